This is an optimization exercise on Yosys and OpenROAD, whose aim is small area and a short achievable clock period, not a production implementation.
RTL that was checked went through simulation tests only; none was proved equivalent to the original.
The runs stand in the order in which they began. Some may have run side by side, so a run need not build on the results above it, and the first need not be the original design.
Not every run is shown, and edits may drop behaviour that the tests do not exercise.
The RTL of runs 2 to 7, 11, 14 to 20, 22, 24 to 26, 29, 36, 37, 40, 49, 51, 55 to 59 and 61 was laid out without a check of its function.
In runs 19 and 21 to 61 the design's own scripts or RTL, not TritonCTS, make the clock network.
The flow treats the clock pin as an ideal source. Dropping or thinning the clock tree relies on that and would not hold on a real chip.
Power is estimated from default activity; no workload was simulated.

<file path="design.v">
module mult_unsigned #(
		parameter WIDTHA = 16,
		parameter WIDTHB = 24,
		parameter PIPELINE_DEPTH = 4
)
(
	input clk,rst,
	input [WIDTHA -1 :0] A,
	input [WIDTHB -1 :0] B,
	output [WIDTHA + WIDTHB - 1:0] result
);
reg [WIDTHA -1 :0] rA;
reg [WIDTHB -1 :0] rB;
reg [WIDTHA + WIDTHB - 1:0] M [PIPELINE_DEPTH-1:0];
integer i;
always @(posedge clk or posedge rst)
begin
	if (rst) begin
		rA <= 0;
		rB <= 0;
		for (i=0; i<PIPELINE_DEPTH; i=i+1)
		  M[i] <=0;
		end
	else
	begin
		rA <= A;
		rB <= B;
		M[0] <= rA * rB;
		for (i=0; i<PIPELINE_DEPTH-1; i=i+1)
			M[i+1] <= M[i];
	end
end
assign result = M[PIPELINE_DEPTH-1];
endmodule
</file>
<file path="run.sh">
#!/bin/bash
# synth_recipe.tcl (not shown) runs the flow's synth.tcl, then flattens the netlist and writes it again
# the make line also repeats each setting of config.mk as NAME=value (left out here)
make -C /OpenROAD-flow-scripts/flow DESIGN_CONFIG=/design/flow/config.mk WORK_HOME=/design/flow/orfs CLKGATE_MAP_FILE= SYNTH_SCRIPT=/design/flow/synth_recipe.tcl finish
</file>
<file path="config.mk">
export PLATFORM = sky130hd
export DESIGN_NAME = mult_unsigned
export DESIGN_NICKNAME = mult_unsigned
export VERILOG_FILES = /design/flow/design.v
export SDC_FILE = /design/flow/constraint.sdc
export NUM_CORES = 4
export LEC_CHECK = 0
export CAP_MARGIN = 20
export CORE_MARGIN = 2
export CORE_UTILIZATION = 40
export SLEW_MARGIN = 20
</file>
<file path="constraint.sdc">
create_clock -name core_clock -period 8.0 [get_ports {clk}]
set_input_delay 1.6000 -clock core_clock [delete_from_list [all_inputs] [get_ports {clk}]]
set_output_delay 1.6000 -clock core_clock [all_outputs]
set_load 0.01 [all_outputs]
</file>
==> impl_metrics.env, run 1 <==
export IMPL_num_nets_final=2152
export IMPL_rsz0062_at_grt="false"
export IMPL_netlist_instances=1655
export IMPL_crit_arrival_ns=6.86
export IMPL_setup_violations_final=0
export IMPL_max_slew_margin=0.390
export IMPL_cts_buffers=17
export IMPL_cts_clk_slew_worst_paths_ns=0.07
export IMPL_ioPinCount=82
export IMPL_cts_tree="yes"
export IMPL_fmax_ghz=0.153
export IMPL_worstHoldStart="M[2][24]"
export IMPL_syn_cell_area_mm2=0.0175
export IMPL_io_buffers=81
export IMPL_async_reset_ff_frac=1.00
export IMPL_placed_area_mm2=0.0189
export IMPL_utilization=0.451
export IMPL_cpMostUsedCell="fa_1"
export IMPL_final_cell_mix="inv_1 (352), fa_1 (306), nand2_1 (232)"
export IMPL_slew_viol_final=0
export IMPL_grt_max_degree=137
export IMPL_htree_num_levels=4
export IMPL_die_area_mm2=0.0456
export IMPL_r2r_start="rA[1]"
export IMPL_ctsResizeCount=0
export IMPL_hp_class="register to register"
export IMPL_grt_first_pass_wirelength_um=62200
export IMPL_fill_cells=4107
export IMPL_synth_edf_count=0
export IMPL_max_stage_delay_ns=0.93
export IMPL_crit_required_ns=8.34
export IMPL_n_antenna_cell=0
export IMPL_setup_tns_ns=0
export IMPL_cp_end_kind="register"
export IMPL_place_gp_congestion=0.862
export IMPL_detail_route_antenna_nets=0
export IMPL_insertion_delay_ns=0.46
export IMPL_path_cells="nand2_1 -> fa_1 -> fa_1 -> fa_1 -> inv_1 -> fa_1 -> fa_1 -> inv_1 -> fa_1 -> inv_1 -> ha_1 -> a21oi_2 -> nor2b_1 -> or4_4 -> o21ai_2 -> o211ai_4 -> o21a_1 -> o211a_1"
export IMPL_viasPerCell=4.84
export IMPL_die_y_um=213
export IMPL_ys_seq_elements=200
export IMPL_fin_crit_ns=6.52
export IMPL_cp_max_fo=24
export IMPL_remaining_drc_errors=0
export IMPL_status="no timing/DRC/antenna violations"
export IMPL_syn_to_final_growth_pct=11.0
export IMPL_coreArea_mm2=0.0432
export IMPL_final_hold_violation_count=0
export IMPL_drv_cap=0
export IMPL_ys_flop_type="dfrtp_1"
export IMPL_drtPass1Iterations=4
export IMPL_grt_ovfl_total=0
export IMPL_synth_seq_area_share=0.285
export IMPL_final_common_cell="inv_1"
export IMPL_postCtsHoldBufs=0
export IMPL_multiInputGateArea_mm2=0.0109
export IMPL_ys_warn_count=2
export IMPL_syn_area_per_cell_um2=10.6
export IMPL_crit_slowest_cell="dfrtp_1"
export IMPL_cts_setup_buffers=0
export IMPL_cts_sinks=200
export IMPL_regArea_mm2=0.00500
export IMPL_crit_type="register to register"
export IMPL_reg2reg_slack_ns=1.48
export IMPL_first_global_vias=12225
export IMPL_synthDistinctLibCells=55
export IMPL_cts_root_buf="clkbuf_16"
export IMPL_start_kind="register"
export IMPL_antenna_found_initial=0
export IMPL_routed_wl_um=37000
export IMPL_hpwl_um=29200
export IMPL_die_x_um=213
export IMPL_fin_crit_sh=0.815
export IMPL_grt_usage=0.178
export IMPL_rows=76
export IMPL_crit_start="rA[1]"
export IMPL_first_iter_violations=601
export IMPL_vias=11085
export IMPL_start_util=0.407
export IMPL_cts_buffer_depth=2
export IMPL_finClkSkew_ns=0.0154
export IMPL_drive_above_1_share=0.0299
export IMPL_wire_per_inst_um=16.2
export IMPL_stdcell_area_mm2=0.0195
export IMPL_worst_pin_slew_ns=0.914
worst max-delay path: cells and delay by family (launching register included):
kind / cells / cell delay (ns)
adder cells (fa/ha/maj): 7 / 3.51
flip-flops: 1 / 0.93
AO/OA/AOI/OAI: 5 / 1.12
buffers and inverters: 3 / 0.17
AND/OR/NAND/NOR: 3 / 0.67
synth_stat cells (2+ instances only):
| library cell | instances | area [um^2] |
|---|---|---|
| o21ai_1 | 2 | 10.0 |
| nor4_1 | 2 | 12.5 |
| clkbuf_1 | 59 | 221 |
| nand3_1 | 10 | 50.1 |
| nand4_1 | 5 | 31.3 |
| fa_1 | 306 | 6130 |
| and2_1 | 176 | 1100 |
| and4_1 | 2 | 17.5 |
| o211ai_1 | 3 | 22.5 |
| xor2_1 | 12 | 105 |
| o21ai_2 | 3 | 26.3 |
| a21oi_1 | 39 | 195 |
| nand2_1 | 232 | 871 |
| ha_1 | 112 | 1400 |
| nor2b_1 | 5 | 31.3 |
| inv_1 | 353 | 1330 |
| o21bai_1 | 4 | 30.0 |
| a21boi_0 | 2 | 15.0 |
| o21ai_0 | 12 | 60.1 |
| dfrtp_1 | 200 | 5000 |
| and3_1 | 3 | 18.8 |
| buf_2 | 4 | 20.0 |
| a21oi_2 | 2 | 17.5 |
| a211o_1 | 3 | 26.3 |
| a22oi_1 | 2 | 15.0 |
| a31oi_2 | 2 | 25.0 |
| nor3_1 | 3 | 15.0 |
| nand2b_1 | 2 | 12.5 |
| a21o_1 | 22 | 165 |
| nor2_1 | 20 | 75.1 |
| o21a_1 | 2 | 15.0 |
| a31oi_1 | 4 | 25.0 |
| xnor2_1 | 24 | 210 |
| nand4b_1 | 2 | 17.5 |
final cells by class:
class	instances	area share
multi-input cells	1036	0.562
flip-flops and latches	200	0.257
inverters	353	0.0684
repair buffers	84	0.0428
well taps	585	0.0376
clock buffers	19	0.0232
clock inverters	12	0.00925
cells by family (layout without fill, tap and decap cells):
| family | after synthesis | after routing | share of synthesized area |
|---|---|---|---|
| compound gates | 113 | 113 | 0.0443 |
| xor+xnor | 36 | 36 | 0.0180 |
| fa+ha+maj | 418 | 418 | 0.429 |
| buf+inv | 419 | 468 | 0.0910 |
| flops | 200 | 200 | 0.285 |
| simple gates | 469 | 469 | 0.133 |
final timing paths:
path / endpoint / depth (start not counted)
worst min-delay path: M[3][24] / 0
worst max register to register: M[0][39] / 18
min in group asynchronous: M[3][19] / 2
worst max-delay path: M[0][39] / 18
max in group asynchronous: rA[11] / 3
worst min register to register: M[3][24] / 0
registers in the layout, indices dropped and copies added (netlist names):
signal / count
M: 160
rB: 24
rA: 16
metal layers:
metal  vias to the layer above  part of all wire  global-route usage
met5                         -                 0                   0
met4                         0             0.027              0.0635
met3                        59             0.040              0.0261
met2                       244              0.54               0.323
met1                      5825              0.39               0.215
li1                       4957                 -                   -
through the flow:
step	instances	hold slack (ns)	setup slack, ns
finish	2289	0.343	1.48
global route	2289	0.349	1.17
CTS	2289	0.344	1.47
detailed placement	2258	0.335	1.48
global placement	2258	0.332	1.63
floorplan	1655	0.331	0.946
Power of run 1 is left out: the tool's default activity adds up to more than one toggle a clock period on the data nets, which glitch-free logic cannot reach.
## Run 2: large edit since run 1, in outline
design.v: 34 -> 1288 lines; modules unchanged: 0
  mult_unsigned: edited, 34 -> 1288 lines, not shown
==> run 2 against run 1 <==
Net effect: critical path depth is 4 higher; clock skew grew 0.021 ns; global-route usage increased by 5.3 points; fmax up 4.6%.
==> impl_metrics.env, run 2 <==
export IMPL_synth_top_family_by_area="adder cells"
export IMPL_slew_viol_final=0
export IMPL_final_cell_mix="a21oi_1 (220), dfxtp_1 (211), nand2_1 (185)"
export IMPL_drtPass1Iterations=6
export IMPL_die_y_um=225
export IMPL_fmax_ghz=0.161
export IMPL_crit_type="register to register"
export IMPL_regMostFlops="r2"
export IMPL_num_nets_final=2418
export IMPL_syn_area_per_cell_um2=8.62
export IMPL_fill_cells=4658
export IMPL_layout_setup_ws_ns=1.77
export IMPL_start_kind="register"
export IMPL_netlist_instances=2259
export IMPL_cts_root_buf="clkbuf_16"
export IMPL_synth_adder_area_share=0.236
export IMPL_setup_violations_final=0
export IMPL_insertion_delay_ns=0.60
export IMPL_crit_arrival_ns=6.69
export IMPL_cpMostUsedCell="fa_1"
export IMPL_synth_simple_area_share=0.132
export IMPL_hp_class="register to register"
export IMPL_antenna_found_initial=0
export IMPL_setup_tns_ns=0
export IMPL_status="no timing/DRC/antenna violations"
export IMPL_max_stage_delay_ns=0.69
export IMPL_wire_per_inst_um=20.9
export IMPL_fin_crit_ns=6.23
export IMPL_drive_above_1_share=0.0561
export IMPL_htree_num_levels=1
export IMPL_crit_required_ns=8.46
export IMPL_io_buffers=81
export IMPL_syn_to_final_growth_pct=10.7
export IMPL_ys_flop_type="dfxtp_1"
export IMPL_cts_buffers=29
export IMPL_ioPinCount=82
export IMPL_first_global_vias=15446
export IMPL_synth_edf_count=0
export IMPL_yosys_top_cells_area="dfxtp_1 (23%), fa_1 (19%), a21oi_1 (5.7%)"
export IMPL_hpwl_um=40800
export IMPL_remaining_drc_errors=0
export IMPL_rsz0062_at_grt="false"
export IMPL_cts_setup_buffers=0
export IMPL_post_place_ws_ns=1.79
export IMPL_worst_pin_slew_ns=1.15
export IMPL_grt_usage=0.231
export IMPL_synthMuxAreaShare=0
export IMPL_path_cells="fa_1 -> inv_1 -> fa_1 -> fa_1 -> fa_1 -> fa_1 -> fa_1 -> fa_1 -> fa_1 -> inv_1 -> fa_1 -> inv_1 -> fa_1 -> inv_1 -> fa_1 -> ha_1 -> and4b_1 -> nand2_1 -> nor4_1 -> nor4_2 -> o221ai_1 -> xor2_1"
export IMPL_die_x_um=225
export IMPL_detail_route_antenna_nets=0
export IMPL_postCtsHoldBufs=0
export IMPL_ys_seq_elements=264
export IMPL_synth_seq_area_share=0.283
export IMPL_max_slew_margin=0.235
export IMPL_grt_first_pass_wirelength_um=90500
export IMPL_fin_crit_sh=0.779
export IMPL_viasPerCell=5.91
export IMPL_cts_clk_slew_worst_paths_ns=0.07
export IMPL_first_iter_violations=1768
export IMPL_synth_top_cell_by_area="dfxtp_1"
export IMPL_ys_warn_count=1
export IMPL_die_area_mm2=0.0504
export IMPL_crit_slowest_cell="nor4_2"
export IMPL_async_reset_ff_frac=0.167
export IMPL_grt_max_degree=101
export IMPL_vias=16597
export IMPL_drv_cap=0
export IMPL_synth_compound_area_frac=0.229
export IMPL_regArea_mm2=0.00553
export IMPL_n_antenna_cell=0
export IMPL_place_gp_congestion=0.854
-- run 2: per-layer routing --
layer  part of all wire  vias to the layer above  global-route usage  routed length, um
met5                  0                        -                   0                  0
li1                   -                     7577                   -                  -
met2               0.45                      837               0.370              26500
met1               0.43                     8059               0.320              25300
met3              0.085                      124              0.0336               4990
met4              0.036                        0              0.0784               2110
-- run 2: cell type report --
type                            count  area share
Tap cell                          615      0.0357
Timing Repair Buffer              128      0.0544
Inverter                          191      0.0333
Clock inverter                     18      0.0108
Sequential cell                   264       0.257
Multi-Input combinational cell   1557       0.572
Clock buffer                       36      0.0372
-- run 2: metrics by stage --
step	std cells	cell area (um^2)	utilization	power, mW	hold WS (ns)
2_1_floorplan	2259	19500	-	5.41	0.310
3_3_place_gp	2754	20500	0.428	6.84	0.312
3_5_place_dp	2755	20500	0.429	6.94	0.312
4_1_cts	2809	21500	0.450	8.42	0.328
5_1_grt	2809	21500	0.450	9.04	0.330
6_report	2809	21500	0.450	8.38	0.326
-- run 2: critical path: cells and delay by family, from the launching register on --
kind / cells / cell delay (ns)
AOI/OAI and AO/OA: 1 / 0.27
adders and majority gates: 12 / 3.89
DFF: 1 / 0.35
xor gates and xnor gates: 1 / 0.19
buffers and inverters: 4 / 0.27
and+or+nand+nor: 4 / 1.14
-- run 2: kinds of logic (layout without fill, tap and decap cells) --
kind of cell | after synthesis | after routing
XOR/XNOR | 77 | 77
flip-flops | 264 | 264
other | 1 | 1
AO/OA/AOI/OAI | 674 | 674
adder cells (fa/ha/maj) | 273 | 273
buffers and inverters | 438 | 373
AND/OR/NAND/NOR | 532 | 532
-- run 2: worst paths after layout --
kind	from	to	slack, ns	cells past startpoint
min in group asynchronous	rst	r5[15]	1.52	2
worst max register to register	r2[6]	r3[31]	1.77	22
worst max-delay path	r2[6]	r3[31]	1.77	22
worst min register to register	r3[6]	r4[6]	0.33	0
worst min-delay path	r3[6]	r4[6]	0.33	0
max in group asynchronous	rst	r5[21]	5.93	2
==> run 3, diff against run 2 <==
--- a/config.mk
+++ b/config.mk
@@ -5,6 +5,7 @@
 export SDC_FILE = /design/flow/constraint.sdc
 export NUM_CORES = 4
 export LEC_CHECK = 0
+export ABC_CLOCK_PERIOD_IN_PS = 1500
 export CAP_MARGIN = 20
 export CORE_MARGIN = 2
 export CORE_UTILIZATION = 40
==> run 3 against run 2 <==
Net effect: wire length unchanged; global-route usage unchanged; register-to-register slack about the same; fmax unchanged; synthesized area did not move; clock skew unchanged; core utilization is the same; sequential share of layout area stayed put; first-iteration DRC count unchanged; non-clock buffer count did not move; sequential power barely moved; combinational power about the same; critical endpoint unchanged.
==> impl_metrics.env, run 3 <==
export IMPL_status="no timing/DRC/antenna violations"
export IMPL_setup_tns_ns=0
export IMPL_yosys_top_cells_area="dfxtp_1 (23%), fa_1 (19%), a21oi_1 (5.7%)"
export IMPL_drv_cap=0
export IMPL_n_antenna_cell=0
export IMPL_hp_class="register to register"
export IMPL_crit_type="register to register"
export IMPL_fin_crit_sh=0.779
export IMPL_final_cell_mix="a21oi_1 (220), dfxtp_1 (211), nand2_1 (185)"
export IMPL_remaining_drc_errors=0
export IMPL_start_kind="register"
export IMPL_htree_num_levels=1
export IMPL_wire_per_inst_um=20.9
export IMPL_first_iter_violations=1768
export IMPL_cts_sinks=264
export IMPL_post_place_ws_ns=1.79
export IMPL_hpwl_um=40800
export IMPL_crit_arrival_ns=6.69
export IMPL_viasPerCell=5.91
export IMPL_antenna_found_initial=0
export IMPL_utilization=0.450
export IMPL_crit_required_ns=8.46
export IMPL_drtPass1Iterations=6
export IMPL_worstHoldStart="r3[6]"
export IMPL_path_cells="fa_1 -> inv_1 -> fa_1 -> fa_1 -> fa_1 -> fa_1 -> fa_1 -> fa_1 -> fa_1 -> inv_1 -> fa_1 -> inv_1 -> fa_1 -> inv_1 -> fa_1 -> ha_1 -> and4b_1 -> nand2_1 -> nor4_1 -> nor4_2 -> o221ai_1 -> xor2_1"
export IMPL_cts_buffers=29
export IMPL_layout_setup_ws_ns=1.77
export IMPL_r2r_start="r2[6]"
export IMPL_syn_to_final_growth_pct=10.7
export IMPL_synth_seq_area_share=0.283
export IMPL_cts_clk_slew_worst_paths_ns=0.07
export IMPL_detail_route_antenna_nets=0
export IMPL_ioPinCount=82
export IMPL_grt_max_degree=101
export IMPL_cp_end_kind="register"
export IMPL_crit_slowest_cell="nor4_2"
export IMPL_reg2reg_slack_ns=1.77
export IMPL_ys_seq_elements=264
export IMPL_setup_violations_final=0
export IMPL_synth_edf_count=0
export IMPL_die_area_mm2=0.0504
export IMPL_max_stage_delay_ns=0.69
export IMPL_syn_area_per_cell_um2=8.62
export IMPL_postCtsHoldBufs=0
export IMPL_fmax_ghz=0.161
export IMPL_fin_crit_ns=6.23
export IMPL_grt_first_pass_wirelength_um=90500
export IMPL_grt_usage=0.231
export IMPL_rsz0062_at_grt="false"
export IMPL_slew_viol_final=0
export IMPL_crit_buf_inv=4
export IMPL_max_slew_margin=0.235
export IMPL_place_gp_congestion=0.854
export IMPL_io_buffers=81
export IMPL_ctsResizeCount=0
export IMPL_synth_top_cell_by_area="dfxtp_1"
export IMPL_r2r_cells=22
export IMPL_ys_warn_count=1
export IMPL_async_reset_ff_frac=0.167
export IMPL_vias=16597
export IMPL_cts_setup_buffers=0
export IMPL_die_y_um=225
export IMPL_die_x_um=225
export IMPL_holdPathStages=0
export IMPL_hold_slack_ns=0.326
export IMPL_first_global_vias=15446
export IMPL_worst_pin_slew_ns=1.15
export IMPL_drive_above_1_share=0.0561
export IMPL_insertion_delay_ns=0.60
export IMPL_r2r_end="r3[31]"
export IMPL_regMostFlops="r2"
run 3: cell counts after synthesis:
No cell type changed its count.
run 3: cell type report:
class,count,area [um^2]
Clock buffer,36,802
Clock inverter,18,233
Fill cell,4658,26300
Inverter,191,717
Multi-Input combinational cell,1557,12300
Sequential cell,264,5530
Tap cell,615,769
Timing Repair Buffer,128,1170
run 3: worst max-delay path by stage:
stage	startpoint	endpoint	slack [ns]	depth (start not counted)
2_1_floorplan	r2[6]	r3[31]	2.36	21
3_3_place_gp	r2[6]	r3[31]	1.89	22
3_5_place_dp	r2[6]	r3[31]	1.79	22
4_1_cts	r2[6]	r3[31]	1.77	22
5_1_grt	r2[6]	r3[31]	1.47	22
6_report	r2[6]	r3[31]	1.77	22
run 3: metal layers:
layer  part of all wire  global-route usage  wire length (um)
met5                  0                   0                 0
met4              0.036              0.0784              2110
met3              0.085              0.0336              4990
met2               0.45               0.370             26500
met1               0.43               0.320             25300
run 3: cell families after synthesis:
kind of cell | share of synthesized area
compound gates | 0.229
fa+ha+maj | 0.236
buf+inv | 0.0845
other cells | 0.000193
simple gates | 0.132
flops | 0.283
xor+xnor | 0.0346
run 3: power groups by stage:
| stage | Clock, mW | Combinational (mW) | Sequential, mW |
|---|---|---|---|
| 4_1_cts | 1.48 | 4.83 | 2.10 |
| 6_report | 1.44 | 4.85 | 2.09 |
| 2_1_floorplan | 0 | 3.34 | 2.07 |
| 3_3_place_gp | 0 | 4.73 | 2.11 |
| 5_1_grt | 1.53 | 5.36 | 2.15 |
| 3_5_place_dp | 0 | 4.81 | 2.13 |
run 3: through the flow:
stage	power [mW]	instances	cell area (um^2)
floorplan	5.41	2259	19500
global placement	6.84	2754	20500
detailed placement	6.94	2755	20500
CTS	8.42	2809	21500
global route	9.04	2809	21500
finish	8.38	2809	21500
==> run 4: too many edits to list; what changed since run 3 <==
design.v: 1288 -> 2552 lines; modules unchanged: 0
  mult_unsigned: edited, 1288 -> 2552 lines, not shown
--- a/config.mk
+++ b/config.mk
@@ -5,8 +5,8 @@
 export SDC_FILE = /design/flow/constraint.sdc
 export NUM_CORES = 4
 export LEC_CHECK = 0
-export ABC_CLOCK_PERIOD_IN_PS = 1500
 export CAP_MARGIN = 20
 export CORE_MARGIN = 2
 export CORE_UTILIZATION = 40
+export SETUP_SLACK_MARGIN = 5
 export SLEW_MARGIN = 20
==> run 4 against run 3 <==
Net effect: still clean on timing, DRC and antenna; register-to-register slack better by 2.9 ns; count of clock-buffer cells in the layout is 14 higher; sequential share of layout area is 1.2 points higher; global-route usage is 2.7 points lower; via count is 32% lower; final cell count is 15% lower; synthesized cell count is 28% lower; core utilization is 5.5 points higher; setup slack better by 2.9 ns; highest routed layer unchanged.
==> impl_metrics.env, run 4 <==
export IMPL_grt_util_met1=0.273
export IMPL_r2r_cells=11
export IMPL_rsz0062_at_grt="true"
export IMPL_fin_crit_sh=0.412
export IMPL_top_layer="met4"
export IMPL_crit_arrival_ns=3.72
export IMPL_setup_tns_ns=0
export IMPL_drtPass1Iterations=4
export IMPL_cp_end_kind="register"
export IMPL_wire_per_inst_um=18.5
export IMPL_cp_max_fo=2
export IMPL_r2r_end="r3[33]"
export IMPL_final_cell_mix="inv_1 (299), and2_1 (274), fa_1 (254)"
export IMPL_start_kind="register"
export IMPL_grt_max_degree=45
export IMPL_fin_crit_ns=3.30
export IMPL_p_total_mw=7.94
export IMPL_ys_seq_elements=276
export IMPL_hp_class="register to register"
export IMPL_drv_cap=0
export IMPL_remaining_drc_errors=0
export IMPL_setup_violations_final=0
export IMPL_crit_type="register to register"
export IMPL_synth_seq_area_share=0.328
export IMPL_cts_sinks=276
export IMPL_worstHoldStart="r3[38]"
export IMPL_pwr_group_sequential_mw=2.10
export IMPL_vias=11260
export IMPL_ys_warn_count=1
export IMPL_cellPowerDensity_mw_per_mm2=364
export IMPL_r2r_start="r2[26]"
export IMPL_max_slew_margin=0.389
export IMPL_syn_to_final_growth_pct=24.5
export IMPL_switchingPower_mw=3.16
export IMPL_stdcell_area_mm2=0.0218
export IMPL_die_x_um=213
export IMPL_ioPinCount=82
export IMPL_drive_above_1_share=0.199
export IMPL_async_reset_ff_frac=0.159
export IMPL_met2_usage=0.329
export IMPL_fmax_ghz=0.303
export IMPL_dr_wl_met2_um=20900
export IMPL_first_iter_violations=672
export IMPL_detail_route_antenna_nets=0
export IMPL_antenna_found_initial=0
export IMPL_place_gp_congestion=0.827
export IMPL_n_antenna_cell=0
export IMPL_synth_edf_count=0
export IMPL_wl_met1_um=19100
export IMPL_die_y_um=213
export IMPL_die_area_mm2=0.0455
export IMPL_crit_required_ns=8.42
export IMPL_io_buffers=81
export IMPL_cts_clk_slew_worst_paths_ns=0.06
export IMPL_worst_pin_slew_ns=0.916
export IMPL_syn_area_per_cell_um2=10.8
export IMPL_first_global_vias=12236
export IMPL_power_leader="combinational logic"
export IMPL_insertion_delay_ns=0.54
export IMPL_status="no timing/DRC/antenna violations"
export IMPL_slew_viol_final=0
export IMPL_viasPerCell=4.72
export IMPL_htree_num_levels=2
export IMPL_cts_buffers=34
export IMPL_postCtsHoldBufs=0
export IMPL_crit_start="r2[26]"
export IMPL_power_clock_mw=1.54
export IMPL_reg2reg_slack_ns=4.70
export IMPL_grt_usage=0.204
export IMPL_busiest_layer="met2"
export IMPL_hpwl_um=27800
## run 4: cell types whose count changed after synthesis, moves of 48 or more
cell | before | now
and2_1 | 71 | 298
a21oi_1 | 220 | 25
clkbuf_1 | 203 | 61
inv_1 | 184 | 323
fa_1 | 180 | 313
nor2_1 | 124 | 19
o22ai_1 | 86 | 1
a211oi_1 | 78 | 1
nor2b_1 | 72 | 1
maj3_1 | 68 | 0
o21ai_0 | 67 | 9
a22oi_1 | 51 | 0
o311a_1 | 50 | 2
## run 4: through the flow
step           hold slack, ns   util  std cells  worst slack [ns]
2_1_floorplan           0.310      -       1618              4.97
3_3_place_gp            0.313  0.441       2230              4.34
3_5_place_dp            0.312  0.441       2230              4.30
4_1_cts                 0.324  0.495       2374              4.66
5_1_grt                 0.329  0.505       2388              4.56
6_report                0.321  0.505       2388              4.70
## run 4: cells by family after synthesis
kind of cell,share of synthesized area
other,0.000214
AND/OR/NAND/NOR,0.154
XOR/XNOR,0.0105
adder cells (fa/ha/maj),0.395
flip-flops,0.328
buffers and inverters,0.0826
AO/OA/AOI/OAI,0.0301
## run 4: cell type report
cell class,instances,area [um^2]
Clock buffer,50,1010
Multi-Input combinational cell,957,10900
Timing Repair Buffer,186,1990
Sequential cell,276,5860
Tap cell,585,732
Fill cell,3947,21400
Clock inverter,11,118
Inverter,323,1210
## run 4: timing repair
item                                    4_1_cts  5_1_grt
cloned                                        3        1
setup buffers                                80       12
pin swaps                                    54       54
resized for setup                           182       94
endpoints found under the setup margin      116       54
## run 4: how the worst max path moves through the flow
stage                     slack [ns]      to
after floorplan                 4.97  r2[71]
after global placement          4.34  r2[77]
after detailed placement        4.30  r2[71]
after CTS                       4.66  r3[33]
after global routing            4.56  r3[17]
final                           4.70  r3[33]
## run 4: worst max-delay path, cell delays in order (launching register included)
cell and delay, ns:
dfxtp_2 0.32, fa_1 0.52, ha_1 0.32, nand4_1 0.21, a211oi_4 0.36, o2111ai_4 0.21
a211oi_4 0.32, o21ai_2 0.10, o21ai_2 0.16, a21oi_2 0.08, fa_2 0.55, inv_2 0.03
## Run 5: large edit since run 4, in outline
design.v: 2552 -> 1754 lines; modules unchanged: 0
  mult_unsigned: edited, 2552 -> 1754 lines, not shown
==> run 5 against run 4 <==
Net effect: synthesized cell count is 35% higher; final cell count is 21% higher; fmax rose by 5.4%; critical endpoint unchanged.
==> impl_metrics.env, run 5 <==
export IMPL_status="no timing/DRC/antenna violations"
export IMPL_drive_above_1_share=0.191
export IMPL_synth_top_family_by_area="adder cells"
export IMPL_max_stage_delay_ns=0.58
export IMPL_fmax_ghz=0.320
export IMPL_busiest_layer="met2"
export IMPL_dp_cells=2689
export IMPL_synth_edf_count=0
export IMPL_final_cell_mix="nand2_1 (245), dfxtp_1 (218), a21oi_1 (192)"
export IMPL_grt_max_degree=55
export IMPL_insertion_delay_ns=0.57
export IMPL_crit_slowest_cell="fa_1"
export IMPL_dr_wl_met2_um=27400
export IMPL_met2_usage=0.377
export IMPL_viasPerCell=5.95
export IMPL_fill_cells=4176
export IMPL_cp_endpoint="r3[33]"
export IMPL_hp_class="register to register"
export IMPL_top_layer="met4"
export IMPL_setup_violations_final=0
export IMPL_start_kind="register"
export IMPL_first_iter_violations=2447
export IMPL_syn_area_per_cell_um2=8.57
export IMPL_synth_xor_area_frac=0.0205
export IMPL_htree_num_levels=2
export IMPL_die_area_mm2=0.0487
export IMPL_grt_usage=0.261
export IMPL_io_buffers=81
export IMPL_critical_path_cell_count=9
export IMPL_synth_simple_area_share=0.138
export IMPL_worst_pin_slew_ns=0.812
export IMPL_instances_no_fill=2886
export IMPL_crit_start="r2[47]"
export IMPL_crit_arrival_ns=3.57
export IMPL_crit_type="register to register"
export IMPL_drv_cap=0
export IMPL_syn_to_final_growth_pct=27.5
export IMPL_wl_met1_um=25700
export IMPL_power_clock_mw=1.62
export IMPL_synth_compound_area_frac=0.199
export IMPL_die_x_um=221
export IMPL_crit_family="adder cells"
export IMPL_r2r_cells=9
export IMPL_drtPass1Iterations=8
export IMPL_cp_max_fo=4
export IMPL_rsz0062_at_grt="true"
export IMPL_fin_crit_sh=0.391
export IMPL_synthMuxAreaShare=0.00320
export IMPL_wire_per_inst_um=23.0
export IMPL_crit_required_ns=8.45
export IMPL_grt_util_met1=0.363
export IMPL_fin_crit_ns=3.13
export IMPL_die_y_um=221
export IMPL_n_antenna_cell=0
export IMPL_cts_sinks=280
export IMPL_cellPowerDensity_mw_per_mm2=355
export IMPL_reg2reg_slack_ns=4.87
export IMPL_vias=17178
export IMPL_p_total_mw=8.49
export IMPL_antenna_found_initial=0
export IMPL_remaining_drc_errors=0
export IMPL_r2r_start="r2[47]"
export IMPL_hpwl_um=36300
export IMPL_regArea_mm2=0.00588
export IMPL_power_leader="combinational logic"
export IMPL_cts_clk_slew_worst_paths_ns=0.07
export IMPL_r2r_end="r3[33]"
export IMPL_setup_tns_ns=0
export IMPL_ioPinCount=82
export IMPL_cts_buffers=34
export IMPL_postCtsHoldBufs=0
-- run 5: cell type report --
| type | count | share of cell area |
|---|---|---|
| repair buffers | 245 | 0.121 |
| flip-flops and latches | 280 | 0.246 |
| repair inverters | 3 | 0.000942 |
| clock inverters | 16 | 0.00821 |
| clock buffers | 46 | 0.0417 |
| well taps | 607 | 0.0318 |
| inverters | 171 | 0.0284 |
| multi-input cells | 1518 | 0.522 |
-- run 5: through the flow --
step / setup slack (ns) / util / hold WS, ns / cell area [um^2]
2_1_floorplan: 5.00 / - / 0.310 / 18800
4_1_cts: 4.84 / 0.490 / 0.326 / 22700
5_1_grt: 4.76 / 0.515 / 0.331 / 23900
6_report: 4.87 / 0.515 / 0.323 / 23900
3_3_place_gp: 3.95 / 0.427 / 0.310 / 19800
3_5_place_dp: 3.91 / 0.427 / 0.313 / 19800
-- run 5: how the worst min path moves through the flow --
stage           start     end  slack, ns  depth (start not counted)
2_1_floorplan   r3[0]   r4[0]       0.31                          0
3_3_place_gp   r3[38]  r4[38]       0.31                          0
3_5_place_dp   r3[18]  r4[18]       0.31                          0
4_1_cts        r3[24]  r4[24]       0.33                          0
5_1_grt        r3[29]  r4[29]       0.33                          0
6_report       r3[10]  r4[10]       0.32                          0
-- run 5: worst register-to-register path, stage by stage (launching register included) --
cell	delay, ns
dfxtp_2	0.36
fa_1	0.59
ha_4	0.23
a21o_1	0.18
a221o_1	0.36
a221oi_4	0.38
a2bb2oi_4	0.25
nand2_4	0.13
fa_2	0.38
xor2_1	0.15
-- run 5: what timing repair did --
action                     in CTS  in global routing
cloned                         25                 11
pin swaps                      28                 38
resized for setup             250                141
setup buffers                  51                 48
setup endpoints to repair     139                 59
-- run 5: kinds of logic (layout without fill, tap and decap cells) --
kind of cell / after synthesis / in the layout
AND/OR/NAND/NOR: 600 / 611
AO/OA/AOI/OAI: 576 / 576
buffers and inverters: 402 / 481
adder cells (fa/ha/maj): 280 / 280
flip-flops: 280 / 280
XOR/XNOR: 44 / 44
multiplexers: 6 / 6
other: 1 / 1
## Run 6: large edit since run 5, in outline
design.v: 1754 -> 1754 lines; modules unchanged: 0
  mult_unsigned: edited, 1754 -> 1754 lines, not shown
==> run 6 against run 5 <==
Net effect: die area is 1.9% higher; sequential share of layout area is 5.3 points lower; final cell count is 6.2% higher; core utilization is 5.1 points higher; largest cell class unchanged; synthesized area is 2.0% higher; highest routed layer unchanged; still clean on timing, DRC and antenna.
==> impl_metrics.env, run 6 <==
export IMPL_ys_flop_type="dfxtp_1"
export IMPL_grt_util_met1=0.355
export IMPL_met2_usage=0.422
export IMPL_clk_share=0.0354
export IMPL_yosys_area_top_type_share=0.208
export IMPL_grt_ovfl_total=0
export IMPL_nFlopsAndLatches=243
export IMPL_num_nonclk_inverters=214
export IMPL_setup_violations_final=0
export IMPL_crit_slowest_cell="fa_2"
export IMPL_syn_to_final_growth_pct=40.3
export IMPL_synth_edf_count=0
export IMPL_rows=80
export IMPL_clkbuf_count=34
export IMPL_insertion_delay_ns=0.58
export IMPL_start_kind="register"
export IMPL_grt_use_met3=0.0681
export IMPL_hpwl_um=37100
export IMPL_busiest_layer="met2"
export IMPL_r2r_cells=12
export IMPL_worst_pin_slew_ns=0.925
export IMPL_remaining_drc_errors=0
export IMPL_cts_clk_slew_worst_paths_ns=0.06
export IMPL_rsz0062_at_grt="true"
export IMPL_fin_crit_sh=0.436
export IMPL_final_cell_mix="a21oi_1 (229), nand2_1 (186), dfxtp_1 (170)"
export IMPL_fill_cells=3944
export IMPL_synth_compound_area_frac=0.243
export IMPL_top_layer="met4"
export IMPL_r2r_start="ra[6]"
export IMPL_max_stage_delay_ns=0.56
export IMPL_htree_num_levels=1
export IMPL_viasPerCell=6.15
export IMPL_die_x_um=223
export IMPL_die_y_um=223
export IMPL_layout_setup_ws_ns=4.52
export IMPL_cts_sinks=243
export IMPL_multiInputGateArea_mm2=0.0141
export IMPL_pwr_share_comb=0.518
export IMPL_synth_top_family_by_area="adder cells"
export IMPL_coreArea_mm2=0.0474
export IMPL_holdPathStages=0
export IMPL_first_global_vias=17954
export IMPL_synth_simple_area_share=0.114
export IMPL_cpMostUsedCell="fa_2"
export IMPL_antenna_found_initial=0
export IMPL_hp_class="register to register"
export IMPL_worstHoldStart="r3[21]"
export IMPL_regArea_mm2=0.00517
export IMPL_cellPowerDensity_mw_per_mm2=246
export IMPL_cts_root_buf="clkbuf_16"
export IMPL_post_place_ws_ns=3.03
export IMPL_fmax_ghz=0.287
export IMPL_cp_max_fo=6
export IMPL_synthMostInstantiatedCell="a21oi_1"
export IMPL_drive_above_1_share=0.323
export IMPL_cts_buffers=28
export IMPL_p_int_mw=4.03
export IMPL_dr_wl_met2_um=31400
export IMPL_crit_required_ns=8.48
export IMPL_wire_per_inst_um=23.7
export IMPL_io_buffers=81
export IMPL_nonClkBufAreaFrac=0.181
export IMPL_nWellTaps=615
export IMPL_slew_viol_final=0
export IMPL_crit_arrival_ns=3.97
export IMPL_wl_met1_um=27400
export IMPL_crit_type="register to register"
export IMPL_seq_share=0.193
export IMPL_grt_max_degree=56
export IMPL_ys_seq_elements=243
export IMPL_placed_area_mm2=0.0205
export IMPL_synth_xor_area_frac=0.0311
export IMPL_fin_crit_ns=3.48
export IMPL_synthDistinctLibCells=55
export IMPL_synthMuxAreaShare=0.000523
export IMPL_stdcell_area_mm2=0.0268
export IMPL_whs_endpoint="r4[21]"
export IMPL_drv_cap=0
export IMPL_max_slew_margin=0.383
export IMPL_crit_family="adder cells"
export IMPL_buffers=356
export IMPL_drtPass1Iterations=7
export IMPL_dominant_cells="multi-input gates"
export IMPL_die_area_mm2=0.0496
export IMPL_setup_tns_ns=0
export IMPL_multi_input_area_share=0.526
export IMPL_synth_seq_area_share=0.266
export IMPL_cts_tree="yes"
export IMPL_vias=18856
export IMPL_grt_usage=0.276
export IMPL_switching_share=0.390
export IMPL_reg2reg_slack_ns=4.52
export IMPL_ioPinCount=82
export IMPL_status="no timing/DRC/antenna violations"
export IMPL_first_iter_violations=2659
export IMPL_multi_input_comb_cells=1586
export IMPL_start_util=0.403
export IMPL_synth_adder_area_share=0.255
export IMPL_syn_area_per_cell_um2=8.39
export IMPL_r2r_end="r2[58]"
export IMPL_n_antenna_cell=0
==> run 6: cell types whose count changed after synthesis, moves of 33 or more <==
| cell | before | now |
|---|---|---|
| a211oi_1 | 8 | 59 |
| a21oi_1 | 204 | 281 |
| a221oi_1 | 90 | 26 |
| dfxtp_1 | 236 | 199 |
| inv_1 | 170 | 203 |
| nand2_1 | 252 | 193 |
| nor2_1 | 193 | 115 |
| nor2b_1 | 21 | 64 |
| o22ai_1 | 67 | 101 |
| o31ai_1 | 14 | 57 |
==> run 6: cells by family after synthesis <==
| family | after synthesis |
|---|---|
| AOI/OAI and AO/OA | 730 |
| and+or+nand+nor | 477 |
| buffers and inverters | 458 |
| adders and majority gates | 303 |
| DFF | 243 |
| xor gates and xnor gates | 68 |
| other | 1 |
| muxes | 1 |
==> run 6: worst max-delay path by stage <==
stage	cells after the start	end	startpoint	slack (ns)
after floorplan	14	r2[32]	ra[1]	4.80
after global placement	11	r2[46]	ra[4]	3.08
after detailed placement	11	r2[36]	ra[4]	3.03
after CTS	11	r2[44]	ra[7]	4.63
after global routing	12	r2[46]	ra[13]	4.46
final	12	r2[58]	ra[6]	4.52
==> run 6: power by group through the flow <==
stage                     Sequential, mW  Clock (mW)  Combinational [mW]
after floorplan                     1.87           0                2.07
after global placement              1.92           0                2.76
after detailed placement            1.92           0                2.87
after CTS                           1.88        1.35                3.20
after global routing                1.93        1.40                3.82
final                               1.89        1.30                3.42
==> run 6: repair_timing <==
action | CTS | global route
buffers inserted | 133 | 55
gates resized for setup | 445 | 215
hold buffers | 0 | 0
gates cloned | 48 | 6
pin swaps | 122 | 110
endpoints found under the setup margin | 103 | 57
==> run 6: through the flow <==
| stage | power (mW) | util | hold slack, ns | std cells |
|---|---|---|---|---|
| final | 6.61 | 0.566 | 0.305 | 3066 |
| after global routing | 7.15 | 0.566 | 0.320 | 3066 |
| after CTS | 6.42 | 0.536 | 0.316 | 3005 |
| after detailed placement | 4.79 | 0.431 | 0.312 | 2772 |
| after global placement | 4.67 | 0.431 | 0.310 | 2772 |
| after floorplan | 3.94 | - | 0.310 | 2281 |
## Run 7: large edit since run 6, in outline
design.v: 1754 -> 1560 lines; modules unchanged: 0
  mult_unsigned: edited, 1754 -> 1552 lines, not shown
  mult_fa: new, 4 lines
  mult_ha: new, 4 lines
==> module mult_fa as of run 7 <==
module mult_fa (input a, b, c, output s, co);
assign s = a ^ b ^ c;
assign co = (a & b) | (a & c) | (b & c);
endmodule
==> module mult_ha as of run 7 <==
module mult_ha (input a, b, output s, co);
assign s = a ^ b;
assign co = a & b;
endmodule
--- a/config.mk
+++ b/config.mk
@@ -10,3 +10,5 @@
 export CORE_UTILIZATION = 40
 export SETUP_SLACK_MARGIN = 5
 export SLEW_MARGIN = 20
+export SYNTH_HIERARCHICAL = 1
+export SYNTH_MINIMUM_KEEP_SIZE = 0
==> run 7 against run 6 <==
Net effect: hold slack gained 0.015 ns; largest power group unchanged; die area shrank 19%; sequential share of layout area grew 14 points; total power grew 21%; count of clock-buffer cells in the layout grew 11; non-clock buffer count shrank 252; final cell count shrank 39%; still clean; flip-flop and latch count grew 45; largest cell class unchanged.
==> impl_metrics.env, run 7 <==
export IMPL_insertion_delay_ns=0.58
export IMPL_vdd_drop_max_mv=0.191
export IMPL_die_area_mm2=0.0404
export IMPL_n_antenna_cell=0
export IMPL_final_hold_violation_count=0
export IMPL_first_iter_violations=778
export IMPL_cts_clk_slew_worst_paths_ns=0.06
export IMPL_seq_share=0.335
export IMPL_buffers=104
export IMPL_p_total_mw=8.02
export IMPL_max_stage_delay_ns=0.96
export IMPL_cp_end_kind="register"
export IMPL_final_cell_mix="dfxtp_1 (223), xnor2_1 (217), a22oi_1 (184)"
export IMPL_hp_class="register to register"
export IMPL_viasPerCell=5.25
export IMPL_fill_cells=3566
export IMPL_clk_share=0.0574
export IMPL_crit_slowest_cell="dfxtp_1"
export IMPL_cts_buffers=31
export IMPL_num_nets_final=1612
export IMPL_num_nonclk_inverters=40
export IMPL_critical_path_cell_count=5
export IMPL_layout_setup_ws_ns=5.00
export IMPL_crit_buf_inv=0
export IMPL_synthMostInstantiatedCell="dfxtp_1"
export IMPL_r2r_cells=5
export IMPL_crit_family="adder cells"
export IMPL_die_y_um=201
export IMPL_ys_warn_count=7
export IMPL_setup_violations_final=0
export IMPL_drive_above_1_share=0.0922
export IMPL_cts_sinks=288
export IMPL_crit_arrival_ns=3.41
export IMPL_holdPathStages=0
export IMPL_multi_input_area_share=0.510
export IMPL_p_leak_nw=7.07
export IMPL_routed_wl_um=37800
export IMPL_syn_cell_area_mm2=0.0155
export IMPL_grt_max_degree=52
export IMPL_fin_crit_ns=3.00
export IMPL_rows=72
export IMPL_io_buffers=81
export IMPL_fmax_ghz=0.334
export IMPL_place_gp_congestion=0.830
export IMPL_die_x_um=201
export IMPL_postCtsHoldBufs=0
export IMPL_ys_seq_elements=288
export IMPL_yosys_top_cells_area="dfxtp_1 (31%), fa_1 (22%), xnor2_1 (12%)"
export IMPL_multi_input_comb_cells=879
export IMPL_cellPowerDensity_mw_per_mm2=447
export IMPL_cts_tree="yes"
export IMPL_coreArea_mm2=0.0385
export IMPL_clkbuf_count=45
export IMPL_status="no timing/DRC/antenna violations"
export IMPL_largest_reg_flops=116
export IMPL_hpwl_um=24200
export IMPL_final_common_cell="dfxtp_1"
export IMPL_start_util=0.403
export IMPL_setup_tns_ns=0
export IMPL_ioPinCount=82
export IMPL_first_global_vias=10723
export IMPL_multiInputGateArea_mm2=0.00915
export IMPL_grt_usage=0.190
export IMPL_drtPass1Iterations=8
export IMPL_htree_num_levels=1
export IMPL_regMostFlops="r2"
export IMPL_cp_max_fo=17
export IMPL_antenna_found_initial=0
export IMPL_start_kind="register"
export IMPL_vias=9900
export IMPL_ys_flop_type="dfxtp_1"
export IMPL_cts_buffer_depth=3
export IMPL_slew_viol_final=0
export IMPL_synthDistinctLibCells=52
export IMPL_nonClkBufAreaFrac=0.0521
export IMPL_nFlopsAndLatches=288
export IMPL_crit_required_ns=8.41
export IMPL_drv_cap=0
export IMPL_regArea_mm2=0.00601
export IMPL_grt_first_pass_wirelength_um=60100
export IMPL_synth_edf_count=0
export IMPL_grt_ovfl_total=0
export IMPL_nWellTaps=518
export IMPL_async_reset_ff_frac=0.153
export IMPL_netlist_instances=1319
export IMPL_syn_to_final_growth_pct=15.6
export IMPL_cts_root_buf="clkbuf_16"
export IMPL_yosys_area_top_type_share=0.315
export IMPL_max_slew_margin=0.348
export IMPL_syn_area_per_cell_um2=11.8
export IMPL_synth_top_cell_by_area="dfxtp_1"
export IMPL_remaining_drc_errors=0
export IMPL_post_place_ws_ns=4.67
export IMPL_dominant_cells="multi-input gates"
export IMPL_rsz0062_at_grt="true"
export IMPL_worst_pin_slew_ns=0.977
export IMPL_cpMostUsedCell="fa_1"
export IMPL_wire_per_inst_um=20.1
export IMPL_detail_route_antenna_nets=0
export IMPL_crit_type="register to register"
export IMPL_fin_crit_sh=0.375
export IMPL_synth_seq_area_share=0.386
==> run 7: stage by stage <==
step	hold WS [ns]	utilization	std cells	area (um^2)
2_1_floorplan	0.310	-	1319	15500
3_3_place_gp	0.313	0.434	1824	16700
3_5_place_dp	0.312	0.434	1824	16700
4_1_cts	0.323	0.462	1883	17800
5_1_grt	0.331	0.466	1885	17900
6_report	0.320	0.466	1885	17900
==> run 7: logic make-up (layout without fill, tap and decap cells) <==
group | after synthesis | after routing | synth area share
flops | 288 | 288 | 0.386
compound gates | 254 | 254 | 0.122
xor+xnor | 232 | 232 | 0.131
fa+ha+maj | 226 | 226 | 0.266
simple gates | 165 | 165 | 0.0566
buf+inv | 152 | 200 | 0.0368
other cells | 1 | 1 | 0.000242
mux | 1 | 1 | 0.000726
==> run 7: final timing paths <==
check | endpoint | start | slack [ns]
worst max register to register | r2[53] | rb[7] | 5.00
min in group asynchronous | r5[19] | rst | 1.54
max in group asynchronous | r5[0] | rst | 6.01
worst min register to register | r4[34] | r3[34] | 0.32
worst max-delay path | r2[53] | rb[7] | 5.00
worst min-delay path | r4[34] | r3[34] | 0.32
==> run 7: Yosys stat by module (local to each module, per instance) <==
module	cell area [um^2]	cells inside
mult_ha	12.5	1
mult_fa	20.0	1
mult_unsigned	12000	1137
==> run 7: routing by layer <==
metal | share of wire | track usage | up-vias
met5 | 0 | 0 | -
met4 | 0.024 | 0.0646 | 0
met3 | 0.095 | 0.0537 | 73
met2 | 0.44 | 0.294 | 407
met1 | 0.44 | 0.256 | 4967
li1 | - | - | 4453
==> run 7: repair_timing <==
item                       in CTS  in global routing
setup buffers                   3                  2
setup endpoints to repair      78                 45
pin swaps                       2                 16
resized for setup              56                 33
==> run 7: power breakdown <==
part	internal, mW	total [mW]	switching, mW
logic	2.02	4.30	2.28
registers	2.04	2.31	0.265
clock network	0.837	1.42	0.579
total	4.89	8.02	3.12
## Run 8: large edit since run 7, in outline
design.v: 1560 -> 1560 lines; modules unchanged: 2
  mult_unsigned: edited, 1552 -> 1552 lines, not shown
==> run 8 against run 7 <==
Net effect: still clean on timing, DRC and antenna; total power down 22%; via count hardly changed; first-iteration DRC count rose by 22%; final area is 2.5% lower; synthesized cell count shrank 2.8%; count of clock-buffer cells in the layout down 4; fmax down 0.27%; non-clock buffer count up 22; critical path type unchanged; highest routed layer unchanged.
==> impl_metrics.env, run 8 <==
export IMPL_status="no timing/DRC/antenna violations"
export IMPL_post_place_ws_ns=4.50
export IMPL_first_iter_violations=947
export IMPL_ys_seq_elements=251
export IMPL_synth_seq_area_share=0.355
export IMPL_die_y_um=196
export IMPL_first_global_vias=10079
export IMPL_vias=9892
export IMPL_rsz0062_at_grt="true"
export IMPL_cts_buffer_depth=3
export IMPL_detail_route_antenna_nets=0
export IMPL_netlist_instances=1282
export IMPL_ctsResizeCount=94
export IMPL_synth_top_cell_by_area="dfxtp_1"
export IMPL_cp_end_kind="register"
export IMPL_synth_edf_count=0
export IMPL_coreArea_mm2=0.0365
export IMPL_cp_max_fo=24
export IMPL_remaining_drc_errors=0
export IMPL_dp_cells=1740
export IMPL_drv_cap=0
export IMPL_synth_commonest_cells="xnor2_1 (217), dfxtp_1 (207), a22oi_1 (184), fa_1 (173), clkbuf_1 (99)"
export IMPL_setup_violations_final=0
export IMPL_crit_type="register to register"
export IMPL_start_util=0.404
export IMPL_cts_root_buf="clkbuf_16"
export IMPL_worst_pin_slew_ns=0.664
export IMPL_grt_usage=0.192
export IMPL_viasPerCell=5.46
export IMPL_cts_tree="yes"
export IMPL_p_leak_nw=6.90
export IMPL_synthDistinctLibCells=52
export IMPL_hp_class="register to register"
export IMPL_fill_cells=3313
export IMPL_regMostFlops="r2"
export IMPL_antenna_found_initial=0
export IMPL_crit_arrival_ns=3.42
export IMPL_setup_tns_ns=0
export IMPL_fin_crit_ns=3.01
export IMPL_syn_to_final_growth_pct=18.3
export IMPL_rows=70
export IMPL_fmax_ghz=0.333
export IMPL_htree_num_levels=1
export IMPL_crit_required_ns=8.42
export IMPL_stdcell_area_mm2=0.0175
export IMPL_hpwl_um=23200
export IMPL_syn_area_per_cell_um2=11.5
export IMPL_drtPass1Iterations=6
export IMPL_vdd_drop_max_mv=0.183
export IMPL_cts_buffers=26
export IMPL_placed_area_mm2=0.0159
export IMPL_cts_setup_buffers=0
export IMPL_cts_sinks=251
export IMPL_drive_above_1_share=0.112
export IMPL_final_hold_violation_count=0
export IMPL_final_cell_mix="xnor2_1 (217), a22oi_1 (177), dfxtp_1 (172)"
export IMPL_insertion_delay_ns=0.55
export IMPL_path_cells="a22oi_1 -> xnor2_1 -> fa_1 -> fa_1 -> fa_1 -> fa_1"
export IMPL_synthMostInstantiatedCell="xnor2_1"
export IMPL_finClkSkew_ns=0.0185
export IMPL_max_stage_delay_ns=0.56
export IMPL_start_kind="register"
export IMPL_hold_slack_ns=0.323
export IMPL_place_gp_congestion=0.846
export IMPL_ys_flop_type="dfxtp_1"
export IMPL_grt_max_degree=52
export IMPL_die_area_mm2=0.0385
export IMPL_wire_per_inst_um=21.2
export IMPL_postCtsHoldBufs=0
export IMPL_yosys_area_top_type_share=0.281
export IMPL_utilization=0.478
export IMPL_p_total_mw=6.26
export IMPL_die_x_um=196
export IMPL_async_reset_ff_frac=0.175
export IMPL_yosys_top_cells_area="dfxtp_1 (28%), fa_1 (23%), xnor2_1 (13%)"
export IMPL_slew_viol_final=0
export IMPL_cts_clk_slew_worst_paths_ns=0.07
export IMPL_ioPinCount=82
export IMPL_grt_first_pass_wirelength_um=57200
export IMPL_routed_wl_um=38400
export IMPL_num_nets_final=1592
export IMPL_cellPowerDensity_mw_per_mm2=358
export IMPL_syn_cell_area_mm2=0.0148
export IMPL_layout_setup_ws_ns=4.99
export IMPL_max_slew_margin=0.557
export IMPL_ys_warn_count=7
export IMPL_io_buffers=81
export IMPL_largest_reg_flops=79
export IMPL_cpMostUsedCell="fa_1"
export IMPL_fin_crit_sh=0.376
export IMPL_instances_no_fill=1813
export IMPL_final_common_cell="xnor2_1"
export IMPL_crit_slowest_cell="dfxtp_4"
export IMPL_grt_ovfl_total=0
==> run 8: logic make-up (layout without fill, tap and decap cells) <==
logic type	count (synthesis)	count (layout)	synth area share
compound gates	254	254	0.129
flops	251	251	0.355
xor+xnor	232	232	0.138
fa+ha+maj	226	226	0.279
simple gates	165	165	0.0595
buf+inv	152	214	0.0386
other cells	1	2	0.000254
mux	1	1	0.000763
==> run 8: critical path, delay by kind of cell (launching register included) <==
| family | cells | cell delay (ns) |
|---|---|---|
| compound gates | 1 | 0.13 |
| xor+xnor | 1 | 0.25 |
| fa+ha+maj | 4 | 1.91 |
| flops | 1 | 0.56 |
==> run 8: report_power, final <==
group / internal (mW) / total, mW / leakage (nW) / switching [mW]
sequential: 1.79 / 1.97 / 2.32 / 0.177
clock: 0.741 / 1.23 / 0.421 / 0.491
combinational: 1.43 / 3.06 / 4.16 / 1.63
==> run 8: Yosys stat by module, one instance, submodules excluded <==
module,times used,flip-flops and latches
mult_fa,168,0
mult_ha,14,0
mult_unsigned,1,251
==> run 8: layout make-up <==
class / instances / area, um^2 / share of cell area
Antenna cell: 1 / 2.50 / 0.000143
Clock buffer: 41 / 790 / 0.0452
Clock inverter: 7 / 92.6 / 0.00530
Inverter: 40 / 150 / 0.00859
Multi-Input combinational cell: 879 / 9030 / 0.517
Sequential cell: 251 / 5360 / 0.307
Tap cell: 468 / 586 / 0.0335
Timing Repair Buffer: 126 / 1460 / 0.0836
==> run 8: routing by layer <==
metal,vias up,global-route usage,routed length (um)
li1,4376,-,-
met4,0,0.0746,1140
met5,-,0,0
met1,4906,0.268,16300
met2,522,0.296,17300
met3,88,0.0358,3560
==> run 8: final timing paths <==
kind	depth (start not counted)	end	from	slack, ns
worst max-delay path	6	r2[32]	r_two[1]	4.99
worst min-delay path	0	r4[17]	r3[17]	0.32
worst max register to register	6	r2[32]	r_two[1]	4.99
worst min register to register	0	r4[17]	r3[17]	0.32
max in group asynchronous	3	r5[34]	rst	5.98
min in group asynchronous	3	r5[13]	rst	1.58
==> run 9, diff against run 8 <==
==> flow/run.sh (new file) <==
#!/bin/bash
# Layout flow: the standard synthesis unchanged, then the standard ORFS
# steps with plain buffers on the ports and a tighter setup-repair target.
set -euo pipefail
bash standard.sh synth > synth.log 2>&1
sed -e 's/SETUP_SLACK_MARGIN=[-0-9.]*/SETUP_SLACK_MARGIN=5/' standard.sh > layout.sh
export BUFFER_PORTS_ARGS="-buffer_cell sky130_fd_sc_hd__buf_1"

bash layout.sh finish > layout.log 2>&1
==> standard.sh (new file) <==
#!/bin/bash
# synth_recipe.tcl (not shown) runs the flow's synth.tcl, then flattens the netlist and writes it again
# the make line also repeats each setting of config.mk as NAME=value (left out here)
make -C /OpenROAD-flow-scripts/flow DESIGN_CONFIG=/design/flow/config.mk WORK_HOME=/design/flow/orfs CLKGATE_MAP_FILE= SYNTH_SCRIPT=/design/flow/synth_recipe.tcl "${@:-finish}"
removed: run.sh
==> run 9 against run 8 <==
Net effect: non-clock buffer count did not move; count of clock-buffer cells in the layout fell by 5; hold slack got worse by 0.0071 ns; combinational power fell by 3%; die area did not move; global-route usage rose by 0.22 points; flip-flop and latch count did not move; total power rose by 0.95%; synthesized area did not move; critical path depth did not move; final area fell by 2.6%; first-iteration DRC count fell by 17%; critical path type unchanged; largest cell class unchanged; largest power group unchanged.
==> impl_metrics.env, run 9 <==
export IMPL_vias=9812
export IMPL_first_iter_violations=789
export IMPL_ys_flop_type="dfxtp_1"
export IMPL_max_slew_margin=0.562
export IMPL_rsz0062_at_grt="true"
export IMPL_cts_tree="yes"
export IMPL_setup_tns_ns=0
export IMPL_synth_seq_area_share=0.355
export IMPL_r2r_start="rb[12]"
export IMPL_ys_seq_elements=251
export IMPL_regMostFlops="r2"
export IMPL_utilization=0.466
export IMPL_crit_buf_inv=0
export IMPL_start_util=0.404
export IMPL_grt_ovfl_total=0
export IMPL_cellPowerDensity_mw_per_mm2=371
export IMPL_cts_root_buf="clkbuf_16"
export IMPL_drive_above_1_share=0.117
export IMPL_syn_area_per_cell_um2=11.5
export IMPL_max_stage_delay_ns=0.59
export IMPL_status="no timing/DRC/antenna violations"
export IMPL_grt_first_pass_wirelength_um=58000
export IMPL_drv_cap=0
export IMPL_die_x_um=196
export IMPL_crit_start="rb[12]"
export IMPL_finClkSkew_ns=0.0270
export IMPL_cts_buffers=28
export IMPL_crit_required_ns=8.42
export IMPL_place_gp_congestion=0.858
export IMPL_placed_area_mm2=0.0154
export IMPL_fin_crit_sh=0.377
export IMPL_grt_util_met1=0.262
export IMPL_fin_crit_ns=3.02
export IMPL_hpwl_um=23600
export IMPL_stdcell_area_mm2=0.0170
export IMPL_p_leak_nw=6.59
export IMPL_grt_use_met3=0.0409
export IMPL_grt_max_degree=52
export IMPL_cp_end_kind="register"
export IMPL_remaining_drc_errors=0
export IMPL_post_place_ws_ns=4.42
export IMPL_async_reset_ff_frac=0.175
export IMPL_synth_edf_count=0
export IMPL_setup_violations_final=0
export IMPL_detail_route_antenna_nets=0
export IMPL_hold_slack_ns=0.316
export IMPL_num_nets_final=1594
export IMPL_netlist_instances=1282
export IMPL_yosys_area_top_type_share=0.281
export IMPL_syn_cell_area_mm2=0.0148
export IMPL_p_total_mw=6.32
export IMPL_fmax_ghz=0.331
export IMPL_cts_buffer_depth=3
export IMPL_cts_sinks=251
export IMPL_start_kind="register"
export IMPL_crit_arrival_ns=3.44
export IMPL_insertion_delay_ns=0.57
export IMPL_instances_no_fill=1817
export IMPL_crit_family="adder cells"
export IMPL_io_buffers=81
export IMPL_cp_max_fo=17
export IMPL_vdd_drop_max_mv=0.192
export IMPL_cpMostUsedCell="fa_1"
export IMPL_synth_top_cell_by_area="dfxtp_1"
export IMPL_cts_clk_slew_worst_paths_ns=0.06
export IMPL_grt_usage=0.194
export IMPL_final_hold_violation_count=0
export IMPL_slew_viol_final=0
export IMPL_rows=70
export IMPL_wire_per_inst_um=20.4
export IMPL_synthDistinctLibCells=52
==> run 9: cell counts after synthesis <==
No cell type changed its count.
==> run 9: worst register-to-register path, cell delays in order (launching register included) <==
cell and delay, ns:
dfxtp_4 0.54, a22oi_1 0.19, xnor2_1 0.22, fa_1 0.49, fa_1 0.42, fa_1 0.59
fa_1 0.44
==> run 9: layer usage <==
metal	vias to the layer above	share of wire	wire length, um
li1	4385	-	-
met1	4853	0.43	15900
met2	494	0.46	16900
met3	80	0.089	3300
met4	0	0.028	1040
met5	-	0	0
==> run 9: Yosys stat by module, one instance, submodules excluded <==
module | cells | flip-flops and latches | times used | cell area [um^2]
mult_fa | 1 | 0 | 168 | 20.0
mult_ha | 1 | 0 | 14 | 12.5
mult_unsigned | 1100 | 251 | 1 | 11200
==> run 9: logic make-up (layout without fill, tap and decap cells) <==
family | Yosys count | in the layout | share of synthesized area
adder cells (fa/ha/maj) | 226 | 226 | 0.279
other | 1 | 2 | 0.000254
buffers and inverters | 152 | 218 | 0.0386
multiplexers | 1 | 1 | 0.000763
AO/OA/AOI/OAI | 254 | 254 | 0.129
XOR/XNOR | 232 | 232 | 0.138
flip-flops | 251 | 251 | 0.355
AND/OR/NAND/NOR | 165 | 165 | 0.0595
==> run 9: repair_timing <==
item / CTS / global route
setup endpoints to repair: 50 / 33
setup buffers: 0 / 25
resized for setup: 58 / 53
gates cloned: 0 / 1
pin swaps: 0 / 12
==> run 9: cell type report <==
type | instances | area (um^2)
multi-input cells | 879 | 9010
diodes | 1 | 2.50
flip-flops and latches | 251 | 5360
inverters | 40 | 150
repair buffers | 126 | 898
fillers | 3354 | 19500
clock inverters | 16 | 173
well taps | 468 | 586
clock buffers | 36 | 825
==> run 9: power by group <==
group          internal, mW  switching, mW
Combinational          1.37           1.61
Sequential             1.79          0.184
Clock                 0.828          0.531
==> run 9: path summary, 6_finish.rpt <==
kind | endpoint | depth (start not counted)
min in group asynchronous | r5[13] | 3
max in group asynchronous | r5[33] | 3
max | r2[26] | 6
min reg2reg | r4[19] | 0
max reg2reg | r2[26] | 6
min | r4[19] | 0
==> run 10, diff against run 9 <==
==> flow/run.sh (replaced) <==
#!/bin/bash
# Layout flow: the standard synthesis unchanged, then the standard ORFS
# steps with plain buffers on the ports and a tighter setup-repair target.
set -euo pipefail
bash standard.sh synth > synth.log 2>&1
sed -e 's/SETUP_SLACK_MARGIN=[-0-9.]*/SETUP_SLACK_MARGIN=5.5/' standard.sh > layout.sh
export BUFFER_PORTS_ARGS="-buffer_cell sky130_fd_sc_hd__buf_1"

bash layout.sh finish > layout.log 2>&1
==> run 10 against run 9 <==
Net effect: sequential share of layout area is 4.5 points lower; combinational power increased by 21%; global-route usage grew 2.1 points; wire length up 17%; register-to-register slack better by 0.04 ns; clock skew shrank 0.015 ns; critical path depth increased by 1; synthesized cell count unchanged; critical endpoint is now r2[40]; largest power group unchanged.
==> impl_metrics.env, run 10 <==
export IMPL_yosys_area_top_type_share=0.281
export IMPL_cts_root_buf="clkbuf_16"
export IMPL_first_iter_violations=979
export IMPL_p_leak_nw=7.81
export IMPL_fmax_ghz=0.336
export IMPL_io_buffers=81
export IMPL_synth_edf_count=0
export IMPL_crit_arrival_ns=3.39
export IMPL_start_util=0.404
export IMPL_vias=10414
export IMPL_cts_clk_slew_worst_paths_ns=0.06
export IMPL_place_gp_congestion=0.844
export IMPL_setup_tns_ns=0
export IMPL_cp_max_fo=12
export IMPL_regArea_mm2=0.00540
export IMPL_cts_setup_buffers=66
export IMPL_fin_crit_ns=2.98
export IMPL_cp_end_kind="register"
export IMPL_holdPathStages=0
export IMPL_slew_viol_final=0
export IMPL_fin_crit_sh=0.372
export IMPL_grt_max_degree=45
export IMPL_multiInputGateArea_mm2=0.0105
export IMPL_r2r_end="r2[40]"
export IMPL_ys_warn_count=7
export IMPL_crit_family="adder cells"
export IMPL_cts_buffers=27
export IMPL_num_nets_final=1694
export IMPL_cts_sinks=251
export IMPL_ys_flop_type="dfxtp_1"
export IMPL_rsz0062_at_grt="true"
export IMPL_crit_required_ns=8.41
export IMPL_status="no timing/DRC/antenna violations"
export IMPL_crit_start="r_one[3]"
export IMPL_drv_cap=0
export IMPL_start_kind="register"
export IMPL_syn_area_per_cell_um2=11.5
export IMPL_rows=70
export IMPL_detail_route_antenna_nets=0
export IMPL_setup_violations_final=0
export IMPL_insertion_delay_ns=0.55
export IMPL_utilization=0.547
export IMPL_wire_per_inst_um=22.7
export IMPL_cellPowerDensity_mw_per_mm2=346
export IMPL_n_antenna_cell=0
export IMPL_ys_seq_elements=251
export IMPL_async_reset_ff_frac=0.175
export IMPL_fill_cells=3001
export IMPL_cts_tree="yes"
export IMPL_whs_endpoint="r4[21]"
export IMPL_r2r_start="r_one[3]"
export IMPL_remaining_drc_errors=0
export IMPL_finClkSkew_ns=0.0115
export IMPL_ctsResizeCount=219
export IMPL_crit_buf_inv=1
export IMPL_grt_first_pass_wirelength_um=63400
export IMPL_hpwl_um=24400
export IMPL_grt_ovfl_total=0
export IMPL_hold_slack_ns=0.324
export IMPL_cts_buffer_depth=3
export IMPL_final_cell_mix="dfxtp_1 (165), xnor2_1 (150), a22oi_2 (113)"
export IMPL_synth_seq_area_share=0.355
export IMPL_netlist_instances=1282
export IMPL_synth_top_cell_by_area="dfxtp_1"
export IMPL_synthDistinctLibCells=52
export IMPL_instances_no_fill=1914
export IMPL_vdd_drop_max_mv=0.161
export IMPL_max_stage_delay_ns=0.54
export IMPL_post_place_ws_ns=4.47
export IMPL_final_hold_violation_count=0
export IMPL_drive_above_1_share=0.409
-- run 10: cell counts after synthesis --
No cell type changed its count.
-- run 10: worst max path at each step --
stage	to	slack (ns)	cells past startpoint
floorplan	r2[42]	5.20	8
global placement	r2[42]	4.46	6
detailed placement	r2[42]	4.47	6
CTS	r2[42]	5.08	6
global route	r2[48]	5.00	7
finish	r2[40]	5.02	7
-- run 10: report_power, final --
part / switching [mW] / internal (mW) / total, mW
sequential: 0.191 / 1.79 / 1.98
clock: 0.504 / 0.829 / 1.33
combinational: 1.87 / 1.73 / 3.60
-- run 10: routing by layer --
layer | routed length [um] | global-route usage | vias up
met5 | 0 | 0 | -
met4 | 1600 | 0.0853 | 0
met3 | 4080 | 0.0359 | 107
met2 | 19500 | 0.336 | 554
met1 | 18300 | 0.298 | 5161
li1 | - | - | 4592
-- run 10: cells by family (layout without fill, tap and decap cells) --
group | Yosys count | after routing | synth area share
AO/OA/AOI/OAI | 254 | 254 | 0.129
flip-flops | 251 | 251 | 0.355
adder cells (fa/ha/maj) | 226 | 226 | 0.279
other | 1 | 1 | 0.000254
XOR/XNOR | 232 | 232 | 0.138
AND/OR/NAND/NOR | 165 | 165 | 0.0595
buffers and inverters | 152 | 316 | 0.0386
multiplexers | 1 | 1 | 0.000763
-- run 10: Yosys stat by module (local to each module, per instance) --
module / flip-flops and latches / cells inside / copies in the design / area (um^2)
mult_fa: 0 / 1 / 168 / 20.0
mult_ha: 0 / 1 / 14 / 12.5
mult_unsigned: 251 / 1100 / 1 / 11200
-- run 10: final cells by class --
class,instances,share of cell area
well taps,468,0.0293
repair buffers,227,0.121
flip-flops and latches,251,0.270
clock inverters,12,0.0101
inverters,40,0.00771
clock buffers,37,0.0382
multi-input cells,879,0.524
-- run 10: stage by stage --
stage                     area (um^2)  power [mW]
final                           20000        6.91
after global routing            20000        7.46
after CTS                       18600        6.70
after detailed placement        15900        5.11
after global placement          15900        5.00
after floorplan                 16000        4.25
==> run 11, diff against run 10 <==
==> design.v: back to that of run 7 <==
==> flow/run.sh (replaced) <==
#!/bin/bash
# Layout flow: the standard synthesis unchanged, then the standard ORFS
# steps with plain buffers on the ports and the setup-repair target below.
set -euo pipefail
bash standard.sh synth > synth.log 2>&1
sed -e 's/SETUP_SLACK_MARGIN=[-0-9.]*/SETUP_SLACK_MARGIN=5/' standard.sh > layout.sh
export BUFFER_PORTS_ARGS="-buffer_cell sky130_fd_sc_hd__buf_1"

bash layout.sh finish > layout.log 2>&1
==> run 11 against run 10 <==
Net effect: still clean; core utilization down 9.3 points; clock skew grew 0.022 ns; hold slack gained 0.0016 ns; critical path depth rose by 3; synthesized area up 5.0%; final area is 13% lower; wire length down 11%; count of clock-buffer cells in the layout rose by 4; combinational power increased by 17%; total power up 15%; critical path type unchanged.
==> impl_metrics.env, run 11 <==
export IMPL_synth_seq_area_share=0.386
export IMPL_max_stage_delay_ns=0.59
export IMPL_utilization=0.453
export IMPL_fmax_ghz=0.335
export IMPL_synth_top_cell_by_area="dfxtp_1"
export IMPL_start_util=0.403
export IMPL_synth_edf_count=0
export IMPL_crit_buf_inv=1
export IMPL_crit_family="adder cells"
export IMPL_slew_viol_final=0
export IMPL_async_reset_ff_frac=0.153
export IMPL_cp_max_fo=3
export IMPL_syn_area_per_cell_um2=11.8
export IMPL_hpwl_um=24700
export IMPL_ys_warn_count=7
export IMPL_grt_ovfl_total=0
export IMPL_netlist_instances=1319
export IMPL_wire_per_inst_um=20.6
export IMPL_cts_buffer_depth=3
export IMPL_grt_max_degree=52
export IMPL_crit_required_ns=8.46
export IMPL_fin_crit_sh=0.373
export IMPL_detail_route_antenna_nets=0
export IMPL_place_gp_congestion=0.867
export IMPL_hold_slack_ns=0.325
export IMPL_cts_tree="yes"
export IMPL_vdd_drop_max_mv=0.213
export IMPL_grt_use_met3=0.0482
export IMPL_first_iter_violations=831
export IMPL_cts_buffers=31
export IMPL_top_layer="met4"
export IMPL_grt_util_met1=0.267
export IMPL_cts_root_buf="clkbuf_16"
export IMPL_met2_usage=0.301
export IMPL_synthDistinctLibCells=52
export IMPL_crit_arrival_ns=3.45
export IMPL_ys_flop_type="dfxtp_1"
export IMPL_wl_met3_um=3340
export IMPL_num_nets_final=1608
export IMPL_fill_cells=3547
export IMPL_vias=10044
export IMPL_rows=72
export IMPL_setup_violations_final=0
export IMPL_synth_commonest_cells="dfxtp_1 (244), xnor2_1 (217), a22oi_1 (184), fa_1 (173), clkbuf_1 (99)"
export IMPL_cellPowerDensity_mw_per_mm2=456
export IMPL_n_antenna_cell=0
export IMPL_yosys_area_top_type_share=0.315
export IMPL_final_hold_violation_count=0
export IMPL_io_buffers=81
export IMPL_cts_clk_slew_worst_paths_ns=0.06
export IMPL_placed_area_mm2=0.0161
export IMPL_drv_cap=0
export IMPL_post_place_ws_ns=4.63
export IMPL_ys_seq_elements=288
export IMPL_cp_end_kind="register"
export IMPL_die_y_um=201
export IMPL_fin_crit_ns=2.99
export IMPL_start_kind="register"
export IMPL_p_total_mw=7.96
export IMPL_insertion_delay_ns=0.58
export IMPL_busiest_layer="met2"
export IMPL_drive_above_1_share=0.0953
export IMPL_remaining_drc_errors=0
export IMPL_first_global_vias=10712
export IMPL_status="no timing/DRC/antenna violations"
export IMPL_stdcell_area_mm2=0.0174
export IMPL_instances_no_fill=1882
export IMPL_wl_met1_um=17200
export IMPL_setup_tns_ns=0
export IMPL_p_leak_nw=6.71
export IMPL_cts_sinks=288
## run 11: kinds of logic (layout without fill, tap and decap cells)
logic type,Yosys count,in the layout,share of synthesized area
xor+xnor,232,232,0.131
buf+inv,152,197,0.0368
mux,1,1,0.000726
simple gates,165,165,0.0566
flops,288,288,0.386
fa+ha+maj,226,226,0.266
compound gates,254,254,0.122
other cells,1,1,0.000242
## run 11: worst paths after layout
check / from / endpoint / slack, ns / cells after the start
setup / recovery: r2[13] / r3[33] / 5.01 / 10
hold / removal: r3[33] / r4[33] / 0.33 / 0
setup reg to reg: r2[13] / r3[33] / 5.01 / 10
hold reg to reg: r3[33] / r4[33] / 0.33 / 0
max in group asynchronous: rst / r5[2] / 6.33 / 3
min in group asynchronous: rst / r5[19] / 1.21 / 3
## run 11: worst reg2reg max path: stages, from the launching register on
cell and delay [ns]:
dfxtp_1 0.31, fa_1 0.59, ha_4 0.23, a21oi_1 0.28
o22ai_2 0.16, o21ai_4 0.24, a2111oi_4 0.11, buf_6 0.15
or2_4 0.27, fa_1 0.37, xor2_1 0.16
## run 11: repair_timing
item | in CTS | in global routing
pin swaps | 7 | 20
buffers inserted | 2 | 4
setup endpoints to repair | 43 | 44
gates resized for setup | 21 | 32
endpoints found under the hold margin | 0 | 0
## run 11: power breakdown
group / total [mW] / internal, mW / switching, mW
sequential: 2.33 / 2.04 / 0.287
combinational: 4.20 / 1.94 / 2.26
clock: 1.43 / 0.837 / 0.595
## run 11: cell type report
cell class | count | area, um^2 | share of cell area
Clock buffer | 41 | 876 | 0.0502
Clock inverter | 16 | 156 | 0.00897
Inverter | 40 | 150 | 0.00861
Sequential cell | 288 | 6020 | 0.345
Timing Repair Buffer | 100 | 450 | 0.0258
Tap cell | 518 | 648 | 0.0372
Multi-Input combinational cell | 879 | 9140 | 0.524
## run 11: Yosys stat by module, one instance, submodules excluded
module / cells / cell area, um^2 / copies in the design / flip-flops and latches
mult_unsigned: 1137 / 12000 / 1 / 288
mult_fa: 1 / 20.0 / 168 / 0
mult_ha: 1 / 12.5 / 14 / 0
==> run 12, diff against run 11 <==
==> design.v: back to that of run 8 <==
==> flow/run.sh (replaced) <==
#!/bin/bash
# Layout flow: the standard synthesis unchanged, then the standard ORFS
# steps with plain buffers on the ports and the setup-repair target below.
set -euo pipefail
bash standard.sh synth > synth.log 2>&1
sed -e 's/SETUP_SLACK_MARGIN=[-0-9.]*/SETUP_SLACK_MARGIN=4.8/' standard.sh > layout.sh
export BUFFER_PORTS_ARGS="-buffer_cell sky130_fd_sc_hd__buf_1"

bash layout.sh finish > layout.log 2>&1
==> run 12 against run 11 <==
Net effect: critical path depth is 4 lower; register-to-register slack lost 0.16 ns; die area fell by 4.7%; clock skew is 0.017 ns lower; first-iteration DRC count increased by 2.8%; combinational power is about 30% lower; synthesized area shrank 4.8%; setup slack got worse by 0.16 ns; synthesized cell count is 2.8% lower; still clean.
==> impl_metrics.env, run 12 <==
export IMPL_htree_num_levels=1
export IMPL_fill_cells=3375
export IMPL_fin_crit_ns=3.14
export IMPL_first_global_vias=10309
export IMPL_cts_tree="yes"
export IMPL_ys_flop_type="dfxtp_1"
export IMPL_syn_area_per_cell_um2=11.5
export IMPL_die_y_um=196
export IMPL_rows=70
export IMPL_wire_per_inst_um=20.2
export IMPL_fin_crit_sh=0.393
export IMPL_netlist_instances=1282
export IMPL_p_total_mw=6.10
export IMPL_io_buffers=81
export IMPL_final_hold_violation_count=0
export IMPL_drive_above_1_share=0.0801
export IMPL_instances_no_fill=1791
export IMPL_status="no timing/DRC/antenna violations"
export IMPL_r2r_cells=6
export IMPL_cellPowerDensity_mw_per_mm2=374
export IMPL_async_reset_ff_frac=0.175
export IMPL_fmax_ghz=0.318
export IMPL_crit_required_ns=8.41
export IMPL_yosys_area_top_type_share=0.281
export IMPL_placed_area_mm2=0.0154
export IMPL_hpwl_um=23400
export IMPL_slew_viol_final=0
export IMPL_r2r_end="r2[38]"
export IMPL_cts_clk_slew_worst_paths_ns=0.06
export IMPL_cts_buffers=27
export IMPL_synth_commonest_cells="xnor2_1 (217), dfxtp_1 (207), a22oi_1 (184), fa_1 (173), clkbuf_1 (99)"
export IMPL_crit_type="register to register"
export IMPL_first_iter_violations=854
export IMPL_num_nets_final=1570
export IMPL_n_antenna_cell=0
export IMPL_crit_buf_inv=0
export IMPL_drv_cap=0
export IMPL_cp_endpoint="r2[38]"
export IMPL_ctsResizeCount=24
export IMPL_grt_ovfl_total=0
export IMPL_place_gp_congestion=0.842
export IMPL_ys_warn_count=7
export IMPL_max_stage_delay_ns=0.65
export IMPL_setup_tns_ns=0
export IMPL_syn_cell_area_mm2=0.0148
export IMPL_critical_path_cell_count=6
export IMPL_synth_edf_count=0
export IMPL_synth_top_cell_by_area="dfxtp_1"
export IMPL_post_place_ws_ns=4.44
export IMPL_cts_buffer_depth=3
export IMPL_start_util=0.404
export IMPL_crit_start="rb[13]"
export IMPL_synth_seq_area_share=0.355
export IMPL_vdd_drop_max_mv=0.177
export IMPL_grt_max_degree=52
export IMPL_crit_arrival_ns=3.56
export IMPL_setup_violations_final=0
export IMPL_cts_setup_buffers=0
export IMPL_vias=9621
export IMPL_cp_max_fo=17
export IMPL_detail_route_antenna_nets=0
export IMPL_viasPerCell=5.37
export IMPL_r2r_start="rb[13]"
export IMPL_cts_root_buf="clkbuf_16"
export IMPL_start_kind="register"
export IMPL_remaining_drc_errors=0
export IMPL_crit_family="adder cells"
export IMPL_stdcell_area_mm2=0.0163
export IMPL_p_leak_nw=6.31
export IMPL_synthDistinctLibCells=52
export IMPL_insertion_delay_ns=0.55
-- run 12: cell type report --
type	count	area, um^2	share of cell area
Tap cell	468	586	0.0359
Clock buffer	39	761	0.0466
Multi-Input combinational cell	879	8960	0.549
Clock inverter	11	92.6	0.00567
Sequential cell	251	5300	0.324
Timing Repair Buffer	103	475	0.0291
Inverter	40	150	0.00920
-- run 12: stage by stage --
stage,hold slack (ns),utilization
global route,0.331,0.447
finish,0.323,0.447
detailed placement,0.313,0.422
floorplan,0.310,-
global placement,0.312,0.422
CTS,0.326,0.446
-- run 12: report_power, final --
group	switching [mW]	leakage [nW]	total [mW]	internal, mW
registers	0.183	2.31	1.98	1.79
clock network	0.502	0.417	1.19	0.693
logic	1.60	3.59	2.93	1.33
-- run 12: worst min-delay path by stage --
stage	cells after the start	to	slack [ns]	startpoint
6_report	0	r4[29]	0.32	r3[29]
5_1_grt	0	r4[5]	0.33	r3[5]
4_1_cts	0	r4[6]	0.33	r3[6]
3_5_place_dp	0	r4[5]	0.31	r3[5]
3_3_place_gp	0	r4[34]	0.31	r3[34]
2_1_floorplan	0	r4[0]	0.31	r3[0]
-- run 12: routing by layer --
| layer | wire length [um] | vias to the layer above | global-route usage |
|---|---|---|---|
| li1 | - | 4326 | - |
| met1 | 15600 | 4758 | 0.269 |
| met2 | 16200 | 451 | 0.299 |
| met3 | 3340 | 86 | 0.0442 |
| met4 | 962 | 0 | 0.0690 |
| met5 | 0 | - | 0 |
-- run 12: per-module statistics from Yosys (local to each module, per instance) --
| module | cells | times used | area (um^2) | flip-flops and latches |
|---|---|---|---|---|
| mult_fa | 1 | 168 | 20.0 | 0 |
| mult_ha | 1 | 14 | 12.5 | 0 |
| mult_unsigned | 1100 | 1 | 11200 | 251 |
-- run 12: cells by family after synthesis --
logic type / synth area share
AOI/OAI and AO/OA: 0.129
DFF: 0.355
xor gates and xnor gates: 0.138
adders and majority gates: 0.279
and+or+nand+nor: 0.0595
buffers and inverters: 0.0386
other: 0.000254
muxes: 0.000763
==> run 13, diff against run 12 <==
==> flow/run.sh (replaced) <==
#!/bin/bash
# Layout flow: the standard synthesis unchanged, then the standard ORFS
# steps with plain buffers on the ports and the setup-repair target below.
set -euo pipefail
bash standard.sh synth > synth.log 2>&1
sed -e 's/SETUP_SLACK_MARGIN=[-0-9.]*/SETUP_SLACK_MARGIN=5/' standard.sh > layout.sh
export BUFFER_PORTS_ARGS="-buffer_cell sky130_fd_sc_hd__buf_1"

bash layout.sh finish > layout.log 2>&1
--- a/config.mk
+++ b/config.mk
@@ -8,6 +8,8 @@
 export CAP_MARGIN = 20
 export CORE_MARGIN = 2
 export CORE_UTILIZATION = 40
+export CTS_CLUSTER_DIAMETER = 100
+export CTS_CLUSTER_SIZE = 30
 export SETUP_SLACK_MARGIN = 5
 export SLEW_MARGIN = 20
 export SYNTH_HIERARCHICAL = 1
==> run 13 against run 12 <==
Net effect: still clean on timing, DRC and antenna; die area is the same; via count grew 0.81%; global-route usage shrank 0.27 points; hold slack gained 0.014 ns; core utilization grew 0.83 points; critical path depth is the same; total power shrank 5.4%.
==> impl_metrics.env, run 13 <==
export IMPL_first_iter_violations=948
export IMPL_setup_tns_ns=0
export IMPL_grt_use_met3=0.0352
export IMPL_vias=9699
export IMPL_synthDistinctLibCells=52
export IMPL_rows=70
export IMPL_fin_crit_sh=0.380
export IMPL_remaining_drc_errors=0
export IMPL_cts_buffers=13
export IMPL_start_util=0.404
export IMPL_regArea_mm2=0.00537
export IMPL_synth_top_family_by_area="adder cells"
export IMPL_async_reset_ff_frac=0.175
export IMPL_synth_top_cell_by_area="dfxtp_1"
export IMPL_synthMostInstantiatedCell="xnor2_1"
export IMPL_cts_buffer_depth=3
export IMPL_drv_cap=0
export IMPL_io_buffers=81
export IMPL_cts_clk_slew_worst_paths_ns=0.11
export IMPL_yosys_area_top_type_share=0.281
export IMPL_num_nets_final=1582
export IMPL_hpwl_um=23600
export IMPL_crit_start="rb[16]"
export IMPL_r2r_start="rb[16]"
export IMPL_syn_cell_area_mm2=0.0148
export IMPL_utilization=0.455
export IMPL_p_leak_nw=6.37
export IMPL_final_hold_violation_count=0
export IMPL_met2_usage=0.306
export IMPL_fill_cells=3350
export IMPL_synth_commonest_cells="xnor2_1 (217), dfxtp_1 (207), a22oi_1 (184), fa_1 (173), clkbuf_1 (99)"
export IMPL_place_gp_congestion=0.858
export IMPL_status="no timing/DRC/antenna violations"
export IMPL_cellPowerDensity_mw_per_mm2=347
export IMPL_crit_arrival_ns=3.43
export IMPL_max_stage_delay_ns=0.55
export IMPL_start_kind="register"
export IMPL_grt_util_met1=0.266
export IMPL_synth_simple_area_share=0.0595
export IMPL_vdd_drop_max_mv=0.181
export IMPL_setup_violations_final=0
export IMPL_synth_adder_area_share=0.279
export IMPL_synth_compound_area_frac=0.129
export IMPL_grt_ovfl_total=0
export IMPL_syn_area_per_cell_um2=11.5
export IMPL_fin_crit_ns=3.04
export IMPL_synthMuxAreaShare=0.000763
export IMPL_die_y_um=196
export IMPL_crit_type="register to register"
export IMPL_netlist_instances=1282
export IMPL_slew_viol_final=0
export IMPL_synth_xor_area_frac=0.138
export IMPL_viasPerCell=5.42
export IMPL_worstHoldStart="r3[6]"
export IMPL_die_area_mm2=0.0385
export IMPL_max_slew_margin=0.562
export IMPL_insertion_delay_ns=0.52
export IMPL_busiest_layer="met2"
export IMPL_grt_max_degree=52
export IMPL_cts_root_buf="clkbuf_16"
export IMPL_htree_num_levels=1
export IMPL_cts_tree="yes"
export IMPL_crit_required_ns=8.39
export IMPL_ys_warn_count=7
export IMPL_drive_above_1_share=0.107
export IMPL_cp_max_fo=17
export IMPL_antenna_found_initial=1
export IMPL_synth_seq_area_share=0.355
export IMPL_crit_family="adder cells"
export IMPL_first_global_vias=10152
export IMPL_fmax_ghz=0.329
## run 13: cell counts after synthesis
No cell type changed its count.
## run 13: final cells by class
class	count	share of cell area
inverter	40	0.00903
antenna	1	0.000151
sequential	251	0.323
clock buffer	16	0.0221
tap	468	0.0352
clock inverter	6	0.00369
timing repair buffer	129	0.0614
multi-input combinational	879	0.545
## run 13: kinds of logic (layout without fill, tap and decap cells)
family / Yosys count / in the layout
buffers and inverters: 152 / 191
and+or+nand+nor: 165 / 165
adders and majority gates: 226 / 226
muxes: 1 / 1
AOI/OAI and AO/OA: 254 / 254
other: 1 / 2
xor gates and xnor gates: 232 / 232
DFF: 251 / 251
## run 13: stage by stage
step	total power [mW]	hold WS [ns]	cells	area (um^2)	setup WS [ns]
after detailed placement	4.93	0.312	1738	15400	4.42
after floorplan	4.14	0.310	1282	14800	5.00
after global routing	6.33	0.329	1789	16600	4.93
after CTS	5.74	0.331	1760	15900	4.94
after global placement	4.84	0.312	1738	15400	4.50
final	5.77	0.337	1790	16600	4.96
## run 13: power by group
group	internal [mW]	switching, mW
Sequential	1.79	0.181
Combinational	1.39	1.63
Clock	0.346	0.436
Total	3.52	2.25
## run 13: timing repair
item	in CTS	in global routing
setup buffers	0	25
resized for setup	61	69
setup endpoints to repair	49	35
pin swaps	0	16
cloned	0	4
hold buffers	0	0
## run 13: path summary, 6_finish.rpt
path | endpoint | slack (ns) | cells after the start
setup / recovery | r2[40] | 4.96 | 6
setup reg to reg | r2[40] | 4.96 | 6
min in group asynchronous | r5[13] | 1.22 | 3
max in group asynchronous | r5[31] | 6.32 | 3
hold reg to reg | r4[6] | 0.34 | 0
hold / removal | r4[6] | 0.34 | 0
## run 13: worst register-to-register path, cell delays in order (launching register included)
cell	delay [ns]
dfxtp_4	0.54
a22oi_1	0.15
xnor2_1	0.24
fa_1	0.55
fa_1	0.49
fa_1	0.53
fa_1	0.43
## run 13: routing by layer
layer,vias up,wire (um)
li1,4346,-
met1,4785,15900
met2,493,16900
met3,75,3570
met4,0,818
met5,-,0
--- run 14: outline of the changes from run 13 ---
design.v: 1560 -> 1524 lines; modules unchanged: 2
  mult_unsigned: edited, 1552 -> 1512 lines, not shown
  mult_pg: new, 4 lines
==> module mult_pg as of run 14 <==
module mult_pg (input a, b, output p, g);
assign p = a ^ b;
assign g = a & b;
endmodule
--- a/config.mk
+++ b/config.mk
@@ -8,8 +8,6 @@
 export CAP_MARGIN = 20
 export CORE_MARGIN = 2
 export CORE_UTILIZATION = 40
-export CTS_CLUSTER_DIAMETER = 100
-export CTS_CLUSTER_SIZE = 30
 export SETUP_SLACK_MARGIN = 5
 export SLEW_MARGIN = 20
 export SYNTH_HIERARCHICAL = 1
==> run 14 against run 13 <==
Net effect: final area rose by 5.0%; first-iteration DRC count is 22% lower; hold slack worse by 0.017 ns; register-to-register slack improved by 0.05 ns; critical endpoint is now r3[39].
==> impl_metrics.env, run 14 <==
export IMPL_cts_buffer_depth=3
export IMPL_synth_seq_area_share=0.388
export IMPL_grt_max_degree=52
export IMPL_fmax_ghz=0.335
export IMPL_buffers=105
export IMPL_insertion_delay_ns=0.54
export IMPL_hold_slack_ns=0.320
export IMPL_r2r_end="r3[39]"
export IMPL_die_area_mm2=0.0401
export IMPL_multi_input_area_share=0.520
export IMPL_p_leak_nw=6.77
export IMPL_ys_flop_type="dfxtp_1"
export IMPL_synthDistinctLibCells=49
export IMPL_hp_class="register to register"
export IMPL_num_nets_final=1590
export IMPL_placed_area_mm2=0.0161
export IMPL_final_hold_violation_count=0
export IMPL_antenna_found_initial=0
export IMPL_viasPerCell=5.31
export IMPL_drive_above_1_share=0.106
export IMPL_fin_crit_ns=2.99
export IMPL_stdcell_area_mm2=0.0175
export IMPL_postCtsHoldBufs=0
export IMPL_n_antenna_cell=0
export IMPL_fill_cells=3549
export IMPL_yosys_area_top_type_share=0.317
export IMPL_hpwl_um=22900
export IMPL_post_place_ws_ns=4.88
export IMPL_finClkSkew_ns=0.0165
export IMPL_cts_buffers=34
export IMPL_first_iter_violations=738
export IMPL_crit_arrival_ns=3.41
export IMPL_cpMostUsedCell="a21o_1"
export IMPL_worstHoldStart="r3[8]"
export IMPL_cts_sinks=288
export IMPL_rows=71
export IMPL_regArea_mm2=0.00601
export IMPL_nFlopsAndLatches=288
export IMPL_cp_endpoint="r3[39]"
export IMPL_synth_commonest_cells="dfxtp_1 (244), xnor2_1 (222), a22oi_1 (184), fa_1 (168), clkbuf_1 (97)"
export IMPL_start_kind="register"
export IMPL_synthMostInstantiatedCell="dfxtp_1"
export IMPL_r2r_cells=11
export IMPL_async_reset_ff_frac=0.153
export IMPL_largest_reg_flops=116
export IMPL_ys_seq_elements=288
export IMPL_dominant_cells="multi-input gates"
export IMPL_ioPinCount=82
export IMPL_cts_clk_slew_worst_paths_ns=0.06
export IMPL_layout_setup_ws_ns=5.01
export IMPL_yosys_top_cells_area="dfxtp_1 (32%), fa_1 (22%), xnor2_1 (13%)"
export IMPL_die_y_um=200
export IMPL_crit_start="r2[37]"
export IMPL_die_x_um=200
export IMPL_start_util=0.407
export IMPL_vdd_drop_max_mv=0.203
export IMPL_cp_max_fo=4
export IMPL_cellPowerDensity_mw_per_mm2=452
export IMPL_crit_required_ns=8.42
export IMPL_syn_cell_area_mm2=0.0154
export IMPL_fin_crit_sh=0.374
export IMPL_drv_cap=0
export IMPL_seq_share=0.344
export IMPL_cts_root_buf="clkbuf_16"
export IMPL_nonClkBufAreaFrac=0.0277
export IMPL_slew_viol_final=0
export IMPL_clk_share=0.0662
export IMPL_grt_usage=0.185
export IMPL_multi_input_comb_cells=869
export IMPL_rsz0062_at_grt="true"
export IMPL_holdPathStages=0
export IMPL_grt_ovfl_total=0
export IMPL_num_nonclk_inverters=22
export IMPL_routed_wl_um=36700
export IMPL_cts_tree="yes"
export IMPL_nWellTaps=511
export IMPL_syn_to_final_growth_pct=13.2
export IMPL_drtPass1Iterations=6
export IMPL_synth_top_cell_by_area="dfxtp_1"
export IMPL_netlist_instances=1290
export IMPL_io_buffers=81
export IMPL_crit_type="register to register"
export IMPL_place_gp_congestion=0.876
export IMPL_htree_num_levels=2
export IMPL_max_stage_delay_ns=0.59
export IMPL_first_global_vias=10321
export IMPL_setup_violations_final=0
export IMPL_syn_area_per_cell_um2=12.0
export IMPL_vias=9839
export IMPL_max_slew_margin=0.417
export IMPL_final_common_cell="dfxtp_1"
export IMPL_setup_tns_ns=0
export IMPL_reg2reg_slack_ns=5.01
export IMPL_synth_edf_count=0
export IMPL_r2r_start="r2[37]"
export IMPL_whs_endpoint="r4[8]"
export IMPL_path_cells="fa_1 -> ha_4 -> a21o_1 -> a21o_1 -> a21oi_2 -> o211ai_4 -> a31o_4 -> a21oi_4 -> o211ai_2 -> and3_1 -> a311o_1"
export IMPL_wire_per_inst_um=19.8
export IMPL_status="no timing/DRC/antenna violations"
export IMPL_clkbuf_count=49
export IMPL_ys_warn_count=7
export IMPL_remaining_drc_errors=0
## run 14: cell types whose count changed after synthesis, moves of 5 or more
cell,delta
xnor2_1,+5
nor2_1,-6
a31oi_1,+5
dfxtp_1,+37
nand2_1,-7
ha_1,+7
fa_1,-5
inv_1,-18
## run 14: repair_timing
item                       4_1_cts  5_1_grt
setup endpoints to repair       28       44
resized for setup               11       30
setup buffers                    4        2
pin swaps                        8        7
## run 14: where the power goes
part / switching [mW] / leakage, nW / internal (mW)
clock network: 0.599 / 0.572 / 0.960
logic: 2.08 / 3.57 / 1.94
registers: 0.266 / 2.62 / 2.05
## run 14: per-stage QoR
stage	instances	util	power, mW
floorplan	1290	-	5.08
global placement	1789	0.425	5.94
detailed placement	1789	0.425	6.01
CTS	1852	0.458	7.79
global route	1854	0.461	8.57
finish	1854	0.461	7.89
## run 14: worst max-delay path, delay by kind of cell, from the launching register on
kind            cells  cell delay [ns]
compound gates      8             1.58
fa+ha+maj           2             0.82
flops               1             0.31
simple gates        1             0.17
## run 14: logic make-up (layout without fill, tap and decap cells)
group | count (synthesis) | count (layout) | synth area share
flops | 288 | 288 | 0.388
xor+xnor | 235 | 235 | 0.133
compound gates | 249 | 249 | 0.123
simple gates | 155 | 155 | 0.0553
fa+ha+maj | 228 | 228 | 0.267
other cells | 2 | 2 | 0.000487
buf+inv | 133 | 186 | 0.0324
## run 14: layer usage
| layer | vias up | global-route usage | share of wire |
|---|---|---|---|
| met5 | - | 0 | 0 |
| met3 | 80 | 0.0566 | 0.094 |
| met4 | 0 | 0.0765 | 0.028 |
| li1 | 4381 | - | - |
| met1 | 4935 | 0.248 | 0.44 |
| met2 | 443 | 0.278 | 0.44 |
## run 14: modules after synthesis, one instance, submodules excluded
module / times used / flip-flops and latches / area [um^2]
mult_fa: 168 / 0 / 20.0
mult_pg: 40 / 0 / 12.5
mult_unsigned: 1 / 288 / 11400
mult_ha: 14 / 0 / 12.5
==> run 15, diff against run 14 <==
==> flow/run.sh (replaced) <==
#!/bin/bash
# Layout flow: the standard synthesis unchanged, then the standard ORFS
# steps with plain buffers on the ports and the setup-repair target below.
set -euo pipefail
bash standard.sh synth > synth.log 2>&1
sed -e 's/SETUP_SLACK_MARGIN=[-0-9.]*/SETUP_SLACK_MARGIN=5.3/' standard.sh > layout.sh
export BUFFER_PORTS_ARGS="-buffer_cell sky130_fd_sc_hd__buf_1"

bash layout.sh finish > layout.log 2>&1
--- a/config.mk
+++ b/config.mk
@@ -8,6 +8,8 @@
 export CAP_MARGIN = 20
 export CORE_MARGIN = 2
 export CORE_UTILIZATION = 40
+export CTS_CLUSTER_DIAMETER = 100
+export CTS_CLUSTER_SIZE = 30
 export SETUP_SLACK_MARGIN = 5
 export SLEW_MARGIN = 20
 export SYNTH_HIERARCHICAL = 1
==> run 15 against run 14 <==
Net effect: non-clock buffer count up 14; largest power group unchanged; count of clock-buffer cells in the layout down 30; clock skew up 0.0094 ns; synthesized cell count unchanged; core utilization down 0.92 points; hold slack better by 0.015 ns; highest routed layer unchanged; wire length down 0.16%; sequential share of layout area up 0.97 points; final cell count down 1.0%; combinational power up 11%; total power down 2.9%.
==> impl_metrics.env, run 15 <==
export IMPL_status="no timing/DRC/antenna violations"
export IMPL_synth_simple_area_share=0.0553
export IMPL_setup_tns_ns=0
export IMPL_finClkSkew_ns=0.0260
export IMPL_crit_required_ns=8.40
export IMPL_max_slew_margin=0.586
export IMPL_crit_arrival_ns=3.39
export IMPL_reg2reg_slack_ns=5.02
export IMPL_fmax_ghz=0.335
export IMPL_vias=9749
export IMPL_grt_usage=0.185
export IMPL_synthDistinctLibCells=49
export IMPL_cp_max_fo=4
export IMPL_synth_top_cell_by_area="dfxtp_1"
export IMPL_hp_class="register to register"
export IMPL_start_util=0.407
export IMPL_wire_per_inst_um=19.9
export IMPL_cts_tree="yes"
export IMPL_ys_flop_type="dfxtp_1"
export IMPL_syn_area_per_cell_um2=12.0
export IMPL_die_x_um=200
export IMPL_layout_setup_ws_ns=5.02
export IMPL_die_y_um=200
export IMPL_cts_sinks=288
export IMPL_synth_commonest_cells="dfxtp_1 (244), xnor2_1 (222), a22oi_1 (184), fa_1 (168), clkbuf_1 (97)"
export IMPL_final_hold_violation_count=0
export IMPL_cellPowerDensity_mw_per_mm2=448
export IMPL_async_reset_ff_frac=0.153
export IMPL_num_nets_final=1585
export IMPL_hpwl_um=23300
export IMPL_yosys_top_cells_area="dfxtp_1 (32%), fa_1 (22%), xnor2_1 (13%)"
export IMPL_utilization=0.452
export IMPL_place_gp_congestion=0.856
export IMPL_r2r_end="r3[39]"
export IMPL_yosys_area_top_type_share=0.317
export IMPL_synthMostInstantiatedCell="dfxtp_1"
export IMPL_first_iter_violations=833
export IMPL_fin_crit_sh=0.373
export IMPL_start_kind="register"
export IMPL_synth_seq_area_share=0.388
export IMPL_crit_type="register to register"
export IMPL_die_area_mm2=0.0401
export IMPL_cts_root_buf="clkbuf_16"
export IMPL_htree_num_levels=1
export IMPL_first_global_vias=10449
export IMPL_final_common_cell="xnor2_1"
export IMPL_cts_clk_slew_worst_paths_ns=0.10
export IMPL_grt_max_degree=52
export IMPL_r2r_cells=11
export IMPL_ys_seq_elements=288
export IMPL_drtPass1Iterations=7
export IMPL_insertion_delay_ns=0.51
export IMPL_routed_wl_um=36600
export IMPL_p_leak_nw=6.52
export IMPL_fin_crit_ns=2.98
export IMPL_synth_top_family_by_area="adder cells"
export IMPL_synth_edf_count=0
export IMPL_slew_viol_final=0
export IMPL_rows=71
export IMPL_antenna_found_initial=1
export IMPL_r2r_start="r2[37]"
export IMPL_vdd_drop_max_mv=0.256
export IMPL_remaining_drc_errors=0
export IMPL_ioPinCount=82
export IMPL_ys_warn_count=7
export IMPL_postCtsHoldBufs=0
export IMPL_netlist_instances=1290
export IMPL_instances_no_fill=1835
export IMPL_drive_above_1_share=0.117
export IMPL_dp_cells=1789
export IMPL_synth_adder_area_share=0.267
-- run 15: cell counts after synthesis --
No cell type changed its count.
-- run 15: power by group --
group          switching, mW  leakage (nW)  internal [mW]
combinational           2.22          3.65           2.24
clock                  0.500         0.241          0.398
sequential             0.269          2.62           2.04
-- run 15: area by class of cell --
cell class,count,area [um^2],share of cell area
tap,511,639,0.0374
clock buffer,19,422,0.0246
timing repair buffer,119,613,0.0358
inverter,22,82.6,0.00483
multi-input combinational,869,9210,0.538
clock inverter,6,85.1,0.00497
antenna,1,2.50,0.000146
sequential,288,6060,0.354
-- run 15: critical path, stage by stage (launching register included) --
cell      delay, ns
dfxtp_2        0.33
fa_1           0.59
ha_4           0.22
a21o_1         0.17
a21o_1         0.18
a21oi_2        0.18
o211ai_4       0.15
a31o_4         0.27
a21oi_4        0.21
o211ai_2       0.15
and3_1         0.17
a311o_1        0.26
-- run 15: what timing repair did --
item	4_1_cts	5_1_grt
gates resized for setup	48	43
setup buffers	13	7
pin swaps	16	20
endpoints found under the setup margin	62	52
-- run 15: how the worst max path moves through the flow --
stage             end   start  depth (start not counted)
3_3_place_gp   r3[30]  r2[49]                         11
4_1_cts        r3[39]  r2[37]                         11
6_report       r3[39]  r2[37]                         11
2_1_floorplan  r3[39]  r2[29]                         11
3_5_place_dp   r3[30]  r2[49]                         11
5_1_grt        r3[33]  r2[47]                         13
-- run 15: through the flow --
stage | power (mW) | instance area, um^2 | hold WS (ns)
3_5_place_dp | 6.04 | 16100 | 0.312
3_3_place_gp | 5.97 | 16100 | 0.313
4_1_cts | 7.34 | 16800 | 0.332
5_1_grt | 8.37 | 17100 | 0.344
2_1_floorplan | 5.12 | 15500 | 0.310
6_report | 7.66 | 17100 | 0.335
-- run 15: per-layer routing --
layer / GRT usage / wire (um) / vias to the layer above / part of all wire
li1: - / - / 4354 / -
met1: 0.254 / 16200 / 4891 / 0.44
met2: 0.296 / 16600 / 436 / 0.45
met3: 0.0410 / 3090 / 68 / 0.084
met4: 0.0476 / 707 / 0 / 0.019
met5: 0 / 0 / - / 0
==> run 16, diff against run 15 <==
==> flow/run.sh (replaced) <==
#!/bin/bash
# Layout flow: the standard synthesis unchanged, then the standard ORFS
# steps with plain buffers on the ports and the setup-repair target below.
set -euo pipefail
bash standard.sh synth > synth.log 2>&1
sed -e 's/SETUP_SLACK_MARGIN=[-0-9.]*/SETUP_SLACK_MARGIN=5.2/' standard.sh > layout.sh
export BUFFER_PORTS_ARGS="-buffer_cell sky130_fd_sc_hd__buf_1"

bash layout.sh finish > layout.log 2>&1
==> run 16 against run 15 <==
Net effect: still clean; combinational power shrank 7.9%; final cell count shrank 0.76%; flip-flop and latch count is the same; count of clock-buffer cells in the layout grew 1; die area is the same; sequential share of layout area grew 0.41 points; core utilization shrank 0.67 points; first-iteration DRC count shrank 12%.
==> impl_metrics.env, run 16 <==
export IMPL_die_x_um=200
export IMPL_setup_tns_ns=0
export IMPL_slew_viol_final=0
export IMPL_first_iter_violations=737
export IMPL_utilization=0.445
export IMPL_postCtsHoldBufs=0
export IMPL_drtPass1Iterations=5
export IMPL_syn_to_final_growth_pct=9.31
export IMPL_layout_setup_ws_ns=5.00
export IMPL_routed_wl_um=36800
export IMPL_ys_seq_elements=288
export IMPL_cp_max_fo=4
export IMPL_cts_setup_buffers=4
export IMPL_yosys_top_cells_area="dfxtp_1 (32%), fa_1 (22%), xnor2_1 (13%)"
export IMPL_grt_max_degree=52
export IMPL_fill_cells=3602
export IMPL_crit_required_ns=8.40
export IMPL_yosys_area_top_type_share=0.317
export IMPL_first_global_vias=10517
export IMPL_dp_cells=1789
export IMPL_vias=9745
export IMPL_htree_num_levels=1
export IMPL_stdcell_area_mm2=0.0169
export IMPL_viasPerCell=5.35
export IMPL_hp_class="register to register"
export IMPL_p_seq_frac=0.317
export IMPL_p_leak_nw=6.43
export IMPL_syn_area_per_cell_um2=12.0
export IMPL_coreArea_mm2=0.0378
export IMPL_async_reset_ff_frac=0.153
export IMPL_syn_cell_area_mm2=0.0154
export IMPL_wire_per_inst_um=20.2
export IMPL_hold_slack_ns=0.326
export IMPL_ioPinCount=82
export IMPL_synth_edf_count=0
export IMPL_antenna_found_initial=0
export IMPL_final_cell_mix="xnor2_1 (222), dfxtp_1 (208), a22oi_1 (184)"
export IMPL_synth_commonest_cells="dfxtp_1 (244), xnor2_1 (222), a22oi_1 (184), fa_1 (168), clkbuf_1 (97)"
export IMPL_detail_route_antenna_nets=0
export IMPL_n_antenna_cell=0
export IMPL_vdd_drop_max_mv=0.191
export IMPL_status="no timing/DRC/antenna violations"
export IMPL_start_kind="register"
export IMPL_pwr_share_comb=0.563
export IMPL_cts_buffer_depth=3
export IMPL_max_slew_margin=0.486
export IMPL_grt_usage=0.186
export IMPL_ys_flop_type="dfxtp_1"
export IMPL_place_gp_congestion=0.866
export IMPL_ys_warn_count=7
export IMPL_insertion_delay_ns=0.53
export IMPL_fmax_ghz=0.333
export IMPL_num_nets_final=1572
export IMPL_io_buffers=81
export IMPL_cellPowerDensity_mw_per_mm2=432
export IMPL_instances_no_fill=1821
export IMPL_final_common_cell="xnor2_1"
export IMPL_cts_clk_slew_worst_paths_ns=0.12
export IMPL_post_place_ws_ns=4.87
export IMPL_crit_type="register to register"
export IMPL_drv_cap=0
export IMPL_netlist_instances=1290
export IMPL_regMostFlops="r2"
export IMPL_p_int_mw=4.42
export IMPL_cts_tree="yes"
export IMPL_switchingPower_mw=2.87
export IMPL_placed_area_mm2=0.0161
export IMPL_finClkSkew_ns=0.0351
export IMPL_rsz0062_at_grt="true"
export IMPL_rows=71
export IMPL_ctsResizeCount=36
export IMPL_die_y_um=200
export IMPL_grt_ovfl_total=0
export IMPL_hpwl_um=23500
export IMPL_setup_violations_final=0
export IMPL_cts_root_buf="clkbuf_16"
export IMPL_die_area_mm2=0.0401
export IMPL_cts_buffers=14
export IMPL_final_hold_violation_count=0
export IMPL_synth_top_cell_by_area="dfxtp_1"
export IMPL_pwr_share_clk=0.120
export IMPL_crit_arrival_ns=3.40
export IMPL_fin_crit_ns=3.00
export IMPL_drive_above_1_share=0.0985
export IMPL_switching_share=0.394
export IMPL_p_total_mw=7.29
export IMPL_remaining_drc_errors=0
export IMPL_cts_sinks=288
export IMPL_worst_pin_slew_ns=0.770
export IMPL_synthDistinctLibCells=49
export IMPL_synth_seq_area_share=0.388
export IMPL_regArea_mm2=0.00604
export IMPL_multiInputGateArea_mm2=0.00912
export IMPL_cp_end_kind="register"
export IMPL_start_util=0.407
export IMPL_synthMostInstantiatedCell="dfxtp_1"
export IMPL_largest_reg_flops=116
export IMPL_grt_first_pass_wirelength_um=59100
export IMPL_fin_crit_sh=0.375
[run 16: per-layer routing]
metal / track usage / vias up / share of wire
met3: 0.0402 / 59 / 0.081
met1: 0.257 / 4939 / 0.44
li1: - / 4334 / -
met4: 0.0497 / 0 / 0.018
met5: 0 / - / 0
met2: 0.294 / 413 / 0.46
[run 16: critical path, stage by stage, from the launching register on]
cell and delay, ns:
dfxtp_2 0.34, fa_1 0.58, ha_4 0.22, a21o_1 0.18
a21o_1 0.18, a21oi_2 0.19, o211ai_4 0.14, a31o_4 0.26
a21oi_4 0.22, o211ai_2 0.13, and3_1 0.17, a311o_1 0.27
[run 16: power groups by stage]
stage | logic (mW) | registers (mW) | clock network (mW)
2_1_floorplan | 2.83 | 2.25 | 0
3_3_place_gp | 3.59 | 2.34 | 0
3_5_place_dp | 3.69 | 2.35 | 0
4_1_cts | 3.92 | 2.31 | 0.912
5_1_grt | 4.62 | 2.37 | 0.971
6_report | 4.10 | 2.31 | 0.874
[run 16: kinds of logic after synthesis]
logic type | count (synthesis) | synth area share
AOI/OAI and AO/OA | 249 | 0.123
adders and majority gates | 228 | 0.267
DFF | 288 | 0.388
other | 2 | 0.000487
and+or+nand+nor | 155 | 0.0553
xor gates and xnor gates | 235 | 0.133
buffers and inverters | 133 | 0.0324
[run 16: path summary, 6_finish.rpt]
check | startpoint | endpoint | slack [ns] | cells after the start
max in group asynchronous | rst | r5[30] | 6.36 | 3
setup reg to reg | r2[37] | r3[39] | 5.00 | 11
min in group asynchronous | rst | r5[15] | 1.21 | 3
hold reg to reg | r3[31] | r4[31] | 0.33 | 0
setup / recovery | r2[37] | r3[39] | 5.00 | 11
hold / removal | r3[31] | r4[31] | 0.33 | 0
[run 16: final cells by class]
cell class	count	area share
Tap cell	511	0.0379
Clock inverter	4	0.00267
Timing Repair Buffer	107	0.0298
Inverter	22	0.00490
Sequential cell	288	0.358
Clock buffer	20	0.0252
Multi-Input combinational cell	869	0.541
==> run 17: too many edits to list; what changed since run 16 <==
design.v: 1524 -> 1734 lines; modules unchanged: 3
  mult_unsigned: edited, 1512 -> 1716 lines, not shown
  mult_xor2: new, 3 lines
  mult_maj3: new, 3 lines
==> module mult_xor2 as of run 17 <==
module mult_xor2 (input a, b, output s);
assign s = a ^ b;
endmodule
==> module mult_maj3 as of run 17 <==
module mult_maj3 (input a, b, c, output co);
assign co = (a & b) | (a & c) | (b & c);
endmodule
==> flow/run.sh (replaced) <==
#!/bin/bash
# Layout flow: the standard synthesis unchanged, then the standard ORFS
# steps with plain buffers on the ports and the setup-repair target below.
set -euo pipefail
bash standard.sh synth > synth.log 2>&1
sed -e 's/SETUP_SLACK_MARGIN=[-0-9.]*/SETUP_SLACK_MARGIN=5.3/' standard.sh > layout.sh
export BUFFER_PORTS_ARGS="-buffer_cell sky130_fd_sc_hd__buf_1"

bash layout.sh finish > layout.log 2>&1
==> run 17 against run 16 <==
Net effect: global-route usage increased by 1.6 points; sequential power decreased by 14%; flip-flop and latch count decreased by 37; wire length increased by 16%; still clean on timing, DRC and antenna; synthesized area decreased by 1.5%; clock power decreased by 12%; final cell count increased by 14%; synthesized cell count increased by 7.8%; register-to-register slack improved by 0.11 ns; total power decreased by 5.6%; critical endpoint unchanged; final area increased by 16%.
==> impl_metrics.env, run 17 <==
export IMPL_post_place_ws_ns=4.34
export IMPL_fin_crit_ns=2.89
export IMPL_crit_type="register to register"
export IMPL_vdd_drop_max_mv=0.174
export IMPL_crit_family="simple AND/OR/NAND/NOR gates"
export IMPL_p_leak_nw=7.58
export IMPL_power_clock_uw=766
export IMPL_place_gp_congestion=0.857
export IMPL_die_x_um=199
export IMPL_finClkSkew_ns=0.0207
export IMPL_n_antenna_cell=0
export IMPL_final_common_cell="xnor2_1"
export IMPL_setup_violations_final=0
export IMPL_slew_viol_final=0
export IMPL_remaining_drc_errors=0
export IMPL_power_leader="combinational logic"
export IMPL_r2r_start="r2[15]"
export IMPL_netlist_instances=1391
export IMPL_cpMostUsedCell="a311oi_4"
export IMPL_crit_arrival_ns=3.34
export IMPL_hold_slack_ns=0.314
export IMPL_die_y_um=199
export IMPL_io_buffers=81
export IMPL_fin_crit_sh=0.361
export IMPL_crit_buf_inv=0
export IMPL_ys_flop_type="dfxtp_1"
export IMPL_synthMostInstantiatedCell="xnor2_1"
export IMPL_switchingPower_mw=2.67
export IMPL_ioPinCount=82
export IMPL_crit_required_ns=8.45
export IMPL_cts_clk_slew_worst_paths_ns=0.11
export IMPL_coreArea_mm2=0.0375
export IMPL_yosys_area_top_type_share=0.273
export IMPL_fill_cells=3254
export IMPL_cp_max_fo=4
export IMPL_first_iter_violations=970
export IMPL_comb_cell_power_mw=4.13
export IMPL_reg2reg_slack_ns=5.11
export IMPL_drtPass1Iterations=6
export IMPL_synthDistinctLibCells=47
export IMPL_final_hold_violation_count=0
export IMPL_pwr_share_comb=0.601
export IMPL_grt_max_degree=45
export IMPL_syn_to_final_growth_pct=28.9
export IMPL_yosys_top_cells_area="dfxtp_1 (27%), fa_1 (13%), xnor2_1 (13%)"
export IMPL_syn_area_per_cell_um2=10.9
export IMPL_rsz0062_at_grt="true"
export IMPL_status="no timing/DRC/antenna violations"
export IMPL_grt_first_pass_wirelength_um=61800
export IMPL_crit_start="r2[15]"
export IMPL_p_total_mw=6.88
export IMPL_cts_buffers=13
export IMPL_pwr_share_clk=0.111
export IMPL_rows=71
export IMPL_detail_route_antenna_nets=0
export IMPL_pwr_group_sequential_mw=1.98
export IMPL_grt_ovfl_total=0
export IMPL_worstHoldStart="r3[32]"
export IMPL_cellPowerDensity_mw_per_mm2=352
export IMPL_cts_buffer_depth=3
export IMPL_worst_pin_slew_ns=0.641
export IMPL_hpwl_um=23500
export IMPL_max_stage_delay_ns=0.53
export IMPL_wire_per_inst_um=20.6
export IMPL_p_int_mw=4.21
export IMPL_ys_seq_elements=251
export IMPL_viasPerCell=5.35
export IMPL_antenna_found_initial=0
export IMPL_cts_root_buf="clkbuf_16"
export IMPL_insertion_delay_ns=0.51
export IMPL_regMostFlops="r2"
==> run 17: changes by cell type after synthesis, moves of 4 or more <==
| cell | before | now |
|---|---|---|
| xor2_1 | 13 | 150 |
| fa_1 | 168 | 100 |
| maj3_2 | 0 | 67 |
| dfxtp_1 | 244 | 207 |
| a21oi_4 | 4 | 0 |
| inv_1 | 22 | 26 |
==> run 17: layout make-up <==
type	count	area (um^2)	area share
Sequential cell	251	5410	0.277
Multi-Input combinational cell	1003	10600	0.543
Inverter	26	97.6	0.00499
Timing Repair Buffer	257	2380	0.121
Clock buffer	17	360	0.0184
Tap cell	511	639	0.0327
Clock inverter	4	56.3	0.00288
==> run 17: layer usage <==
layer	wire, um	track usage
met2	19000	0.324
met3	4290	0.0424
met1	17700	0.274
met4	1660	0.0544
met5	0	0
==> run 17: worst paths after layout <==
| path | to | depth (start not counted) |
|---|---|---|
| hold / removal | r4[32] | 0 |
| setup reg to reg | r3[39] | 10 |
| min in group asynchronous | r5[18] | 3 |
| hold reg to reg | r4[32] | 0 |
| max in group asynchronous | r5[35] | 3 |
| setup / recovery | r3[39] | 10 |
==> run 17: what timing repair did <==
item / CTS / global route
buffers inserted: 61 / 91
hold buffers: 0 / 0
setup endpoints to repair: 71 / 54
resized for setup: 174 / 250
cloned: 4 / 4
pin swaps: 68 / 205
==> run 17: stage by stage <==
| stage | utilization | std cells |
|---|---|---|
| finish | 0.522 | 2069 |
| global route | 0.522 | 2069 |
| CTS | 0.470 | 1974 |
| detailed placement | 0.422 | 1888 |
| global placement | 0.422 | 1888 |
| floorplan | - | 1391 |
==> run 17: kinds of logic (layout without fill, tap and decap cells) <==
family          count (synthesis)  count (layout)  share of synthesized area
compound gates                252             252                      0.121
xor+xnor                      369             369                      0.213
fa+ha+maj                     227             227                      0.231
buf+inv                       137             304                     0.0339
flops                         251             251                      0.345
other cells                     2               2                   0.000495
simple gates                  153             153                     0.0550
==> run 18: too many edits to list; what changed since run 17 <==
design.v: 1734 -> 1638 lines; modules unchanged: 5
  mult_unsigned: edited, 1716 -> 1620 lines, shown in part
==> module mult_unsigned, changes in run 18, first 92 of 1353 lines <==
@@ -484,212 +484,212 @@
 wire c464;
 wire s465;
 wire c466;
-wire h467;
-wire s468;
-wire c469;
-wire h470;
+wire s467;
+wire c468;
+wire s469;
+wire c470;
 wire s471;
 wire c472;
-wire h473;
-wire s474;
-wire c475;
-wire h476;
+wire s473;
+wire c474;
+wire s475;
+wire c476;
 wire s477;
 wire c478;
-wire h479;
-wire s480;
-wire c481;
-wire h482;
+wire s479;
+wire c480;
+wire s481;
+wire c482;
 wire s483;
 wire c484;
-wire h485;
-wire s486;
-wire c487;
-wire h488;
+wire s485;
+wire c486;
+wire s487;
+wire c488;
 wire s489;
 wire c490;
-wire h491;
-wire s492;
-wire c493;
-wire h494;
+wire s491;
+wire c492;
+wire s493;
+wire c494;
 wire s495;
 wire c496;
-wire h497;
-wire s498;
-wire c499;
-wire h500;
+wire s497;
+wire c498;
+wire s499;
+wire c500;
 wire s501;
 wire c502;
-wire h503;
-wire s504;
-wire c505;
-wire h506;
+wire s503;
+wire c504;
+wire s505;
+wire c506;
 wire s507;
 wire c508;
-wire h509;
-wire s510;
-wire c511;
-wire h512;
+wire s509;
+wire c510;
+wire s511;
+wire c512;
 wire s513;
 wire c514;
-wire h515;
-wire s516;
-wire c517;
-wire h518;
+wire s515;
+wire c516;
+wire s517;
+wire c518;
==> run 18 against run 17 <==
Net effect: still clean; flip-flop and latch count is the same; register-to-register slack lost 0.12 ns; die area shrank 1.6%; count of clock-buffer cells in the layout is the same; clock power shrank 6.4%; total power grew 0.15%; first-iteration DRC count grew 11%.
==> impl_metrics.env, run 18 <==
export IMPL_synth_xor_area_frac=0.181
export IMPL_worst_pin_slew_ns=0.661
export IMPL_cp_max_fo=3
export IMPL_fin_crit_sh=0.376
export IMPL_syn_to_final_growth_pct=30.3
export IMPL_wl_met3_um=4150
export IMPL_dr_wl_met2_um=18800
export IMPL_regMostFlops="r2"
export IMPL_crit_type="register to register"
export IMPL_die_x_um=197
export IMPL_synthDistinctLibCells=43
export IMPL_vdd_drop_max_mv=0.194
export IMPL_first_global_vias=10990
export IMPL_cts_buffer_depth=3
export IMPL_crit_required_ns=8.39
export IMPL_ioPinCount=82
export IMPL_cts_buffers=12
export IMPL_crit_family="compound AO/OA/AOI/OAI gates"
export IMPL_rows=70
export IMPL_ys_flop_type="dfxtp_1"
export IMPL_remaining_drc_errors=0
export IMPL_yosys_top_cells_area="dfxtp_1 (28%), fa_1 (18%), xnor2_1 (13%)"
export IMPL_largest_reg_flops=79
export IMPL_top_layer="met4"
export IMPL_ys_seq_elements=251
export IMPL_place_gp_congestion=0.845
export IMPL_netlist_instances=1331
export IMPL_grt_first_pass_wirelength_um=63100
export IMPL_p_leak_nw=7.51
export IMPL_antenna_found_initial=0
export IMPL_async_reset_ff_frac=0.175
export IMPL_cellPowerDensity_mw_per_mm2=354
export IMPL_fill_cells=3067
export IMPL_rsz0062_at_grt="true"
export IMPL_detail_route_antenna_nets=0
export IMPL_synth_adder_area_share=0.254
export IMPL_crit_buf_inv=1
export IMPL_grt_max_degree=45
export IMPL_synthMuxAreaShare=0
export IMPL_postCtsHoldBufs=0
export IMPL_met2_usage=0.325
export IMPL_slew_viol_final=0
export IMPL_viasPerCell=5.59
export IMPL_wl_met1_um=18100
export IMPL_insertion_delay_ns=0.51
export IMPL_final_hold_violation_count=0
export IMPL_synthMostInstantiatedCell="xnor2_1"
export IMPL_coreArea_mm2=0.0367
export IMPL_status="no timing/DRC/antenna violations"
export IMPL_yosys_area_top_type_share=0.278
export IMPL_n_antenna_cell=0
export IMPL_cts_tree="yes"
export IMPL_cts_root_buf="clkbuf_16"
export IMPL_wire_per_inst_um=22.1
export IMPL_syn_area_per_cell_um2=11.2
export IMPL_finClkSkew_ns=0.0192
export IMPL_max_stage_delay_ns=0.35
export IMPL_synth_simple_area_share=0.0581
export IMPL_grt_util_met1=0.291
export IMPL_synth_top_family_by_area="adder cells"
export IMPL_p_total_mw=6.89
export IMPL_die_y_um=197
export IMPL_cts_clk_slew_worst_paths_ns=0.11
export IMPL_final_common_cell="xnor2_1"
export IMPL_drtPass1Iterations=6
export IMPL_grt_ovfl_total=0
export IMPL_crit_arrival_ns=3.40
export IMPL_setup_violations_final=0
export IMPL_busiest_layer="met2"
export IMPL_io_buffers=81
export IMPL_fin_crit_ns=3.01
## run 18: cell count changes after synthesis, sizes merged, moves of 3 or more
| cell | delta |
|---|---|
| a211oi | +4 |
| a31oi | -4 |
| fa | +32 |
| maj3 | -32 |
| nor2 | +6 |
| o21a | -4 |
| or4 | -3 |
| xnor2 | +4 |
| xor2 | -65 |
## run 18: modules after synthesis, one instance, submodules excluded
module         times used  flip-flops and latches
mult_unsigned           1                     251
mult_fa               132                       0
mult_ha                14                       0
mult_pg                40                       0
mult_maj3              35                       0
mult_xor2              72                       0
## run 18: path summary, 6_finish.rpt
path / start / endpoint / slack, ns / cells after the start
max reg2reg: r2[28] / r3[31] / 4.99 / 11
max: r2[28] / r3[31] / 4.99 / 11
min in group asynchronous: rst / r5[19] / 1.24 / 3
min reg2reg: r3[36] / r4[36] / 0.33 / 0
max in group asynchronous: rst / r5[3] / 6.30 / 3
min: r3[36] / r4[36] / 0.33 / 0
## run 18: where the power goes
part	internal, mW	switching, mW	total [mW]	leakage, nW
sequential	1.79	0.179	1.97	2.32
clock	0.315	0.402	0.717	0.185
combinational	2.15	2.05	4.20	5.01
## run 18: metrics by stage
step,worst slack (ns),std cells,instance area [um^2],hold WS [ns],util
after global routing,4.86,1952,19500,0.344,0.530
after floorplan,5.29,1331,15500,0.310,-
after global placement,4.53,1784,15700,0.311,0.429
final,4.99,1952,19500,0.329,0.530
after detailed placement,4.44,1784,15700,0.312,0.429
after CTS,4.98,1903,18100,0.338,0.493
## run 18: layout make-up
class / instances / area (um^2) / area share
Multi-Input combinational cell: 944 / 10700 / 0.548
Inverter: 25 / 93.8 / 0.00482
Clock buffer: 17 / 350 / 0.0180
Clock inverter: 3 / 21.3 / 0.00109
Sequential cell: 251 / 5410 / 0.278
Tap cell: 468 / 586 / 0.0301
Timing Repair Buffer: 244 / 2330 / 0.120
## run 18: repair_timing
item	in CTS	in global routing
gates cloned	4	4
pin swaps	104	202
setup buffers	95	45
gates resized for setup	235	170
setup endpoints to repair	70	56
==> run 19: too many edits to list; what changed since run 18 <==
design.v: 1638 -> 1679 lines; modules unchanged: 5
  mult_unsigned: edited, 1620 -> 1661 lines, not shown
new, not shown: flow/manual_cts.tcl
==> flow/run.sh (replaced) <==
#!/bin/bash
# Layout flow: the standard synthesis unchanged, then the standard ORFS
# steps with plain buffers on the ports and the setup-repair target below.
set -euo pipefail
bash standard.sh synth > synth.log 2>&1
sed -e 's/SETUP_SLACK_MARGIN=[-0-9.]*/SETUP_SLACK_MARGIN=5.5/' standard.sh > layout.sh
export BUFFER_PORTS_ARGS="-buffer_cell sky130_fd_sc_hd__buf_1"
export PRE_CTS_TCL=$(pwd)/flow/manual_cts.tcl MCTS_LEAVES=12 MCTS_ROOTS=4
bash layout.sh finish > layout.log 2>&1
==> run 19 against run 18 <==
Net effect: still clean; die area grew 4.3%; critical path depth shrank 3; combinational power decreased by 8.1%; final cell count rose by 5.2%; synthesized cell count increased by 5.0%; setup slack improved by 0.23 ns; final area is 2.1% higher; sequential power is 8% higher; critical endpoint is now r2[61]; largest power group unchanged.
==> impl_metrics.env, run 19 <==
export IMPL_status="no timing/DRC/antenna violations"
export IMPL_slew_viol_final=0
export IMPL_crit_slowest_cell="fa_2"
export IMPL_syn_cell_area_mm2=0.0156
export IMPL_drv_cap=0
export IMPL_worst_pin_slew_ns=0.621
export IMPL_grt_first_pass_wirelength_um=60500
export IMPL_insertion_delay_ns=0.33
export IMPL_p_int_mw=4.30
export IMPL_regMostFlops="r2"
export IMPL_first_global_vias=10991
export IMPL_crit_type="register to register"
export IMPL_switching_share=0.361
export IMPL_max_stage_delay_ns=0.49
export IMPL_synthMostInstantiatedCell="dfxtp_1"
export IMPL_max_slew_margin=0.586
export IMPL_synth_edf_count=0
export IMPL_rows=72
export IMPL_post_place_ws_ns=4.56
export IMPL_postCtsHoldBufs=0
export IMPL_ys_seq_elements=272
export IMPL_synthDistinctLibCells=36
export IMPL_detail_route_antenna_nets=0
export IMPL_top_regs="r2 x79, r4 x40, r5 x40"
export IMPL_r2r_start="r_one[5]"
export IMPL_io_buffers=81
export IMPL_vias=10853
export IMPL_ys_flop_type="dfxtp_1"
export IMPL_start_kind="register"
export IMPL_final_common_cell="dfxtp_1"
export IMPL_hold_slack_ns=0.286
export IMPL_async_reset_ff_frac=0.162
export IMPL_n_antenna_cell=0
export IMPL_grt_max_degree=45
export IMPL_yosys_top_cells_area="dfxtp_1 (29%), fa_1 (13%), xnor2_1 (12%)"
export IMPL_first_iter_violations=902
export IMPL_crit_arrival_ns=2.95
export IMPL_synth_top_cell_by_area="dfxtp_1"
export IMPL_hpwl_um=23500
export IMPL_cp_end_kind="register"
export IMPL_power_leader="combinational logic"
export IMPL_crit_start="r_one[5]"
export IMPL_finClkSkew_ns=0.0556
export IMPL_instances_no_fill=2054
export IMPL_ioPinCount=82
export IMPL_routed_wl_um=39600
export IMPL_place_gp_congestion=0.837
export IMPL_p_leak_nw=7.82
export IMPL_vdd_drop_max_mv=0.137
export IMPL_comb_cell_power_mw=3.86
export IMPL_ys_warn_count=7
export IMPL_fmax_ghz=0.360
export IMPL_start_util=0.404
export IMPL_rsz0062_at_grt="true"
export IMPL_p_total_mw=6.73
export IMPL_fin_crit_ns=2.78
export IMPL_placed_area_mm2=0.0165
export IMPL_power_clock_uw=744
export IMPL_fin_crit_sh=0.348
export IMPL_die_x_um=201
export IMPL_layout_setup_ws_ns=5.22
export IMPL_setup_violations_final=0
export IMPL_pwr_group_sequential_mw=2.12
export IMPL_antenna_found_initial=0
export IMPL_yosys_area_top_type_share=0.293
export IMPL_stdcell_area_mm2=0.0199
export IMPL_dp_cells=1912
export IMPL_cp_max_fo=8
export IMPL_p_seq_frac=0.316
export IMPL_netlist_instances=1398
export IMPL_final_hold_violation_count=0
export IMPL_grt_ovfl_total=0
export IMPL_synth_commonest_cells="dfxtp_1 (228), xnor2_1 (220), a22oi_1 (184), xor2_1 (151), fa_1 (100)"
export IMPL_cellPowerDensity_mw_per_mm2=339
export IMPL_synth_seq_area_share=0.364
export IMPL_setup_tns_ns=0
export IMPL_syn_area_per_cell_um2=11.1
export IMPL_grt_usage=0.185
export IMPL_cts_clk_slew_worst_paths_ns=0.11
export IMPL_path_cells="buf_12 -> buf_4 -> a22oi_2 -> xnor2_1 -> fa_2 -> fa_2 -> maj3_2 -> maj3_2"
export IMPL_drive_above_1_share=0.347
export IMPL_worstHoldStart="r2[55]"
export IMPL_remaining_drc_errors=0
export IMPL_crit_required_ns=8.17
export IMPL_hp_class="register to register"
export IMPL_wire_per_inst_um=19.3
export IMPL_die_area_mm2=0.0405
export IMPL_syn_to_final_growth_pct=27.5
export IMPL_final_cell_mix="dfxtp_1 (182), xnor2_1 (169), xor2_1 (140)"
export IMPL_num_nets_final=1746
export IMPL_pwr_share_comb=0.574
export IMPL_coreArea_mm2=0.0386
export IMPL_largest_reg_flops=79
export IMPL_drtPass1Iterations=5
export IMPL_pwr_share_clk=0.111
export IMPL_die_y_um=201
export IMPL_utilization=0.515
export IMPL_switchingPower_mw=2.43
export IMPL_viasPerCell=5.28
-- run 19: cell types whose count changed in the layout (fill, tap and decap cells not counted), moves of 12 or more --
cell / before / now
fa_1: 49 / 34
maj3_2: 35 / 67
xor2_1: 76 / 140
buf_12: 40 / 28
ha_1: 50 / 63
dfxtp_1: 155 / 182
buf_6: 29 / 11
fa_2: 83 / 66
-- run 19: kinds of logic after synthesis --
logic type	synth area share
buffers and inverters	0.0328
XOR/XNOR	0.209
flip-flops	0.364
AO/OA/AOI/OAI	0.114
adder cells (fa/ha/maj)	0.230
AND/OR/NAND/NOR	0.0504
other	0.000482
-- run 19: layout make-up --
cell class                      instances  area, um^2
Timing Repair Buffer                  231        2260
Inverter                               25        97.6
Tap cell                              518         648
Sequential cell                       272        5820
Multi-Input combinational cell        992       10600
Fill cell                            3409       18700
Buffer                                 16         400
-- run 19: per-layer routing --
layer  share of wire  global-route usage  vias to the layer above
li1                -                   -                     4965
met5               0                   0                        -
met4           0.030              0.0488                        0
met3           0.084              0.0288                       85
met1            0.43               0.256                     5331
met2            0.46               0.301                      472
-- run 19: what timing repair did --
item,4_1_cts,5_1_grt
buffers inserted,49,58
pin swaps,132,176
cloned,12,7
resized for setup,226,130
endpoints found under the setup margin,65,54
-- run 19: final timing paths --
check	slack [ns]	endpoint	cells after the start
min in group asynchronous	1.44	r5[19]	3
worst min-delay path	0.29	r3x[28]	0
worst min register to register	0.29	r3x[28]	0
worst max-delay path	5.22	r2[61]	8
max in group asynchronous	6.07	r5[39]	3
worst max register to register	5.22	r2[61]	8
-- run 19: critical path, delay by kind of cell, from the launching register on --
| kind | cells | cell delay, ns |
|---|---|---|
| XOR/XNOR | 1 | 0.18 |
| AO/OA/AOI/OAI | 1 | 0.22 |
| flip-flops | 1 | 0.40 |
| adder cells (fa/ha/maj) | 4 | 1.55 |
| buffers and inverters | 2 | 0.28 |
--- run 20: outline of the changes from run 19 ---
design.v: 1679 -> 1583 lines; modules unchanged: 5
  mult_unsigned: edited, 1661 -> 1565 lines, shown in part
==> module mult_unsigned, changes in run 20, first 63 of 1396 lines <==
@@ -486,212 +486,212 @@
 wire c464;
 wire s465;
 wire c466;
-wire h467;
-wire s468;
-wire c469;
-wire h470;
+wire s467;
+wire c468;
+wire s469;
+wire c470;
 wire s471;
 wire c472;
-wire h473;
-wire s474;
-wire c475;
-wire h476;
+wire s473;
+wire c474;
+wire s475;
+wire c476;
 wire s477;
 wire c478;
-wire h479;
-wire s480;
-wire c481;
-wire h482;
+wire s479;
+wire c480;
+wire s481;
+wire c482;
 wire s483;
 wire c484;
-wire h485;
-wire s486;
-wire c487;
-wire h488;
+wire s485;
+wire c486;
+wire s487;
+wire c488;
 wire s489;
 wire c490;
-wire h491;
-wire s492;
-wire c493;
-wire h494;
+wire s491;
+wire c492;
+wire s493;
+wire c494;
 wire s495;
 wire c496;
-wire h497;
-wire s498;
-wire c499;
-wire h500;
+wire s497;
+wire c498;
+wire s499;
+wire c500;
 wire s501;
removed: flow/manual_cts.tcl
==> flow/run.sh (replaced) <==
#!/bin/bash
# Layout flow: the standard synthesis unchanged, then the standard ORFS
# steps with plain buffers on the ports and the setup-repair target below.
set -euo pipefail
bash standard.sh synth > synth.log 2>&1
sed -e 's/SETUP_SLACK_MARGIN=[-0-9.]*/SETUP_SLACK_MARGIN=5.3/' standard.sh > layout.sh
export BUFFER_PORTS_ARGS="-buffer_cell sky130_fd_sc_hd__buf_1"

bash layout.sh finish > layout.log 2>&1
==> run 20 against run 19 <==
Net effect: fmax fell by 0.44%; setup slack got worse by 0.012 ns; global-route usage increased by 0.96 points; highest routed layer is now met5.
==> impl_metrics.env, run 20 <==
export IMPL_stdcell_area_mm2=0.0190
export IMPL_synthMostInstantiatedCell="dfxtp_1"
export IMPL_pwr_group_sequential_mw=2.11
export IMPL_antenna_found_initial=0
export IMPL_comb_cell_power_mw=3.57
export IMPL_cp_max_fo=7
export IMPL_setup_violations_final=0
export IMPL_viasPerCell=5.30
export IMPL_cts_setup_buffers=58
export IMPL_max_slew_margin=0.573
export IMPL_fin_crit_sh=0.349
export IMPL_fmax_ghz=0.358
export IMPL_synth_edf_count=0
export IMPL_dp_cells=1836
export IMPL_crit_family="adder cells"
export IMPL_place_gp_congestion=0.837
export IMPL_pwr_share_comb=0.548
export IMPL_pwr_share_clk=0.128
export IMPL_cp_end_kind="register"
export IMPL_ys_warn_count=7
export IMPL_vdd_drop_max_mv=0.155
export IMPL_fill_cells=3374
export IMPL_fin_crit_ns=2.79
export IMPL_cts_buffer_depth=3
export IMPL_hpwl_um=22900
export IMPL_hp_class="register to register"
export IMPL_post_place_ws_ns=4.57
export IMPL_synthDistinctLibCells=36
export IMPL_utilization=0.504
export IMPL_p_total_mw=6.52
export IMPL_final_cell_mix="xnor2_1 (187), dfxtp_1 (184), a22oi_1 (107)"
export IMPL_crit_buf_inv=1
export IMPL_drive_above_1_share=0.291
export IMPL_path_cells="buf_12 -> a22oi_1 -> xnor2_1 -> fa_2 -> fa_2 -> fa_2 -> maj3_2"
export IMPL_cellPowerDensity_mw_per_mm2=343
export IMPL_synth_top_cell_by_area="dfxtp_1"
export IMPL_synth_seq_area_share=0.370
export IMPL_die_area_mm2=0.0398
export IMPL_instances_no_fill=1966
export IMPL_grt_first_pass_wirelength_um=59600
export IMPL_drv_cap=0
export IMPL_yosys_top_cells_area="dfxtp_1 (30%), fa_1 (17%), xnor2_1 (13%)"
export IMPL_netlist_instances=1334
export IMPL_async_reset_ff_frac=0.162
export IMPL_wire_per_inst_um=20.5
export IMPL_die_x_um=200
export IMPL_switching_share=0.366
export IMPL_regMostFlops="r2"
export IMPL_crit_required_ns=8.42
export IMPL_remaining_drc_errors=0
export IMPL_largest_reg_flops=79
export IMPL_postCtsHoldBufs=0
export IMPL_die_y_um=200
export IMPL_regArea_mm2=0.00581
export IMPL_start_util=0.406
export IMPL_detail_route_antenna_nets=0
export IMPL_crit_type="register to register"
export IMPL_synth_commonest_cells="dfxtp_1 (228), xnor2_1 (220), a22oi_1 (184), fa_1 (132), clkbuf_1 (96)"
export IMPL_finClkSkew_ns=0.0203
export IMPL_first_global_vias=10587
export IMPL_p_leak_nw=7.40
export IMPL_rows=71
export IMPL_start_kind="register"
export IMPL_first_iter_violations=1023
export IMPL_n_antenna_cell=0
export IMPL_rsz0062_at_grt="true"
export IMPL_max_stage_delay_ns=0.56
export IMPL_top_regs="r2 x79, r4 x40, r5 x40"
export IMPL_grt_max_degree=45
export IMPL_routed_wl_um=40300
export IMPL_hold_slack_ns=0.331
export IMPL_p_int_mw=4.13
export IMPL_drtPass1Iterations=5
export IMPL_crit_slowest_cell="fa_2"
export IMPL_vias=10427
export IMPL_multiInputGateArea_mm2=0.00996
export IMPL_syn_to_final_growth_pct=24.1
export IMPL_crit_arrival_ns=3.21
export IMPL_p_seq_frac=0.324
export IMPL_slew_viol_final=0
export IMPL_syn_area_per_cell_um2=11.5
export IMPL_power_clock_uw=834
export IMPL_ctsResizeCount=147
export IMPL_ys_seq_elements=272
export IMPL_setup_tns_ns=0
export IMPL_final_common_cell="xnor2_1"
export IMPL_io_buffers=81
export IMPL_ioPinCount=82
export IMPL_ys_flop_type="dfxtp_1"
export IMPL_coreArea_mm2=0.0377
export IMPL_switchingPower_mw=2.39
export IMPL_num_nets_final=1687
export IMPL_grt_ovfl_total=0
export IMPL_cts_clk_slew_worst_paths_ns=0.11
export IMPL_grt_usage=0.194
export IMPL_worst_pin_slew_ns=0.641
export IMPL_status="no timing/DRC/antenna violations"
export IMPL_power_leader="combinational logic"
export IMPL_yosys_area_top_type_share=0.298
export IMPL_syn_cell_area_mm2=0.0153
export IMPL_layout_setup_ws_ns=5.21
export IMPL_placed_area_mm2=0.0162
run 20: cell types whose count changed after synthesis, sizes merged:
cell	previous run	this run
xor2	151	87
fa	100	132
maj3	67	35
buf	14	15
clkbuf	97	96
run 20: path summary, 6_finish.rpt:
kind                            cells after the start  endpoint     start  slack, ns
worst max-delay path                                7    r2[47]  r_one[5]       5.21
worst min-delay path                                0     r4[7]   r3lo[7]       0.33
worst max register to register                      7    r2[47]  r_one[5]       5.21
worst min register to register                      0     r4[7]   r3lo[7]       0.33
max in group asynchronous                           3    r5[38]       rst       6.34
min in group asynchronous                           3    r5[15]       rst       1.23
run 20: routing by layer:
metal	track usage	vias up	wire (um)
met3	0.0459	89	3900
met2	0.304	510	18000
met4	0.0453	2	1140
li1	-	4692	-
met1	0.272	5134	17200
met5	0.0115	-	57
run 20: kinds of logic after synthesis:
logic type / share of synthesized area
xor+xnor: 0.176
flops: 0.370
compound gates: 0.116
fa+ha+maj: 0.252
simple gates: 0.0514
buf+inv: 0.0334
other cells: 0.000491
run 20: worst reg2reg max path, cell delays in order (launching register included):
cell and delay [ns]:
dfxtp_4 0.41, buf_12 0.15, a22oi_1 0.22, xnor2_1 0.13, fa_2 0.42, fa_2 0.56, fa_2 0.48, maj3_2 0.32
run 20: final cells by class:
class	instances	share of cell area
Clock buffer	17	0.0202
Clock inverter	7	0.00369
Inverter	25	0.00494
Multi-Input combinational cell	928	0.525
Sequential cell	272	0.306
Tap cell	511	0.0337
Timing Repair Buffer	206	0.107
run 20: modules after synthesis (local to each module, per instance):
| module | cell area (um^2) | copies in the design | flops+latches | cells |
|---|---|---|---|---|
| mult_ha | 12.5 | 14 | 0 | 1 |
| mult_unsigned | 10900 | 1 | 272 | 1039 |
| mult_xor2 | 8.76 | 72 | 0 | 1 |
| mult_maj3 | 11.3 | 35 | 0 | 1 |
| mult_fa | 20.0 | 132 | 0 | 1 |
| mult_pg | 12.5 | 42 | 0 | 1 |
==> run 21, diff against run 20 <==
==> design.v: back to that of run 8 <==
==> flow/run.sh (replaced) <==
#!/bin/bash
# Layout flow: the standard synthesis unchanged, then the standard ORFS
# steps with plain buffers on the ports and the setup-repair target below.
set -euo pipefail
bash standard.sh synth > synth.log 2>&1
sed -e 's/SETUP_SLACK_MARGIN=[-0-9.]*/SETUP_SLACK_MARGIN=5.0/' standard.sh > layout.sh
export BUFFER_PORTS_ARGS="-buffer_cell sky130_fd_sc_hd__buf_1"
export PRE_CTS_TCL=$(pwd)/flow/manual_cts.tcl MCTS_LEAVES=12 MCTS_ROOTS=4
bash layout.sh finish > layout.log 2>&1
==> flow/manual_cts.tcl: back to that of run 19 <==
--- a/config.mk
+++ b/config.mk
@@ -8,8 +8,6 @@
 export CAP_MARGIN = 20
 export CORE_MARGIN = 2
 export CORE_UTILIZATION = 40
-export CTS_CLUSTER_DIAMETER = 100
-export CTS_CLUSTER_SIZE = 30
 export SETUP_SLACK_MARGIN = 5
 export SLEW_MARGIN = 20
 export SYNTH_HIERARCHICAL = 1
==> run 21 against run 20 <==
Net effect: clock skew up 0.016 ns; die area is 3.4% lower; clock power decreased by 12%; hold slack worse by 0.0041 ns; critical endpoint is now r2[40]; register-to-register slack worse by 0.22 ns; wire length decreased by 7.9%; combinational power shrank 16%; global-route usage shrank 0.65 points.
==> impl_metrics.env, run 21 <==
export IMPL_status="no timing/DRC/antenna violations"
export IMPL_synth_top_cell_by_area="dfxtp_1"
export IMPL_num_nets_final=1590
export IMPL_coreArea_mm2=0.0365
export IMPL_stdcell_area_mm2=0.0165
export IMPL_wl_met1_um=15800
export IMPL_remaining_drc_errors=0
export IMPL_switchingPower_mw=2.18
export IMPL_hpwl_um=23600
export IMPL_ys_flop_type="dfxtp_1"
export IMPL_syn_area_per_cell_um2=11.5
export IMPL_fmax_ghz=0.332
export IMPL_io_buffers=81
export IMPL_fin_crit_sh=0.377
export IMPL_die_y_um=196
export IMPL_cpMostUsedCell="fa_1"
export IMPL_synth_seq_area_share=0.355
export IMPL_routed_wl_um=37100
export IMPL_cellPowerDensity_mw_per_mm2=346
export IMPL_synth_edf_count=0
export IMPL_hold_slack_ns=0.327
export IMPL_fin_crit_ns=3.01
export IMPL_detail_route_antenna_nets=0
export IMPL_drv_cap=0
export IMPL_ioPinCount=82
export IMPL_rows=70
export IMPL_grt_util_met1=0.263
export IMPL_setup_tns_ns=0
export IMPL_p_leak_nw=6.33
export IMPL_grt_first_pass_wirelength_um=57400
export IMPL_insertion_delay_ns=0.32
export IMPL_yosys_top_cells_area="dfxtp_1 (28%), fa_1 (23%), xnor2_1 (13%)"
export IMPL_wl_met3_um=3450
export IMPL_rsz0062_at_grt="true"
export IMPL_yosys_area_top_type_share=0.281
export IMPL_final_common_cell="xnor2_1"
export IMPL_drtPass1Iterations=6
export IMPL_top_layer="met4"
export IMPL_setup_violations_final=0
export IMPL_cp_max_fo=13
export IMPL_ys_seq_elements=251
export IMPL_regMostFlops="r2"
export IMPL_final_hold_violation_count=0
export IMPL_slew_viol_final=0
export IMPL_grt_usage=0.188
export IMPL_instances_no_fill=1788
export IMPL_first_iter_violations=907
export IMPL_netlist_instances=1282
export IMPL_start_util=0.404
export IMPL_antenna_found_initial=0
export IMPL_n_antenna_cell=0
export IMPL_drive_above_1_share=0.102
export IMPL_synth_commonest_cells="xnor2_1 (217), dfxtp_1 (207), a22oi_1 (184), fa_1 (173), clkbuf_1 (99)"
export IMPL_wire_per_inst_um=20.8
export IMPL_crit_family="adder cells"
export IMPL_crit_required_ns=8.18
export IMPL_placed_area_mm2=0.0154
export IMPL_max_slew_margin=0.564
export IMPL_crit_arrival_ns=3.19
export IMPL_dr_wl_met2_um=16900
export IMPL_pwr_share_comb=0.527
export IMPL_p_seq_frac=0.344
export IMPL_busiest_layer="met2"
export IMPL_vdd_drop_max_mv=0.193
export IMPL_max_stage_delay_ns=0.54
export IMPL_async_reset_ff_frac=0.175
export IMPL_ys_warn_count=7
export IMPL_grt_ovfl_total=0
export IMPL_pwr_share_clk=0.128
export IMPL_cp_end_kind="register"
export IMPL_hp_class="register to register"
export IMPL_viasPerCell=5.44
export IMPL_synthMostInstantiatedCell="xnor2_1"
export IMPL_synthDistinctLibCells=52
export IMPL_met2_usage=0.307
export IMPL_path_cells="a22oi_1 -> xnor2_1 -> fa_1 -> fa_1 -> fa_1 -> fa_1"
export IMPL_switching_share=0.382
export IMPL_final_cell_mix="xnor2_1 (216), a22oi_1 (177), dfxtp_1 (174)"
export IMPL_largest_reg_flops=79
export IMPL_dp_cells=1738
export IMPL_syn_to_final_growth_pct=11.6
export IMPL_place_gp_congestion=0.858
export IMPL_crit_type="register to register"
export IMPL_p_int_mw=3.53
export IMPL_crit_buf_inv=0
export IMPL_worst_pin_slew_ns=0.653
export IMPL_cts_clk_slew_worst_paths_ns=0.09
export IMPL_grt_use_met3=0.0296
export IMPL_vias=9728
export IMPL_start_kind="register"
export IMPL_die_x_um=196
export IMPL_finClkSkew_ns=0.0361
export IMPL_die_area_mm2=0.0385
export IMPL_first_global_vias=10192
export IMPL_grt_max_degree=52
export IMPL_syn_cell_area_mm2=0.0148
export IMPL_crit_slowest_cell="fa_1"
-- run 21: what timing repair did --
item                       CTS  global route
resized for setup           61            52
setup endpoints to repair   50            34
pin swaps                    0            11
buffers inserted             0            33
gates cloned                 0             1
hold buffers                 0             0
-- run 21: area by class of cell --
| class | count | area [um^2] |
|---|---|---|
| Tap cell | 468 | 586 |
| Sequential cell | 251 | 5360 |
| Timing Repair Buffer | 134 | 940 |
| Multi-Input combinational cell | 879 | 9050 |
| Fill cell | 3378 | 20000 |
| Inverter | 40 | 150 |
| Buffer | 16 | 400 |
-- run 21: kinds of logic after synthesis --
| group | synth area share |
|---|---|
| simple gates | 0.0595 |
| flops | 0.355 |
| other cells | 0.000254 |
| fa+ha+maj | 0.279 |
| compound gates | 0.129 |
| buf+inv | 0.0386 |
| mux | 0.000763 |
| xor+xnor | 0.138 |
-- run 21: final timing paths --
path | slack (ns) | cells past startpoint | end | startpoint
min | 0.33 | 0 | r4[35] | r3[35]
max reg2reg | 4.99 | 6 | r2[40] | r_one[0]
max in group asynchronous | 6.10 | 3 | r5[35] | rst
min reg2reg | 0.33 | 0 | r4[35] | r3[35]
max | 4.99 | 6 | r2[40] | r_one[0]
min in group asynchronous | 1.42 | 3 | r5[1] | rst
-- run 21: stage by stage --
step | worst slack [ns] | power (mW) | util
global route | 4.90 | 6.26 | 0.451
detailed placement | 4.42 | 4.93 | 0.421
global placement | 4.50 | 4.84 | 0.421
CTS | 4.95 | 5.69 | 0.436
floorplan | 5.00 | 4.14 | -
finish | 4.99 | 5.71 | 0.451
-- run 21: power by group through the flow --
stage               sequential, mW  clock, mW  combinational [mW]
floorplan                     1.94          0                2.20
global placement              2.01          0                2.82
detailed placement            2.02          0                2.91
CTS                           1.99      0.765                2.93
global route                  2.01      0.812                3.44
finish                        1.97      0.733                3.01
-- run 21: per-module statistics from Yosys, one instance, submodules excluded --
module | area (um^2) | times used
mult_fa | 20.0 | 168
mult_unsigned | 11200 | 1
mult_ha | 12.5 | 14
--- run 22: outline of the changes from run 21 ---
design.v: 1560 -> 1469 lines; modules unchanged: 2
  mult_unsigned: edited, 1552 -> 1457 lines, not shown
  mult_pg: new, 4 lines
==> module mult_pg as of run 22 <==
module mult_pg (input a, b, output p, g);
assign p = a ^ b;
assign g = a & b;
endmodule
changed, not shown: flow/manual_cts.tcl
==> flow/run.sh (replaced) <==
#!/bin/bash
# Layout flow: the standard synthesis unchanged, then the standard ORFS
# steps with plain buffers on the ports and the setup-repair target below.
set -euo pipefail
bash standard.sh synth > synth.log 2>&1
sed -e 's/SETUP_SLACK_MARGIN=[-0-9.]*/SETUP_SLACK_MARGIN=5.3/' standard.sh > layout.sh
export BUFFER_PORTS_ARGS="-buffer_cell sky130_fd_sc_hd__buf_1"
export PRE_CTS_TCL=$(pwd)/flow/manual_cts.tcl MCTS_LEAVES=16 MCTS_ROOTS=4
bash layout.sh finish > layout.log 2>&1
==> run 22 against run 21 <==
Net effect: still clean; die area is 6.4% higher; final area is 4.2% higher; final cell count is 2.3% higher; synthesized area is 6.6% higher; fmax is 12% higher; global-route usage is 1.4 points lower; clock power is 24% higher; hold slack better by 0.0046 ns; critical path depth is 4 higher; sequential share of layout area is 5.3 points higher; first-iteration DRC count is 15% lower; wire length is 4.9% lower; largest cell class unchanged.
==> impl_metrics.env, run 22 <==
export IMPL_setup_tns_ns=0
export IMPL_crit_type="register to register"
export IMPL_p_int_mw=4.03
export IMPL_first_global_vias=10321
export IMPL_hpwl_um=23200
export IMPL_die_x_um=202
export IMPL_pwr_share_comb=0.464
export IMPL_synth_seq_area_share=0.407
export IMPL_worst_pin_slew_ns=0.813
export IMPL_grt_util_met1=0.247
export IMPL_start_util=0.406
export IMPL_grt_usage=0.174
export IMPL_synthMostInstantiatedCell="dfxtp_1"
export IMPL_cellPowerDensity_mw_per_mm2=367
export IMPL_yosys_area_top_type_share=0.337
export IMPL_rows=72
export IMPL_routed_wl_um=35300
export IMPL_die_area_mm2=0.0409
export IMPL_syn_area_per_cell_um2=12.1
export IMPL_remaining_drc_errors=0
export IMPL_synth_commonest_cells="dfxtp_1 (265), xnor2_1 (220), a22oi_1 (184), fa_1 (168), clkbuf_1 (102)"
export IMPL_fmax_ghz=0.370
export IMPL_utilization=0.443
export IMPL_setup_violations_final=0
export IMPL_cp_max_fo=4
export IMPL_largest_reg_flops=116
export IMPL_holdPathStages=0
export IMPL_p_leak_nw=6.59
export IMPL_cts_clk_slew_worst_paths_ns=0.08
export IMPL_final_common_cell="dfxtp_1"
export IMPL_vdd_drop_max_mv=0.186
export IMPL_syn_to_final_growth_pct=9.10
export IMPL_grt_use_met3=0.0263
export IMPL_post_place_ws_ns=4.81
export IMPL_synthDistinctLibCells=35
export IMPL_ys_flop_type="dfxtp_1"
export IMPL_crit_arrival_ns=2.92
export IMPL_drv_cap=0
export IMPL_busiest_layer="met2"
export IMPL_drtPass1Iterations=7
export IMPL_grt_first_pass_wirelength_um=57000
export IMPL_switchingPower_mw=2.27
export IMPL_ioPinCount=82
export IMPL_async_reset_ff_frac=0.142
export IMPL_first_iter_violations=772
export IMPL_fin_crit_sh=0.337
export IMPL_rsz0062_at_grt="true"
export IMPL_wire_per_inst_um=19.3
export IMPL_top_regs="r2 x116, r4 x40, r5 x40"
export IMPL_regMostFlops="r2"
export IMPL_yosys_top_cells_area="dfxtp_1 (34%), fa_1 (21%), xnor2_1 (12%)"
export IMPL_start_kind="register"
export IMPL_p_seq_frac=0.392
export IMPL_dp_cells=1807
export IMPL_synth_edf_count=0
export IMPL_vias=9481
export IMPL_netlist_instances=1300
export IMPL_placed_area_mm2=0.0164
export IMPL_max_slew_margin=0.457
export IMPL_fin_crit_ns=2.70
export IMPL_met2_usage=0.281
export IMPL_cp_end_kind="register"
export IMPL_die_y_um=202
export IMPL_final_hold_violation_count=0
export IMPL_hp_class="register to register"
export IMPL_postCtsHoldBufs=0
export IMPL_drive_above_1_share=0.0763
export IMPL_viasPerCell=5.18
export IMPL_final_cell_mix="dfxtp_1 (229), xnor2_1 (220), a22oi_1 (184)"
export IMPL_ys_seq_elements=309
export IMPL_r2r_cells=10
export IMPL_finClkSkew_ns=0.0115
export IMPL_place_gp_congestion=0.826
export IMPL_coreArea_mm2=0.0387
export IMPL_syn_cell_area_mm2=0.0157
export IMPL_stdcell_area_mm2=0.0172
export IMPL_antenna_found_initial=0
export IMPL_insertion_delay_ns=0.31
export IMPL_crit_required_ns=8.22
export IMPL_p_total_mw=6.30
export IMPL_grt_ovfl_total=0
export IMPL_pwr_share_clk=0.144
export IMPL_grt_max_degree=52
export IMPL_ys_warn_count=7
export IMPL_num_nets_final=1589
export IMPL_io_buffers=81
export IMPL_n_antenna_cell=0
export IMPL_synth_top_cell_by_area="dfxtp_1"
export IMPL_layout_setup_ws_ns=5.30
export IMPL_slew_viol_final=0
export IMPL_switching_share=0.360
export IMPL_status="no timing/DRC/antenna violations"
export IMPL_instances_no_fill=1829
export IMPL_hold_slack_ns=0.332
export IMPL_detail_route_antenna_nets=0
-- run 22: cell types whose count changed in the layout (fill, tap and decap cells not counted), moves of 8 or more --
cell and change:
buf_12 -11, dfxtp_2 +14, nand2_1 -12, inv_1 -15, dfxtp_4 -11, dfxtp_1 +55
buf_6 -13, buf_4 -8
-- run 22: kinds of logic after synthesis --
logic type | count (synthesis) | share of synthesized area
compound gates | 241 | 0.113
xor+xnor | 235 | 0.131
fa+ha+maj | 234 | 0.266
buf+inv | 136 | 0.0324
flops | 309 | 0.407
other cells | 2 | 0.000477
simple gates | 143 | 0.0499
-- run 22: what timing repair did --
item                                    in CTS  in global routing
buffers inserted                             2                  0
pin swaps                                   10                 12
endpoints found under the setup margin      57                 31
gates resized for setup                     45                 33
endpoints found under the hold margin        0                  0
-- run 22: worst paths after layout --
path                          from       end  slack, ns
max in group asynchronous      rst    r5[36]       6.11
min in group asynchronous      rst    r5[19]       1.39
setup reg to reg            r2[23]  r3lo[19]       5.30
hold reg to reg            r3lo[1]     r4[1]       0.33
setup / recovery            r2[23]  r3lo[19]       5.30
hold / removal             r3lo[1]     r4[1]       0.33
-- run 22: cell type report --
class,count,area [um^2]
fillers,3632,21600
multi-input cells,857,8950
flip-flops and latches,309,6500
well taps,518,648
plain buffers,20,500
repair buffers,100,473
inverters,25,95.1
-- run 22: critical path, stage by stage (launching register included) --
cell and delay (ns):
dfxtp_2 0.33, fa_1 0.53, ha_4 0.32, nand3_4 0.08, a211oi_4 0.23, nor3_2 0.05
buf_4 0.15, a211oi_4 0.27, o2111ai_2 0.18, a311o_1 0.38, o311ai_2 0.08
-- run 22: routing by layer --
layer	wire, um	part of all wire	vias to the layer above
met3	2970	0.084	69
met1	15400	0.44	4687
li1	-	-	4337
met5	0	0	-
met2	16000	0.45	388
met4	852	0.024	0
-- run 22: power groups by stage --
stage	Sequential [mW]	Combinational, mW	Clock (mW)
after floorplan	2.41	2.10	0
after global placement	2.50	2.73	0
after detailed placement	2.51	2.79	0
after CTS	2.48	2.92	0.952
after global routing	2.53	3.36	1.01
final	2.47	2.92	0.909
==> run 23: too many edits to list; what changed since run 22 <==
design.v: 1469 -> 1571 lines; modules unchanged: 3
  mult_unsigned: edited, 1457 -> 1553 lines, shown in part
  mult_xor2: new, 3 lines
  mult_maj3: new, 3 lines
==> module mult_unsigned, changes in run 23, first 34 of 1095 lines <==
@@ -486,100 +486,100 @@
 wire c464;
 wire s465;
 wire c466;
-wire s467;
-wire c468;
-wire s469;
-wire c470;
+wire h467;
+wire s468;
+wire c469;
+wire h470;
 wire s471;
 wire c472;
-wire s473;
-wire c474;
-wire s475;
-wire c476;
+wire h473;
+wire s474;
+wire c475;
+wire h476;
 wire s477;
 wire c478;
-wire s479;
-wire c480;
-wire s481;
-wire c482;
+wire h479;
+wire s480;
+wire c481;
+wire h482;
 wire s483;
 wire c484;
==> module mult_xor2 as of run 23 <==
module mult_xor2 (input a, b, output s);
assign s = a ^ b;
endmodule
==> module mult_maj3 as of run 23 <==
module mult_maj3 (input a, b, c, output co);
assign co = (a & b) | (a & c) | (b & c);
endmodule
==> flow/run.sh (replaced) <==
#!/bin/bash
# Layout flow: the standard synthesis unchanged, then the standard ORFS
# steps with plain buffers on the ports and the setup-repair target below.
set -euo pipefail
bash standard.sh synth > synth.log 2>&1
sed -e 's/SETUP_SLACK_MARGIN=[-0-9.]*/SETUP_SLACK_MARGIN=5.4/' standard.sh > layout.sh
export BUFFER_PORTS_ARGS="-buffer_cell sky130_fd_sc_hd__buf_1"
export PRE_CTS_TCL=$(pwd)/flow/manual_cts.tcl MCTS_LEAVES=16 MCTS_ROOTS=4
bash layout.sh finish > layout.log 2>&1
==> run 23 against run 22 <==
Net effect: still clean on timing, DRC and antenna; sequential share of layout area shrank 0.90 points; sequential power is essentially flat; first-iteration DRC count grew 4.7%; wire length grew 3.4%; fmax grew 3.6%; global-route usage grew 0.29 points; register-to-register slack gained 0.09 ns; synthesized cell count grew 4.9%; critical path depth is the same; clock power grew 2%; core utilization is essentially flat; combinational power grew 9.6%; critical endpoint unchanged.
==> impl_metrics.env, run 23 <==
export IMPL_grt_max_degree=52
export IMPL_first_global_vias=10509
export IMPL_place_gp_congestion=0.841
export IMPL_fin_crit_ns=2.61
export IMPL_cellPowerDensity_mw_per_mm2=375
export IMPL_p_seq_frac=0.372
export IMPL_cp_max_fo=4
export IMPL_ys_flop_type="dfxtp_1"
export IMPL_synth_top_cell_by_area="dfxtp_1"
export IMPL_finClkSkew_ns=0.0411
export IMPL_multiInputGateArea_mm2=0.00924
export IMPL_max_slew_margin=0.543
export IMPL_hpwl_um=24100
export IMPL_met2_usage=0.286
export IMPL_grt_ovfl_total=0
export IMPL_crit_buf_inv=1
export IMPL_wl_met3_um=2610
export IMPL_synth_edf_count=0
export IMPL_crit_start="r2[11]"
export IMPL_syn_area_per_cell_um2=11.7
export IMPL_grt_first_pass_wirelength_um=58600
export IMPL_p_total_mw=6.57
export IMPL_vdd_drop_max_mv=0.203
export IMPL_final_cell_mix="dfxtp_1 (230), xnor2_1 (220), a22oi_1 (184)"
export IMPL_synthDistinctLibCells=36
export IMPL_grt_use_met3=0.0236
export IMPL_io_buffers=81
export IMPL_crit_required_ns=8.23
export IMPL_regArea_mm2=0.00648
export IMPL_synth_seq_area_share=0.400
export IMPL_status="no timing/DRC/antenna violations"
export IMPL_r2r_start="r2[11]"
export IMPL_final_common_cell="dfxtp_1"
export IMPL_wire_per_inst_um=19.1
export IMPL_syn_to_final_growth_pct=9.60
export IMPL_wl_met1_um=16200
export IMPL_switching_share=0.363
export IMPL_synthMostInstantiatedCell="dfxtp_1"
export IMPL_slew_viol_final=0
export IMPL_ys_seq_elements=309
export IMPL_crit_type="register to register"
export IMPL_dr_wl_met2_um=16600
export IMPL_rows=73
export IMPL_top_regs="r2 x116, r4 x40, r5 x40"
export IMPL_die_y_um=204
export IMPL_p_int_mw=4.19
export IMPL_n_antenna_cell=0
export IMPL_synth_commonest_cells="dfxtp_1 (265), xnor2_1 (220), a22oi_1 (184), fa_1 (136), clkbuf_1 (98)"
export IMPL_async_reset_ff_frac=0.142
export IMPL_max_stage_delay_ns=0.52
export IMPL_p_leak_nw=6.81
export IMPL_busiest_layer="met2"
export IMPL_cp_end_kind="register"
export IMPL_fill_cells=3737
export IMPL_worstHoldStart="r3lo[7]"
export IMPL_ys_warn_count=7
export IMPL_pwr_share_clk=0.141
export IMPL_syn_cell_area_mm2=0.0160
export IMPL_start_kind="register"
export IMPL_fin_crit_sh=0.326
export IMPL_cts_clk_slew_worst_paths_ns=0.09
export IMPL_drtPass1Iterations=6
export IMPL_regMostFlops="r2"
export IMPL_drive_above_1_share=0.104
export IMPL_vias=9922
export IMPL_yosys_top_cells_area="dfxtp_1 (33%), fa_1 (17%), xnor2_1 (12%)"
export IMPL_grt_util_met1=0.250
export IMPL_crit_slowest_cell="fa_1"
export IMPL_routed_wl_um=36500
export IMPL_largest_reg_flops=116
export IMPL_grt_usage=0.177
[run 23: cell count changes in the layout (fill, tap and decap cells not counted), moves of 2 or more]
cell	previous run	this run
buf_6	5	8
fa_1	166	136
maj3_2	0	32
fa_2	2	0
dfxtp_2	18	21
buf_4	13	22
dfxtp_4	18	14
xor2_1	15	79
[run 23: kinds of logic (layout without fill, tap and decap cells)]
group                      count (synthesis)  in the layout  synth area share
buffers and inverters                    136            157            0.0319
xor gates and xnor gates                 299            299             0.164
DFF                                      309            309             0.400
AOI/OAI and AO/OA                        241            241             0.111
other                                      2              4          0.000469
and+or+nand+nor                          143            143            0.0491
adders and majority gates                234            234             0.244
[run 23: layout make-up]
class | instances | area share
multi-input cells | 921 | 0.526
flip-flops and latches | 309 | 0.369
well taps | 525 | 0.0374
repair buffers | 112 | 0.0326
plain buffers | 20 | 0.0285
inverters | 25 | 0.00556
[run 23: worst paths after layout]
kind                                  to  slack [ns]  depth (start not counted)
worst max-delay path            r3lo[19]        5.39                         10
worst min-delay path               r4[7]        0.29                          0
worst max register to register  r3lo[19]        5.39                         10
worst min register to register     r4[7]        0.29                          0
max in group asynchronous         r5[39]        6.08                          3
min in group asynchronous         r5[10]        1.45                          3
[run 23: per-module statistics from Yosys (local to each module, per instance)]
module         flip-flops and latches  cells  copies in the design  cell area, um^2
mult_pg                             0      1                    42             12.5
mult_maj3                           0      1                    32             11.3
mult_xor2                           0      1                    64             8.76
mult_ha                             0      1                    14             12.5
mult_unsigned                     309   1076                     1            11700
mult_fa                             0      1                   136             20.0
[run 23: stage by stage]
step	instances	hold slack (ns)	area [um^2]	worst slack [ns]
2_1_floorplan	1366	0.310	16000	5.41
3_3_place_gp	1885	0.312	16800	5.15
3_5_place_dp	1885	0.312	16800	5.09
4_1_cts	1911	0.291	17500	5.37
5_1_grt	1912	0.300	17600	5.26
6_report	1912	0.295	17600	5.39
[run 23: repair_timing]
action                     4_1_cts  5_1_grt
resized for setup               47       30
setup buffers                    6        1
setup endpoints to repair       57       31
pin swaps                       12        3
hold endpoints to repair         0        0
## Run 24: large edit since run 23, in outline
design.v: 1571 -> 1679 lines; modules unchanged: 5
  mult_unsigned: edited, 1553 -> 1661 lines, shown in part
==> module mult_unsigned, changes in run 24, first 55 of 1012 lines <==
@@ -586,112 +586,112 @@
 wire c564;
 wire s565;
 wire c566;
-wire s567;
-wire c568;
-wire s569;
-wire c570;
+wire h567;
+wire s568;
+wire c569;
+wire h570;
 wire s571;
 wire c572;
-wire s573;
-wire c574;
-wire s575;
-wire c576;
+wire h573;
+wire s574;
+wire c575;
+wire h576;
 wire s577;
 wire c578;
-wire s579;
-wire c580;
-wire s581;
-wire c582;
+wire h579;
+wire s580;
+wire c581;
+wire h582;
 wire s583;
 wire c584;
-wire s585;
-wire c586;
-wire s587;
-wire c588;
+wire h585;
+wire s586;
+wire c587;
+wire h588;
 wire s589;
 wire c590;
-wire s591;
-wire c592;
-wire s593;
-wire c594;
+wire h591;
+wire s592;
+wire c593;
+wire h594;
 wire s595;
 wire c596;
-wire s597;
==> flow/run.sh (replaced) <==
#!/bin/bash
# Layout flow: the standard synthesis unchanged, then the standard ORFS
# steps with plain buffers on the ports and the setup-repair target below.
set -euo pipefail
bash standard.sh synth > synth.log 2>&1
sed -e 's/SETUP_SLACK_MARGIN=[-0-9.]*/SETUP_SLACK_MARGIN=5.5/' standard.sh > layout.sh
export BUFFER_PORTS_ARGS="-buffer_cell sky130_fd_sc_hd__buf_1"
export PRE_CTS_TCL=$(pwd)/flow/manual_cts.tcl MCTS_LEAVES=16 MCTS_ROOTS=4
bash layout.sh finish > layout.log 2>&1
==> run 24 against run 23 <==
Net effect: setup slack gained 0.080 ns; critical path depth grew 1; global-route usage grew 0.086 points; clock power is essentially flat; sequential power grew 2%; flip-flop and latch count is the same; total power grew 3.8%; hold slack gained 0.030 ns; final cell count grew 3.7%; sequential share of layout area shrank 0.51 points; largest cell class unchanged.
==> impl_metrics.env, run 24 <==
export IMPL_final_common_cell="dfxtp_1"
export IMPL_cp_max_fo=3
export IMPL_first_global_vias=10780
export IMPL_wire_per_inst_um=19.0
export IMPL_final_hold_violation_count=0
export IMPL_multiInputGateArea_mm2=0.00952
export IMPL_finClkSkew_ns=0.0198
export IMPL_p_leak_nw=6.98
export IMPL_num_nets_final=1667
export IMPL_r2r_start="r2[15]"
export IMPL_crit_slowest_cell="ha_1"
export IMPL_crit_buf_inv=1
export IMPL_ys_seq_elements=309
export IMPL_cpMostUsedCell="xor2_1"
export IMPL_syn_to_final_growth_pct=9.66
export IMPL_grt_max_degree=52
export IMPL_top_regs="r2 x116, r4 x40, r5 x40"
export IMPL_regMostFlops="r2"
export IMPL_max_slew_margin=0.532
export IMPL_ctsResizeCount=58
export IMPL_first_iter_violations=807
export IMPL_setup_violations_final=0
export IMPL_remaining_drc_errors=0
export IMPL_final_cell_mix="dfxtp_1 (226), xnor2_1 (219), a22oi_1 (184)"
export IMPL_max_stage_delay_ns=0.36
export IMPL_vdd_drop_max_mv=0.193
export IMPL_rsz0062_at_grt="true"
export IMPL_hp_class="register to register"
export IMPL_vias=10448
export IMPL_synthDistinctLibCells=36
export IMPL_drive_above_1_share=0.126
export IMPL_synthMostInstantiatedCell="dfxtp_1"
export IMPL_fmax_ghz=0.396
export IMPL_postCtsHoldBufs=0
export IMPL_cts_setup_buffers=8
export IMPL_slew_viol_final=0
export IMPL_setup_tns_ns=0
export IMPL_die_x_um=206
export IMPL_detail_route_antenna_nets=0
export IMPL_synth_commonest_cells="dfxtp_1 (265), xnor2_1 (220), a22oi_1 (184), xor2_1 (151), fa_1 (100)"
export IMPL_crit_start="r2[15]"
export IMPL_coreArea_mm2=0.0400
export IMPL_place_gp_congestion=0.840
export IMPL_ys_flop_type="dfxtp_1"
export IMPL_synth_seq_area_share=0.393
export IMPL_synth_edf_count=0
export IMPL_crit_type="register to register"
export IMPL_routed_wl_um=37700
export IMPL_ys_warn_count=7
export IMPL_syn_area_per_cell_um2=11.4
export IMPL_status="no timing/DRC/antenna violations"
export IMPL_syn_cell_area_mm2=0.0163
export IMPL_drv_cap=0
export IMPL_crit_required_ns=8.23
export IMPL_largest_reg_flops=116
export IMPL_die_area_mm2=0.0424
export IMPL_yosys_area_top_type_share=0.325
export IMPL_crit_arrival_ns=2.75
export IMPL_worstHoldStart="r3lo[4]"
export IMPL_io_buffers=81
export IMPL_grt_first_pass_wirelength_um=59600
export IMPL_fin_crit_ns=2.53
export IMPL_netlist_instances=1435
export IMPL_insertion_delay_ns=0.32
export IMPL_crit_family="compound AO/OA/AOI/OAI gates"
export IMPL_fill_cells=3781
export IMPL_p_total_mw=6.82
export IMPL_yosys_top_cells_area="dfxtp_1 (33%), fa_1 (12%), xnor2_1 (12%)"
export IMPL_hpwl_um=24100
export IMPL_ioPinCount=82
export IMPL_fin_crit_sh=0.316
export IMPL_start_util=0.408
export IMPL_die_y_um=206
export IMPL_path_cells="xor2_1 -> xor2_1 -> ha_1 -> nand3_2 -> a211oi_2 -> nor3_2 -> buf_4 -> a211oi_4 -> o2111ai_4 -> a311o_1 -> o311ai_2"
export IMPL_drtPass1Iterations=6
export IMPL_cts_clk_slew_worst_paths_ns=0.09
export IMPL_worst_pin_slew_ns=0.701
export IMPL_n_antenna_cell=0
export IMPL_antenna_found_initial=0
export IMPL_cp_end_kind="register"
export IMPL_reg2reg_slack_ns=5.47
export IMPL_regArea_mm2=0.00652
export IMPL_synth_top_cell_by_area="dfxtp_1"
export IMPL_grt_usage=0.178
export IMPL_async_reset_ff_frac=0.142
export IMPL_start_kind="register"
export IMPL_cellPowerDensity_mw_per_mm2=381
export IMPL_grt_ovfl_total=0
export IMPL_rows=73
export IMPL_viasPerCell=5.27
-- run 24: per-layer routing --
metal / track usage / wire length (um)
met5: 0 / 0
met4: 0.0406 / 887
met2: 0.282 / 16900
met3: 0.0292 / 3320
met1: 0.253 / 16600
-- run 24: through the flow --
| stage | utilization | hold WS, ns | instances | setup slack [ns] | cell area [um^2] |
|---|---|---|---|---|---|
| floorplan | - | 0.310 | 1437 | 5.52 | 16400 |
| finish | 0.447 | 0.324 | 1982 | 5.47 | 17900 |
| CTS | 0.443 | 0.331 | 1979 | 5.43 | 17700 |
| detailed placement | 0.425 | 0.312 | 1951 | 4.95 | 17000 |
| global route | 0.447 | 0.335 | 1982 | 5.35 | 17900 |
| global placement | 0.425 | 0.312 | 1951 | 5.02 | 17000 |
-- run 24: cells by family (layout without fill, tap and decap cells) --
| group | after synthesis | count (layout) | share of synthesized area |
|---|---|---|---|
| AOI/OAI and AO/OA | 241 | 241 | 0.109 |
| and+or+nand+nor | 143 | 143 | 0.0481 |
| DFF | 309 | 309 | 0.393 |
| other | 2 | 4 | 0.000460 |
| buffers and inverters | 136 | 156 | 0.0313 |
| xor gates and xnor gates | 371 | 371 | 0.199 |
| adders and majority gates | 233 | 233 | 0.219 |
-- run 24: worst paths after layout --
path,endpoint,cells past startpoint
max in group asynchronous,r5[37],3
hold / removal,r4[4],0
setup reg to reg,r3lo[19],11
hold reg to reg,r4[4],0
setup / recovery,r3lo[19],11
min in group asynchronous,r5[17],3
-- run 24: power by group --
group | switching [mW] | internal (mW) | total (mW) | leakage, nW
clock | 0.474 | 0.448 | 0.922 | 0.246
combinational | 1.71 | 1.68 | 3.39 | 3.93
sequential | 0.330 | 2.18 | 2.51 | 2.81
total | 2.51 | 4.31 | 6.82 | 6.98
-- run 24: area by class of cell --
class | instances | area share
inverters | 25 | 0.00545
multi-input cells | 992 | 0.532
flip-flops and latches | 309 | 0.364
repair buffers | 111 | 0.0336
well taps | 525 | 0.0367
plain buffers | 20 | 0.0280
==> run 25, diff against run 24 <==
--- a/config.mk
+++ b/config.mk
@@ -7,7 +7,7 @@
 export LEC_CHECK = 0
 export CAP_MARGIN = 20
 export CORE_MARGIN = 2
-export CORE_UTILIZATION = 40
+export CORE_UTILIZATION = 30
 export SETUP_SLACK_MARGIN = 5
 export SLEW_MARGIN = 20
 export SYNTH_HIERARCHICAL = 1
==> run 25 against run 24 <==
Net effect: synthesized cell count is the same; still clean on timing, DRC and antenna; highest routed layer unchanged; clock power down 1%; wire length up 2.7%; first-iteration DRC count down 6.8%; largest cell class unchanged; final area increased by 2.1%; sequential share of layout area down 0.71 points; largest power group unchanged.
==> impl_metrics.env, run 25 <==
export IMPL_final_cell_mix="dfxtp_1 (224), xnor2_1 (220), a22oi_1 (184)"
export IMPL_post_place_ws_ns=5.02
export IMPL_hold_slack_ns=0.326
export IMPL_crit_slowest_cell="ha_1"
export IMPL_largest_reg_flops=116
export IMPL_vias=10488
export IMPL_p_leak_nw=7.06
export IMPL_status="no timing/DRC/antenna violations"
export IMPL_wire_per_inst_um=17.9
export IMPL_yosys_top_cells_area="dfxtp_1 (33%), fa_1 (12%), xnor2_1 (12%)"
export IMPL_synth_simple_area_share=0.0481
export IMPL_grt_ovfl_total=0
export IMPL_cellPowerDensity_mw_per_mm2=370
export IMPL_die_x_um=237
export IMPL_synth_top_cell_by_area="dfxtp_1"
export IMPL_met2_usage=0.218
export IMPL_netlist_instances=1435
export IMPL_drive_above_1_share=0.131
export IMPL_placed_area_mm2=0.0172
export IMPL_drv_cap=0
export IMPL_hp_class="register to register"
export IMPL_regMostFlops="r2"
export IMPL_rows=85
export IMPL_vdd_drop_max_mv=0.185
export IMPL_grt_util_met1=0.183
export IMPL_path_cells="xor2_1 -> xor2_1 -> ha_1 -> nand3_2 -> a211oi_2 -> nor3_2 -> buf_4 -> a211oi_4 -> o2111ai_4 -> a311o_1 -> o311ai_2"
export IMPL_antenna_found_initial=0
export IMPL_start_kind="register"
export IMPL_utilization=0.340
export IMPL_setup_tns_ns=0
export IMPL_async_reset_ff_frac=0.142
export IMPL_cpMostUsedCell="xor2_1"
export IMPL_synth_compound_area_frac=0.109
export IMPL_die_area_mm2=0.0563
export IMPL_crit_required_ns=8.23
export IMPL_syn_cell_area_mm2=0.0163
export IMPL_top_regs="r2 x116, r4 x40, r5 x40"
export IMPL_cp_end_kind="register"
export IMPL_busiest_layer="met2"
export IMPL_max_stage_delay_ns=0.35
export IMPL_final_common_cell="dfxtp_1"
export IMPL_ys_seq_elements=309
export IMPL_routed_wl_um=38700
export IMPL_synthDistinctLibCells=36
export IMPL_max_slew_margin=0.497
export IMPL_num_nets_final=1678
export IMPL_synth_edf_count=0
export IMPL_grt_use_met3=0.0175
export IMPL_detail_route_antenna_nets=0
export IMPL_fmax_ghz=0.394
export IMPL_die_y_um=237
export IMPL_grt_usage=0.132
export IMPL_synth_top_family_by_area="adder cells"
export IMPL_grt_first_pass_wirelength_um=60300
export IMPL_first_iter_violations=752
export IMPL_cts_clk_slew_worst_paths_ns=0.08
export IMPL_start_util=0.303
export IMPL_cp_max_fo=4
export IMPL_rsz0062_at_grt="true"
export IMPL_worst_pin_slew_ns=0.753
export IMPL_place_gp_congestion=0.821
export IMPL_crit_buf_inv=1
export IMPL_first_global_vias=10955
export IMPL_ys_warn_count=7
export IMPL_grt_max_degree=52
export IMPL_synth_seq_area_share=0.393
export IMPL_coreArea_mm2=0.0538
export IMPL_io_buffers=81
export IMPL_ys_flop_type="dfxtp_1"
export IMPL_crit_type="register to register"
export IMPL_drtPass1Iterations=6
-- run 25: cell types whose count changed in the layout (fill, tap and decap cells not counted), sizes merged --
| cell | previous run | this run |
|---|---|---|
| clkbuf | 20 | 22 |
| buf | 111 | 120 |
-- run 25: kinds of logic after synthesis --
group,after synthesis
flip-flops,309
adder cells (fa/ha/maj),233
XOR/XNOR,371
buffers and inverters,136
AND/OR/NAND/NOR,143
AO/OA/AOI/OAI,241
other,2
-- run 25: what timing repair did --
action / 4_1_cts / 5_1_grt
setup buffers: 8 / 15
resized for setup: 60 / 57
endpoints found under the setup margin: 72 / 47
pin swaps: 15 / 7
-- run 25: metrics by stage --
stage | cells | power, mW
after floorplan | 1437 | 4.97
after global placement | 2121 | 5.63
after detailed placement | 2121 | 5.71
after CTS | 2149 | 6.77
after global routing | 2164 | 7.33
final | 2164 | 6.77
-- run 25: layout make-up --
| cell class | instances | area [um^2] | share of cell area |
|---|---|---|---|
| Buffer | 20 | 500 | 0.0274 |
| Tap cell | 696 | 871 | 0.0477 |
| Sequential cell | 309 | 6530 | 0.357 |
| Timing Repair Buffer | 122 | 772 | 0.0422 |
| Multi-Input combinational cell | 992 | 9510 | 0.520 |
| Inverter | 25 | 97.6 | 0.00534 |
-- run 25: path summary, 6_finish.rpt --
path                       slack, ns  endpoint  depth (start not counted)      from
min in group asynchronous       1.46     r5[5]                          3       rst
min reg2reg                     0.33    r4[10]                          0  r3lo[10]
max                             5.46  r3lo[19]                         11    r2[24]
max in group asynchronous       6.09    r5[35]                          3       rst
max reg2reg                     5.46  r3lo[19]                         11    r2[24]
min                             0.33    r4[10]                          0  r3lo[10]
-- run 25: power by group --
group          total, mW  internal [mW]  switching [mW]
sequential          2.51           2.18           0.330
combinational       3.34           1.66            1.68
clock              0.913          0.448           0.466
total               6.77           4.29            2.48
-- run 25: routing by layer --
| layer | vias to the layer above | wire length (um) |
|---|---|---|
| met5 | - | 0 |
| met1 | 5124 | 17100 |
| li1 | 4855 | - |
| met2 | 433 | 17700 |
| met3 | 76 | 2890 |
| met4 | 0 | 953 |
==> run 26, diff against run 25 <==
--- a/config.mk
+++ b/config.mk
@@ -7,7 +7,8 @@
 export LEC_CHECK = 0
 export CAP_MARGIN = 20
 export CORE_MARGIN = 2
-export CORE_UTILIZATION = 30
+export CORE_UTILIZATION = 55
+export PLACE_DENSITY = 0.65
 export SETUP_SLACK_MARGIN = 5
 export SLEW_MARGIN = 20
 export SYNTH_HIERARCHICAL = 1
==> run 26 against run 25 <==
Net effect: register-to-register slack worse by 0.06 ns; synthesized cell count unchanged; die area fell by 45%; sequential power barely moved; flip-flop and latch count unchanged; largest power group unchanged.
==> impl_metrics.env, run 26 <==
export IMPL_syn_area_per_cell_um2=11.4
export IMPL_vias=10370
export IMPL_drv_cap=0
export IMPL_n_antenna_cell=0
export IMPL_r2r_start="r2[17]"
export IMPL_netlist_instances=1435
export IMPL_placed_area_mm2=0.0169
export IMPL_whs_endpoint="r4[13]"
export IMPL_detail_route_antenna_nets=0
export IMPL_remaining_drc_errors=0
export IMPL_die_y_um=176
export IMPL_switching_share=0.362
export IMPL_pwr_share_clk=0.136
export IMPL_cts_clk_slew_worst_paths_ns=0.09
export IMPL_p_int_mw=4.26
export IMPL_worst_pin_slew_ns=0.752
export IMPL_insertion_delay_ns=0.32
export IMPL_ioPinCount=82
export IMPL_routed_wl_um=34700
export IMPL_grt_first_pass_wirelength_um=56200
export IMPL_hold_slack_ns=0.330
export IMPL_syn_to_final_growth_pct=8.55
export IMPL_reg2reg_slack_ns=5.40
export IMPL_crit_type="register to register"
export IMPL_r2r_end="r3lo[19]"
export IMPL_wl_met3_um=2720
export IMPL_viasPerCell=5.61
export IMPL_num_nets_final=1668
export IMPL_coreArea_mm2=0.0294
export IMPL_wire_per_inst_um=18.8
export IMPL_antenna_found_initial=1
export IMPL_syn_cell_area_mm2=0.0163
export IMPL_regArea_mm2=0.00650
export IMPL_p_seq_frac=0.375
export IMPL_post_place_ws_ns=5.04
export IMPL_synthMostInstantiatedCell="dfxtp_1"
export IMPL_r2r_cells=11
export IMPL_worstHoldStart="r3lo[13]"
export IMPL_slew_viol_final=0
export IMPL_die_x_um=176
export IMPL_utilization=0.603
export IMPL_status="no timing/DRC/antenna violations"
export IMPL_synth_seq_area_share=0.393
export IMPL_rows=63
export IMPL_ys_flop_type="dfxtp_1"
export IMPL_holdPathStages=0
export IMPL_p_total_mw=6.68
export IMPL_crit_arrival_ns=2.81
export IMPL_layout_setup_ws_ns=5.40
export IMPL_switchingPower_mw=2.42
export IMPL_crit_required_ns=8.22
export IMPL_rsz0062_at_grt="true"
export IMPL_hp_class="register to register"
export IMPL_final_common_cell="dfxtp_1"
export IMPL_vdd_drop_max_mv=0.197
export IMPL_largest_reg_flops=116
export IMPL_start_util=0.555
export IMPL_start_kind="register"
export IMPL_fill_cells=2463
export IMPL_die_area_mm2=0.0311
export IMPL_fmax_ghz=0.385
export IMPL_cp_max_fo=3
export IMPL_cellPowerDensity_mw_per_mm2=377
export IMPL_first_global_vias=10550
export IMPL_finClkSkew_ns=0.0227
export IMPL_first_iter_violations=759
export IMPL_top_regs="r2 x116, r4 x40, r5 x40"
export IMPL_pwr_share_comb=0.489
export IMPL_io_buffers=81
export IMPL_wl_met1_um=15300
export IMPL_drtPass1Iterations=6
export IMPL_top_layer="met5"
export IMPL_grt_usage=0.225
export IMPL_synth_edf_count=0
export IMPL_p_leak_nw=7.00
export IMPL_synth_top_cell_by_area="dfxtp_1"
export IMPL_cp_end_kind="register"
export IMPL_regMostFlops="r2"
export IMPL_yosys_area_top_type_share=0.325
export IMPL_final_cell_mix="dfxtp_1 (230), xnor2_1 (220), a22oi_1 (183)"
export IMPL_synth_commonest_cells="dfxtp_1 (265), xnor2_1 (220), a22oi_1 (184), xor2_1 (151), fa_1 (100)"
export IMPL_dp_cells=1818
export IMPL_stdcell_area_mm2=0.0177
export IMPL_fin_crit_ns=2.60
export IMPL_ys_seq_elements=309
export IMPL_hpwl_um=22700
export IMPL_fin_crit_sh=0.324
export IMPL_dr_wl_met2_um=15900
export IMPL_final_hold_violation_count=0
export IMPL_postCtsHoldBufs=0
export IMPL_grt_max_degree=52
export IMPL_multiInputGateArea_mm2=0.00949
export IMPL_drive_above_1_share=0.121
export IMPL_instances_no_fill=1848
export IMPL_setup_tns_ns=0
export IMPL_setup_violations_final=0
export IMPL_max_slew_margin=0.498
export IMPL_place_gp_congestion=0.859
export IMPL_grt_ovfl_total=0
export IMPL_synthDistinctLibCells=36
export IMPL_yosys_top_cells_area="dfxtp_1 (33%), fa_1 (12%), xnor2_1 (12%)"
export IMPL_ys_warn_count=7
export IMPL_async_reset_ff_frac=0.142
run 26: cell counts after synthesis:
Identical to the previous run, type by type.
run 26: worst max-delay path, cell delays in order, from the launching register on:
cell and delay, ns:
dfxtp_1 0.34, xor2_1 0.17, xor2_1 0.19, ha_1 0.34, nand3_2 0.11, a211oi_2 0.19, nor3_2 0.07, buf_4 0.16
a211oi_4 0.30, o2111ai_2 0.20, a311o_1 0.37, o311ai_2 0.08
run 26: power by group through the flow:
stage / combinational (mW) / clock (mW) / sequential (mW)
floorplan: 2.52 / 0 / 2.45
global placement: 3.04 / 0 / 2.52
detailed placement: 3.10 / 0 / 2.54
CTS: 3.24 / 0.942 / 2.51
global route: 3.69 / 0.993 / 2.57
finish: 3.27 / 0.911 / 2.50
run 26: worst max path at each step:
stage	slack, ns	cells after the start	startpoint	to
finish	5.40	11	r2[17]	r3lo[19]
global route	5.30	11	r2[24]	r3lo[19]
CTS	5.40	11	r2[18]	r3lo[19]
detailed placement	5.04	5	r_one[4]	r2[47]
global placement	5.11	5	r_one[4]	r2[47]
floorplan	5.52	8	rb[14]	r2[46]
run 26: metal layers:
layer  GRT usage  up-vias
met4      0.0592        2
met2       0.365      377
met5           0        -
li1            -     4844
met1       0.317     5090
met3      0.0334       57
run 26: cells by family after synthesis:
group,after synthesis,synth area share
flip-flops,309,0.393
adder cells (fa/ha/maj),233,0.219
buffers and inverters,136,0.0313
XOR/XNOR,371,0.199
AO/OA/AOI/OAI,241,0.109
AND/OR/NAND/NOR,143,0.0481
other,2,0.000460
run 26: final cells by class:
type,instances,area share
inverter,25,0.00551
tap,390,0.0275
timing repair buffer,112,0.0359
sequential,309,0.367
multi-input combinational,992,0.536
buffer,20,0.0283
run 26: repair_timing:
| action | 4_1_cts | 5_1_grt |
|---|---|---|
| pin swaps | 17 | 16 |
| buffers inserted | 7 | 2 |
| gates resized for setup | 48 | 49 |
| endpoints found under the setup margin | 70 | 45 |
--- run 27: outline of the changes from run 26 ---
design.v: 1679 -> 1619 lines; modules unchanged: 5
  mult_unsigned: edited, 1661 -> 1601 lines, shown in part
==> module mult_unsigned, changes in run 27, first 69 of 754 lines <==
@@ -634,64 +634,64 @@
 wire h612;
 wire s613;
 wire c614;
-wire h615;
-wire s616;
-wire c617;
-wire h618;
+wire s615;
+wire c616;
+wire s617;
+wire c618;
 wire s619;
 wire c620;
-wire h621;
-wire s622;
-wire c623;
-wire h624;
+wire s621;
+wire c622;
+wire s623;
+wire c624;
 wire s625;
 wire c626;
-wire h627;
-wire s628;
-wire c629;
-wire h630;
+wire s627;
+wire c628;
+wire s629;
+wire c630;
 wire s631;
 wire c632;
-wire h633;
-wire s634;
-wire c635;
-wire h636;
+wire s633;
+wire c634;
+wire s635;
+wire c636;
 wire s637;
 wire c638;
-wire h639;
-wire s640;
-wire c641;
-wire h642;
+wire s639;
+wire c640;
+wire s641;
+wire c642;
 wire s643;
 wire c644;
-wire h645;
-wire s646;
-wire c647;
-wire h648;
+wire s645;
+wire c646;
+wire s647;
+wire c648;
 wire s649;
 wire c650;
-wire h651;
-wire s652;
-wire c653;
-wire h654;
-wire s655;
--- a/config.mk
+++ b/config.mk
@@ -7,8 +7,7 @@
 export LEC_CHECK = 0
 export CAP_MARGIN = 20
 export CORE_MARGIN = 2
-export CORE_UTILIZATION = 55
-export PLACE_DENSITY = 0.65
+export CORE_UTILIZATION = 40
 export SETUP_SLACK_MARGIN = 5
 export SLEW_MARGIN = 20
 export SYNTH_HIERARCHICAL = 1
==> run 27 against run 26 <==
Net effect: still clean on timing, DRC and antenna; clock power grew 2%; final cell count is 5.1% higher; hold slack worse by 0.00097 ns; synthesized area fell by 1.0%; global-route usage fell by 5.0 points; clock skew grew 0.012 ns; setup slack gained 0.053 ns; combinational power shrank 2%; sequential power about the same; critical path type unchanged.
==> impl_metrics.env, run 27 <==
export IMPL_status="no timing/DRC/antenna violations"
export IMPL_crit_start="r2[24]"
export IMPL_wl_met3_um=2600
export IMPL_path_cells="xor2_1 -> xor2_1 -> ha_1 -> buf_4 -> nand3_2 -> a211oi_2 -> nor3_2 -> buf_4 -> a211oi_4 -> o2111ai_2 -> a311o_1 -> o311ai_2"
export IMPL_slew_viol_final=0
export IMPL_final_hold_violation_count=0
export IMPL_stdcell_area_mm2=0.0177
export IMPL_ioPinCount=82
export IMPL_multi_input_comb_cells=953
export IMPL_crit_slowest_cell="dfxtp_2"
export IMPL_hpwl_um=23500
export IMPL_cp_end_kind="register"
export IMPL_fmax_ghz=0.393
export IMPL_syn_to_final_growth_pct=9.41
export IMPL_start_kind="register"
export IMPL_met2_usage=0.289
export IMPL_dp_cells=1914
export IMPL_max_slew_margin=0.483
export IMPL_finClkSkew_ns=0.0352
export IMPL_syn_area_per_cell_um2=11.6
export IMPL_dominant_cells="multi-input gates"
export IMPL_setup_violations_final=0
export IMPL_regArea_mm2=0.00651
export IMPL_r2r_start="r2[24]"
export IMPL_crit_required_ns=8.23
export IMPL_dr_wl_met2_um=16900
export IMPL_holdPathStages=0
export IMPL_r2r_end="r3lo[19]"
export IMPL_synth_commonest_cells="dfxtp_1 (265), xnor2_1 (220), a22oi_1 (184), fa_1 (120), xor2_1 (111)"
export IMPL_wl_met1_um=16300
export IMPL_placed_area_mm2=0.0169
export IMPL_hold_slack_ns=0.329
export IMPL_nWellTaps=525
export IMPL_cts_clk_slew_worst_paths_ns=0.08
export IMPL_r2r_cells=12
export IMPL_crit_type="register to register"
export IMPL_routed_wl_um=36600
export IMPL_synth_edf_count=0
export IMPL_wire_per_inst_um=18.8
export IMPL_vias=10218
export IMPL_cts_setup_buffers=6
export IMPL_max_stage_delay_ns=0.33
export IMPL_syn_cell_area_mm2=0.0162
export IMPL_grt_max_degree=52
export IMPL_synthMostInstantiatedCell="dfxtp_1"
export IMPL_nFlopsAndLatches=309
export IMPL_first_global_vias=10742
export IMPL_worstHoldStart="r3lo[9]"
export IMPL_ys_flop_type="dfxtp_1"
export IMPL_crit_arrival_ns=2.78
export IMPL_busiest_layer="met2"
export IMPL_instances_no_fill=1943
export IMPL_insertion_delay_ns=0.34
export IMPL_rsz0062_at_grt="true"
export IMPL_detail_route_antenna_nets=0
export IMPL_synth_xor_area_frac=0.179
export IMPL_worst_pin_slew_ns=0.775
export IMPL_drive_above_1_share=0.111
export IMPL_cellPowerDensity_mw_per_mm2=375
export IMPL_drtPass1Iterations=5
export IMPL_die_x_um=205
export IMPL_fin_crit_ns=2.54
export IMPL_synth_top_family_by_area="adder cells"
export IMPL_antenna_found_initial=0
export IMPL_hp_class="register to register"
export IMPL_grt_util_met1=0.243
export IMPL_viasPerCell=5.26
export IMPL_synthMuxAreaShare=0
export IMPL_ys_seq_elements=309
export IMPL_die_y_um=205
export IMPL_synth_adder_area_share=0.233
-- run 27: changes by cell type after synthesis, sizes merged --
cell	before	now
maj3	67	48
fa	100	120
xor2	151	111
buf	15	16
clkbuf	96	95
-- run 27: per-module statistics from Yosys (local to each module, per instance) --
module | cells inside | flip-flops and latches | cell area (um^2) | copies in the design
mult_unsigned | 1076 | 309 | 11700 | 1
mult_fa | 1 | 0 | 20.0 | 120
mult_ha | 1 | 0 | 12.5 | 14
mult_pg | 1 | 0 | 12.5 | 42
mult_maj3 | 1 | 0 | 11.3 | 48
mult_xor2 | 1 | 0 | 8.76 | 96
-- run 27: metrics by stage --
stage / utilization / power (mW) / setup slack [ns]
3_3_place_gp: 0.424 / 5.52 / 5.09
6_report: 0.444 / 6.63 / 5.46
2_1_floorplan: - / 4.83 / 5.52
4_1_cts: 0.440 / 6.65 / 5.41
3_5_place_dp: 0.424 / 5.57 / 5.04
5_1_grt: 0.444 / 7.22 / 5.35
-- run 27: power by group --
| group | internal (mW) | switching (mW) | leakage, nW | total (mW) |
|---|---|---|---|---|
| clock network | 0.448 | 0.480 | 0.246 | 0.928 |
| registers | 2.18 | 0.304 | 2.81 | 2.49 |
| logic | 1.58 | 1.63 | 3.83 | 3.21 |
-- run 27: critical path, delay by kind of cell, from the launching register on --
family | cells | cell delay [ns]
adder cells (fa/ha/maj) | 1 | 0.30
flip-flops | 1 | 0.33
buffers and inverters | 2 | 0.28
AND/OR/NAND/NOR | 2 | 0.16
AO/OA/AOI/OAI | 5 | 1.07
XOR/XNOR | 2 | 0.31
-- run 27: worst max-delay path by stage --
| stage | end | slack (ns) | cells past startpoint |
|---|---|---|---|
| final | r3lo[19] | 5.46 | 12 |
| after detailed placement | r2[73] | 5.04 | 6 |
| after global placement | r2[47] | 5.09 | 5 |
| after global routing | r3lo[17] | 5.35 | 14 |
| after floorplan | r2[46] | 5.52 | 8 |
| after CTS | r3lo[19] | 5.41 | 11 |
==> run 28, diff against run 27 <==
==> flow/run.sh (replaced) <==
#!/bin/bash
# Layout flow: the standard synthesis unchanged, then the standard ORFS
# steps with plain buffers on the ports and the setup-repair target below.
set -euo pipefail
bash standard.sh synth > synth.log 2>&1
sed -e 's/SETUP_SLACK_MARGIN=[-0-9.]*/SETUP_SLACK_MARGIN=5.4/' standard.sh > layout.sh
export BUFFER_PORTS_ARGS="-buffer_cell sky130_fd_sc_hd__buf_1"
export PRE_CTS_TCL=$(pwd)/flow/manual_cts.tcl MCTS_LEAVES=16 MCTS_ROOTS=4
bash layout.sh finish > layout.log 2>&1
==> run 28 against run 27 <==
Net effect: still clean; global-route usage is 0.23 points higher; core utilization is 0.15 points lower; synthesized cell count unchanged; via count decreased by 0.51%; sequential power hardly changed; die area is the same; final area down 0.33%; final cell count is essentially flat; register-to-register slack hardly changed; clock power barely moved; hold slack hardly changed; critical path type unchanged; critical endpoint unchanged; largest cell class unchanged; largest power group unchanged.
==> impl_metrics.env, run 28 <==
export IMPL_p_seq_frac=0.374
export IMPL_fmax_ghz=0.395
export IMPL_hold_slack_ns=0.329
export IMPL_final_cell_mix="dfxtp_1 (231), xnor2_1 (220), a22oi_1 (184)"
export IMPL_antenna_found_initial=0
export IMPL_routed_wl_um=37300
export IMPL_grt_util_met1=0.247
export IMPL_status="no timing/DRC/antenna violations"
export IMPL_pwr_share_comb=0.486
export IMPL_power_leader="combinational logic"
export IMPL_worst_pin_slew_ns=0.692
export IMPL_die_x_um=205
export IMPL_pwr_share_clk=0.140
export IMPL_crit_buf_inv=1
export IMPL_syn_to_final_growth_pct=9.04
export IMPL_power_clock_uw=929
export IMPL_first_global_vias=10916
export IMPL_crit_start="r2[23]"
export IMPL_path_cells="xor2_2 -> xor2_1 -> ha_1 -> nand3_2 -> nor3b_2 -> nor3_2 -> buf_4 -> a211oi_4 -> o2111ai_4 -> a311o_1 -> o311ai_2"
export IMPL_p_int_mw=4.20
export IMPL_num_nets_final=1646
export IMPL_insertion_delay_ns=0.34
export IMPL_wire_per_inst_um=19.2
export IMPL_rsz0062_at_grt="true"
export IMPL_hp_class="register to register"
export IMPL_crit_type="register to register"
export IMPL_switchingPower_mw=2.43
export IMPL_critical_path_cell_count=11
export IMPL_comb_cell_power_mw=3.22
export IMPL_syn_cell_area_mm2=0.0162
export IMPL_drive_above_1_share=0.109
export IMPL_switching_share=0.367
export IMPL_busiest_layer="met2"
export IMPL_synth_commonest_cells="dfxtp_1 (265), xnor2_1 (220), a22oi_1 (184), fa_1 (120), xor2_1 (111)"
export IMPL_hpwl_um=23500
export IMPL_pwr_group_sequential_mw=2.48
export IMPL_cp_end_kind="register"
export IMPL_start_kind="register"
export IMPL_stdcell_area_mm2=0.0176
export IMPL_max_slew_margin=0.538
export IMPL_fin_crit_ns=2.53
export IMPL_finClkSkew_ns=0.0340
export IMPL_holdPathStages=0
export IMPL_r2r_end="r3lo[19]"
export IMPL_cellPowerDensity_mw_per_mm2=376
export IMPL_ioPinCount=82
export IMPL_ys_flop_type="dfxtp_1"
export IMPL_cp_endpoint="r3lo[19]"
export IMPL_utilization=0.442
export IMPL_p_total_mw=6.63
export IMPL_worstHoldStart="r3lo[0]"
export IMPL_syn_area_per_cell_um2=11.6
export IMPL_crit_slowest_cell="dfxtp_2"
export IMPL_r2r_cells=11
export IMPL_setup_violations_final=0
export IMPL_ys_seq_elements=309
export IMPL_met2_usage=0.282
export IMPL_drtPass1Iterations=5
export IMPL_slew_viol_final=0
export IMPL_die_y_um=205
export IMPL_crit_required_ns=8.23
export IMPL_grt_max_degree=52
export IMPL_r2r_start="r2[23]"
export IMPL_max_stage_delay_ns=0.34
export IMPL_placed_area_mm2=0.0169
export IMPL_crit_family="compound AO/OA/AOI/OAI gates"
export IMPL_detail_route_antenna_nets=0
export IMPL_vias=10166
export IMPL_viasPerCell=5.23
export IMPL_synth_edf_count=0
export IMPL_synthMostInstantiatedCell="dfxtp_1"
-- run 28: cell count changes in the layout (fill, tap and decap cells not counted), moves of 8 or more --
cell	delta
buf_4	+8
buf_6	-9
dfxtp_2	+8
dfxtp_4	-9
-- run 28: per-module statistics from Yosys, one instance, submodules excluded --
module / flip-flops and latches / cells inside
mult_maj3: 0 / 1
mult_pg: 0 / 1
mult_unsigned: 309 / 1076
mult_xor2: 0 / 1
mult_fa: 0 / 1
mult_ha: 0 / 1
-- run 28: layer usage --
| metal | share of wire | up-vias |
|---|---|---|
| li1 | - | 4687 |
| met1 | 0.45 | 5044 |
| met2 | 0.45 | 380 |
| met3 | 0.081 | 55 |
| met4 | 0.019 | 0 |
| met5 | 0 | - |
-- run 28: layout make-up --
cell class              instances  area [um^2]
flip-flops and latches        309         6490
well taps                     525          657
diodes                          1         2.50
inverters                      25         97.6
repair buffers                109          533
multi-input cells             953         9340
plain buffers                  20          500
fillers                      3828        22200
-- run 28: logic make-up after synthesis --
| logic type | count (synthesis) | synth area share |
|---|---|---|
| AOI/OAI and AO/OA | 241 | 0.110 |
| xor gates and xnor gates | 331 | 0.179 |
| and+or+nand+nor | 143 | 0.0486 |
| buffers and inverters | 136 | 0.0316 |
| other | 2 | 0.000465 |
| adders and majority gates | 234 | 0.233 |
| DFF | 309 | 0.397 |
-- run 28: metrics by stage --
step / setup slack [ns] / std cells
after floorplan: 5.41 / 1398
after global placement: 5.12 / 1915
after detailed placement: 5.06 / 1915
after CTS: 5.40 / 1941
after global routing: 5.33 / 1941
final: 5.47 / 1942
-- run 28: worst register-to-register path: stages (launching register included) --
cell and delay (ns):
dfxtp_2 0.34, xor2_2 0.17, xor2_1 0.17, ha_1 0.34
nand3_2 0.12, nor3b_2 0.20, nor3_2 0.05, buf_4 0.15
a211oi_4 0.33, o2111ai_4 0.18, a311o_1 0.32, o311ai_2 0.08
-- run 28: what timing repair did --
action | in CTS | in global routing
setup buffers | 6 | 0
pin swaps | 9 | 8
endpoints found under the hold margin | 0 | 0
endpoints found under the setup margin | 64 | 35
gates resized for setup | 38 | 31
--- run 29: outline of the changes from run 28 ---
design.v: 1619 -> 1589 lines; modules unchanged: 5
  mult_unsigned: edited, 1601 -> 1571 lines, shown in part
==> module mult_unsigned, changes in run 29, first 36 of 1183 lines <==
@@ -486,94 +486,94 @@
 wire c464;
 wire s465;
 wire c466;
-wire h467;
-wire s468;
-wire c469;
-wire h470;
+wire s467;
+wire c468;
+wire s469;
+wire c470;
 wire s471;
 wire c472;
-wire h473;
-wire s474;
-wire c475;
-wire h476;
-wire s477;
-wire c478;
-wire h479;
-wire s480;
-wire c481;
-wire h482;
-wire s483;
-wire c484;
-wire h485;
-wire s486;
-wire c487;
-wire h488;
-wire s489;
-wire c490;
-wire h491;
-wire s492;
-wire c493;
-wire h494;
--- a/flow/manual_cts.tcl
+++ b/flow/manual_cts.tcl
@@ -75,6 +75,8 @@
   set db [ord::get_db]
   set clknet [[$block findBTerm clk] getNet]
   set master [$db findMaster sky130_fd_sc_hd__clkbuf_16]
+  set lmaster $master
+  if {[info exists ::env(MCTS_LEAF_CELL)]} { set lmaster [$db findMaster $::env(MCTS_LEAF_CELL)] }
   set sinks {}; set pts {}
   foreach it [$clknet getITerms] {
     set inst [$it getInst]
@@ -134,7 +136,7 @@
   set leafnets [lrepeat $nleaf {}]
   set j 0
   foreach i $lidx {
-    set leaf [odb::dbInst_create $block $master mcts_leaf_$i]
+    set leaf [odb::dbInst_create $block $lmaster mcts_leaf_$i]
     $leaf setLocation [expr {int([lindex $cx $i])}] [expr {int([lindex $cy $i])}]
     $leaf setPlacementStatus PLACED
     [$leaf findITerm A] connect [lindex $rootnets [lindex $rassign $j]]
==> run 29 against run 28 <==
Net effect: still clean on timing, DRC and antenna; final area fell by 0.33%; via count fell by 1.2%; combinational power fell by 2%; wire length fell by 1.5%; die area fell by 0.53%; total power fell by 1.2%; fmax fell by 2.0%; register-to-register slack got worse by 0.05 ns; core utilization barely moved; global-route usage fell by 0.17 points; final cell count fell by 0.98%; critical endpoint is now r2[68].
==> impl_metrics.env, run 29 <==
export IMPL_status="no timing/DRC/antenna violations"
export IMPL_final_cell_mix="dfxtp_1 (229), xnor2_1 (220), a22oi_1 (184)"
export IMPL_crit_type="register to register"
export IMPL_fmax_ghz=0.387
export IMPL_largest_reg_flops=116
export IMPL_drive_above_1_share=0.108
export IMPL_dp_cells=1894
export IMPL_switching_share=0.363
export IMPL_slew_viol_final=0
export IMPL_ys_seq_elements=309
export IMPL_pwr_group_sequential_mw=2.49
export IMPL_max_stage_delay_ns=0.68
export IMPL_grt_util_met1=0.248
export IMPL_wl_met3_um=2750
export IMPL_busiest_layer="met2"
export IMPL_detail_route_antenna_nets=0
export IMPL_syn_area_per_cell_um2=11.7
export IMPL_finClkSkew_ns=0.0302
export IMPL_stdcell_area_mm2=0.0176
export IMPL_wire_per_inst_um=19.1
export IMPL_syn_to_final_growth_pct=9.28
export IMPL_vias=10041
export IMPL_path_cells="a22oi_1 -> xnor2_1 -> fa_1 -> fa_1 -> maj3_2"
export IMPL_pwr_share_clk=0.139
export IMPL_power_leader="combinational logic"
export IMPL_insertion_delay_ns=0.32
export IMPL_setup_violations_final=0
export IMPL_top_regs="r2 x116, r4 x40, r5 x40"
export IMPL_cp_max_fo=17
export IMPL_die_x_um=204
export IMPL_start_kind="register"
export IMPL_p_int_mw=4.17
export IMPL_max_slew_margin=0.563
export IMPL_synthMostInstantiatedCell="dfxtp_1"
export IMPL_worst_pin_slew_ns=0.656
export IMPL_regArea_mm2=0.00648
export IMPL_crit_slowest_cell="dfxtp_2"
export IMPL_drtPass1Iterations=6
export IMPL_dr_wl_met2_um=17200
export IMPL_power_clock_uw=913
export IMPL_synth_edf_count=0
export IMPL_placed_area_mm2=0.0168
export IMPL_syn_cell_area_mm2=0.0161
export IMPL_comb_cell_power_mw=3.15
export IMPL_met2_usage=0.290
export IMPL_hpwl_um=23800
export IMPL_fill_cells=3671
export IMPL_hp_class="register to register"
export IMPL_num_nets_final=1638
export IMPL_multiInputGateArea_mm2=0.00928
export IMPL_grt_max_degree=52
export IMPL_crit_required_ns=8.19
export IMPL_switchingPower_mw=2.38
export IMPL_pwr_share_comb=0.481
export IMPL_fin_crit_ns=2.58
export IMPL_viasPerCell=5.22
export IMPL_first_global_vias=10376
export IMPL_cp_end_kind="register"
export IMPL_routed_wl_um=36700
export IMPL_top_layer="met4"
export IMPL_io_buffers=81
export IMPL_instances_no_fill=1923
export IMPL_ys_flop_type="dfxtp_1"
export IMPL_n_antenna_cell=0
export IMPL_antenna_found_initial=0
export IMPL_cellPowerDensity_mw_per_mm2=373
export IMPL_wl_met1_um=16100
export IMPL_p_seq_frac=0.380
export IMPL_synth_commonest_cells="dfxtp_1 (265), xnor2_1 (220), a22oi_1 (184), fa_1 (130), clkbuf_1 (95)"
export IMPL_crit_family="adder cells"
export IMPL_crit_buf_inv=0
## run 29: cell count changes after synthesis
cell / change
fa_1: +10
maj3_2: -10
xor2_1: -20
## run 29: final timing paths
check / startpoint / to / slack, ns / cells past startpoint
worst min-delay path: r3lo[0] / r4[0] / 0.33 / 0
min in group asynchronous: rst / r5[30] / 1.47 / 3
max in group asynchronous: rst / r5[2] / 6.07 / 3
worst max-delay path: rb[16] / r2[68] / 5.42 / 5
worst min register to register: r3lo[0] / r4[0] / 0.33 / 0
worst max register to register: rb[16] / r2[68] / 5.42 / 5
## run 29: stage by stage
stage / util / hold slack [ns] / setup WS [ns] / power, mW
final: 0.442 / 0.330 / 5.42 / 6.55
after global routing: 0.442 / 0.337 / 5.29 / 7.17
after CTS: 0.438 / 0.331 / 5.32 / 6.58
after detailed placement: 0.422 / 0.314 / 4.95 / 5.53
after global placement: 0.422 / 0.311 / 5.04 / 5.49
after floorplan: - / 0.310 / 5.41 / 4.80
## run 29: repair_timing
action,4_1_cts,5_1_grt
endpoints found under the setup margin,64,33
buffers inserted,6,3
resized for setup,37,33
hold endpoints to repair,0,0
pin swaps,12,16
## run 29: cells by family after synthesis
logic type                 Yosys count  synth area share
xor gates and xnor gates           311             0.170
DFF                                309             0.399
AOI/OAI and AO/OA                  241             0.111
adders and majority gates          234             0.240
and+or+nand+nor                    143            0.0489
buffers and inverters              136            0.0318
other                                2          0.000467
## run 29: per-module statistics from Yosys, one instance, submodules excluded
module	flops+latches	times used	cell area [um^2]
mult_fa	0	130	20.0
mult_pg	0	42	12.5
mult_ha	0	14	12.5
mult_xor2	0	76	8.76
mult_unsigned	309	1	11700
mult_maj3	0	38	11.3
## run 29: final cells by class
class                   instances  share of cell area
repair buffers                111              0.0314
flip-flops and latches        309               0.369
multi-input cells             933               0.528
well taps                     525              0.0374
plain buffers                  20              0.0285
inverters                      25             0.00556
## run 29: worst reg2reg max path: cells and delay by family (launching register included)
family,cells,cell delay [ns]
AOI/OAI and AO/OA,1,0.22
xor gates and xnor gates,1,0.29
adders and majority gates,3,1.27
DFF,1,0.68
==> run 30, diff against run 29 <==
==> design.v: back to that of run 27 <==
--- a/flow/run.sh
+++ b/flow/run.sh
@@ -5,5 +5,5 @@
 bash standard.sh synth > synth.log 2>&1
 sed -e 's/SETUP_SLACK_MARGIN=[-0-9.]*/SETUP_SLACK_MARGIN=5.4/' standard.sh > layout.sh
 export BUFFER_PORTS_ARGS="-buffer_cell sky130_fd_sc_hd__buf_1"
-export PRE_CTS_TCL=$(pwd)/flow/manual_cts.tcl MCTS_LEAVES=16 MCTS_ROOTS=4
+export PRE_CTS_TCL=$(pwd)/flow/manual_cts.tcl MCTS_LEAVES=20 MCTS_ROOTS=4 MCTS_LEAF_CELL=sky130_fd_sc_hd__clkbuf_8
 bash layout.sh finish > layout.log 2>&1
==> run 30 against run 29 <==
Net effect: setup slack got worse by 0.0066 ns; global-route usage increased by 0.071 points; sequential share of layout area increased by 0.15 points; first-iteration DRC count down 18%; largest power group unchanged; combinational power rose by 3%; wire length rose by 0.63%; clock power decreased by 16%; critical path type unchanged; total power is 0.96% lower; via count is 1.6% higher; highest routed layer unchanged.
==> impl_metrics.env, run 30 <==
export IMPL_hold_slack_ns=0.333
export IMPL_syn_to_final_growth_pct=8.34
export IMPL_final_cell_mix="dfxtp_1 (233), xnor2_1 (220), a22oi_1 (184)"
export IMPL_synthMostInstantiatedCell="dfxtp_1"
export IMPL_met2_usage=0.282
export IMPL_cp_end_kind="register"
export IMPL_crit_buf_inv=2
export IMPL_top_layer="met4"
export IMPL_viasPerCell=5.24
export IMPL_crit_slowest_cell="a311o_1"
export IMPL_die_x_um=205
export IMPL_ys_flop_type="dfxtp_1"
export IMPL_detail_route_antenna_nets=0
export IMPL_slew_viol_final=0
export IMPL_cp_max_fo=3
export IMPL_grt_first_pass_wirelength_um=59100
export IMPL_wl_met3_um=2980
export IMPL_dr_wl_met2_um=16800
export IMPL_ctsResizeCount=33
export IMPL_netlist_instances=1396
export IMPL_hpwl_um=23500
export IMPL_crit_type="register to register"
export IMPL_largest_reg_flops=116
export IMPL_worst_pin_slew_ns=0.698
export IMPL_start_kind="register"
export IMPL_drive_above_1_share=0.111
export IMPL_busiest_layer="met2"
export IMPL_status="no timing/DRC/antenna violations"
export IMPL_synth_edf_count=0
export IMPL_max_stage_delay_ns=0.36
export IMPL_num_nets_final=1653
export IMPL_top_regs="r2 x116, r4 x40, r5 x40"
export IMPL_r2r_cells=12
export IMPL_coreArea_mm2=0.0398
export IMPL_cts_setup_buffers=7
export IMPL_vias=10206
export IMPL_reg2reg_slack_ns=5.41
export IMPL_wl_met1_um=16600
export IMPL_drtPass1Iterations=5
export IMPL_grt_max_degree=52
export IMPL_regMostFlops="r2"
export IMPL_routed_wl_um=37000
export IMPL_io_buffers=81
export IMPL_finClkSkew_ns=0.0260
export IMPL_r2r_start="r2[23]"
export IMPL_max_slew_margin=0.534
export IMPL_n_antenna_cell=0
export IMPL_cellPowerDensity_mw_per_mm2=371
export IMPL_ys_seq_elements=309
export IMPL_fmax_ghz=0.386
export IMPL_syn_cell_area_mm2=0.0162
export IMPL_syn_area_per_cell_um2=11.6
export IMPL_utilization=0.440
export IMPL_grt_util_met1=0.245
export IMPL_r2r_end="r3lo[19]"
export IMPL_insertion_delay_ns=0.32
export IMPL_antenna_found_initial=0
export IMPL_rsz0062_at_grt="true"
export IMPL_path_cells="xor2_2 -> xor2_1 -> ha_1 -> nand3_2 -> a211oi_2 -> nor3_2 -> buf_4 -> a211oi_4 -> buf_6 -> o2111ai_4 -> a311o_1 -> o311ai_2"
export IMPL_first_global_vias=10964
export IMPL_holdPathStages=0
export IMPL_fill_cells=3843
export IMPL_crit_family="compound AO/OA/AOI/OAI gates"
export IMPL_crit_required_ns=8.24
export IMPL_synth_commonest_cells="dfxtp_1 (265), xnor2_1 (220), a22oi_1 (184), fa_1 (120), xor2_1 (111)"
export IMPL_whs_endpoint="r4[0]"
export IMPL_fin_crit_ns=2.59
export IMPL_worstHoldStart="r3lo[0]"
export IMPL_setup_violations_final=0
export IMPL_wire_per_inst_um=19.0
export IMPL_hp_class="register to register"
## run 30: cells by family (layout without fill, tap and decap cells)
| kind of cell | Yosys count | after routing | share of synthesized area |
|---|---|---|---|
| AO/OA/AOI/OAI | 241 | 241 | 0.110 |
| other | 2 | 4 | 0.000465 |
| AND/OR/NAND/NOR | 143 | 143 | 0.0486 |
| flip-flops | 309 | 309 | 0.397 |
| adder cells (fa/ha/maj) | 234 | 234 | 0.233 |
| buffers and inverters | 136 | 161 | 0.0316 |
| XOR/XNOR | 331 | 331 | 0.179 |
## run 30: stage by stage
stage / setup slack, ns / cells / total power [mW] / instance area (um^2)
2_1_floorplan: 5.41 / 1398 / 4.83 / 16200
3_3_place_gp: 5.12 / 1915 / 5.52 / 16900
3_5_place_dp: 5.06 / 1915 / 5.57 / 16900
4_1_cts: 5.40 / 1946 / 6.47 / 17400
5_1_grt: 5.29 / 1948 / 7.09 / 17500
6_report: 5.41 / 1948 / 6.49 / 17500
## run 30: report_power, final
group,switching (mW),total [mW],internal (mW)
sequential,0.297,2.48,2.18
clock,0.449,0.766,0.317
combinational,1.66,3.24,1.58
## run 30: area by class of cell
cell class	count	area, um^2	area share
Timing Repair Buffer	112	559	0.0320
Tap cell	525	657	0.0375
Inverter	25	97.6	0.00558
Buffer	24	375	0.0214
Sequential cell	309	6480	0.370
Multi-Input combinational cell	953	9330	0.533
## run 30: worst max-delay path by stage
stage | startpoint | to | cells past startpoint | slack [ns]
floorplan | r_neg[0] | r2[46] | 7 | 5.41
global placement | r_one[5] | r2[47] | 5 | 5.12
detailed placement | r_one[4] | r2[65] | 5 | 5.06
CTS | r_neg[2] | r2[76] | 6 | 5.40
global route | r2[24] | r3lo[19] | 13 | 5.29
finish | r2[23] | r3lo[19] | 12 | 5.41
## run 30: modules after synthesis (local to each module, per instance)
module / copies in the design / cells inside
mult_pg: 42 / 1
mult_ha: 14 / 1
mult_xor2: 96 / 1
mult_maj3: 48 / 1
mult_unsigned: 1 / 1076
mult_fa: 120 / 1
--- run 31: outline of the changes from run 30 ---
design.v: 1619 -> 1704 lines; modules unchanged: 5
  mult_unsigned: edited, 1601 -> 1686 lines, not shown
==> flow/run.sh (replaced) <==
#!/bin/bash
# Layout flow: the standard synthesis unchanged, then the standard ORFS
# steps with plain buffers on the ports and the setup-repair target below.
set -euo pipefail
bash standard.sh synth > synth.log 2>&1
sed -e 's/SETUP_SLACK_MARGIN=[-0-9.]*/SETUP_SLACK_MARGIN=5.5/' standard.sh > layout.sh
export BUFFER_PORTS_ARGS="-buffer_cell sky130_fd_sc_hd__buf_1"
export PRE_CTS_TCL=$(pwd)/flow/manual_cts.tcl MCTS_LEAVES=16 MCTS_ROOTS=4
bash layout.sh finish > layout.log 2>&1
--- a/config.mk
+++ b/config.mk
@@ -12,3 +12,4 @@
 export SLEW_MARGIN = 20
 export SYNTH_HIERARCHICAL = 1
 export SYNTH_MINIMUM_KEEP_SIZE = 0
+export TNS_END_PERCENT = 20
==> run 31 against run 30 <==
Net effect: still clean; first-iteration DRC count is 33% higher; wire length is 2.2% higher; global-route usage down 0.54 points; final cell count is 4.5% higher; core utilization rose by 0.42 points; clock power grew 21%; die area up 2.8%; critical endpoint is now r2[49]; largest cell class unchanged.
==> impl_metrics.env, run 31 <==
export IMPL_ys_seq_elements=311
export IMPL_wl_met1_um=17000
export IMPL_detail_route_antenna_nets=0
export IMPL_first_global_vias=11064
export IMPL_drtPass1Iterations=6
export IMPL_stdcell_area_mm2=0.0182
export IMPL_hp_class="register to register"
export IMPL_grt_util_met1=0.240
export IMPL_dr_wl_met2_um=17300
export IMPL_pwr_share_comb=0.503
export IMPL_grt_first_pass_wirelength_um=60400
export IMPL_busiest_layer="met2"
export IMPL_path_cells="a22oi_1 -> xnor2_1 -> fa_1 -> xor2_1 -> xor2_1 -> xor2_1"
export IMPL_cp_max_fo=17
export IMPL_regMostFlops="r2"
export IMPL_max_stage_delay_ns=0.83
export IMPL_start_util=0.406
export IMPL_synthMostInstantiatedCell="dfxtp_1"
export IMPL_fill_cells=3882
export IMPL_ctsResizeCount=37
export IMPL_cp_end_kind="register"
export IMPL_ys_flop_type="dfxtp_1"
export IMPL_cts_setup_buffers=1
export IMPL_crit_required_ns=8.24
export IMPL_status="no timing/DRC/antenna violations"
export IMPL_syn_to_final_growth_pct=9.33
export IMPL_max_slew_margin=0.478
export IMPL_crit_slowest_cell="dfxtp_1"
export IMPL_p_total_mw=6.86
export IMPL_met2_usage=0.276
export IMPL_wire_per_inst_um=18.6
export IMPL_syn_cell_area_mm2=0.0166
export IMPL_crit_family="flip-flops"
export IMPL_insertion_delay_ns=0.34
export IMPL_pwr_share_clk=0.135
export IMPL_routed_wl_um=37800
export IMPL_coreArea_mm2=0.0409
export IMPL_ys_warn_count=7
export IMPL_cellPowerDensity_mw_per_mm2=378
export IMPL_crit_buf_inv=0
export IMPL_postCtsHoldBufs=0
export IMPL_p_int_mw=4.30
export IMPL_synth_commonest_cells="dfxtp_1 (267), xnor2_1 (218), a22oi_1 (184), xor2_1 (162), clkbuf_1 (96)"
export IMPL_hpwl_um=25800
export IMPL_fin_crit_ns=2.51
export IMPL_final_cell_mix="dfxtp_1 (230), xnor2_1 (218), a22oi_1 (184)"
export IMPL_grt_ovfl_total=0
export IMPL_fmax_ghz=0.399
export IMPL_synth_edf_count=0
export IMPL_switching_share=0.374
export IMPL_n_antenna_cell=0
export IMPL_p_seq_frac=0.362
export IMPL_io_buffers=81
export IMPL_viasPerCell=5.22
export IMPL_drive_above_1_share=0.125
export IMPL_die_x_um=208
export IMPL_grt_max_degree=45
export IMPL_netlist_instances=1482
export IMPL_start_kind="register"
export IMPL_setup_violations_final=0
export IMPL_vias=10621
export IMPL_antenna_found_initial=0
export IMPL_num_nets_final=1706
export IMPL_drv_cap=0
export IMPL_largest_reg_flops=116
export IMPL_placed_area_mm2=0.0173
export IMPL_top_regs="r2 x116, r4 x40, r5 x40"
export IMPL_wl_met3_um=2620
export IMPL_worst_pin_slew_ns=0.782
export IMPL_crit_type="register to register"
export IMPL_rsz0062_at_grt="true"
-- run 31: cell count changes after synthesis, moves of 4 or more --
cell      delta
a21oi_1      +4
fa_1        -27
maj3_2      +27
nand2_1     +14
o311ai_1     +4
xor2_1      +51
-- run 31: final timing paths --
kind,start,to,slack (ns),cells after the start
worst max register to register,rb[3],r2[49],5.49,6
min in group asynchronous,rst,r5[28],1.28,2
worst min register to register,r3lo[9],r4[9],0.33,0
worst min-delay path,r3lo[9],r4[9],0.33,0
max in group asynchronous,rst,r5[4],6.19,3
worst max-delay path,rb[3],r2[49],5.49,6
-- run 31: cell families (layout without fill, tap and decap cells) --
logic type               after synthesis  count (layout)  synth area share
XOR/XNOR                             380             380             0.200
flip-flops                           311             311             0.388
AO/OA/AOI/OAI                        255             255             0.112
adder cells (fa/ha/maj)              234             234             0.213
AND/OR/NAND/NOR                      160             160            0.0529
buffers and inverters                138             157            0.0318
other                                  2               4          0.000452
multiplexers                           2               2           0.00128
-- run 31: power by group through the flow --
stage / clock [mW] / sequential (mW) / combinational [mW]
final: 0.927 / 2.48 / 3.45
after floorplan: 0 / 2.44 / 2.63
after CTS: 0.967 / 2.49 / 3.34
after global placement: 0 / 2.51 / 3.24
after global routing: 1.02 / 2.55 / 3.90
after detailed placement: 0 / 2.52 / 3.29
-- run 31: final cells by class --
| class | count | area (um^2) | area share |
|---|---|---|---|
| Tap cell | 532 | 666 | 0.0367 |
| Inverter | 26 | 101 | 0.00558 |
| Sequential cell | 311 | 6540 | 0.360 |
| Buffer | 20 | 500 | 0.0276 |
| Multi-Input combinational cell | 1035 | 9720 | 0.536 |
| Timing Repair Buffer | 111 | 632 | 0.0348 |
-- run 31: through the flow --
stage	instances	utilization	hold slack [ns]	setup WS (ns)
3_5_place_dp	2004	0.423	0.312	5.06
2_1_floorplan	1484	-	0.310	5.50
4_1_cts	2025	0.437	0.331	5.43
3_3_place_gp	2004	0.423	0.312	5.11
6_report	2035	0.444	0.330	5.49
5_1_grt	2035	0.444	0.334	5.38
==> run 32, diff against run 31 <==
--- a/config.mk
+++ b/config.mk
@@ -12,4 +12,4 @@
 export SLEW_MARGIN = 20
 export SYNTH_HIERARCHICAL = 1
 export SYNTH_MINIMUM_KEEP_SIZE = 0
-export TNS_END_PERCENT = 20
+export TNS_END_PERCENT = 0
==> run 32 against run 31 <==
Net effect: hold slack about the same; global-route usage up 0.19 points; final cell count up 0.29%; die area unchanged; critical endpoint is now r3lo[14]; largest cell class unchanged; highest routed layer unchanged.
==> impl_metrics.env, run 32 <==
export IMPL_hpwl_um=25400
export IMPL_ys_flop_type="dfxtp_1"
export IMPL_start_kind="register"
export IMPL_drive_above_1_share=0.124
export IMPL_ctsResizeCount=40
export IMPL_final_common_cell="dfxtp_1"
export IMPL_max_slew_margin=0.441
export IMPL_cp_end_kind="register"
export IMPL_die_x_um=208
export IMPL_setup_violations_final=0
export IMPL_remaining_drc_errors=0
export IMPL_setup_tns_ns=0
export IMPL_top_regs="r2 x116, r4 x40, r5 x40"
export IMPL_synth_top_cell_by_area="dfxtp_1"
export IMPL_viasPerCell=5.21
export IMPL_first_global_vias=11101
export IMPL_cts_setup_buffers=3
export IMPL_async_reset_ff_frac=0.141
export IMPL_rsz0062_at_grt="true"
export IMPL_slew_viol_final=0
export IMPL_ys_seq_elements=311
export IMPL_crit_required_ns=8.20
export IMPL_num_nets_final=1712
export IMPL_grt_first_pass_wirelength_um=61200
export IMPL_die_area_mm2=0.0432
export IMPL_synthMostInstantiatedCell="dfxtp_1"
export IMPL_path_cells="xor2_1 -> xor2_1 -> ha_1 -> a21o_1 -> a21oi_1 -> a21o_1 -> a21bo_2 -> or4b_1 -> o311ai_1"
export IMPL_detail_route_antenna_nets=0
export IMPL_insertion_delay_ns=0.34
export IMPL_instances_no_fill=2041
export IMPL_rows=74
export IMPL_fin_crit_ns=2.47
export IMPL_grt_ovfl_total=0
export IMPL_antenna_found_initial=0
export IMPL_first_iter_violations=916
export IMPL_hp_class="register to register"
export IMPL_yosys_top_cells_area="dfxtp_1 (32%), xnor2_1 (11%), fa_1 (11%)"
export IMPL_ioPinCount=82
export IMPL_die_y_um=208
export IMPL_regMostFlops="r2"
export IMPL_n_antenna_cell=0
export IMPL_largest_reg_flops=116
export IMPL_crit_buf_inv=0
export IMPL_synth_seq_area_share=0.388
export IMPL_cellPowerDensity_mw_per_mm2=377
export IMPL_netlist_instances=1482
export IMPL_yosys_area_top_type_share=0.322
export IMPL_synth_edf_count=0
export IMPL_dp_cells=2009
export IMPL_start_util=0.406
export IMPL_grt_usage=0.173
export IMPL_fmax_ghz=0.404
export IMPL_drtPass1Iterations=6
export IMPL_placed_area_mm2=0.0173
export IMPL_crit_slowest_cell="or4b_1"
export IMPL_crit_arrival_ns=2.68
export IMPL_final_hold_violation_count=0
export IMPL_vdd_drop_max_mv=0.413
export IMPL_worst_pin_slew_ns=0.838
export IMPL_vias=10630
export IMPL_status="no timing/DRC/antenna violations"
export IMPL_p_leak_nw=7.11
export IMPL_cts_clk_slew_worst_paths_ns=0.09
export IMPL_synth_commonest_cells="dfxtp_1 (267), xnor2_1 (218), a22oi_1 (184), xor2_1 (162), clkbuf_1 (96)"
export IMPL_dr_wl_met2_um=17500
export IMPL_grt_max_degree=45
export IMPL_syn_area_per_cell_um2=11.2
export IMPL_syn_cell_area_mm2=0.0166
export IMPL_wire_per_inst_um=18.6
export IMPL_final_cell_mix="dfxtp_1 (233), xnor2_1 (218), a22oi_1 (184)"
export IMPL_finClkSkew_ns=0.0428
export IMPL_top_layer="met4"
export IMPL_ys_warn_count=7
export IMPL_wl_met3_um=2850
export IMPL_io_buffers=81
export IMPL_wl_met1_um=17000
export IMPL_post_place_ws_ns=5.13
export IMPL_cp_max_fo=4
export IMPL_hold_slack_ns=0.330
export IMPL_place_gp_congestion=0.815
export IMPL_postCtsHoldBufs=0
export IMPL_layout_setup_ws_ns=5.53
export IMPL_drv_cap=0
export IMPL_stdcell_area_mm2=0.0182
export IMPL_routed_wl_um=38000
export IMPL_crit_family="compound AO/OA/AOI/OAI gates"
export IMPL_fin_crit_sh=0.309
export IMPL_max_stage_delay_ns=0.44
export IMPL_crit_type="register to register"
export IMPL_synthDistinctLibCells=54
export IMPL_coreArea_mm2=0.0409
export IMPL_syn_to_final_growth_pct=9.43
## run 32: cell types whose count changed in the layout (fill, tap and decap cells not counted), moves of 2 or more
cell	delta
dfxtp_4	+3
buf_4	+5
dfxtp_1	+3
buf_8	+2
dfxtp_2	-6
## run 32: area by class of cell
class	instances	area [um^2]
Sequential cell	311	6540
Timing Repair Buffer	117	679
Fill cell	3844	22700
Buffer	20	500
Inverter	26	101
Tap cell	532	666
Multi-Input combinational cell	1035	9690
## run 32: cell families (layout without fill, tap and decap cells)
kind of cell / Yosys count / after routing / share of synthesized area
AOI/OAI and AO/OA: 255 / 255 / 0.112
xor gates and xnor gates: 380 / 380 / 0.200
adders and majority gates: 234 / 234 / 0.213
buffers and inverters: 138 / 163 / 0.0318
DFF: 311 / 311 / 0.388
muxes: 2 / 2 / 0.00128
other: 2 / 4 / 0.000452
and+or+nand+nor: 160 / 160 / 0.0529
## run 32: layer usage
metal,up-vias,track usage
met5,-,0
met4,0,0.0311
met2,368,0.279
met1,5188,0.242
li1,5031,-
met3,43,0.0380
## run 32: power by group
group	switching [mW]	total [mW]	internal [mW]
Clock	0.480	0.929	0.448
Combinational	1.81	3.46	1.65
Sequential	0.274	2.47	2.19
## run 32: final timing paths
path                       depth (start not counted)  slack (ns)    start        to
setup / recovery                                   9        5.53   r2[12]  r3lo[14]
hold / removal                                     0        0.33  r3lo[3]     r4[3]
setup reg to reg                                   9        5.53   r2[12]  r3lo[14]
hold reg to reg                                    0        0.33  r3lo[3]     r4[3]
max in group asynchronous                          3        6.19      rst     r5[3]
min in group asynchronous                          2        1.30      rst    r5[25]
## run 32: metrics by stage
stage / utilization / power [mW]
after detailed placement: 0.424 / 5.82
after global routing: 0.444 / 7.47
final: 0.444 / 6.85
after floorplan: - / 5.07
after global placement: 0.424 / 5.76
after CTS: 0.439 / 6.83
## run 32: per-module statistics from Yosys (local to each module, per instance)
module	flip-flops and latches	times used
mult_fa	0	93
mult_ha	0	14
mult_maj3	0	75
mult_pg	0	42
mult_unsigned	311	1
mult_xor2	0	150
==> run 33, diff against run 32 <==
--- a/config.mk
+++ b/config.mk
@@ -12,4 +12,3 @@
 export SLEW_MARGIN = 20
 export SYNTH_HIERARCHICAL = 1
 export SYNTH_MINIMUM_KEEP_SIZE = 0
-export TNS_END_PERCENT = 0
==> run 33 against run 32 <==
Net effect: via count barely moved; highest routed layer unchanged; critical path depth rose by 2; die area did not move; clock power barely moved; critical endpoint is now r3lo[17]; still clean on timing, DRC and antenna.
==> impl_metrics.env, run 33 <==
export IMPL_layout_setup_ws_ns=5.55
export IMPL_start_util=0.406
export IMPL_wire_per_inst_um=18.6
export IMPL_cp_end_kind="register"
export IMPL_final_common_cell="dfxtp_1"
export IMPL_dominant_cells="multi-input gates"
export IMPL_hold_slack_ns=0.330
export IMPL_final_hold_violation_count=0
export IMPL_synthMostInstantiatedCell="dfxtp_1"
export IMPL_netlist_instances=1482
export IMPL_top_regs="r2 x116, r4 x40, r5 x40"
export IMPL_detail_route_antenna_nets=0
export IMPL_p_leak_nw=7.14
export IMPL_finClkSkew_ns=0.0426
export IMPL_setup_tns_ns=0
export IMPL_multi_input_area_share=0.533
export IMPL_n_antenna_cell=0
export IMPL_coreArea_mm2=0.0409
export IMPL_crit_required_ns=8.20
export IMPL_post_place_ws_ns=5.06
export IMPL_yosys_top_cells_area="dfxtp_1 (32%), xnor2_1 (11%), fa_1 (11%)"
export IMPL_max_slew_margin=0.469
export IMPL_seq_share=0.359
export IMPL_nFlopsAndLatches=311
export IMPL_first_iter_violations=913
export IMPL_r2r_start="r2[24]"
export IMPL_ys_seq_elements=311
export IMPL_fmax_ghz=0.408
export IMPL_setup_violations_final=0
export IMPL_ys_warn_count=7
export IMPL_regArea_mm2=0.00656
export IMPL_instances_no_fill=2040
export IMPL_worst_pin_slew_ns=0.795
export IMPL_fill_cells=3875
export IMPL_ioPinCount=82
export IMPL_synth_edf_count=0
export IMPL_place_gp_congestion=0.834
export IMPL_io_buffers=81
export IMPL_num_nonclk_inverters=26
export IMPL_crit_arrival_ns=2.65
export IMPL_cts_clk_slew_worst_paths_ns=0.08
export IMPL_synth_seq_area_share=0.388
export IMPL_rsz0062_at_grt="true"
export IMPL_drv_cap=0
export IMPL_vdd_drop_max_mv=0.299
export IMPL_rows=74
export IMPL_routed_wl_um=37900
export IMPL_final_cell_mix="dfxtp_1 (228), xnor2_1 (218), a22oi_1 (184)"
export IMPL_cp_max_fo=4
export IMPL_fin_crit_sh=0.306
export IMPL_status="no timing/DRC/antenna violations"
export IMPL_crit_start="r2[24]"
export IMPL_num_nets_final=1711
export IMPL_syn_cell_area_mm2=0.0166
export IMPL_fin_crit_ns=2.45
export IMPL_utilization=0.447
export IMPL_dp_cells=2004
export IMPL_synthDistinctLibCells=54
export IMPL_hpwl_um=25800
export IMPL_multiInputGateArea_mm2=0.00974
export IMPL_drtPass1Iterations=6
export IMPL_multi_input_comb_cells=1035
export IMPL_nWellTaps=532
export IMPL_synth_commonest_cells="dfxtp_1 (267), xnor2_1 (218), a22oi_1 (184), xor2_1 (162), clkbuf_1 (96)"
export IMPL_grt_first_pass_wirelength_um=60500
export IMPL_slew_viol_final=0
export IMPL_grt_max_degree=45
export IMPL_ys_flop_type="dfxtp_1"
export IMPL_postCtsHoldBufs=0
export IMPL_largest_reg_flops=116
export IMPL_insertion_delay_ns=0.34
export IMPL_vias=10623
export IMPL_die_x_um=208
export IMPL_grt_ovfl_total=0
export IMPL_regMostFlops="r2"
export IMPL_grt_usage=0.172
export IMPL_async_reset_ff_frac=0.141
export IMPL_synth_top_cell_by_area="dfxtp_1"
export IMPL_syn_to_final_growth_pct=10.2
export IMPL_yosys_area_top_type_share=0.322
export IMPL_drive_above_1_share=0.131
export IMPL_viasPerCell=5.21
export IMPL_hp_class="register to register"
export IMPL_crit_type="register to register"
export IMPL_remaining_drc_errors=0
export IMPL_worstHoldStart="r3lo[9]"
export IMPL_die_y_um=208
export IMPL_antenna_found_initial=0
export IMPL_cellPowerDensity_mw_per_mm2=377
export IMPL_first_global_vias=11095
export IMPL_syn_area_per_cell_um2=11.2
export IMPL_die_area_mm2=0.0432
export IMPL_start_kind="register"
-- run 33: cell counts after synthesis --
Identical to the previous run, type by type.
-- run 33: per-layer routing --
metal	vias to the layer above	global-route usage	wire length, um
li1	5034	-	-
met1	5197	0.240	17100
met2	345	0.277	17300
met3	47	0.0313	2690
met4	0	0.0396	819
met5	-	0	0
-- run 33: per-stage QoR --
stage / power, mW / instance area, um^2
2_1_floorplan: 5.07 / 16600
3_3_place_gp: 5.75 / 17300
3_5_place_dp: 5.81 / 17300
4_1_cts: 6.82 / 17900
5_1_grt: 7.52 / 18300
6_report: 6.91 / 18300
-- run 33: final timing paths --
kind	to	slack (ns)	cells after the start
hold reg to reg	r4[9]	0.33	0
setup / recovery	r3lo[17]	5.55	11
hold / removal	r4[9]	0.33	0
max in group asynchronous	r5[4]	6.19	3
min in group asynchronous	r5[28]	1.28	2
setup reg to reg	r3lo[17]	5.55	11
-- run 33: worst max-delay path, cell delays in order (launching register included) --
cell and delay (ns):
dfxtp_2 0.34, xor2_2 0.17, xor2_1 0.17, ha_1 0.35, and3_4 0.23, nand3_2 0.09
a21o_1 0.25, a211o_1 0.34, nand2_2 0.08, ha_1 0.14, nor2_1 0.05, xnor2_1 0.11
-- run 33: kinds of logic (layout without fill, tap and decap cells) --
logic type / Yosys count / count (layout) / share of synthesized area
adder cells (fa/ha/maj): 234 / 234 / 0.213
AO/OA/AOI/OAI: 255 / 255 / 0.112
XOR/XNOR: 380 / 380 / 0.200
other: 2 / 4 / 0.000452
buffers and inverters: 138 / 162 / 0.0318
flip-flops: 311 / 311 / 0.388
AND/OR/NAND/NOR: 160 / 160 / 0.0529
multiplexers: 2 / 2 / 0.00128
-- run 33: report_power, final --
group          internal (mW)  switching (mW)  leakage (nW)  total (mW)
Clock                  0.448           0.477         0.246       0.926
Combinational           1.68            1.82          4.07        3.50
Sequential              2.19           0.287          2.82        2.48
-- run 33: timing repair --
item,4_1_cts,5_1_grt
endpoints found under the setup margin,51,31
setup buffers,3,12
gates resized for setup,39,78
pin swaps,6,28
==> run 34, diff against run 33 <==
--- a/config.mk
+++ b/config.mk
@@ -5,10 +5,10 @@
 export SDC_FILE = /design/flow/constraint.sdc
 export NUM_CORES = 4
 export LEC_CHECK = 0
-export CAP_MARGIN = 20
+export CAP_MARGIN = 0
 export CORE_MARGIN = 2
 export CORE_UTILIZATION = 40
 export SETUP_SLACK_MARGIN = 5
-export SLEW_MARGIN = 20
+export SLEW_MARGIN = 0
 export SYNTH_HIERARCHICAL = 1
 export SYNTH_MINIMUM_KEEP_SIZE = 0
==> run 34 against run 33 <==
Net effect: largest power group unchanged; fmax barely moved; critical endpoint unchanged; clock skew fell by 0.00074 ns; register-to-register slack barely moved; flip-flop and latch count did not move; total power barely moved; critical path type unchanged.
==> impl_metrics.env, run 34 <==
export IMPL_hold_slack_ns=0.330
export IMPL_grt_max_degree=45
export IMPL_multiInputGateArea_mm2=0.00974
export IMPL_status="no timing/DRC/antenna violations"
export IMPL_yosys_top_cells_area="dfxtp_1 (32%), xnor2_1 (11%), fa_1 (11%)"
export IMPL_final_cell_mix="dfxtp_1 (228), xnor2_1 (218), a22oi_1 (184)"
export IMPL_setup_tns_ns=0
export IMPL_max_slew_margin=0.294
export IMPL_ys_warn_count=7
export IMPL_synth_commonest_cells="dfxtp_1 (267), xnor2_1 (218), a22oi_1 (184), xor2_1 (162), clkbuf_1 (96)"
export IMPL_synthMostInstantiatedCell="dfxtp_1"
export IMPL_rows=74
export IMPL_fill_cells=3877
export IMPL_cp_end_kind="register"
export IMPL_vdd_drop_max_mv=0.300
export IMPL_top_layer="met4"
export IMPL_netlist_instances=1482
export IMPL_routed_wl_um=37900
export IMPL_async_reset_ff_frac=0.141
export IMPL_regArea_mm2=0.00656
export IMPL_instances_no_fill=2039
export IMPL_syn_area_per_cell_um2=11.2
export IMPL_drv_cap=0
export IMPL_syn_cell_area_mm2=0.0166
export IMPL_reg2reg_slack_ns=5.55
export IMPL_stdcell_area_mm2=0.0183
export IMPL_viasPerCell=5.20
export IMPL_detail_route_antenna_nets=0
export IMPL_crit_required_ns=8.24
export IMPL_n_antenna_cell=0
export IMPL_die_area_mm2=0.0432
export IMPL_place_gp_congestion=0.834
export IMPL_p_leak_nw=7.13
export IMPL_regMostFlops="r2"
export IMPL_cts_clk_slew_worst_paths_ns=0.08
export IMPL_setup_violations_final=0
export IMPL_cp_endpoint="r3lo[17]"
export IMPL_layout_setup_ws_ns=5.55
export IMPL_coreArea_mm2=0.0409
export IMPL_fmax_ghz=0.408
export IMPL_dr_wl_met2_um=17300
export IMPL_p_total_mw=6.91
export IMPL_wl_met1_um=17000
export IMPL_syn_to_final_growth_pct=10.0
export IMPL_top_regs="r2 x116, r4 x40, r5 x40"
export IMPL_wl_met3_um=2770
export IMPL_insertion_delay_ns=0.34
export IMPL_r2r_start="r2[30]"
export IMPL_ctsResizeCount=39
export IMPL_io_buffers=81
export IMPL_utilization=0.447
export IMPL_num_nets_final=1710
export IMPL_postCtsHoldBufs=0
export IMPL_start_util=0.406
export IMPL_largest_reg_flops=116
export IMPL_ys_flop_type="dfxtp_1"
export IMPL_grt_first_pass_wirelength_um=60500
export IMPL_post_place_ws_ns=5.06
export IMPL_cts_setup_buffers=3
export IMPL_fin_crit_sh=0.306
export IMPL_hp_class="register to register"
export IMPL_r2r_end="r3lo[17]"
export IMPL_synth_seq_area_share=0.388
export IMPL_first_global_vias=11095
export IMPL_hpwl_um=25800
export IMPL_first_iter_violations=938
export IMPL_remaining_drc_errors=0
export IMPL_cellPowerDensity_mw_per_mm2=378
export IMPL_final_hold_violation_count=0
export IMPL_synthDistinctLibCells=54
export IMPL_worst_pin_slew_ns=1.06
run 34: cell counts after synthesis:
No cell type changed its count.
run 34: final cells by class:
cell class,instances,area share
inverter,26,0.00554
buffer,20,0.0274
multi-input combinational,1035,0.533
timing repair buffer,115,0.0386
sequential,311,0.359
tap,532,0.0364
run 34: layer usage:
layer,global-route usage,vias up
met3,0.0313,43
met2,0.277,362
met5,0,-
li1,-,5036
met4,0.0396,0
met1,0.240,5169
run 34: worst min-delay path by stage:
stage                     cells after the start  startpoint     end  slack (ns)
after CTS                                     0    r3lo[14]  r4[14]        0.33
after global routing                          0     r3lo[1]   r4[1]        0.33
after global placement                        0     r3lo[2]   r4[2]        0.31
after detailed placement                      0    r3lo[14]  r4[14]        0.31
final                                         0     r3lo[9]   r4[9]        0.33
after floorplan                               0     r3lo[0]   r4[0]        0.31
run 34: kinds of logic (layout without fill, tap and decap cells):
group,count (synthesis),after routing,synth area share
adders and majority gates,234,234,0.213
buffers and inverters,138,161,0.0318
xor gates and xnor gates,380,380,0.200
muxes,2,2,0.00128
other,2,4,0.000452
DFF,311,311,0.388
and+or+nand+nor,160,160,0.0529
AOI/OAI and AO/OA,255,255,0.112
run 34: power by group:
part	total (mW)	switching (mW)	leakage (nW)	internal, mW
Clock	0.926	0.477	0.246	0.448
Combinational	3.50	1.82	4.06	1.68
Sequential	2.48	0.287	2.82	2.19
Total	6.91	2.58	7.13	4.32
run 34: worst max-delay path, delay by kind of cell (launching register included):
kind | cells | cell delay, ns
flip-flops | 1 | 0.35
buffers and inverters | 2 | 0.30
AND/OR/NAND/NOR | 3 | 0.26
adder cells (fa/ha/maj) | 2 | 0.48
AO/OA/AOI/OAI | 2 | 0.44
XOR/XNOR | 3 | 0.52
run 34: Yosys stat by module, one instance, submodules excluded:
module	area, um^2	cells inside
mult_ha	12.5	1
mult_fa	20.0	1
mult_xor2	8.76	1
mult_maj3	11.3	1
mult_unsigned	11900	1108
mult_pg	12.5	1
==> run 35, diff against run 34 <==
--- a/config.mk
+++ b/config.mk
@@ -5,10 +5,11 @@
 export SDC_FILE = /design/flow/constraint.sdc
 export NUM_CORES = 4
 export LEC_CHECK = 0
-export CAP_MARGIN = 0
+export CAP_MARGIN = 20
 export CORE_MARGIN = 2
 export CORE_UTILIZATION = 40
+export PLACE_DENSITY = 0.8
 export SETUP_SLACK_MARGIN = 5
-export SLEW_MARGIN = 0
+export SLEW_MARGIN = 20
 export SYNTH_HIERARCHICAL = 1
 export SYNTH_MINIMUM_KEEP_SIZE = 0
==> run 35 against run 34 <==
Net effect: total power grew 1.6%; fmax shrank 4.3%; final area is essentially flat; setup slack lost 0.11 ns; synthesized cell count is the same; die area is the same; largest cell class unchanged.
==> impl_metrics.env, run 35 <==
export IMPL_grt_max_degree=52
export IMPL_synth_edf_count=0
export IMPL_drive_above_1_share=0.133
export IMPL_die_x_um=208
export IMPL_max_stage_delay_ns=0.46
export IMPL_crit_buf_inv=0
export IMPL_cpMostUsedCell="xor2_1"
export IMPL_yosys_area_top_type_share=0.322
export IMPL_netlist_instances=1482
export IMPL_grt_usage=0.173
export IMPL_final_cell_mix="dfxtp_1 (228), xnor2_1 (217), a22oi_1 (182)"
export IMPL_instances_no_fill=2044
export IMPL_fin_crit_sh=0.320
export IMPL_hpwl_um=25500
export IMPL_synth_commonest_cells="dfxtp_1 (267), xnor2_1 (218), a22oi_1 (184), xor2_1 (162), clkbuf_1 (96)"
export IMPL_path_cells="xor2_1 -> xor2_1 -> ha_1 -> a21oi_2 -> o21ai_2 -> a31oi_4 -> a21bo_2 -> or4b_4 -> o311ai_2"
export IMPL_async_reset_ff_frac=0.141
export IMPL_hp_class="register to register"
export IMPL_crit_required_ns=8.22
export IMPL_coreArea_mm2=0.0409
export IMPL_synth_seq_area_share=0.388
export IMPL_first_iter_violations=1215
export IMPL_crit_family="compound AO/OA/AOI/OAI gates"
export IMPL_cts_clk_slew_worst_paths_ns=0.07
export IMPL_synth_top_cell_by_area="dfxtp_1"
export IMPL_num_nets_final=1715
export IMPL_slew_viol_final=0
export IMPL_max_slew_margin=0.497
export IMPL_worst_pin_slew_ns=0.753
export IMPL_ys_flop_type="dfxtp_1"
export IMPL_cellPowerDensity_mw_per_mm2=384
export IMPL_start_kind="register"
export IMPL_cp_end_kind="register"
export IMPL_layout_setup_ws_ns=5.44
export IMPL_setup_tns_ns=0
export IMPL_stdcell_area_mm2=0.0183
export IMPL_finClkSkew_ns=0.0334
export IMPL_post_place_ws_ns=5.10
export IMPL_rows=74
export IMPL_syn_cell_area_mm2=0.0166
export IMPL_insertion_delay_ns=0.33
export IMPL_grt_first_pass_wirelength_um=61300
export IMPL_syn_to_final_growth_pct=10.1
export IMPL_crit_type="register to register"
export IMPL_drv_cap=0
export IMPL_drtPass1Iterations=5
export IMPL_crit_arrival_ns=2.78
export IMPL_synthMostInstantiatedCell="dfxtp_1"
export IMPL_postCtsHoldBufs=0
export IMPL_dp_cells=1999
export IMPL_vias=10990
export IMPL_fill_cells=3711
export IMPL_crit_slowest_cell="or4b_4"
export IMPL_detail_route_antenna_nets=0
export IMPL_regMostFlops="r2"
export IMPL_top_regs="r2 x116, r4 x40, r5 x40"
export IMPL_placed_area_mm2=0.0173
export IMPL_die_y_um=208
export IMPL_ys_warn_count=7
export IMPL_viasPerCell=5.38
export IMPL_ioPinCount=82
export IMPL_largest_reg_flops=116
export IMPL_status="no timing/DRC/antenna violations"
export IMPL_grt_ovfl_total=0
export IMPL_first_global_vias=11454
export IMPL_synthDistinctLibCells=54
export IMPL_routed_wl_um=38900
export IMPL_start_util=0.406
export IMPL_ys_seq_elements=311
export IMPL_p_leak_nw=7.15
export IMPL_wire_per_inst_um=19.0
export IMPL_die_area_mm2=0.0432
export IMPL_fin_crit_ns=2.56
export IMPL_utilization=0.447
export IMPL_fmax_ghz=0.390
export IMPL_cp_max_fo=3
export IMPL_remaining_drc_errors=0
export IMPL_hold_slack_ns=0.330
export IMPL_p_total_mw=7.02
export IMPL_antenna_found_initial=0
export IMPL_setup_violations_final=0
export IMPL_place_gp_congestion=0.904
export IMPL_io_buffers=81
export IMPL_final_hold_violation_count=0
export IMPL_rsz0062_at_grt="true"
export IMPL_syn_area_per_cell_um2=11.2
export IMPL_final_common_cell="dfxtp_1"
export IMPL_reg2reg_slack_ns=5.44
export IMPL_vdd_drop_max_mv=0.264
export IMPL_n_antenna_cell=0
export IMPL_yosys_top_cells_area="dfxtp_1 (32%), xnor2_1 (11%), fa_1 (11%)"
## run 35: cells by family after synthesis
family / after synthesis / share of synthesized area
XOR/XNOR: 380 / 0.200
AND/OR/NAND/NOR: 160 / 0.0529
buffers and inverters: 138 / 0.0318
adder cells (fa/ha/maj): 234 / 0.213
flip-flops: 311 / 0.388
other: 2 / 0.000452
AO/OA/AOI/OAI: 255 / 0.112
multiplexers: 2 / 0.00128
## run 35: worst paths after layout
check                        start  cells after the start       end
hold / removal             r3lo[6]                      0     r4[6]
max in group asynchronous      rst                      3    r5[34]
setup / recovery            r2[23]                      9  r3lo[14]
min in group asynchronous      rst                      2      v[3]
setup reg to reg            r2[23]                      9  r3lo[14]
hold reg to reg            r3lo[6]                      0     r4[6]
## run 35: repair_timing
action | 4_1_cts | 5_1_grt
gates resized for setup | 49 | 66
setup buffers | 6 | 17
cloned | 0 | 0
pin swaps | 10 | 16
endpoints found under the setup margin | 68 | 37
## run 35: Yosys stat by module (local to each module, per instance)
module / area, um^2 / cells
mult_xor2: 8.76 / 1
mult_fa: 20.0 / 1
mult_ha: 12.5 / 1
mult_unsigned: 11900 / 1108
mult_pg: 12.5 / 1
mult_maj3: 11.3 / 1
## run 35: cell type report
class | instances | area [um^2] | share of cell area
timing repair buffer | 120 | 727 | 0.0397
sequential | 311 | 6570 | 0.359
tap | 532 | 666 | 0.0364
buffer | 20 | 500 | 0.0274
multi-input combinational | 1035 | 9730 | 0.532
inverter | 26 | 101 | 0.00554
## run 35: per-layer routing
| layer | up-vias | wire [um] | GRT usage |
|---|---|---|---|
| met5 | - | 0 | 0 |
| met4 | 0 | 1190 | 0.0619 |
| met3 | 99 | 3250 | 0.0271 |
| met2 | 496 | 18100 | 0.284 |
| met1 | 5356 | 16300 | 0.231 |
| li1 | 5039 | - | - |
## run 35: report_power, final
part           switching (mW)  internal (mW)
sequential              0.306           2.19
clock                   0.474          0.448
combinational            1.88           1.72
## Run 36: large edit since run 35, in outline
design.v: 1704 -> 1733 lines; modules unchanged: 5
  mult_unsigned: edited, 1686 -> 1715 lines, not shown
--- a/flow/run.sh
+++ b/flow/run.sh
@@ -5,5 +5,5 @@
 bash standard.sh synth > synth.log 2>&1
 sed -e 's/SETUP_SLACK_MARGIN=[-0-9.]*/SETUP_SLACK_MARGIN=5.5/' standard.sh > layout.sh
 export BUFFER_PORTS_ARGS="-buffer_cell sky130_fd_sc_hd__buf_1"
-export PRE_CTS_TCL=$(pwd)/flow/manual_cts.tcl MCTS_LEAVES=16 MCTS_ROOTS=4
+export PRE_CTS_TCL=$(pwd)/flow/manual_cts.tcl MCTS_LEAVES=14 MCTS_ROOTS=4
 bash layout.sh finish > layout.log 2>&1
--- a/config.mk
+++ b/config.mk
@@ -8,7 +8,6 @@
 export CAP_MARGIN = 20
 export CORE_MARGIN = 2
 export CORE_UTILIZATION = 40
-export PLACE_DENSITY = 0.8
 export SETUP_SLACK_MARGIN = 5
 export SLEW_MARGIN = 20
 export SYNTH_HIERARCHICAL = 1
==> run 36 against run 35 <==
Net effect: fmax decreased by 11%; final cell count grew 3.8%; die area shrank 5.1%; core utilization increased by 5.5 points; final area increased by 6.3%; total power grew 0.45%; sequential power down 14%; register-to-register slack got worse by 0.33 ns; global-route usage grew 1.5 points; synthesized cell count decreased by 3.2%; wire length rose by 6.8%; critical path type unchanged; largest cell class unchanged.
==> impl_metrics.env, run 36 <==
export IMPL_status="no timing/DRC/antenna violations"
export IMPL_cts_clk_slew_worst_paths_ns=0.08
export IMPL_routed_wl_um=41500
export IMPL_vdd_drop_max_mv=0.137
export IMPL_synth_seq_area_share=0.360
export IMPL_slew_viol_final=0
export IMPL_vias=11473
export IMPL_layout_setup_ws_ns=5.11
export IMPL_hold_slack_ns=0.328
export IMPL_top_regs="r2 x79, r4 x40, r5 x40"
export IMPL_instances_no_fill=2122
export IMPL_fin_crit_ns=2.89
export IMPL_io_buffers=81
export IMPL_fmax_ghz=0.346
export IMPL_first_global_vias=11253
export IMPL_utilization=0.502
export IMPL_insertion_delay_ns=0.32
export IMPL_synthDistinctLibCells=36
export IMPL_viasPerCell=5.41
export IMPL_grt_max_degree=45
export IMPL_cp_end_kind="register"
export IMPL_placed_area_mm2=0.0164
export IMPL_async_reset_ff_frac=0.162
export IMPL_post_place_ws_ns=4.57
export IMPL_crit_arrival_ns=3.10
export IMPL_drive_above_1_share=0.282
export IMPL_multiInputGateArea_mm2=0.0102
export IMPL_p_leak_nw=7.77
export IMPL_grt_ovfl_total=0
export IMPL_grt_first_pass_wirelength_um=61600
export IMPL_finClkSkew_ns=0.0452
export IMPL_crit_required_ns=8.22
export IMPL_start_kind="register"
export IMPL_rows=72
export IMPL_final_hold_violation_count=0
export IMPL_yosys_area_top_type_share=0.290
export IMPL_crit_buf_inv=1
export IMPL_die_area_mm2=0.0410
export IMPL_die_y_um=202
export IMPL_ys_seq_elements=272
export IMPL_place_gp_congestion=0.812
export IMPL_stdcell_area_mm2=0.0194
export IMPL_max_slew_margin=0.620
export IMPL_remaining_drc_errors=0
export IMPL_synth_top_cell_by_area="dfxtp_1"
export IMPL_start_util=0.407
export IMPL_grt_usage=0.188
export IMPL_detail_route_antenna_nets=0
export IMPL_ys_flop_type="dfxtp_1"
export IMPL_ys_warn_count=7
export IMPL_wire_per_inst_um=19.6
export IMPL_n_antenna_cell=0
export IMPL_syn_area_per_cell_um2=11.0
export IMPL_hp_class="register to register"
export IMPL_ioPinCount=82
export IMPL_syn_to_final_growth_pct=23.5
export IMPL_dp_cells=1937
export IMPL_final_cell_mix="xnor2_1 (201), dfxtp_1 (187), xor2_1 (181)"
export IMPL_largest_reg_flops=79
export IMPL_path_cells="buf_12 -> a22oi_2 -> xnor2_2 -> fa_1 -> xor2_1 -> xor2_1 -> xor2_1 -> xor2_1 -> xor2_1 -> xor2_1"
export IMPL_fill_cells=3475
export IMPL_postCtsHoldBufs=0
export IMPL_regMostFlops="r2"
export IMPL_synth_commonest_cells="dfxtp_1 (228), xnor2_1 (220), xor2_1 (187), a22oi_1 (184), clkbuf_1 (97)"
export IMPL_netlist_instances=1435
export IMPL_crit_family="XOR/XNOR gates"
export IMPL_coreArea_mm2=0.0387
export IMPL_drtPass1Iterations=6
export IMPL_syn_cell_area_mm2=0.0157
export IMPL_rsz0062_at_grt="true"
export IMPL_yosys_top_cells_area="dfxtp_1 (29%), xnor2_1 (12%), fa_1 (10%)"
export IMPL_die_x_um=202
export IMPL_drv_cap=0
export IMPL_first_iter_violations=894
export IMPL_regArea_mm2=0.00580
export IMPL_hpwl_um=23800
export IMPL_cpMostUsedCell="xor2_1"
export IMPL_antenna_found_initial=1
export IMPL_max_stage_delay_ns=0.48
export IMPL_setup_violations_final=0
export IMPL_setup_tns_ns=0
export IMPL_crit_type="register to register"
export IMPL_cellPowerDensity_mw_per_mm2=363
export IMPL_worst_pin_slew_ns=0.570
export IMPL_crit_slowest_cell="fa_1"
export IMPL_p_total_mw=7.05
export IMPL_fin_crit_sh=0.361
export IMPL_final_common_cell="xnor2_1"
export IMPL_cp_max_fo=11
export IMPL_synthMostInstantiatedCell="dfxtp_1"
export IMPL_synth_edf_count=0
export IMPL_num_nets_final=1796
-- run 36: changes by cell type after synthesis, moves of 3 or more --
cell,delta
dfxtp_1,-39
xor2_1,+25
nand2_1,-14
fa_1,-11
maj3_2,+11
a21oi_1,-4
o311ai_1,-4
a21o_1,+3
nor2b_1,-3
-- run 36: cells by family after synthesis --
kind of cell             share of synthesized area
other                                     0.000477
AND/OR/NAND/NOR                             0.0499
adder cells (fa/ha/maj)                      0.218
XOR/XNOR                                     0.226
flip-flops                                   0.360
AO/OA/AOI/OAI                                0.113
buffers and inverters                       0.0324
-- run 36: power by group --
part           internal, mW  switching (mW)  total, mW
sequential             1.95           0.189       2.14
clock                 0.403           0.403      0.806
combinational          2.10            2.01       4.11
total                  4.45            2.60       7.05
-- run 36: final cells by class --
class | instances | area share
Sequential cell | 272 | 0.298
Buffer | 18 | 0.0232
Tap cell | 518 | 0.0333
Inverter | 25 | 0.00502
Multi-Input combinational cell | 1029 | 0.526
Timing Repair Buffer | 260 | 0.114
-- run 36: worst paths after layout --
| kind | depth (start not counted) | end | start | slack [ns] |
|---|---|---|---|---|
| max reg2reg | 10 | r2[52] | r_one[4] | 5.11 |
| min in group asynchronous | 2 | r5[25] | rst | 1.26 |
| min | 0 | r4[1] | r3lo[1] | 0.33 |
| min reg2reg | 0 | r4[1] | r3lo[1] | 0.33 |
| max in group asynchronous | 3 | r5[3] | rst | 6.25 |
| max | 10 | r2[52] | r_one[4] | 5.11 |
-- run 36: repair_timing --
action                     4_1_cts  5_1_grt
resized for setup              156       90
pin swaps                      139      125
gates cloned                     2        2
setup endpoints to repair       70       58
setup buffers                  112       50
-- run 36: layer usage --
metal	GRT usage	vias up	routed length, um
met5	0	-	0
met4	0.0540	0	1760
met3	0.0297	153	3870
met2	0.324	575	19600
met1	0.242	5585	16300
li1	-	5160	-
--- run 37: outline of the changes from run 36 ---
design.v: 1733 -> 1745 lines; modules unchanged: 5
  mult_unsigned: edited, 1715 -> 1727 lines, shown in part
==> module mult_unsigned, changes in run 37, first 83 of 557 lines <==
@@ -8,8 +8,8 @@
 reg [7:0] r_one, r_two, r_neg;
 reg r_a15;
 reg [78:0] r2;
-reg [20:0] r3lo;
-reg [39:20] r3x, r3y;
+reg [24:0] r3lo;
+reg [39:24] r3x, r3y;
 reg [39:0] r4, r5;
 reg [3:0] v;
 wire [16:0] ax = {A, 1'b0};
@@ -753,14 +753,14 @@
 wire g731;
 wire p732;
 wire g733;
-wire g734;
-wire p735;
-wire g736;
-wire p737;
-wire g738;
-wire p739;
-wire g740;
-wire p741;
+wire p734;
+wire g735;
+wire p736;
+wire g737;
+wire p738;
+wire g739;
+wire p740;
+wire g741;
 wire g742;
 wire p743;
 wire g744;
@@ -772,7 +772,7 @@
 wire g750;
 wire p751;
 wire g752;
-wire g753;
+wire p753;
 wire g754;
 wire p755;
 wire g756;
@@ -784,15 +784,15 @@
 wire g762;
 wire p763;
 wire g764;
-wire p765;
+wire g765;
 wire g766;
 wire p767;
 wire g768;
 wire p769;
 wire g770;
-wire g771;
+wire p771;
 wire g772;
-wire g773;
+wire p773;
 wire g774;
 wire p775;
 wire g776;
@@ -804,46 +804,46 @@
 wire g782;
 wire p783;
 wire g784;
-wire g785;
+wire p785;
 wire g786;
 wire g787;
 wire g788;
 wire g789;
 wire g790;
-wire g791;
+wire p791;
 wire g792;
-wire g793;
+wire p793;
 wire g794;
-wire g795;
+wire p795;
 wire g796;
-wire g797;
==> run 37 against run 36 <==
Net effect: synthesized area fell by 0.16%; via count is 2.3% lower; register-to-register slack improved by 0.07 ns; clock power is 0.6% lower; combinational power grew 4%; largest cell class unchanged.
==> impl_metrics.env, run 37 <==
export IMPL_status="no timing/DRC/antenna violations"
export IMPL_fmax_ghz=0.355
export IMPL_drtPass1Iterations=5
export IMPL_drive_above_1_share=0.307
export IMPL_finClkSkew_ns=0.0358
export IMPL_die_x_um=202
export IMPL_rsz0062_at_grt="true"
export IMPL_io_buffers=81
export IMPL_p_leak_nw=7.95
export IMPL_start_util=0.406
export IMPL_ys_seq_elements=268
export IMPL_detail_route_antenna_nets=0
export IMPL_instances_no_fill=2145
export IMPL_yosys_top_cells_area="dfxtp_1 (29%), xnor2_1 (12%), fa_1 (10%)"
export IMPL_wl_met3_um=3020
export IMPL_netlist_instances=1437
export IMPL_grt_use_met3=0.0229
export IMPL_crit_arrival_ns=3.01
export IMPL_worst_pin_slew_ns=0.542
export IMPL_insertion_delay_ns=0.31
export IMPL_setup_violations_final=0
export IMPL_wl_met1_um=17600
export IMPL_grt_usage=0.189
export IMPL_grt_max_degree=45
export IMPL_remaining_drc_errors=0
export IMPL_top_regs="r2 x79, r4 x40, r5 x40"
export IMPL_die_y_um=202
export IMPL_first_global_vias=11071
export IMPL_drv_cap=0
export IMPL_reg2reg_slack_ns=5.18
export IMPL_fin_crit_ns=2.82
export IMPL_r2r_end="r2[53]"
export IMPL_met2_usage=0.306
export IMPL_cp_endpoint="r2[53]"
export IMPL_place_gp_congestion=0.806
export IMPL_rows=72
export IMPL_start_kind="register"
export IMPL_max_stage_delay_ns=0.48
export IMPL_ioPinCount=82
export IMPL_grt_util_met1=0.262
export IMPL_crit_type="register to register"
export IMPL_die_area_mm2=0.0409
export IMPL_p_int_mw=4.54
export IMPL_cp_end_kind="register"
export IMPL_wire_per_inst_um=18.9
export IMPL_synthDistinctLibCells=51
export IMPL_async_reset_ff_frac=0.164
export IMPL_final_cell_mix="xnor2_1 (188), dfxtp_1 (182), xor2_1 (176)"
export IMPL_regMostFlops="r2"
export IMPL_fill_cells=3493
export IMPL_critical_path_cell_count=11
export IMPL_pwr_share_clk=0.111
export IMPL_max_slew_margin=0.639
export IMPL_syn_area_per_cell_um2=10.9
export IMPL_hp_class="register to register"
export IMPL_routed_wl_um=40500
export IMPL_synthMostInstantiatedCell="dfxtp_1"
export IMPL_switching_share=0.369
export IMPL_crit_start="r_one[2]"
export IMPL_grt_first_pass_wirelength_um=61700
export IMPL_crit_buf_inv=4
export IMPL_hpwl_um=23900
export IMPL_yosys_area_top_type_share=0.285
export IMPL_num_nets_final=1818
export IMPL_switchingPower_mw=2.65
export IMPL_vias=11213
export IMPL_cp_max_fo=4
export IMPL_largest_reg_flops=79
export IMPL_top_layer="met4"
export IMPL_crit_required_ns=8.19
export IMPL_antenna_found_initial=0
run 37: cell count changes after synthesis, moves of 3 or more:
cell	delta
nor2_1	-6
inv_1	-5
dfxtp_1	-4
a21oi_2	+3
a31oi_1	-3
run 37: how the worst min path moves through the flow:
| stage | start | to | slack [ns] | depth (start not counted) |
|---|---|---|---|---|
| 2_1_floorplan | r2[47] | r3x[24] | 0.31 | 0 |
| 3_3_place_gp | r3lo[4] | r4[4] | 0.31 | 0 |
| 3_5_place_dp | r2[57] | r3x[29] | 0.31 | 0 |
| 4_1_cts | r2[70] | r3y[35] | 0.32 | 0 |
| 5_1_grt | r3lo[6] | r4[6] | 0.34 | 0 |
| 6_report | r2[70] | r3y[35] | 0.32 | 0 |
run 37: cell families after synthesis:
logic type,count (synthesis),share of synthesized area
flops,268,0.355
buf+inv,131,0.0313
fa+ha+maj,233,0.218
simple gates,145,0.0518
compound gates,251,0.117
xor+xnor,407,0.227
other cells,2,0.000478
run 37: cell type report:
| cell class | count | area share |
|---|---|---|
| sequential | 268 | 0.291 |
| buffer | 18 | 0.0229 |
| tap | 518 | 0.0329 |
| timing repair buffer | 281 | 0.121 |
| inverter | 20 | 0.00400 |
| multi-input combinational | 1040 | 0.528 |
run 37: metrics by stage:
step                       util  area, um^2  setup slack (ns)  hold WS, ns
after CTS                 0.481       18600              5.28        0.321
after global routing      0.508       19700              5.06        0.335
after floorplan               -       16400              5.38        0.310
after global placement    0.427       16500              4.54        0.310
after detailed placement  0.427       16500              4.46        0.312
final                     0.508       19700              5.18        0.324
run 37: what timing repair did:
action                     4_1_cts  5_1_grt
cloned                           3        4
resized for setup              151       82
buffers inserted               112       68
pin swaps                      113      162
hold buffers                     0        0
setup endpoints to repair       64       53
run 37: power by group through the flow:
stage | registers (mW) | clock network, mW | logic [mW]
global placement | 2.18 | 0 | 3.53
CTS | 2.12 | 0.842 | 3.96
detailed placement | 2.19 | 0 | 3.58
global route | 2.17 | 0.891 | 4.73
finish | 2.11 | 0.801 | 4.28
floorplan | 2.07 | 0 | 3.02
==> run 38, diff against run 37 <==
==> design.v: back to that of run 31 <==
==> flow/run.sh (replaced) <==
#!/bin/bash
# Layout flow: the standard synthesis unchanged, then the standard ORFS
# steps with plain buffers on the ports and the setup-repair target below.
set -euo pipefail
bash standard.sh synth > synth.log 2>&1
sed -e 's/SETUP_SLACK_MARGIN=[-0-9.]*/SETUP_SLACK_MARGIN=5.3/' standard.sh > layout.sh
export BUFFER_PORTS_ARGS="-buffer_cell sky130_fd_sc_hd__buf_1"
export PRE_CTS_TCL=$(pwd)/flow/manual_cts.tcl MCTS_LEAVES=16 MCTS_ROOTS=4
bash layout.sh finish > layout.log 2>&1
==> run 38 against run 37 <==
Net effect: sequential share of layout area rose by 7.1 points; sequential power rose by 18%; core utilization fell by 7.0 points; register-to-register slack improved by 0.22 ns; first-iteration DRC count is 4.3% lower; clock power up 13%; still clean on timing, DRC and antenna; critical path depth down 4; die area grew 5.5%; hold slack lost 0.0030 ns; final area shrank 8.9%; setup slack improved by 0.22 ns; global-route usage down 1.5 points.
==> impl_metrics.env, run 38 <==
export IMPL_status="no timing/DRC/antenna violations"
export IMPL_insertion_delay_ns=0.32
export IMPL_grt_max_degree=45
export IMPL_synthMostInstantiatedCell="dfxtp_1"
export IMPL_drtPass1Iterations=7
export IMPL_ioPinCount=82
export IMPL_final_cell_mix="dfxtp_1 (240), xnor2_1 (218), a22oi_1 (184)"
export IMPL_met2_usage=0.281
export IMPL_rows=74
export IMPL_synth_top_family_by_area="adder cells"
export IMPL_max_slew_margin=0.418
export IMPL_netlist_instances=1482
export IMPL_fin_crit_ns=2.60
export IMPL_r2r_end="r2[70]"
export IMPL_vias=10619
export IMPL_remaining_drc_errors=0
export IMPL_wl_met1_um=16900
export IMPL_place_gp_congestion=0.838
export IMPL_async_reset_ff_frac=0.141
export IMPL_cpMostUsedCell="xor2_1"
export IMPL_cp_end_kind="register"
export IMPL_utilization=0.438
export IMPL_hpwl_um=25700
export IMPL_synth_xor_area_frac=0.200
export IMPL_detail_route_antenna_nets=0
export IMPL_finClkSkew_ns=0.0230
export IMPL_wire_per_inst_um=18.8
export IMPL_crit_arrival_ns=2.83
export IMPL_die_area_mm2=0.0432
export IMPL_crit_slowest_cell="dfxtp_2"
export IMPL_top_layer="met4"
export IMPL_holdPathStages=0
export IMPL_crit_type="register to register"
export IMPL_reg2reg_slack_ns=5.40
export IMPL_placed_area_mm2=0.0173
export IMPL_p_leak_nw=7.02
export IMPL_rsz0062_at_grt="true"
export IMPL_largest_reg_flops=116
export IMPL_start_util=0.406
export IMPL_synthMuxAreaShare=0.00128
export IMPL_die_y_um=208
export IMPL_grt_util_met1=0.247
export IMPL_synth_compound_area_frac=0.112
export IMPL_first_global_vias=11093
export IMPL_stdcell_area_mm2=0.0179
export IMPL_grt_use_met3=0.0312
export IMPL_whs_endpoint="r4[0]"
export IMPL_wl_met3_um=3250
export IMPL_fmax_ghz=0.385
export IMPL_ys_seq_elements=311
export IMPL_grt_usage=0.174
export IMPL_hp_class="register to register"
export IMPL_yosys_area_top_type_share=0.322
export IMPL_r2r_start="r_neg[4]"
export IMPL_cp_endpoint="r2[70]"
export IMPL_die_x_um=208
export IMPL_synth_simple_area_share=0.0529
export IMPL_io_buffers=81
export IMPL_crit_start="r_neg[4]"
export IMPL_start_kind="register"
export IMPL_regMostFlops="r2"
export IMPL_syn_area_per_cell_um2=11.2
export IMPL_setup_violations_final=0
export IMPL_drive_above_1_share=0.108
export IMPL_yosys_top_cells_area="dfxtp_1 (32%), xnor2_1 (11%), fa_1 (11%)"
export IMPL_routed_wl_um=38100
export IMPL_first_iter_violations=871
export IMPL_max_stage_delay_ns=0.53
export IMPL_num_nets_final=1699
export IMPL_antenna_found_initial=0
export IMPL_worstHoldStart="r3lo[0]"
[run 38: changes by cell type after synthesis, moves of 3 or more]
| cell | before | now |
|---|---|---|
| a21o_1 | 10 | 5 |
| dfxtp_1 | 224 | 267 |
| fa_1 | 82 | 93 |
| inv_1 | 20 | 26 |
| maj3_2 | 86 | 75 |
| nand2_1 | 28 | 40 |
| nand2b_1 | 12 | 9 |
| nor2_1 | 14 | 20 |
| o21bai_1 | 1 | 4 |
| o311ai_1 | 0 | 4 |
| xor2_1 | 187 | 162 |
[run 38: through the flow]
step | hold WS [ns] | setup WS, ns
after CTS | 0.326 | 5.28
after detailed placement | 0.312 | 5.15
after global placement | 0.312 | 5.15
after floorplan | 0.310 | 5.34
final | 0.321 | 5.40
after global routing | 0.325 | 5.25
[run 38: Yosys stat by module (local to each module, per instance)]
| module | cells | area [um^2] | copies in the design |
|---|---|---|---|
| mult_fa | 1 | 20.0 | 93 |
| mult_ha | 1 | 12.5 | 14 |
| mult_maj3 | 1 | 11.3 | 75 |
| mult_pg | 1 | 12.5 | 42 |
| mult_unsigned | 1108 | 11900 | 1 |
| mult_xor2 | 1 | 8.76 | 150 |
[run 38: worst max-delay path, delay by kind of cell, from the launching register on]
kind | cells | cell delay (ns)
xor gates and xnor gates | 5 | 1.14
adders and majority gates | 1 | 0.49
buffers and inverters | 1 | 0.33
DFF | 1 | 0.53
[run 38: repair_timing]
| item | CTS | global route |
|---|---|---|
| gates resized for setup | 20 | 21 |
| endpoints found under the setup margin | 27 | 36 |
| hold buffers | 0 | 0 |
| buffers inserted | 0 | 1 |
[run 38: cell type report]
class / count / area (um^2)
diodes: 1 / 2.50
plain buffers: 20 / 500
fillers: 3888 / 23000
inverters: 26 / 98.8
multi-input cells: 1035 / 9660
flip-flops and latches: 311 / 6490
well taps: 532 / 666
repair buffers: 104 / 510
[run 38: power by group]
group	internal [mW]	switching, mW
combinational	1.55	1.77
sequential	2.19	0.281
clock	0.448	0.461
==> run 39, diff against run 38 <==
==> flow/run.sh (replaced) <==
#!/bin/bash
# Layout flow: the standard synthesis unchanged, then the standard ORFS
# steps with plain buffers on the ports and the setup-repair target below.
set -euo pipefail
bash standard.sh synth > synth.log 2>&1
sed -e 's/SETUP_SLACK_MARGIN=[-0-9.]*/SETUP_SLACK_MARGIN=5.6/' standard.sh > layout.sh
export BUFFER_PORTS_ARGS="-buffer_cell sky130_fd_sc_hd__buf_1"
export PRE_CTS_TCL=$(pwd)/flow/manual_cts.tcl MCTS_LEAVES=16 MCTS_ROOTS=4
bash layout.sh finish > layout.log 2>&1
==> run 39 against run 38 <==
Net effect: sequential share of layout area down 1.2 points; critical path type unchanged; fmax up 4.5%; combinational power up 13%; still clean on timing, DRC and antenna; largest cell class unchanged; die area did not move; final area rose by 4.8%; register-to-register slack improved by 0.11 ns; clock skew up 0.011 ns; sequential power about the same.
==> impl_metrics.env, run 39 <==
export IMPL_stdcell_area_mm2=0.0188
export IMPL_max_slew_margin=0.622
export IMPL_yosys_top_cells_area="dfxtp_1 (32%), xnor2_1 (11%), fa_1 (11%)"
export IMPL_largest_reg_flops=116
export IMPL_postCtsHoldBufs=0
export IMPL_synth_edf_count=0
export IMPL_top_regs="r2 x116, r4 x40, r5 x40"
export IMPL_drtPass1Iterations=5
export IMPL_finClkSkew_ns=0.0336
export IMPL_num_nets_final=1737
export IMPL_place_gp_congestion=0.810
export IMPL_final_hold_violation_count=0
export IMPL_placed_area_mm2=0.0173
export IMPL_async_reset_ff_frac=0.141
export IMPL_regMostFlops="r2"
export IMPL_p_leak_nw=7.44
export IMPL_syn_to_final_growth_pct=13.1
export IMPL_start_util=0.406
export IMPL_rsz0062_at_grt="true"
export IMPL_fill_cells=3770
export IMPL_vias=10925
export IMPL_final_cell_mix="dfxtp_1 (222), xnor2_1 (215), a22oi_1 (175)"
export IMPL_fin_crit_sh=0.310
export IMPL_crit_buf_inv=1
export IMPL_viasPerCell=5.29
export IMPL_syn_cell_area_mm2=0.0166
export IMPL_cellPowerDensity_mw_per_mm2=381
export IMPL_detail_route_antenna_nets=0
export IMPL_grt_ovfl_total=0
export IMPL_drive_above_1_share=0.186
export IMPL_die_y_um=208
export IMPL_final_common_cell="dfxtp_1"
export IMPL_remaining_drc_errors=0
export IMPL_insertion_delay_ns=0.33
export IMPL_yosys_area_top_type_share=0.322
export IMPL_start_kind="register"
export IMPL_drv_cap=0
export IMPL_cpMostUsedCell="xor2_1"
export IMPL_crit_slowest_cell="fa_1"
export IMPL_synthMostInstantiatedCell="dfxtp_1"
export IMPL_hp_class="register to register"
export IMPL_grt_first_pass_wirelength_um=61300
export IMPL_first_iter_violations=800
export IMPL_ys_flop_type="dfxtp_1"
export IMPL_worst_pin_slew_ns=0.566
export IMPL_vdd_drop_max_mv=0.327
export IMPL_fin_crit_ns=2.48
export IMPL_cts_clk_slew_worst_paths_ns=0.08
export IMPL_fmax_ghz=0.403
export IMPL_dp_cells=2004
export IMPL_rows=74
export IMPL_post_place_ws_ns=4.98
export IMPL_layout_setup_ws_ns=5.52
export IMPL_wire_per_inst_um=18.9
export IMPL_syn_area_per_cell_um2=11.2
export IMPL_synth_commonest_cells="dfxtp_1 (267), xnor2_1 (218), a22oi_1 (184), xor2_1 (162), clkbuf_1 (96)"
export IMPL_path_cells="buf_12 -> a22oi_2 -> xnor2_2 -> fa_1 -> xor2_1 -> xor2_1 -> xor2_1 -> xor2_1"
export IMPL_io_buffers=81
export IMPL_die_x_um=208
export IMPL_grt_usage=0.174
export IMPL_ys_warn_count=7
export IMPL_netlist_instances=1482
export IMPL_die_area_mm2=0.0432
export IMPL_slew_viol_final=0
export IMPL_crit_required_ns=8.24
export IMPL_hpwl_um=25400
export IMPL_ioPinCount=82
export IMPL_hold_slack_ns=0.306
export IMPL_crit_type="register to register"
export IMPL_antenna_found_initial=0
export IMPL_setup_tns_ns=0
export IMPL_grt_max_degree=52
export IMPL_r2r_start="r_two[4]"
export IMPL_ys_seq_elements=311
export IMPL_crit_arrival_ns=2.72
export IMPL_utilization=0.459
export IMPL_routed_wl_um=39000
export IMPL_first_global_vias=11087
export IMPL_setup_violations_final=0
export IMPL_status="no timing/DRC/antenna violations"
export IMPL_instances_no_fill=2066
export IMPL_cp_end_kind="register"
export IMPL_synth_seq_area_share=0.388
export IMPL_cp_max_fo=24
export IMPL_p_total_mw=7.16
export IMPL_synthDistinctLibCells=54
export IMPL_crit_family="XOR/XNOR gates"
export IMPL_synth_top_cell_by_area="dfxtp_1"
export IMPL_max_stage_delay_ns=0.59
export IMPL_coreArea_mm2=0.0409
export IMPL_n_antenna_cell=0
export IMPL_crit_start="r_two[4]"
export IMPL_worstHoldStart="r3lo[4]"
==> run 39: power breakdown <==
group	internal [mW]	total, mW	switching [mW]
Sequential	2.19	2.48	0.290
Combinational	1.84	3.75	1.91
Clock	0.448	0.926	0.478
==> run 39: per-layer routing <==
metal  track usage  routed length (um)  vias to the layer above
met4        0.0367                 808                        0
met3        0.0239                3040                       56
li1              -                   -                     5093
met5             0                   0                        -
met2         0.287               18000                      397
met1         0.243               17200                     5379
==> run 39: cells by family (layout without fill, tap and decap cells) <==
family	after synthesis	in the layout	synth area share
compound gates	255	255	0.112
flops	311	311	0.388
simple gates	160	160	0.0529
buf+inv	138	188	0.0318
xor+xnor	380	380	0.200
fa+ha+maj	234	234	0.213
mux	2	2	0.00128
other cells	2	4	0.000452
==> run 39: what timing repair did <==
| action | 4_1_cts | 5_1_grt |
|---|---|---|
| pin swaps | 17 | 78 |
| gates resized for setup | 84 | 111 |
| setup endpoints to repair | 117 | 80 |
| setup buffers | 11 | 29 |
| cloned | 0 | 2 |
| endpoints found under the hold margin | 0 | 0 |
==> run 39: area by class of cell <==
cell class	instances	area [um^2]	share of cell area
Buffer	20	500	0.0266
Inverter	26	101	0.00539
Multi-Input combinational cell	1035	9860	0.525
Sequential cell	311	6570	0.350
Tap cell	532	666	0.0354
Timing Repair Buffer	142	1080	0.0577
==> run 39: path summary, 6_finish.rpt <==
check | end | slack [ns] | cells after the start
setup / recovery | r2[73] | 5.52 | 8
hold / removal | r4[4] | 0.31 | 0
setup reg to reg | r2[73] | 5.52 | 8
hold reg to reg | r4[4] | 0.31 | 0
max in group asynchronous | r5[38] | 6.17 | 3
min in group asynchronous | r5[3] | 1.31 | 2
==> run 39: Yosys stat by module (local to each module, per instance) <==
module	times used	area, um^2	cells inside
mult_unsigned	1	11900	1108
mult_fa	93	20.0	1
mult_ha	14	12.5	1
mult_pg	42	12.5	1
mult_maj3	75	11.3	1
mult_xor2	150	8.76	1
==> run 40: too many edits to list; what changed since run 39 <==
design.v: 1704 -> 1716 lines; modules unchanged: 5
  mult_unsigned: edited, 1686 -> 1698 lines, not shown
==> flow/run.sh (replaced) <==
#!/bin/bash
# Layout flow: the standard synthesis unchanged, then the standard ORFS
# steps with plain buffers on the ports and the setup-repair target below.
set -euo pipefail
bash standard.sh synth > synth.log 2>&1
sed -e 's/SETUP_SLACK_MARGIN=[-0-9.]*/SETUP_SLACK_MARGIN=5.5/' standard.sh > layout.sh
export BUFFER_PORTS_ARGS="-buffer_cell sky130_fd_sc_hd__buf_1"
export PRE_CTS_TCL=$(pwd)/flow/manual_cts.tcl MCTS_LEAVES=16 MCTS_ROOTS=4
bash layout.sh finish > layout.log 2>&1
==> run 40 against run 39 <==
Net effect: sequential power about the same; via count shrank 2.2%; first-iteration DRC count increased by 3.8%; synthesized area down 1.2%; total power shrank 0.43%; die area decreased by 1.2%; global-route usage increased by 0.49 points; hold slack better by 0.024 ns; critical endpoint is now r3lo[21].
==> impl_metrics.env, run 40 <==
export IMPL_setup_tns_ns=0
export IMPL_drtPass1Iterations=8
export IMPL_ys_flop_type="dfxtp_1"
export IMPL_synth_adder_area_share=0.213
export IMPL_crit_arrival_ns=2.79
export IMPL_syn_to_final_growth_pct=11.3
export IMPL_synth_xor_area_frac=0.209
export IMPL_first_global_vias=10731
export IMPL_async_reset_ff_frac=0.143
export IMPL_slew_viol_final=0
export IMPL_met2_usage=0.303
export IMPL_max_stage_delay_ns=0.35
export IMPL_syn_cell_area_mm2=0.0164
export IMPL_grt_max_degree=45
export IMPL_cellPowerDensity_mw_per_mm2=390
export IMPL_rows=74
export IMPL_start_kind="register"
export IMPL_num_nets_final=1700
export IMPL_top_regs="r2 x116, r4 x40, r5 x40"
export IMPL_wl_met1_um=16700
export IMPL_rsz0062_at_grt="true"
export IMPL_status="no timing/DRC/antenna violations"
export IMPL_synthMuxAreaShare=0.000610
export IMPL_syn_area_per_cell_um2=11.3
export IMPL_synth_seq_area_share=0.388
export IMPL_crit_required_ns=8.24
export IMPL_die_x_um=207
export IMPL_routed_wl_um=38900
export IMPL_viasPerCell=5.25
export IMPL_start_util=0.404
export IMPL_grt_ovfl_total=0
export IMPL_yosys_top_cells_area="dfxtp_1 (32%), xnor2_1 (12%), fa_1 (11%)"
export IMPL_grt_first_pass_wirelength_um=59700
export IMPL_grt_usage=0.179
export IMPL_largest_reg_flops=116
export IMPL_crit_type="register to register"
export IMPL_vdd_drop_max_mv=0.229
export IMPL_final_cell_mix="xnor2_1 (221), dfxtp_1 (220), a22oi_1 (183)"
export IMPL_place_gp_congestion=0.847
export IMPL_crit_slowest_cell="dfxtp_2"
export IMPL_ioPinCount=82
export IMPL_fin_crit_sh=0.319
export IMPL_fin_crit_ns=2.55
export IMPL_die_y_um=207
export IMPL_grt_util_met1=0.242
export IMPL_yosys_area_top_type_share=0.321
export IMPL_dr_wl_met2_um=18300
export IMPL_synth_commonest_cells="dfxtp_1 (263), xnor2_1 (222), a22oi_1 (184), xor2_1 (169), clkbuf_1 (97)"
export IMPL_regMostFlops="r2"
export IMPL_cpMostUsedCell="xor2_1"
export IMPL_max_slew_margin=0.627
export IMPL_postCtsHoldBufs=0
export IMPL_ys_warn_count=7
export IMPL_synth_edf_count=0
export IMPL_hpwl_um=24800
export IMPL_grt_use_met3=0.0284
export IMPL_fill_cells=3765
export IMPL_synthDistinctLibCells=48
export IMPL_p_leak_nw=7.16
export IMPL_synth_top_family_by_area="adder cells"
export IMPL_crit_family="simple AND/OR/NAND/NOR gates"
export IMPL_coreArea_mm2=0.0406
export IMPL_detail_route_antenna_nets=0
export IMPL_synth_simple_area_share=0.0496
export IMPL_final_common_cell="xnor2_1"
export IMPL_wire_per_inst_um=19.2
export IMPL_insertion_delay_ns=0.34
export IMPL_final_hold_violation_count=0
export IMPL_setup_violations_final=0
export IMPL_p_total_mw=7.13
export IMPL_busiest_layer="met2"
==> run 40: cell types whose count changed after synthesis, moves of 5 or more <==
cell	change
inv_1	-7
xor2_1	+7
a21o_1	+5
a21oi_1	-5
nand2_1	-5
==> run 40: path summary, 6_finish.rpt <==
check,startpoint,to,slack [ns],cells past startpoint
worst max-delay path,r2[38],r3lo[21],5.45,11
worst min-delay path,r3lo[17],r4[17],0.33,0
worst max register to register,r2[38],r3lo[21],5.45,11
worst min register to register,r3lo[17],r4[17],0.33,0
max in group asynchronous,rst,r5[10],6.26,3
min in group asynchronous,rst,r5[38],1.24,2
==> run 40: what timing repair did <==
action | in CTS | in global routing
gates resized for setup | 73 | 35
pin swaps | 22 | 22
setup endpoints to repair | 77 | 32
buffers inserted | 8 | 25
==> run 40: through the flow <==
step	area [um^2]	hold slack (ns)	worst slack (ns)	util	cells
after global placement	17100	0.313	4.95	0.421	1979
final	18300	0.329	5.45	0.449	2033
after CTS	17900	0.331	5.42	0.440	2007
after global routing	18300	0.339	5.32	0.449	2033
after detailed placement	17100	0.312	4.91	0.421	1979
after floorplan	16400	0.310	5.51	-	1460
==> run 40: area by class of cell <==
class / count / area (um^2) / share of cell area
Inverter: 19 / 75.1 / 0.00411
Tap cell: 532 / 666 / 0.0365
Sequential cell: 307 / 6500 / 0.356
Timing Repair Buffer: 132 / 836 / 0.0458
Buffer: 20 / 500 / 0.0274
Multi-Input combinational cell: 1023 / 9680 / 0.530
==> run 40: where the power goes <==
group	internal, mW	switching, mW	total [mW]
clock	0.448	0.474	0.922
combinational	1.85	1.90	3.75
sequential	2.17	0.288	2.45
total	4.46	2.66	7.13
==> run 40: worst register-to-register path, stage by stage (launching register included) <==
cell      delay, ns
dfxtp_2        0.35
xor2_1         0.18
xor2_1         0.22
ha_1           0.28
and3_4         0.19
nand4_1        0.15
and2b_2        0.26
o311ai_4       0.28
buf_6          0.17
a21oi_4        0.08
a21oi_2        0.17
xnor2_1        0.12
==> run 41: too many edits to list; what changed since run 40 <==
design.v: 1716 -> 1524 lines; modules unchanged: 3
  mult_unsigned: edited, 1698 -> 1512 lines, not shown
  removed: mult_xor2, mult_maj3
changed, not shown: flow/manual_cts.tcl
--- a/flow/run.sh
+++ b/flow/run.sh
@@ -5,5 +5,5 @@
 bash standard.sh synth > synth.log 2>&1
 sed -e 's/SETUP_SLACK_MARGIN=[-0-9.]*/SETUP_SLACK_MARGIN=5.5/' standard.sh > layout.sh
 export BUFFER_PORTS_ARGS="-buffer_cell sky130_fd_sc_hd__buf_1"
-export PRE_CTS_TCL=$(pwd)/flow/manual_cts.tcl MCTS_LEAVES=16 MCTS_ROOTS=4
+export PRE_CTS_TCL=$(pwd)/flow/manual_cts.tcl MCTS_LEAVES=14 MCTS_ROOTS=4 MCTS_CLASSES='r2:sky130_fd_sc_hd__dlygate4sd3_1 r3:sky130_fd_sc_hd__dlygate4sd3_1 r4:sky130_fd_sc_hd__dlygate4sd3_1'
 bash layout.sh finish > layout.log 2>&1
==> run 41 against run 40 <==
Net effect: final cell count fell by 13%; global-route usage is 2.3 points higher; still clean on timing, DRC and antenna; critical path type unchanged; sequential share of layout area shrank 4.1 points; largest power group unchanged; combinational power decreased by 15%.
==> impl_metrics.env, run 41 <==
export IMPL_status="no timing/DRC/antenna violations"
export IMPL_critical_path_cell_count=11
export IMPL_drive_above_1_share=0.216
export IMPL_p_leak_nw=6.25
export IMPL_synth_top_cell_by_area="dfxtp_1"
export IMPL_synth_commonest_cells="xnor2_1 (222), dfxtp_1 (207), a22oi_1 (184), fa_1 (168), clkbuf_1 (97)"
export IMPL_netlist_instances=1253
export IMPL_cp_end_kind="register"
export IMPL_max_stage_delay_ns=0.33
export IMPL_first_iter_violations=738
export IMPL_final_cell_mix="xnor2_1 (220), dfxtp_1 (173), a22oi_1 (110)"
export IMPL_crit_type="register to register"
export IMPL_grt_ovfl_total=0
export IMPL_crit_family="compound AO/OA/AOI/OAI gates"
export IMPL_fmax_ghz=0.391
export IMPL_routed_wl_um=38100
export IMPL_largest_reg_flops=79
export IMPL_worstHoldStart="r_neg[1]"
export IMPL_num_nets_final=1569
export IMPL_grt_first_pass_wirelength_um=60400
export IMPL_crit_arrival_ns=3.39
export IMPL_drv_cap=0
export IMPL_fill_cells=3287
export IMPL_whs_endpoint="r2[3]"
export IMPL_async_reset_ff_frac=0.175
export IMPL_start_kind="register"
export IMPL_vdd_drop_max_mv=0.204
export IMPL_yosys_top_cells_area="dfxtp_1 (28%), fa_1 (23%), xnor2_1 (13%)"
export IMPL_synth_seq_area_share=0.357
export IMPL_fin_crit_ns=2.56
export IMPL_crit_slowest_cell="dfxtp_2"
export IMPL_final_hold_violation_count=0
export IMPL_drtPass1Iterations=5
export IMPL_cp_endpoint="r3[39]"
export IMPL_max_slew_margin=0.476
export IMPL_ys_seq_elements=251
export IMPL_r2r_start="r2[2]"
export IMPL_vias=9601
export IMPL_slew_viol_final=0
export IMPL_ioPinCount=82
export IMPL_instances_no_fill=1765
export IMPL_placed_area_mm2=0.0159
export IMPL_syn_to_final_growth_pct=15.6
export IMPL_grt_usage=0.202
export IMPL_ys_flop_type="dfxtp_1"
export IMPL_cp_max_fo=4
export IMPL_synthDistinctLibCells=49
export IMPL_cts_clk_slew_worst_paths_ns=0.10
export IMPL_synthMostInstantiatedCell="xnor2_1"
export IMPL_finClkSkew_ns=0.664
export IMPL_rows=70
export IMPL_fin_crit_sh=0.320
export IMPL_p_total_mw=6.21
export IMPL_synth_edf_count=0
export IMPL_hold_slack_ns=0.124
export IMPL_path_cells="ha_4 -> ha_4 -> o211ai_4 -> a21oi_4 -> o21ai_4 -> o211ai_4 -> a31o_4 -> a21oi_4 -> o211ai_2 -> and3_1 -> a311o_1"
export IMPL_crit_required_ns=8.83
export IMPL_post_place_ws_ns=4.48
export IMPL_wire_per_inst_um=21.6
export IMPL_die_area_mm2=0.0382
export IMPL_r2r_cells=11
export IMPL_start_util=0.404
export IMPL_layout_setup_ws_ns=5.44
export IMPL_rsz0062_at_grt="true"
export IMPL_die_y_um=196
export IMPL_io_buffers=81
export IMPL_ys_warn_count=7
export IMPL_detail_route_antenna_nets=0
export IMPL_stdcell_area_mm2=0.0170
export IMPL_r2r_end="r3[39]"
export IMPL_insertion_delay_ns=0.92
export IMPL_coreArea_mm2=0.0363
export IMPL_die_x_um=196
export IMPL_remaining_drc_errors=0
export IMPL_final_common_cell="xnor2_1"
export IMPL_postCtsHoldBufs=0
export IMPL_yosys_area_top_type_share=0.282
export IMPL_regMostFlops="r2"
export IMPL_holdPathStages=2
export IMPL_first_global_vias=10618
export IMPL_setup_violations_final=0
export IMPL_grt_max_degree=52
export IMPL_hpwl_um=23600
export IMPL_crit_buf_inv=0
export IMPL_n_antenna_cell=0
export IMPL_syn_area_per_cell_um2=11.7
export IMPL_crit_start="r2[2]"
export IMPL_setup_tns_ns=0
export IMPL_viasPerCell=5.44
export IMPL_reg2reg_slack_ns=5.44
export IMPL_worst_pin_slew_ns=0.784
export IMPL_cellPowerDensity_mw_per_mm2=366
export IMPL_antenna_found_initial=0
export IMPL_hp_class="register to register"
export IMPL_utilization=0.467
export IMPL_dp_cells=1711
export IMPL_place_gp_congestion=0.825
export IMPL_syn_cell_area_mm2=0.0147
==> run 41: per-layer routing <==
metal / vias up / share of wire / track usage
met5: - / 0 / 0
met4: 0 / 0.014 / 0.0396
met3: 41 / 0.074 / 0.0325
met2: 376 / 0.46 / 0.327
met1: 4914 / 0.45 / 0.286
li1: 4270 / - / -
==> run 41: modules after synthesis (local to each module, per instance) <==
module | flip-flops and latches | copies in the design
mult_fa | 0 | 168
mult_ha | 0 | 14
mult_pg | 0 | 40
mult_unsigned | 251 | 1
==> run 41: logic make-up after synthesis <==
kind of cell	after synthesis	synth area share
simple gates	155	0.0581
compound gates	249	0.129
other cells	2	0.000512
flops	251	0.357
buf+inv	133	0.0340
fa+ha+maj	228	0.280
xor+xnor	235	0.140
==> run 41: worst reg2reg max path: stages, from the launching register on <==
cell and delay, ns:
dfxtp_2 0.33, ha_4 0.21, ha_4 0.16, o211ai_4 0.21, a21oi_4 0.11, o21ai_4 0.22, o211ai_4 0.17, a31o_4 0.30
a21oi_4 0.19, o211ai_2 0.13, and3_1 0.21, a311o_1 0.27
==> run 41: where the power goes <==
part / switching, mW / internal (mW)
clock: 0.476 / 0.539
sequential: 0.198 / 1.79
combinational: 1.64 / 1.57
total: 2.31 / 3.90
==> run 41: cell type report <==
| cell class | instances | area, um^2 | share of cell area |
|---|---|---|---|
| flip-flops and latches | 251 | 5350 | 0.315 |
| plain buffers | 32 | 636 | 0.0375 |
| repair buffers | 123 | 692 | 0.0408 |
| multi-input cells | 869 | 9620 | 0.567 |
| inverters | 22 | 86.3 | 0.00509 |
| well taps | 468 | 586 | 0.0345 |
==> run 41: what timing repair did <==
action,CTS,global route
endpoints found under the setup margin,53,28
buffers inserted,11,11
gates resized for setup,46,36
pin swaps,14,19
hold endpoints to repair,0,0
==> run 42, diff against run 41 <==
==> flow/run.sh (replaced) <==
#!/bin/bash
# Layout flow: the standard synthesis unchanged, then the standard ORFS
# steps with plain buffers on the ports and the setup-repair target below.
set -euo pipefail
bash standard.sh synth > synth.log 2>&1
sed -e 's/SETUP_SLACK_MARGIN=[-0-9.]*/SETUP_SLACK_MARGIN=5.3/' standard.sh > layout.sh
export BUFFER_PORTS_ARGS="-buffer_cell sky130_fd_sc_hd__buf_1"
export PRE_CTS_TCL=$(pwd)/flow/manual_cts.tcl MCTS_LEAVES=14 MCTS_ROOTS=4 MCTS_CLASSES='r2:sky130_fd_sc_hd__dlygate4sd3_1 r3:sky130_fd_sc_hd__dlygate4sd3_1 r4:sky130_fd_sc_hd__dlygate4sd3_1'
bash layout.sh finish > layout.log 2>&1
==> run 42 against run 41 <==
Net effect: total power is 3.3% lower; fmax is 5.1% lower; clock skew is 0.025 ns lower; register-to-register slack worse by 0.14 ns; critical path type unchanged; critical endpoint is now r2[42]; largest power group unchanged.
==> impl_metrics.env, run 42 <==
export IMPL_n_antenna_cell=0
export IMPL_crit_arrival_ns=3.46
export IMPL_final_hold_violation_count=0
export IMPL_setup_violations_final=0
export IMPL_multiInputGateArea_mm2=0.00941
export IMPL_grt_usage=0.195
export IMPL_slew_viol_final=0
export IMPL_detail_route_antenna_nets=0
export IMPL_insertion_delay_ns=0.92
export IMPL_setup_tns_ns=0
export IMPL_cts_clk_slew_worst_paths_ns=0.07
export IMPL_regArea_mm2=0.00530
export IMPL_drv_cap=0
export IMPL_async_reset_ff_frac=0.175
export IMPL_utilization=0.455
export IMPL_crit_buf_inv=0
export IMPL_final_common_cell="xnor2_1"
export IMPL_first_iter_violations=743
export IMPL_max_slew_margin=0.463
export IMPL_routed_wl_um=37200
export IMPL_start_kind="register"
export IMPL_r2r_end="r2[42]"
export IMPL_hpwl_um=23500
export IMPL_synth_edf_count=0
export IMPL_place_gp_congestion=0.834
export IMPL_synthDistinctLibCells=49
export IMPL_r2r_start="r_two[0]"
export IMPL_ys_seq_elements=251
export IMPL_synthMostInstantiatedCell="xnor2_1"
export IMPL_syn_to_final_growth_pct=12.6
export IMPL_wl_met1_um=16800
export IMPL_p_leak_nw=6.17
export IMPL_synth_commonest_cells="xnor2_1 (222), dfxtp_1 (207), a22oi_1 (184), fa_1 (168), clkbuf_1 (97)"
export IMPL_max_stage_delay_ns=0.84
export IMPL_cp_endpoint="r2[42]"
export IMPL_viasPerCell=5.45
export IMPL_drtPass1Iterations=5
export IMPL_final_cell_mix="xnor2_1 (222), dfxtp_1 (176), fa_1 (122)"
export IMPL_crit_family="adder cells"
export IMPL_dr_wl_met2_um=16900
export IMPL_fin_crit_sh=0.337
export IMPL_io_buffers=81
export IMPL_syn_area_per_cell_um2=11.7
export IMPL_r2r_cells=6
export IMPL_status="no timing/DRC/antenna violations"
export IMPL_rows=70
export IMPL_syn_cell_area_mm2=0.0147
export IMPL_crit_slowest_cell="dfxtp_2"
export IMPL_remaining_drc_errors=0
export IMPL_largest_reg_flops=79
export IMPL_reg2reg_slack_ns=5.31
export IMPL_crit_required_ns=8.77
export IMPL_num_nets_final=1555
export IMPL_rsz0062_at_grt="true"
export IMPL_fmax_ghz=0.371
export IMPL_worst_pin_slew_ns=0.804
export IMPL_drive_above_1_share=0.169
export IMPL_fin_crit_ns=2.69
export IMPL_path_cells="a22oi_2 -> xnor2_1 -> fa_2 -> fa_2 -> fa_1 -> fa_1"
export IMPL_die_area_mm2=0.0382
export IMPL_synth_seq_area_share=0.357
export IMPL_cellPowerDensity_mw_per_mm2=363
export IMPL_ioPinCount=82
export IMPL_yosys_top_cells_area="dfxtp_1 (28%), fa_1 (23%), xnor2_1 (13%)"
export IMPL_wire_per_inst_um=21.3
export IMPL_netlist_instances=1253
export IMPL_cp_end_kind="register"
export IMPL_critical_path_cell_count=6
export IMPL_holdPathStages=0
export IMPL_crit_type="register to register"
export IMPL_crit_start="r_two[0]"
export IMPL_wl_met3_um=2660
export IMPL_grt_ovfl_total=0
export IMPL_worstHoldStart="r_neg[0]"
export IMPL_start_util=0.404
export IMPL_ys_flop_type="dfxtp_1"
export IMPL_antenna_found_initial=1
export IMPL_vias=9535
export IMPL_vdd_drop_max_mv=0.161
export IMPL_cp_max_fo=24
export IMPL_regMostFlops="r2"
export IMPL_coreArea_mm2=0.0363
export IMPL_ys_warn_count=7
export IMPL_die_x_um=196
export IMPL_finClkSkew_ns=0.639
export IMPL_synth_top_cell_by_area="dfxtp_1"
export IMPL_grt_first_pass_wirelength_um=58600
export IMPL_grt_max_degree=52
export IMPL_hp_class="register to register"
export IMPL_yosys_area_top_type_share=0.282
export IMPL_fill_cells=3325
export IMPL_top_layer="met4"
export IMPL_first_global_vias=10328
export IMPL_die_y_um=196
[run 42: cell counts after synthesis]
Identical to the previous run, type by type.
[run 42: worst min-delay path by stage]
| stage | end | slack [ns] |
|---|---|---|
| floorplan | r4[0] | 0.31 |
| global placement | r4[30] | 0.31 |
| detailed placement | r4[28] | 0.31 |
| CTS | r2[0] | 0.08 |
| global route | r2[0] | 0.08 |
| finish | r2[0] | 0.08 |
[run 42: kinds of logic after synthesis]
group | after synthesis | synth area share
xor gates and xnor gates | 235 | 0.140
and+or+nand+nor | 155 | 0.0581
other | 2 | 0.000512
AOI/OAI and AO/OA | 249 | 0.129
DFF | 251 | 0.357
buffers and inverters | 133 | 0.0340
adders and majority gates | 228 | 0.280
[run 42: power by group]
group          internal (mW)  leakage [nW]  switching [mW]
Sequential              1.79          2.31           0.195
Combinational           1.42          3.55            1.58
Clock                  0.539         0.305           0.475
Total                   3.75          6.17            2.25
[run 42: layout make-up]
type,count,area share
well taps,468,0.0354
inverters,22,0.00500
plain buffers,32,0.0384
repair buffers,109,0.0316
flip-flops and latches,251,0.321
multi-input cells,869,0.569
[run 42: per-stage QoR]
| step | setup slack, ns | power [mW] | hold slack [ns] | std cells | area (um^2) |
|---|---|---|---|---|---|
| finish | 5.31 | 6.00 | 0.0810 | 1751 | 16500 |
| global route | 5.29 | 6.54 | 0.0755 | 1751 | 16500 |
| CTS | 5.31 | 6.03 | 0.0786 | 1748 | 16500 |
| detailed placement | 4.46 | 4.95 | 0.312 | 1712 | 15700 |
| global placement | 4.47 | 4.87 | 0.313 | 1712 | 15700 |
| floorplan | 5.19 | 4.20 | 0.310 | 1253 | 15700 |
[run 42: repair_timing]
item | in CTS | in global routing
buffers inserted | 4 | 3
pin swaps | 4 | 11
gates resized for setup | 25 | 13
hold buffers | 0 | 0
endpoints found under the setup margin | 39 | 20
[run 42: per-layer routing]
layer / track usage / vias to the layer above
met5: 0 / -
met4: 0.0481 / 0
met3: 0.0335 / 51
met2: 0.312 / 361
met1: 0.276 / 4877
li1: - / 4246
==> run 43, diff against run 42 <==
==> flow/run.sh (replaced) <==
#!/bin/bash
# Layout flow: the standard synthesis unchanged, then the standard ORFS
# steps with plain buffers on the ports and the setup-repair target below.
set -euo pipefail
bash standard.sh synth > synth.log 2>&1
sed -e 's/SETUP_SLACK_MARGIN=[-0-9.]*/SETUP_SLACK_MARGIN=5.5/' standard.sh > layout.sh
export BUFFER_PORTS_ARGS="-buffer_cell sky130_fd_sc_hd__buf_1"
export PRE_CTS_TCL=$(pwd)/flow/manual_cts.tcl MCTS_LEAVES=14 MCTS_ROOTS=4 MCTS_CLASSES='r2:sky130_fd_sc_hd__dlygate4sd3_1+sky130_fd_sc_hd__dlygate4sd1_1 r3:sky130_fd_sc_hd__dlygate4sd3_1+sky130_fd_sc_hd__dlygate4sd3_1 r4:sky130_fd_sc_hd__dlygate4sd3_1+sky130_fd_sc_hd__dlygate4sd3_1'
bash layout.sh finish > layout.log 2>&1
==> run 43 against run 42 <==
Net effect: register-to-register slack gained 0.25 ns; clock power increased by 8%; die area is the same; synthesized area unchanged; synthesized cell count did not move; flip-flop and latch count unchanged; sequential power barely moved; hold slack got worse by 0.064 ns; first-iteration DRC count shrank 2.0%; combinational power about the same; sequential share of layout area fell by 0.34 points; global-route usage rose by 0.64 points; largest power group unchanged.
==> impl_metrics.env, run 43 <==
export IMPL_io_buffers=81
export IMPL_worstHoldStart="r_neg[0]"
export IMPL_crit_type="register to primary output"
export IMPL_yosys_area_top_type_share=0.282
export IMPL_worst_pin_slew_ns=0.804
export IMPL_detail_route_antenna_nets=0
export IMPL_setup_violations_final=0
export IMPL_fill_cells=3327
export IMPL_syn_cell_area_mm2=0.0147
export IMPL_synth_top_cell_by_area="dfxtp_1"
export IMPL_drtPass1Iterations=6
export IMPL_synth_top_family_by_area="adder cells"
export IMPL_fin_crit_ns=2.45
export IMPL_placed_area_mm2=0.0159
export IMPL_whs_endpoint="r2[1]"
export IMPL_synth_commonest_cells="xnor2_1 (222), dfxtp_1 (207), a22oi_1 (184), fa_1 (168), clkbuf_1 (97)"
export IMPL_cp_end_kind="primary output"
export IMPL_async_reset_ff_frac=0.175
export IMPL_fmax_ghz=0.409
export IMPL_cp_max_fo=1
export IMPL_status="no timing/DRC/antenna violations"
export IMPL_rsz0062_at_grt="false"
export IMPL_r2r_cells=6
export IMPL_drive_above_1_share=0.186
export IMPL_hp_class="register to register"
export IMPL_ctsResizeCount=21
export IMPL_postCtsHoldBufs=3
export IMPL_netlist_instances=1253
export IMPL_synth_edf_count=0
export IMPL_synth_xor_area_frac=0.140
export IMPL_crit_slowest_cell="dfrtp_1"
export IMPL_final_cell_mix="xnor2_1 (220), dfxtp_1 (178), a22oi_1 (110)"
export IMPL_viasPerCell=5.43
export IMPL_regArea_mm2=0.00530
export IMPL_insertion_delay_ns=1.48
export IMPL_wire_per_inst_um=21.5
export IMPL_first_global_vias=10604
export IMPL_remaining_drc_errors=0
export IMPL_vdd_drop_max_mv=0.205
export IMPL_start_util=0.404
export IMPL_synthMostInstantiatedCell="xnor2_1"
export IMPL_max_stage_delay_ns=0.34
export IMPL_dr_wl_met2_um=17400
export IMPL_setup_tns_ns=0
export IMPL_path_cells="buf_1"
export IMPL_cellPowerDensity_mw_per_mm2=362
export IMPL_crit_required_ns=6.40
export IMPL_top_layer="met4"
export IMPL_largest_reg_flops=79
export IMPL_ioPinCount=82
export IMPL_multiInputGateArea_mm2=0.00951
export IMPL_synth_compound_area_frac=0.129
export IMPL_final_hold_violation_count=0
export IMPL_routed_wl_um=37900
export IMPL_die_area_mm2=0.0382
export IMPL_drv_cap=0
export IMPL_die_y_um=196
export IMPL_antenna_found_initial=0
export IMPL_synth_simple_area_share=0.0581
export IMPL_p_leak_nw=6.19
export IMPL_layout_setup_ws_ns=5.55
export IMPL_wl_met1_um=16900
export IMPL_start_kind="register"
export IMPL_synthDistinctLibCells=49
export IMPL_ys_flop_type="dfxtp_1"
export IMPL_first_iter_violations=728
export IMPL_reg2reg_slack_ns=5.56
export IMPL_yosys_top_cells_area="dfxtp_1 (28%), fa_1 (23%), xnor2_1 (13%)"
export IMPL_holdPathStages=1
export IMPL_stdcell_area_mm2=0.0167
export IMPL_fin_crit_sh=0.306
[run 43: cell counts after synthesis]
Identical to the previous run, type by type.
[run 43: how the worst max path moves through the flow]
stage | from | endpoint | cells after the start
2_1_floorplan | rb[7] | r2[38] | 8
3_3_place_gp | rb[8] | r2[42] | 6
3_5_place_dp | rb[8] | r2[42] | 6
4_1_cts | rb[22] | r2[46] | 6
5_1_grt | r_neg[7] | r2[58] | 7
6_report | r5[34] | result[34] | 1
[run 43: cell families (layout without fill, tap and decap cells)]
| logic type | after synthesis | count (layout) |
|---|---|---|
| DFF | 251 | 251 |
| and+or+nand+nor | 155 | 155 |
| adders and majority gates | 228 | 228 |
| buffers and inverters | 133 | 169 |
| AOI/OAI and AO/OA | 249 | 249 |
| other | 2 | 3 |
| xor gates and xnor gates | 235 | 235 |
[run 43: area by class of cell]
| type | instances | area share |
|---|---|---|
| Antenna cell | 1 | 0.000150 |
| Inverter | 22 | 0.00517 |
| Timing Repair Buffer | 104 | 0.0292 |
| Tap cell | 468 | 0.0351 |
| Sequential cell | 251 | 0.317 |
| Buffer | 43 | 0.0443 |
| Multi-Input combinational cell | 869 | 0.569 |
[run 43: power by group]
part / total, mW / internal [mW] / switching, mW
Clock: 1.09 / 0.599 / 0.493
Sequential: 1.98 / 1.79 / 0.192
Combinational: 2.98 / 1.40 / 1.58
[run 43: modules after synthesis (local to each module, per instance)]
module         copies in the design  cell area (um^2)  flip-flops and latches  cells inside
mult_pg                          40              12.5                       0             1
mult_ha                          14              12.5                       0             1
mult_unsigned                     1             10600                     251          1031
mult_fa                         168              20.0                       0             1
[run 43: per-stage QoR]
stage	power, mW	std cells
after floorplan	4.25	1253
after global placement	4.94	1711
after detailed placement	5.01	1711
after CTS	6.13	1757
after global routing	6.62	1757
final	6.05	1758
[run 43: routing by layer]
| layer | GRT usage | vias to the layer above |
|---|---|---|
| met2 | 0.325 | 402 |
| met5 | 0 | - |
| li1 | - | 4260 |
| met4 | 0.0416 | 0 |
| met1 | 0.286 | 4839 |
| met3 | 0.0344 | 50 |
==> run 44, diff against run 43 <==
==> flow/run.sh (replaced) <==
#!/bin/bash
# Layout flow: the standard synthesis unchanged, then the standard ORFS
# steps with plain buffers on the ports and the setup-repair target below.
set -euo pipefail
bash standard.sh synth > synth.log 2>&1
sed -e 's/SETUP_SLACK_MARGIN=[-0-9.]*/SETUP_SLACK_MARGIN=5.5/' standard.sh > layout.sh
export BUFFER_PORTS_ARGS="-buffer_cell sky130_fd_sc_hd__buf_1"
export PRE_CTS_TCL=$(pwd)/flow/manual_cts.tcl MCTS_LEAVES=14 MCTS_ROOTS=4 MCTS_CLASSES='r2:sky130_fd_sc_hd__dlygate4sd3_1+sky130_fd_sc_hd__dlygate4sd1_1 r3:sky130_fd_sc_hd__dlygate4sd3_1+sky130_fd_sc_hd__dlygate4sd3_1 r4:sky130_fd_sc_hd__dlygate4sd3_1+sky130_fd_sc_hd__dlygate4sd3_1' REMOVE_ABC_BUFFERS=1
bash layout.sh finish > layout.log 2>&1
==> run 44 against run 43 <==
Net effect: highest routed layer unchanged; largest power group unchanged; critical path type is now register to register; wire length is 7.5% lower; sequential power hardly changed; register-to-register slack worse by 0.02 ns; final cell count stayed put; total power is 2.2% lower.
==> impl_metrics.env, run 44 <==
export IMPL_status="no timing/DRC/antenna violations"
export IMPL_largest_reg_flops=79
export IMPL_cellPowerDensity_mw_per_mm2=367
export IMPL_synth_commonest_cells="xnor2_1 (222), dfxtp_1 (207), a22oi_1 (184), fa_1 (168), clkbuf_1 (97)"
export IMPL_cp_max_fo=24
export IMPL_crit_family="adder cells"
export IMPL_io_buffers=81
export IMPL_remaining_drc_errors=0
export IMPL_setup_tns_ns=0
export IMPL_synth_edf_count=0
export IMPL_p_seq_frac=0.336
export IMPL_p_leak_nw=6.21
export IMPL_rsz0062_at_grt="true"
export IMPL_crit_slowest_cell="dfxtp_2"
export IMPL_yosys_top_cells_area="dfxtp_1 (28%), fa_1 (23%), xnor2_1 (13%)"
export IMPL_routed_wl_um=35000
export IMPL_synth_top_family_by_area="adder cells"
export IMPL_path_cells="a22oi_1 -> xnor2_1 -> fa_1 -> fa_1 -> fa_1 -> fa_1"
export IMPL_fin_crit_sh=0.307
export IMPL_start_kind="register"
export IMPL_comb_cell_power_mw=2.86
export IMPL_final_hold_violation_count=0
export IMPL_die_x_um=196
export IMPL_crit_type="register to register"
export IMPL_synth_seq_area_share=0.357
export IMPL_viasPerCell=5.32
export IMPL_switchingPower_mw=2.19
export IMPL_yosys_area_top_type_share=0.282
export IMPL_worst_pin_slew_ns=0.833
export IMPL_power_clock_mw=1.07
export IMPL_ioPinCount=82
export IMPL_synth_compound_area_frac=0.129
export IMPL_detail_route_antenna_nets=0
export IMPL_reg2reg_slack_ns=5.54
export IMPL_fmax_ghz=0.407
export IMPL_layout_setup_ws_ns=5.54
export IMPL_cp_end_kind="register"
export IMPL_die_area_mm2=0.0382
export IMPL_first_iter_violations=822
export IMPL_p_int_mw=3.73
export IMPL_switching_share=0.369
export IMPL_stdcell_area_mm2=0.0161
export IMPL_power_leader="combinational logic"
export IMPL_insertion_delay_ns=1.45
export IMPL_hp_class="register to register"
export IMPL_start_util=0.404
export IMPL_antenna_found_initial=1
export IMPL_first_global_vias=10085
export IMPL_wire_per_inst_um=19.9
export IMPL_crit_required_ns=8.94
export IMPL_drive_above_1_share=0.0760
export IMPL_synthDistinctLibCells=49
export IMPL_final_cell_mix="xnor2_1 (222), a22oi_1 (184), dfxtp_1 (176)"
export IMPL_setup_violations_final=0
export IMPL_pwr_share_clk=0.181
export IMPL_synth_top_cell_by_area="dfxtp_1"
export IMPL_drv_cap=0
export IMPL_drtPass1Iterations=5
export IMPL_async_reset_ff_frac=0.175
export IMPL_netlist_instances=1253
export IMPL_syn_cell_area_mm2=0.0147
export IMPL_synthMostInstantiatedCell="xnor2_1"
export IMPL_vdd_drop_max_mv=0.154
export IMPL_die_y_um=196
export IMPL_pwr_share_comb=0.483
export IMPL_pwr_group_sequential_mw=1.99
export IMPL_max_stage_delay_ns=0.75
export IMPL_synth_xor_area_frac=0.140
export IMPL_fin_crit_ns=2.46
export IMPL_ys_flop_type="dfxtp_1"
export IMPL_p_total_mw=5.92
[run 44: path summary, 6_finish.rpt]
path	from	endpoint	cells after the start
worst max-delay path	r_two[0]	r2[40]	6
worst min-delay path	r_one[1]	r2[3]	2
max in group asynchronous	rst	v[3]	2
worst max register to register	r_two[0]	r2[40]	6
min in group asynchronous	rst	r5[10]	2
worst min register to register	r_one[1]	r2[3]	2
[run 44: tightest hold or removal path: cells and delay by family, from the launching register on]
| family | cells | cell delay, ns |
|---|---|---|
| flip-flops | 1 | 0.50 |
| XOR/XNOR | 1 | 0.07 |
| AND/OR/NAND/NOR | 1 | 0.17 |
[run 44: stage by stage]
stage | cells | utilization | hold WS [ns]
6_report | 1758 | 0.444 | 0.0293
5_1_grt | 1758 | 0.444 | 0.0386
4_1_cts | 1751 | 0.442 | 0.0215
3_5_place_dp | 1707 | 0.420 | 0.312
3_3_place_gp | 1707 | 0.420 | 0.313
2_1_floorplan | 1142 | - | 0.310
[run 44: per-module statistics from Yosys (local to each module, per instance)]
| module | flops+latches | cells |
|---|---|---|
| mult_fa | 0 | 1 |
| mult_ha | 0 | 1 |
| mult_pg | 0 | 1 |
| mult_unsigned | 251 | 1031 |
[run 44: cell type report]
| class | count | area (um^2) |
|---|---|---|
| Antenna cell | 1 | 2.50 |
| Inverter | 22 | 83.8 |
| Fill cell | 3367 | 20200 |
| Timing Repair Buffer | 104 | 485 |
| Buffer | 43 | 739 |
| Sequential cell | 251 | 5290 |
| Multi-Input combinational cell | 869 | 8940 |
| Tap cell | 468 | 586 |
[run 44: routing by layer]
| layer | vias up | share of wire | track usage |
|---|---|---|---|
| li1 | 4255 | - | - |
| met5 | - | 0 | 0 |
| met4 | 0 | 0.022 | 0.0489 |
| met3 | 64 | 0.083 | 0.0363 |
| met1 | 4641 | 0.44 | 0.262 |
| met2 | 387 | 0.45 | 0.296 |
[run 44: repair_timing]
item / CTS / global route
hold buffers: 1 / 1
resized for setup: 23 / 10
pin swaps: 0 / 4
setup endpoints to repair: 37 / 32
hold endpoints to repair: 1 / 1
setup buffers: 0 / 5
==> run 45, diff against run 44 <==
==> flow/run.sh (replaced) <==
#!/bin/bash
# Layout flow: the standard synthesis unchanged, then the standard ORFS
# steps with plain buffers on the ports and the setup-repair target below.
set -euo pipefail
bash standard.sh synth > synth.log 2>&1
sed -e 's/SETUP_SLACK_MARGIN=[-0-9.]*/SETUP_SLACK_MARGIN=5.5/' standard.sh > layout.sh
export BUFFER_PORTS_ARGS="-buffer_cell sky130_fd_sc_hd__buf_1"
export PRE_CTS_TCL=$(pwd)/flow/manual_cts.tcl MCTS_LEAVES=14 MCTS_ROOTS=4 MCTS_CLASSES='r2:sky130_fd_sc_hd__dlygate4sd3_1+sky130_fd_sc_hd__dlygate4sd1_1+sky130_fd_sc_hd__dlygate4sd1_1 r3:sky130_fd_sc_hd__dlygate4sd3_1+sky130_fd_sc_hd__dlygate4sd3_1+sky130_fd_sc_hd__dlygate4sd1_1 r4:sky130_fd_sc_hd__dlygate4sd3_1+sky130_fd_sc_hd__dlygate4sd3_1+sky130_fd_sc_hd__dlygate4sd1_1' REMOVE_ABC_BUFFERS=1
bash layout.sh finish > layout.log 2>&1
==> run 45 against run 44 <==
Net effect: still clean on timing, DRC and antenna; global-route usage rose by 0.25 points; hold slack improved by 0.0037 ns; sequential power about the same; register-to-register slack is essentially flat; total power up 1.8%; fmax up 0.56%; sequential share of layout area fell by 0.43 points; combinational power up 1%; critical path depth is the same; setup slack better by 0.014 ns; die area unchanged; critical path type unchanged; critical endpoint is now r2[45]; highest routed layer unchanged.
==> impl_metrics.env, run 45 <==
export IMPL_drive_above_1_share=0.0672
export IMPL_fin_crit_sh=0.305
export IMPL_fin_crit_ns=2.44
export IMPL_drtPass1Iterations=8
export IMPL_vdd_drop_max_mv=0.154
export IMPL_rsz0062_at_grt="true"
export IMPL_max_stage_delay_ns=0.90
export IMPL_io_buffers=81
export IMPL_remaining_drc_errors=0
export IMPL_async_reset_ff_frac=0.175
export IMPL_grt_util_met1=0.266
export IMPL_crit_type="register to register"
export IMPL_viasPerCell=5.34
export IMPL_status="no timing/DRC/antenna violations"
export IMPL_start_util=0.404
export IMPL_ys_flop_type="dfxtp_1"
export IMPL_netlist_instances=1253
export IMPL_dp_cells=1707
export IMPL_wire_per_inst_um=20.0
export IMPL_synth_compound_area_frac=0.129
export IMPL_insertion_delay_ns=1.71
export IMPL_synth_xor_area_frac=0.140
export IMPL_final_cell_mix="xnor2_1 (222), dfxtp_1 (188), a22oi_1 (184)"
export IMPL_r2r_start="rb[17]"
export IMPL_wl_met1_um=15600
export IMPL_syn_cell_area_mm2=0.0147
export IMPL_crit_slowest_cell="dfxtp_1"
export IMPL_die_y_um=196
export IMPL_start_kind="register"
export IMPL_synth_top_cell_by_area="dfxtp_1"
export IMPL_largest_reg_flops=79
export IMPL_setup_violations_final=0
export IMPL_drv_cap=0
export IMPL_fmax_ghz=0.409
export IMPL_first_iter_violations=837
export IMPL_wl_met3_um=3100
export IMPL_synth_top_family_by_area="adder cells"
export IMPL_worstHoldStart="r_neg[0]"
export IMPL_dr_wl_met2_um=16000
export IMPL_antenna_found_initial=1
export IMPL_fill_cells=3360
export IMPL_cellPowerDensity_mw_per_mm2=370
export IMPL_crit_buf_inv=0
export IMPL_cp_end_kind="register"
export IMPL_multiInputGateArea_mm2=0.00894
export IMPL_yosys_area_top_type_share=0.282
export IMPL_ys_seq_elements=251
export IMPL_regArea_mm2=0.00527
export IMPL_path_cells="a22oi_1 -> xnor2_1 -> fa_1 -> fa_1 -> fa_1 -> fa_1"
export IMPL_utilization=0.448
export IMPL_die_x_um=196
export IMPL_crit_start="rb[17]"
export IMPL_final_hold_violation_count=0
export IMPL_stdcell_area_mm2=0.0163
export IMPL_top_layer="met4"
export IMPL_synth_edf_count=0
export IMPL_routed_wl_um=35500
export IMPL_synth_commonest_cells="xnor2_1 (222), dfxtp_1 (207), a22oi_1 (184), fa_1 (168), clkbuf_1 (97)"
export IMPL_crit_family="adder cells"
export IMPL_synth_seq_area_share=0.357
export IMPL_detail_route_antenna_nets=0
export IMPL_worst_pin_slew_ns=0.877
export IMPL_met2_usage=0.297
export IMPL_busiest_layer="met2"
export IMPL_p_leak_nw=6.31
export IMPL_yosys_top_cells_area="dfxtp_1 (28%), fa_1 (23%), xnor2_1 (13%)"
export IMPL_ioPinCount=82
export IMPL_crit_required_ns=9.10
export IMPL_die_area_mm2=0.0382
export IMPL_first_global_vias=10234
export IMPL_synthDistinctLibCells=49
## run 45: cell counts after synthesis
Identical to the previous run, type by type.
## run 45: what timing repair did
item / CTS / global route
hold endpoints to repair: 7 / 0
hold buffers: 9 / 0
resized for setup: 5 / 14
buffers inserted: 0 / 7
cloned: 0 / 0
setup endpoints to repair: 26 / 33
pin swaps: 0 / 4
## run 45: final timing paths
kind                           to  slack, ns  cells past startpoint
hold reg to reg             r2[6]       0.03                      3
hold / removal              r2[6]       0.03                      3
max in group asynchronous    v[3]       6.01                      2
min in group asynchronous  r5[10]       1.38                      2
setup reg to reg           r2[45]       5.56                      6
setup / recovery           r2[45]       5.56                      6
## run 45: cells by family (layout without fill, tap and decap cells)
kind of cell             after synthesis  in the layout
other                                  2              3
XOR/XNOR                             235            235
buffers and inverters                133            189
AND/OR/NAND/NOR                      155            155
adder cells (fa/ha/maj)              228            228
flip-flops                           251            251
AO/OA/AOI/OAI                        249            249
## run 45: cell type report
cell class / instances / share of cell area
Sequential cell: 251 / 0.324
Tap cell: 468 / 0.0360
Inverter: 22 / 0.00515
Buffer: 54 / 0.0513
Timing Repair Buffer: 113 / 0.0348
Multi-Input combinational cell: 869 / 0.549
Antenna cell: 1 / 0.000154
## run 45: report_power, final
group / internal, mW / switching, mW / total [mW]
Clock: 0.649 / 0.492 / 1.14
Sequential: 1.79 / 0.197 / 1.99
Combinational: 1.36 / 1.53 / 2.90
## run 45: stage by stage
| stage | hold WS (ns) | setup WS (ns) | power, mW |
|---|---|---|---|
| detailed placement | 0.312 | 4.38 | 4.86 |
| finish | 0.0329 | 5.56 | 6.03 |
| floorplan | 0.310 | 4.34 | 4.08 |
| global placement | 0.313 | 4.42 | 4.80 |
| global route | 0.0378 | 5.49 | 6.60 |
| CTS | 0.0139 | 5.50 | 6.06 |
## run 45: modules after synthesis, one instance, submodules excluded
| module | flip-flops and latches | times used |
|---|---|---|
| mult_pg | 0 | 40 |
| mult_fa | 0 | 168 |
| mult_ha | 0 | 14 |
| mult_unsigned | 251 | 1 |
==> run 46, diff against run 45 <==
==> flow/run.sh (replaced) <==
#!/bin/bash
# Layout flow: the standard synthesis unchanged, then the standard ORFS
# steps with plain buffers on the ports and the setup-repair target below.
set -euo pipefail
bash standard.sh synth > synth.log 2>&1
sed -e 's/SETUP_SLACK_MARGIN=[-0-9.]*/SETUP_SLACK_MARGIN=5.58/' standard.sh > layout.sh
export BUFFER_PORTS_ARGS="-buffer_cell sky130_fd_sc_hd__buf_1"
export PRE_CTS_TCL=$(pwd)/flow/manual_cts.tcl MCTS_LEAVES=14 MCTS_ROOTS=4 MCTS_CLASSES='r2:sky130_fd_sc_hd__dlygate4sd3_1+sky130_fd_sc_hd__dlygate4sd1_1+sky130_fd_sc_hd__dlygate4sd1_1 r3:sky130_fd_sc_hd__dlygate4sd3_1+sky130_fd_sc_hd__dlygate4sd3_1+sky130_fd_sc_hd__dlygate4sd1_1 r4:sky130_fd_sc_hd__dlygate4sd3_1+sky130_fd_sc_hd__dlygate4sd3_1+sky130_fd_sc_hd__dlygate4sd1_1' REMOVE_ABC_BUFFERS=1
bash layout.sh finish > layout.log 2>&1
==> run 46 against run 45 <==
Net effect: clock power about the same; via count rose by 0.29%; die area unchanged; core utilization up 0.35 points; final area up 0.79%; flip-flop and latch count is the same; sequential share of layout area is 0.20 points lower; critical path type is now register to primary output.
==> impl_metrics.env, run 46 <==
export IMPL_ys_flop_type="dfxtp_1"
export IMPL_viasPerCell=5.35
export IMPL_drive_above_1_share=0.0861
export IMPL_grt_ovfl_total=0
export IMPL_cts_clk_slew_worst_paths_ns=0.09
export IMPL_synth_edf_count=0
export IMPL_dr_wl_met2_um=16200
export IMPL_wire_per_inst_um=20.1
export IMPL_synthMuxAreaShare=0
export IMPL_start_kind="register"
export IMPL_busiest_layer="met2"
export IMPL_status="no timing/DRC/antenna violations"
export IMPL_detail_route_antenna_nets=0
export IMPL_top_layer="met4"
export IMPL_synth_commonest_cells="xnor2_1 (222), dfxtp_1 (207), a22oi_1 (184), fa_1 (168), clkbuf_1 (97)"
export IMPL_final_cell_mix="xnor2_1 (222), a22oi_1 (184), dfxtp_1 (181)"
export IMPL_final_hold_violation_count=0
export IMPL_ys_warn_count=7
export IMPL_ioPinCount=82
export IMPL_crit_buf_inv=1
export IMPL_p_total_mw=6.06
export IMPL_antenna_found_initial=1
export IMPL_ys_seq_elements=251
export IMPL_routed_wl_um=35800
export IMPL_rsz0062_at_grt="true"
export IMPL_synth_top_family_by_area="adder cells"
export IMPL_die_area_mm2=0.0382
export IMPL_wl_met1_um=15900
export IMPL_hpwl_um=21700
export IMPL_vdd_drop_max_mv=0.154
export IMPL_crit_type="register to primary output"
export IMPL_crit_required_ns=6.40
export IMPL_regMostFlops="r2"
export IMPL_vias=9528
export IMPL_hp_class="register to register"
export IMPL_start_util=0.404
export IMPL_worst_pin_slew_ns=0.836
export IMPL_synth_compound_area_frac=0.129
export IMPL_slew_viol_final=0
export IMPL_place_gp_congestion=0.886
export IMPL_cp_end_kind="primary output"
export IMPL_synth_xor_area_frac=0.140
export IMPL_crit_slowest_cell="dfrtp_1"
export IMPL_fin_crit_ns=2.42
export IMPL_synth_adder_area_share=0.280
export IMPL_met2_usage=0.297
export IMPL_num_nets_final=1585
export IMPL_largest_reg_flops=79
export IMPL_drv_cap=0
export IMPL_crit_family="flip-flops"
export IMPL_setup_tns_ns=0
export IMPL_finClkSkew_ns=1.45
export IMPL_grt_max_degree=52
export IMPL_final_common_cell="xnor2_1"
export IMPL_p_leak_nw=6.36
export IMPL_max_stage_delay_ns=0.37
export IMPL_placed_area_mm2=0.0153
export IMPL_grt_use_met3=0.0380
export IMPL_io_buffers=81
export IMPL_max_slew_margin=0.442
export IMPL_coreArea_mm2=0.0363
export IMPL_fmax_ghz=0.413
export IMPL_cp_max_fo=1
export IMPL_first_global_vias=10235
export IMPL_reg2reg_slack_ns=5.65
export IMPL_remaining_drc_errors=0
export IMPL_cellPowerDensity_mw_per_mm2=369
export IMPL_fin_crit_sh=0.302
export IMPL_syn_to_final_growth_pct=11.8
export IMPL_yosys_top_cells_area="dfxtp_1 (28%), fa_1 (23%), xnor2_1 (13%)"
export IMPL_rows=70
export IMPL_die_y_um=196
export IMPL_synthDistinctLibCells=49
export IMPL_synth_seq_area_share=0.357
export IMPL_async_reset_ff_frac=0.175
export IMPL_synthMostInstantiatedCell="xnor2_1"
export IMPL_syn_area_per_cell_um2=11.7
export IMPL_insertion_delay_ns=1.71
export IMPL_grt_usage=0.189
export IMPL_stdcell_area_mm2=0.0164
export IMPL_yosys_area_top_type_share=0.282
export IMPL_first_iter_violations=841
export IMPL_path_cells="clkbuf_2"
export IMPL_syn_cell_area_mm2=0.0147
export IMPL_setup_violations_final=0
export IMPL_drtPass1Iterations=5
export IMPL_wl_met3_um=2880
export IMPL_grt_util_met1=0.266
export IMPL_die_x_um=196
export IMPL_grt_first_pass_wirelength_um=57400
export IMPL_netlist_instances=1253
export IMPL_synth_top_cell_by_area="dfxtp_1"
export IMPL_crit_arrival_ns=0.82
export IMPL_synth_simple_area_share=0.0581
==> run 46: cell count changes in the layout (fill, tap and decap cells not counted), sizes merged <==
cell / previous run / this run
clkbuf: 21 / 32
buf: 104 / 94
dlygate4sd3: 26 / 29
==> run 46: layout make-up <==
type,instances,area (um^2)
antenna,1,2.50
buffer,54,836
fill,3348,19900
inverter,22,83.8
multi-input combinational,869,9000
sequential,251,5280
tap,468,586
timing repair buffer,117,626
==> run 46: power by group <==
group / total, mW / switching [mW] / internal, mW
sequential: 2.00 / 0.203 / 1.79
combinational: 2.93 / 1.54 / 1.38
clock: 1.14 / 0.491 / 0.649
==> run 46: cell families (layout without fill, tap and decap cells) <==
family,count (synthesis),count (layout)
adder cells (fa/ha/maj),228,228
XOR/XNOR,235,235
other,2,3
buffers and inverters,133,193
flip-flops,251,251
AO/OA/AOI/OAI,249,249
AND/OR/NAND/NOR,155,155
==> run 46: repair_timing <==
action / 4_1_cts / 5_1_grt
pin swaps: 0 / 12
setup buffers: 0 / 8
gates cloned: 0 / 0
hold buffers: 9 / 3
endpoints found under the setup margin: 44 / 49
endpoints found under the hold margin: 7 / 2
gates resized for setup: 10 / 38
==> run 46: worst paths after layout <==
kind	start	endpoint	depth (start not counted)
max reg2reg	rb[7]	r2[45]	6
max	r5[15]	result[15]	1
min	rb[23]	r2[78]	2
max in group asynchronous	rst	v[3]	2
min in group asynchronous	rst	r5[10]	2
min reg2reg	rb[23]	r2[78]	2
==> run 46: stage by stage <==
| step | instances | hold slack [ns] | setup WS [ns] | util |
|---|---|---|---|---|
| after global routing | 1782 | 0.0413 | 5.55 | 0.452 |
| after CTS | 1770 | 0.0139 | 5.55 | 0.446 |
| after global placement | 1707 | 0.313 | 4.42 | 0.420 |
| after detailed placement | 1707 | 0.312 | 4.38 | 0.420 |
| final | 1782 | 0.0274 | 5.58 | 0.452 |
| after floorplan | 1142 | 0.310 | 4.34 | - |
==> run 47, diff against run 46 <==
==> flow/run.sh (replaced) <==
#!/bin/bash
# Layout flow: the standard synthesis unchanged, then the standard ORFS
# steps with plain buffers on the ports and the setup-repair target below.
set -euo pipefail
bash standard.sh synth > synth.log 2>&1
sed -e 's/SETUP_SLACK_MARGIN=[-0-9.]*/SETUP_SLACK_MARGIN=5.63/' standard.sh > layout.sh
export BUFFER_PORTS_ARGS="-buffer_cell sky130_fd_sc_hd__buf_1"
export PRE_CTS_TCL=$(pwd)/flow/manual_cts.tcl MCTS_LEAVES=14 MCTS_ROOTS=4 MCTS_CLASSES='r2:sky130_fd_sc_hd__dlygate4sd3_1+sky130_fd_sc_hd__dlygate4sd1_1+sky130_fd_sc_hd__dlygate4sd1_1 r3:sky130_fd_sc_hd__dlygate4sd3_1+sky130_fd_sc_hd__dlygate4sd3_1+sky130_fd_sc_hd__dlygate4sd1_1 r4:sky130_fd_sc_hd__dlygate4sd3_1+sky130_fd_sc_hd__dlygate4sd3_1+sky130_fd_sc_hd__dlygate4sd1_1' REMOVE_ABC_BUFFERS=1
bash layout.sh finish > layout.log 2>&1
==> run 47 against run 46 <==
Net effect: still clean; register-to-register slack better by 0.06 ns; synthesized cell count unchanged; clock skew up 0.0014 ns; wire length up 0.26%; synthesized area unchanged; critical path depth unchanged.
==> impl_metrics.env, run 47 <==
export IMPL_synth_seq_area_share=0.357
export IMPL_grt_max_degree=52
export IMPL_whs_endpoint="r2[78]"
export IMPL_yosys_area_top_type_share=0.282
export IMPL_crit_slowest_cell="dfrtp_1"
export IMPL_post_place_ws_ns=4.38
export IMPL_die_y_um=196
export IMPL_async_reset_ff_frac=0.175
export IMPL_grt_first_pass_wirelength_um=57500
export IMPL_setup_tns_ns=0
export IMPL_p_leak_nw=6.46
export IMPL_cp_max_fo=1
export IMPL_viasPerCell=5.36
export IMPL_slew_viol_final=0
export IMPL_synthDistinctLibCells=49
export IMPL_die_x_um=196
export IMPL_ioPinCount=82
export IMPL_max_slew_margin=0.444
export IMPL_grt_usage=0.190
export IMPL_worstHoldStart="rb[23]"
export IMPL_met2_usage=0.298
export IMPL_vdd_drop_max_mv=0.154
export IMPL_largest_reg_flops=79
export IMPL_dp_cells=1707
export IMPL_crit_arrival_ns=0.82
export IMPL_syn_to_final_growth_pct=12.3
export IMPL_io_buffers=81
export IMPL_synth_commonest_cells="xnor2_1 (222), dfxtp_1 (207), a22oi_1 (184), fa_1 (168), clkbuf_1 (97)"
export IMPL_final_common_cell="xnor2_1"
export IMPL_setup_violations_final=0
export IMPL_cellPowerDensity_mw_per_mm2=370
export IMPL_insertion_delay_ns=1.72
export IMPL_syn_cell_area_mm2=0.0147
export IMPL_first_iter_violations=800
export IMPL_vias=9554
export IMPL_final_hold_violation_count=0
export IMPL_worst_pin_slew_ns=0.834
export IMPL_netlist_instances=1253
export IMPL_coreArea_mm2=0.0363
export IMPL_ctsResizeCount=21
export IMPL_synth_edf_count=0
export IMPL_fin_crit_ns=2.42
export IMPL_antenna_found_initial=1
export IMPL_synthMostInstantiatedCell="xnor2_1"
export IMPL_status="no timing/DRC/antenna violations"
export IMPL_final_cell_mix="xnor2_1 (222), a22oi_1 (184), dfxtp_1 (177)"
export IMPL_instances_no_fill=1783
export IMPL_detail_route_antenna_nets=0
export IMPL_fin_crit_sh=0.302
export IMPL_path_cells="clkbuf_2"
export IMPL_p_total_mw=6.10
export IMPL_crit_buf_inv=1
export IMPL_r2r_start="r_neg[7]"
export IMPL_remaining_drc_errors=0
export IMPL_die_area_mm2=0.0382
export IMPL_ys_seq_elements=251
export IMPL_busiest_layer="met2"
export IMPL_crit_required_ns=6.40
export IMPL_placed_area_mm2=0.0153
export IMPL_rows=70
export IMPL_yosys_top_cells_area="dfxtp_1 (28%), fa_1 (23%), xnor2_1 (13%)"
export IMPL_first_global_vias=10268
export IMPL_r2r_cells=7
export IMPL_regMostFlops="r2"
export IMPL_holdPathStages=2
export IMPL_grt_ovfl_total=0
export IMPL_max_stage_delay_ns=0.37
export IMPL_drv_cap=0
export IMPL_place_gp_congestion=0.886
export IMPL_hpwl_um=21700
export IMPL_drive_above_1_share=0.110
export IMPL_drtPass1Iterations=5
export IMPL_postCtsHoldBufs=9
export IMPL_start_util=0.404
export IMPL_syn_area_per_cell_um2=11.7
export IMPL_cts_setup_buffers=2
export IMPL_crit_type="register to primary output"
export IMPL_crit_family="flip-flops"
export IMPL_num_nets_final=1586
export IMPL_routed_wl_um=35900
export IMPL_finClkSkew_ns=1.45
export IMPL_rsz0062_at_grt="true"
export IMPL_stdcell_area_mm2=0.0165
export IMPL_cp_end_kind="primary output"
export IMPL_ys_flop_type="dfxtp_1"
export IMPL_ys_warn_count=7
export IMPL_cts_clk_slew_worst_paths_ns=0.09
export IMPL_start_kind="register"
export IMPL_reg2reg_slack_ns=5.71
export IMPL_fmax_ghz=0.413
export IMPL_r2r_end="r2[60]"
export IMPL_hp_class="register to register"
export IMPL_layout_setup_ws_ns=5.58
export IMPL_grt_util_met1=0.266
export IMPL_synth_top_cell_by_area="dfxtp_1"
export IMPL_grt_use_met3=0.0377
export IMPL_wire_per_inst_um=20.1
run 47: modules after synthesis, one instance, submodules excluded:
module | copies in the design | flip-flops and latches | cells | cell area, um^2
mult_unsigned | 1 | 251 | 1031 | 10600
mult_pg | 40 | 0 | 1 | 12.5
mult_ha | 14 | 0 | 1 | 12.5
mult_fa | 168 | 0 | 1 | 20.0
run 47: layer usage:
| metal | up-vias | wire (um) |
|---|---|---|
| met4 | 0 | 715 |
| met2 | 413 | 16300 |
| met1 | 4783 | 15900 |
| li1 | 4306 | - |
| met3 | 52 | 2940 |
| met5 | - | 0 |
run 47: worst min-delay path, stage by stage, from the launching register on:
cell and delay, ns:
dfxtp_2 0.59, and2_1 0.23, fa_1 0.16
run 47: per-stage QoR:
step | hold slack, ns | utilization
after CTS | 0.0139 | 0.447
after floorplan | 0.310 | -
final | 0.0280 | 0.453
after global routing | 0.0401 | 0.453
after global placement | 0.313 | 0.420
after detailed placement | 0.312 | 0.420
run 47: worst max path at each step:
stage | start | to | slack, ns | cells past startpoint
after floorplan | r_neg[7] | r2[58] | 4.34 | 6
after global placement | r_one[0] | r2[42] | 4.42 | 6
after detailed placement | r_one[0] | r2[40] | 4.38 | 6
after CTS | r5[12] | result[12] | 5.55 | 1
after global routing | r5[15] | result[15] | 5.55 | 1
final | r5[15] | result[15] | 5.58 | 1
run 47: area by class of cell:
| class | instances | area, um^2 |
|---|---|---|
| Tap cell | 468 | 586 |
| Sequential cell | 251 | 5280 |
| Fill cell | 3339 | 19900 |
| Inverter | 22 | 83.8 |
| Timing Repair Buffer | 118 | 679 |
| Multi-Input combinational cell | 869 | 9010 |
| Buffer | 54 | 836 |
| Antenna cell | 1 | 2.50 |
run 47: where the power goes:
part	internal [mW]	switching (mW)	leakage, nW	total [mW]
Sequential	1.79	0.203	2.31	2.00
Combinational	1.41	1.55	3.73	2.96
Clock	0.649	0.495	0.422	1.14
run 47: logic make-up after synthesis:
logic type	synth area share
buf+inv	0.0340
other cells	0.000512
compound gates	0.129
simple gates	0.0581
xor+xnor	0.140
fa+ha+maj	0.280
flops	0.357
==> run 48, diff against run 47 <==
==> flow/run.sh (replaced) <==
#!/bin/bash
# Layout flow: the standard synthesis unchanged, then the standard ORFS
# steps with plain buffers on the ports and the setup-repair target below.
set -euo pipefail
bash standard.sh synth > synth.log 2>&1
sed -e 's/SETUP_SLACK_MARGIN=[-0-9.]*/SETUP_SLACK_MARGIN=5.58/' standard.sh > layout.sh
export BUFFER_PORTS_ARGS="-buffer_cell sky130_fd_sc_hd__buf_1"
export PRE_CTS_TCL=$(pwd)/flow/manual_cts.tcl MCTS_LEAVES=14 MCTS_ROOTS=4 MCTS_CLASSES='r2:sky130_fd_sc_hd__dlygate4sd3_1+sky130_fd_sc_hd__dlygate4sd1_1 r3:sky130_fd_sc_hd__dlygate4sd3_1+sky130_fd_sc_hd__dlygate4sd3_1 r4:sky130_fd_sc_hd__dlygate4sd3_1+sky130_fd_sc_hd__dlygate4sd3_1' REMOVE_ABC_BUFFERS=1
bash layout.sh finish > layout.log 2>&1
==> run 48 against run 47 <==
Net effect: clock skew shrank 0.26 ns; combinational power shrank 2%; total power shrank 2.3%; synthesized area is the same; final area shrank 1.7%; fmax is essentially flat; final cell count shrank 1.2%; sequential share of layout area grew 0.68 points; critical path type unchanged; largest power group unchanged; highest routed layer unchanged.
==> impl_metrics.env, run 48 <==
export IMPL_r2r_start="rb[12]"
export IMPL_antenna_found_initial=1
export IMPL_synth_compound_area_frac=0.129
export IMPL_vdd_drop_max_mv=0.154
export IMPL_setup_tns_ns=0
export IMPL_wire_per_inst_um=20.0
export IMPL_synthDistinctLibCells=49
export IMPL_critical_path_cell_count=1
export IMPL_wl_met3_um=2730
export IMPL_synth_top_cell_by_area="dfxtp_1"
export IMPL_synth_edf_count=0
export IMPL_grt_first_pass_wirelength_um=56700
export IMPL_wl_met1_um=15800
export IMPL_synthMuxAreaShare=0
export IMPL_crit_slowest_cell="dfrtp_1"
export IMPL_top_layer="met4"
export IMPL_path_cells="clkbuf_2"
export IMPL_crit_start="r5[15]"
export IMPL_die_x_um=196
export IMPL_drv_cap=0
export IMPL_crit_type="register to primary output"
export IMPL_met2_usage=0.297
export IMPL_final_cell_mix="xnor2_1 (222), a22oi_1 (184), dfxtp_1 (175)"
export IMPL_ys_flop_type="dfxtp_1"
export IMPL_coreArea_mm2=0.0363
export IMPL_fin_crit_sh=0.303
export IMPL_finClkSkew_ns=1.19
export IMPL_switchingPower_mw=2.20
export IMPL_status="no timing/DRC/antenna violations"
export IMPL_pwr_share_clk=0.179
export IMPL_dr_wl_met2_um=16000
export IMPL_grt_util_met1=0.262
export IMPL_grt_usage=0.187
export IMPL_place_gp_congestion=0.886
export IMPL_vias=9382
export IMPL_switching_share=0.370
export IMPL_synth_adder_area_share=0.280
export IMPL_cellPowerDensity_mw_per_mm2=368
export IMPL_synthMostInstantiatedCell="xnor2_1"
export IMPL_synth_xor_area_frac=0.140
export IMPL_die_y_um=196
export IMPL_p_int_mw=3.76
export IMPL_holdPathStages=2
export IMPL_r2r_end="r2[49]"
export IMPL_grt_max_degree=52
export IMPL_setup_violations_final=0
export IMPL_synth_simple_area_share=0.0581
export IMPL_first_global_vias=10094
export IMPL_drtPass1Iterations=6
export IMPL_fmax_ghz=0.413
export IMPL_syn_cell_area_mm2=0.0147
export IMPL_r2r_cells=6
export IMPL_start_util=0.404
export IMPL_start_kind="register"
export IMPL_cts_clk_slew_worst_paths_ns=0.09
export IMPL_regMostFlops="r2"
export IMPL_syn_to_final_growth_pct=10.3
export IMPL_synth_seq_area_share=0.357
export IMPL_netlist_instances=1253
export IMPL_fill_cells=3372
export IMPL_crit_family="flip-flops"
export IMPL_final_common_cell="xnor2_1"
export IMPL_ioPinCount=82
export IMPL_layout_setup_ws_ns=5.58
export IMPL_cp_max_fo=1
export IMPL_num_nets_final=1564
export IMPL_whs_endpoint="r2[2]"
export IMPL_p_leak_nw=6.27
export IMPL_synth_commonest_cells="xnor2_1 (222), dfxtp_1 (207), a22oi_1 (184), fa_1 (168), clkbuf_1 (97)"
export IMPL_cp_endpoint="result[15]"
export IMPL_pwr_share_comb=0.487
-- run 48: through the flow --
| step | utilization | instances | hold WS (ns) | power, mW | area, um^2 |
|---|---|---|---|---|---|
| finish | 0.446 | 1761 | 0.0547 | 5.96 | 16200 |
| global route | 0.446 | 1761 | 0.0924 | 6.54 | 16200 |
| CTS | 0.442 | 1751 | 0.0215 | 5.98 | 16100 |
| detailed placement | 0.420 | 1707 | 0.312 | 4.86 | 15300 |
| global placement | 0.420 | 1707 | 0.313 | 4.80 | 15300 |
| floorplan | - | 1142 | 0.310 | 4.08 | 14300 |
-- run 48: modules after synthesis, one instance, submodules excluded --
module / cell area [um^2] / copies in the design / cells inside / flops+latches
mult_ha: 12.5 / 14 / 1 / 0
mult_unsigned: 10600 / 1 / 1031 / 251
mult_fa: 20.0 / 168 / 1 / 0
mult_pg: 12.5 / 40 / 1 / 0
-- run 48: repair_timing --
action                                  in CTS  in global routing
setup buffers                                0                  7
hold buffers                                 1                  2
resized for setup                           32                 22
hold endpoints to repair                     1                  2
pin swaps                                    0                  6
endpoints found under the setup margin      50                 42
-- run 48: area by class of cell --
type	count	area (um^2)	area share
Tap cell	468	586	0.0362
Timing Repair Buffer	107	532	0.0328
Antenna cell	1	2.50	0.000155
Inverter	22	83.8	0.00518
Multi-Input combinational cell	869	8950	0.553
Buffer	43	739	0.0457
Sequential cell	251	5300	0.327
-- run 48: kinds of logic after synthesis --
family	count (synthesis)
adders and majority gates	228
and+or+nand+nor	155
DFF	251
buffers and inverters	133
AOI/OAI and AO/OA	249
xor gates and xnor gates	235
other	2
-- run 48: worst min-delay path, cell delays in order, from the launching register on --
cell     delay, ns
dfxtp_4       0.46
a22oi_1       0.21
xnor2_1       0.09
-- run 48: power by group through the flow --
stage / Clock [mW] / Sequential [mW] / Combinational, mW
6_report: 1.07 / 1.99 / 2.90
5_1_grt: 1.18 / 2.04 / 3.32
4_1_cts: 1.13 / 1.99 / 2.86
3_5_place_dp: 0 / 2.02 / 2.84
3_3_place_gp: 0 / 2.01 / 2.78
2_1_floorplan: 0 / 2.00 / 2.08
==> run 49, diff against run 48 <==
--- a/design.v
+++ b/design.v
@@ -743,24 +743,24 @@
 wire p723;
 wire g724;
 wire g725;
-wire g726;
-wire p727;
-wire g728;
-wire p729;
-wire g730;
-wire p731;
-wire g732;
-wire p733;
-wire g734;
-wire p735;
-wire g736;
-wire p737;
-wire g738;
-wire p739;
-wire g740;
-wire p741;
-wire g742;
-wire p743;
+wire p726;
+wire g727;
+wire p728;
+wire g729;
+wire p730;
+wire g731;
+wire p732;
+wire g733;
+wire p734;
+wire g735;
+wire p736;
+wire g737;
+wire p738;
+wire g739;
+wire p740;
+wire g741;
+wire p742;
+wire g743;
 wire g744;
 wire p745;
 wire g746;
@@ -770,99 +770,43 @@
 wire g750;
 wire p751;
 wire g752;
-wire p753;
-wire g754;
-wire p755;
+wire g753;
+wire p754;
+wire g755;
 wire g756;
-wire p757;
+wire g757;
 wire g758;
-wire p759;
+wire g759;
 wire g760;
-wire p761;
+wire g761;
 wire g762;
 wire g763;
 wire g764;
 wire g765;
 wire g766;
-wire p767;
+wire g767;
 wire g768;
-wire p769;
+wire g769;
 wire g770;
-wire p771;
+wire g771;
 wire g772;
-wire p773;
+wire g773;
 wire g774;
-wire p775;
+wire g775;
 wire g776;
-wire p777;
+wire g777;
 wire g778;
-wire p779;
+wire g779;
 wire g780;
-wire p781;
+wire g781;
 wire g782;
-wire p783;
+wire g783;
 wire g784;
-wire p785;
+wire g785;
 wire g786;
-wire p787;
+wire g787;
 wire g788;
-wire p789;
-wire g790;
-wire p791;
-wire g792;
-wire p793;
-wire g794;
-wire p795;
-wire g796;
-wire p797;
-wire g798;
-wire g799;
-wire g800;
-wire g801;
-wire g802;
-wire g803;
-wire g804;
-wire g805;
-wire g806;
-wire p807;
-wire g808;
-wire p809;
-wire g810;
-wire p811;
-wire g812;
-wire p813;
-wire g814;
-wire p815;
-wire g816;
-wire p817;
-wire g818;
-wire p819;
-wire g820;
-wire p821;
-wire g822;
-wire g823;
-wire g824;
-wire g825;
-wire g826;
-wire g827;
-wire g828;
-wire g829;
-wire g830;
-wire g831;
-wire g832;
-wire g833;
-wire g834;
-wire g835;
-wire g836;
-wire g837;
-wire g838;
-wire g839;
-wire g840;
-wire g841;
-wire g842;
-wire g843;
-wire g844;
-wire g845;
+wire g789;
 assign pp1 = ((r_one[0] & rb[0])) ^ r_neg[0];
 assign pp2 = ((r_one[0] & rb[1]) | (r_two[0] & rb[0])) ^ r_neg[0];
 assign pp3 = ((r_one[0] & rb[2]) | (r_two[0] & rb[1])) ^ r_neg[0];
@@ -1364,131 +1308,75 @@
 assign p721 = p680 & p678;
 assign g722 = g683 | (p684 & g681);
 assign p723 = p684 & p682;
-assign g724 = g609 | (p610 & g685);
-assign g725 = g686 | (p687 & g685);
-assign g726 = g617 | (p618 & g688);
-assign p727 = p618 & p689;
-assign g728 = g690 | (p691 & g688);
-assign p729 = p691 & p689;
-assign g730 = g625 | (p626 & g692);
-assign p731 = p626 & p693;
-assign g732 = g694 | (p695 & g692);
-assign p733 = p695 & p693;
-assign g734 = g633 | (p634 & g696);
-assign p735 = p634 & p697;
-assign g736 = g698 | (p699 & g696);
-assign p737 = p699 & p697;
-assign g738 = g641 | (p642 & g700);
-assign p739 = p642 & p701;
-assign g740 = g702 | (p703 & g700);
-assign p741 = p703 & p701;
-assign g742 = g649 | (p650 & g704);
-assign p743 = p650 & p705;
-assign g744 = g706 | (p707 & g704);
-assign p745 = p707 & p705;
-assign g746 = g657 | (p658 & g708);
-assign p747 = p658 & p709;
-assign g748 = g710 | (p711 & g708);
-assign p749 = p711 & p709;
-assign g750 = g665 | (p666 & g712);
-assign p751 = p666 & p713;
-assign g752 = g714 | (p715 & g712);
-assign p753 = p715 & p713;
-assign g754 = g673 | (p674 & g716);
-assign p755 = p674 & p717;
-assign g756 = g718 | (p719 & g716);
-assign p757 = p719 & p717;
-assign g758 = g681 | (p682 & g720);
-assign p759 = p682 & p721;
-assign g760 = g722 | (p723 & g720);
-assign p761 = p723 & p721;
-assign g762 = g613 | (p614 & g725);
-assign g763 = g688 | (p689 & g725);
-assign g764 = g726 | (p727 & g725);
-assign g765 = g728 | (p729 & g725);
-assign g766 = g629 | (p630 & g732);
-assign p767 = p630 & p733;
-assign g768 = g696 | (p697 & g732);
-assign p769 = p697 & p733;
-assign g770 = g734 | (p735 & g732);
-assign p771 = p735 & p733;
-assign g772 = g736 | (p737 & g732);
-assign p773 = p737 & p733;
-assign g774 = g645 | (p646 & g740);
-assign p775 = p646 & p741;
-assign g776 = g704 | (p705 & g740);
-assign p777 = p705 & p741;
-assign g778 = g742 | (p743 & g740);
-assign p779 = p743 & p741;
-assign g780 = g744 | (p745 & g740);
-assign p781 = p745 & p741;
-assign g782 = g661 | (p662 & g748);
-assign p783 = p662 & p749;
-assign g784 = g712 | (p713 & g748);
-assign p785 = p713 & p749;
-assign g786 = g750 | (p751 & g748);
-assign p787 = p751 & p749;
-assign g788 = g752 | (p753 & g748);
-assign p789 = p753 & p749;
-assign g790 = g677 | (p678 & g756);
-assign p791 = p678 & p757;
-assign g792 = g720 | (p721 & g756);
-assign p793 = p721 & p757;
-assign g794 = g758 | (p759 & g756);
-assign p795 = p759 & p757;
-assign g796 = g760 | (p761 & g756);
-assign p797 = p761 & p757;
-assign g798 = g621 | (p622 & g765);
-assign g799 = g692 | (p693 & g765);
-assign g800 = g730 | (p731 & g765);
-assign g801 = g732 | (p733 & g765);
-assign g802 = g766 | (p767 & g765);
-assign g803 = g768 | (p769 & g765);
-assign g804 = g770 | (p771 & g765);
-assign g805 = g772 | (p773 & g765);
-assign g806 = g653 | (p654 & g780);
-assign p807 = p654 & p781;
-assign g808 = g708 | (p709 & g780);
-assign p809 = p709 & p781;
-assign g810 = g746 | (p747 & g780);
-assign p811 = p747 & p781;
-assign g812 = g748 | (p749 & g780);
-assign p813 = p749 & p781;
-assign g814 = g782 | (p783 & g780);
-assign p815 = p783 & p781;
-assign g816 = g784 | (p785 & g780);
-assign p817 = p785 & p781;
-assign g818 = g786 | (p787 & g780);
-assign p819 = p787 & p781;
-assign g820 = g788 | (p789 & g780);
-assign p821 = p789 & p781;
-assign g822 = g637 | (p638 & g805);
-assign g823 = g700 | (p701 & g805);
-assign g824 = g738 | (p739 & g805);
-assign g825 = g740 | (p741 & g805);
-assign g826 = g774 | (p775 & g805);
-assign g827 = g776 | (p777 & g805);
-assign g828 = g778 | (p779 & g805);
-assign g829 = g780 | (p781 & g805);
-assign g830 = g806 | (p807 & g805);
-assign g831 = g808 | (p809 & g805);
-assign g832 = g810 | (p811 & g805);
-assign g833 = g812 | (p813 & g805);
-assign g834 = g814 | (p815 & g805);
-assign g835 = g816 | (p817 & g805);
-assign g836 = g818 | (p819 & g805);
-assign g837 = g820 | (p821 & g805);
-assign g838 = g669 | (p670 & g837);
-assign g839 = g716 | (p717 & g837);
-assign g840 = g754 | (p755 & g837);
-assign g841 = g756 | (p757 & g837);
-assign g842 = g790 | (p791 & g837);
-assign g843 = g792 | (p793 & g837);
-assign g844 = g794 | (p795 & g837);
-assign g845 = g796 | (p797 & g837);
+assign g724 = g686 | (p687 & g685);
+assign g725 = g690 | (p691 & g688);
+assign p726 = p691 & p689;
+assign g727 = g694 | (p695 & g692);
+assign p728 = p695 & p693;
+assign g729 = g698 | (p699 & g696);
+assign p730 = p699 & p697;
+assign g731 = g702 | (p703 & g700);
+assign p732 = p703 & p701;
+assign g733 = g706 | (p707 & g704);
+assign p734 = p707 & p705;
+assign g735 = g710 | (p711 & g708);
+assign p736 = p711 & p709;
+assign g737 = g714 | (p715 & g712);
+assign p738 = p715 & p713;
+assign g739 = g718 | (p719 & g716);
+assign p740 = p719 & p717;
+assign g741 = g722 | (p723 & g720);
+assign p742 = p723 & p721;
+assign g743 = g725 | (p726 & g724);
+assign g744 = g729 | (p730 & g727);
+assign p745 = p730 & p728;
+assign g746 = g733 | (p734 & g731);
+assign p747 = p734 & p732;
+assign g748 = g737 | (p738 & g735);
+assign p749 = p738 & p736;
+assign g750 = g741 | (p742 & g739);
+assign p751 = p742 & p740;
+assign g752 = g744 | (p745 & g743);
+assign g753 = g748 | (p749 & g746);
+assign p754 = p749 & p747;
+assign g755 = g753 | (p754 & g752);
+assign g756 = g746 | (p747 & g752);
+assign g757 = g750 | (p751 & g755);
+assign g758 = g727 | (p728 & g743);
+assign g759 = g731 | (p732 & g752);
+assign g760 = g735 | (p736 & g756);
+assign g761 = g739 | (p740 & g755);
+assign g762 = g688 | (p689 & g724);
+assign g763 = g692 | (p693 & g743);
+assign g764 = g696 | (p697 & g758);
+assign g765 = g700 | (p701 & g752);
+assign g766 = g704 | (p705 & g759);
+assign g767 = g708 | (p709 & g756);
+assign g768 = g712 | (p713 & g760);
+assign g769 = g716 | (p717 & g755);
+assign g770 = g720 | (p721 & g761);
+assign g771 = g609 | (p610 & g685);
+assign g772 = g613 | (p614 & g724);
+assign g773 = g617 | (p618 & g762);
+assign g774 = g621 | (p622 & g743);
+assign g775 = g625 | (p626 & g763);
+assign g776 = g629 | (p630 & g758);
+assign g777 = g633 | (p634 & g764);
+assign g778 = g637 | (p638 & g752);
+assign g779 = g641 | (p642 & g765);
+assign g780 = g645 | (p646 & g759);
+assign g781 = g649 | (p650 & g766);
+assign g782 = g653 | (p654 & g756);
+assign g783 = g657 | (p658 & g767);
+assign g784 = g661 | (p662 & g760);
+assign g785 = g665 | (p666 & g768);
+assign g786 = g669 | (p670 & g755);
+assign g787 = g673 | (p674 & g769);
+assign g788 = g677 | (p678 & g761);
+assign g789 = g681 | (p682 & g770);
 wire [39:0] sx = {r2[77], r2[75], r2[73], r2[71], r2[69], r2[67], r2[65], r2[63], r2[61], r2[59], r2[57], r2[55], r2[53], r2[51], r2[49], r2[47], r2[45], r2[43], r2[41], r2[39], r2[37], r2[35], r2[33], r2[31], r2[29], r2[27], r2[25], r2[23], r2[21], r2[19], r2[17], r2[15], r2[13], r2[11], r2[9], r2[7], r2[5], r2[3], r2[2], r2[0]};
 wire [39:0] sy = {r2[78], r2[76], r2[74], r2[72], r2[70], r2[68], r2[66], r2[64], r2[62], r2[60], r2[58], r2[56], r2[54], r2[52], r2[50], r2[48], r2[46], r2[44], r2[42], r2[40], r2[38], r2[36], r2[34], r2[32], r2[30], r2[28], r2[26], r2[24], r2[22], r2[20], r2[18], r2[16], r2[14], r2[12], r2[10], r2[8], r2[6], r2[4], 1'b0, r2[1]};
-wire [39:0] prod = {(p684 ^ g844), (p682 ^ g843), (p680 ^ g842), (p678 ^ g841), (p676 ^ g840), (p674 ^ g839), (p672 ^ g838), (p670 ^ g837), (p668 ^ g836), (p666 ^ g835), (p664 ^ g834), (p662 ^ g833), (p660 ^ g832), (p658 ^ g831), (p656 ^ g830), (p654 ^ g829), (p652 ^ g828), (p650 ^ g827), (p648 ^ g826), (p646 ^ g825), (p644 ^ g824), (p642 ^ g823), (p640 ^ g822), (p638 ^ g805), (p636 ^ g804), (p634 ^ g803), (p632 ^ g802), (p630 ^ g801), (p628 ^ g800), (p626 ^ g799), (p624 ^ g798), (p622 ^ g765), (p620 ^ g764), (p618 ^ g763), (p616 ^ g762), (p614 ^ g725), (p612 ^ g724), (p610 ^ g685), (p608 ^ g605), p606};
+wire [39:0] prod = {(p684 ^ g789), (p682 ^ g770), (p680 ^ g788), (p678 ^ g761), (p676 ^ g787), (p674 ^ g769), (p672 ^ g786), (p670 ^ g755), (p668 ^ g785), (p666 ^ g768), (p664 ^ g784), (p662 ^ g760), (p660 ^ g783), (p658 ^ g767), (p656 ^ g782), (p654 ^ g756), (p652 ^ g781), (p650 ^ g766), (p648 ^ g780), (p646 ^ g759), (p644 ^ g779), (p642 ^ g765), (p640 ^ g778), (p638 ^ g752), (p636 ^ g777), (p634 ^ g764), (p632 ^ g776), (p630 ^ g758), (p628 ^ g775), (p626 ^ g763), (p624 ^ g774), (p622 ^ g743), (p620 ^ g773), (p618 ^ g762), (p616 ^ g772), (p614 ^ g724), (p612 ^ g771), (p610 ^ g685), (p608 ^ g605), p606};
 always @(posedge clk) begin
 	rb <= B;
 	r_one <= e_one;
==> run 49 against run 48 <==
Net effect: final area shrank 0.33%; global-route usage about the same; clock skew decreased by 0.023 ns; setup slack got worse by 0.0084 ns; final cell count down 0.97%.
==> impl_metrics.env, run 49 <==
export IMPL_synth_commonest_cells="xnor2_1 (219), dfxtp_1 (207), a22oi_1 (184), fa_1 (168), clkbuf_1 (96)"
export IMPL_cp_endpoint="result[38]"
export IMPL_setup_violations_final=0
export IMPL_drtPass1Iterations=6
export IMPL_regMostFlops="r2"
export IMPL_grt_first_pass_wirelength_um=56400
export IMPL_p_int_mw=3.74
export IMPL_synth_adder_area_share=0.294
export IMPL_antenna_found_initial=4
export IMPL_placed_area_mm2=0.0152
export IMPL_path_cells="buf_6"
export IMPL_netlist_instances=1241
export IMPL_p_leak_nw=6.30
export IMPL_die_y_um=195
export IMPL_grt_usage=0.187
export IMPL_switching_share=0.368
export IMPL_dp_cells=1689
export IMPL_finClkSkew_ns=1.17
export IMPL_ys_flop_type="dfxtp_1"
export IMPL_cp_max_fo=1
export IMPL_yosys_top_cells_area="dfxtp_1 (28%), fa_1 (23%), xnor2_1 (13%)"
export IMPL_pwr_group_sequential_mw=1.99
export IMPL_crit_slowest_cell="dfrtp_1"
export IMPL_first_global_vias=9949
export IMPL_setup_tns_ns=0
export IMPL_cp_end_kind="primary output"
export IMPL_ioPinCount=82
export IMPL_fmax_ghz=0.412
export IMPL_critical_path_cell_count=1
export IMPL_comb_cell_power_mw=2.86
export IMPL_crit_family="flip-flops"
export IMPL_final_cell_mix="xnor2_1 (219), a22oi_1 (184), dfxtp_1 (177)"
export IMPL_synthMuxAreaShare=0
export IMPL_num_nets_final=1567
export IMPL_fin_crit_ns=2.43
export IMPL_synthDistinctLibCells=42
export IMPL_synthMostInstantiatedCell="xnor2_1"
export IMPL_drv_cap=0
export IMPL_switchingPower_mw=2.18
export IMPL_p_total_mw=5.92
export IMPL_stdcell_area_mm2=0.0161
export IMPL_r2r_start="rb[12]"
export IMPL_crit_buf_inv=1
export IMPL_fill_cells=3388
export IMPL_ctsResizeCount=33
export IMPL_slew_viol_final=0
export IMPL_synth_compound_area_frac=0.121
export IMPL_start_kind="register"
export IMPL_cts_clk_slew_worst_paths_ns=0.09
export IMPL_r2r_end="r2[34]"
export IMPL_power_leader="combinational logic"
export IMPL_vias=9323
export IMPL_synth_edf_count=0
export IMPL_place_gp_congestion=0.848
export IMPL_instances_no_fill=1744
export IMPL_pwr_share_clk=0.181
export IMPL_vdd_drop_max_mv=0.200
export IMPL_pwr_share_comb=0.483
export IMPL_final_common_cell="xnor2_1"
export IMPL_syn_cell_area_mm2=0.0146
export IMPL_synth_simple_area_share=0.0541
export IMPL_ys_warn_count=7
export IMPL_power_clock_mw=1.07
export IMPL_synth_top_cell_by_area="dfxtp_1"
export IMPL_die_x_um=195
export IMPL_cts_setup_buffers=1
export IMPL_fin_crit_sh=0.304
export IMPL_coreArea_mm2=0.0357
export IMPL_status="no timing/DRC/antenna violations"
export IMPL_cellPowerDensity_mw_per_mm2=367
export IMPL_crit_type="register to primary output"
run 49: cell families (layout without fill, tap and decap cells):
kind of cell	Yosys count	after routing
adder cells (fa/ha/maj)	242	242
XOR/XNOR	226	226
AO/OA/AOI/OAI	239	239
AND/OR/NAND/NOR	148	148
other	2	4
flip-flops	251	251
buffers and inverters	133	173
run 49: worst min-delay path by stage:
stage	start	end	slack, ns	cells after the start
3_3_place_gp	r3[1]	r4[1]	0.31	0
3_5_place_dp	r3[1]	r4[1]	0.31	0
4_1_cts	rb[0]	r2[3]	0.03	2
5_1_grt	r_two[0]	r2[2]	0.01	2
2_1_floorplan	r3[0]	r4[0]	0.31	0
6_report	r_two[0]	r2[2]	0.00001	2
run 49: through the flow:
stage	worst slack (ns)	utilization	hold slack (ns)
detailed placement	4.47	0.424	0.312
global placement	4.48	0.424	0.310
CTS	5.55	0.448	0.0295
global route	5.54	0.452	0.0137
finish	5.57	0.452	0.0000127
floorplan	4.33	-	0.310
run 49: Yosys stat by module, one instance, submodules excluded:
module | area [um^2] | cells inside | flops+latches
mult_fa | 20.0 | 1 | 0
mult_unsigned | 10500 | 1019 | 251
mult_ha | 12.5 | 1 | 0
mult_pg | 12.5 | 1 | 0
run 49: area by class of cell:
cell class / instances / area [um^2] / share of cell area
Antenna cell: 2 / 5.00 / 0.000310
Buffer: 43 / 739 / 0.0458
Inverter: 22 / 83.8 / 0.00519
Multi-Input combinational cell: 857 / 8890 / 0.551
Sequential cell: 251 / 5300 / 0.328
Tap cell: 461 / 577 / 0.0357
Timing Repair Buffer: 108 / 543 / 0.0336
run 49: layer usage:
| layer | track usage | part of all wire | vias to the layer above |
|---|---|---|---|
| li1 | - | - | 4212 |
| met5 | 0 | 0.00077 | - |
| met2 | 0.289 | 0.44 | 405 |
| met1 | 0.263 | 0.45 | 4629 |
| met3 | 0.0373 | 0.083 | 73 |
| met4 | 0.0611 | 0.028 | 4 |
run 49: tightest hold or removal path, cell delays in order (launching register included):
cell and delay [ns]:
dfxtp_4 0.44, a22oi_1 0.21, xnor2_1 0.08
==> run 50, diff against run 49 <==
==> design.v: back to that of run 41 <==
==> flow/run.sh (replaced) <==
#!/bin/bash
# Layout flow: the standard synthesis unchanged, then the standard ORFS
# steps with plain buffers on the ports and the setup-repair target below.
set -euo pipefail
bash standard.sh synth > synth.log 2>&1
sed -e 's/SETUP_SLACK_MARGIN=[-0-9.]*/SETUP_SLACK_MARGIN=5.58/' standard.sh > layout.sh
export BUFFER_PORTS_ARGS="-buffer_cell sky130_fd_sc_hd__buf_1"
export PRE_CTS_TCL=$(pwd)/flow/manual_cts.tcl MCTS_LEAVES=12 MCTS_ROOTS=4 MCTS_CLASSES='r2:sky130_fd_sc_hd__dlygate4sd3_1+sky130_fd_sc_hd__dlygate4sd1_1 r3:sky130_fd_sc_hd__dlygate4sd3_1+sky130_fd_sc_hd__dlygate4sd3_1 r4:sky130_fd_sc_hd__dlygate4sd3_1+sky130_fd_sc_hd__dlygate4sd3_1' REMOVE_ABC_BUFFERS=1
bash layout.sh finish > layout.log 2>&1
==> run 50 against run 49 <==
Net effect: clock skew increased by 0.077 ns; flip-flop and latch count unchanged; via count increased by 0.46%; critical endpoint is now result[8]; final area is 0.49% lower; largest cell class unchanged; wire length decreased by 0.42%.
==> impl_metrics.env, run 50 <==
export IMPL_comb_cell_power_mw=2.89
export IMPL_fill_cells=3380
export IMPL_remaining_drc_errors=0
export IMPL_multiInputGateArea_mm2=0.00894
export IMPL_hpwl_um=21700
export IMPL_regArea_mm2=0.00531
export IMPL_coreArea_mm2=0.0363
export IMPL_yosys_top_cells_area="dfxtp_1 (28%), fa_1 (23%), xnor2_1 (13%)"
export IMPL_crit_slowest_cell="dfrtp_1"
export IMPL_path_cells="clkbuf_2"
export IMPL_vdd_drop_max_mv=0.152
export IMPL_wire_per_inst_um=19.9
export IMPL_p_total_mw=5.81
export IMPL_num_nets_final=1554
export IMPL_critical_path_cell_count=1
export IMPL_crit_arrival_ns=0.82
export IMPL_switching_share=0.375
export IMPL_fin_crit_sh=0.303
export IMPL_async_reset_ff_frac=0.175
export IMPL_first_iter_violations=975
export IMPL_synth_edf_count=0
export IMPL_crit_required_ns=6.40
export IMPL_netlist_instances=1253
export IMPL_start_kind="register"
export IMPL_worst_pin_slew_ns=0.829
export IMPL_p_leak_nw=6.20
export IMPL_io_buffers=81
export IMPL_power_leader="combinational logic"
export IMPL_final_cell_mix="xnor2_1 (222), a22oi_1 (184), dfxtp_1 (175)"
export IMPL_ys_warn_count=7
export IMPL_drtPass1Iterations=6
export IMPL_switchingPower_mw=2.18
export IMPL_antenna_found_initial=2
export IMPL_rows=70
export IMPL_grt_first_pass_wirelength_um=56400
export IMPL_insertion_delay_ns=1.51
export IMPL_crit_family="flip-flops"
export IMPL_start_util=0.404
export IMPL_syn_area_per_cell_um2=11.7
export IMPL_setup_violations_final=0
export IMPL_fmax_ghz=0.413
export IMPL_pwr_group_sequential_mw=1.99
export IMPL_crit_buf_inv=1
export IMPL_max_stage_delay_ns=0.40
export IMPL_largest_reg_flops=79
export IMPL_vias=9366
export IMPL_first_global_vias=10062
export IMPL_hp_class="register to register"
export IMPL_cp_end_kind="primary output"
export IMPL_synth_commonest_cells="xnor2_1 (222), dfxtp_1 (207), a22oi_1 (184), fa_1 (168), clkbuf_1 (97)"
export IMPL_cts_clk_slew_worst_paths_ns=0.10
export IMPL_syn_cell_area_mm2=0.0147
export IMPL_rsz0062_at_grt="true"
export IMPL_regMostFlops="r2"
export IMPL_fin_crit_ns=2.42
export IMPL_ioPinCount=82
export IMPL_ys_flop_type="dfxtp_1"
export IMPL_setup_tns_ns=0
export IMPL_pwr_share_clk=0.160
export IMPL_synthMostInstantiatedCell="xnor2_1"
export IMPL_die_y_um=196
export IMPL_drive_above_1_share=0.0850
export IMPL_status="no timing/DRC/antenna violations"
export IMPL_die_x_um=196
export IMPL_place_gp_congestion=0.886
export IMPL_grt_ovfl_total=0
export IMPL_synthDistinctLibCells=49
export IMPL_r2r_cells=6
export IMPL_p_int_mw=3.63
export IMPL_power_clock_uw=928
export IMPL_grt_max_degree=52
export IMPL_p_seq_frac=0.343
export IMPL_synth_top_cell_by_area="dfxtp_1"
export IMPL_cp_max_fo=1
export IMPL_viasPerCell=5.35
export IMPL_die_area_mm2=0.0382
export IMPL_cellPowerDensity_mw_per_mm2=362
export IMPL_max_slew_margin=0.447
export IMPL_final_common_cell="xnor2_1"
export IMPL_crit_type="register to primary output"
export IMPL_slew_viol_final=0
export IMPL_grt_usage=0.186
export IMPL_syn_to_final_growth_pct=9.43
export IMPL_routed_wl_um=34900
export IMPL_finClkSkew_ns=1.25
export IMPL_holdPathStages=2
export IMPL_ys_seq_elements=251
export IMPL_final_hold_violation_count=0
export IMPL_detail_route_antenna_nets=0
export IMPL_pwr_share_comb=0.498
export IMPL_drv_cap=0
export IMPL_yosys_area_top_type_share=0.282
export IMPL_synth_seq_area_share=0.357
==> run 50: cell families after synthesis <==
family / after synthesis / share of synthesized area
flip-flops: 251 / 0.357
AO/OA/AOI/OAI: 249 / 0.129
XOR/XNOR: 235 / 0.140
adder cells (fa/ha/maj): 228 / 0.280
AND/OR/NAND/NOR: 155 / 0.0581
buffers and inverters: 133 / 0.0340
other: 2 / 0.000512
==> run 50: area by class of cell <==
type	count	area share
repair buffers	107	0.0344
well taps	468	0.0365
multi-input cells	869	0.557
flip-flops and latches	251	0.331
inverters	22	0.00522
plain buffers	33	0.0361
diodes	2	0.000312
==> run 50: final timing paths <==
kind | startpoint | end | slack, ns
max reg2reg | rb[11] | r2[45] | 5.65
min | r_two[0] | r2[2] | 0.001
max in group asynchronous | rst | v[3] | 6.01
min reg2reg | r_two[0] | r2[2] | 0.001
max | r5[8] | result[8] | 5.58
min in group asynchronous | rst | r5[9] | 1.41
==> run 50: per-stage QoR <==
stage / hold WS, ns / cell area (um^2) / instances / worst slack, ns / utilization
floorplan: 0.310 / 14300 / 1142 / 4.34 / -
global placement: 0.313 / 15300 / 1707 / 4.42 / 0.420
finish: 0.00120 / 16100 / 1752 / 5.58 / 0.442
detailed placement: 0.312 / 15300 / 1707 / 4.38 / 0.420
global route: 0.0292 / 16100 / 1752 / 5.51 / 0.442
CTS: 0.0174 / 16000 / 1745 / 5.56 / 0.439
==> run 50: repair_timing <==
action,4_1_cts,5_1_grt
endpoints found under the hold margin,2,1
pin swaps,2,2
buffers inserted,2,4
setup endpoints to repair,45,36
gates resized for setup,35,28
hold buffers,3,1
==> run 50: Yosys stat by module (local to each module, per instance) <==
module,cells inside,flip-flops and latches,area [um^2],times used
mult_fa,1,0,20.0,168
mult_ha,1,0,12.5,14
mult_pg,1,0,12.5,40
mult_unsigned,1031,251,10600,1
==> run 50: per-layer routing <==
metal  global-route usage  vias to the layer above  wire length [um]
li1                     -                     4239                 -
met1                0.263                     4649             15300
met2                0.296                      407             15700
met3               0.0344                       71              3030
met4               0.0435                        0               896
met5                    0                        -                 0
==> run 51, diff against run 50 <==
--- a/design.v
+++ b/design.v
@@ -7,7 +7,7 @@
 reg [23:0] rb;
 reg [7:0] r_one, r_two, r_neg;
 reg r_a15;
-reg [78:0] r2;
+reg [39:0] r2;
 reg [39:0] r3, r4, r5;
 reg [3:0] v;
 wire [16:0] ax = {A, 1'b0};
@@ -1285,46 +1285,46 @@
 mult_fa u180 (.a(pp206), .b(s527), .c(c526), .s(s599), .co(c600));
 mult_fa u181 (.a(i240), .b(pp207), .c(c528), .s(s601), .co(c602));
 mult_fa u182 (.a(ns208), .b(pp232), .c(pp231), .s(s603), .co(c604));
-mult_pg u183 (.a(r2[0]), .b(r2[1]), .p(p606), .g(g605));
-mult_pg u184 (.a(r2[2]), .b(1'b0), .p(p608), .g(g607));
-mult_pg u185 (.a(r2[3]), .b(r2[4]), .p(p610), .g(g609));
-mult_pg u186 (.a(r2[5]), .b(r2[6]), .p(p612), .g(g611));
-mult_pg u187 (.a(r2[7]), .b(r2[8]), .p(p614), .g(g613));
-mult_pg u188 (.a(r2[9]), .b(r2[10]), .p(p616), .g(g615));
-mult_pg u189 (.a(r2[11]), .b(r2[12]), .p(p618), .g(g617));
-mult_pg u190 (.a(r2[13]), .b(r2[14]), .p(p620), .g(g619));
-mult_pg u191 (.a(r2[15]), .b(r2[16]), .p(p622), .g(g621));
-mult_pg u192 (.a(r2[17]), .b(r2[18]), .p(p624), .g(g623));
-mult_pg u193 (.a(r2[19]), .b(r2[20]), .p(p626), .g(g625));
-mult_pg u194 (.a(r2[21]), .b(r2[22]), .p(p628), .g(g627));
-mult_pg u195 (.a(r2[23]), .b(r2[24]), .p(p630), .g(g629));
-mult_pg u196 (.a(r2[25]), .b(r2[26]), .p(p632), .g(g631));
-mult_pg u197 (.a(r2[27]), .b(r2[28]), .p(p634), .g(g633));
-mult_pg u198 (.a(r2[29]), .b(r2[30]), .p(p636), .g(g635));
-mult_pg u199 (.a(r2[31]), .b(r2[32]), .p(p638), .g(g637));
-mult_pg u200 (.a(r2[33]), .b(r2[34]), .p(p640), .g(g639));
-mult_pg u201 (.a(r2[35]), .b(r2[36]), .p(p642), .g(g641));
-mult_pg u202 (.a(r2[37]), .b(r2[38]), .p(p644), .g(g643));
-mult_pg u203 (.a(r2[39]), .b(r2[40]), .p(p646), .g(g645));
-mult_pg u204 (.a(r2[41]), .b(r2[42]), .p(p648), .g(g647));
-mult_pg u205 (.a(r2[43]), .b(r2[44]), .p(p650), .g(g649));
-mult_pg u206 (.a(r2[45]), .b(r2[46]), .p(p652), .g(g651));
-mult_pg u207 (.a(r2[47]), .b(r2[48]), .p(p654), .g(g653));
-mult_pg u208 (.a(r2[49]), .b(r2[50]), .p(p656), .g(g655));
-mult_pg u209 (.a(r2[51]), .b(r2[52]), .p(p658), .g(g657));
-mult_pg u210 (.a(r2[53]), .b(r2[54]), .p(p660), .g(g659));
-mult_pg u211 (.a(r2[55]), .b(r2[56]), .p(p662), .g(g661));
-mult_pg u212 (.a(r2[57]), .b(r2[58]), .p(p664), .g(g663));
-mult_pg u213 (.a(r2[59]), .b(r2[60]), .p(p666), .g(g665));
-mult_pg u214 (.a(r2[61]), .b(r2[62]), .p(p668), .g(g667));
-mult_pg u215 (.a(r2[63]), .b(r2[64]), .p(p670), .g(g669));
-mult_pg u216 (.a(r2[65]), .b(r2[66]), .p(p672), .g(g671));
-mult_pg u217 (.a(r2[67]), .b(r2[68]), .p(p674), .g(g673));
-mult_pg u218 (.a(r2[69]), .b(r2[70]), .p(p676), .g(g675));
-mult_pg u219 (.a(r2[71]), .b(r2[72]), .p(p678), .g(g677));
-mult_pg u220 (.a(r2[73]), .b(r2[74]), .p(p680), .g(g679));
-mult_pg u221 (.a(r2[75]), .b(r2[76]), .p(p682), .g(g681));
-mult_pg u222 (.a(r2[77]), .b(r2[78]), .p(p684), .g(g683));
+mult_pg u183 (.a(r_neg[0]), .b(pp1), .p(p606), .g(g605));
+mult_pg u184 (.a(pp2), .b(1'b0), .p(p608), .g(g607));
+mult_pg u185 (.a(pp27), .b(s529), .p(p610), .g(g609));
+mult_pg u186 (.a(c530), .b(s531), .p(p612), .g(g611));
+mult_pg u187 (.a(c532), .b(s533), .p(p614), .g(g613));
+mult_pg u188 (.a(c534), .b(s535), .p(p616), .g(g615));
+mult_pg u189 (.a(c536), .b(s537), .p(p618), .g(g617));
+mult_pg u190 (.a(c538), .b(s539), .p(p620), .g(g619));
+mult_pg u191 (.a(c540), .b(s541), .p(p622), .g(g621));
+mult_pg u192 (.a(c542), .b(s543), .p(p624), .g(g623));
+mult_pg u193 (.a(c544), .b(s545), .p(p626), .g(g625));
+mult_pg u194 (.a(c546), .b(s547), .p(p628), .g(g627));
+mult_pg u195 (.a(c548), .b(s549), .p(p630), .g(g629));
+mult_pg u196 (.a(c550), .b(s551), .p(p632), .g(g631));
+mult_pg u197 (.a(c552), .b(s553), .p(p634), .g(g633));
+mult_pg u198 (.a(c554), .b(s555), .p(p636), .g(g635));
+mult_pg u199 (.a(c556), .b(s557), .p(p638), .g(g637));
+mult_pg u200 (.a(c558), .b(s559), .p(p640), .g(g639));
+mult_pg u201 (.a(c560), .b(s561), .p(p642), .g(g641));
+mult_pg u202 (.a(c562), .b(s563), .p(p644), .g(g643));
+mult_pg u203 (.a(c564), .b(s565), .p(p646), .g(g645));
+mult_pg u204 (.a(c566), .b(s567), .p(p648), .g(g647));
+mult_pg u205 (.a(c568), .b(s569), .p(p650), .g(g649));
+mult_pg u206 (.a(c570), .b(s571), .p(p652), .g(g651));
+mult_pg u207 (.a(c572), .b(s573), .p(p654), .g(g653));
+mult_pg u208 (.a(c574), .b(s575), .p(p656), .g(g655));
+mult_pg u209 (.a(c576), .b(s577), .p(p658), .g(g657));
+mult_pg u210 (.a(c578), .b(s579), .p(p660), .g(g659));
+mult_pg u211 (.a(c580), .b(s581), .p(p662), .g(g661));
+mult_pg u212 (.a(c582), .b(s583), .p(p664), .g(g663));
+mult_pg u213 (.a(c584), .b(s585), .p(p666), .g(g665));
+mult_pg u214 (.a(c586), .b(s587), .p(p668), .g(g667));
+mult_pg u215 (.a(c588), .b(s589), .p(p670), .g(g669));
+mult_pg u216 (.a(c590), .b(s591), .p(p672), .g(g671));
+mult_pg u217 (.a(c592), .b(s593), .p(p674), .g(g673));
+mult_pg u218 (.a(c594), .b(s595), .p(p676), .g(g675));
+mult_pg u219 (.a(c596), .b(s597), .p(p678), .g(g677));
+mult_pg u220 (.a(c598), .b(s599), .p(p680), .g(g679));
+mult_pg u221 (.a(c600), .b(s601), .p(p682), .g(g681));
+mult_pg u222 (.a(c602), .b(s603), .p(p684), .g(g683));
 assign g685 = g607 | (p608 & g605);
 assign g686 = g611 | (p612 & g609);
 assign p687 = p612 & p610;
@@ -1486,8 +1486,8 @@
 assign g843 = g792 | (p793 & g837);
 assign g844 = g794 | (p795 & g837);
 assign g845 = g796 | (p797 & g837);
-wire [39:0] sx = {r2[77], r2[75], r2[73], r2[71], r2[69], r2[67], r2[65], r2[63], r2[61], r2[59], r2[57], r2[55], r2[53], r2[51], r2[49], r2[47], r2[45], r2[43], r2[41], r2[39], r2[37], r2[35], r2[33], r2[31], r2[29], r2[27], r2[25], r2[23], r2[21], r2[19], r2[17], r2[15], r2[13], r2[11], r2[9], r2[7], r2[5], r2[3], r2[2], r2[0]};
-wire [39:0] sy = {r2[78], r2[76], r2[74], r2[72], r2[70], r2[68], r2[66], r2[64], r2[62], r2[60], r2[58], r2[56], r2[54], r2[52], r2[50], r2[48], r2[46], r2[44], r2[42], r2[40], r2[38], r2[36], r2[34], r2[32], r2[30], r2[28], r2[26], r2[24], r2[22], r2[20], r2[18], r2[16], r2[14], r2[12], r2[10], r2[8], r2[6], r2[4], 1'b0, r2[1]};
+wire [39:0] sx = {c602, c600, c598, c596, c594, c592, c590, c588, c586, c584, c582, c580, c578, c576, c574, c572, c570, c568, c566, c564, c562, c560, c558, c556, c554, c552, c550, c548, c546, c544, c542, c540, c538, c536, c534, c532, c530, pp27, pp2, r_neg[0]};
+wire [39:0] sy = {s603, s601, s599, s597, s595, s593, s591, s589, s587, s585, s583, s581, s579, s577, s575, s573, s571, s569, s567, s565, s563, s561, s559, s557, s555, s553, s551, s549, s547, s545, s543, s541, s539, s537, s535, s533, s531, s529, 1'b0, pp1};
 wire [39:0] prod = {(p684 ^ g844), (p682 ^ g843), (p680 ^ g842), (p678 ^ g841), (p676 ^ g840), (p674 ^ g839), (p672 ^ g838), (p670 ^ g837), (p668 ^ g836), (p666 ^ g835), (p664 ^ g834), (p662 ^ g833), (p660 ^ g832), (p658 ^ g831), (p656 ^ g830), (p654 ^ g829), (p652 ^ g828), (p650 ^ g827), (p648 ^ g826), (p646 ^ g825), (p644 ^ g824), (p642 ^ g823), (p640 ^ g822), (p638 ^ g805), (p636 ^ g804), (p634 ^ g803), (p632 ^ g802), (p630 ^ g801), (p628 ^ g800), (p626 ^ g799), (p624 ^ g798), (p622 ^ g765), (p620 ^ g764), (p618 ^ g763), (p616 ^ g762), (p614 ^ g725), (p612 ^ g724), (p610 ^ g685), (p608 ^ g605), p606};
 always @(posedge clk) begin
 	rb <= B;
@@ -1495,8 +1495,8 @@
 	r_two <= e_two;
 	r_neg <= e_neg;
 	r_a15 <= A[15];
-	r2 <= {s603, c602, s601, c600, s599, c598, s597, c596, s595, c594, s593, c592, s591, c590, s589, c588, s587, c586, s585, c584, s583, c582, s581, c580, s579, c578, s577, c576, s575, c574, s573, c572, s571, c570, s569, c568, s567, c566, s565, c564, s563, c562, s561, c560, s559, c558, s557, c556, s555, c554, s553, c552, s551, c550, s549, c548, s547, c546, s545, c544, s543, c542, s541, c540, s539, c538, s537, c536, s535, c534, s533, c532, s531, c530, s529, pp27, pp2, pp1, r_neg[0]};
-	r3 <= prod;
+	r2 <= prod;
+	r3 <= r2;
 	r4 <= r3;
 end
 always @(posedge clk or posedge rst) begin
==> flow/run.sh (replaced) <==
#!/bin/bash
# Layout flow: the standard synthesis unchanged, then the standard ORFS
# steps with plain buffers on the ports and the setup-repair target below.
set -euo pipefail
bash standard.sh synth > synth.log 2>&1
sed -e 's/SETUP_SLACK_MARGIN=[-0-9.]*/SETUP_SLACK_MARGIN=5.58/' standard.sh > layout.sh
export BUFFER_PORTS_ARGS="-buffer_cell sky130_fd_sc_hd__buf_1"
export PRE_CTS_TCL=$(pwd)/flow/manual_cts.tcl MCTS_LEAVES=14 MCTS_ROOTS=4 MCTS_CLASSES='r2:sky130_fd_sc_hd__dlygate4sd3_1+sky130_fd_sc_hd__dlygate4sd3_1+sky130_fd_sc_hd__dlygate4sd3_1+sky130_fd_sc_hd__dlygate4sd3_1+sky130_fd_sc_hd__dlygate4sd1_1 r3:sky130_fd_sc_hd__dlygate4sd3_1+sky130_fd_sc_hd__dlygate4sd3_1 r4:sky130_fd_sc_hd__dlygate4sd3_1' REMOVE_ABC_BUFFERS=1
bash layout.sh finish > layout.log 2>&1
==> run 51 against run 50 <==
Net effect: the layout now fails its checks (hold timing); hold slack worse by 1.1 ns; largest cell class unchanged; sequential share of layout area down 7.1 points; first-iteration DRC count down 7.5%; final area up 11%; synthesized area down 5.6%; fmax down 1.9%; final cell count up 6.7%.
==> impl_metrics.env, run 51 <==
export IMPL_fin_crit_sh=0.309
export IMPL_worst_pin_slew_ns=0.797
export IMPL_synth_commonest_cells="xnor2_1 (219), a22oi_1 (184), dfxtp_1 (168), fa_1 (168), clkbuf_1 (98)"
export IMPL_grt_usage=0.214
export IMPL_num_nets_final=1686
export IMPL_start_util=0.403
export IMPL_insertion_delay_ns=2.76
export IMPL_grt_ovfl_total=0
export IMPL_crit_start="r_one[2]"
export IMPL_ys_flop_type="dfxtp_1"
export IMPL_path_cells="buf_12 -> buf_16 -> a22oi_1 -> xnor2_1 -> fa_2 -> fa_1 -> fa_1 -> fa_1 -> ha_4 -> a21oi_2 -> o21ai_2 -> a221oi_2 -> or2_1 -> a21oi_4 -> o21ai_4 -> o21ai_4 -> o21a_4 -> o211ai_1"
export IMPL_fmax_ghz=0.405
export IMPL_place_gp_congestion=0.907
export IMPL_layout_setup_ws_ns=5.53
export IMPL_drv_cap=0
export IMPL_setup_violations_final=0
export IMPL_fin_crit_ns=2.47
export IMPL_placed_area_mm2=0.0145
export IMPL_grt_first_pass_wirelength_um=60300
export IMPL_synthDistinctLibCells=50
export IMPL_syn_cell_area_mm2=0.0139
export IMPL_first_global_vias=10687
export IMPL_syn_to_final_growth_pct=28.1
export IMPL_multiInputGateArea_mm2=0.00944
export IMPL_cpMostUsedCell="fa_1"
export IMPL_ys_seq_elements=212
export IMPL_hpwl_um=22300
export IMPL_start_kind="register"
export IMPL_slew_viol_final=0
export IMPL_hp_class="register to register"
export IMPL_regArea_mm2=0.00461
export IMPL_crit_required_ns=10.62
export IMPL_final_hold_violation_count=32
export IMPL_ys_warn_count=7
export IMPL_vias=10092
export IMPL_yosys_top_cells_area="dfxtp_1 (24%), fa_1 (24%), xnor2_1 (14%)"
export IMPL_crit_type="register to register"
export IMPL_remaining_drc_errors=0
export IMPL_crit_slowest_cell="fa_1"
export IMPL_holdPathStages=5
export IMPL_r2r_start="r_one[2]"
export IMPL_finClkSkew_ns=2.49
export IMPL_worstHoldStart="r_neg[4]"
export IMPL_stdcell_area_mm2=0.0178
export IMPL_drive_above_1_share=0.184
export IMPL_async_reset_ff_frac=0.208
export IMPL_hold_slack_ns=-1.07
export IMPL_n_antenna_cell=0
export IMPL_viasPerCell=5.40
export IMPL_synth_seq_area_share=0.322
export IMPL_fill_cells=2995
export IMPL_r2r_end="r2[39]"
export IMPL_grt_max_degree=45
export IMPL_cp_end_kind="register"
export IMPL_final_common_cell="xnor2_1"
export IMPL_detail_route_antenna_nets=0
export IMPL_cp_max_fo=7
export IMPL_io_buffers=81
export IMPL_die_y_um=190
export IMPL_crit_family="adder cells"
export IMPL_ioPinCount=82
export IMPL_synthMostInstantiatedCell="xnor2_1"
export IMPL_crit_arrival_ns=5.09
export IMPL_drtPass1Iterations=5
export IMPL_crit_buf_inv=2
export IMPL_r2r_cells=18
export IMPL_max_stage_delay_ns=0.51
export IMPL_failed_checks="hold timing"
export IMPL_die_x_um=190
export IMPL_synth_edf_count=0
export IMPL_yosys_area_top_type_share=0.243
export IMPL_max_slew_margin=0.468
export IMPL_antenna_found_initial=0
export IMPL_rsz0062_at_grt="true"
export IMPL_final_cell_mix="xnor2_1 (212), a22oi_1 (160), fa_1 (140)"
export IMPL_synth_top_cell_by_area="dfxtp_1"
export IMPL_status="failed layout checks"
export IMPL_die_area_mm2=0.0362
export IMPL_post_place_ws_ns=2.36
export IMPL_critical_path_cell_count=18
export IMPL_netlist_instances=1218
export IMPL_cp_endpoint="r2[39]"
export IMPL_reg2reg_slack_ns=5.53
export IMPL_whs_endpoint="r2[9]"
export IMPL_first_iter_violations=902
export IMPL_coreArea_mm2=0.0344
export IMPL_rows=68
export IMPL_wire_per_inst_um=20.8
export IMPL_utilization=0.517
export IMPL_syn_area_per_cell_um2=11.4
export IMPL_setup_tns_ns=0
export IMPL_routed_wl_um=38900
export IMPL_cts_clk_slew_worst_paths_ns=0.10
==> run 51: cell types whose count changed after synthesis, moves of 3 or more <==
cell / before / now
and2_1: 58 / 61
a21oi_1: 13 / 18
a21oi_4: 4 / 0
dfxtp_1: 207 / 168
a21o_1: 7 / 10
o211ai_1: 0 / 4
xnor2_1: 222 / 219
==> run 51: cell families (layout without fill, tap and decap cells) <==
logic type               count (synthesis)  in the layout  share of synthesized area
AO/OA/AOI/OAI                          254            254                      0.135
XOR/XNOR                               232            232                      0.147
adder cells (fa/ha/maj)                228            228                      0.297
flip-flops                             212            212                      0.322
AND/OR/NAND/NOR                        159            159                     0.0633
buffers and inverters                  131            327                     0.0355
other                                    2              2                   0.000542
==> run 51: per-layer routing <==
layer | vias up | track usage | part of all wire
met5 | - | 0 | 0
met4 | 0 | 0.0751 | 0.038
met3 | 95 | 0.0504 | 0.098
met2 | 545 | 0.344 | 0.46
met1 | 4960 | 0.282 | 0.41
li1 | 4492 | - | -
==> run 51: per-module statistics from Yosys (local to each module, per instance) <==
module	copies in the design	cell area (um^2)	flip-flops and latches
mult_unsigned	1	9820	212
mult_ha	14	12.5	0
mult_fa	168	20.0	0
mult_pg	40	12.5	0
==> run 51: area by class of cell <==
cell class              instances  area share
plain buffers                  43      0.0401
inverters                      20     0.00430
multi-input cells             875       0.532
flip-flops and latches        212       0.259
well taps                     455      0.0321
repair buffers                264       0.133
==> run 51: repair_timing <==
action	in CTS	in global routing
buffers inserted	50	17
hold buffers	88	1
resized for setup	160	73
hold endpoints to repair	40	32
pin swaps	45	34
gates cloned	4	3
setup endpoints to repair	24	16
==> run 51: per-stage QoR <==
stage,std cells,hold slack [ns]
4_1_cts,1848,-1.18
6_report,1869,-1.07
5_1_grt,1869,-1.13
2_1_floorplan,1107,0.310
3_5_place_dp,1663,0.312
3_3_place_gp,1663,0.311
Power of run 51 is not shown: the default activity estimate is doubtful for this run.
==> run 52, diff against run 51 <==
==> design.v: back to that of run 41 <==
==> flow/run.sh (replaced) <==
#!/bin/bash
# Layout flow: the standard synthesis unchanged, then the standard ORFS
# steps with plain buffers on the ports and the setup-repair target below.
set -euo pipefail
bash standard.sh synth > synth.log 2>&1
sed -e 's/SETUP_SLACK_MARGIN=[-0-9.]*/SETUP_SLACK_MARGIN=5.58/' standard.sh > layout.sh
export BUFFER_PORTS_ARGS="-buffer_cell sky130_fd_sc_hd__buf_1"
export PRE_CTS_TCL=$(pwd)/flow/manual_cts.tcl MCTS_LEAVES=14 MCTS_ROOTS=4 MCTS_CLASSES='r2:sky130_fd_sc_hd__dlygate4sd3_1+sky130_fd_sc_hd__dlygate4sd1_1 r3:sky130_fd_sc_hd__dlygate4sd3_1+sky130_fd_sc_hd__dlygate4sd3_1' REMOVE_ABC_BUFFERS=1
bash layout.sh finish > layout.log 2>&1
==> run 52 against run 51 <==
Net effect: the run now finishes clean; largest cell class unchanged; clock skew shrank 1.3 ns; hold slack improved by 1.1 ns; register-to-register slack gained 0.13 ns; setup slack gained 0.020 ns; global-route usage is 2.8 points lower; final cell count shrank 5.9%; synthesized cell count is 2.9% higher; die area up 5.8%; core utilization fell by 7.1 points; first-iteration DRC count is 6.8% lower.
==> impl_metrics.env, run 52 <==
export IMPL_grt_usage=0.185
export IMPL_cts_clk_slew_worst_paths_ns=0.12
export IMPL_post_place_ws_ns=4.38
export IMPL_ys_seq_elements=251
export IMPL_drv_cap=0
export IMPL_crit_buf_inv=1
export IMPL_crit_family="flip-flops"
export IMPL_grt_use_met3=0.0368
export IMPL_synthDistinctLibCells=49
export IMPL_drtPass1Iterations=5
export IMPL_setup_violations_final=0
export IMPL_yosys_area_top_type_share=0.282
export IMPL_holdPathStages=2
export IMPL_synth_edf_count=0
export IMPL_hpwl_um=21700
export IMPL_synth_commonest_cells="xnor2_1 (222), dfxtp_1 (207), a22oi_1 (184), fa_1 (168), clkbuf_1 (97)"
export IMPL_max_stage_delay_ns=0.40
export IMPL_place_gp_congestion=0.886
export IMPL_first_iter_violations=841
export IMPL_crit_arrival_ns=0.85
export IMPL_hp_class="register to register"
export IMPL_async_reset_ff_frac=0.175
export IMPL_worst_pin_slew_ns=0.831
export IMPL_first_global_vias=9994
export IMPL_dp_cells=1707
export IMPL_busiest_layer="met2"
export IMPL_grt_util_met1=0.262
export IMPL_crit_slowest_cell="dfrtp_1"
export IMPL_yosys_top_cells_area="dfxtp_1 (28%), fa_1 (23%), xnor2_1 (13%)"
export IMPL_final_common_cell="xnor2_1"
export IMPL_final_cell_mix="xnor2_1 (222), a22oi_1 (184), dfxtp_1 (175)"
export IMPL_fin_crit_sh=0.306
export IMPL_ioPinCount=82
export IMPL_p_leak_nw=6.27
export IMPL_cp_max_fo=1
export IMPL_layout_setup_ws_ns=5.55
export IMPL_drive_above_1_share=0.0963
export IMPL_syn_to_final_growth_pct=10.3
export IMPL_die_x_um=196
export IMPL_syn_cell_area_mm2=0.0147
export IMPL_synth_seq_area_share=0.357
export IMPL_start_util=0.404
export IMPL_ys_flop_type="dfxtp_1"
export IMPL_io_buffers=81
export IMPL_crit_required_ns=6.40
export IMPL_insertion_delay_ns=1.46
export IMPL_grt_max_degree=52
export IMPL_grt_ovfl_total=0
export IMPL_cp_end_kind="primary output"
export IMPL_ys_warn_count=7
export IMPL_vdd_drop_max_mv=0.159
export IMPL_max_slew_margin=0.446
export IMPL_hold_slack_ns=0.0605
export IMPL_r2r_cells=6
export IMPL_met2_usage=0.294
export IMPL_syn_area_per_cell_um2=11.7
export IMPL_grt_first_pass_wirelength_um=56300
export IMPL_rsz0062_at_grt="true"
export IMPL_viasPerCell=5.30
export IMPL_routed_wl_um=35100
export IMPL_remaining_drc_errors=0
export IMPL_fin_crit_ns=2.45
export IMPL_path_cells="buf_6"
export IMPL_regMostFlops="r2"
export IMPL_fill_cells=3376
export IMPL_netlist_instances=1253
export IMPL_critical_path_cell_count=1
export IMPL_status="no timing/DRC/antenna violations"
export IMPL_start_kind="register"
export IMPL_rows=70
export IMPL_finClkSkew_ns=1.17
export IMPL_coreArea_mm2=0.0363
export IMPL_final_hold_violation_count=0
export IMPL_cellPowerDensity_mw_per_mm2=366
export IMPL_die_y_um=196
export IMPL_fmax_ghz=0.408
export IMPL_slew_viol_final=0
export IMPL_antenna_found_initial=2
export IMPL_synthMostInstantiatedCell="xnor2_1"
export IMPL_num_nets_final=1559
export IMPL_instances_no_fill=1759
export IMPL_synth_top_cell_by_area="dfxtp_1"
export IMPL_detail_route_antenna_nets=0
export IMPL_crit_type="register to primary output"
export IMPL_wire_per_inst_um=20.0
export IMPL_die_area_mm2=0.0382
export IMPL_vias=9324
export IMPL_largest_reg_flops=79
export IMPL_setup_tns_ns=0
-- run 52: power by group --
group / internal (mW) / switching [mW]
registers: 1.79 / 0.200
clock network: 0.539 / 0.464
logic: 1.38 / 1.54
total: 3.71 / 2.20
-- run 52: path summary, 6_finish.rpt --
check / start / to / slack (ns)
max in group asynchronous: rst / v[3] / 6.02
min in group asynchronous: rst / r5[10] / 1.37
hold reg to reg: rb[1] / r2[2] / 0.06
setup reg to reg: rb[16] / r2[42] / 5.66
setup / recovery: r5[38] / result[38] / 5.55
hold / removal: rb[1] / r2[2] / 0.06
-- run 52: per-module statistics from Yosys (local to each module, per instance) --
module	area, um^2	flip-flops and latches	cells inside
mult_ha	12.5	0	1
mult_pg	12.5	0	1
mult_fa	20.0	0	1
mult_unsigned	10600	251	1031
-- run 52: per-layer routing --
metal / wire (um) / vias to the layer above
met2: 15800 / 360
met3: 2750 / 54
li1: - / 4257
met4: 719 / 0
met1: 15800 / 4653
met5: 0 / -
-- run 52: final cells by class --
type                    count  area (um^2)  area share
repair buffers            109          569      0.0352
multi-input cells         869         8980       0.555
well taps                 468          586      0.0362
diodes                      4         10.0    0.000618
inverters                  22         83.8     0.00518
flip-flops and latches    251         5300       0.328
plain buffers              36          654      0.0404
-- run 52: timing repair --
action / in CTS / in global routing
endpoints found under the hold margin: 1 / 2
pin swaps: 2 / 9
resized for setup: 34 / 35
endpoints found under the setup margin: 53 / 47
buffers inserted: 1 / 8
hold buffers: 1 / 2
-- run 52: through the flow --
stage | cell area, um^2 | util | power (mW)
detailed placement | 15300 | 0.420 | 4.86
global placement | 15300 | 0.420 | 4.80
CTS | 16000 | 0.440 | 5.92
finish | 16200 | 0.445 | 5.92
global route | 16200 | 0.445 | 6.48
floorplan | 14300 | - | 4.08
-- run 52: cell families after synthesis --
family / count (synthesis) / synth area share
buf+inv: 133 / 0.0340
compound gates: 249 / 0.129
other cells: 2 / 0.000512
simple gates: 155 / 0.0581
xor+xnor: 235 / 0.140
flops: 251 / 0.357
fa+ha+maj: 228 / 0.280
==> run 53, diff against run 52 <==
==> flow/run.sh (replaced) <==
#!/bin/bash
# Layout flow: the standard synthesis unchanged, then the standard ORFS
# steps with plain buffers on the ports and the setup-repair target below.
set -euo pipefail
bash standard.sh synth > synth.log 2>&1
sed -e 's/SETUP_SLACK_MARGIN=[-0-9.]*/SETUP_SLACK_MARGIN=5.58/' standard.sh > layout.sh
export BUFFER_PORTS_ARGS="-buffer_cell sky130_fd_sc_hd__buf_1"
export PRE_CTS_TCL=$(pwd)/flow/manual_cts.tcl MCTS_LEAVES=12 MCTS_ROOTS=4 MCTS_CLASSES='r2:sky130_fd_sc_hd__dlygate4sd3_1+sky130_fd_sc_hd__dlygate4sd1_1 r3:sky130_fd_sc_hd__dlygate4sd3_1+sky130_fd_sc_hd__dlygate4sd3_1' REMOVE_ABC_BUFFERS=1
bash layout.sh finish > layout.log 2>&1
==> run 53 against run 52 <==
Net effect: die area stayed put; flip-flop and latch count stayed put; core utilization is 0.28 points lower; global-route usage is 0.060 points lower; clock power is 12% lower; still clean on timing, DRC and antenna; total power is 2.2% lower; largest cell class unchanged; critical path type unchanged; register-to-register slack worse by 0.02 ns.
==> impl_metrics.env, run 53 <==
export IMPL_status="no timing/DRC/antenna violations"
export IMPL_synth_seq_area_share=0.357
export IMPL_crit_required_ns=6.40
export IMPL_setup_violations_final=0
export IMPL_start_kind="register"
export IMPL_whs_endpoint="r2[2]"
export IMPL_routed_wl_um=35000
export IMPL_fin_crit_ns=2.41
export IMPL_multiInputGateArea_mm2=0.00898
export IMPL_cp_max_fo=1
export IMPL_rows=70
export IMPL_crit_arrival_ns=0.81
export IMPL_power_clock_uw=881
export IMPL_r2r_cells=6
export IMPL_worst_pin_slew_ns=0.823
export IMPL_cellPowerDensity_mw_per_mm2=360
export IMPL_detail_route_antenna_nets=0
export IMPL_max_stage_delay_ns=0.39
export IMPL_reg2reg_slack_ns=5.64
export IMPL_holdPathStages=2
export IMPL_syn_cell_area_mm2=0.0147
export IMPL_hpwl_um=21700
export IMPL_grt_max_degree=52
export IMPL_p_total_mw=5.79
export IMPL_yosys_top_cells_area="dfxtp_1 (28%), fa_1 (23%), xnor2_1 (13%)"
export IMPL_ys_warn_count=7
export IMPL_viasPerCell=5.36
export IMPL_p_leak_nw=6.22
export IMPL_die_x_um=196
export IMPL_fill_cells=3370
export IMPL_comb_cell_power_mw=2.92
export IMPL_hp_class="register to register"
export IMPL_final_common_cell="xnor2_1"
export IMPL_remaining_drc_errors=0
export IMPL_pwr_share_comb=0.504
export IMPL_largest_reg_flops=79
export IMPL_pwr_share_clk=0.152
export IMPL_ys_seq_elements=251
export IMPL_grt_first_pass_wirelength_um=56100
export IMPL_rsz0062_at_grt="true"
export IMPL_fin_crit_sh=0.301
export IMPL_cts_clk_slew_worst_paths_ns=0.10
export IMPL_num_nets_final=1554
export IMPL_fmax_ghz=0.415
export IMPL_vdd_drop_max_mv=0.140
export IMPL_crit_buf_inv=1
export IMPL_async_reset_ff_frac=0.175
export IMPL_coreArea_mm2=0.0363
export IMPL_start_util=0.404
export IMPL_wire_per_inst_um=20.0
export IMPL_synth_top_cell_by_area="dfxtp_1"
export IMPL_r2r_start="rb[12]"
export IMPL_ioPinCount=82
export IMPL_pwr_group_sequential_mw=1.99
export IMPL_netlist_instances=1253
export IMPL_ys_flop_type="dfxtp_1"
export IMPL_crit_slowest_cell="dfrtp_1"
export IMPL_r2r_end="r2[49]"
export IMPL_crit_family="flip-flops"
export IMPL_slew_viol_final=0
export IMPL_first_global_vias=9991
export IMPL_drive_above_1_share=0.0952
export IMPL_n_antenna_cell=0
export IMPL_first_iter_violations=820
export IMPL_drv_cap=0
export IMPL_final_hold_violation_count=0
export IMPL_max_slew_margin=0.452
export IMPL_yosys_area_top_type_share=0.282
export IMPL_place_gp_congestion=0.886
export IMPL_switching_share=0.375
export IMPL_drtPass1Iterations=6
run 53: layout make-up:
cell class,instances,share of cell area
buffer,29,0.0336
inverter,22,0.00521
multi-input combinational,869,0.558
sequential,251,0.330
tap,468,0.0364
timing repair buffer,111,0.0368
run 53: layer usage:
metal	routed length [um]	vias to the layer above	track usage
met5	9	-	0
met4	786	2	0.0447
met3	2840	60	0.0347
met2	15800	395	0.293
met1	15600	4683	0.261
li1	-	4238	-
run 53: cell families (layout without fill, tap and decap cells):
family / count (synthesis) / after routing / share of synthesized area
fa+ha+maj: 228 / 228 / 0.280
buf+inv: 133 / 162 / 0.0340
flops: 251 / 251 / 0.357
simple gates: 155 / 155 / 0.0581
xor+xnor: 235 / 235 / 0.140
compound gates: 249 / 249 / 0.129
other cells: 2 / 2 / 0.000512
run 53: timing repair:
| item | in CTS | in global routing |
|---|---|---|
| setup endpoints to repair | 43 | 45 |
| hold endpoints to repair | 4 | 2 |
| setup buffers | 2 | 6 |
| hold buffers | 4 | 2 |
| gates resized for setup | 33 | 38 |
| pin swaps | 2 | 11 |
run 53: per-stage QoR:
stage / cells / instance area (um^2) / utilization / hold WS (ns) / setup WS [ns]
6_report: 1750 / 16100 / 0.443 / 0.00395 / 5.59
5_1_grt: 1750 / 16100 / 0.443 / 0.0278 / 5.52
4_1_cts: 1742 / 15900 / 0.438 / 0.00706 / 5.56
3_5_place_dp: 1707 / 15300 / 0.420 / 0.312 / 4.38
3_3_place_gp: 1707 / 15300 / 0.420 / 0.313 / 4.42
2_1_floorplan: 1142 / 14300 / - / 0.310 / 4.34
run 53: worst max path at each step:
stage / slack [ns] / to / depth (start not counted)
floorplan: 4.34 / r2[58] / 6
global placement: 4.42 / r2[42] / 6
detailed placement: 4.38 / r2[40] / 6
CTS: 5.56 / result[8] / 1
global route: 5.52 / r3[39] / 10
finish: 5.59 / result[8] / 1
run 53: per-module statistics from Yosys, one instance, submodules excluded:
module | cells | flops+latches | copies in the design
mult_fa | 1 | 0 | 168
mult_ha | 1 | 0 | 14
mult_unsigned | 1031 | 251 | 1
mult_pg | 1 | 0 | 40
==> run 54, diff against run 53 <==
--- a/flow/run.sh
+++ b/flow/run.sh
@@ -1,6 +1,15 @@
 #!/bin/bash
-# Layout flow: the standard synthesis unchanged, then the standard ORFS
-# steps with plain buffers on the ports and the setup-repair target below.
+# Layout flow. Every tool's output goes to a log here (synth.log, layout.log)
+# besides ORFS's own per-step logs.
+#  - synthesis: the standard synthesis, unchanged (standard.sh synth)
+#  - the rest: the standard ORFS steps (standard.sh finish) with
+#    * a tighter setup-repair target (SETUP_SLACK_MARGIN 5.58 at the 8 ns
+#      clock, i.e. repair towards about 2.42 ns),
+#    * buf_1 as the port buffer (every input and output still gets one),
+#    * REMOVE_ABC_BUFFERS, so floorplan does not resize against ideal clocks,
+#    * the hand-built clock tree of flow/manual_cts.tcl (PRE_CTS_TCL), with
+#      extra delay in front of the r2 and r3 leaf buffers (useful skew on
+#      internal register-to-register paths only).
 set -euo pipefail
 bash standard.sh synth > synth.log 2>&1
 sed -e 's/SETUP_SLACK_MARGIN=[-0-9.]*/SETUP_SLACK_MARGIN=5.58/' standard.sh > layout.sh
--- a/flow/manual_cts.tcl
+++ b/flow/manual_cts.tcl
@@ -1,8 +1,3 @@
-# Two-level clock tree built by hand, in place of the flow's clock tree
-# synthesis: the clock port drives a few root buffers; each root buffer drives
-# the leaf buffers of its region, and each leaf buffer drives one cluster of
-# flip-flops (k-means on their positions). Every register gets the same two
-# buffer stages; no register's clock is delayed on purpose.
 proc mcts_kmeans {pts k} {
   # pts: list of {x y}; returns {assign cx cy counts}
   set n [llength $pts]
==> run 54 against run 53 <==
Net effect: final cell count stayed put; critical path type unchanged; fmax stayed put; largest power group unchanged; critical endpoint unchanged; highest routed layer unchanged; first-iteration DRC count stayed put; still clean; via count stayed put; setup slack stayed put.
==> impl_metrics.env, run 54 <==
export IMPL_drv_cap=0
export IMPL_final_common_cell="xnor2_1"
export IMPL_routed_wl_um=35000
export IMPL_first_global_vias=9991
export IMPL_detail_route_antenna_nets=0
export IMPL_cp_max_fo=1
export IMPL_wl_met3_um=2840
export IMPL_fmax_ghz=0.415
export IMPL_io_buffers=81
export IMPL_setup_tns_ns=0
export IMPL_vdd_drop_max_mv=0.140
export IMPL_insertion_delay_ns=1.46
export IMPL_utilization=0.443
export IMPL_vias=9378
export IMPL_r2r_start="rb[12]"
export IMPL_start_util=0.404
export IMPL_syn_to_final_growth_pct=9.62
export IMPL_hp_class="register to register"
export IMPL_ys_warn_count=7
export IMPL_crit_family="flip-flops"
export IMPL_max_stage_delay_ns=0.39
export IMPL_wire_per_inst_um=20.0
export IMPL_grt_ovfl_total=0
export IMPL_drtPass1Iterations=6
export IMPL_die_y_um=196
export IMPL_grt_first_pass_wirelength_um=56100
export IMPL_placed_area_mm2=0.0153
export IMPL_r2r_end="r2[49]"
export IMPL_crit_slowest_cell="dfrtp_1"
export IMPL_drive_above_1_share=0.0952
export IMPL_syn_area_per_cell_um2=11.7
export IMPL_rows=70
export IMPL_hpwl_um=21700
export IMPL_rsz0062_at_grt="true"
export IMPL_grt_max_degree=52
export IMPL_async_reset_ff_frac=0.175
export IMPL_synth_edf_count=0
export IMPL_place_gp_congestion=0.886
export IMPL_finClkSkew_ns=1.18
export IMPL_netlist_instances=1253
export IMPL_synth_commonest_cells="xnor2_1 (222), dfxtp_1 (207), a22oi_1 (184), fa_1 (168), clkbuf_1 (97)"
export IMPL_crit_buf_inv=1
export IMPL_synth_seq_area_share=0.357
export IMPL_fin_crit_sh=0.301
export IMPL_syn_cell_area_mm2=0.0147
export IMPL_post_place_ws_ns=4.38
export IMPL_crit_arrival_ns=0.81
export IMPL_yosys_top_cells_area="dfxtp_1 (28%), fa_1 (23%), xnor2_1 (13%)"
export IMPL_num_nets_final=1554
export IMPL_instances_no_fill=1750
export IMPL_holdPathStages=2
export IMPL_r2r_cells=6
export IMPL_synthDistinctLibCells=49
export IMPL_regMostFlops="r2"
export IMPL_ys_seq_elements=251
export IMPL_first_iter_violations=820
export IMPL_status="no timing/DRC/antenna violations"
export IMPL_p_total_mw=5.79
export IMPL_slew_viol_final=0
export IMPL_final_cell_mix="xnor2_1 (222), a22oi_1 (184), dfxtp_1 (175)"
export IMPL_wl_met1_um=15600
export IMPL_remaining_drc_errors=0
export IMPL_final_hold_violation_count=0
export IMPL_worstHoldStart="rb[1]"
export IMPL_cellPowerDensity_mw_per_mm2=360
export IMPL_cts_clk_slew_worst_paths_ns=0.10
export IMPL_ys_flop_type="dfxtp_1"
export IMPL_ioPinCount=82
export IMPL_dp_cells=1707
export IMPL_die_area_mm2=0.0382
export IMPL_coreArea_mm2=0.0363
export IMPL_whs_endpoint="r2[2]"
export IMPL_fin_crit_ns=2.41
export IMPL_reg2reg_slack_ns=5.64
export IMPL_synthMostInstantiatedCell="xnor2_1"
export IMPL_dr_wl_met2_um=15800
export IMPL_die_x_um=196
export IMPL_layout_setup_ws_ns=5.59
export IMPL_start_kind="register"
export IMPL_crit_type="register to primary output"
export IMPL_yosys_area_top_type_share=0.282
export IMPL_top_layer="met5"
export IMPL_worst_pin_slew_ns=0.823
export IMPL_n_antenna_cell=0
export IMPL_viasPerCell=5.36
export IMPL_largest_reg_flops=79
export IMPL_p_leak_nw=6.22
export IMPL_cp_end_kind="primary output"
export IMPL_antenna_found_initial=1
export IMPL_stdcell_area_mm2=0.0161
export IMPL_max_slew_margin=0.452
export IMPL_path_cells="clkbuf_2"
export IMPL_grt_usage=0.185
export IMPL_synth_top_cell_by_area="dfxtp_1"
export IMPL_crit_required_ns=6.40
export IMPL_setup_violations_final=0
export IMPL_hold_slack_ns=0.00395
==> run 54: logic make-up after synthesis <==
group / Yosys count / share of synthesized area
other: 2 / 0.000512
flip-flops: 251 / 0.357
buffers and inverters: 133 / 0.0340
XOR/XNOR: 235 / 0.140
AND/OR/NAND/NOR: 155 / 0.0581
AO/OA/AOI/OAI: 249 / 0.129
adder cells (fa/ha/maj): 228 / 0.280
==> run 54: per-module statistics from Yosys (local to each module, per instance) <==
| module | copies in the design | cells |
|---|---|---|
| mult_unsigned | 1 | 1031 |
| mult_fa | 168 | 1 |
| mult_ha | 14 | 1 |
| mult_pg | 40 | 1 |
==> run 54: worst max-delay path by stage <==
stage | from | to | cells after the start
6_report | r5[8] | result[8] | 1
2_1_floorplan | r_neg[7] | r2[58] | 6
3_3_place_gp | r_one[0] | r2[42] | 6
4_1_cts | r5[8] | result[8] | 1
3_5_place_dp | r_one[0] | r2[40] | 6
5_1_grt | r2[33] | r3[39] | 10
==> run 54: what timing repair did <==
item,4_1_cts,5_1_grt
endpoints found under the setup margin,43,45
hold buffers,4,2
gates resized for setup,33,38
setup buffers,2,6
cloned,0,0
pin swaps,2,11
endpoints found under the hold margin,4,2
==> run 54: layer usage <==
layer | vias to the layer above | GRT usage
met4 | 2 | 0.0447
li1 | 4238 | -
met2 | 395 | 0.293
met1 | 4683 | 0.261
met5 | - | 0
met3 | 60 | 0.0347
==> run 54: power by group <==
group | leakage [nW] | internal, mW | switching, mW
clock network | 0.266 | 0.450 | 0.430
registers | 2.31 | 1.79 | 0.199
logic | 3.65 | 1.38 | 1.54
total | 6.22 | 3.62 | 2.17
==> run 54: final cells by class <==
cell class,count,area (um^2)
Timing Repair Buffer,111,592
Buffer,29,541
Inverter,22,83.8
Fill cell,3370,20300
Sequential cell,251,5300
Tap cell,468,586
Multi-Input combinational cell,869,8980
==> run 55, diff against run 54 <==
--- a/design.v
+++ b/design.v
@@ -5,18 +5,16 @@
 	output [39:0] result
 );
 reg [23:0] rb;
-reg [7:0] r_one, r_two, r_neg;
-reg r_a15;
+reg [15:0] ra;
 reg [78:0] r2;
 reg [39:0] r3, r4, r5;
 reg [3:0] v;
-wire [16:0] ax = {A, 1'b0};
-wire [7:0] e_one, e_two, e_neg;
+wire [16:0] ax = {ra, 1'b0};
+wire [7:0] r_one, r_two, r_neg;
+wire r_a15 = ra[15];
 genvar gi;
 generate for (gi = 0; gi < 8; gi = gi + 1) begin : enc
-	assign e_one[gi] = ax[2*gi+1] ^ ax[2*gi];
-	assign e_two[gi] = (ax[2*gi+2] & ~ax[2*gi+1] & ~ax[2*gi]) | (~ax[2*gi+2] & ax[2*gi+1] & ax[2*gi]);
-	assign e_neg[gi] = ax[2*gi+2];
+	mult_booth_enc u_enc (.a(ax[2*gi+2:2*gi]), .one(r_one[gi]), .two(r_two[gi]), .neg(r_neg[gi]));
 end endgenerate
 wire pp1;
 wire pp2;
@@ -743,24 +741,24 @@
 wire p723;
 wire g724;
 wire g725;
-wire g726;
-wire p727;
-wire g728;
-wire p729;
-wire g730;
-wire p731;
-wire g732;
-wire p733;
-wire g734;
-wire p735;
-wire g736;
-wire p737;
-wire g738;
-wire p739;
-wire g740;
-wire p741;
-wire g742;
-wire p743;
+wire p726;
+wire g727;
+wire p728;
+wire g729;
+wire p730;
+wire g731;
+wire p732;
+wire g733;
+wire p734;
+wire g735;
+wire p736;
+wire g737;
+wire p738;
+wire g739;
+wire p740;
+wire g741;
+wire p742;
+wire g743;
 wire g744;
 wire p745;
 wire g746;
@@ -770,99 +768,43 @@
 wire g750;
 wire p751;
 wire g752;
-wire p753;
-wire g754;
-wire p755;
+wire g753;
+wire p754;
+wire g755;
 wire g756;
-wire p757;
+wire g757;
 wire g758;
-wire p759;
+wire g759;
 wire g760;
-wire p761;
+wire g761;
 wire g762;
 wire g763;
 wire g764;
 wire g765;
 wire g766;
-wire p767;
+wire g767;
 wire g768;
-wire p769;
+wire g769;
 wire g770;
-wire p771;
+wire g771;
 wire g772;
-wire p773;
+wire g773;
 wire g774;
-wire p775;
+wire g775;
 wire g776;
-wire p777;
+wire g777;
 wire g778;
-wire p779;
+wire g779;
 wire g780;
-wire p781;
+wire g781;
 wire g782;
-wire p783;
+wire g783;
 wire g784;
-wire p785;
+wire g785;
 wire g786;
-wire p787;
+wire g787;
 wire g788;
-wire p789;
-wire g790;
-wire p791;
-wire g792;
-wire p793;
-wire g794;
-wire p795;
-wire g796;
-wire p797;
-wire g798;
-wire g799;
-wire g800;
-wire g801;
-wire g802;
-wire g803;
-wire g804;
-wire g805;
-wire g806;
-wire p807;
-wire g808;
-wire p809;
-wire g810;
-wire p811;
-wire g812;
-wire p813;
-wire g814;
-wire p815;
-wire g816;
-wire p817;
-wire g818;
-wire p819;
-wire g820;
-wire p821;
-wire g822;
-wire g823;
-wire g824;
-wire g825;
-wire g826;
-wire g827;
-wire g828;
-wire g829;
-wire g830;
-wire g831;
-wire g832;
-wire g833;
-wire g834;
-wire g835;
-wire g836;
-wire g837;
-wire g838;
-wire g839;
-wire g840;
-wire g841;
-wire g842;
-wire g843;
-wire g844;
-wire g845;
+wire g789;
 assign pp1 = ((r_one[0] & rb[0])) ^ r_neg[0];
 assign pp2 = ((r_one[0] & rb[1]) | (r_two[0] & rb[0])) ^ r_neg[0];
 assign pp3 = ((r_one[0] & rb[2]) | (r_two[0] & rb[1])) ^ r_neg[0];
@@ -1364,137 +1306,78 @@
 assign p721 = p680 & p678;
 assign g722 = g683 | (p684 & g681);
 assign p723 = p684 & p682;
-assign g724 = g609 | (p610 & g685);
-assign g725 = g686 | (p687 & g685);
-assign g726 = g617 | (p618 & g688);
-assign p727 = p618 & p689;
-assign g728 = g690 | (p691 & g688);
-assign p729 = p691 & p689;
-assign g730 = g625 | (p626 & g692);
-assign p731 = p626 & p693;
-assign g732 = g694 | (p695 & g692);
-assign p733 = p695 & p693;
-assign g734 = g633 | (p634 & g696);
-assign p735 = p634 & p697;
-assign g736 = g698 | (p699 & g696);
-assign p737 = p699 & p697;
-assign g738 = g641 | (p642 & g700);
-assign p739 = p642 & p701;
-assign g740 = g702 | (p703 & g700);
-assign p741 = p703 & p701;
-assign g742 = g649 | (p650 & g704);
-assign p743 = p650 & p705;
-assign g744 = g706 | (p707 & g704);
-assign p745 = p707 & p705;
-assign g746 = g657 | (p658 & g708);
-assign p747 = p658 & p709;
-assign g748 = g710 | (p711 & g708);
-assign p749 = p711 & p709;
-assign g750 = g665 | (p666 & g712);
-assign p751 = p666 & p713;
-assign g752 = g714 | (p715 & g712);
-assign p753 = p715 & p713;
-assign g754 = g673 | (p674 & g716);
-assign p755 = p674 & p717;
-assign g756 = g718 | (p719 & g716);
-assign p757 = p719 & p717;
-assign g758 = g681 | (p682 & g720);
-assign p759 = p682 & p721;
-assign g760 = g722 | (p723 & g720);
-assign p761 = p723 & p721;
-assign g762 = g613 | (p614 & g725);
-assign g763 = g688 | (p689 & g725);
-assign g764 = g726 | (p727 & g725);
-assign g765 = g728 | (p729 & g725);
-assign g766 = g629 | (p630 & g732);
-assign p767 = p630 & p733;
-assign g768 = g696 | (p697 & g732);
-assign p769 = p697 & p733;
-assign g770 = g734 | (p735 & g732);
-assign p771 = p735 & p733;
-assign g772 = g736 | (p737 & g732);
-assign p773 = p737 & p733;
-assign g774 = g645 | (p646 & g740);
-assign p775 = p646 & p741;
-assign g776 = g704 | (p705 & g740);
-assign p777 = p705 & p741;
-assign g778 = g742 | (p743 & g740);
-assign p779 = p743 & p741;
-assign g780 = g744 | (p745 & g740);
-assign p781 = p745 & p741;
-assign g782 = g661 | (p662 & g748);
-assign p783 = p662 & p749;
-assign g784 = g712 | (p713 & g748);
-assign p785 = p713 & p749;
-assign g786 = g750 | (p751 & g748);
-assign p787 = p751 & p749;
-assign g788 = g752 | (p753 & g748);
-assign p789 = p753 & p749;
-assign g790 = g677 | (p678 & g756);
-assign p791 = p678 & p757;
-assign g792 = g720 | (p721 & g756);
-assign p793 = p721 & p757;
-assign g794 = g758 | (p759 & g756);
-assign p795 = p759 & p757;
-assign g796 = g760 | (p761 & g756);
-assign p797 = p761 & p757;
-assign g798 = g621 | (p622 & g765);
-assign g799 = g692 | (p693 & g765);
-assign g800 = g730 | (p731 & g765);
-assign g801 = g732 | (p733 & g765);
-assign g802 = g766 | (p767 & g765);
-assign g803 = g768 | (p769 & g765);
-assign g804 = g770 | (p771 & g765);
-assign g805 = g772 | (p773 & g765);
-assign g806 = g653 | (p654 & g780);
-assign p807 = p654 & p781;
-assign g808 = g708 | (p709 & g780);
-assign p809 = p709 & p781;
-assign g810 = g746 | (p747 & g780);
-assign p811 = p747 & p781;
-assign g812 = g748 | (p749 & g780);
-assign p813 = p749 & p781;
-assign g814 = g782 | (p783 & g780);
-assign p815 = p783 & p781;
-assign g816 = g784 | (p785 & g780);
-assign p817 = p785 & p781;
-assign g818 = g786 | (p787 & g780);
-assign p819 = p787 & p781;
-assign g820 = g788 | (p789 & g780);
-assign p821 = p789 & p781;
-assign g822 = g637 | (p638 & g805);
-assign g823 = g700 | (p701 & g805);
-assign g824 = g738 | (p739 & g805);
-assign g825 = g740 | (p741 & g805);
-assign g826 = g774 | (p775 & g805);
-assign g827 = g776 | (p777 & g805);
-assign g828 = g778 | (p779 & g805);
-assign g829 = g780 | (p781 & g805);
-assign g830 = g806 | (p807 & g805);
-assign g831 = g808 | (p809 & g805);
-assign g832 = g810 | (p811 & g805);
-assign g833 = g812 | (p813 & g805);
-assign g834 = g814 | (p815 & g805);
-assign g835 = g816 | (p817 & g805);
-assign g836 = g818 | (p819 & g805);
-assign g837 = g820 | (p821 & g805);
-assign g838 = g669 | (p670 & g837);
-assign g839 = g716 | (p717 & g837);
-assign g840 = g754 | (p755 & g837);
-assign g841 = g756 | (p757 & g837);
-assign g842 = g790 | (p791 & g837);
-assign g843 = g792 | (p793 & g837);
-assign g844 = g794 | (p795 & g837);
-assign g845 = g796 | (p797 & g837);
+assign g724 = g686 | (p687 & g685);
+assign g725 = g690 | (p691 & g688);
+assign p726 = p691 & p689;
+assign g727 = g694 | (p695 & g692);
+assign p728 = p695 & p693;
+assign g729 = g698 | (p699 & g696);
+assign p730 = p699 & p697;
+assign g731 = g702 | (p703 & g700);
+assign p732 = p703 & p701;
+assign g733 = g706 | (p707 & g704);
+assign p734 = p707 & p705;
+assign g735 = g710 | (p711 & g708);
+assign p736 = p711 & p709;
+assign g737 = g714 | (p715 & g712);
+assign p738 = p715 & p713;
+assign g739 = g718 | (p719 & g716);
+assign p740 = p719 & p717;
+assign g741 = g722 | (p723 & g720);
+assign p742 = p723 & p721;
+assign g743 = g725 | (p726 & g724);
+assign g744 = g729 | (p730 & g727);
+assign p745 = p730 & p728;
+assign g746 = g733 | (p734 & g731);
+assign p747 = p734 & p732;
+assign g748 = g737 | (p738 & g735);
+assign p749 = p738 & p736;
+assign g750 = g741 | (p742 & g739);
+assign p751 = p742 & p740;
+assign g752 = g744 | (p745 & g743);
+assign g753 = g748 | (p749 & g746);
+assign p754 = p749 & p747;
+assign g755 = g753 | (p754 & g752);
+assign g756 = g746 | (p747 & g752);
+assign g757 = g750 | (p751 & g755);
+assign g758 = g727 | (p728 & g743);
+assign g759 = g731 | (p732 & g752);
+assign g760 = g735 | (p736 & g756);
+assign g761 = g739 | (p740 & g755);
+assign g762 = g688 | (p689 & g724);
+assign g763 = g692 | (p693 & g743);
+assign g764 = g696 | (p697 & g758);
+assign g765 = g700 | (p701 & g752);
+assign g766 = g704 | (p705 & g759);
+assign g767 = g708 | (p709 & g756);
+assign g768 = g712 | (p713 & g760);
+assign g769 = g716 | (p717 & g755);
+assign g770 = g720 | (p721 & g761);
+assign g771 = g609 | (p610 & g685);
+assign g772 = g613 | (p614 & g724);
+assign g773 = g617 | (p618 & g762);
+assign g774 = g621 | (p622 & g743);
+assign g775 = g625 | (p626 & g763);
+assign g776 = g629 | (p630 & g758);
+assign g777 = g633 | (p634 & g764);
+assign g778 = g637 | (p638 & g752);
+assign g779 = g641 | (p642 & g765);
+assign g780 = g645 | (p646 & g759);
+assign g781 = g649 | (p650 & g766);
+assign g782 = g653 | (p654 & g756);
+assign g783 = g657 | (p658 & g767);
+assign g784 = g661 | (p662 & g760);
+assign g785 = g665 | (p666 & g768);
+assign g786 = g669 | (p670 & g755);
+assign g787 = g673 | (p674 & g769);
+assign g788 = g677 | (p678 & g761);
+assign g789 = g681 | (p682 & g770);
 wire [39:0] sx = {r2[77], r2[75], r2[73], r2[71], r2[69], r2[67], r2[65], r2[63], r2[61], r2[59], r2[57], r2[55], r2[53], r2[51], r2[49], r2[47], r2[45], r2[43], r2[41], r2[39], r2[37], r2[35], r2[33], r2[31], r2[29], r2[27], r2[25], r2[23], r2[21], r2[19], r2[17], r2[15], r2[13], r2[11], r2[9], r2[7], r2[5], r2[3], r2[2], r2[0]};
 wire [39:0] sy = {r2[78], r2[76], r2[74], r2[72], r2[70], r2[68], r2[66], r2[64], r2[62], r2[60], r2[58], r2[56], r2[54], r2[52], r2[50], r2[48], r2[46], r2[44], r2[42], r2[40], r2[38], r2[36], r2[34], r2[32], r2[30], r2[28], r2[26], r2[24], r2[22], r2[20], r2[18], r2[16], r2[14], r2[12], r2[10], r2[8], r2[6], r2[4], 1'b0, r2[1]};
-wire [39:0] prod = {(p684 ^ g844), (p682 ^ g843), (p680 ^ g842), (p678 ^ g841), (p676 ^ g840), (p674 ^ g839), (p672 ^ g838), (p670 ^ g837), (p668 ^ g836), (p666 ^ g835), (p664 ^ g834), (p662 ^ g833), (p660 ^ g832), (p658 ^ g831), (p656 ^ g830), (p654 ^ g829), (p652 ^ g828), (p650 ^ g827), (p648 ^ g826), (p646 ^ g825), (p644 ^ g824), (p642 ^ g823), (p640 ^ g822), (p638 ^ g805), (p636 ^ g804), (p634 ^ g803), (p632 ^ g802), (p630 ^ g801), (p628 ^ g800), (p626 ^ g799), (p624 ^ g798), (p622 ^ g765), (p620 ^ g764), (p618 ^ g763), (p616 ^ g762), (p614 ^ g725), (p612 ^ g724), (p610 ^ g685), (p608 ^ g605), p606};
+wire [39:0] prod = {(p684 ^ g789), (p682 ^ g770), (p680 ^ g788), (p678 ^ g761), (p676 ^ g787), (p674 ^ g769), (p672 ^ g786), (p670 ^ g755), (p668 ^ g785), (p666 ^ g768), (p664 ^ g784), (p662 ^ g760), (p660 ^ g783), (p658 ^ g767), (p656 ^ g782), (p654 ^ g756), (p652 ^ g781), (p650 ^ g766), (p648 ^ g780), (p646 ^ g759), (p644 ^ g779), (p642 ^ g765), (p640 ^ g778), (p638 ^ g752), (p636 ^ g777), (p634 ^ g764), (p632 ^ g776), (p630 ^ g758), (p628 ^ g775), (p626 ^ g763), (p624 ^ g774), (p622 ^ g743), (p620 ^ g773), (p618 ^ g762), (p616 ^ g772), (p614 ^ g724), (p612 ^ g771), (p610 ^ g685), (p608 ^ g605), p606};
 always @(posedge clk) begin
 	rb <= B;
-	r_one <= e_one;
-	r_two <= e_two;
-	r_neg <= e_neg;
-	r_a15 <= A[15];
+	ra <= A;
 	r2 <= {s603, c602, s601, c600, s599, c598, s597, c596, s595, c594, s593, c592, s591, c590, s589, c588, s587, c586, s585, c584, s583, c582, s581, c580, s579, c578, s577, c576, s575, c574, s573, c572, s571, c570, s569, c568, s567, c566, s565, c564, s563, c562, s561, c560, s559, c558, s557, c556, s555, c554, s553, c552, s551, c550, s549, c548, s547, c546, s545, c544, s543, c542, s541, c540, s539, c538, s537, c536, s535, c534, s533, c532, s531, c530, s529, pp27, pp2, pp1, r_neg[0]};
 	r3 <= prod;
 	r4 <= r3;
@@ -1514,6 +1397,11 @@
 assign p = a ^ b;
 assign g = a & b;
 endmodule
+module mult_booth_enc (input [2:0] a, output one, two, neg);
+assign one = a[1] ^ a[0];
+assign two = (a[2] & ~a[1] & ~a[0]) | (~a[2] & a[1] & a[0]);
+assign neg = a[2];
+endmodule
 module mult_fa (input a, b, c, output s, co);
 assign s = a ^ b ^ c;
 assign co = (a & b) | (a & c) | (b & c);
==> flow/run.sh (replaced) <==
#!/bin/bash
# Layout flow: the standard synthesis unchanged, then the standard ORFS
# steps with plain buffers on the ports and the setup-repair target below.
set -euo pipefail
bash standard.sh synth > synth.log 2>&1
sed -e 's/SETUP_SLACK_MARGIN=[-0-9.]*/SETUP_SLACK_MARGIN=5.58/' standard.sh > layout.sh
export BUFFER_PORTS_ARGS="-buffer_cell sky130_fd_sc_hd__buf_1"
export PRE_CTS_TCL=$(pwd)/flow/manual_cts.tcl MCTS_LEAVES=12 MCTS_ROOTS=4 MCTS_CLASSES='r2:sky130_fd_sc_hd__dlygate4sd3_1+sky130_fd_sc_hd__dlygate4sd3_1 r3:sky130_fd_sc_hd__dlygate4sd3_1+sky130_fd_sc_hd__dlygate4sd3_1+sky130_fd_sc_hd__dlygate4sd1_1' REMOVE_ABC_BUFFERS=1
bash layout.sh finish > layout.log 2>&1
--- a/flow/manual_cts.tcl
+++ b/flow/manual_cts.tcl
@@ -1,3 +1,8 @@
+# Two-level clock tree built by hand, in place of the flow's clock tree
+# synthesis: the clock port drives a few root buffers; each root buffer drives
+# the leaf buffers of its region, and each leaf buffer drives one cluster of
+# flip-flops (k-means on their positions). Every register gets the same two
+# buffer stages; no register's clock is delayed on purpose.
 proc mcts_kmeans {pts k} {
   # pts: list of {x y}; returns {assign cx cy counts}
   set n [llength $pts]
==> run 55 against run 54 <==
Net effect: now fails the layout checks on hold timing; combinational power rose by 15%; synthesized cell count shrank 0.80%; synthesized area decreased by 1.0%; wire length up 12%; flip-flop and latch count is 8 lower; clock power is 4.3% lower; core utilization rose by 4.8 points.
==> impl_metrics.env, run 55 <==
export IMPL_status="failed layout checks"
export IMPL_failed_checks="hold timing"
export IMPL_grt_usage=0.194
export IMPL_r2r_start="ra[15]"
export IMPL_drtPass1Iterations=6
export IMPL_first_global_vias=10240
export IMPL_ys_flop_type="dfxtp_1"
export IMPL_synth_edf_count=0
export IMPL_viasPerCell=5.42
export IMPL_place_gp_congestion=0.866
export IMPL_final_cell_mix="xnor2_1 (217), a22oi_1 (184), dfxtp_1 (172)"
export IMPL_remaining_drc_errors=0
export IMPL_regMostFlops="r2"
export IMPL_antenna_found_initial=2
export IMPL_start_util=0.407
export IMPL_finClkSkew_ns=1.32
export IMPL_worst_pin_slew_ns=0.942
export IMPL_p_total_mw=6.14
export IMPL_drv_cap=0
export IMPL_crit_type="register to register"
export IMPL_synth_top_cell_by_area="dfxtp_1"
export IMPL_synth_seq_area_share=0.350
export IMPL_whs_endpoint="r2[2]"
export IMPL_crit_family="adder cells"
export IMPL_slew_viol_final=0
export IMPL_coreArea_mm2=0.0357
export IMPL_setup_tns_ns=0
export IMPL_synth_commonest_cells="xnor2_1 (219), dfxtp_1 (199), a22oi_1 (184), fa_1 (168), clkbuf_1 (98)"
export IMPL_crit_required_ns=9.34
export IMPL_start_kind="register"
export IMPL_io_buffers=81
export IMPL_hp_class="register to register"
export IMPL_n_antenna_cell=0
export IMPL_yosys_area_top_type_share=0.274
export IMPL_insertion_delay_ns=1.60
export IMPL_first_iter_violations=816
export IMPL_vdd_drop_max_mv=0.224
export IMPL_r2r_cells=10
export IMPL_die_y_um=195
export IMPL_netlist_instances=1243
export IMPL_hpwl_um=22300
export IMPL_crit_arrival_ns=3.76
export IMPL_reg2reg_slack_ns=5.58
export IMPL_ioPinCount=82
export IMPL_die_x_um=195
export IMPL_path_cells="buf_12 -> nand2b_1 -> o22ai_4 -> buf_12 -> a22oi_1 -> xnor2_1 -> fa_1 -> fa_1 -> fa_1 -> fa_2"
export IMPL_rsz0062_at_grt="true"
export IMPL_syn_area_per_cell_um2=11.7
export IMPL_setup_violations_final=0
export IMPL_max_stage_delay_ns=0.64
export IMPL_holdPathStages=4
export IMPL_cp_end_kind="register"
export IMPL_synthDistinctLibCells=42
export IMPL_post_place_ws_ns=3.92
export IMPL_detail_route_antenna_nets=0
export IMPL_crit_buf_inv=2
export IMPL_max_slew_margin=0.371
export IMPL_ys_seq_elements=243
export IMPL_yosys_top_cells_area="dfxtp_1 (27%), fa_1 (23%), xnor2_1 (13%)"
export IMPL_fin_crit_ns=2.42
export IMPL_utilization=0.491
export IMPL_placed_area_mm2=0.0151
export IMPL_cellPowerDensity_mw_per_mm2=351
export IMPL_syn_to_final_growth_pct=20.4
export IMPL_fmax_ghz=0.414
export IMPL_die_area_mm2=0.0379
export IMPL_r2r_end="r2[42]"
export IMPL_cp_max_fo=14
export IMPL_instances_no_fill=1811
export IMPL_crit_slowest_cell="fa_2"
export IMPL_cts_clk_slew_worst_paths_ns=0.10
export IMPL_grt_max_degree=45
export IMPL_final_hold_violation_count=1
export IMPL_dp_cells=1693
export IMPL_vias=9818
export IMPL_fill_cells=3168
export IMPL_worstHoldStart="ra[0]"
export IMPL_largest_reg_flops=79
export IMPL_ys_warn_count=7
export IMPL_drive_above_1_share=0.178
export IMPL_stdcell_area_mm2=0.0175
export IMPL_grt_first_pass_wirelength_um=58400
export IMPL_synthMostInstantiatedCell="xnor2_1"
export IMPL_fin_crit_sh=0.302
export IMPL_num_nets_final=1636
export IMPL_rows=69
export IMPL_layout_setup_ws_ns=5.58
export IMPL_hold_slack_ns=-0.0281
export IMPL_async_reset_ff_frac=0.181
export IMPL_final_common_cell="xnor2_1"
export IMPL_routed_wl_um=39100
export IMPL_syn_cell_area_mm2=0.0145
export IMPL_wire_per_inst_um=21.6
export IMPL_cpMostUsedCell="fa_1"
export IMPL_p_leak_nw=6.85
export IMPL_grt_ovfl_total=0
run 55: changes by cell type after synthesis, sizes merged, moves of 5 or more:
cell / delta
dfxtp: -8
o22ai: +8
nand3b: -7
ha: +14
xor2: -5
buf: +6
nand2: +11
run 55: report_power, final:
group,internal [mW],switching (mW),total [mW]
clock,0.444,0.399,0.843
combinational,1.61,1.74,3.35
sequential,1.76,0.193,1.95
total,3.81,2.33,6.14
run 55: worst max-delay path by stage:
| stage | startpoint | end | cells past startpoint |
|---|---|---|---|
| 3_5_place_dp | ra[9] | r2[44] | 9 |
| 6_report | ra[15] | r2[42] | 10 |
| 5_1_grt | ra[7] | r2[46] | 11 |
| 3_3_place_gp | ra[9] | r2[40] | 9 |
| 4_1_cts | r5[32] | result[32] | 1 |
| 2_1_floorplan | ra[1] | r2[32] | 7 |
run 55: metal layers:
metal | global-route usage | up-vias | share of wire
li1 | - | 4350 | -
met1 | 0.268 | 4877 | 0.43
met2 | 0.312 | 490 | 0.46
met3 | 0.0323 | 99 | 0.083
met4 | 0.0627 | 2 | 0.035
met5 | 0 | - | 0.00033
run 55: area by class of cell:
cell class / count / area, um^2 / area share
Multi-Input combinational cell: 863 / 9320 / 0.533
Sequential cell: 243 / 5130 / 0.293
Inverter: 22 / 82.6 / 0.00472
Timing Repair Buffer: 192 / 1840 / 0.105
Tap cell: 461 / 577 / 0.0330
Buffer: 30 / 538 / 0.0308
run 55: what timing repair did:
action,in CTS,in global routing
endpoints found under the setup margin,55,55
buffers inserted,10,40
pin swaps,15,69
gates cloned,8,11
resized for setup,59,120
hold buffers,17,1
hold endpoints to repair,24,4
run 55: cell families after synthesis:
logic type,after synthesis,share of synthesized area
adder cells (fa/ha/maj),242,0.295
flip-flops,243,0.350
other,2,0.000517
XOR/XNOR,227,0.137
AND/OR/NAND/NOR,149,0.0527
buffers and inverters,140,0.0382
AO/OA/AOI/OAI,240,0.126
==> run 56, diff against run 55 <==
==> flow/run.sh (replaced) <==
#!/bin/bash
# Layout flow: the standard synthesis unchanged, then the standard ORFS
# steps with plain buffers on the ports and the setup-repair target below.
set -euo pipefail
bash standard.sh synth > synth.log 2>&1
sed -e 's/SETUP_SLACK_MARGIN=[-0-9.]*/SETUP_SLACK_MARGIN=5.58/' standard.sh > layout.sh
export BUFFER_PORTS_ARGS="-buffer_cell sky130_fd_sc_hd__buf_1"
export PRE_CTS_TCL=$(pwd)/flow/manual_cts.tcl MCTS_LEAVES=12 MCTS_ROOTS=4 MCTS_CLASSES='r2:sky130_fd_sc_hd__dlygate4sd3_1+sky130_fd_sc_hd__dlygate4sd1_1 r3:sky130_fd_sc_hd__dlygate4sd3_1+sky130_fd_sc_hd__dlygate4sd3_1' REMOVE_ABC_BUFFERS=1
bash layout.sh finish > layout.log 2>&1
==> run 56 against run 55 <==
Net effect: the run now finishes clean; final cell count increased by 0.88%; global-route usage is 1.1 points higher; combinational power hardly changed; hold slack gained 0.092 ns; critical path depth is 4 lower; final area up 3.7%; core utilization rose by 1.8 points; fmax shrank 11%; synthesized area unchanged; total power shrank 0.29%; critical endpoint is now r2[50]; largest power group unchanged.
==> impl_metrics.env, run 56 <==
export IMPL_die_area_mm2=0.0379
export IMPL_synth_simple_area_share=0.0527
export IMPL_first_global_vias=10381
export IMPL_ys_flop_type="dfxtp_1"
export IMPL_setup_violations_final=0
export IMPL_syn_cell_area_mm2=0.0145
export IMPL_regMostFlops="r2"
export IMPL_status="no timing/DRC/antenna violations"
export IMPL_wire_per_inst_um=22.1
export IMPL_vias=10027
export IMPL_vdd_drop_max_mv=0.214
export IMPL_largest_reg_flops=79
export IMPL_viasPerCell=5.49
export IMPL_final_hold_violation_count=0
export IMPL_grt_ovfl_total=0
export IMPL_layout_setup_ws_ns=5.28
export IMPL_syn_area_per_cell_um2=11.7
export IMPL_synth_top_family_by_area="adder cells"
export IMPL_drtPass1Iterations=6
export IMPL_cp_max_fo=17
export IMPL_final_cell_mix="xnor2_1 (200), dfxtp_1 (167), a22oi_1 (158)"
export IMPL_cts_clk_slew_worst_paths_ns=0.10
export IMPL_synth_edf_count=0
export IMPL_drv_cap=0
export IMPL_reg2reg_slack_ns=5.28
export IMPL_hp_class="register to register"
export IMPL_finClkSkew_ns=1.15
export IMPL_coreArea_mm2=0.0357
export IMPL_synth_seq_area_share=0.350
export IMPL_start_util=0.407
export IMPL_p_seq_frac=0.314
export IMPL_grt_usage=0.206
export IMPL_setup_tns_ns=0
export IMPL_yosys_top_cells_area="dfxtp_1 (27%), fa_1 (23%), xnor2_1 (13%)"
export IMPL_synth_compound_area_frac=0.126
export IMPL_async_reset_ff_frac=0.181
export IMPL_synthMuxAreaShare=0
export IMPL_pwr_share_comb=0.551
export IMPL_r2r_start="rb[22]"
export IMPL_ys_seq_elements=243
export IMPL_holdPathStages=2
export IMPL_synth_xor_area_frac=0.137
export IMPL_insertion_delay_ns=1.42
export IMPL_remaining_drc_errors=0
export IMPL_p_int_mw=3.81
export IMPL_hpwl_um=22300
export IMPL_placed_area_mm2=0.0151
export IMPL_r2r_cells=6
export IMPL_synth_adder_area_share=0.295
export IMPL_antenna_found_initial=2
export IMPL_rows=69
export IMPL_crit_arrival_ns=3.65
export IMPL_cp_end_kind="register"
export IMPL_worstHoldStart="rb[0]"
export IMPL_synthDistinctLibCells=42
export IMPL_rsz0062_at_grt="true"
export IMPL_post_place_ws_ns=3.92
export IMPL_whs_endpoint="r2[3]"
export IMPL_pwr_share_clk=0.135
export IMPL_p_total_mw=6.12
export IMPL_p_leak_nw=7.15
export IMPL_die_y_um=195
export IMPL_start_kind="register"
export IMPL_dp_cells=1693
export IMPL_instances_no_fill=1827
export IMPL_crit_type="register to register"
export IMPL_grt_max_degree=45
export IMPL_worst_pin_slew_ns=0.913
export IMPL_synth_top_cell_by_area="dfxtp_1"
export IMPL_synthMostInstantiatedCell="xnor2_1"
export IMPL_switching_share=0.379
[run 56: per-module statistics from Yosys, one instance, submodules excluded]
module / copies in the design / area [um^2]
mult_booth_enc: 8 / 38.8
mult_unsigned: 1 / 10200
mult_fa: 168 / 20.0
mult_ha: 14 / 12.5
mult_pg: 40 / 12.5
[run 56: cell type report]
type	instances	share of cell area
multi-input combinational	863	0.529
sequential	243	0.284
timing repair buffer	210	0.122
inverter	22	0.00455
tap	461	0.0318
buffer	28	0.0284
[run 56: logic make-up after synthesis]
group                      Yosys count
and+or+nand+nor                    149
buffers and inverters              140
adders and majority gates          242
AOI/OAI and AO/OA                  240
DFF                                243
other                                2
xor gates and xnor gates           227
[run 56: power by group through the flow]
stage	registers [mW]	clock network [mW]	logic [mW]
after global routing	1.97	0.909	3.78
final	1.93	0.825	3.37
after floorplan	1.94	0	2.00
after CTS	1.92	0.865	3.19
after global placement	1.95	0	2.86
after detailed placement	1.95	0	2.94
[run 56: critical path, stage by stage (launching register included)]
cell     delay (ns)
dfxtp_1        0.88
a22oi_1        0.25
xnor2_1        0.32
fa_2           0.50
fa_2           0.40
fa_1           0.52
fa_2           0.47
[run 56: routing by layer]
layer  wire length, um  vias to the layer above  global-route usage
met2             18000                      585               0.326
met3              4050                      126              0.0408
met4              1820                        2              0.0783
li1                  -                     4393                   -
met1             16400                     4921               0.279
met5                13                        -                   0
[run 56: worst max path at each step]
stage                         to  slack [ns]  depth (start not counted)
final                     r2[50]        5.28                          6
after CTS                 r2[44]        5.35                          6
after global routing      r2[48]        5.27                         12
after floorplan           r2[32]        3.33                          7
after global placement    r2[40]        3.94                          9
after detailed placement  r2[44]        3.92                          9
[run 56: repair_timing]
| action | 4_1_cts | 5_1_grt |
|---|---|---|
| pin swaps | 50 | 104 |
| endpoints found under the setup margin | 60 | 74 |
| cloned | 21 | 7 |
| hold endpoints to repair | 1 | 0 |
| setup buffers | 53 | 23 |
| hold buffers | 1 | 0 |
| resized for setup | 176 | 130 |
==> run 57, diff against run 56 <==
--- a/design.v
+++ b/design.v
@@ -5,16 +5,18 @@
 	output [39:0] result
 );
 reg [23:0] rb;
-reg [15:0] ra;
+reg [7:0] r_one, r_two, r_neg;
+reg r_a15;
 reg [78:0] r2;
 reg [39:0] r3, r4, r5;
 reg [3:0] v;
-wire [16:0] ax = {ra, 1'b0};
-wire [7:0] r_one, r_two, r_neg;
-wire r_a15 = ra[15];
+wire [16:0] ax = {A, 1'b0};
+wire [7:0] e_one, e_two, e_neg;
 genvar gi;
 generate for (gi = 0; gi < 8; gi = gi + 1) begin : enc
-	mult_booth_enc u_enc (.a(ax[2*gi+2:2*gi]), .one(r_one[gi]), .two(r_two[gi]), .neg(r_neg[gi]));
+	assign e_one[gi] = ax[2*gi+1] ^ ax[2*gi];
+	assign e_two[gi] = (ax[2*gi+2] & ~ax[2*gi+1] & ~ax[2*gi]) | (~ax[2*gi+2] & ax[2*gi+1] & ax[2*gi]);
+	assign e_neg[gi] = ax[2*gi+2];
 end endgenerate
 wire pp1;
 wire pp2;
@@ -1377,7 +1379,10 @@
 wire [39:0] prod = {(p684 ^ g789), (p682 ^ g770), (p680 ^ g788), (p678 ^ g761), (p676 ^ g787), (p674 ^ g769), (p672 ^ g786), (p670 ^ g755), (p668 ^ g785), (p666 ^ g768), (p664 ^ g784), (p662 ^ g760), (p660 ^ g783), (p658 ^ g767), (p656 ^ g782), (p654 ^ g756), (p652 ^ g781), (p650 ^ g766), (p648 ^ g780), (p646 ^ g759), (p644 ^ g779), (p642 ^ g765), (p640 ^ g778), (p638 ^ g752), (p636 ^ g777), (p634 ^ g764), (p632 ^ g776), (p630 ^ g758), (p628 ^ g775), (p626 ^ g763), (p624 ^ g774), (p622 ^ g743), (p620 ^ g773), (p618 ^ g762), (p616 ^ g772), (p614 ^ g724), (p612 ^ g771), (p610 ^ g685), (p608 ^ g605), p606};
 always @(posedge clk) begin
 	rb <= B;
-	ra <= A;
+	r_one <= e_one;
+	r_two <= e_two;
+	r_neg <= e_neg;
+	r_a15 <= A[15];
 	r2 <= {s603, c602, s601, c600, s599, c598, s597, c596, s595, c594, s593, c592, s591, c590, s589, c588, s587, c586, s585, c584, s583, c582, s581, c580, s579, c578, s577, c576, s575, c574, s573, c572, s571, c570, s569, c568, s567, c566, s565, c564, s563, c562, s561, c560, s559, c558, s557, c556, s555, c554, s553, c552, s551, c550, s549, c548, s547, c546, s545, c544, s543, c542, s541, c540, s539, c538, s537, c536, s535, c534, s533, c532, s531, c530, s529, pp27, pp2, pp1, r_neg[0]};
 	r3 <= prod;
 	r4 <= r3;
@@ -1397,11 +1402,6 @@
 assign p = a ^ b;
 assign g = a & b;
 endmodule
-module mult_booth_enc (input [2:0] a, output one, two, neg);
-assign one = a[1] ^ a[0];
-assign two = (a[2] & ~a[1] & ~a[0]) | (~a[2] & a[1] & a[0]);
-assign neg = a[2];
-endmodule
 module mult_fa (input a, b, c, output s, co);
 assign s = a ^ b ^ c;
 assign co = (a & b) | (a & c) | (b & c);
==> run 57 against run 56 <==
Net effect: now fails the layout checks on hold timing; core utilization decreased by 6.3 points; sequential power is 3% higher; fmax is 12% higher; die area is 0.36% higher; hold slack worse by 0.091 ns; global-route usage fell by 2.1 points; combinational power is 16% lower; final cell count is 5.4% lower; flip-flop and latch count increased by 8; via count fell by 8.1%; critical path type is now register to primary output; largest cell class unchanged; largest power group unchanged; highest routed layer is now met4.
==> impl_metrics.env, run 57 <==
export IMPL_crit_arrival_ns=0.83
export IMPL_post_place_ws_ns=4.47
export IMPL_die_area_mm2=0.0380
export IMPL_rsz0062_at_grt="true"
export IMPL_instances_no_fill=1729
export IMPL_grt_usage=0.184
export IMPL_pwr_group_sequential_mw=1.99
export IMPL_async_reset_ff_frac=0.175
export IMPL_switching_share=0.372
export IMPL_start_util=0.408
export IMPL_path_cells="buf_6"
export IMPL_yosys_top_cells_area="dfxtp_1 (28%), fa_1 (23%), xnor2_1 (13%)"
export IMPL_power_leader="combinational logic"
export IMPL_cp_max_fo=1
export IMPL_insertion_delay_ns=1.52
export IMPL_crit_buf_inv=1
export IMPL_wl_met3_um=3240
export IMPL_first_global_vias=9756
export IMPL_regMostFlops="r2"
export IMPL_failed_checks="hold timing"
export IMPL_cp_end_kind="primary output"
export IMPL_worst_pin_slew_ns=0.779
export IMPL_remaining_drc_errors=0
export IMPL_placed_area_mm2=0.0152
export IMPL_vias=9213
export IMPL_comb_cell_power_mw=2.83
export IMPL_cp_endpoint="result[25]"
export IMPL_grt_ovfl_total=0
export IMPL_ys_flop_type="dfxtp_1"
export IMPL_synth_top_cell_by_area="dfxtp_1"
export IMPL_max_stage_delay_ns=0.39
export IMPL_crit_family="flip-flops"
export IMPL_cts_clk_slew_worst_paths_ns=0.11
export IMPL_vdd_drop_max_mv=0.250
export IMPL_final_hold_violation_count=1
export IMPL_wire_per_inst_um=20.0
export IMPL_synthDistinctLibCells=42
export IMPL_top_layer="met4"
export IMPL_syn_area_per_cell_um2=11.7
export IMPL_p_seq_frac=0.349
export IMPL_finClkSkew_ns=1.23
export IMPL_synth_edf_count=0
export IMPL_status="failed layout checks"
export IMPL_fmax_ghz=0.412
export IMPL_antenna_found_initial=2
export IMPL_syn_cell_area_mm2=0.0146
export IMPL_grt_max_degree=52
export IMPL_coreArea_mm2=0.0357
export IMPL_hpwl_um=22400
export IMPL_start_kind="register"
export IMPL_pwr_share_clk=0.154
export IMPL_wl_met1_um=15500
export IMPL_final_cell_mix="xnor2_1 (219), a22oi_1 (184), dfxtp_1 (176)"
export IMPL_hold_slack_ns=-0.0267
export IMPL_p_leak_nw=6.28
export IMPL_reg2reg_slack_ns=5.65
export IMPL_p_total_mw=5.70
export IMPL_r2r_start="r_two[1]"
export IMPL_drtPass1Iterations=6
export IMPL_largest_reg_flops=79
export IMPL_drv_cap=0
export IMPL_p_int_mw=3.58
export IMPL_dp_cells=1689
export IMPL_layout_setup_ws_ns=5.57
export IMPL_rows=69
export IMPL_crit_type="register to primary output"
export IMPL_place_gp_congestion=0.848
export IMPL_critical_path_cell_count=1
export IMPL_crit_slowest_cell="dfrtp_1"
export IMPL_synthMostInstantiatedCell="xnor2_1"
export IMPL_setup_tns_ns=0
[run 57: changes by cell type in the layout (fill, tap and decap cells not counted), sizes merged, moves of 3 or more]
cell,change
buf,-100
bufbuf,-9
dfxtp,+8
nand2,-8
o22ai,-8
nand3b,+7
o21ai,+7
dlygate4sd3,+5
clkbuf,+3
conb,-3
[run 57: final cells by class]
class / count / share of cell area
antenna: 1 / 0.000157
sequential: 251 / 0.332
multi-input combinational: 857 / 0.556
buffer: 29 / 0.0339
timing repair buffer: 108 / 0.0362
inverter: 22 / 0.00526
tap: 461 / 0.0362
[run 57: metal layers]
layer / GRT usage / up-vias
met5: 0 / -
met4: 0.0464 / 0
met3: 0.0380 / 70
met2: 0.287 / 436
met1: 0.263 / 4524
li1: - / 4183
[run 57: per-module statistics from Yosys (local to each module, per instance)]
module,cells inside,times used,flops+latches,cell area (um^2)
mult_fa,1,168,0,20.0
mult_ha,1,14,0,12.5
mult_pg,1,40,0,12.5
mult_unsigned,1019,1,251,10500
[run 57: worst min-delay path by stage]
stage	startpoint	end	slack, ns	cells past startpoint
6_report	r_two[0]	r2[2]	-0.03	2
5_1_grt	r_neg[1]	r2[3]	0.04	2
4_1_cts	r2[1]	r3[0]	0.004	1
3_5_place_dp	r3[1]	r4[1]	0.31	0
3_3_place_gp	r3[1]	r4[1]	0.31	0
2_1_floorplan	r3[0]	r4[0]	0.31	0
[run 57: kinds of logic after synthesis]
logic type	count (synthesis)	synth area share
compound gates	239	0.121
xor+xnor	226	0.136
fa+ha+maj	242	0.294
buf+inv	133	0.0342
flops	251	0.360
other cells	2	0.000515
simple gates	148	0.0541
[run 57: what timing repair did]
item	in CTS	in global routing
endpoints found under the setup margin	52	64
setup buffers	0	4
pin swaps	0	3
endpoints found under the hold margin	5	0
hold buffers	6	0
gates resized for setup	30	49
==> run 58, diff against run 57 <==
==> flow/run.sh (replaced) <==
#!/bin/bash
# Layout flow: the standard synthesis unchanged, then the standard ORFS
# steps with plain buffers on the ports and the setup-repair target below.
set -euo pipefail
bash standard.sh synth > synth.log 2>&1
sed -e 's/SETUP_SLACK_MARGIN=[-0-9.]*/SETUP_SLACK_MARGIN=5.58/' standard.sh > layout.sh
export BUFFER_PORTS_ARGS="-buffer_cell sky130_fd_sc_hd__buf_1"
export PRE_CTS_TCL=$(pwd)/flow/manual_cts.tcl MCTS_LEAVES=12 MCTS_ROOTS=4 MCTS_CLASSES='r2:sky130_fd_sc_hd__dlygate4sd3_1+sky130_fd_sc_hd__dlygate4sd1_1 r3:sky130_fd_sc_hd__dlygate4sd3_1+sky130_fd_sc_hd__dlygate4sd3_1+sky130_fd_sc_hd__dlygate4sd1_1' REMOVE_ABC_BUFFERS=1
bash layout.sh finish > layout.log 2>&1
==> run 58 against run 57 <==
Net effect: still fails the layout checks on hold timing; final cell count up 0.52%; clock skew up 0.17 ns; setup slack worse by 0.00078 ns; clock power up 1%; core utilization up 0.19 points; synthesized area unchanged; fmax about the same; critical path depth unchanged; via count up 0.12%; total power about the same; register-to-register slack worse by 0.02 ns.
==> impl_metrics.env, run 58 <==
export IMPL_status="failed layout checks"
export IMPL_failed_checks="hold timing"
export IMPL_stdcell_area_mm2=0.0160
export IMPL_post_place_ws_ns=4.47
export IMPL_r2r_start="rb[9]"
export IMPL_reg2reg_slack_ns=5.63
export IMPL_rsz0062_at_grt="true"
export IMPL_final_hold_violation_count=1
export IMPL_cp_end_kind="primary output"
export IMPL_crit_start="r5[25]"
export IMPL_start_util=0.408
export IMPL_synthDistinctLibCells=42
export IMPL_grt_ovfl_total=0
export IMPL_coreArea_mm2=0.0357
export IMPL_comb_cell_power_mw=2.82
export IMPL_vias=9224
export IMPL_dp_cells=1689
export IMPL_hpwl_um=22400
export IMPL_ys_flop_type="dfxtp_1"
export IMPL_p_seq_frac=0.349
export IMPL_die_area_mm2=0.0380
export IMPL_placed_area_mm2=0.0152
export IMPL_finClkSkew_ns=1.41
export IMPL_start_kind="register"
export IMPL_yosys_top_cells_area="dfxtp_1 (28%), fa_1 (23%), xnor2_1 (13%)"
export IMPL_p_total_mw=5.70
export IMPL_first_global_vias=9846
export IMPL_insertion_delay_ns=1.70
export IMPL_cts_clk_slew_worst_paths_ns=0.11
export IMPL_remaining_drc_errors=0
export IMPL_max_stage_delay_ns=0.39
export IMPL_pwr_group_sequential_mw=1.99
export IMPL_largest_reg_flops=79
export IMPL_num_nets_final=1562
export IMPL_r2r_end="r2[34]"
export IMPL_wire_per_inst_um=19.9
export IMPL_critical_path_cell_count=1
export IMPL_synth_seq_area_share=0.360
export IMPL_syn_area_per_cell_um2=11.7
export IMPL_drv_cap=0
export IMPL_power_leader="combinational logic"
export IMPL_max_slew_margin=0.481
export IMPL_crit_buf_inv=1
export IMPL_p_int_mw=3.59
export IMPL_antenna_found_initial=2
export IMPL_path_cells="buf_6"
export IMPL_crit_slowest_cell="dfrtp_1"
export IMPL_crit_family="flip-flops"
export IMPL_layout_setup_ws_ns=5.57
export IMPL_syn_cell_area_mm2=0.0146
export IMPL_regMostFlops="r2"
export IMPL_crit_arrival_ns=0.83
export IMPL_synth_top_cell_by_area="dfxtp_1"
export IMPL_fmax_ghz=0.412
export IMPL_cp_max_fo=1
export IMPL_grt_usage=0.185
export IMPL_async_reset_ff_frac=0.175
export IMPL_drtPass1Iterations=6
export IMPL_grt_max_degree=52
export IMPL_syn_to_final_growth_pct=9.87
export IMPL_p_leak_nw=6.32
export IMPL_instances_no_fill=1738
export IMPL_cp_endpoint="result[25]"
export IMPL_setup_tns_ns=0
export IMPL_place_gp_congestion=0.848
export IMPL_crit_type="register to primary output"
export IMPL_synthMostInstantiatedCell="xnor2_1"
export IMPL_fin_crit_ns=2.43
export IMPL_synth_edf_count=0
export IMPL_r2r_cells=6
export IMPL_hold_slack_ns=-0.0196
==> run 58: cell counts after synthesis <==
No cell type changed its count.
==> run 58: modules after synthesis (local to each module, per instance) <==
| module | flops+latches | cell area (um^2) |
|---|---|---|
| mult_unsigned | 251 | 10500 |
| mult_fa | 0 | 20.0 |
| mult_ha | 0 | 12.5 |
| mult_pg | 0 | 12.5 |
==> run 58: cell families after synthesis <==
| kind of cell | Yosys count | share of synthesized area |
|---|---|---|
| other cells | 2 | 0.000515 |
| buf+inv | 133 | 0.0342 |
| flops | 251 | 0.360 |
| xor+xnor | 226 | 0.136 |
| simple gates | 148 | 0.0541 |
| fa+ha+maj | 242 | 0.294 |
| compound gates | 239 | 0.121 |
==> run 58: layout make-up <==
type                       count  share of cell area
timing repair buffer         115              0.0409
sequential                   251               0.331
buffer                        31              0.0348
inverter                      22             0.00523
antenna                        1            0.000156
multi-input combinational    857               0.552
tap                          461              0.0360
==> run 58: timing repair <==
item                                   4_1_cts  5_1_grt
pin swaps                                    0        1
setup buffers                                0        1
endpoints found under the hold margin       12        0
gates resized for setup                     30       47
hold buffers                                16        0
gates cloned                                 0        0
setup endpoints to repair                   52       61
==> run 58: worst min-delay path by stage <==
stage	slack [ns]	startpoint	cells after the start	end
floorplan	0.31	r3[0]	0	r4[0]
CTS	0.001	r2[53]	2	r3[27]
detailed placement	0.31	r3[1]	0	r4[1]
finish	-0.02	r_two[0]	2	r2[2]
global route	0.03	r2[58]	2	r3[29]
global placement	0.31	r3[1]	0	r4[1]
==> run 58: worst register-to-register path, delay by kind of cell, from the launching register on <==
kind	cells	cell delay [ns]
flops	1	0.67
xor+xnor	1	0.19
compound gates	1	0.21
fa+ha+maj	4	1.95
==> run 58: metal layers <==
metal / track usage / wire, um / vias up
li1: - / - / 4202
met1: 0.263 / 15500 / 4586
met2: 0.290 / 15400 / 378
met3: 0.0382 / 2960 / 58
met4: 0.0466 / 725 / 0
met5: 0 / 0 / -
==> run 59, diff against run 58 <==
==> flow/run.sh (replaced) <==
#!/bin/bash
# Layout flow: the standard synthesis unchanged, then the standard ORFS
# steps with plain buffers on the ports and the setup-repair target below.
set -euo pipefail
bash standard.sh synth > synth.log 2>&1
sed -e 's/SETUP_SLACK_MARGIN=[-0-9.]*/SETUP_SLACK_MARGIN=5.58/' standard.sh > layout.sh
export BUFFER_PORTS_ARGS="-buffer_cell sky130_fd_sc_hd__buf_1"
export PRE_CTS_TCL=$(pwd)/flow/manual_cts.tcl MCTS_LEAVES=12 MCTS_ROOTS=4 MCTS_CLASSES='r2:sky130_fd_sc_hd__dlygate4sd3_1+sky130_fd_sc_hd__dlygate4sd1_1 r3:sky130_fd_sc_hd__dlygate4sd3_1+sky130_fd_sc_hd__dlygate4sd3_1' REMOVE_ABC_BUFFERS=1
bash layout.sh finish > layout.log 2>&1
--- a/config.mk
+++ b/config.mk
@@ -8,6 +8,7 @@
 export CAP_MARGIN = 20
 export CORE_MARGIN = 2
 export CORE_UTILIZATION = 40
+export HOLD_SLACK_MARGIN = 0.05
 export SETUP_SLACK_MARGIN = 5
 export SLEW_MARGIN = 20
 export SYNTH_HIERARCHICAL = 1
==> run 59 against run 58 <==
Net effect: wire length about the same; final area decreased by 0.24%; setup slack improved by 0.0024 ns; fmax increased by 0.10%; die area unchanged; synthesized cell count unchanged; largest power group unchanged; first-iteration DRC count decreased by 9.4%; the layout still fails its checks (hold timing); sequential share of layout area increased by 0.080 points.
==> impl_metrics.env, run 59 <==
export IMPL_max_stage_delay_ns=0.39
export IMPL_num_nets_final=1556
export IMPL_drive_above_1_share=0.0953
export IMPL_p_leak_nw=6.29
export IMPL_antenna_found_initial=2
export IMPL_final_hold_violation_count=1
export IMPL_detail_route_antenna_nets=0
export IMPL_synth_seq_area_share=0.360
export IMPL_cts_setup_buffers=0
export IMPL_drv_cap=0
export IMPL_slew_viol_final=0
export IMPL_hp_class="register to register"
export IMPL_top_layer="met4"
export IMPL_syn_to_final_growth_pct=9.60
export IMPL_postCtsHoldBufs=9
export IMPL_routed_wl_um=34700
export IMPL_grt_usage=0.185
export IMPL_wl_met1_um=15500
export IMPL_die_area_mm2=0.0380
export IMPL_p_int_mw=3.58
export IMPL_status="failed layout checks"
export IMPL_synth_top_cell_by_area="dfxtp_1"
export IMPL_pwr_share_comb=0.497
export IMPL_wire_per_inst_um=20.0
export IMPL_largest_reg_flops=79
export IMPL_start_kind="register"
export IMPL_ys_flop_type="dfxtp_1"
export IMPL_netlist_instances=1241
export IMPL_start_util=0.408
export IMPL_synth_edf_count=0
export IMPL_setup_violations_final=0
export IMPL_grt_first_pass_wirelength_um=55800
export IMPL_insertion_delay_ns=1.52
export IMPL_first_global_vias=9778
export IMPL_viasPerCell=5.33
export IMPL_rows=69
export IMPL_cp_max_fo=1
export IMPL_met2_usage=0.288
export IMPL_ctsResizeCount=30
export IMPL_crit_buf_inv=1
export IMPL_async_reset_ff_frac=0.175
export IMPL_final_common_cell="xnor2_1"
export IMPL_syn_cell_area_mm2=0.0146
export IMPL_hpwl_um=22400
export IMPL_synthMostInstantiatedCell="xnor2_1"
export IMPL_die_x_um=195
export IMPL_vdd_drop_max_mv=0.250
export IMPL_grt_max_degree=52
export IMPL_fin_crit_ns=2.42
export IMPL_coreArea_mm2=0.0357
export IMPL_ys_seq_elements=251
export IMPL_hold_slack_ns=-0.00864
export IMPL_grt_ovfl_total=0
export IMPL_synth_commonest_cells="xnor2_1 (219), dfxtp_1 (207), a22oi_1 (184), fa_1 (168), clkbuf_1 (96)"
export IMPL_p_total_mw=5.70
export IMPL_fin_crit_sh=0.303
export IMPL_fmax_ghz=0.412
export IMPL_switching_share=0.372
export IMPL_failed_checks="hold timing"
export IMPL_cp_end_kind="primary output"
export IMPL_synthDistinctLibCells=42
export IMPL_drtPass1Iterations=7
export IMPL_fill_cells=3398
export IMPL_vias=9230
export IMPL_setup_tns_ns=0
export IMPL_max_slew_margin=0.480
export IMPL_p_seq_frac=0.349
export IMPL_first_iter_violations=733
export IMPL_dr_wl_met2_um=15200
export IMPL_switchingPower_mw=2.12
export IMPL_yosys_area_top_type_share=0.284
export IMPL_die_y_um=195
export IMPL_finClkSkew_ns=1.23
export IMPL_grt_use_met3=0.0380
export IMPL_grt_util_met1=0.263
export IMPL_place_gp_congestion=0.848
export IMPL_final_cell_mix="xnor2_1 (219), a22oi_1 (184), dfxtp_1 (176)"
export IMPL_regMostFlops="r2"
export IMPL_path_cells="buf_6"
export IMPL_crit_required_ns=6.40
export IMPL_cts_clk_slew_worst_paths_ns=0.11
export IMPL_crit_arrival_ns=0.82
export IMPL_ys_warn_count=7
export IMPL_busiest_layer="met2"
export IMPL_crit_type="register to primary output"
export IMPL_remaining_drc_errors=0
export IMPL_wl_met3_um=3190
export IMPL_rsz0062_at_grt="true"
export IMPL_crit_family="flip-flops"
export IMPL_worst_pin_slew_ns=0.779
export IMPL_yosys_top_cells_area="dfxtp_1 (28%), fa_1 (23%), xnor2_1 (13%)"
export IMPL_cellPowerDensity_mw_per_mm2=357
export IMPL_syn_area_per_cell_um2=11.7
export IMPL_crit_slowest_cell="dfrtp_1"
export IMPL_ioPinCount=82
export IMPL_io_buffers=81
export IMPL_pwr_share_clk=0.154
run 59: cell types whose count changed in the layout (fill, tap and decap cells not counted), sizes merged:
cell	change
buf	+3
dlygate4sd1	-2
dlygate4sd3	-7
run 59: cells by family after synthesis:
logic type                 count (synthesis)  share of synthesized area
AOI/OAI and AO/OA                        239                      0.121
and+or+nand+nor                          148                     0.0541
adders and majority gates                242                      0.294
other                                      2                   0.000515
DFF                                      251                      0.360
xor gates and xnor gates                 226                      0.136
buffers and inverters                    133                     0.0342
run 59: area by class of cell:
type                    instances  area, um^2  area share
multi-input cells             857        8860       0.555
flip-flops and latches        251        5300       0.332
repair buffers                111         608      0.0381
well taps                     461         577      0.0361
plain buffers                  29         541      0.0338
inverters                      22        83.8     0.00525
diodes                          1        2.50    0.000157
run 59: per-module statistics from Yosys, one instance, submodules excluded:
module,times used,cells inside,area (um^2)
mult_fa,168,1,20.0
mult_ha,14,1,12.5
mult_pg,40,1,12.5
mult_unsigned,1,1019,10500
run 59: path summary, 6_finish.rpt:
check,from,endpoint,slack (ns),cells past startpoint
worst max-delay path,r5[25],result[25],5.58,1
worst min-delay path,rb[1],r2[2],-0.009,2
worst max register to register,rb[9],r2[34],5.64,6
worst min register to register,rb[1],r2[2],-0.009,2
max in group asynchronous,rst,v[3],6.10,2
min in group asynchronous,rst,r5[12],1.37,2
run 59: power groups by stage:
| stage | registers [mW] | clock network, mW | logic [mW] |
|---|---|---|---|
| after floorplan | 2.00 | 0 | 1.93 |
| after global placement | 2.01 | 0 | 2.71 |
| after detailed placement | 2.02 | 0 | 2.77 |
| after CTS | 1.99 | 0.931 | 2.79 |
| after global routing | 2.03 | 0.975 | 3.27 |
| final | 1.99 | 0.876 | 2.84 |
run 59: per-stage QoR:
stage               instances  hold WS [ns]  area, um^2  worst slack [ns]   util
finish                   1732      -0.00864       16000              5.58  0.447
global route             1732        0.0723       16000              5.54  0.447
CTS                      1727        0.0785       15800              5.56  0.443
detailed placement       1689         0.312       15200              4.47  0.424
global placement         1689         0.310       15200              4.48  0.424
floorplan                1130         0.310       14200              4.33      -
==> run 60, diff against run 59 <==
==> design.v: back to that of run 41 <==
==> run 60 against run 59 <==
Net effect: via count is 1.1% higher; fmax up 0.53%; the run now finishes clean; setup slack improved by 0.013 ns; die area grew 0.67%; sequential power barely moved; total power is 1.8% higher; clock skew decreased by 0.058 ns; combinational power rose by 3%; final cell count grew 1.2%; sequential share of layout area fell by 0.28 points; largest power group unchanged; wire length increased by 0.49%; synthesized cell count rose by 0.97%.
==> impl_metrics.env, run 60 <==
export IMPL_reg2reg_slack_ns=5.63
export IMPL_grt_first_pass_wirelength_um=56300
export IMPL_slew_viol_final=0
export IMPL_cts_clk_slew_worst_paths_ns=0.10
export IMPL_crit_type="register to primary output"
export IMPL_setup_violations_final=0
export IMPL_die_x_um=196
export IMPL_grt_max_degree=52
export IMPL_insertion_delay_ns=1.45
export IMPL_worst_pin_slew_ns=0.831
export IMPL_switching_share=0.375
export IMPL_crit_buf_inv=1
export IMPL_p_int_mw=3.62
export IMPL_start_util=0.404
export IMPL_n_antenna_cell=0
export IMPL_fin_crit_sh=0.301
export IMPL_setup_tns_ns=0
export IMPL_synthDistinctLibCells=49
export IMPL_p_total_mw=5.80
export IMPL_hp_class="register to register"
export IMPL_regMostFlops="r2"
export IMPL_die_area_mm2=0.0382
export IMPL_cellPowerDensity_mw_per_mm2=360
export IMPL_hold_slack_ns=0.00801
export IMPL_detail_route_antenna_nets=0
export IMPL_ys_seq_elements=251
export IMPL_crit_slowest_cell="dfrtp_1"
export IMPL_layout_setup_ws_ns=5.59
export IMPL_grt_ovfl_total=0
export IMPL_syn_cell_area_mm2=0.0147
export IMPL_drive_above_1_share=0.0949
export IMPL_r2r_end="r2[49]"
export IMPL_ys_warn_count=7
export IMPL_pwr_share_comb=0.505
export IMPL_viasPerCell=5.32
export IMPL_coreArea_mm2=0.0363
export IMPL_place_gp_congestion=0.886
export IMPL_max_stage_delay_ns=0.39
export IMPL_synthMostInstantiatedCell="xnor2_1"
export IMPL_pwr_share_clk=0.152
export IMPL_hpwl_um=21700
export IMPL_rsz0062_at_grt="true"
export IMPL_remaining_drc_errors=0
export IMPL_die_y_um=196
export IMPL_switchingPower_mw=2.18
export IMPL_comb_cell_power_mw=2.93
export IMPL_grt_usage=0.185
export IMPL_io_buffers=81
export IMPL_path_cells="clkbuf_2"
export IMPL_synth_edf_count=0
export IMPL_num_nets_final=1557
export IMPL_ioPinCount=82
export IMPL_largest_reg_flops=79
export IMPL_synth_commonest_cells="xnor2_1 (222), dfxtp_1 (207), a22oi_1 (184), fa_1 (168), clkbuf_1 (97)"
export IMPL_drv_cap=0
export IMPL_crit_required_ns=6.40
export IMPL_syn_to_final_growth_pct=9.82
export IMPL_fin_crit_ns=2.41
export IMPL_antenna_found_initial=1
export IMPL_first_global_vias=10016
export IMPL_ys_flop_type="dfxtp_1"
export IMPL_synth_seq_area_share=0.357
export IMPL_routed_wl_um=34800
export IMPL_yosys_top_cells_area="dfxtp_1 (28%), fa_1 (23%), xnor2_1 (13%)"
export IMPL_final_cell_mix="xnor2_1 (222), a22oi_1 (184), dfxtp_1 (175)"
export IMPL_crit_arrival_ns=0.81
export IMPL_syn_area_per_cell_um2=11.7
export IMPL_status="no timing/DRC/antenna violations"
export IMPL_utilization=0.443
export IMPL_r2r_cells=6
export IMPL_worstHoldStart="rb[1]"
## run 60: repair_timing
item,4_1_cts,5_1_grt
pin swaps,2,11
resized for setup,33,38
hold buffers,8,1
endpoints found under the hold margin,5,1
endpoints found under the setup margin,43,45
setup buffers,2,6
## run 60: routing by layer
| layer | global-route usage | up-vias | share of wire |
|---|---|---|---|
| li1 | - | 4241 | - |
| met1 | 0.261 | 4669 | 0.45 |
| met2 | 0.295 | 363 | 0.45 |
| met3 | 0.0354 | 52 | 0.083 |
| met4 | 0.0441 | 2 | 0.022 |
| met5 | 0 | - | 0.00037 |
## run 60: cells by family after synthesis
group,synth area share
buffers and inverters,0.0340
xor gates and xnor gates,0.140
DFF,0.357
and+or+nand+nor,0.0581
other,0.000512
AOI/OAI and AO/OA,0.129
adders and majority gates,0.280
## run 60: per-module statistics from Yosys (local to each module, per instance)
module         flip-flops and latches  cells inside  area [um^2]
mult_fa                             0             1         20.0
mult_unsigned                     251          1031        10600
mult_pg                             0             1         12.5
mult_ha                             0             1         12.5
## run 60: worst min-delay path: stages (launching register included)
cell     delay, ns
dfxtp_2       0.45
a22oi_1       0.25
xnor2_1       0.09
## run 60: worst max-delay path by stage
stage | from | to | slack [ns] | cells past startpoint
2_1_floorplan | r_neg[7] | r2[58] | 4.34 | 6
4_1_cts | r5[8] | result[8] | 5.56 | 1
3_5_place_dp | r_one[0] | r2[40] | 4.38 | 6
6_report | r5[8] | result[8] | 5.59 | 1
5_1_grt | r2[33] | r3[39] | 5.52 | 10
3_3_place_gp | r_one[0] | r2[42] | 4.42 | 6
## run 60: area by class of cell
class | instances | area, um^2
buffer | 29 | 541
timing repair buffer | 114 | 622
tap | 468 | 586
inverter | 22 | 83.8
fill | 3374 | 20200
sequential | 251 | 5300
multi-input combinational | 869 | 8980
## run 60: metrics by stage
stage / area (um^2) / std cells
after CTS: 16000 / 1746
after global routing: 16100 / 1753
after global placement: 15300 / 1707
after detailed placement: 15300 / 1707
after floorplan: 14300 / 1142
final: 16100 / 1753
==> run 61, diff against run 60 <==
==> design.v: back to that of run 49 <==
--- a/config.mk
+++ b/config.mk
@@ -8,7 +8,7 @@
 export CAP_MARGIN = 20
 export CORE_MARGIN = 2
 export CORE_UTILIZATION = 40
-export HOLD_SLACK_MARGIN = 0.05
+export HOLD_SLACK_MARGIN = 0.2
 export SETUP_SLACK_MARGIN = 5
 export SLEW_MARGIN = 20
 export SYNTH_HIERARCHICAL = 1
==> run 61 against run 60 <==
Net effect: still clean on timing, DRC and antenna; final area up 1.2%; synthesized cell count decreased by 0.96%; synthesized area down 0.68%; sequential power barely moved; setup slack got worse by 0.014 ns; flip-flop and latch count is the same; total power up 0.11%; fmax is 0.57% lower; core utilization is 1.3 points higher; combinational power about the same; critical endpoint is now result[25]; largest power group unchanged.
==> impl_metrics.env, run 61 <==
export IMPL_fill_cells=3383
export IMPL_syn_area_per_cell_um2=11.7
export IMPL_synthMostInstantiatedCell="xnor2_1"
export IMPL_worst_pin_slew_ns=0.779
export IMPL_syn_cell_area_mm2=0.0146
export IMPL_p_leak_nw=6.42
export IMPL_rsz0062_at_grt="true"
export IMPL_r2r_end="r2[32]"
export IMPL_crit_buf_inv=1
export IMPL_crit_required_ns=6.40
export IMPL_max_stage_delay_ns=0.39
export IMPL_die_y_um=195
export IMPL_syn_to_final_growth_pct=11.9
export IMPL_pwr_share_comb=0.506
export IMPL_regMostFlops="r2"
export IMPL_crit_arrival_ns=0.83
export IMPL_pwr_share_clk=0.151
export IMPL_dp_cells=1689
export IMPL_crit_start="r5[25]"
export IMPL_insertion_delay_ns=1.52
export IMPL_num_nets_final=1586
export IMPL_grt_max_degree=52
export IMPL_hold_slack_ns=0.151
export IMPL_multiInputGateArea_mm2=0.00889
export IMPL_worstHoldStart="rb[1]"
export IMPL_antenna_found_initial=2
export IMPL_slew_viol_final=0
export IMPL_hpwl_um=22400
export IMPL_synth_commonest_cells="xnor2_1 (219), dfxtp_1 (207), a22oi_1 (184), fa_1 (168), clkbuf_1 (96)"
export IMPL_path_cells="buf_6"
export IMPL_hp_class="register to register"
export IMPL_grt_usage=0.187
export IMPL_ys_flop_type="dfxtp_1"
export IMPL_yosys_top_cells_area="dfxtp_1 (28%), fa_1 (23%), xnor2_1 (13%)"
export IMPL_r2r_cells=6
export IMPL_routed_wl_um=35200
export IMPL_placed_area_mm2=0.0152
export IMPL_cp_end_kind="primary output"
export IMPL_ys_warn_count=7
export IMPL_cp_endpoint="result[25]"
export IMPL_place_gp_congestion=0.848
export IMPL_status="no timing/DRC/antenna violations"
export IMPL_synthDistinctLibCells=42
export IMPL_fin_crit_ns=2.43
export IMPL_start_util=0.408
export IMPL_p_total_mw=5.81
export IMPL_setup_tns_ns=0
export IMPL_die_x_um=195
export IMPL_instances_no_fill=1762
export IMPL_switchingPower_mw=2.15
export IMPL_drv_cap=0
export IMPL_coreArea_mm2=0.0357
export IMPL_drive_above_1_share=0.0969
export IMPL_regArea_mm2=0.00531
export IMPL_cts_clk_slew_worst_paths_ns=0.10
export IMPL_stdcell_area_mm2=0.0163
export IMPL_detail_route_antenna_nets=0
export IMPL_crit_family="flip-flops"
export IMPL_p_int_mw=3.66
export IMPL_setup_violations_final=0
export IMPL_fin_crit_sh=0.303
export IMPL_final_cell_mix="xnor2_1 (219), a22oi_1 (184), dfxtp_1 (176)"
export IMPL_ys_seq_elements=251
export IMPL_die_area_mm2=0.0380
export IMPL_io_buffers=81
export IMPL_remaining_drc_errors=0
export IMPL_reg2reg_slack_ns=5.63
export IMPL_netlist_instances=1241
export IMPL_viasPerCell=5.32
export IMPL_largest_reg_flops=79
export IMPL_crit_slowest_cell="dfrtp_1"
## run 61: cell types whose count changed in the layout (fill, tap and decap cells not counted), sizes merged, moves of 6 or more
cell,previous run,this run
dlygate4sd3,17,47
ha,60,74
buf,86,75
clkbuf,36,44
xor2,13,7
## run 61: worst register-to-register path, delay by kind of cell (launching register included)
| kind | cells | cell delay (ns) |
|---|---|---|
| AOI/OAI and AO/OA | 1 | 0.21 |
| xor gates and xnor gates | 1 | 0.20 |
| adders and majority gates | 4 | 1.94 |
| DFF | 1 | 0.69 |
## run 61: through the flow
stage                util  setup WS [ns]
global placement    0.424           4.48
floorplan               -           4.33
global route        0.456           5.54
CTS                 0.451           5.56
detailed placement  0.424           4.47
finish              0.456           5.57
## run 61: final cells by class
class,instances,area share
well taps,461,0.0354
diodes,1,0.000153
multi-input cells,857,0.545
inverters,22,0.00514
repair buffers,141,0.0557
flip-flops and latches,251,0.325
plain buffers,29,0.0331
## run 61: cell families (layout without fill, tap and decap cells)
group           count (synthesis)  count (layout)  share of synthesized area
simple gates                  148             148                     0.0541
xor+xnor                      226             226                      0.136
fa+ha+maj                     242             242                      0.294
other cells                     2               3                   0.000515
compound gates                239             239                      0.121
buf+inv                       133             192                     0.0342
flops                         251             251                      0.360
## run 61: per-layer routing
layer,vias to the layer above,wire [um],GRT usage
met2,428,15600,0.292
met5,-,13,0
met4,2,862,0.0466
met3,75,3040,0.0389
met1,4619,15700,0.264
li1,4252,-,-
## run 61: what timing repair did
action                                  in CTS  in global routing
gates resized for setup                     30                 57
cloned                                       0                  0
setup buffers                                0                  4
pin swaps                                    0                  3
hold endpoints to repair                    28                  3
endpoints found under the setup margin      52                 64
hold buffers                                35                  4
## run 61: power by group through the flow
stage               combinational [mW]  clock, mW  sequential, mW
finish                            2.94      0.878            1.99
CTS                               2.87      0.931            1.99
global route                      3.38      0.975            2.03
floorplan                         1.93          0            2.00
detailed placement                2.77          0            2.02
global placement                  2.71          0            2.01

static timing again, ports no longer ideal:
The results above use ideal ports. As a check the final layouts listed here were re-extracted and re-timed, cells and wires unchanged.
Step 1, drivers: a clkbuf_16 drives clk and a buf_2 each remaining input, both assumed.
Step 2, shift: input delay + t, output delay - t, t = (earliest + latest rising clock arrival at the registers) / 2. This alone moves slack from input paths to output paths.
Slacks: no drivers / after step 1 / after step 2; pairs: no drivers / after step 1.
run | t (ns) | slack for setup (ns) | hold WS [ns] | worst setup path at the end | latest minus earliest clock arrival (ns)
run 1 | 0.504 | 1.483 / 1.483 / 1.483 | 0.343 / 0.343 / 0.343 | register to register | 0.016 / 0.015
run 2 | 0.637 | 1.771 / 1.771 / 1.771 | 0.326 / 0.326 / 0.326 | register to register | 0.038 / 0.038
run 3 | 0.637 | 1.771 / 1.771 / 1.771 | 0.326 / 0.326 / 0.326 | register to register | 0.038 / 0.038
run 4 | 0.576 | 4.703 / 4.703 / 4.703 | 0.321 / 0.321 / 0.321 | register to register | 0.026 / 0.026
run 5 | 0.613 | 4.870 / 4.870 / 4.870 | 0.323 / 0.323 / 0.323 | register to register | 0.029 / 0.029
run 6 | 0.619 | 4.516 / 4.516 / 4.516 | 0.305 / 0.305 / 0.305 | register to register | 0.035 / 0.034
run 7 | 0.615 | 5.002 / 5.002 / 5.002 | 0.320 / 0.320 / 0.320 | register to register | 0.034 / 0.034
run 8 | 0.595 | 4.994 / 4.994 / 4.994 | 0.323 / 0.323 / 0.323 | register to register | 0.019 / 0.018
run 9 | 0.607 | 4.982 / 4.982 / 4.982 | 0.316 / 0.316 / 0.316 | register to register | 0.028 / 0.028
run 10 | 0.596 | 5.023 / 5.023 / 5.023 | 0.324 / 0.324 / 0.324 | register to register | 0.012 / 0.012
run 11 | 0.619 | 5.013 / 5.013 / 5.013 | 0.325 / 0.325 / 0.325 | register to register | 0.036 / 0.035
run 12 | 0.595 | 4.858 / 4.858 / 4.858 | 0.323 / 0.323 / 0.323 | register to register | 0.017 / 0.018
run 13 | 0.557 | 4.957 / 4.957 / 4.957 | 0.337 / 0.337 / 0.337 | register to register | 0.020 / 0.019
run 14 | 0.587 | 5.011 / 5.011 / 5.011 | 0.320 / 0.320 / 0.320 | register to register | 0.017 / 0.017
run 15 | 0.553 | 5.016 / 5.016 / 5.016 | 0.335 / 0.335 / 0.335 | register to register | 0.026 / 0.026
run 16 | 0.565 | 5.000 / 5.000 / 5.000 | 0.326 / 0.326 / 0.326 | register to register | 0.036 / 0.036
run 17 | 0.548 | 5.109 / 5.109 / 5.109 | 0.314 / 0.314 / 0.314 | register to register | 0.021 / 0.022
run 18 | 0.544 | 4.988 / 4.988 / 4.988 | 0.329 / 0.329 / 0.329 | register to register | 0.020 / 0.020
run 19 | 0.420 | 5.219 / 5.219 / 5.219 | 0.286 / 0.286 / 0.286 | register to register | 0.057 / 0.057
run 20 | 0.563 | 5.207 / 5.207 / 5.207 | 0.331 / 0.331 / 0.331 | register to register | 0.020 / 0.020
run 21 | 0.421 | 4.987 / 4.986 / 4.986 | 0.327 / 0.327 / 0.327 | register to register | 0.037 / 0.037
run 22 | 0.415 | 5.300 / 5.300 / 5.300 | 0.332 / 0.332 / 0.332 | register to register | 0.013 / 0.013
run 23 | 0.426 | 5.395 / 5.395 / 5.395 | 0.295 / 0.294 / 0.294 | register to register | 0.042 / 0.043
run 24 | 0.435 | 5.475 / 5.461 / 5.475 | 0.324 / 0.325 / 0.325 | register to register | 0.020 / 0.020
run 25 | 0.430 | 5.462 / 5.435 / 5.462 | 0.326 / 0.326 / 0.326 | register to register | 0.021 / 0.021
run 26 | 0.406 | 5.404 / 5.404 / 5.404 | 0.330 / 0.330 / 0.330 | register to register | 0.025 / 0.025
run 27 | 0.428 | 5.457 / 5.456 / 5.457 | 0.329 / 0.329 / 0.329 | register to register | 0.035 / 0.036
run 28 | 0.444 | 5.469 / 5.434 / 5.470 | 0.329 / 0.329 / 0.329 | register to register | 0.044 / 0.045
run 29 | 0.432 | 5.418 / 5.418 / 5.418 | 0.330 / 0.330 / 0.330 | register to register | 0.031 / 0.031
run 30 | 0.431 | 5.411 / 5.412 / 5.412 | 0.333 / 0.333 / 0.333 | register to register | 0.026 / 0.025
run 31 | 0.434 | 5.494 / 5.435 / 5.494 | 0.330 / 0.330 / 0.330 | register to register | 0.044 / 0.044
run 32 | 0.427 | 5.526 / 5.456 / 5.526 | 0.330 / 0.330 / 0.330 | register to register | 0.043 / 0.042
run 33 | 0.433 | 5.550 / 5.437 / 5.550 | 0.330 / 0.330 / 0.330 | register to register | 0.043 / 0.043
run 34 | 0.432 | 5.548 / 5.439 / 5.548 | 0.330 / 0.330 / 0.330 | register to register | 0.042 / 0.042
run 35 | 0.432 | 5.437 / 5.437 / 5.437 | 0.330 / 0.330 / 0.330 | register to register | 0.036 / 0.037
run 36 | 0.423 | 5.112 / 5.112 / 5.112 | 0.328 / 0.328 / 0.328 | register to register | 0.045 / 0.046
run 37 | 0.410 | 5.180 / 5.180 / 5.180 | 0.324 / 0.324 / 0.324 | register to register | 0.036 / 0.035
run 38 | 0.427 | 5.405 / 5.405 / 5.405 | 0.321 / 0.321 / 0.321 | register to register | 0.025 / 0.024
run 39 | 0.430 | 5.517 / 5.441 / 5.517 | 0.306 / 0.306 / 0.306 | register to register | 0.035 / 0.034
run 40 | 0.428 | 5.450 / 5.451 / 5.451 | 0.329 / 0.329 / 0.329 | register to register | 0.042 / 0.041
run 41 | 0.715 | 5.444 / 5.444 / 5.425 | 0.124 / 0.124 / 0.124 | input, reset recovery | 0.674 / 0.675
run 42 | 0.737 | 5.305 / 5.305 / 5.305 | 0.081 / 0.081 / 0.081 | register to register | 0.661 / 0.660
run 43 | 0.984 | 5.554 / 5.437 / 5.160 | 0.017 / 0.017 / 0.017 | input, reset recovery | 1.217 / 1.217
run 44 | 0.975 | 5.544 / 5.469 / 5.124 | 0.029 / 0.029 / 0.029 | input, reset recovery | 1.192 / 1.192
run 45 | 1.107 | 5.557 / 5.467 / 5.000 | 0.033 / 0.033 / 0.033 | input, reset recovery | 1.454 / 1.454
run 46 | 1.107 | 5.581 / 5.462 / 4.998 | 0.027 / 0.027 / 0.027 | input, reset recovery | 1.454 / 1.453
run 47 | 1.109 | 5.581 / 5.463 / 4.994 | 0.028 / 0.028 / 0.028 | input, reset recovery | 1.454 / 1.455
run 48 | 0.976 | 5.580 / 5.463 / 5.128 | 0.055 / 0.055 / 0.055 | input, reset recovery | 1.194 / 1.193
run 49 | 0.972 | 5.571 / 5.457 / 5.175 | 0.000 / 0.000 / 0.000 | input, reset recovery | 1.181 / 1.181
run 50 | 0.988 | 5.577 / 5.475 / 5.103 | 0.001 / 0.001 / 0.001 | input, reset recovery | 1.248 / 1.248
run 51 | 1.638 | 5.531 / 5.470 / 4.531 | -1.067 / -1.067 / -1.067 | input, reset recovery | 2.496 / 2.496
run 52 | 0.970 | 5.550 / 5.449 / 5.133 | 0.061 / 0.061 / 0.061 | input, reset recovery | 1.184 / 1.184
run 53 | 0.984 | 5.589 / 5.474 / 5.152 | 0.004 / 0.004 / 0.004 | input, reset recovery | 1.188 / 1.187
run 54 | 0.984 | 5.589 / 5.474 / 5.152 | 0.004 / 0.004 / 0.004 | input, reset recovery | 1.188 / 1.187
run 55 | 1.042 | 5.583 / 5.489 / 5.365 | -0.028 / -0.028 / -0.028 | input, reset recovery | 1.321 / 1.321
run 56 | 0.952 | 5.279 / 5.280 / 5.280 | 0.064 / 0.064 / 0.064 | register to register | 1.147 / 1.147
run 57 | 0.997 | 5.574 / 5.461 / 5.196 | -0.027 / -0.027 / -0.027 | input, reset recovery | 1.277 / 1.277
run 58 | 1.085 | 5.573 / 5.459 / 5.110 | -0.020 / -0.020 / -0.020 | input, reset recovery | 1.451 / 1.451
run 59 | 0.998 | 5.576 / 5.461 / 5.196 | -0.009 / -0.009 / -0.009 | input, reset recovery | 1.277 / 1.277
run 60 | 0.982 | 5.588 / 5.472 / 5.146 | 0.008 / 0.008 / 0.008 | input, reset recovery | 1.184 / 1.185
run 61 | 0.997 | 5.575 / 5.462 / 5.196 | 0.151 / 0.151 / 0.151 | input, reset recovery | 1.277 / 1.277
In 21 of these runs the clock reaches the registers at very different times; t lies between them, and the last value is a rough guide only. The setup slack of run 51, which loses most, moves by -0.061 ns with the drivers and by -1.000 ns with both steps. The worst setup slack also covers recovery checks on asynchronous resets.
